What follows belongs to an exercise in optimizing a design on an open flow for small area and a short achievable clock period; a production flow would make more cautious choices. At most, simulation tests tie the RTL to the original design; equivalence was not proved. The runs stand in the order in which they began. Some may have run side by side, so a run need not build on the results above it, and the first need not be the original design. The series may have gaps, and a smaller design here may also do less where the tests do not look. The RTL of runs 5 to 7, 9, 13, 14, 16 to 19, 26 and 49 was laid out without a check of its function. The flow treats the clock pin as an ideal source, which a real chip does not have.

==> flow/design.v <==
module Transmitter #(parameter BIT_RATE_VAL = 16'h01B0)(
	input wire clk,
	input wire rst,
	input wire res,
	input wire drl,
	output wire load,
	input wire [7:0] din,
	output wire tx
);
reg [3:0] FSM;
reg [3:0] bit_count;
reg [15:0] clk_count;
reg [9:0] transmit;
reg tx_reg;
assign tx = tx_reg;
assign load = (FSM == 4'h1)? 1'b1:1'b0;
always @(posedge clk) begin
	if (rst | res)
		FSM <= 4'h0;
	else begin
		case (FSM)
			4'h0: begin
				if (drl)
					FSM <= 4'h1;
			end
			4'h1:
				FSM <= 4'h2;
			4'h2:
				FSM <= 4'h3;
			4'h3:
				FSM <= 4'h4;
			4'h4: begin
				if (clk_count == 4'h0)
					FSM <= 4'h5;
			end
			4'h5: begin
				if (bit_count == 'h0)
					FSM <= 4'h0;
				else
					FSM <= 4'h3;
			end
			default: 
				FSM <= 4'h0;
		endcase
	end
end
always @ (posedge clk) begin
	if (rst | res) begin
		bit_count <= 4'h0;
	end
	else begin
		if (FSM == 4'h2)
			bit_count <= 4'ha;
		if (FSM == 4'h3)
			bit_count <= bit_count - 1;
	end
end
always @ (posedge clk) begin
	if (rst | res)
		clk_count <= 16'h0000;
	else begin
		if (FSM == 4'h3)
			clk_count <= BIT_RATE_VAL;
		if (FSM == 4'h4)
			clk_count <= clk_count - 1;
	end
end
always @ (posedge clk) begin
	if (rst | res)
		transmit <= {10{1'b0}};
	else begin
		if (FSM == 4'h2)
			transmit <= {1'b1,din,1'b0};
		if (FSM == 4'h3)
			transmit <= {1'b0,transmit[9:1]};
	end
end
always @ (posedge clk) begin
	if (rst | res)
		tx_reg <= 1'b1;
	else begin 
		if (FSM == 4'h3) 
			tx_reg <= transmit[0];
	end
end
endmodule
module Interface #(parameter NUM_OF_TAPS = 5, NUM_OF_MODULES = 20)(
	input clk,
	input rst,
	input [NUM_OF_MODULES*(NUM_OF_TAPS*8)-1:0] co_buf,	
	input [NUM_OF_MODULES-1:0] found,
	output reg [NUM_OF_MODULES-1:0] res,
	output TX
);
reg [7:0] 	byte_out;
reg 			transmit_byte;
reg [(NUM_OF_TAPS*8)-1:0] 	buff;
reg [5:0] state;
parameter	IDLE 		= 6'b000001,
				SELECT 	= 6'b000010,
				SENDING	= 6'b000100,
				RESET		= 6'b001000;
wire jeden; 
assign jeden = 1'b0;
wire tx_ready;
wire transmit;
reg [5:0] which;
reg [5:0] i;
integer k;
Transmitter transmitter (
	.clk		(clk),
	.rst		(rst),
	.res		(jeden),
	.drl		(transmit),
	.load		(tx_ready),
	.din		(byte_out),
	.tx		(TX)
);
always @ (posedge clk) begin
	if (rst) begin
		byte_out		<= 8'h11;
		buff			<= {NUM_OF_TAPS{8'h00}};
		which			<= 0;
		transmit_byte		<= 1'b0;
		i				<= 1;
		state 		<= IDLE;
		res 			<= {NUM_OF_MODULES{1'b0}};
	end else begin
	case (state)
		IDLE: begin
			if (found != {NUM_OF_MODULES{1'b0}}) begin
				state <= SELECT;
				for (k=0;k<NUM_OF_MODULES;k=k+1) begin
					if (found[k] == 1'b1) begin
						which <= k;
					end
				end
			end
		end
		SELECT: begin
			buff 		<= co_buf[(which+1)*(NUM_OF_TAPS*8)-1-:NUM_OF_TAPS*8];
			transmit_byte <= 1'b1;
			state 	<= SENDING;
			i <= 0;
		end
		SENDING: begin
			if (buff	== {NUM_OF_TAPS{8'h00}} || buff[7:0] == 8'h00) begin
				state <= RESET;
			end else begin
				if (tx_ready) begin
					if (i == 0) begin
						byte_out <= 8'hff;
					end
					if (i>0 && i<NUM_OF_TAPS+1) begin
						byte_out <= buff[i*8-1-:8];
					end
					if (i == NUM_OF_TAPS + 1) begin
						byte_out <= 8'hfe;
					end
					i 	<= i + 1;
				end
				if (i == NUM_OF_TAPS + 2) begin
					transmit_byte		<= 1'b0;
					res[which] 			<= 1'b1;
					i <= i + 1;
				end
				if (i == NUM_OF_TAPS + 3) begin
					state					<= RESET;
				end
			end
		end
		RESET: begin
			res 			<= {NUM_OF_MODULES{1'b0}};
			byte_out		<= 8'h11;
			buff			<= {NUM_OF_TAPS{8'h00}};
			which			<= 0;
			i				<= 1;
			state 		<= IDLE;
		end
	endcase
	end
end
assign transmit = (transmit_byte) ? 1'b1:1'b0;
endmodule
module PRNG #(parameter SEED = 3515) (
	input 				clk,
	input 				rst,
	input					res,
	output reg [7:0] 	dout,
	output reg 			done
);
reg [31:0] 	lfsr;
reg [7:0] 	waiter;
reg [3:0] 	i;
wire feedback;
assign feedback 	= (lfsr[31] ^ lfsr[21] ^ lfsr[1] ^ lfsr[0]);
always @ (posedge clk) begin
	if (rst) begin
		lfsr 			<= SEED;
		dout			<= 8'h00;
		waiter		<= 8'h00;
		i 				<= 4'b0000;
		done 			<= 1'b0;
	end else begin
	if (res) begin
		dout		<= 8'h00;
		done 		<= 1'b0;
		waiter	<= 8'h00;
	end 
	if (waiter < 33) begin
		waiter <= waiter + 1;  
	end 
	if (waiter >= 33) begin
		lfsr <= {feedback,lfsr[31:1]};
		if (i < 7) begin
			done <= 1'b0;
			dout[i] <= lfsr[31];
			i <= i + 1;
		end
		if (i == 7) begin
			dout[i] <= lfsr[31];
			done <= 1'b1;
			i <= 0;
		end
	end
	end
end
endmodule
module Selector #(parameter NUM_OF_TAPS = 15, SIZE = 32)(
	input 		rst,
	input 		res,
	input 		clk,
	input [7:0] din,
	input 		take,
	input			ena,
	output reg [NUM_OF_TAPS*8-1:0] taps,
	output reg done
);
reg 		occured;	 
reg 		finished;  
integer 	count;
always @ (posedge clk) begin
	if (rst) begin
		done 		<= 1'b0;
		count 	<= 1;
		taps		<= {NUM_OF_TAPS*8{1'b0}};
		occured	<= 1'b0;
		finished	<= 1'b0;
	end else begin
	if (res) begin
		done 		<= 1'b0;
		count 	<= 1;
		taps		<= {NUM_OF_TAPS*8{1'b0}};
		occured	<= 1'b0;
		finished	<= 1'b0;
	end
	if (ena) begin
		if (take && !finished) begin
			if (din[4:0] != 5'b00000 && din[4:0] < SIZE) begin
				case(count)
					1:	begin
						taps[count*8-1-:8] <= {3'b000,din[4:0]};
					end
					2: begin
						if ({3'b000,din[4:0]} != taps[(count-1)*8-1-:8]) begin
							taps[count*8-1-:8] <= {3'b000,din[4:0]};
						end
					end
					3: begin
							taps[count*8-1-:8] <= {3'b000,din[4:0]};
					end
					4: begin
							taps[count*8-1-:8] <= {3'b000,din[4:0]};
					end
					5:	begin
						taps[count*8-1-:8] <= {3'b000,din[4:0]};
					end
					6: begin
							taps[count*8-1-:8] <= {3'b000,din[4:0]};
					end
				endcase
				count <= count + 1;
				if (count == NUM_OF_TAPS + 1)
					finished <= 1'b1;
			end
		end
		if (finished && !done) begin
			done <= 1'b1;
		end
	end
	end
end
endmodule
module XORs #(parameter NUM_OF_TAPS = 16,SIZE = 32)(
	input clk,
	input res,
	input start,
	input [NUM_OF_TAPS*8-1:0] co_buf,	 
	input [SIZE-1:0] register,					 
	output result
);
reg [NUM_OF_TAPS:1] TAPS;
assign result = (TAPS[1] & TAPS[2]) ^ TAPS[3] ^ TAPS[4] ^ TAPS[5] ^ TAPS[6]; 
genvar i;
generate
for (i = 1; i <= NUM_OF_TAPS; i = i + 1) 
	begin: TAPSY
	always @ (*) begin
		TAPS[i] = 1'b0;
		begin
			case (co_buf[i*8-1-:8])
				8'h01 :	TAPS[i] = register[1];
				8'h02 :	TAPS[i] = register[2];
				8'h03 :	TAPS[i] = register[3];
				8'h04 :	TAPS[i] = register[4];
				8'h05 :	TAPS[i] = register[5];
				8'h06 :	TAPS[i] = register[6];
				8'h07 :	TAPS[i] = register[7];
				8'h08 :	TAPS[i] = register[8];
				8'h09 :	TAPS[i] = register[9];
				8'h0a :	TAPS[i] = register[10];
			endcase
		end
	end
end
endgenerate
endmodule
module NLFSR #(parameter SIZE = 32)(
	input 						clk,
	input 						rst,
	input 						res,
	input 						ena,
	input							selector_done,
	input 						feedback,
	output reg					failure,
	output reg					found,
	output reg [SIZE-1:0]	state
);
wire feedback1 = feedback ^ state[0];
parameter [35:0] period = (2**SIZE) - 1;
parameter per1 = (2**SIZE) / 4;
parameter per2 = (2**SIZE) / 2;
reg [35:0] i;
reg [SIZE-1:0] control1, control2;
parameter INIT_VAL = {1'b1,{SIZE-1{1'b0}}};
always @ (posedge clk) begin
	if (rst) begin
		i <= 0;
		state <= INIT_VAL;
		failure <= 1'b0;
		found 	<= 1'b0;
		control1 <= {SIZE{1'b0}};
		control2 <= {SIZE{1'b0}};
	end else begin
	if (res) begin
		state 	<= INIT_VAL;
		found 	<= 1'b0;
		failure 	<= 1'b0;
		i 			<= 0;
		control1 <= {SIZE{1'b0}};
		control2 <= {SIZE{1'b0}};
	end
	if (ena && selector_done) begin
		if (!found && !failure) begin
			state <= {feedback1,state[SIZE-1:1]};
			i <= i + 1;
		end
		if (state == INIT_VAL) begin
			if (i == period) begin
				found <= 1'b1;   
			end
			if (i > 5 && i < period) begin
				failure <= 1'b1;
			end
		end
		if (i > period + 3)
			failure <= 1'b1;
	end
	end
end
endmodule
module SearchModule #(parameter NUM_OF_TAPS = 16, SIZE = 32, SEED = 13413515)(
	input 			clk		,
	input 			rst		,
	input 			start		,
	input				ext_res	,
	output 	wire 	found		,
	output	reg	started	,
	output 	[NUM_OF_TAPS*8-1:0]		co_buf
);
reg 	ena;
reg   res;
wire [7:0] temp1; 
wire temp2, temp3;
wire failure;
wire feedback;
wire [SIZE-1:0]	nlfsr_reg;
wire [NUM_OF_TAPS*8-1:0] taps_from_selector; 
assign co_buf = taps_from_selector;
PRNG #(.SEED(SEED) ) generator (
	.clk 		(clk)			,
	.rst 		(rst)			,
	.res 		(res)			,
	.dout 	(temp1)		,
	.done 	(temp2)
);
Selector #(.NUM_OF_TAPS (NUM_OF_TAPS), .SIZE(SIZE)) selector (
	.rst 		(rst)						,
	.res 		(res)						,
	.clk 		(clk)						,
	.din 		(temp1)					,
	.ena		(ena)						,
	.take 	(temp2)					,
	.taps 	(taps_from_selector)	,
	.done 	(temp3)
);
XORs #(
	.NUM_OF_TAPS (NUM_OF_TAPS), .SIZE (SIZE) ) xory (
	.clk			(clk)						,
	.res			(res)						,
	.start		(temp3)					,
	.co_buf		(taps_from_selector)	,	
	.register	(nlfsr_reg)				,	
	.result		(feedback)
);
NLFSR #(.SIZE(SIZE) ) nlfsr (
	.clk				(clk)			,
	.rst				(rst)			,
	.res				(res)			,
	.ena				(ena)			,
	.feedback		(feedback)	,
	.selector_done	(temp3)		,
	.found			(found)		,
	.failure			(failure)	,
	.state			(nlfsr_reg)	
);
always @ (posedge clk) begin
	if (rst) begin
		ena <= 1'b0;
		started <= 1'b0;
		res <= 1'b0;
	end else begin
	if (start) begin
		ena <= 1'b1;
		started <= 1'b1;
	end
	if (started) begin
		if (failure) begin
			res <= 1'b1;
		end
		if (res) begin
			res <= 1'b0;
		end
		if (ext_res) begin
			res <= 1'b1;
		end
	end
	end
end
endmodule
module FPGA #(parameter NUM_OF_TAPS = 6, SIZE = 11, NUM_OF_MODULES = 30, SEED = 1351) (
	input clk,
	input rst,
	input start,
	output wire TX,
	output reg found_smth,
	output wire startedmod,
	output wire [NUM_OF_MODULES-1:0] found_mods
);
reg start_S;
wire [NUM_OF_MODULES*(NUM_OF_TAPS*8)-1:0] coefficient_buff;
wire [NUM_OF_MODULES-1:0] found;
wire [NUM_OF_MODULES-1:0] res;
wire [NUM_OF_MODULES-1:0] started;
assign startedmod = started[2];
assign found_mods = found;
Interface #(
			.NUM_OF_TAPS		(NUM_OF_TAPS)		, 
			.NUM_OF_MODULES	(NUM_OF_MODULES)	)
	interfejs (	
		.clk		(clk)					,
		.rst		(rst)					,
		.co_buf	(coefficient_buff),	
		.found	(found)				,
		.res		(res)					,
		.TX		(TX)
);
genvar i;
generate
for (i=0; i<NUM_OF_MODULES; i=i+1) begin: Trololo
	SearchModule #(
				.NUM_OF_TAPS 	(NUM_OF_TAPS), 
				.SIZE 			(SIZE), 
				.SEED 			(SEED + i) )
		szukacz (
			.clk		(clk)	,
			.rst		(rst)	,
			.start	(start_S)	,
			.ext_res (res[i]),
			.found	(found[i])	,
			.started	(started[i]),
			.co_buf	(coefficient_buff[(i+1)*(NUM_OF_TAPS*8)-1-:NUM_OF_TAPS*8])
	);
end
endgenerate
always @ (posedge clk) begin
	if (rst) begin
		found_smth <= 1'b0;
		start_S <= 1'b0;
	end else begin
	if (!start) begin
		start_S <= 1'b1;
	end
	if (found != {NUM_OF_MODULES{1'b0}}) begin
		found_smth <= 1'b1;
	end
	else found_smth <= 1'b0;
	end
end
endmodule
==> flow/run.sh <==
#!/bin/bash
# synth_recipe.tcl (not shown) runs the flow's synth.tcl, then flattens the netlist and writes it again
# the make line also repeats each setting of config.mk as NAME=value (left out here)
make -C /OpenROAD-flow-scripts/flow DESIGN_CONFIG=/design/flow/config.mk WORK_HOME=/design/flow/orfs CLKGATE_MAP_FILE= SYNTH_SCRIPT=/design/flow/synth_recipe.tcl finish
==> flow/config.mk <==
export PLATFORM = sky130hd
export DESIGN_NAME = FPGA
export DESIGN_NICKNAME = FPGA
export VERILOG_FILES = /design/flow/design.v
export SDC_FILE = /design/flow/constraint.sdc
export NUM_CORES = 8
export LEC_CHECK = 0
export CAP_MARGIN = 20
export CORE_MARGIN = 2
export CORE_UTILIZATION = 40
export SLEW_MARGIN = 20
==> flow/constraint.sdc <==
create_clock -name core_clock -period 8.0 [get_ports {clk}]
set_input_delay 1.6000 -clock core_clock [delete_from_list [all_inputs] [get_ports {clk}]]
set_output_delay 1.6000 -clock core_clock [all_outputs]
set_load 0.01 [all_outputs]
==> impl_metrics.py, run 1 <==
metrics = {
    "cts": {
        "clk_path_buf_depth": 5,
        "cts_tree": "built",
        "insertion_delay_ns": 1.16,
        "htree_levels": 6,
        "post_cts_buffers": 0,
        "clock-sinks": 5599,
        "holdBufCountCts": 0,
        "numCtsBuffers": 689,
        "cts_resized": 0,
        "path_clk_slew_ns": 0.06,
        "clockRootBuffer": "clkbuf_16",
    },
    "logic_synthesis": {
        "yosysMostFrequentCell": "nand2_1",
        "synth_edf_count": 0,
        "postSynthCellCount": 49500,
        "synthFlopType": "dfxtp_1",
        "ys_top_cells_by_count": "nand2_1, dfxtp_1, nor2_1",
        "synth.avg_cell_area_um2": 7.69,
        "ys_ff_latch": 5599,
        "ys_types": 121,
        "synth_top_area_frac": 0.294,
        "syn_nets": 50100,
        "syn-cell-area_um2": 381000,
        "synth_area_leaders": "dfxtp_1, mux4_2, nand2_1",
        "ys_seq_area_frac": 0.294,
        "yosys.area.top_type": "dfxtp_1",
        "ys_warn_count": 66,
        "async_flop_share": 0,
    },
    "timing": {
        "drv_slew": 0,
        "max_freq_mhz": 144,
        "layout_min_cycle_time_ns": 6.94,
        "finalSetupTns_ns": 0,
        "slew_headroom": 0.0625,
        "clock_skew_ns": 0.119,
        "post-route-period-util": 0.867,
        "finalHoldViolCount": 0,
        "setup_viol": 0,
        "rsz0062_at_grt": "no",
        "worst_pin_slew_ns": 1.39,
    },
    "routing": {
        "vias": 386000,
        "drc": 0,
        "antenna_left": 0,
        "vias_per_cell": 6.40,
        "drtIter0Drc": 41600,
        "postRouteWirelength_um": 1540000,
        "routedWlPerCell_um": 25.5,
        "dr.pass1.iters": 8,
    },
    "die": {
        "die_h_um": 980,
        "die_w_um": 980,
        "die-area_um2": 960000,
        "pin_count": 36,
        "initial_core_util": 0.401,
        "core_area_um2": 950000,
        "rows": 358,
    },
    "setup_path": {
        "worstSetupPathType": "reg2reg",
        "crit_path_top_delay_cell": "nor2b_1",
        "cp_data_arrival_time_ns": 7.90,
        "r2r_cells": 15,
        "path_cells": "buf_4 -> inv_1 -> ha_1 -> nor2b_1 -> nand4_1 -> xnor2_1 -> or3_1 -> or2_2 -> or4_1 -> xor2_1 -> or4b_1 -> a211oi_2 -> nand2_1 -> o31ai_1 -> o22ai_1",
        "cp_max_fo": 30,
        "reg2reg_to": "Trololo[25].szukacz.selector.taps[9]",
        "regToRegSetupSlack_ns": 1.06,
        "r2r_start": "Trololo[25].szukacz.selector.count[0]",
        "cpPeakStageDelay_ns": 0.79,
        "startpoint_type": "register",
        "worstPathRequired_ns": 8.97,
        "worstSetupStartpoint": "Trololo[25].szukacz.selector.count[0]",
        "cp-end-kind": "register",
    },
    "final_layout": {
        "largest-register": "Trololo.szukacz.selector.taps",
        "biggestRegsByFlops": "Trololo.szukacz.selector.taps (1440), Trololo.szukacz.nlfsr.i (1080)",
        "final_util": 0.435,
        "largest_reg_flops": 1440,
        "area_growth_pct": 8.58,
        "nNetsFinal": 47700,
        "drive_above_1_share": 0.0888,
    },
    "worst_hold_path": {
        "hold_end": "Trololo[25].szukacz.generator.lfsr[28]",
        "holdPathStages": 2,
        "hp-class": "reg2reg",
        "hp-start": "Trololo[25].szukacz.generator.lfsr[29]",
    },
    "place": {
        "place_congestion": 1.04,
        "io_buffers": 35,
        "hpwlAfterDp_um": 1130000,
    },
    "global_route": {
        "gr-usage-all-layers": 0.303,
        "gr-usage-met2": 0.477,
        "antenna_found_initial": 124,
        "top_usage_layer": "met2",
        "use_met3": 0.0625,
        "grt_start_max_net_pins": 169,
        "first_global_vias": 354000,
        "grt_pass1_wl_um": 2280000,
        "grt-ovfl-total": 0,
        "met1_usage": 0.384,
    },
    "outcome": {
        "status": "timing/DRC/antenna clean",
    },
    "run": {
        "maxCapViolCount": 0,
    },
}
metal layers:
| layer | share of wire | wire, µm |
|---|---|---|
| met5 | 0.00030 | 464 |
| met4 | 0.069 | 106000 |
| met1 | 0.41 | 623000 |
| met3 | 0.083 | 128000 |
| met2 | 0.44 | 680000 |
metrics by stage:
| stage | hold slack (ns) | setup WS, ns | cells | cell area, µm² |
|---|---|---|---|---|
| 3_5_place_dp | 0.443 | 1.31 | 59100 | 389000 |
| 2_1_floorplan | 0.420 | 0.0896 | 49500 | 381000 |
| 6_report | 0.420 | 1.06 | 60400 | 413000 |
| 4_1_cts | 0.404 | 1.26 | 60300 | 413000 |
| 3_3_place_gp | 0.437 | 1.41 | 59100 | 389000 |
| 5_1_grt | 0.443 | 0.712 | 60300 | 413000 |
kinds of logic after synthesis:
group	synth area share
and+or+nand+nor	0.294
AOI/OAI and AO/OA	0.200
DFF	0.294
buffers and inverters	0.0480
muxes	0.108
xor gates and xnor gates	0.0367
adders and majority gates	0.0184
final cells by class:
class / count / area, µm²
Clock inverter: 293 / 3980
Antenna cell: 76 / 190
Multi-Input combinational cell: 39100 / 251000
Clock buffer: 946 / 19600
Fill cell: 94200 / 536000
Inverter: 888 / 3350
Tap cell: 12600 / 15800
Sequential cell: 5599 / 112000
Timing Repair Buffer: 869 / 7130
worst max-delay path by stage:
stage                                             to  slack [ns]  depth (start not counted)
2_1_floorplan                     interfejs.buff[33]        0.09                         28
3_3_place_gp   Trololo[25].szukacz.selector.taps[18]        1.41                         15
3_5_place_dp   Trololo[25].szukacz.selector.taps[18]        1.31                         15
4_1_cts         Trololo[25].szukacz.selector.taps[9]        1.26                         15
5_1_grt        Trololo[25].szukacz.selector.taps[10]        0.71                         15
6_report        Trololo[25].szukacz.selector.taps[9]        1.06                         15
critical path: cells and delay by family (launching register included):
kind	cells	cell delay, ns
XOR/XNOR	2	0.40
adder cells (fa/ha/maj)	1	0.47
buffers and inverters	2	0.51
AO/OA/AOI/OAI	3	1.45
flip-flops	1	0.29
AND/OR/NAND/NOR	7	3.61
cell usage in the layout, fill, tap and decap left out, drive strengths merged, types with 557 or more instances in the layout:
cell type / instances
mux4: 1381
nor3: 1635
and2: 807
inv: 910
buf: 834
nand2: 6389
a31oi: 781
ha: 557
nor4: 1202
or3: 624
clkbuf: 949
mux2i: 833
nor2: 4979
xor2: 599
a21oi: 4062
xnor2: 899
o21ai: 2702
dfxtp: 5599
nand4: 740
and3: 1041
nand3: 2331
a211oi: 578
Power of run 1 is not shown: the default activity estimate is doubtful for this run.
==> run 2, diff against run 1 <==
==> flow/design.v (replaced) <==
module Interface (
	input clk,
	input rst,
	input [30*24-1:0] co_buf,
	input [29:0] found,
	output ext_on,           
	output reg [4:0] which,
	output reg TX
);
localparam [2:0] IDLE = 3'd0, IDLEC = 3'd1, SELECT = 3'd2, SEND = 3'd3, RESET = 3'd4;
reg [2:0] state;
reg [3:0] i;
reg [2:0] fsm;
reg [3:0] bit_count;
reg [8:0] clk_count;
reg [3:0] nib;
reg       upper;
assign ext_on = (state == RESET) | (state == IDLEC);
wire load = (fsm == 3'd1);
integer k;
reg [4:0] hi;
always @(*) begin
	hi = 5'd0;
	for (k = 0; k < 30; k = k + 1)
		if (found[k]) hi = k;
end
wire [23:0] sel = co_buf[which*24 +: 24];
reg [3:0] tap;
always @(*) begin
	case (i)
		4'd2: tap = sel[3:0];
		4'd3: tap = sel[7:4];
		4'd4: tap = sel[11:8];
		4'd5: tap = sel[15:12];
		4'd6: tap = sel[19:16];
		default: tap = sel[23:20];
	endcase
end
always @(posedge clk) begin
	if (rst) begin
		state <= IDLE;
	end else begin
		case (state)
			IDLE, IDLEC: begin
				if (found != 30'd0) begin
					state <= SELECT;
					which <= hi;
				end else
					state <= IDLE;
			end
			SELECT: begin
				state <= SEND;
				i <= 4'd0;
			end
			SEND: begin
				if (load) i <= i + 4'd1;
				if (i == 4'd8) i <= 4'd9;
				if (i == 4'd9) state <= RESET;
			end
			default: state <= IDLEC;
		endcase
	end
end
wire drl = (state == SEND) & (i != 4'd9);
always @(posedge clk) begin
	if (rst) begin
		fsm <= 3'd0;
		TX <= 1'b1;
	end else begin
		case (fsm)
			3'd0: if (drl) fsm <= 3'd1;
			3'd1: fsm <= 3'd2;
			3'd2: begin
				fsm <= 3'd3;
				bit_count <= 4'd10;
				if (i == 4'd1) begin
					nib <= 4'hf; upper <= 1'b1;
				end else if (i == 4'd8) begin
					nib <= 4'he; upper <= 1'b1;
				end else begin
					nib <= tap; upper <= 1'b0;
				end
			end
			3'd3: begin
				fsm <= 3'd4;
				bit_count <= bit_count - 4'd1;
				clk_count <= 9'd432;
				case (bit_count)
					4'd10: TX <= 1'b0;
					4'd9: TX <= nib[0];
					4'd8: TX <= nib[1];
					4'd7: TX <= nib[2];
					4'd6: TX <= nib[3];
					4'd1: TX <= 1'b1;
					default: TX <= upper;
				endcase
			end
			3'd4: begin
				clk_count <= clk_count - 9'd1;
				if (clk_count == 9'd0) fsm <= 3'd5;
			end
			3'd5: fsm <= (bit_count == 4'd0) ? 3'd0 : 3'd3;
			default: fsm <= 3'd0;
		endcase
	end
end
endmodule
module SearchModule #(parameter SEED = 1351) (
	input clk,
	input rst,
	input ena,             
	input ext,             
	output reg found,
	output [23:0] co_buf   
);
localparam [1:0] PW = 2'd0, PC = 2'd1, PR = 2'd2, PF = 2'd3;
localparam [10:0] S0 = 11'b10000000000;
localparam [10:0] INIT = 11'b10000000000;
reg [31:0] lfsr;
reg [2:0]  b;
reg [2:0]  m;
reg        take;
reg [1:0]  ph;
reg [10:0] cnt;
reg [10:0] st;
reg [3:0]  t1, t2, t3, t4, t5, t6;
assign co_buf = {t6, t5, t4, t3, t2, t1};
wire shifting = (ph != PW);
wire fail2    = (ph == PF) & cnt[9];
wire resp     = fail2 | ext;
wire w_end    = (ph == PW) & cnt[0] & cnt[5];
wire fin      = (ph == PC) & st[3];
wire [4:0] din = lfsr[27:23] & {(m <= 3'd4), (m <= 3'd3), (m <= 3'd2), (m <= 3'd1), (m == 3'd0)};
wire inrange  = ~din[4] & (din[3:0] != 4'd0) & (din[3:0] <= 4'd10);
wire valid    = take & ena & (ph == PC) & ~st[3] & inrange;
wire run      = (ph == PR) & ~found;
wire low0     = (cnt[9:0] == 10'd0);
wire stinit   = (st == INIT);
wire found_set = run & low0 & ~cnt[10];
wire fail_set  = run & stinit & ~low0;
function tapv(input [3:0] t, input [10:0] s);
	case (t)
		4'd1: tapv = s[1];
		4'd2: tapv = s[2];
		4'd3: tapv = s[3];
		4'd4: tapv = s[4];
		4'd5: tapv = s[5];
		4'd6: tapv = s[6];
		4'd7: tapv = s[7];
		4'd8: tapv = s[8];
		4'd9: tapv = s[9];
		4'd10: tapv = s[10];
		default: tapv = 1'b0;
	endcase
endfunction
wire fb = st[0] ^ (tapv(t1, st) & tapv(t2, st)) ^ tapv(t3, st) ^ tapv(t4, st) ^ tapv(t5, st) ^ tapv(t6, st);
wire cfb = cnt[0] ^ cnt[2] ^ (cnt[10:1] == 10'd0);
wire prfb = lfsr[31] ^ lfsr[21] ^ lfsr[1] ^ lfsr[0];
always @(posedge clk) begin
	if (rst) begin
		lfsr <= SEED;
		b <= 3'd0;
	end else if (shifting) begin
		lfsr <= {prfb, lfsr[31:1]};
		b <= b + 3'd1;
	end
	take <= shifting & (b == 3'd7) & ~resp;
	if (shifting & (b == 3'd0))
		m <= 3'd0;
	else if (resp)
		m <= b;
	if (rst | fail2 | (found & ext)) begin
		ph <= PW;
		cnt <= S0;
		found <= 1'b0;
	end else begin
		cnt <= {cfb, cnt[10:1]};
		if (w_end) ph <= PC;
		if (fin) begin
			ph <= PR;
			cnt <= S0;
		end
		if (fail_set) begin
			ph <= PF;
			cnt <= S0;
		end
		if (found_set) found <= 1'b1;
	end
	if ((ph == PW) | fin)
		st <= INIT;
	else if (valid)
		st <= {1'b0, st[10:1]};
	else if (run)
		st <= {fb, st[10:1]};
	if (valid) begin
		if (st[10]) begin
			t1 <= din[3:0];
			t2 <= 4'd0;
		end
		if (st[9] && din[3:0] != t1) t2 <= din[3:0];
		if (st[8]) t3 <= din[3:0];
		if (st[7]) t4 <= din[3:0];
		if (st[6]) t5 <= din[3:0];
		if (st[5]) t6 <= din[3:0];
	end
end
endmodule
module FPGA (
	input clk,
	input rst,
	input start,
	output wire TX,
	output reg found_smth,
	output wire startedmod,
	output wire [29:0] found_mods
);
reg start_S;
reg started;
wire [30*24-1:0] co_buf;
wire [29:0] found;
wire ext_on;
wire [4:0] which;
assign startedmod = started;
assign found_mods = found;
Interface interfejs (
	.clk    (clk),
	.rst    (rst),
	.co_buf (co_buf),
	.found  (found),
	.ext_on (ext_on),
	.which  (which),
	.TX     (TX)
);
genvar g;
generate
for (g = 0; g < 30; g = g + 1) begin: Trololo
	SearchModule #(.SEED(1351 + g)) szukacz (
		.clk    (clk),
		.rst    (rst),
		.ena    (started),
		.ext    (ext_on & (which == g)),
		.found  (found[g]),
		.co_buf (co_buf[g*24 +: 24])
	);
end
endgenerate
always @(posedge clk) begin
	if (rst) begin
		found_smth <= 1'b0;
		start_S <= 1'b0;
		started <= 1'b0;
	end else begin
		if (!start) start_S <= 1'b1;
		if (start_S) started <= 1'b1;
		found_smth <= (found != 30'd0);
	end
end
endmodule
==> impl_metrics.py, run 2 <==
metrics = {
    "routing": {
        "antenna_left": 0,
        "vias": 91800,
        "dr.pass1.iters": 6,
        "postRouteWirelength_um": 320000,
        "drtIter0Drc": 8279,
        "drc": 0,
        "routedWlPerCell_um": 19.0,
        "vias_per_cell": 5.46,
    },
    "final_layout": {
        "biggestRegsByFlops": "Trololo.szukacz.lfsr (960), Trololo.szukacz.cnt (330), Trololo.szukacz.st (330)",
        "nNetsFinal": 12600,
        "layout_commonest_cell": "nand2_1",
        "largest_reg_flops": 960,
        "final_cell_area_um2": 136000,
        "largest-register": "Trololo.szukacz.lfsr",
        "regArea_um2": 61100,
        "drive_above_1_share": 0.0844,
        "fillers": 29300,
        "area_growth_pct": 9.59,
        "final_util": 0.440,
        "mostFrequentLayoutCells": "nand2_1, dfxtp_1, a21oi_1",
        "multiInputGateArea_um2": 57500,
    },
    "global_route": {
        "grt-ovfl-total": 0,
        "met1_usage": 0.282,
        "use_met3": 0.0373,
        "top_usage_layer": "met2",
        "gr-usage-all-layers": 0.196,
        "grt_start_max_net_pins": 183,
        "antenna_found_initial": 12,
        "gr-usage-met2": 0.289,
        "first_global_vias": 84500,
        "grt_pass1_wl_um": 498000,
    },
    "logic_synthesis": {
        "yosysMostFrequentCell": "nand2_1",
        "ys_types": 84,
        "ys_top_cells_by_count": "nand2_1, dfxtp_1, a21oi_1",
        "yosys.area.top_type": "dfxtp_1",
        "synth.avg_cell_area_um2": 9.50,
        "ys_warn_count": 32,
        "synth_top_area_frac": 0.312,
        "synth_area_leaders": "dfxtp_1, edfxtp_1, nand2_1",
        "syn_nets": 13100,
        "synth_edf_count": 747,
        "ys_ff_latch": 2677,
        "async_flop_share": 0,
        "syn-cell-area_um2": 124000,
        "synthFlopType": "dfxtp_1",
        "postSynthCellCount": 13000,
        "ys_seq_area_frac": 0.493,
    },
    "timing": {
        "rsz0062_at_grt": "no",
        "finalSetupTns_ns": 0,
        "max_freq_mhz": 223,
        "post-route-period-util": 0.561,
        "finalHoldViolCount": 0,
        "setup_viol": 0,
        "slew_headroom": 0.203,
        "layout_min_cycle_time_ns": 4.49,
        "worst_pin_slew_ns": 1.18,
        "clock_skew_ns": 0.0573,
        "drv_slew": 0,
    },
    "die": {
        "die_h_um": 560,
        "die-area_um2": 314000,
        "core_area_um2": 309000,
        "initial_core_util": 0.401,
        "pin_count": 36,
        "die_w_um": 560,
        "rows": 204,
    },
    "setup_path": {
        "cp-end-kind": "primary output",
        "cp_data_arrival_time_ns": 2.89,
        "worstSetupPathType": "reg2out",
        "path_cells": "buf_4 -> clkdlybuf4s50_1",
        "cp_max_fo": 21,
        "r2r_cells": 7,
        "cpPeakStageDelay_ns": 0.74,
        "worstPathRequired_ns": 6.40,
        "crit_path_top_delay_cell": "buf_4",
        "startpoint_type": "register",
    },
    "place": {
        "hpwlAfterDp_um": 217000,
        "io_buffers": 35,
        "place_congestion": 0.928,
        "post_dp_cell_area_um2": 126000,
    },
    "cts": {
        "clock-sinks": 2677,
        "clockRootBuffer": "clkbuf_16",
        "numCtsBuffers": 296,
        "cts_tree": "built",
        "cts_resized": 0,
        "insertion_delay_ns": 0.88,
        "post_cts_buffers": 0,
        "clk_path_buf_depth": 4,
        "holdBufCountCts": 0,
        "htree_levels": 5,
        "path_clk_slew_ns": 0.06,
    },
    "run": {
        "maxCapViolCount": 0,
    },
    "worst_hold_path": {
        "hp-class": "reg2reg",
        "holdPathStages": 1,
    },
    "outcome": {
        "status": "timing/DRC/antenna clean",
    },
}
-- run 2: cell type report --
class / instances / share of cell area
antenna: 4 / 0.0000737
clock buffer: 419 / 0.0643
clock inverter: 112 / 0.00756
inverter: 340 / 0.00946
multi-input combinational: 9039 / 0.423
sequential: 2677 / 0.450
tap: 4120 / 0.0380
timing repair buffer: 113 / 0.00734
-- run 2: layer usage --
metal  vias up  share of wire
met5         -              0
met4         0          0.040
met3       544          0.078
met2      2860           0.43
met1     44000           0.46
li1      44400              -
-- run 2: final timing paths --
path                                  start                         to  slack (ns)
setup / recovery                    started                 startedmod        3.51
hold / removal    Trololo[3].szukacz.cnt[1]  Trololo[3].szukacz.cnt[0]        0.43
setup reg to reg         interfejs.which[1]  Trololo[1].szukacz.cnt[0]        4.06
hold reg to reg   Trololo[3].szukacz.cnt[1]  Trololo[3].szukacz.cnt[0]        0.43
-- run 2: cells by family after synthesis --
group | count (synthesis) | synth area share
AOI/OAI and AO/OA | 2311 | 0.113
adders and majority gates | 101 | 0.0102
buffers and inverters | 1327 | 0.0439
DFF | 2677 | 0.493
muxes | 1089 | 0.122
xor gates and xnor gates | 428 | 0.0303
and+or+nand+nor | 5110 | 0.187
-- run 2: worst max-delay path, delay by kind of cell, from the launching register on --
family   cells  cell delay [ns]
buf+inv      2             1.43
flops        1             0.59
-- run 2: metrics by stage --
| step | hold WS (ns) | instances | setup slack (ns) |
|---|---|---|---|
| floorplan | 0.425 | 13000 | 4.77 |
| global placement | 0.434 | 16300 | 3.80 |
| detailed placement | 0.438 | 16300 | 3.77 |
| CTS | 0.426 | 16800 | 3.40 |
| global route | 0.451 | 16800 | 3.45 |
| finish | 0.431 | 16800 | 3.51 |
Power of run 2 is not shown: the default activity estimate is doubtful for this run.
==> run 3, diff against run 2 <==
==> flow/design.v (replaced) <==
module Interface (
	input clk,
	input rst,
	input [30*4-1:0] taps,   
	input [29:0] found,
	output ext_on,           
	output rotp,             
	output reg [4:0] which,
	output reg TX
);
localparam [2:0] IDLE = 3'd0, IDLEC = 3'd1, SELECT = 3'd2, SEND = 3'd3, RESET = 3'd4;
reg [2:0] state;
reg [3:0] i;
reg [2:0] fsm;
reg [3:0] bit_count;
reg [8:0] clk_count;
reg       upper;         
reg       last;          
assign ext_on = (state == RESET) | (state == IDLEC);
wire load = (fsm == 3'd1);
assign rotp = load & (i >= 4'd2) & (i <= 4'd6);
integer k;
reg [4:0] hi;
always @(*) begin
	hi = 5'd0;
	for (k = 0; k < 30; k = k + 1)
		if (found[k]) hi = k;
end
wire [3:0] tap = taps[which*4 +: 4];
always @(posedge clk) begin
	if (rst) begin
		state <= IDLE;
	end else begin
		case (state)
			IDLE, IDLEC: begin
				if (found != 30'd0) begin
					state <= SELECT;
					which <= hi;
				end else
					state <= IDLE;
			end
			SELECT: begin
				state <= SEND;
				i <= 4'd0;
			end
			SEND: begin
				if (load) i <= i + 4'd1;
				if (i == 4'd8) i <= 4'd9;
				if (i == 4'd9) state <= RESET;
			end
			default: state <= IDLEC;
		endcase
	end
end
wire drl = (state == SEND) & (i != 4'd9);
always @(posedge clk) begin
	if (rst) begin
		fsm <= 3'd0;
		TX <= 1'b1;
	end else begin
		case (fsm)
			3'd0: if (drl) fsm <= 3'd1;
			3'd1: begin
				fsm <= 3'd2;
				upper <= (i == 4'd0) | (i == 4'd7);
				last <= (i == 4'd7);
			end
			3'd2: begin
				fsm <= 3'd3;
				bit_count <= 4'd10;
			end
			3'd3: begin
				fsm <= 3'd4;
				bit_count <= bit_count - 4'd1;
				clk_count <= 9'd432;
				case (bit_count)
					4'd10: TX <= 1'b0;
					4'd9: TX <= upper ? ~last : tap[0];
					4'd8: TX <= upper | tap[1];
					4'd7: TX <= upper | tap[2];
					4'd6: TX <= upper | tap[3];
					4'd1: TX <= 1'b1;
					default: TX <= upper;
				endcase
			end
			3'd4: begin
				clk_count <= clk_count - 9'd1;
				if (clk_count == 9'd0) fsm <= 3'd5;
			end
			3'd5: fsm <= (bit_count == 4'd0) ? 3'd0 : 3'd3;
			default: fsm <= 3'd0;
		endcase
	end
end
endmodule
module SearchModule #(parameter SEED = 1351) (
	input clk,
	input rst,
	input enan,            
	input ext,             
	input rot,             
	input boot,            
	input bootend,         
	input [10:0] sl,       
	output reg found,
	output [3:0] tap       
);
localparam [1:0] PW = 2'd0, PC = 2'd1, PR = 2'd2, PF = 2'd3;
localparam [10:0] S0 = 11'b10000000000;
localparam [10:0] INIT = 11'b10000000000;
reg [32:0] r;
reg [2:0]  b;       
reg [2:0]  m;       
reg [1:0]  ph;
reg [10:0] cnt;
reg [10:0] st;
reg [3:0]  c0, c1, c2, c3, c4, c5;
assign tap = c5;
wire shifting = (ph != PW);
wire fail2    = (ph == PF) & cnt[9];
wire resp     = fail2 | ext;
wire w_end    = (ph == PW) & (boot ? bootend : (cnt[0] & cnt[5]));
wire fin      = (ph == PC) & st[2];
wire [4:0] din = r[29:25] & {(m <= 3'd4), (m <= 3'd3), (m <= 3'd2), (m <= 3'd1), (m == 3'd0)};
wire inrange  = ~din[4] & (din[3:0] != 4'd0) & (din[3:0] <= 4'd10);
wire valid    = (b == 3'd7) & enan & (ph == PC) & ~st[3] & ~st[2] & inrange;
wire run      = (ph == PR) & ~found;
wire low0     = (cnt[9:0] == 10'd0);
wire stinit   = (st == INIT);
wire found_set = run & low0 & ~cnt[10];
wire fail_set  = run & stinit & ~low0;
function tapv(input [3:0] t, input [10:0] s);
	reg [15:0] v;
	begin
		v = {5'b0, s[10:1], 1'b0};
		tapv = v[t];
	end
endfunction
wire fb = st[0] ^ (tapv(c5, st) & tapv(c4, st)) ^ tapv(c3, st) ^ tapv(c2, st) ^ tapv(c1, st) ^ tapv(c0, st);
wire cfb = cnt[0] ^ cnt[2] ^ (cnt[10:1] == 10'd0);
wire prfb = r[32] ^ r[22] ^ r[2] ^ r[1];
wire seedbit = |(sl & SEED[10:0]);
always @(posedge clk) begin
	r <= {boot ? seedbit : shifting ? prfb : r[0], r[32:1]};
	if (rst)
		b <= 3'd0;
	else if (shifting)
		b <= b + 3'd1;
	if (shifting & (b == 3'd0))
		m <= 3'd0;
	else if (resp)
		m <= b;
	if (rst | fail2 | (found & ext)) begin
		ph <= PW;
		found <= 1'b0;
	end else begin
		if (w_end) ph <= PC;
		if (fin) ph <= PR;
		if (fail_set) ph <= PF;
		if (found_set) found <= 1'b1;
	end
	if (fail2 | (found & ext) | fin | fail_set)
		cnt <= S0;
	else
		cnt <= {cfb, cnt[10:1]};
	if ((ph == PW) | fin)
		st <= INIT;
	else if (valid | ((ph == PC) & st[3]))
		st <= {1'b0, st[10:1]};
	else if (run)
		st <= {fb, st[10:1]};
	if (valid & ~st[4]) begin
		c0 <= (st[9] && din[3:0] == c0) ? 4'd0 : din[3:0];
		{c5, c4, c3, c2, c1} <= {c4, c3, c2, c1, c0};
	end else if (rot) begin
		{c5, c4, c3, c2, c1, c0} <= {c4, c3, c2, c1, c0, c5};
	end
end
endmodule
module FPGA (
	input clk,
	input rst,
	input start,
	output wire TX,
	output reg found_smth,
	output wire startedmod,
	output wire [29:0] found_mods
);
reg start_S;
reg started;
reg started_o;     
reg [5:0] gcnt;      
wire boot = (gcnt != 6'd33);
wire bootend = (gcnt == 6'd32);
wire [10:0] sl;
genvar j;
generate
for (j = 0; j < 11; j = j + 1) begin: SL
	assign sl[j] = (gcnt == j + 1);
end
endgenerate
wire [30*4-1:0] taps;
wire [29:0] found;
wire ext_on, rotp;
wire [4:0] which;
wire enan = started | start_S;
assign startedmod = started_o;
assign found_mods = found;
Interface interfejs (
	.clk    (clk),
	.rst    (rst),
	.taps   (taps),
	.found  (found),
	.ext_on (ext_on),
	.rotp   (rotp),
	.which  (which),
	.TX     (TX)
);
genvar g;
generate
for (g = 0; g < 30; g = g + 1) begin: Trololo
	SearchModule #(.SEED(1351 + g)) szukacz (
		.clk     (clk),
		.rst     (rst),
		.enan    (enan),
		.ext     (ext_on & (which == g)),
		.rot     (rotp & (which == g)),
		.boot    (boot),
		.bootend (bootend),
		.sl      (sl),
		.found   (found[g]),
		.tap     (taps[g*4 +: 4])
	);
end
endgenerate
always @(posedge clk) begin
	if (rst) begin
		found_smth <= 1'b0;
		start_S <= 1'b0;
		started <= 1'b0;
		started_o <= 1'b0;
		gcnt <= 6'd0;
	end else begin
		if (boot) gcnt <= gcnt + 6'd1;
		if (!start) start_S <= 1'b1;
		if (start_S) started <= 1'b1;
		if (start_S) started_o <= 1'b1;
		found_smth <= (found != 30'd0);
	end
end
endmodule
--- a/flow/config.mk
+++ b/flow/config.mk
@@ -9,3 +9,4 @@
 export CORE_MARGIN = 2
 export CORE_UTILIZATION = 40
+export SETUP_SLACK_MARGIN = 5
 export SLEW_MARGIN = 20
==> impl_metrics.py, run 3 <==
metrics = {
    "outcome": {
        "status": "timing/DRC/antenna clean",
    },
    "logic_synthesis": {
        "ys_seq_area_frac": 0.574,
        "ys_types": 75,
        "ys_warn_count": 32,
        "yosys.area.top_type": "dfxtp_1",
        "postSynthCellCount": 9514,
        "async_flop_share": 0,
        "syn_nets": 9620,
        "synth_edf_count": 744,
        "ys_top_cells_by_count": "dfxtp_1, nor2_1, nand2_1",
        "ys_ff_latch": 2680,
        "synth_top_area_frac": 0.364,
        "synthFlopType": "dfxtp_1",
        "syn-cell-area_um2": 106000,
        "synth_area_leaders": "dfxtp_1, edfxtp_1, mux2i_1",
        "synth.avg_cell_area_um2": 11.2,
        "yosysMostFrequentCell": "dfxtp_1",
    },
    "routing": {
        "vias": 71600,
        "antenna_left": 0,
        "vias_per_cell": 5.42,
        "drtIter0Drc": 6316,
        "drc": 0,
        "postRouteWirelength_um": 262000,
        "dr.pass1.iters": 8,
        "routedWlPerCell_um": 19.8,
    },
    "timing": {
        "finalSetupTns_ns": 0,
        "drv_slew": 0,
        "rsz0062_at_grt": "yes",
        "setup_slack_ns": 4.97,
        "clock_skew_ns": 0.0660,
        "post-route-period-util": 0.379,
        "finalHoldViolCount": 0,
        "layout_min_cycle_time_ns": 3.03,
        "worst_pin_slew_ns": 1.09,
        "slew_headroom": 0.273,
        "max_freq_mhz": 330,
        "setup_viol": 0,
    },
    "die": {
        "die-area_um2": 270000,
        "die_h_um": 520,
        "pin_count": 36,
        "initial_core_util": 0.402,
        "die_w_um": 520,
        "rows": 189,
        "core_area_um2": 265000,
    },
    "setup_path": {
        "crit_path_top_delay_cell": "dfxtp_2",
        "worstPathRequired_ns": 6.40,
        "startpoint_type": "register",
        "cp_top_family": "flip-flops",
        "cp-end-kind": "primary output",
        "worstSetupPathType": "reg2out",
        "cp_data_arrival_time_ns": 1.43,
        "path_cells": "buf_6 -> buf_8",
        "cp_max_fo": 2,
        "cp_num_buf_inv": 2,
        "cpPeakStageDelay_ns": 0.31,
    },
    "global_route": {
        "use_met3": 0.0320,
        "grt_start_max_net_pins": 53,
        "grt_pass1_wl_um": 404000,
        "grt-ovfl-total": 0,
        "first_global_vias": 69100,
        "met1_usage": 0.260,
        "top_usage_layer": "met2",
        "antenna_found_initial": 9,
        "gr-usage-met2": 0.289,
        "gr-usage-all-layers": 0.186,
    },
    "cts": {
        "clock-sinks": 2680,
        "numCtsBuffers": 289,
        "cts_tree": "built",
        "htree_levels": 5,
        "clockRootBuffer": "clkbuf_16",
        "path_clk_slew_ns": 0.06,
        "clk_path_buf_depth": 4,
        "insertion_delay_ns": 0.86,
    },
    "worst_hold_path": {
        "hp-class": "reg2reg",
    },
    "place": {
        "place_ws_ns": 4.19,
        "place_congestion": 0.884,
        "io_buffers": 35,
        "hpwlAfterDp_um": 172000,
    },
    "run": {
        "maxCapViolCount": 0,
    },
    "final_layout": {
        "layout_commonest_cell": "dfxtp_1",
        "largest_reg_flops": 990,
        "mostFrequentLayoutCells": "dfxtp_1, nor2_1, nand2_1",
        "largest-register": "Trololo.szukacz.r",
        "biggestRegsByFlops": "Trololo.szukacz.r (990), Trololo.szukacz.cnt (330), Trololo.szukacz.st (330)",
        "drive_above_1_share": 0.113,
        "area_growth_pct": 13.4,
        "nNetsFinal": 9549,
        "final_util": 0.456,
    },
}
[run 3: changes by cell type in the layout (fill, tap and decap cells not counted), sizes merged, moves of 151 or more]
cell,delta
a21oi,-778
nand2,-1586
nor2,-191
o221ai,+189
nand3,-151
o21ai,+295
[run 3: per-stage QoR]
stage / hold WS (ns) / instance area, µm² / instances
after global placement: 0.310 / 110000 / 12600
after global routing: 0.304 / 121000 / 13200
after detailed placement: 0.312 / 110000 / 12600
after CTS: 0.287 / 120000 / 13200
after floorplan: 0.310 / 107000 / 9514
final: 0.283 / 121000 / 13200
[run 3: metal layers]
layer,vias to the layer above,share of wire
met4,4,0.036
met1,35000,0.45
met5,-,0.00010
li1,33800,-
met2,2216,0.45
met3,500,0.063
[run 3: final timing paths]
path                            slack, ns  cells after the start                        end                       from
worst min-delay path                 0.28                      0   Trololo[13].szukacz.r[5]   Trololo[13].szukacz.r[6]
worst min register to register       0.28                      0   Trololo[13].szukacz.r[5]   Trololo[13].szukacz.r[6]
worst max-delay path                 4.97                      2             found_mods[12]  Trololo[12].szukacz.found
worst max register to register       4.99                      4  Trololo[10].szukacz.c1[3]         interfejs.which[1]
[run 3: logic make-up (layout without fill, tap and decap cells)]
family	count (synthesis)	count (layout)	share of synthesized area
AO/OA/AOI/OAI	1603	1622	0.0946
XOR/XNOR	456	456	0.0384
adder cells (fa/ha/maj)	103	103	0.0121
buffers and inverters	745	885	0.0291
flip-flops	2680	2680	0.574
multiplexers	981	981	0.117
other	0	2	0
AND/OR/NAND/NOR	2946	2946	0.135
[run 3: cell type report]
cell class / count / area, µm²
Tap cell: 3533 / 4420
Fill cell: 23800 / 144000
Antenna cell: 2 / 5.00
Inverter: 226 / 848
Clock inverter: 117 / 1290
Sequential cell: 2680 / 61200
Clock buffer: 404 / 8620
Timing Repair Buffer: 138 / 1280
Multi-Input combinational cell: 6108 / 43100
[run 3: repair_timing]
item | in CTS | in global routing
hold buffers | 0 | 0
setup endpoints to repair | 1124 | 740
setup buffers | 27 | 16
gates cloned | 12 | 7
pin swaps | 13 | 17
gates resized for setup | 290 | 30
Power of run 3 is not shown: the default activity estimate is doubtful for this run.
==> run 4, diff against run 3 <==
--- a/flow/config.mk
+++ b/flow/config.mk
@@ -8,5 +8,8 @@
 export CAP_MARGIN = 20
 export CORE_MARGIN = 2
-export CORE_UTILIZATION = 40
+export CORE_UTILIZATION = 60
+export CTS_CLUSTER_DIAMETER = 110
+export CTS_CLUSTER_SIZE = 26
+export PLACE_DENSITY = 0.72
 export SETUP_SLACK_MARGIN = 5
 export SLEW_MARGIN = 20
==> impl_metrics.py, run 4 <==
metrics = {
    "logic_synthesis": {
        "yosysMostFrequentCell": "dfxtp_1",
        "ys_top_cells_by_count": "dfxtp_1, nor2_1, nand2_1",
        "synth-compound-area-share": 0.0946,
        "synthFlopType": "dfxtp_1",
        "async_flop_share": 0,
        "ys_warn_count": 32,
        "synth_mux_area_frac": 0.117,
        "ys_ff_latch": 2680,
        "synth_area_leaders": "dfxtp_1, edfxtp_1, mux2i_1",
        "ys_types": 75,
        "ys_seq_area_frac": 0.574,
        "synth_edf_count": 744,
        "synth.avg_cell_area_um2": 11.2,
        "postSynthCellCount": 9514,
        "synth-xor-area-share": 0.0384,
        "yosys.area.top_type": "dfxtp_1",
        "synth_top_family_by_area": "simple AND/OR/NAND/NOR gates",
        "yosys.area_share.simple": 0.135,
        "synth_top_area_frac": 0.364,
        "syn_nets": 9620,
        "synthAdderAreaFrac": 0.0121,
        "syn-cell-area_um2": 106000,
    },
    "setup_path": {
        "cp_max_fo": 2,
        "worstSetupPathType": "reg2out",
        "cp_data_arrival_time_ns": 1.42,
        "r2r_start": "interfejs.which[3]",
        "startpoint_type": "register",
        "regToRegSetupSlack_ns": 5.03,
        "r2r_cells": 6,
        "worstPathRequired_ns": 6.40,
        "cp-end-kind": "primary output",
        "reg2reg_to": "Trololo[19].szukacz.cnt[4]",
    },
    "cts": {
        "numCtsBuffers": 113,
        "htree_levels": 3,
        "insertion_delay_ns": 0.84,
        "clk_path_buf_depth": 3,
        "cts_tree": "built",
        "clockRootBuffer": "clkbuf_16",
        "clock-sinks": 2680,
        "path_clk_slew_ns": 0.10,
    },
    "worst_hold_path": {
        "hold_end": "Trololo[12].szukacz.r[15]",
        "hp-class": "reg2reg",
        "holdPathStages": 0,
        "hp-start": "Trololo[12].szukacz.r[16]",
    },
    "final_layout": {
        "mostFrequentLayoutCells": "dfxtp_1, nor2_1, nand2_1",
        "biggestRegsByFlops": "Trololo.szukacz.r (990), Trololo.szukacz.cnt (330), Trololo.szukacz.st (330)",
        "drive_above_1_share": 0.0810,
        "largest_reg_flops": 990,
        "largest-register": "Trololo.szukacz.r",
        "area_growth_pct": 6.04,
        "fin_cells": 11700,
        "nNetsFinal": 9387,
        "layout_commonest_cell": "dfxtp_1",
    },
    "routing": {
        "routedWlPerCell_um": 21.0,
        "vias": 70800,
        "drc": 0,
        "postRouteWirelength_um": 246000,
        "antenna_left": 0,
        "drtIter0Drc": 7118,
        "dr.pass1.iters": 6,
        "vias_per_cell": 6.05,
    },
    "die": {
        "initial_core_util": 0.604,
        "die-area_um2": 181000,
        "core_area_um2": 176000,
        "die_h_um": 425,
        "die_w_um": 425,
        "rows": 154,
        "pin_count": 36,
    },
    "timing": {
        "post-route-period-util": 0.377,
        "drv_slew": 0,
        "setup_slack_ns": 4.98,
        "clock_skew_ns": 0.0485,
        "max_freq_mhz": 331,
        "worst_pin_slew_ns": 1.14,
        "finalSetupTns_ns": 0,
        "rsz0062_at_grt": "yes",
        "finalHoldViolCount": 0,
        "setup_viol": 0,
        "slew_headroom": 0.236,
        "layout_min_cycle_time_ns": 3.02,
    },
    "place": {
        "place_congestion": 0.943,
        "io_buffers": 35,
        "place_ws_ns": 4.24,
        "dpl.cell_count": 11400,
        "hpwlAfterDp_um": 165000,
    },
    "run": {
        "maxCapViolCount": 0,
    },
    "global_route": {
        "grt_start_max_net_pins": 83,
        "gr-usage-all-layers": 0.265,
        "grt-ovfl-total": 0,
        "grt_pass1_wl_um": 382000,
        "antenna_found_initial": 8,
        "first_global_vias": 67100,
    },
    "outcome": {
        "status": "timing/DRC/antenna clean",
    },
}
-- run 4: cell counts after synthesis --
Identical to the previous run, type by type.
-- run 4: how the worst max path moves through the flow --
stage | start | endpoint | slack [ns] | depth (start not counted)
detailed placement | interfejs.which[1] | Trololo[18].szukacz.c2[1] | 4.24 | 4
finish | Trololo[28].szukacz.found | found_mods[28] | 4.98 | 2
global placement | interfejs.which[1] | Trololo[18].szukacz.c1[2] | 4.34 | 4
floorplan | interfejs.i[0] | Trololo[11].szukacz.c0[0] | 4.44 | 6
CTS | Trololo[25].szukacz.found | found_mods[25] | 4.69 | 1
global route | Trololo[28].szukacz.found | found_mods[28] | 4.92 | 2
-- run 4: timing repair --
action | in CTS | in global routing
setup endpoints to repair | 1034 | 629
setup buffers | 39 | 24
pin swaps | 25 | 19
gates cloned | 15 | 5
hold endpoints to repair | 0 | 0
hold buffers | 0 | 0
gates resized for setup | 276 | 29
-- run 4: through the flow --
stage	cell area, µm²	hold slack (ns)	utilization
2_1_floorplan	107000	0.310	-
3_3_place_gp	108000	0.309	0.613
3_5_place_dp	108000	0.312	0.613
4_1_cts	112000	0.312	0.637
5_1_grt	113000	0.306	0.640
6_report	113000	0.306	0.640
-- run 4: cell families after synthesis --
kind of cell	after synthesis
AND/OR/NAND/NOR	2946
flip-flops	2680
AO/OA/AOI/OAI	1603
multiplexers	981
buffers and inverters	745
XOR/XNOR	456
adder cells (fa/ha/maj)	103
-- run 4: critical path, cell delays in order, from the launching register on --
cell and delay, ns:
dfxtp_2 0.34, buf_12 0.13, buf_6 0.11
-- run 4: layout make-up --
cell class	count	area, µm²
Inverter	226	848
Fill cell	13500	63400
Clock buffer	194	3150
Tap cell	2340	2930
Multi-Input combinational cell	6109	43100
Clock inverter	9	103
Timing Repair Buffer	151	1540
Sequential cell	2680	61200
Antenna cell	1	2.50
-- run 4: layer usage --
layer  GRT usage  vias up  wire length [µm]
li1            -    33300                 -
met1       0.381    34600            108000
met2       0.410     2501            110000
met3      0.0369      371             17800
met4      0.0969        0              9170
met5           0        -                 0
Power of run 4 is not shown: the default activity estimate is doubtful for this run.
==> run 5, diff against run 4 <==
--- a/flow/design.v
+++ b/flow/design.v
@@ -122,5 +122,5 @@
 wire w_end    = (ph == PW) & (boot ? bootend : (cnt[0] & cnt[5]));
 wire fin      = (ph == PC) & st[2];
-wire [4:0] din = r[29:25] & {(m <= 3'd4), (m <= 3'd3), (m <= 3'd2), (m <= 3'd1), (m == 3'd0)};
+wire [4:0] din = r[29:25] & {~(m[2] & (m[1] | m[0])), ~m[2], ~(m[2] | (m[1] & m[0])), ~(m[2] | m[1]), ~(m[2] | m[1] | m[0])};
 wire inrange  = ~din[4] & (din[3:0] != 4'd0) & (din[3:0] <= 4'd10);
 wire valid    = (b == 3'd7) & enan & (ph == PC) & ~st[3] & ~st[2] & inrange;
==> flow/flow/run.sh (new file) <==
#!/bin/bash
set -e
bash standard.sh SETUP_SLACK_MARGIN=5.5 finish > standard.log 2>&1
==> flow/standard.sh (new file) <==
#!/bin/bash
# synth_recipe.tcl (not shown) runs the flow's synth.tcl, then flattens the netlist and writes it again
# the make line also repeats each setting of config.mk as NAME=value (left out here)
make -C /OpenROAD-flow-scripts/flow DESIGN_CONFIG=/design/flow/config.mk WORK_HOME=/design/flow/orfs CLKGATE_MAP_FILE= SYNTH_SCRIPT=/design/flow/synth_recipe.tcl "${@:-finish}"
--- a/flow/config.mk
+++ b/flow/config.mk
@@ -8,8 +8,7 @@
 export CAP_MARGIN = 20
 export CORE_MARGIN = 2
-export CORE_UTILIZATION = 60
-export CTS_CLUSTER_DIAMETER = 110
-export CTS_CLUSTER_SIZE = 26
-export PLACE_DENSITY = 0.72
+export CORE_UTILIZATION = 40
+export CTS_CLUSTER_DIAMETER = 100
+export CTS_CLUSTER_SIZE = 24
 export SETUP_SLACK_MARGIN = 5
 export SLEW_MARGIN = 20
removed: flow/run.sh
==> impl_metrics.py, run 5 <==
metrics = {
    "outcome": {
        "status": "timing/DRC/antenna clean",
    },
    "cts": {
        "clk_path_buf_depth": 3,
        "insertion_delay_ns": 0.83,
        "clock-sinks": 2680,
        "htree_levels": 4,
        "numCtsBuffers": 135,
        "path_clk_slew_ns": 0.10,
        "cts_tree": "built",
        "clockRootBuffer": "clkbuf_16",
        "holdBufCountCts": 0,
    },
    "place": {
        "place_ws_ns": 3.90,
        "place_congestion": 0.867,
        "dpl.cell_count": 12600,
        "hpwlAfterDp_um": 172000,
        "io_buffers": 35,
    },
    "timing": {
        "worst_pin_slew_ns": 0.997,
        "finalSetupTns_ns": 0,
        "max_freq_mhz": 336,
        "layout_min_cycle_time_ns": 2.98,
        "setup_slack_ns": 5.02,
        "slew_headroom": 0.336,
        "whs_ns": 0.305,
        "post-route-period-util": 0.372,
        "finalHoldViolCount": 0,
        "rsz0062_at_grt": "yes",
        "setup_viol": 0,
        "drv_slew": 0,
        "clock_skew_ns": 0.0603,
    },
    "run": {
        "maxCapViolCount": 0,
    },
    "setup_path": {
        "worstSetupPathType": "reg2out",
        "r2r_start": "started_o",
        "startpoint_type": "register",
        "cp-end-kind": "primary output",
        "crit_path_top_delay_cell": "dfxtp_4",
        "cp_max_fo": 2,
        "reg2reg_to": "Trololo[23].szukacz.st[0]",
        "regToRegSetupSlack_ns": 5.12,
        "cpPeakStageDelay_ns": 0.39,
        "cp_data_arrival_time_ns": 1.38,
        "cp_num_buf_inv": 1,
        "cp_top_family": "flip-flops",
        "path_cells": "buf_8",
        "worstPathRequired_ns": 6.40,
        "r2r_cells": 15,
    },
    "die": {
        "die_w_um": 520,
        "die_h_um": 520,
        "die-area_um2": 271000,
        "rows": 189,
        "pin_count": 36,
        "core_area_um2": 265000,
        "initial_core_util": 0.402,
    },
    "final_layout": {
        "biggestRegsByFlops": "Trololo.szukacz.r (990), Trololo.szukacz.cnt (330), Trololo.szukacz.st (330)",
        "fin_cells": 13100,
        "drive_above_1_share": 0.115,
        "layout_commonest_cell": "dfxtp_1",
        "largest-register": "Trololo.szukacz.r",
        "largest_reg_flops": 990,
        "area_growth_pct": 11.8,
        "mostFrequentLayoutCells": "dfxtp_1, nor2_1, nand2_1",
        "nNetsFinal": 9589,
    },
    "logic_synthesis": {
        "ys_warn_count": 32,
        "synthAdderAreaFrac": 0.0121,
        "yosysMostFrequentCell": "dfxtp_1",
        "async_flop_share": 0,
        "synth_edf_count": 744,
        "ys_ff_latch": 2680,
        "postSynthCellCount": 9545,
        "synth-xor-area-share": 0.0368,
        "synth_area_leaders": "dfxtp_1, edfxtp_1, mux2i_1",
        "syn-cell-area_um2": 107000,
        "synth_top_family_by_area": "simple AND/OR/NAND/NOR gates",
        "ys_types": 71,
        "synth-compound-area-share": 0.0908,
        "ys_seq_area_frac": 0.573,
        "synth.avg_cell_area_um2": 11.2,
        "ys_top_cells_by_count": "dfxtp_1, nor2_1, nand2_1",
        "synth_mux_area_frac": 0.125,
        "yosys.area_share.simple": 0.134,
        "synth_top_area_frac": 0.364,
        "yosys.area.top_type": "dfxtp_1",
        "synthFlopType": "dfxtp_1",
        "syn_nets": 9651,
    },
    "routing": {
        "drtIter0Drc": 6190,
        "drc": 0,
        "dr.pass1.iters": 7,
        "vias_per_cell": 5.48,
        "antenna_left": 0,
        "postRouteWirelength_um": 264000,
        "routedWlPerCell_um": 20.1,
        "vias": 71900,
    },
    "worst_hold_path": {
        "holdPathStages": 0,
        "hp-class": "reg2reg",
        "hp-start": "Trololo[7].szukacz.r[4]",
        "hold_end": "Trololo[7].szukacz.r[3]",
    },
    "global_route": {
        "grt_start_max_net_pins": 85,
        "gr-usage-all-layers": 0.186,
        "grt_pass1_wl_um": 402000,
        "grt-ovfl-total": 0,
        "first_global_vias": 68800,
        "antenna_found_initial": 11,
    },
}
run 5: cell types whose count changed after synthesis, sizes merged, moves of 25 or more:
cell | previous run | this run
mux2i | 703 | 777
buf | 148 | 75
a22o | 34 | 7
clkbuf | 371 | 464
nand3b | 158 | 183
or2 | 67 | 32
mux2 | 73 | 48
o21ai | 518 | 592
a21oi | 475 | 422
run 5: worst max-delay path by stage:
stage / slack (ns) / startpoint / cells after the start / to
floorplan: 4.98 / interfejs.i[0] / 8 / Trololo[16].szukacz.c0[0]
global placement: 4.00 / interfejs.which[0] / 4 / Trololo[29].szukacz.c5[3]
detailed placement: 3.90 / interfejs.which[0] / 4 / Trololo[13].szukacz.c2[1]
CTS: 4.96 / Trololo[17].szukacz.found / 1 / found_mods[17]
global route: 4.96 / Trololo[22].szukacz.found / 2 / found_mods[22]
finish: 5.02 / Trololo[18].szukacz.found / 1 / found_mods[18]
run 5: cell type report:
cell class	instances	area (µm²)
multi-input combinational	6153	45000
clock buffer	211	3790
sequential	2680	61200
inverter	218	818
timing repair buffer	295	3670
antenna	3	7.51
tap	3533	4420
clock inverter	25	293
fill	24000	146000
run 5: routing by layer:
metal / up-vias / wire length [µm] / GRT usage / part of all wire
met5: - / 13 / 0 / 0.000049
met4: 2 / 8110 / 0.0603 / 0.031
met3: 372 / 17200 / 0.0293 / 0.065
met2: 2227 / 119000 / 0.295 / 0.45
met1: 35500 / 119000 / 0.259 / 0.45
li1: 33900 / - / - / -
run 5: per-stage QoR:
stage               area, µm²  utilization
floorplan              107000            -
global placement       110000        0.414
detailed placement     110000        0.415
CTS                    117000        0.441
global route           119000        0.450
finish                 119000        0.450
run 5: what timing repair did:
action,in CTS,in global routing
gates cloned,31,33
setup buffers,112,87
gates resized for setup,462,227
endpoints found under the setup margin,1634,1019
pin swaps,53,62
run 5: cell families (layout without fill, tap and decap cells):
| logic type | Yosys count | count (layout) |
|---|---|---|
| simple gates | 2938 | 2948 |
| buf+inv | 757 | 749 |
| other cells | 0 | 3 |
| fa+ha+maj | 103 | 103 |
| xor+xnor | 448 | 448 |
| mux | 1046 | 1046 |
| compound gates | 1573 | 1608 |
| flops | 2680 | 2680 |
Power of run 5 is not shown: the default activity estimate is doubtful for this run.
==> run 6, diff against run 5 <==
==> flow/run.sh (new file) <==
#!/bin/bash
# synth_recipe.tcl (not shown) runs the flow's synth.tcl, then flattens the netlist and writes it again
# the make line also repeats each setting of config.mk as NAME=value (left out here)
make -C /OpenROAD-flow-scripts/flow DESIGN_CONFIG=/design/flow/config.mk WORK_HOME=/design/flow/orfs CLKGATE_MAP_FILE= SYNTH_SCRIPT=/design/flow/synth_recipe.tcl finish
--- a/flow/config.mk
+++ b/flow/config.mk
@@ -6,4 +6,5 @@
 export NUM_CORES = 8
 export LEC_CHECK = 0
+export ABC_AREA = 1
 export CAP_MARGIN = 20
 export CORE_MARGIN = 2
removed: flow/flow/run.sh
removed: flow/standard.sh
==> impl_metrics.py, run 6 <==
metrics = {
    "timing": {
        "rsz0062_at_grt": "yes",
        "setup_viol": 0,
        "worst_pin_slew_ns": 1.13,
        "layout_min_cycle_time_ns": 3.12,
        "post-route-period-util": 0.390,
        "slew_headroom": 0.242,
        "max_freq_mhz": 320,
        "clock_skew_ns": 0.0316,
        "setup_slack_ns": 4.88,
        "finalHoldViolCount": 0,
        "drv_slew": 0,
        "finalSetupTns_ns": 0,
    },
    "cts": {
        "cts_tree": "built",
        "numCtsBuffers": 133,
        "clockRootBuffer": "clkbuf_16",
        "clock-sinks": 2680,
        "holdBufCountCts": 0,
        "insertion_delay_ns": 0.85,
        "clk_path_buf_depth": 3,
        "htree_levels": 4,
        "path_clk_slew_ns": 0.10,
    },
    "setup_path": {
        "path_cells": "buf_6 -> buf_6 -> buf_6",
        "endpoint": "found_mods[2]",
        "crit_path_top_delay_cell": "dfxtp_4",
        "r2r_start": "Trololo[2].szukacz.found",
        "cp_max_fo": 2,
        "cp_num_buf_inv": 3,
        "worstSetupPathType": "reg2out",
        "reg2reg_to": "interfejs.which[0]",
        "r2r_cells": 29,
        "cp-end-kind": "primary output",
        "worstSetupStartpoint": "Trololo[2].szukacz.found",
        "regToRegSetupSlack_ns": 4.96,
        "startpoint_type": "register",
        "worst-path-stages": 3,
        "worstPathRequired_ns": 6.40,
        "cp_top_family": "flip-flops",
        "cpPeakStageDelay_ns": 0.36,
        "crit_top_cell": "buf_6",
        "cp_data_arrival_time_ns": 1.52,
    },
    "logic_synthesis": {
        "ys_ff_latch": 2680,
        "synth_top_area_frac": 0.370,
        "syn_nets": 11500,
        "synth.avg_cell_area_um2": 9.20,
        "syn-cell-area_um2": 105000,
        "async_flop_share": 0,
        "ys_types": 59,
        "ys_warn_count": 32,
        "synthFlopType": "dfxtp_1",
        "synth_edf_count": 744,
        "synth_area_leaders": "dfxtp_1, edfxtp_1, o21ai_0",
        "yosysMostFrequentCell": "dfxtp_1",
        "yosys.area.top_type": "dfxtp_1",
        "postSynthCellCount": 11400,
        "ys_top_cells_by_count": "dfxtp_1, o21ai_0, inv_1",
        "ys_seq_area_frac": 0.583,
    },
    "die": {
        "core_area_um2": 260000,
        "pin_count": 36,
        "die-area_um2": 266000,
        "die_h_um": 516,
        "initial_core_util": 0.403,
        "rows": 187,
        "die_w_um": 516,
    },
    "final_layout": {
        "largest-register": "Trololo.szukacz.r",
        "nNetsFinal": 11500,
        "biggestRegsByFlops": "Trololo.szukacz.r (990), Trololo.szukacz.cnt (330), Trololo.szukacz.st (330)",
        "largest_reg_flops": 990,
        "area_growth_pct": 8.27,
        "drive_above_1_share": 0.0430,
        "mostFrequentLayoutCells": "dfxtp_1, o21ai_0, inv_1",
        "fillers": 24700,
        "layout_commonest_cell": "dfxtp_1",
    },
    "routing": {
        "dr.pass1.iters": 7,
        "drc": 0,
        "vias": 81100,
        "antenna_left": 0,
        "routedWlPerCell_um": 18.1,
        "postRouteWirelength_um": 271000,
        "vias_per_cell": 5.42,
        "drtIter0Drc": 8790,
    },
    "global_route": {
        "gr-usage-all-layers": 0.197,
        "grt_start_max_net_pins": 50,
        "grt-ovfl-total": 0,
        "grt_pass1_wl_um": 420000,
        "antenna_found_initial": 14,
        "first_global_vias": 76400,
    },
    "worst_hold_path": {
        "hp-class": "reg2reg",
    },
    "run": {
        "maxCapViolCount": 0,
    },
    "outcome": {
        "status": "timing/DRC/antenna clean",
    },
    "place": {
        "hpwlAfterDp_um": 187000,
        "place_ws_ns": 4.01,
        "place_congestion": 0.901,
        "io_buffers": 35,
    },
}
## run 6: cell count changes in the layout (fill, tap and decap cells not counted), moves of 139 or more
| cell | delta |
|---|---|
| inv_1 | +1436 |
| o21ai_0 | +1148 |
| a21oi_1 | +867 |
| mux2i_1 | -773 |
| and2_1 | -303 |
| nand3_1 | +299 |
| a31oi_1 | +225 |
| mux4_2 | -215 |
| xnor2_1 | -177 |
| o221ai_1 | -149 |
| nor2_1 | -139 |
## run 6: timing repair
item / in CTS / in global routing
endpoints found under the setup margin: 1048 / 685
setup buffers: 33 / 9
gates cloned: 0 / 1
resized for setup: 319 / 34
pin swaps: 1 / 4
## run 6: cell families after synthesis
family,synth area share
buffers and inverters,0.0722
xor gates and xnor gates,0.0297
adders and majority gates,0.0123
and+or+nand+nor,0.108
DFF,0.583
AOI/OAI and AO/OA,0.194
## run 6: worst min path at each step
stage                         startpoint                         to  slack (ns)  cells after the start
6_report        Trololo[19].szukacz.r[4]   Trololo[19].szukacz.r[3]        0.31                      0
4_1_cts         Trololo[19].szukacz.r[4]   Trololo[19].szukacz.r[3]        0.31                      0
2_1_floorplan   Trololo[0].szukacz.r[11]   Trololo[0].szukacz.r[10]        0.31                      0
3_5_place_dp   Trololo[13].szukacz.r[14]  Trololo[13].szukacz.r[13]        0.31                      0
5_1_grt          Trololo[0].szukacz.r[9]    Trololo[0].szukacz.r[8]        0.32                      0
3_3_place_gp   Trololo[19].szukacz.r[17]  Trololo[19].szukacz.r[16]        0.31                      0
## run 6: through the flow
step	area, µm²	hold WS, ns	util	instances
global placement	109000	0.310	0.418	14700
floorplan	105000	0.310	-	11400
CTS	113000	0.306	0.435	15000
detailed placement	109000	0.312	0.418	14700
finish	113000	0.307	0.436	15000
global route	113000	0.320	0.436	15000
## run 6: cell type report
type	count	area (µm²)	area share
Sequential cell	2680	61200	0.540
Multi-Input combinational cell	6742	36500	0.322
Inverter	1725	6500	0.0573
Tap cell	3496	4370	0.0386
Clock buffer	213	3720	0.0328
Timing Repair Buffer	95	873	0.00770
Clock inverter	22	248	0.00218
Antenna cell	4	10.0	0.0000882
## run 6: routing by layer
layer	up-vias	part of all wire	GRT usage
met2	3005	0.45	0.317
met4	2	0.034	0.0728
met5	-	0.000048	0
li1	39200	-	-
met1	38300	0.45	0.268
met3	542	0.066	0.0273
Power of run 6 is not shown: the default activity estimate is doubtful for this run.
==> run 7, diff against run 6 <==
--- a/flow/config.mk
+++ b/flow/config.mk
@@ -9,7 +9,8 @@
 export CAP_MARGIN = 20
 export CORE_MARGIN = 2
-export CORE_UTILIZATION = 40
+export CORE_UTILIZATION = 50
 export CTS_CLUSTER_DIAMETER = 100
 export CTS_CLUSTER_SIZE = 24
+export PLACE_DENSITY = 0.65
 export SETUP_SLACK_MARGIN = 5
 export SLEW_MARGIN = 20
==> impl_metrics.py, run 7 <==
metrics = {
    "routing": {
        "vias": 81600,
        "drtIter0Drc": 8711,
        "routedWlPerCell_um": 18.6,
        "drc": 0,
        "antenna_left": 0,
        "postRouteWirelength_um": 266000,
        "dr.pass1.iters": 9,
        "vias_per_cell": 5.71,
    },
    "cts": {
        "insertion_delay_ns": 0.84,
        "htree_levels": 4,
        "cts_tree": "built",
        "path_clk_slew_ns": 0.10,
        "numCtsBuffers": 133,
        "clock-sinks": 2680,
        "clockRootBuffer": "clkbuf_16",
        "clk_path_buf_depth": 3,
    },
    "timing": {
        "whs_ns": 0.301,
        "setup_viol": 0,
        "max_freq_mhz": 328,
        "finalHoldViolCount": 0,
        "slew_headroom": 0.322,
        "layout_min_cycle_time_ns": 3.05,
        "post-route-period-util": 0.381,
        "drv_slew": 0,
        "finalSetupTns_ns": 0,
        "worst_pin_slew_ns": 1.01,
        "rsz0062_at_grt": "yes",
        "clock_skew_ns": 0.0445,
    },
    "final_layout": {
        "regArea_um2": 61200,
        "mostFrequentLayoutCells": "dfxtp_1, o21ai_0, inv_1",
        "drive_above_1_share": 0.0428,
        "nNetsFinal": 11500,
        "largest-register": "Trololo.szukacz.r",
        "final_cell_area_um2": 112000,
        "final_util": 0.538,
        "fillers": 18700,
        "largest_reg_flops": 990,
        "area_growth_pct": 7.38,
        "layout_commonest_cell": "dfxtp_1",
        "biggestRegsByFlops": "Trololo.szukacz.r (990), Trololo.szukacz.cnt (330), Trololo.szukacz.st (330)",
        "multiInputGateArea_um2": 36500,
    },
    "logic_synthesis": {
        "ys_warn_count": 32,
        "ys_seq_area_frac": 0.583,
        "synth_area_leaders": "dfxtp_1, edfxtp_1, o21ai_0",
        "yosysMostFrequentCell": "dfxtp_1",
        "syn_nets": 11500,
        "syn-cell-area_um2": 105000,
        "ys_types": 59,
        "synth.avg_cell_area_um2": 9.20,
        "synth_edf_count": 744,
        "ys_ff_latch": 2680,
        "yosys.area.top_type": "dfxtp_1",
        "ys_top_cells_by_count": "dfxtp_1, o21ai_0, inv_1",
        "postSynthCellCount": 11400,
        "async_flop_share": 0,
        "synthFlopType": "dfxtp_1",
        "synth_top_area_frac": 0.370,
    },
    "die": {
        "initial_core_util": 0.501,
        "core_area_um2": 209000,
        "rows": 168,
        "die_w_um": 462,
        "die-area_um2": 213000,
        "pin_count": 36,
        "die_h_um": 462,
    },
    "place": {
        "io_buffers": 35,
        "post_dp_cell_area_um2": 108000,
        "place_congestion": 0.919,
        "hpwlAfterDp_um": 182000,
    },
    "global_route": {
        "grt_start_max_net_pins": 50,
        "gr-usage-all-layers": 0.240,
        "antenna_found_initial": 9,
        "first_global_vias": 75900,
        "grt_pass1_wl_um": 411000,
        "grt-ovfl-total": 0,
    },
    "setup_path": {
        "r2r_cells": 11,
        "cp_data_arrival_time_ns": 3.75,
        "worstSetupStartpoint": "interfejs.which[3]",
        "cp_max_fo": 11,
        "endpoint": "interfejs.TX",
        "worstSetupPathType": "reg2reg",
        "startpoint_type": "register",
        "r2r_start": "interfejs.which[3]",
        "regToRegSetupSlack_ns": 4.95,
        "worstPathRequired_ns": 8.70,
        "cp-end-kind": "register",
        "reg2reg_to": "interfejs.TX",
    },
    "worst_hold_path": {
        "holdPathStages": 0,
        "hp-class": "reg2reg",
    },
    "outcome": {
        "status": "timing/DRC/antenna clean",
    },
    "run": {
        "maxCapViolCount": 0,
    },
}
run 7: logic make-up after synthesis:
logic type,count (synthesis),share of synthesized area
buf+inv,1962,0.0722
xor+xnor,355,0.0297
fa+ha+maj,103,0.0123
flops,2680,0.583
simple gates,2519,0.108
compound gates,3764,0.194
run 7: worst min-delay path by stage:
stage | startpoint | endpoint | slack (ns)
final | Trololo[1].szukacz.r[7] | Trololo[1].szukacz.r[6] | 0.30
after global routing | Trololo[11].szukacz.r[5] | Trololo[11].szukacz.r[4] | 0.31
after CTS | Trololo[8].szukacz.r[12] | Trololo[8].szukacz.r[11] | 0.30
after detailed placement | Trololo[10].szukacz.r[20] | Trololo[10].szukacz.r[19] | 0.31
after global placement | Trololo[17].szukacz.r[17] | Trololo[17].szukacz.r[16] | 0.31
after floorplan | Trololo[0].szukacz.r[11] | Trololo[0].szukacz.r[10] | 0.31
run 7: layout make-up:
cell class	instances	share of cell area
Antenna cell	3	0.0000667
Clock buffer	210	0.0334
Clock inverter	22	0.00208
Inverter	1725	0.0577
Multi-Input combinational cell	6746	0.324
Sequential cell	2680	0.544
Tap cell	2805	0.0312
Timing Repair Buffer	95	0.00706
run 7: worst max-delay path, stage by stage, from the launching register on:
cell	delay, ns
edfxtp_1	0.49
nand2_2	0.54
inv_1	0.43
o21ai_1	0.38
o211ai_1	0.22
a211oi_2	0.38
a211oi_1	0.07
nand3b_1	0.18
nand2_1	0.07
nand2_1	0.05
nand2_1	0.05
nand2_1	0.04
run 7: metrics by stage:
step | setup slack [ns] | cells
after floorplan | 5.13 | 11400
after global placement | 4.12 | 14000
after detailed placement | 3.98 | 14000
after CTS | 4.97 | 14300
after global routing | 4.92 | 14300
final | 4.95 | 14300
run 7: metal layers:
metal | up-vias | part of all wire | GRT usage
met1 | 38500 | 0.44 | 0.335
met3 | 544 | 0.076 | 0.0358
met5 | - | 0 | 0
met4 | 0 | 0.039 | 0.0993
li1 | 39200 | - | -
met2 | 3335 | 0.44 | 0.375
run 7: timing repair:
| action | in CTS | in global routing |
|---|---|---|
| pin swaps | 0 | 9 |
| setup endpoints to repair | 1019 | 471 |
| hold buffers | 0 | 0 |
| buffers inserted | 35 | 4 |
| resized for setup | 296 | 32 |
| cloned | 0 | 5 |
Power of run 7 is not shown: the default activity estimate is doubtful for this run.
==> run 8, diff against run 7 <==
--- a/flow/design.v
+++ b/flow/design.v
@@ -122,5 +122,5 @@
 wire w_end    = (ph == PW) & (boot ? bootend : (cnt[0] & cnt[5]));
 wire fin      = (ph == PC) & st[2];
-wire [4:0] din = r[29:25] & {~(m[2] & (m[1] | m[0])), ~m[2], ~(m[2] | (m[1] & m[0])), ~(m[2] | m[1]), ~(m[2] | m[1] | m[0])};
+wire [4:0] din = r[29:25] & {(m <= 3'd4), (m <= 3'd3), (m <= 3'd2), (m <= 3'd1), (m == 3'd0)};
 wire inrange  = ~din[4] & (din[3:0] != 4'd0) & (din[3:0] <= 4'd10);
 wire valid    = (b == 3'd7) & enan & (ph == PC) & ~st[3] & ~st[2] & inrange;
--- a/flow/config.mk
+++ b/flow/config.mk
@@ -6,11 +6,9 @@
 export NUM_CORES = 8
 export LEC_CHECK = 0
-export ABC_AREA = 1
 export CAP_MARGIN = 20
 export CORE_MARGIN = 2
-export CORE_UTILIZATION = 50
+export CORE_UTILIZATION = 40
 export CTS_CLUSTER_DIAMETER = 100
 export CTS_CLUSTER_SIZE = 24
-export PLACE_DENSITY = 0.65
 export SETUP_SLACK_MARGIN = 5
 export SLEW_MARGIN = 20
==> impl_metrics.py, run 8 <==
metrics = {
    "routing": {
        "dr.pass1.iters": 8,
        "antenna_left": 0,
        "vias": 70200,
        "drc": 0,
        "drtIter0Drc": 6433,
        "routedWlPerCell_um": 19.9,
        "postRouteWirelength_um": 257000,
        "vias_per_cell": 5.43,
    },
    "timing": {
        "slew_headroom": 0.267,
        "max_freq_mhz": 331,
        "layout_min_cycle_time_ns": 3.03,
        "finalSetupTns_ns": 0,
        "drv_slew": 0,
        "finalHoldViolCount": 0,
        "post-route-period-util": 0.378,
        "clock_skew_ns": 0.0489,
        "worst_pin_slew_ns": 1.10,
        "rsz0062_at_grt": "yes",
        "setup_viol": 0,
    },
    "cts": {
        "holdBufCountCts": 0,
        "insertion_delay_ns": 0.86,
        "clk_path_buf_depth": 3,
        "path_clk_slew_ns": 0.10,
        "clock-sinks": 2680,
        "cts_tree": "built",
        "htree_levels": 4,
        "numCtsBuffers": 133,
        "clockRootBuffer": "clkbuf_16",
    },
    "run": {
        "maxCapViolCount": 0,
    },
    "logic_synthesis": {
        "ys_top_cells_by_count": "dfxtp_1, nor2_1, nand2_1",
        "synth.avg_cell_area_um2": 11.2,
        "async_flop_share": 0,
        "yosys.area.top_type": "dfxtp_1",
        "synthFlopType": "dfxtp_1",
        "syn_nets": 9620,
        "syn-cell-area_um2": 106000,
        "yosysMostFrequentCell": "dfxtp_1",
        "synth_edf_count": 744,
        "ys_types": 75,
        "synth_area_leaders": "dfxtp_1, edfxtp_1, mux2i_1",
        "postSynthCellCount": 9514,
        "synth_top_area_frac": 0.364,
        "ys_warn_count": 32,
        "ys_seq_area_frac": 0.574,
        "ys_ff_latch": 2680,
    },
    "setup_path": {
        "cp_data_arrival_time_ns": 1.43,
        "worstSetupPathType": "reg2out",
        "cp_num_buf_inv": 2,
        "crit_top_cell": "buf_6",
        "crit_path_top_delay_cell": "dfxtp_1",
        "r2r_cells": 4,
        "startpoint_type": "register",
        "cp_max_fo": 2,
        "cp-end-kind": "primary output",
        "worst-path-stages": 2,
        "cpPeakStageDelay_ns": 0.32,
        "cp_top_family": "flip-flops",
        "worstPathRequired_ns": 6.40,
        "path_cells": "buf_6 -> buf_6",
    },
    "global_route": {
        "antenna_found_initial": 12,
        "first_global_vias": 67100,
        "grt_pass1_wl_um": 395000,
        "grt_start_max_net_pins": 53,
        "met1_usage": 0.260,
        "gr-usage-all-layers": 0.183,
        "gr-usage-met2": 0.285,
        "use_met3": 0.0248,
        "top_usage_layer": "met2",
        "grt-ovfl-total": 0,
    },
    "final_layout": {
        "layout_commonest_cell": "dfxtp_1",
        "fillers": 24300,
        "area_growth_pct": 8.02,
        "final_cell_area_um2": 115000,
        "nNetsFinal": 9400,
        "fin_cells": 12900,
        "largest-register": "Trololo.szukacz.r",
        "biggestRegsByFlops": "Trololo.szukacz.r (990), Trololo.szukacz.cnt (330), Trololo.szukacz.st (330)",
        "mostFrequentLayoutCells": "dfxtp_1, nor2_1, nand2_1",
        "drive_above_1_share": 0.0845,
        "largest_reg_flops": 990,
    },
    "place": {
        "io_buffers": 35,
        "post_dp_cell_area_um2": 110000,
        "dpl.cell_count": 12600,
        "hpwlAfterDp_um": 172000,
        "place_congestion": 0.884,
    },
    "die": {
        "die-area_um2": 270000,
        "pin_count": 36,
        "die_w_um": 520,
        "die_h_um": 520,
        "rows": 189,
        "initial_core_util": 0.402,
        "core_area_um2": 265000,
    },
    "worst_hold_path": {
        "hp-class": "reg2reg",
        "holdPathStages": 0,
    },
    "outcome": {
        "status": "timing/DRC/antenna clean",
    },
}
==> run 8: path summary, 6_finish.rpt <==
kind,slack (ns),to,start
max reg2reg,4.99,Trololo[26].szukacz.c4[3],interfejs.which[1]
min reg2reg,0.31,Trololo[3].szukacz.r[8],Trololo[3].szukacz.r[9]
min,0.31,Trololo[3].szukacz.r[8],Trololo[3].szukacz.r[9]
max,4.97,found_mods[29],Trololo[29].szukacz.found
==> run 8: layer usage <==
layer	part of all wire	wire length [µm]
met5	0.00018	46
met4	0.035	8970
met3	0.054	13900
met2	0.45	115000
met1	0.46	119000
==> run 8: cell families after synthesis <==
logic type,after synthesis,share of synthesized area
xor gates and xnor gates,456,0.0384
AOI/OAI and AO/OA,1603,0.0946
and+or+nand+nor,2946,0.135
adders and majority gates,103,0.0121
muxes,981,0.117
DFF,2680,0.574
buffers and inverters,745,0.0291
==> run 8: timing repair <==
action | CTS | global route
setup buffers | 33 | 14
pin swaps | 17 | 13
setup endpoints to repair | 1139 | 557
cloned | 15 | 7
resized for setup | 303 | 27
==> run 8: layout make-up <==
cell class                 instances  area, µm²  share of cell area
sequential                      2680      61200               0.532
multi-input combinational       6111      43100               0.375
tap                             3533       4420              0.0384
clock buffer                     215       3780              0.0329
timing repair buffer             142       1380              0.0120
inverter                         226        848             0.00738
clock inverter                    18        231             0.00201
antenna                            2       5.00           0.0000435
==> run 8: worst reg2reg max path: stages, from the launching register on <==
cell,delay (ns)
edfxtp_1,0.40
buf_6,0.46
nor2b_2,0.48
nand2_1,0.55
o21bai_2,0.74
==> run 8: through the flow <==
stage / hold WS [ns] / setup WS [ns] / util
finish: 0.310 / 4.97 / 0.434
global route: 0.309 / 4.92 / 0.434
CTS: 0.312 / 4.69 / 0.433
detailed placement: 0.312 / 4.19 / 0.414
global placement: 0.310 / 3.70 / 0.414
floorplan: 0.310 / 4.44 / -
Power of run 8 is not shown: the default activity estimate is doubtful for this run.
==> run 9, diff against run 8 <==
--- a/flow/design.v
+++ b/flow/design.v
@@ -27,5 +27,14 @@
 		if (found[k]) hi = k;
 end
-wire [3:0] tap = taps[which*4 +: 4];
+wire [3:0] tcode = taps[which*4 +: 4];
+reg [3:0] tap;           
+always @(*) begin
+	case (tcode[3:2])
+		2'b00: tap = (tcode[1:0] == 2'b00) ? 4'd8 : {2'b00, tcode[1:0]};
+		2'b01: tap = {2'b01, tcode[1:0]};
+		2'b10: tap = 4'd9;
+		default: tap = tcode[1] ? 4'd10 : 4'd0;
+	endcase
+end
 always @(posedge clk) begin
 	if (rst) begin
@@ -122,5 +131,5 @@
 wire w_end    = (ph == PW) & (boot ? bootend : (cnt[0] & cnt[5]));
 wire fin      = (ph == PC) & st[2];
-wire [4:0] din = r[29:25] & {(m <= 3'd4), (m <= 3'd3), (m <= 3'd2), (m <= 3'd1), (m == 3'd0)};
+wire [4:0] din = r[29:25] & {~(m[2] & (m[1] | m[0])), ~m[2], ~(m[2] | (m[1] & m[0])), ~(m[2] | m[1]), ~(m[2] | m[1] | m[0])};
 wire inrange  = ~din[4] & (din[3:0] != 4'd0) & (din[3:0] <= 4'd10);
 wire valid    = (b == 3'd7) & enan & (ph == PC) & ~st[3] & ~st[2] & inrange;
@@ -130,12 +139,17 @@
 wire found_set = run & low0 & ~cnt[10];
 wire fail_set  = run & stinit & ~low0;
+function [3:0] tcode(input [3:0] p);
+	tcode = {p[3] & (p[1] | p[0]), p[2] | (p[3] & p[1]), p[1:0]};
+endfunction
 function tapv(input [3:0] t, input [10:0] s);
-	reg [15:0] v;
+	reg a, b;
 	begin
-		v = {5'b0, s[10:1], 1'b0};
-		tapv = v[t];
+		case (t[1:0]) 2'd0: a = s[8]; 2'd1: a = s[1]; 2'd2: a = s[2]; default: a = s[3]; endcase
+		case (t[1:0]) 2'd0: b = s[4]; 2'd1: b = s[5]; 2'd2: b = s[6]; default: b = s[7]; endcase
+		case (t[3:2]) 2'd0: tapv = a; 2'd1: tapv = b; 2'd2: tapv = s[9]; default: tapv = s[10] & t[1]; endcase
 	end
 endfunction
 wire fb = st[0] ^ (tapv(c5, st) & tapv(c4, st)) ^ tapv(c3, st) ^ tapv(c2, st) ^ tapv(c1, st) ^ tapv(c0, st);
+wire [3:0] dcode = tcode(din[3:0]);
 wire cfb = cnt[0] ^ cnt[2] ^ (cnt[10:1] == 10'd0);
 wire prfb = r[32] ^ r[22] ^ r[2] ^ r[1];
@@ -171,5 +185,5 @@
 		st <= {fb, st[10:1]};
 	if (valid & ~st[4]) begin
-		c0 <= (st[9] && din[3:0] == c0) ? 4'd0 : din[3:0];
+		c0 <= (st[9] && dcode == c0) ? 4'b1100 : dcode;
 		{c5, c4, c3, c2, c1} <= {c4, c3, c2, c1, c0};
 	end else if (rot) begin
==> impl_metrics.py, run 9 <==
metrics = {
    "outcome": {
        "status": "timing/DRC/antenna clean",
    },
    "setup_path": {
        "cp_max_fo": 8,
        "crit_path_top_delay_cell": "a222oi_1",
        "cp_data_arrival_time_ns": 3.72,
        "path_cells": "clkbuf_16 -> mux2_2 -> a222oi_1 -> a2111oi_4 -> a31oi_1 -> nand3_2 -> mux2i_1 -> a41o_1 -> a211oi_1 -> a221o_1",
        "r2r_start": "interfejs.which[0]",
        "reg2reg_to": "interfejs.TX",
        "worstSetupPathType": "reg2reg",
        "regToRegSetupSlack_ns": 4.98,
        "cp-end-kind": "register",
        "r2r_cells": 10,
        "cpPeakStageDelay_ns": 0.53,
        "worstPathRequired_ns": 8.70,
        "startpoint_type": "register",
    },
    "timing": {
        "rsz0062_at_grt": "yes",
        "finalHoldViolCount": 0,
        "finalSetupTns_ns": 0,
        "layout_min_cycle_time_ns": 3.02,
        "setup_viol": 0,
        "drv_slew": 0,
        "clock_skew_ns": 0.0410,
        "worst_pin_slew_ns": 1.20,
        "setup_slack_ns": 4.98,
        "whs_ns": 0.298,
        "slew_headroom": 0.203,
        "post-route-period-util": 0.378,
        "max_freq_mhz": 331,
    },
    "place": {
        "hpwlAfterDp_um": 159000,
        "place_ws_ns": 3.82,
        "place_congestion": 0.850,
        "io_buffers": 35,
    },
    "logic_synthesis": {
        "yosys.area.top_type": "dfxtp_1",
        "ys_ff_latch": 2680,
        "ys_seq_area_frac": 0.591,
        "postSynthCellCount": 8194,
        "ys_top_cells_by_count": "dfxtp_1, nor2_1, edfxtp_1",
        "ys_types": 84,
        "synth.avg_cell_area_um2": 12.6,
        "synthFlopType": "dfxtp_1",
        "async_flop_share": 0,
        "ys_warn_count": 32,
        "syn-cell-area_um2": 103000,
        "yosysMostFrequentCell": "dfxtp_1",
        "synth_edf_count": 744,
        "synth_area_leaders": "dfxtp_1, edfxtp_1, mux4_2",
        "syn_nets": 8301,
        "synth_top_area_frac": 0.375,
    },
    "routing": {
        "vias": 63100,
        "postRouteWirelength_um": 238000,
        "wl_met1_um": 105000,
        "routed-wl-met3_um": 13400,
        "wl_met2_um": 112000,
        "routedWlPerCell_um": 20.5,
        "vias_per_cell": 5.43,
        "drtIter0Drc": 5132,
        "top_layer": "met5",
        "dr.pass1.iters": 5,
        "antenna_left": 0,
        "drc": 0,
    },
    "global_route": {
        "grt_pass1_wl_um": 369000,
        "grt-ovfl-total": 0,
        "grt_start_max_net_pins": 116,
        "first_global_vias": 62500,
        "gr-usage-all-layers": 0.177,
        "antenna_found_initial": 13,
    },
    "final_layout": {
        "drive_above_1_share": 0.127,
        "largest-register": "Trololo.szukacz.r",
        "biggestRegsByFlops": "Trololo.szukacz.r (990), Trololo.szukacz.cnt (330), Trololo.szukacz.st (330)",
        "fillers": 23300,
        "area_growth_pct": 8.75,
        "nNetsFinal": 8253,
        "largest_reg_flops": 990,
        "layout_commonest_cell": "dfxtp_1",
        "mostFrequentLayoutCells": "dfxtp_1, nor2_1, edfxtp_1",
        "final_util": 0.438,
    },
    "die": {
        "die_w_um": 512,
        "die-area_um2": 263000,
        "die_h_um": 512,
        "rows": 186,
        "pin_count": 36,
        "initial_core_util": 0.402,
        "core_area_um2": 257000,
    },
    "worst_hold_path": {
        "hp-class": "reg2reg",
        "hp-start": "Trololo[4].szukacz.r[5]",
        "holdPathStages": 0,
        "hold_end": "Trololo[4].szukacz.r[4]",
    },
    "cts": {
        "cts_tree": "built",
        "numCtsBuffers": 132,
        "holdBufCountCts": 0,
        "insertion_delay_ns": 0.82,
        "clockRootBuffer": "clkbuf_16",
        "clock-sinks": 2680,
        "path_clk_slew_ns": 0.10,
        "htree_levels": 4,
        "clk_path_buf_depth": 3,
    },
    "run": {
        "maxCapViolCount": 0,
    },
}
==> run 9: cells by family (layout without fill, tap and decap cells) <==
family / Yosys count / in the layout / share of synthesized area
multiplexers: 822 / 822 / 0.147
AO/OA/AOI/OAI: 1105 / 1133 / 0.0683
AND/OR/NAND/NOR: 2480 / 2481 / 0.121
other: 0 / 3 / 0
flip-flops: 2680 / 2680 / 0.591
XOR/XNOR: 464 / 464 / 0.0393
buffers and inverters: 539 / 558 / 0.0216
adder cells (fa/ha/maj): 104 / 104 / 0.0126
==> run 9: how the worst max path moves through the flow <==
stage	startpoint	to	slack (ns)	cells past startpoint
6_report	interfejs.which[0]	interfejs.TX	4.98	10
5_1_grt	interfejs.which[0]	interfejs.TX	4.78	10
4_1_cts	interfejs.which[0]	interfejs.TX	4.74	10
3_5_place_dp	interfejs.which[0]	interfejs.TX	3.82	10
3_3_place_gp	interfejs.which[0]	interfejs.TX	3.92	10
2_1_floorplan	interfejs.fsm[0]	Trololo[13].szukacz.c0[0]	4.86	6
==> run 9: per-stage QoR <==
step | instances | cell area [µm²]
6_report | 11600 | 112000
5_1_grt | 11600 | 112000
4_1_cts | 11600 | 112000
3_5_place_dp | 11300 | 107000
3_3_place_gp | 11300 | 107000
2_1_floorplan | 8194 | 104000
==> run 9: what timing repair did <==
item,CTS,global route
hold endpoints to repair,0,0
buffers inserted,41,10
endpoints found under the setup margin,1110,97
gates resized for setup,295,27
pin swaps,34,7
gates cloned,29,2
==> run 9: cell type report <==
cell class                 count  area, µm²  area share
clock inverter                19        213     0.00189
clock buffer                 211       3750      0.0334
sequential                  2680      61200       0.544
tap                         3384       4230      0.0377
timing repair buffer         139       1190      0.0106
multi-input combinational   5004      41100       0.366
antenna                        3       7.51   0.0000668
inverter                     189        709     0.00631
==> run 9: metal layers <==
layer  GRT usage  vias up
li1            -    29500
met1       0.242    31600
met2       0.290     1629
met3      0.0272      323
met4      0.0510        4
met5           0        -
==> run 9: critical path: cells and delay by family, from the launching register on <==
family	cells	cell delay, ns
flip-flops	1	0.46
buffers and inverters	1	0.20
AND/OR/NAND/NOR	1	0.14
multiplexers	2	0.53
AO/OA/AOI/OAI	6	1.60
Power of run 9 is not shown: the default activity estimate is doubtful for this run.
==> run 10, diff against run 9 <==
--- a/flow/design.v
+++ b/flow/design.v
@@ -27,5 +27,6 @@
 		if (found[k]) hi = k;
 end
-wire [3:0] tcode = taps[which*4 +: 4];
+reg [3:0] tcode;
+always @(posedge clk) tcode <= taps[which*4 +: 4];
 reg [3:0] tap;           
 always @(*) begin
==> impl_metrics.py, run 10 <==
metrics = {
    "routing": {
        "vias": 65100,
        "dr.pass1.iters": 7,
        "drtIter0Drc": 5671,
        "routedWlPerCell_um": 19.8,
        "drc": 0,
        "vias_per_cell": 5.37,
        "antenna_left": 0,
        "postRouteWirelength_um": 240000,
    },
    "logic_synthesis": {
        "ys_seq_area_frac": 0.583,
        "async_flop_share": 0,
        "postSynthCellCount": 8519,
        "synth.avg_cell_area_um2": 12.3,
        "synthFlopType": "dfxtp_1",
        "ys_top_cells_by_count": "dfxtp_1, nor2_1, edfxtp_1",
        "synth_edf_count": 744,
        "ys_types": 76,
        "yosysMostFrequentCell": "dfxtp_1",
        "syn_nets": 8626,
        "ys_warn_count": 32,
        "ys_ff_latch": 2684,
        "synth_area_leaders": "dfxtp_1, edfxtp_1, mux4_2",
        "synth_top_area_frac": 0.370,
        "syn-cell-area_um2": 105000,
        "yosys.area.top_type": "dfxtp_1",
    },
    "timing": {
        "rsz0062_at_grt": "yes",
        "clock_skew_ns": 0.0407,
        "layout_min_cycle_time_ns": 3.02,
        "setup_slack_ns": 4.98,
        "worst_pin_slew_ns": 1.08,
        "whs_ns": 0.303,
        "drv_slew": 0,
        "slew_headroom": 0.281,
        "max_freq_mhz": 331,
        "setup_viol": 0,
        "finalHoldViolCount": 0,
        "finalSetupTns_ns": 0,
        "post-route-period-util": 0.377,
    },
    "cts": {
        "numCtsBuffers": 134,
        "path_clk_slew_ns": 0.10,
        "holdBufCountCts": 0,
        "clock-sinks": 2684,
        "insertion_delay_ns": 0.85,
        "clockRootBuffer": "clkbuf_16",
        "htree_levels": 4,
        "cts_tree": "built",
        "clk_path_buf_depth": 3,
    },
    "die": {
        "die-area_um2": 266000,
        "core_area_um2": 262000,
        "rows": 188,
        "initial_core_util": 0.401,
        "die_h_um": 516,
        "die_w_um": 516,
        "pin_count": 36,
    },
    "setup_path": {
        "cp_data_arrival_time_ns": 1.42,
        "worstPathRequired_ns": 6.40,
        "cp-end-kind": "primary output",
        "regToRegSetupSlack_ns": 5.03,
        "cp_max_fo": 2,
        "startpoint_type": "register",
        "worstSetupPathType": "reg2out",
    },
    "final_layout": {
        "mostFrequentLayoutCells": "dfxtp_1, nor2_1, edfxtp_1",
        "largest_reg_flops": 990,
        "area_growth_pct": 9.00,
        "layout_commonest_cell": "dfxtp_1",
        "biggestRegsByFlops": "Trololo.szukacz.r (990), Trololo.szukacz.cnt (330), Trololo.szukacz.st (330)",
        "drive_above_1_share": 0.0994,
        "nNetsFinal": 8611,
        "final_util": 0.437,
        "largest-register": "Trololo.szukacz.r",
    },
    "global_route": {
        "grt-ovfl-total": 0,
        "antenna_found_initial": 9,
        "grt_start_max_net_pins": 60,
        "grt_pass1_wl_um": 375000,
        "first_global_vias": 63200,
        "gr-usage-all-layers": 0.177,
    },
    "place": {
        "hpwlAfterDp_um": 160000,
        "io_buffers": 35,
        "place_ws_ns": 3.79,
        "place_congestion": 0.842,
    },
    "run": {
        "maxCapViolCount": 0,
    },
    "outcome": {
        "status": "timing/DRC/antenna clean",
    },
    "worst_hold_path": {
        "hp-class": "reg2reg",
    },
}
[run 10: cell types whose count changed after synthesis, moves of 50 or more]
cell	change
nor2b_1	+66
mux4_1	+107
mux2i_1	+151
nor2_1	+50
mux4_2	-214
clkbuf_1	-58
a211oi_1	+51
xor2_1	+62
and2_1	-84
nand2_1	-128
o21ai_0	+71
xnor2_1	-80
nand3_1	+122
[run 10: final cells by class]
type / count / area, µm²
Inverter: 234 / 878
Clock inverter: 26 / 375
Tap cell: 3515 / 4400
Sequential cell: 2684 / 61300
Timing Repair Buffer: 165 / 1700
Antenna cell: 5 / 12.5
Multi-Input combinational cell: 5285 / 42000
Fill cell: 23900 / 147000
Clock buffer: 215 / 3770
[run 10: final timing paths]
check / from / cells past startpoint / to
setup / recovery: Trololo[27].szukacz.found / 2 / found_mods[27]
setup reg to reg: interfejs.fsm[0] / 6 / Trololo[8].szukacz.c4[0]
hold reg to reg: Trololo[6].szukacz.r[5] / 0 / Trololo[6].szukacz.r[4]
hold / removal: Trololo[6].szukacz.r[5] / 0 / Trololo[6].szukacz.r[4]
[run 10: per-layer routing]
| layer | global-route usage | part of all wire |
|---|---|---|
| met2 | 0.288 | 0.47 |
| met5 | 0 | 0.000092 |
| met4 | 0.0483 | 0.025 |
| met3 | 0.0223 | 0.043 |
| met1 | 0.248 | 0.46 |
[run 10: through the flow]
stage / cells / cell area, µm²
2_1_floorplan: 8519 / 105000
4_1_cts: 12100 / 114000
3_3_place_gp: 11800 / 108000
3_5_place_dp: 11800 / 108000
5_1_grt: 12100 / 114000
6_report: 12100 / 114000
[run 10: what timing repair did]
action,CTS,global route
setup endpoints to repair,1201,279
gates resized for setup,323,13
hold endpoints to repair,0,0
gates cloned,22,1
pin swaps,34,11
setup buffers,69,17
[run 10: cells by family after synthesis]
kind of cell               after synthesis  synth area share
AOI/OAI and AO/OA                     1304            0.0801
xor gates and xnor gates               461            0.0396
adders and majority gates              104            0.0124
buffers and inverters                  573            0.0251
DFF                                   2684             0.583
muxes                                  851             0.138
and+or+nand+nor                       2542             0.122
[run 10: worst max-delay path: stages (launching register included)]
cell	delay (ns)
dfxtp_2	0.33
buf_6	0.13
buf_6	0.12
Power of run 10 is not shown: the default activity estimate is doubtful for this run.
==> run 11, diff against run 10 <==
--- a/flow/config.mk
+++ b/flow/config.mk
@@ -9,6 +9,6 @@
 export CORE_MARGIN = 2
 export CORE_UTILIZATION = 40
-export CTS_CLUSTER_DIAMETER = 100
-export CTS_CLUSTER_SIZE = 24
+export CTS_CLUSTER_DIAMETER = 90
+export CTS_CLUSTER_SIZE = 30
 export SETUP_SLACK_MARGIN = 5
 export SLEW_MARGIN = 20
==> impl_metrics.py, run 11 <==
metrics = {
    "final_layout": {
        "mostFrequentLayoutCells": "dfxtp_1, nor2_1, edfxtp_1",
        "biggestRegsByFlops": "Trololo.szukacz.r (990), Trololo.szukacz.cnt (330), Trololo.szukacz.st (330)",
        "area_growth_pct": 8.87,
        "largest-register": "Trololo.szukacz.r",
        "fillers": 23900,
        "drive_above_1_share": 0.101,
        "nNetsFinal": 8590,
        "largest_reg_flops": 990,
        "layout_commonest_cell": "dfxtp_1",
    },
    "logic_synthesis": {
        "ys_types": 76,
        "ys_seq_area_frac": 0.583,
        "postSynthCellCount": 8519,
        "synth_edf_count": 744,
        "ys_warn_count": 32,
        "yosys.area.top_type": "dfxtp_1",
        "synth_top_area_frac": 0.370,
        "syn-cell-area_um2": 105000,
        "syn_nets": 8626,
        "ys_ff_latch": 2684,
        "synth.avg_cell_area_um2": 12.3,
        "synth_area_leaders": "dfxtp_1, edfxtp_1, mux4_2",
        "async_flop_share": 0,
        "synthFlopType": "dfxtp_1",
        "ys_top_cells_by_count": "dfxtp_1, nor2_1, edfxtp_1",
        "yosysMostFrequentCell": "dfxtp_1",
    },
    "setup_path": {
        "reg2reg_to": "Trololo[19].szukacz.c2[0]",
        "crit_top_cell": "buf_6",
        "path_cells": "buf_6 -> buf_6",
        "crit_path_top_delay_cell": "dfxtp_2",
        "r2r_start": "interfejs.fsm[0]",
        "regToRegSetupSlack_ns": 5.08,
        "r2r_cells": 7,
        "cp_data_arrival_time_ns": 1.44,
        "cp_num_buf_inv": 2,
        "cp-end-kind": "primary output",
        "worstSetupPathType": "reg2out",
        "cp_max_fo": 2,
        "startpoint_type": "register",
        "cp_top_family": "flip-flops",
        "cpPeakStageDelay_ns": 0.34,
        "worstPathRequired_ns": 6.40,
    },
    "routing": {
        "drtIter0Drc": 5521,
        "routedWlPerCell_um": 19.8,
        "drc": 0,
        "postRouteWirelength_um": 239000,
        "dr.pass1.iters": 6,
        "vias_per_cell": 5.37,
        "vias": 64900,
        "antenna_left": 0,
    },
    "timing": {
        "clock_skew_ns": 0.0750,
        "drv_slew": 0,
        "finalSetupTns_ns": 0,
        "worst_pin_slew_ns": 1.08,
        "setup_viol": 0,
        "post-route-period-util": 0.380,
        "max_freq_mhz": 329,
        "finalHoldViolCount": 0,
        "layout_min_cycle_time_ns": 3.04,
        "slew_headroom": 0.271,
        "rsz0062_at_grt": "yes",
    },
    "global_route": {
        "gr-usage-all-layers": 0.176,
        "met1_usage": 0.247,
        "grt_pass1_wl_um": 374000,
        "top_usage_layer": "met2",
        "use_met3": 0.0215,
        "grt_start_max_net_pins": 60,
        "grt-ovfl-total": 0,
        "first_global_vias": 63100,
        "antenna_found_initial": 9,
        "gr-usage-met2": 0.289,
    },
    "cts": {
        "clock-sinks": 2684,
        "clk_path_buf_depth": 3,
        "htree_levels": 3,
        "insertion_delay_ns": 0.85,
        "holdBufCountCts": 0,
        "numCtsBuffers": 115,
        "path_clk_slew_ns": 0.11,
        "clockRootBuffer": "clkbuf_16",
        "cts_tree": "built",
    },
    "outcome": {
        "status": "timing/DRC/antenna clean",
    },
    "die": {
        "die-area_um2": 266000,
        "die_w_um": 516,
        "core_area_um2": 262000,
        "rows": 188,
        "die_h_um": 516,
        "initial_core_util": 0.401,
        "pin_count": 36,
    },
    "worst_hold_path": {
        "hold_end": "Trololo[2].szukacz.r[19]",
        "hp-start": "Trololo[2].szukacz.r[20]",
        "hp-class": "reg2reg",
        "holdPathStages": 0,
    },
    "place": {
        "io_buffers": 35,
        "hpwlAfterDp_um": 160000,
        "place_congestion": 0.842,
    },
    "run": {
        "maxCapViolCount": 0,
    },
}
run 11: cell counts after synthesis:
No cell type changed its count.
run 11: cell families (layout without fill, tap and decap cells):
kind of cell,count (synthesis),in the layout,share of synthesized area
AO/OA/AOI/OAI,1304,1327,0.0801
XOR/XNOR,461,461,0.0396
adder cells (fa/ha/maj),104,104,0.0124
other,0,3,0
AND/OR/NAND/NOR,2542,2542,0.122
multiplexers,851,851,0.138
buffers and inverters,573,613,0.0251
flip-flops,2684,2684,0.583
run 11: worst max-delay path by stage:
stage / startpoint / endpoint / slack (ns) / cells past startpoint
after floorplan: interfejs.fsm[0] / Trololo[27].szukacz.c0[0] / 4.72 / 6
after global placement: interfejs.fsm[0] / Trololo[23].szukacz.c4[2] / 3.87 / 5
after detailed placement: interfejs.which[0] / Trololo[15].szukacz.c1[0] / 3.79 / 4
after CTS: Trololo[27].szukacz.found / found_mods[27] / 4.86 / 2
after global routing: Trololo[27].szukacz.found / found_mods[27] / 4.87 / 2
final: Trololo[27].szukacz.found / found_mods[27] / 4.96 / 2
run 11: timing repair:
action,4_1_cts,5_1_grt
gates resized for setup,329,10
endpoints found under the setup margin,1223,302
buffers inserted,73,11
pin swaps,38,5
gates cloned,23,0
run 11: per-stage QoR:
step | area, µm² | hold slack (ns) | worst slack, ns | util | instances
finish | 114000 | 0.300 | 4.96 | 0.437 | 12100
global route | 114000 | 0.308 | 4.87 | 0.437 | 12100
CTS | 114000 | 0.299 | 4.86 | 0.436 | 12100
detailed placement | 108000 | 0.312 | 3.79 | 0.415 | 11800
global placement | 108000 | 0.310 | 3.87 | 0.414 | 11800
floorplan | 105000 | 0.310 | 4.72 | - | 8519
run 11: final cells by class:
class / instances / area [µm²] / area share
antenna: 3 / 7.51 / 0.0000657
inverter: 234 / 878 / 0.00769
multi-input combinational: 5285 / 42000 / 0.367
timing repair buffer: 163 / 1750 / 0.0154
tap: 3515 / 4400 / 0.0385
sequential: 2684 / 61300 / 0.537
clock inverter: 57 / 781 / 0.00683
clock buffer: 159 / 3160 / 0.0277
run 11: per-layer routing:
| layer | share of wire | wire [µm] |
|---|---|---|
| met1 | 0.46 | 111000 |
| met2 | 0.47 | 112000 |
| met3 | 0.042 | 10100 |
| met4 | 0.025 | 5980 |
| met5 | 0.000092 | 22 |
Power of run 11 is not shown: the default activity estimate is doubtful for this run.
==> run 12, diff against run 11 <==
--- a/flow/config.mk
+++ b/flow/config.mk
@@ -9,6 +9,8 @@
 export CORE_MARGIN = 2
 export CORE_UTILIZATION = 40
-export CTS_CLUSTER_DIAMETER = 90
-export CTS_CLUSTER_SIZE = 30
+export CTS_BUF_LIST = sky130_fd_sc_hd__clkbuf_16
+export CTS_CLUSTER_DIAMETER = 120
+export CTS_CLUSTER_SIZE = 28
+export PLACE_DENSITY = 0.7
 export SETUP_SLACK_MARGIN = 5
 export SLEW_MARGIN = 20
==> impl_metrics.py, run 12 <==
metrics = {
    "cts": {
        "clockRootBuffer": "clkbuf_16",
        "path_clk_slew_ns": 0.11,
        "clk_path_buf_depth": 3,
        "numCtsBuffers": 107,
        "htree_levels": 3,
        "insertion_delay_ns": 0.84,
        "clock-sinks": 2684,
        "cts_tree": "built",
    },
    "final_layout": {
        "area_growth_pct": 7.82,
        "layout_commonest_cell": "dfxtp_1",
        "drive_above_1_share": 0.0907,
        "mostFrequentLayoutCells": "dfxtp_1, nor2_1, edfxtp_1",
        "biggestRegsByFlops": "Trololo.szukacz.r (990), Trololo.szukacz.cnt (330), Trololo.szukacz.st (330)",
        "largest_reg_flops": 990,
        "nNetsFinal": 8556,
        "largest-register": "Trololo.szukacz.r",
    },
    "timing": {
        "setup_slack_ns": 4.91,
        "drv_slew": 0,
        "post-route-period-util": 0.386,
        "finalSetupTns_ns": 0,
        "rsz0062_at_grt": "yes",
        "finalHoldViolCount": 0,
        "slew_headroom": 0.262,
        "max_freq_mhz": 324,
        "setup_viol": 0,
        "layout_min_cycle_time_ns": 3.09,
        "worst_pin_slew_ns": 1.11,
        "clock_skew_ns": 0.0676,
    },
    "logic_synthesis": {
        "ys_ff_latch": 2684,
        "syn-cell-area_um2": 105000,
        "async_flop_share": 0,
        "ys_seq_area_frac": 0.583,
        "syn_nets": 8626,
        "ys_top_cells_by_count": "dfxtp_1, nor2_1, edfxtp_1",
        "synth_top_area_frac": 0.370,
        "synth_area_leaders": "dfxtp_1, edfxtp_1, mux4_2",
        "yosys.area.top_type": "dfxtp_1",
        "ys_warn_count": 32,
        "postSynthCellCount": 8519,
        "synth_edf_count": 744,
        "synth.avg_cell_area_um2": 12.3,
        "synthFlopType": "dfxtp_1",
        "ys_types": 76,
        "yosysMostFrequentCell": "dfxtp_1",
    },
    "place": {
        "place_ws_ns": 3.97,
        "io_buffers": 35,
        "place_congestion": 0.849,
        "hpwlAfterDp_um": 155000,
    },
    "outcome": {
        "status": "timing/DRC/antenna clean",
    },
    "worst_hold_path": {
        "holdPathStages": 0,
        "hp-class": "reg2reg",
    },
    "setup_path": {
        "cp-end-kind": "register",
        "startpoint_type": "register",
        "r2r_cells": 4,
        "worstPathRequired_ns": 8.45,
        "cp_max_fo": 12,
        "worstSetupPathType": "reg2reg",
        "cp_data_arrival_time_ns": 3.54,
    },
    "routing": {
        "wl_met2_um": 109000,
        "vias_per_cell": 5.46,
        "drtIter0Drc": 5602,
        "routedWlPerCell_um": 19.3,
        "vias": 65800,
        "routed-wl-met3_um": 13800,
        "drc": 0,
        "dr.pass1.iters": 6,
        "antenna_left": 0,
        "postRouteWirelength_um": 232000,
        "wl_met1_um": 101000,
        "top_layer": "met5",
    },
    "die": {
        "pin_count": 36,
        "die-area_um2": 266000,
        "die_h_um": 516,
        "initial_core_util": 0.401,
        "die_w_um": 516,
        "rows": 188,
        "core_area_um2": 262000,
    },
    "global_route": {
        "grt_pass1_wl_um": 365000,
        "gr-usage-all-layers": 0.170,
        "grt_start_max_net_pins": 102,
        "grt-ovfl-total": 0,
        "first_global_vias": 63800,
        "antenna_found_initial": 11,
    },
    "run": {
        "maxCapViolCount": 0,
    },
}
==> run 12: final cells by class <==
cell class,count,area [µm²]
inverters,234,878
flip-flops and latches,2684,61300
diodes,1,2.50
fillers,23700,148000
repair buffers,132,1310
well taps,3515,4400
clock buffers,109,2730
clock inverters,88,478
multi-input cells,5290,42100
==> run 12: path summary, 6_finish.rpt <==
check | start | end | slack (ns)
max | interfejs.fsm[0] | Trololo[4].szukacz.c2[1] | 4.91
max reg2reg | interfejs.fsm[0] | Trololo[4].szukacz.c2[1] | 4.91
min | Trololo[18].szukacz.r[14] | Trololo[18].szukacz.r[13] | 0.29
min reg2reg | Trololo[18].szukacz.r[14] | Trololo[18].szukacz.r[13] | 0.29
==> run 12: timing repair <==
action,in CTS,in global routing
setup buffers,64,4
pin swaps,38,4
gates cloned,28,0
hold buffers,0,0
setup endpoints to repair,1205,673
gates resized for setup,329,9
==> run 12: per-layer routing <==
metal,up-vias,GRT usage
met5,-,0
met4,8,0.0612
met3,329,0.0213
met2,1997,0.279
met1,32700,0.231
li1,30700,-
==> run 12: cell families after synthesis <==
family,after synthesis,share of synthesized area
DFF,2684,0.583
and+or+nand+nor,2542,0.122
AOI/OAI and AO/OA,1304,0.0801
muxes,851,0.138
buffers and inverters,573,0.0251
xor gates and xnor gates,461,0.0396
adders and majority gates,104,0.0124
==> run 12: critical path, cell delays in order, from the launching register on <==
cell and delay [ns]:
dfxtp_1 0.48, or3b_2 0.54, a2111oi_4 0.49, nand2_2 0.56, o21ai_4 0.60
==> run 12: metrics by stage <==
stage               area [µm²]  hold slack, ns  utilization  std cells
global route            113000           0.300        0.433      12100
CTS                     113000           0.288        0.432      12000
global placement        108000           0.310        0.414      11800
floorplan               105000           0.310            -       8519
finish                  113000           0.288        0.433      12100
detailed placement      108000           0.312        0.414      11800
Power of run 12 is not shown: the default activity estimate is doubtful for this run.
==> run 13, diff against run 12 <==
--- a/flow/design.v
+++ b/flow/design.v
@@ -114,4 +114,5 @@
 	input [10:0] sl,       
 	output reg found,
+	output reg found_o,    
 	output [3:0] tap       
 );
@@ -175,4 +176,8 @@
 		if (found_set) found <= 1'b1;
 	end
+	if (rst | (found_o & ext))
+		found_o <= 1'b0;
+	else if (found_set)
+		found_o <= 1'b1;
 	if (fail2 | (found & ext) | fin | fail_set)
 		cnt <= S0;
@@ -217,9 +222,10 @@
 wire [30*4-1:0] taps;
 wire [29:0] found;
+wire [29:0] found_o;
 wire ext_on, rotp;
 wire [4:0] which;
 wire enan = started | start_S;
 assign startedmod = started_o;
-assign found_mods = found;
+assign found_mods = found_o;
 Interface interfejs (
 	.clk    (clk),
@@ -245,4 +251,5 @@
 		.sl      (sl),
 		.found   (found[g]),
+		.found_o (found_o[g]),
 		.tap     (taps[g*4 +: 4])
 	);
--- a/flow/config.mk
+++ b/flow/config.mk
@@ -12,5 +12,4 @@
 export CTS_CLUSTER_DIAMETER = 120
 export CTS_CLUSTER_SIZE = 28
-export PLACE_DENSITY = 0.7
 export SETUP_SLACK_MARGIN = 5
 export SLEW_MARGIN = 20
==> impl_metrics.py, run 13 <==
metrics = {
    "outcome": {
        "status": "timing/DRC/antenna clean",
    },
    "global_route": {
        "grt_pass1_wl_um": 377000,
        "antenna_found_initial": 10,
        "first_global_vias": 63900,
        "grt_start_max_net_pins": 68,
        "gr-usage-all-layers": 0.175,
        "grt-ovfl-total": 0,
    },
    "timing": {
        "max_freq_mhz": 325,
        "rsz0062_at_grt": "yes",
        "clock_skew_ns": 0.0519,
        "worst_pin_slew_ns": 1.08,
        "drv_slew": 0,
        "finalHoldViolCount": 0,
        "slew_headroom": 0.270,
        "finalSetupTns_ns": 0,
        "post-route-period-util": 0.384,
        "setup_slack_ns": 4.93,
        "setup_viol": 0,
        "layout_min_cycle_time_ns": 3.07,
    },
    "setup_path": {
        "r2r_start": "interfejs.which[3]",
        "crit_top_cell": "nor2_1",
        "cp_top_family": "simple AND/OR/NAND/NOR gates",
        "cp_data_arrival_time_ns": 3.79,
        "worstSetupPathType": "reg2reg",
        "worstPathRequired_ns": 8.72,
        "regToRegSetupSlack_ns": 4.93,
        "cpPeakStageDelay_ns": 0.65,
        "path_cells": "buf_4 -> nor2_1 -> nand3_1 -> or2_2 -> o21ai_1 -> nor2_1 -> and2_1",
        "cp_max_fo": 11,
        "crit_path_top_delay_cell": "nand3_1",
        "cp-end-kind": "register",
        "startpoint_type": "register",
        "reg2reg_to": "Trololo[18].szukacz.cnt[7]",
        "cp_num_buf_inv": 1,
        "r2r_cells": 7,
    },
    "logic_synthesis": {
        "async_flop_share": 0,
        "synth_edf_count": 744,
        "yosysMostFrequentCell": "dfxtp_1",
        "yosys.area.top_type": "dfxtp_1",
        "ys_top_cells_by_count": "dfxtp_1, nor2_1, edfxtp_1",
        "synth_top_area_frac": 0.374,
        "ys_warn_count": 32,
        "ys_types": 77,
        "syn-cell-area_um2": 106000,
        "ys_ff_latch": 2714,
        "ys_seq_area_frac": 0.585,
        "synth_area_leaders": "dfxtp_1, edfxtp_1, mux4_2",
        "postSynthCellCount": 8525,
        "syn_nets": 8632,
        "synth.avg_cell_area_um2": 12.4,
        "synthFlopType": "dfxtp_1",
    },
    "routing": {
        "postRouteWirelength_um": 242000,
        "antenna_left": 0,
        "dr.pass1.iters": 5,
        "vias_per_cell": 5.41,
        "drtIter0Drc": 5769,
        "drc": 0,
        "vias": 65100,
        "routedWlPerCell_um": 20.1,
    },
    "die": {
        "die_w_um": 518,
        "core_area_um2": 262000,
        "die-area_um2": 268000,
        "rows": 188,
        "initial_core_util": 0.402,
        "die_h_um": 518,
        "pin_count": 36,
    },
    "place": {
        "place_congestion": 0.848,
        "dpl.cell_count": 11700,
        "place_ws_ns": 4.21,
        "hpwlAfterDp_um": 163000,
        "io_buffers": 35,
    },
    "cts": {
        "numCtsBuffers": 106,
        "insertion_delay_ns": 0.83,
        "holdBufCountCts": 0,
        "clk_path_buf_depth": 3,
        "path_clk_slew_ns": 0.12,
        "cts_tree": "built",
        "clockRootBuffer": "clkbuf_16",
        "clock-sinks": 2714,
        "htree_levels": 3,
    },
    "worst_hold_path": {
        "holdPathStages": 0,
        "hp-start": "Trololo[9].szukacz.r[17]",
        "hp-class": "reg2reg",
        "hold_end": "Trololo[9].szukacz.r[16]",
    },
    "final_layout": {
        "biggestRegsByFlops": "Trololo.szukacz.r (990), Trololo.szukacz.cnt (330), Trololo.szukacz.st (330)",
        "mostFrequentLayoutCells": "dfxtp_1, nor2_1, edfxtp_1",
        "layout_commonest_cell": "dfxtp_1",
        "largest-register": "Trololo.szukacz.r",
        "drive_above_1_share": 0.111,
        "area_growth_pct": 7.96,
        "fin_cells": 12000,
        "fillers": 23800,
        "nNetsFinal": 8545,
        "largest_reg_flops": 990,
    },
    "run": {
        "maxCapViolCount": 0,
    },
}
## run 13: worst reg2reg max path: stages, from the launching register on
cell and delay (ns):
edfxtp_1 0.48, buf_4 0.18, nor2_1 0.47, nand3_1 0.66, or2_2 0.57, o21ai_1 0.23
nor2_1 0.18, and2_1 0.20
## run 13: metrics by stage
stage	cell area, µm²	hold slack [ns]	util
4_1_cts	113000	0.307	0.432
3_3_place_gp	109000	0.310	0.416
3_5_place_dp	109000	0.312	0.416
5_1_grt	114000	0.318	0.434
2_1_floorplan	106000	0.310	-
6_report	114000	0.312	0.434
## run 13: worst max path at each step
stage / start / to / cells past startpoint
floorplan: interfejs.fsm[0] / Trololo[27].szukacz.c0[0] / 6
global placement: interfejs.which[1] / Trololo[2].szukacz.c4[2] / 3
detailed placement: interfejs.which[1] / Trololo[2].szukacz.c4[3] / 3
finish: interfejs.which[3] / Trololo[18].szukacz.cnt[7] / 7
global route: Trololo[21].szukacz.found_o / found_mods[21] / 1
CTS: interfejs.fsm[0] / Trololo[9].szukacz.c0[3] / 5
## run 13: metal layers
metal / up-vias / wire length, µm / part of all wire / global-route usage
met3: 298 / 13400 / 0.055 / 0.0249
met1: 32700 / 110000 / 0.45 / 0.246
met5: - / 12 / 0.000050 / 0
li1: 30500 / - / - / -
met2: 1694 / 112000 / 0.46 / 0.280
met4: 2 / 7490 / 0.031 / 0.0524
## run 13: cells by family (layout without fill, tap and decap cells)
kind of cell | Yosys count | after routing | share of synthesized area
AOI/OAI and AO/OA | 1176 | 1202 | 0.0725
adders and majority gates | 104 | 104 | 0.0123
DFF | 2714 | 2714 | 0.585
other | 0 | 5 | 0
buffers and inverters | 638 | 599 | 0.0253
and+or+nand+nor | 2534 | 2535 | 0.120
muxes | 908 | 908 | 0.147
xor gates and xnor gates | 451 | 451 | 0.0381
## run 13: what timing repair did
item / in CTS / in global routing
endpoints found under the setup margin: 1330 / 632
buffers inserted: 54 / 22
resized for setup: 322 / 25
pin swaps: 29 / 23
gates cloned: 19 / 8
## run 13: cell type report
class	count	area [µm²]	share of cell area
sequential	2714	61900	0.543
multi-input combinational	5200	42100	0.369
tap	3515	4400	0.0386
clock buffer	106	2650	0.0233
timing repair buffer	136	1470	0.0129
inverter	280	1050	0.00922
clock inverter	77	380	0.00334
antenna	5	12.5	0.000110
Power of run 13 is not shown: the default activity estimate is doubtful for this run.
==> run 14, diff against run 13 <==
==> flow/flow/run.sh (new file) <==
#!/bin/bash
set -e
bash standard.sh SETUP_SLACK_MARGIN=5.25 finish > standard.log 2>&1
==> flow/standard.sh (new file) <==
#!/bin/bash
# synth_recipe.tcl (not shown) runs the flow's synth.tcl, then flattens the netlist and writes it again
# the make line also repeats each setting of config.mk as NAME=value (left out here)
make -C /OpenROAD-flow-scripts/flow DESIGN_CONFIG=/design/flow/config.mk WORK_HOME=/design/flow/orfs CLKGATE_MAP_FILE= SYNTH_SCRIPT=/design/flow/synth_recipe.tcl "${@:-finish}"
removed: flow/run.sh
==> impl_metrics.py, run 14 <==
metrics = {
    "setup_path": {
        "regToRegSetupSlack_ns": 5.24,
        "cp-end-kind": "primary output",
        "worstSetupPathType": "reg2out",
        "worstPathRequired_ns": 6.40,
        "cp_max_fo": 2,
        "startpoint_type": "register",
        "cpPeakStageDelay_ns": 0.43,
        "cp_num_buf_inv": 1,
        "cp_top_family": "flip-flops",
        "path_cells": "buf_6",
        "cp_data_arrival_time_ns": 1.38,
        "crit_path_top_delay_cell": "dfxtp_4",
    },
    "logic_synthesis": {
        "ys_types": 77,
        "ys_ff_latch": 2714,
        "ys_warn_count": 32,
        "syn_nets": 8632,
        "yosys.area.top_type": "dfxtp_1",
        "yosysMostFrequentCell": "dfxtp_1",
        "synth_area_leaders": "dfxtp_1, edfxtp_1, mux4_2",
        "synth_edf_count": 744,
        "async_flop_share": 0,
        "syn-cell-area_um2": 106000,
        "ys_seq_area_frac": 0.585,
        "synth_top_area_frac": 0.374,
        "synthFlopType": "dfxtp_1",
        "postSynthCellCount": 8525,
        "ys_top_cells_by_count": "dfxtp_1, nor2_1, edfxtp_1",
        "synth.avg_cell_area_um2": 12.4,
    },
    "global_route": {
        "first_global_vias": 64200,
        "grt-ovfl-total": 0,
        "antenna_found_initial": 11,
        "gr-usage-all-layers": 0.177,
        "grt_start_max_net_pins": 82,
        "grt_pass1_wl_um": 381000,
    },
    "final_layout": {
        "largest-register": "Trololo.szukacz.r",
        "layout_commonest_cell": "dfxtp_1",
        "mostFrequentLayoutCells": "dfxtp_1, nor2_1, edfxtp_1",
        "fillers": 23800,
        "final_util": 0.438,
        "area_growth_pct": 8.82,
        "largest_reg_flops": 990,
        "nNetsFinal": 8595,
        "drive_above_1_share": 0.123,
        "biggestRegsByFlops": "Trololo.szukacz.r (990), Trololo.szukacz.cnt (330), Trololo.szukacz.st (330)",
    },
    "cts": {
        "path_clk_slew_ns": 0.11,
        "holdBufCountCts": 0,
        "insertion_delay_ns": 0.85,
        "clk_path_buf_depth": 3,
        "clockRootBuffer": "clkbuf_16",
        "clock-sinks": 2714,
        "numCtsBuffers": 107,
        "cts_tree": "built",
        "htree_levels": 3,
    },
    "routing": {
        "vias": 65400,
        "antenna_left": 0,
        "dr.pass1.iters": 6,
        "drtIter0Drc": 6044,
        "vias_per_cell": 5.41,
        "drc": 0,
        "postRouteWirelength_um": 245000,
        "routedWlPerCell_um": 20.3,
    },
    "die": {
        "rows": 188,
        "initial_core_util": 0.402,
        "die-area_um2": 268000,
        "die_w_um": 518,
        "die_h_um": 518,
        "pin_count": 36,
        "core_area_um2": 262000,
    },
    "timing": {
        "whs_ns": 0.304,
        "drv_slew": 0,
        "slew_headroom": 0.332,
        "max_freq_mhz": 336,
        "worst_pin_slew_ns": 0.995,
        "layout_min_cycle_time_ns": 2.98,
        "finalSetupTns_ns": 0,
        "rsz0062_at_grt": "yes",
        "setup_viol": 0,
        "clock_skew_ns": 0.0513,
        "finalHoldViolCount": 0,
        "post-route-period-util": 0.372,
    },
    "place": {
        "io_buffers": 35,
        "hpwlAfterDp_um": 166000,
        "place_congestion": 0.857,
    },
    "worst_hold_path": {
        "hp-class": "reg2reg",
    },
    "outcome": {
        "status": "timing/DRC/antenna clean",
    },
    "run": {
        "maxCapViolCount": 0,
    },
}
-- run 14: cell counts after synthesis --
No cell type changed its count.
-- run 14: repair_timing --
action	4_1_cts	5_1_grt
setup endpoints to repair	1372	968
cloned	26	2
setup buffers	104	13
pin swaps	49	13
resized for setup	337	79
-- run 14: kinds of logic (layout without fill, tap and decap cells) --
| kind of cell | Yosys count | after routing | share of synthesized area |
|---|---|---|---|
| flip-flops | 2714 | 2714 | 0.585 |
| AND/OR/NAND/NOR | 2534 | 2535 | 0.120 |
| AO/OA/AOI/OAI | 1176 | 1203 | 0.0725 |
| multiplexers | 908 | 908 | 0.147 |
| buffers and inverters | 638 | 647 | 0.0253 |
| XOR/XNOR | 451 | 451 | 0.0381 |
| adder cells (fa/ha/maj) | 104 | 104 | 0.0123 |
| other | 0 | 8 | 0 |
-- run 14: cell type report --
class / count / area, µm² / area share
sequential: 2714 / 61900 / 0.539
multi-input combinational: 5201 / 42400 / 0.369
tap: 3515 / 4400 / 0.0383
clock buffer: 109 / 2730 / 0.0238
timing repair buffer: 184 / 1990 / 0.0173
inverter: 280 / 1050 / 0.00915
clock inverter: 74 / 350 / 0.00305
antenna: 8 / 20.0 / 0.000174
-- run 14: path summary, 6_finish.rpt --
check                                  start                          to  depth (start not counted)
setup / recovery  Trololo[9].szukacz.found_o               found_mods[9]                          1
setup reg to reg          interfejs.which[3]  Trololo[20].szukacz.cnt[3]                          6
hold reg to reg      Trololo[9].szukacz.r[8]     Trololo[9].szukacz.r[7]                          0
hold / removal       Trololo[9].szukacz.r[8]     Trololo[9].szukacz.r[7]                          0
-- run 14: layer usage --
metal,routed length [µm],global-route usage,up-vias
met5,0,0,-
met4,7050,0.0495,0
met3,13100,0.0266,292
met2,113000,0.285,1625
met1,112000,0.247,32800
li1,-,-,30600
-- run 14: stage by stage --
step,std cells,cell area (µm²),setup WS [ns]
final,12100,115000,5.02
after global routing,12100,115000,4.96
after CTS,12100,114000,4.90
after detailed placement,11700,109000,4.39
after floorplan,8525,106000,4.87
after global placement,11700,109000,4.41
Power of run 14 is not shown: the default activity estimate is doubtful for this run.
==> run 15, diff against run 14 <==
--- a/flow/design.v
+++ b/flow/design.v
@@ -114,5 +114,4 @@
 	input [10:0] sl,       
 	output reg found,
-	output reg found_o,    
 	output [3:0] tap       
 );
@@ -176,8 +175,4 @@
 		if (found_set) found <= 1'b1;
 	end
-	if (rst | (found_o & ext))
-		found_o <= 1'b0;
-	else if (found_set)
-		found_o <= 1'b1;
 	if (fail2 | (found & ext) | fin | fail_set)
 		cnt <= S0;
@@ -222,10 +217,9 @@
 wire [30*4-1:0] taps;
 wire [29:0] found;
-wire [29:0] found_o;
 wire ext_on, rotp;
 wire [4:0] which;
 wire enan = started | start_S;
 assign startedmod = started_o;
-assign found_mods = found_o;
+assign found_mods = found;
 Interface interfejs (
 	.clk    (clk),
@@ -251,5 +245,4 @@
 		.sl      (sl),
 		.found   (found[g]),
-		.found_o (found_o[g]),
 		.tap     (taps[g*4 +: 4])
 	);
==> flow/run.sh (new file) <==
#!/bin/bash
# synth_recipe.tcl (not shown) runs the flow's synth.tcl, then flattens the netlist and writes it again
# the make line also repeats each setting of config.mk as NAME=value (left out here)
make -C /OpenROAD-flow-scripts/flow DESIGN_CONFIG=/design/flow/config.mk WORK_HOME=/design/flow/orfs CLKGATE_MAP_FILE= SYNTH_SCRIPT=/design/flow/synth_recipe.tcl finish
removed: flow/flow/run.sh
removed: flow/standard.sh
==> impl_metrics.py, run 15 <==
metrics = {
    "die": {
        "die_h_um": 516,
        "rows": 188,
        "die_w_um": 516,
        "die-area_um2": 266000,
        "core_area_um2": 262000,
        "initial_core_util": 0.401,
        "pin_count": 36,
    },
    "logic_synthesis": {
        "yosys.area.top_type": "dfxtp_1",
        "synthFlopType": "dfxtp_1",
        "synth_top_family_by_area": "multiplexers",
        "async_flop_share": 0,
        "synth_top_area_frac": 0.370,
        "synth-compound-area-share": 0.0801,
        "syn-cell-area_um2": 105000,
        "synth_edf_count": 744,
        "synth-xor-area-share": 0.0396,
        "ys_warn_count": 32,
        "ys_types": 76,
        "postSynthCellCount": 8519,
        "synth_area_leaders": "dfxtp_1, edfxtp_1, mux4_2",
        "yosysMostFrequentCell": "dfxtp_1",
        "syn_nets": 8626,
        "synthAdderAreaFrac": 0.0124,
        "synth_mux_area_frac": 0.138,
        "yosys.area_share.simple": 0.122,
        "synth.avg_cell_area_um2": 12.3,
        "ys_seq_area_frac": 0.583,
        "ys_top_cells_by_count": "dfxtp_1, nor2_1, edfxtp_1",
        "ys_ff_latch": 2684,
    },
    "cts": {
        "clk_path_buf_depth": 3,
        "cts_tree": "built",
        "path_clk_slew_ns": 0.11,
        "htree_levels": 3,
        "clockRootBuffer": "clkbuf_16",
        "numCtsBuffers": 106,
        "insertion_delay_ns": 0.85,
        "clock-sinks": 2684,
    },
    "global_route": {
        "first_global_vias": 63000,
        "antenna_found_initial": 10,
        "grt-ovfl-total": 0,
        "grt_pass1_wl_um": 372000,
        "gr-usage-all-layers": 0.175,
        "grt_start_max_net_pins": 60,
    },
    "routing": {
        "postRouteWirelength_um": 238000,
        "vias": 64800,
        "dr.pass1.iters": 5,
        "vias_per_cell": 5.37,
        "antenna_left": 0,
        "routedWlPerCell_um": 19.7,
        "drtIter0Drc": 5314,
        "drc": 0,
    },
    "timing": {
        "worst_pin_slew_ns": 1.09,
        "post-route-period-util": 0.378,
        "finalSetupTns_ns": 0,
        "layout_min_cycle_time_ns": 3.03,
        "drv_slew": 0,
        "clock_skew_ns": 0.0915,
        "finalHoldViolCount": 0,
        "rsz0062_at_grt": "yes",
        "setup_viol": 0,
        "max_freq_mhz": 331,
        "slew_headroom": 0.265,
    },
    "final_layout": {
        "area_growth_pct": 7.97,
        "nNetsFinal": 8574,
        "drive_above_1_share": 0.0934,
        "largest-register": "Trololo.szukacz.r",
        "biggestRegsByFlops": "Trololo.szukacz.r (990), Trololo.szukacz.cnt (330), Trololo.szukacz.st (330)",
        "mostFrequentLayoutCells": "dfxtp_1, nor2_1, edfxtp_1",
        "layout_commonest_cell": "dfxtp_1",
        "largest_reg_flops": 990,
    },
    "setup_path": {
        "worstSetupPathType": "reg2out",
        "startpoint_type": "register",
        "cpPeakStageDelay_ns": 0.33,
        "cp-end-kind": "primary output",
        "cp_max_fo": 2,
        "cp_data_arrival_time_ns": 1.43,
        "crit_path_top_delay_cell": "dfxtp_2",
        "worstPathRequired_ns": 6.40,
        "path_cells": "buf_6 -> buf_6",
        "crit_top_cell": "buf_6",
    },
    "run": {
        "maxCapViolCount": 0,
    },
    "worst_hold_path": {
        "hp-class": "reg2reg",
    },
    "place": {
        "hpwlAfterDp_um": 160000,
        "place_congestion": 0.842,
        "io_buffers": 35,
    },
    "outcome": {
        "status": "timing/DRC/antenna clean",
    },
}
run 15: critical path: cells and delay by family, from the launching register on:
kind / cells / cell delay [ns]
buffers and inverters: 2 / 0.25
DFF: 1 / 0.33
run 15: final cells by class:
type                       instances  area [µm²]
fill                           24000      148000
sequential                      2684       61300
multi-input combinational       5285       42000
tap                             3515        4400
clock buffer                     106        2650
timing repair buffer             156        1620
inverter                         234         878
clock inverter                    89         484
antenna                            4        10.0
run 15: path summary, 6_finish.rpt:
check | slack [ns] | to | startpoint | depth (start not counted)
max | 4.97 | found_mods[27] | Trololo[27].szukacz.found | 2
min | 0.27 | Trololo[3].szukacz.r[16] | Trololo[3].szukacz.r[17] | 0
max reg2reg | 5.13 | Trololo[6].szukacz.ph[0] | gcnt[1] | 8
min reg2reg | 0.27 | Trololo[3].szukacz.r[16] | Trololo[3].szukacz.r[17] | 0
run 15: timing repair:
action,4_1_cts,5_1_grt
gates resized for setup,323,16
hold buffers,0,0
setup endpoints to repair,1225,300
pin swaps,33,5
cloned,21,2
setup buffers,69,8
hold endpoints to repair,0,0
run 15: per-layer routing:
metal  global-route usage  up-vias  routed length [µm]  part of all wire
met2                0.287     1358              112000              0.47
met5                    0        -                   0                 0
li1                     -    30700                   -                 -
met4               0.0446        0                6060             0.025
met1                0.247    32500              110000              0.46
met3               0.0206      232               10100             0.042
run 15: per-stage QoR:
stage               std cells   util  cell area (µm²)  setup slack (ns)  hold slack [ns]
global placement        11800  0.414           108000              3.87            0.310
CTS                     12100  0.432           113000              4.79            0.269
floorplan                8519      -           105000              4.72            0.310
global route            12100  0.433           113000              4.90            0.290
detailed placement      11800  0.415           108000              3.79            0.312
finish                  12100  0.433           113000              4.97            0.270
run 15: logic make-up after synthesis:
kind of cell / after synthesis
simple gates: 2542
mux: 851
buf+inv: 573
compound gates: 1304
xor+xnor: 461
fa+ha+maj: 104
flops: 2684
Power of run 15 is not shown: the default activity estimate is doubtful for this run.
==> run 16, diff against run 15 <==
--- a/flow/design.v
+++ b/flow/design.v
@@ -64,4 +64,6 @@
 end
 wire drl = (state == SEND) & (i != 4'd9);
+always @(posedge clk)
+	clk_count <= (fsm == 3'd3) ? 9'd432 : clk_count - 9'd1;
 always @(posedge clk) begin
 	if (rst) begin
@@ -83,5 +85,4 @@
 				fsm <= 3'd4;
 				bit_count <= bit_count - 4'd1;
-				clk_count <= 9'd432;
 				case (bit_count)
 					4'd10: TX <= 1'b0;
@@ -95,5 +96,4 @@
 			end
 			3'd4: begin
-				clk_count <= clk_count - 9'd1;
 				if (clk_count == 9'd0) fsm <= 3'd5;
 			end
==> flow/flow/run.sh (new file) <==
#!/bin/bash
set -e
bash standard.sh SETUP_SLACK_MARGIN=5.25 finish > standard.log 2>&1
==> flow/standard.sh (new file) <==
#!/bin/bash
# synth_recipe.tcl (not shown) runs the flow's synth.tcl, then flattens the netlist and writes it again
# the make line also repeats each setting of config.mk as NAME=value (left out here)
make -C /OpenROAD-flow-scripts/flow DESIGN_CONFIG=/design/flow/config.mk WORK_HOME=/design/flow/orfs CLKGATE_MAP_FILE= SYNTH_SCRIPT=/design/flow/synth_recipe.tcl "${@:-finish}"
--- a/flow/config.mk
+++ b/flow/config.mk
@@ -6,4 +6,5 @@
 export NUM_CORES = 8
 export LEC_CHECK = 0
+export ABC_AREA = 1
 export CAP_MARGIN = 20
 export CORE_MARGIN = 2
removed: flow/run.sh
==> impl_metrics.py, run 16 <==
metrics = {
    "logic_synthesis": {
        "ys_ff_latch": 2684,
        "synth_area_leaders": "dfxtp_1, edfxtp_1, a21oi_1",
        "yosys.area.top_type": "dfxtp_1",
        "ys_types": 63,
        "ys_warn_count": 32,
        "synth_edf_count": 735,
        "synthFlopType": "dfxtp_1",
        "ys_seq_area_frac": 0.579,
        "synth_top_area_frac": 0.370,
        "postSynthCellCount": 11600,
        "syn_nets": 11700,
        "yosysMostFrequentCell": "dfxtp_1",
        "ys_top_cells_by_count": "dfxtp_1, inv_1, a21oi_1",
        "synth.avg_cell_area_um2": 9.10,
        "async_flop_share": 0,
        "syn-cell-area_um2": 106000,
    },
    "routing": {
        "vias": 80600,
        "vias_per_cell": 5.31,
        "dr.pass1.iters": 8,
        "antenna_left": 0,
        "routedWlPerCell_um": 17.8,
        "drc": 0,
        "postRouteWirelength_um": 270000,
        "drtIter0Drc": 7846,
    },
    "setup_path": {
        "startpoint_type": "register",
        "worstSetupPathType": "reg2out",
        "cp-end-kind": "primary output",
        "cp_data_arrival_time_ns": 1.42,
        "worstPathRequired_ns": 6.40,
        "cp_max_fo": 2,
    },
    "timing": {
        "layout_min_cycle_time_ns": 3.02,
        "finalHoldViolCount": 0,
        "rsz0062_at_grt": "yes",
        "clock_skew_ns": 0.0388,
        "max_freq_mhz": 331,
        "setup_viol": 0,
        "drv_slew": 0,
        "finalSetupTns_ns": 0,
        "worst_pin_slew_ns": 1.14,
        "slew_headroom": 0.233,
        "post-route-period-util": 0.377,
    },
    "cts": {
        "insertion_delay_ns": 0.81,
        "numCtsBuffers": 106,
        "clk_path_buf_depth": 3,
        "path_clk_slew_ns": 0.11,
        "clockRootBuffer": "clkbuf_16",
        "clock-sinks": 2684,
        "htree_levels": 3,
        "cts_tree": "built",
    },
    "outcome": {
        "status": "timing/DRC/antenna clean",
    },
    "final_layout": {
        "largest-register": "Trololo.szukacz.r",
        "largest_reg_flops": 990,
        "layout_commonest_cell": "dfxtp_1",
        "nNetsFinal": 11700,
        "final_cell_area_um2": 114000,
        "drive_above_1_share": 0.0456,
        "fillers": 24900,
        "area_growth_pct": 8.10,
        "mostFrequentLayoutCells": "dfxtp_1, inv_1, a21oi_1",
        "biggestRegsByFlops": "Trololo.szukacz.r (990), Trololo.szukacz.cnt (330), Trololo.szukacz.st (330)",
    },
    "worst_hold_path": {
        "hp-class": "reg2reg",
    },
    "die": {
        "initial_core_util": 0.402,
        "die_h_um": 518,
        "pin_count": 36,
        "die_w_um": 518,
        "core_area_um2": 262000,
        "die-area_um2": 268000,
        "rows": 188,
    },
    "place": {
        "io_buffers": 35,
        "place_congestion": 0.917,
        "post_dp_cell_area_um2": 109000,
        "hpwlAfterDp_um": 191000,
    },
    "global_route": {
        "first_global_vias": 74700,
        "gr-usage-all-layers": 0.192,
        "grt_start_max_net_pins": 79,
        "antenna_found_initial": 10,
        "grt-ovfl-total": 0,
        "grt_pass1_wl_um": 419000,
    },
    "run": {
        "maxCapViolCount": 0,
    },
}
-- run 16: cells by family (layout without fill, tap and decap cells) --
logic type | Yosys count | count (layout) | share of synthesized area
XOR/XNOR | 335 | 335 | 0.0278
AO/OA/AOI/OAI | 3369 | 3375 | 0.181
other | 0 | 5 | 0
flip-flops | 2684 | 2684 | 0.579
adder cells (fa/ha/maj) | 104 | 104 | 0.0123
AND/OR/NAND/NOR | 3088 | 3088 | 0.126
buffers and inverters | 2020 | 2071 | 0.0739
-- run 16: final timing paths --
kind / slack (ns) / from / end / cells past startpoint
max: 4.98 / Trololo[3].szukacz.found / found_mods[3] / 2
min: 0.32 / Trololo[12].szukacz.r[7] / Trololo[12].szukacz.r[6] / 0
max reg2reg: 5.12 / Trololo[3].szukacz.found / interfejs.which[0] / 29
min reg2reg: 0.32 / Trololo[12].szukacz.r[7] / Trololo[12].szukacz.r[6] / 0
-- run 16: area by class of cell --
cell class / count / area [µm²] / area share
antenna: 5 / 12.5 / 0.000110
tap: 3515 / 4400 / 0.0386
timing repair inverter: 1 / 5.00 / 0.0000439
inverter: 1731 / 6540 / 0.0573
clock inverter: 82 / 360 / 0.00316
sequential: 2684 / 61200 / 0.537
timing repair buffer: 151 / 1470 / 0.0129
clock buffer: 106 / 2650 / 0.0233
multi-input combinational: 6902 / 37400 / 0.328
-- run 16: repair_timing --
item                                     CTS  global route
pin swaps                                 20             8
gates resized for setup                  386            74
endpoints found under the setup margin  1423           866
setup buffers                             50            22
gates cloned                               6             1
hold buffers                               0             0
-- run 16: stage by stage --
stage,cells,hold WS (ns),utilization,setup slack [ns]
2_1_floorplan,11600,0.310,-,5.26
3_3_place_gp,14900,0.310,0.417,4.09
3_5_place_dp,14900,0.312,0.417,4.03
4_1_cts,15100,0.315,0.433,4.95
5_1_grt,15200,0.323,0.435,4.93
6_report,15200,0.319,0.435,4.98
-- run 16: worst max-delay path, stage by stage (launching register included) --
cell and delay (ns):
dfxtp_4 0.36, buf_6 0.13, buf_6 0.12
-- run 16: layer usage --
metal | up-vias | global-route usage | share of wire | wire (µm)
met3 | 416 | 0.0230 | 0.059 | 15900
met4 | 4 | 0.0697 | 0.035 | 9490
met1 | 38300 | 0.276 | 0.47 | 126000
met2 | 2546 | 0.298 | 0.44 | 118000
met5 | - | 0 | 0.00010 | 27
li1 | 39400 | - | - | -
Power of run 16 is not shown: the default activity estimate is doubtful for this run.
==> run 17, diff against run 16 <==
==> flow/run.sh (new file) <==
#!/bin/bash
# synth_recipe.tcl (not shown) runs the flow's synth.tcl, then flattens the netlist and writes it again
# the make line also repeats each setting of config.mk as NAME=value (left out here)
make -C /OpenROAD-flow-scripts/flow DESIGN_CONFIG=/design/flow/config.mk WORK_HOME=/design/flow/orfs CLKGATE_MAP_FILE= SYNTH_SCRIPT=/design/flow/synth_recipe.tcl finish
removed: flow/flow/run.sh
removed: flow/standard.sh
==> impl_metrics.py, run 17 <==
metrics = {
    "setup_path": {
        "worstSetupStartpoint": "start_S",
        "reg2reg_to": "Trololo[26].szukacz.c1[3]",
        "startpoint_type": "register",
        "cp_data_arrival_time_ns": 3.45,
        "worstPathRequired_ns": 8.45,
        "path_cells": "nor2_4 -> buf_6 -> clkinvlp_4 -> buf_12 -> buf_4 -> nand4_1 -> a2111oi_0 -> o221ai_1 -> o21ai_2",
        "cp_max_fo": 20,
        "endpoint": "Trololo[26].szukacz.c1[3]",
        "worstSetupPathType": "reg2reg",
        "cp_top_family": "compound AO/OA/AOI/OAI gates",
        "r2r_start": "start_S",
        "cp_num_buf_inv": 4,
        "regToRegSetupSlack_ns": 5.00,
        "cpPeakStageDelay_ns": 0.64,
        "crit_path_top_delay_cell": "o21ai_2",
        "worst-path-stages": 9,
        "r2r_cells": 9,
        "cp-end-kind": "register",
    },
    "worst_hold_path": {
        "hp-class": "reg2reg",
    },
    "logic_synthesis": {
        "ys_top_cells_by_count": "dfxtp_1, inv_1, a21oi_1",
        "synth-xor-area-share": 0.0278,
        "synth_top_area_frac": 0.370,
        "ys_warn_count": 32,
        "yosys.area_share.simple": 0.126,
        "ys_types": 63,
        "synth_mux_area_frac": 0,
        "syn-cell-area_um2": 106000,
        "synth.avg_cell_area_um2": 9.10,
        "syn_nets": 11700,
        "synth_top_family_by_area": "compound AO/OA/AOI/OAI gates",
        "yosysMostFrequentCell": "dfxtp_1",
        "postSynthCellCount": 11600,
        "synth-compound-area-share": 0.181,
        "ys_ff_latch": 2684,
        "synthAdderAreaFrac": 0.0123,
        "yosys.area.top_type": "dfxtp_1",
        "async_flop_share": 0,
        "synth_edf_count": 735,
        "synth_area_leaders": "dfxtp_1, edfxtp_1, a21oi_1",
        "ys_seq_area_frac": 0.579,
        "synthFlopType": "dfxtp_1",
    },
    "cts": {
        "numCtsBuffers": 106,
        "cts_tree": "built",
        "htree_levels": 3,
        "holdBufCountCts": 0,
        "clk_path_buf_depth": 3,
        "clockRootBuffer": "clkbuf_16",
        "insertion_delay_ns": 0.81,
        "path_clk_slew_ns": 0.10,
        "clock-sinks": 2684,
    },
    "place": {
        "dpl.cell_count": 14900,
        "post_dp_cell_area_um2": 109000,
        "hpwlAfterDp_um": 191000,
        "io_buffers": 35,
        "place_congestion": 0.917,
    },
    "timing": {
        "layout_min_cycle_time_ns": 3.00,
        "slew_headroom": 0.229,
        "rsz0062_at_grt": "yes",
        "worst_pin_slew_ns": 1.14,
        "finalHoldViolCount": 0,
        "max_freq_mhz": 334,
        "finalSetupTns_ns": 0,
        "drv_slew": 0,
        "setup_viol": 0,
        "clock_skew_ns": 0.0360,
        "post-route-period-util": 0.375,
    },
    "final_layout": {
        "biggestRegsByFlops": "Trololo.szukacz.r (990), Trololo.szukacz.cnt (330), Trololo.szukacz.st (330)",
        "final_util": 0.432,
        "area_growth_pct": 7.45,
        "drive_above_1_share": 0.0392,
        "final_cell_area_um2": 113000,
        "largest_reg_flops": 990,
        "fin_cells": 15100,
        "nNetsFinal": 11600,
        "layout_commonest_cell": "dfxtp_1",
        "mostFrequentLayoutCells": "dfxtp_1, inv_1, a21oi_1",
        "largest-register": "Trololo.szukacz.r",
    },
    "routing": {
        "vias": 80400,
        "dr.pass1.iters": 6,
        "postRouteWirelength_um": 269000,
        "routedWlPerCell_um": 17.8,
        "antenna_left": 0,
        "drc": 0,
        "drtIter0Drc": 7793,
        "vias_per_cell": 5.31,
    },
    "outcome": {
        "status": "timing/DRC/antenna clean",
    },
    "global_route": {
        "grt_start_max_net_pins": 79,
        "grt-ovfl-total": 0,
        "gr-usage-all-layers": 0.192,
        "antenna_found_initial": 11,
        "grt_pass1_wl_um": 418000,
        "first_global_vias": 74500,
    },
    "die": {
        "die-area_um2": 268000,
        "core_area_um2": 262000,
        "pin_count": 36,
        "rows": 188,
        "initial_core_util": 0.402,
        "die_w_um": 518,
        "die_h_um": 518,
    },
    "run": {
        "maxCapViolCount": 0,
    },
}
-- run 17: logic make-up (layout without fill, tap and decap cells) --
group / count (synthesis) / in the layout
xor gates and xnor gates: 335 / 335
other: 0 / 4
buffers and inverters: 2020 / 2039
DFF: 2684 / 2684
and+or+nand+nor: 3088 / 3088
AOI/OAI and AO/OA: 3369 / 3371
adders and majority gates: 104 / 104
-- run 17: repair_timing --
action	CTS	global route
gates resized for setup	329	45
setup endpoints to repair	1154	645
buffers inserted	37	3
gates cloned	0	2
pin swaps	13	7
-- run 17: how the worst min path moves through the flow --
stage / startpoint / end / slack (ns) / depth (start not counted)
2_1_floorplan: Trololo[0].szukacz.r[11] / Trololo[0].szukacz.r[10] / 0.31 / 0
3_3_place_gp: Trololo[28].szukacz.r[10] / Trololo[28].szukacz.r[9] / 0.31 / 0
3_5_place_dp: Trololo[25].szukacz.r[30] / Trololo[25].szukacz.r[29] / 0.31 / 0
4_1_cts: Trololo[11].szukacz.r[31] / Trololo[11].szukacz.r[30] / 0.31 / 0
5_1_grt: Trololo[3].szukacz.r[21] / Trololo[3].szukacz.r[20] / 0.32 / 0
6_report: Trololo[11].szukacz.r[31] / Trololo[11].szukacz.r[30] / 0.32 / 0
-- run 17: area by class of cell --
type                            count  area [µm²]
Antenna cell                        4        10.0
Sequential cell                  2684       61200
Multi-Input combinational cell   6898       37100
Timing Repair Buffer              120        1120
Clock buffer                      106        2650
Fill cell                       24900      149000
Inverter                         1731        6520
Clock inverter                     82         360
Tap cell                         3515        4400
-- run 17: metrics by stage --
stage          hold slack [ns]  setup WS (ns)
2_1_floorplan            0.310           5.26
3_3_place_gp             0.310           4.09
3_5_place_dp             0.312           4.03
4_1_cts                  0.315           4.94
5_1_grt                  0.323           4.83
6_report                 0.318           5.00
-- run 17: worst reg2reg max path: stages (launching register included) --
cell and delay (ns):
dfxtp_1 0.39, nor2_4 0.05, buf_6 0.28, clkinvlp_4 0.20, buf_12 0.14, buf_4 0.16, nand4_1 0.08, a2111oi_0 0.30
o221ai_1 0.41, o21ai_2 0.64
-- run 17: metal layers --
layer | global-route usage | part of all wire | wire, µm
met4 | 0.0689 | 0.035 | 9320
met2 | 0.297 | 0.44 | 118000
met3 | 0.0245 | 0.063 | 17100
met1 | 0.274 | 0.46 | 125000
met5 | 0 | 0.00010 | 27
Power of run 17 is not shown: the default activity estimate is doubtful for this run.
==> run 18, diff against run 17 <==
--- a/flow/design.v
+++ b/flow/design.v
@@ -219,4 +219,8 @@
 wire ext_on, rotp;
 wire [4:0] which;
+wire [3:0] hi_dec = 4'b0001 << which[4:3];
+wire [7:0] lo_dec = 8'b00000001 << which[2:0];
+wire [3:0] xa = hi_dec & {4{ext_on}};
+wire [3:0] ra = hi_dec & {4{rotp}};
 wire enan = started | start_S;
 assign startedmod = started_o;
@@ -239,6 +243,6 @@
 		.rst     (rst),
 		.enan    (enan),
-		.ext     (ext_on & (which == g)),
-		.rot     (rotp & (which == g)),
+		.ext     (xa[g / 8] & lo_dec[g % 8]),
+		.rot     (ra[g / 8] & lo_dec[g % 8]),
 		.boot    (boot),
 		.bootend (bootend),
--- a/flow/config.mk
+++ b/flow/config.mk
@@ -6,5 +6,4 @@
 export NUM_CORES = 8
 export LEC_CHECK = 0
-export ABC_AREA = 1
 export CAP_MARGIN = 20
 export CORE_MARGIN = 2
==> impl_metrics.py, run 18 <==
metrics = {
    "setup_path": {
        "worstPathRequired_ns": 8.44,
        "cp_data_arrival_time_ns": 3.45,
        "startpoint_type": "register",
        "cp_max_fo": 24,
        "crit_path_top_delay_cell": "o21ai_4",
        "crit_top_cell": "nand3b_1",
        "worstSetupPathType": "reg2reg",
        "cpPeakStageDelay_ns": 0.69,
        "cp-end-kind": "register",
        "regToRegSetupSlack_ns": 4.99,
        "path_cells": "inv_1 -> ha_1 -> nand3b_1 -> o21ai_0 -> nor3_2 -> nand3b_1 -> buf_4 -> o21ai_4",
    },
    "final_layout": {
        "layout_commonest_cell": "dfxtp_1",
        "biggestRegsByFlops": "Trololo.szukacz.r (990), Trololo.szukacz.cnt (330), Trololo.szukacz.st (330)",
        "final_util": 0.432,
        "nNetsFinal": 8529,
        "drive_above_1_share": 0.0986,
        "fillers": 23400,
        "largest_reg_flops": 990,
        "mostFrequentLayoutCells": "dfxtp_1, nor2_1, edfxtp_1",
        "largest-register": "Trololo.szukacz.r",
        "area_growth_pct": 7.63,
    },
    "logic_synthesis": {
        "yosysMostFrequentCell": "dfxtp_1",
        "syn-cell-area_um2": 104000,
        "postSynthCellCount": 8485,
        "synth_edf_count": 735,
        "ys_ff_latch": 2684,
        "ys_top_cells_by_count": "dfxtp_1, nor2_1, edfxtp_1",
        "synth_top_area_frac": 0.375,
        "synth.avg_cell_area_um2": 12.3,
        "yosys.area.top_type": "dfxtp_1",
        "synthFlopType": "dfxtp_1",
        "ys_seq_area_frac": 0.588,
        "async_flop_share": 0,
        "syn_nets": 8592,
        "synth_area_leaders": "dfxtp_1, edfxtp_1, mux4_2",
        "ys_warn_count": 32,
        "ys_types": 69,
    },
    "global_route": {
        "gr-usage-all-layers": 0.174,
        "grt-ovfl-total": 0,
        "antenna_found_initial": 7,
        "grt_start_max_net_pins": 76,
        "grt_pass1_wl_um": 367000,
        "first_global_vias": 62400,
    },
    "timing": {
        "post-route-period-util": 0.377,
        "whs_ns": 0.309,
        "finalHoldViolCount": 0,
        "finalSetupTns_ns": 0,
        "slew_headroom": 0.309,
        "rsz0062_at_grt": "yes",
        "worst_pin_slew_ns": 1.04,
        "clock_skew_ns": 0.0536,
        "setup_viol": 0,
        "drv_slew": 0,
        "max_freq_mhz": 332,
        "layout_min_cycle_time_ns": 3.01,
    },
    "die": {
        "core_area_um2": 259000,
        "initial_core_util": 0.401,
        "die-area_um2": 264000,
        "rows": 187,
        "die_h_um": 514,
        "die_w_um": 514,
        "pin_count": 36,
    },
    "cts": {
        "clock-sinks": 2684,
        "htree_levels": 3,
        "cts_tree": "built",
        "insertion_delay_ns": 0.83,
        "numCtsBuffers": 107,
        "path_clk_slew_ns": 0.12,
        "clockRootBuffer": "clkbuf_16",
        "holdBufCountCts": 0,
        "clk_path_buf_depth": 3,
    },
    "place": {
        "io_buffers": 35,
        "place_congestion": 0.844,
        "hpwlAfterDp_um": 159000,
    },
    "routing": {
        "postRouteWirelength_um": 237000,
        "antenna_left": 0,
        "dr.pass1.iters": 5,
        "vias_per_cell": 5.43,
        "drc": 0,
        "drtIter0Drc": 5216,
        "routedWlPerCell_um": 19.9,
        "vias": 64700,
    },
    "run": {
        "maxCapViolCount": 0,
    },
    "worst_hold_path": {
        "hp-class": "reg2reg",
    },
    "outcome": {
        "status": "timing/DRC/antenna clean",
    },
}
==> run 18: kinds of logic (layout without fill, tap and decap cells) <==
logic type / Yosys count / in the layout / synth area share
adders and majority gates: 104 / 104 / 0.0125
muxes: 849 / 849 / 0.136
xor gates and xnor gates: 465 / 465 / 0.0398
other: 0 / 7 / 0
AOI/OAI and AO/OA: 1326 / 1346 / 0.0799
and+or+nand+nor: 2486 / 2486 / 0.121
buffers and inverters: 571 / 567 / 0.0234
DFF: 2684 / 2684 / 0.588
==> run 18: critical path: cells and delay by family (launching register included) <==
family | cells | cell delay [ns]
DFF | 1 | 0.48
adders and majority gates | 1 | 0.16
AOI/OAI and AO/OA | 2 | 0.83
and+or+nand+nor | 3 | 0.66
buffers and inverters | 2 | 0.45
==> run 18: final cells by class <==
type / count / area, µm² / share of cell area
clock inverter: 80 / 448 / 0.00400
timing repair buffer: 136 / 1210 / 0.0108
inverter: 243 / 912 / 0.00815
tap: 3402 / 4260 / 0.0380
multi-input combinational: 5250 / 41100 / 0.368
sequential: 2684 / 61200 / 0.547
antenna: 7 / 17.5 / 0.000157
clock buffer: 108 / 2700 / 0.0242
==> run 18: per-stage QoR <==
step / instance area [µm²] / instances / setup WS (ns)
floorplan: 104000 / 8485 / 4.37
global placement: 108000 / 11700 / 4.18
detailed placement: 108000 / 11700 / 4.22
CTS: 112000 / 11900 / 4.78
global route: 112000 / 11900 / 4.85
finish: 112000 / 11900 / 4.99
==> run 18: worst paths after layout <==
path,start,endpoint,cells after the start
setup / recovery,interfejs.i[0],Trololo[9].szukacz.c2[1],8
hold / removal,Trololo[4].szukacz.r[4],Trololo[4].szukacz.r[3],0
setup reg to reg,interfejs.i[0],Trololo[9].szukacz.c2[1],8
hold reg to reg,Trololo[4].szukacz.r[4],Trololo[4].szukacz.r[3],0
==> run 18: repair_timing <==
item,in CTS,in global routing
pin swaps,13,11
buffers inserted,31,5
setup endpoints to repair,1058,524
resized for setup,289,13
gates cloned,11,9
==> run 18: layer usage <==
layer / vias to the layer above / global-route usage / wire length, µm
met3: 269 / 0.0203 / 11500
met2: 1544 / 0.278 / 109000
met5: - / 0 / 0
met4: 0 / 0.0518 / 6290
li1: 30600 / - / -
met1: 32300 / 0.248 / 109000
Power of run 18 is not shown: the default activity estimate is doubtful for this run.
==> run 19, diff against run 18 <==
--- a/flow/design.v
+++ b/flow/design.v
@@ -4,6 +4,6 @@
 	input [30*4-1:0] taps,   
 	input [29:0] found,
-	output ext_on,           
-	output rotp,             
+	output reg ext_on,       
+	output reg rotp,         
 	output reg [4:0] which,
 	output reg TX
@@ -17,7 +17,5 @@
 reg       upper;         
 reg       last;          
-assign ext_on = (state == RESET) | (state == IDLEC);
 wire load = (fsm == 3'd1);
-assign rotp = load & (i >= 4'd2) & (i <= 4'd6);
 integer k;
 reg [4:0] hi;
@@ -37,4 +35,13 @@
 		default: tap = tcode[1] ? 4'd10 : 4'd0;
 	endcase
+end
+always @(posedge clk) begin
+	if (rst) begin
+		ext_on <= 1'b0;
+		rotp <= 1'b0;
+	end else begin
+		ext_on <= ((state == SEND) & (i == 4'd9)) | (state == RESET);
+		rotp <= load & (i >= 4'd2) & (i <= 4'd6);
+	end
 end
 always @(posedge clk) begin
==> impl_metrics.py, run 19 <==
metrics = {
    "outcome": {
        "status": "timing/DRC/antenna clean",
    },
    "global_route": {
        "grt_pass1_wl_um": 361000,
        "grt_start_max_net_pins": 70,
        "antenna_found_initial": 9,
        "gr-usage-all-layers": 0.169,
        "first_global_vias": 62000,
        "grt-ovfl-total": 0,
    },
    "place": {
        "hpwlAfterDp_um": 155000,
        "io_buffers": 35,
        "post_dp_cell_area_um2": 108000,
        "place_congestion": 0.829,
    },
    "die": {
        "initial_core_util": 0.401,
        "die_w_um": 516,
        "core_area_um2": 262000,
        "rows": 188,
        "pin_count": 36,
        "die-area_um2": 267000,
        "die_h_um": 516,
    },
    "routing": {
        "drc": 0,
        "vias": 63200,
        "routedWlPerCell_um": 19.4,
        "antenna_left": 0,
        "dr.pass1.iters": 6,
        "vias_per_cell": 5.34,
        "drtIter0Drc": 5005,
        "postRouteWirelength_um": 230000,
    },
    "logic_synthesis": {
        "ys_warn_count": 32,
        "async_flop_share": 0,
        "ys_types": 69,
        "synth_area_leaders": "dfxtp_1, edfxtp_1, mux4_2",
        "synth_edf_count": 735,
        "ys_top_cells_by_count": "dfxtp_1, nor2_1, edfxtp_1",
        "yosysMostFrequentCell": "dfxtp_1",
        "syn-cell-area_um2": 105000,
        "ys_ff_latch": 2686,
        "syn_nets": 8471,
        "synthFlopType": "dfxtp_1",
        "postSynthCellCount": 8364,
        "ys_seq_area_frac": 0.582,
        "yosys.area.top_type": "dfxtp_1",
        "synth_top_area_frac": 0.372,
        "synth.avg_cell_area_um2": 12.5,
    },
    "timing": {
        "max_freq_mhz": 324,
        "slew_headroom": 0.245,
        "rsz0062_at_grt": "yes",
        "layout_min_cycle_time_ns": 3.09,
        "clock_skew_ns": 0.0468,
        "whs_ns": 0.317,
        "drv_slew": 0,
        "finalHoldViolCount": 0,
        "finalSetupTns_ns": 0,
        "worst_pin_slew_ns": 1.13,
        "setup_viol": 0,
        "post-route-period-util": 0.386,
    },
    "setup_path": {
        "cp_num_buf_inv": 1,
        "cp_data_arrival_time_ns": 1.49,
        "worstPathRequired_ns": 6.40,
        "path_cells": "clkbuf_4",
        "cpPeakStageDelay_ns": 0.47,
        "cp_max_fo": 8,
        "cp_top_family": "flip-flops",
        "cp-end-kind": "primary output",
        "startpoint_type": "register",
        "worstSetupPathType": "reg2out",
        "crit_path_top_delay_cell": "dfxtp_4",
    },
    "final_layout": {
        "largest_reg_flops": 990,
        "largest-register": "Trololo.szukacz.r",
        "mostFrequentLayoutCells": "dfxtp_1, nor2_1, edfxtp_1",
        "drive_above_1_share": 0.0974,
        "nNetsFinal": 8348,
        "biggestRegsByFlops": "Trololo.szukacz.r (990), Trololo.szukacz.cnt (330), Trololo.szukacz.st (330)",
        "final_cell_area_um2": 112000,
        "layout_commonest_cell": "dfxtp_1",
        "fillers": 24000,
        "final_util": 0.428,
        "area_growth_pct": 6.65,
    },
    "run": {
        "maxCapViolCount": 0,
    },
    "cts": {
        "clk_path_buf_depth": 3,
        "cts_tree": "built",
        "insertion_delay_ns": 0.82,
        "clockRootBuffer": "clkbuf_16",
        "numCtsBuffers": 106,
        "path_clk_slew_ns": 0.10,
        "clock-sinks": 2686,
        "htree_levels": 3,
        "holdBufCountCts": 0,
    },
    "worst_hold_path": {
        "hp-class": "reg2reg",
    },
}
run 19: repair_timing:
| item | 4_1_cts | 5_1_grt |
|---|---|---|
| buffers inserted | 39 | 0 |
| pin swaps | 4 | 0 |
| resized for setup | 266 | 6 |
| gates cloned | 4 | 0 |
| setup endpoints to repair | 1129 | 188 |
run 19: path summary, 6_finish.rpt:
| check | end | slack (ns) | cells past startpoint | startpoint |
|---|---|---|---|---|
| min | Trololo[10].szukacz.r[6] | 0.32 | 0 | Trololo[10].szukacz.r[7] |
| min reg2reg | Trololo[10].szukacz.r[6] | 0.32 | 0 | Trololo[10].szukacz.r[7] |
| max reg2reg | Trololo[21].szukacz.cnt[6] | 5.11 | 5 | interfejs.which[3] |
| max | found_mods[21] | 4.91 | 1 | Trololo[21].szukacz.found |
run 19: area by class of cell:
type                       count  area, µm²  area share
multi-input combinational   5106      41400       0.370
sequential                  2686      61200       0.547
inverter                     227        852     0.00761
timing repair buffer         114        976     0.00872
clock inverter                78        378     0.00338
clock buffer                 107       2680      0.0239
tap                         3515       4400      0.0393
antenna                        5       12.5    0.000112
run 19: metal layers:
metal  global-route usage  vias up  part of all wire
li1                     -    30000                 -
met1                0.238    31700              0.46
met2                0.278     1303              0.47
met3               0.0184      214             0.043
met4               0.0453        2             0.022
met5                    0        -          0.000057
run 19: cell families (layout without fill, tap and decap cells):
group                      Yosys count  in the layout  synth area share
xor gates and xnor gates           463            463            0.0394
other                                0              5                 0
adders and majority gates          104            104            0.0124
DFF                               2686           2686             0.582
buffers and inverters              576            526            0.0269
muxes                              901            901             0.147
AOI/OAI and AO/OA                 1125           1129            0.0711
and+or+nand+nor                   2509           2509             0.121
run 19: metrics by stage:
| stage | instances | setup WS (ns) |
|---|---|---|
| after global routing | 11800 | 4.80 |
| after detailed placement | 11600 | 4.17 |
| final | 11800 | 4.91 |
| after global placement | 11600 | 4.05 |
| after floorplan | 8364 | 4.57 |
| after CTS | 11800 | 4.80 |
Power of run 19 is not shown: the default activity estimate is doubtful for this run.
==> run 20, diff against run 19 <==
--- a/flow/design.v
+++ b/flow/design.v
@@ -121,4 +121,5 @@
 	input [10:0] sl,       
 	output reg found,
+	output reg found_o,    
 	output [3:0] tap       
 );
@@ -182,4 +183,8 @@
 		if (found_set) found <= 1'b1;
 	end
+	if (rst | (found_o & ext))
+		found_o <= 1'b0;
+	else if (found_set)
+		found_o <= 1'b1;
 	if (fail2 | (found & ext) | fin | fail_set)
 		cnt <= S0;
@@ -224,4 +229,5 @@
 wire [30*4-1:0] taps;
 wire [29:0] found;
+wire [29:0] found_o;
 wire ext_on, rotp;
 wire [4:0] which;
@@ -232,5 +238,5 @@
 wire enan = started | start_S;
 assign startedmod = started_o;
-assign found_mods = found;
+assign found_mods = found_o;
 Interface interfejs (
 	.clk    (clk),
@@ -256,4 +262,5 @@
 		.sl      (sl),
 		.found   (found[g]),
+		.found_o (found_o[g]),
 		.tap     (taps[g*4 +: 4])
 	);
==> flow/flow/run.sh (new file) <==
#!/bin/bash
set -e
bash standard.sh SETUP_SLACK_MARGIN=5.25 finish > standard.log 2>&1
==> flow/standard.sh (new file) <==
#!/bin/bash
# synth_recipe.tcl (not shown) runs the flow's synth.tcl, then flattens the netlist and writes it again
# the make line also repeats each setting of config.mk as NAME=value (left out here)
make -C /OpenROAD-flow-scripts/flow DESIGN_CONFIG=/design/flow/config.mk WORK_HOME=/design/flow/orfs CLKGATE_MAP_FILE= SYNTH_SCRIPT=/design/flow/synth_recipe.tcl "${@:-finish}"
removed: flow/run.sh
==> impl_metrics.py, run 20 <==
metrics = {
    "setup_path": {
        "cp_top_family": "flip-flops",
        "startpoint_type": "register",
        "path_cells": "buf_6",
        "cpPeakStageDelay_ns": 0.43,
        "cp_max_fo": 2,
        "crit_path_top_delay_cell": "dfxtp_4",
        "cp-end-kind": "primary output",
        "worstSetupPathType": "reg2out",
        "cp_num_buf_inv": 1,
        "worstPathRequired_ns": 6.40,
        "cp_data_arrival_time_ns": 1.38,
    },
    "timing": {
        "layout_min_cycle_time_ns": 2.98,
        "drv_slew": 0,
        "whs_ns": 0.305,
        "clock_skew_ns": 0.0485,
        "worst_pin_slew_ns": 1.19,
        "rsz0062_at_grt": "yes",
        "max_freq_mhz": 336,
        "post-route-period-util": 0.373,
        "finalSetupTns_ns": 0,
        "slew_headroom": 0.198,
        "setup_viol": 0,
        "finalHoldViolCount": 0,
        "setup_slack_ns": 5.02,
    },
    "final_layout": {
        "mostFrequentLayoutCells": "dfxtp_1, nor2_1, edfxtp_1",
        "biggestRegsByFlops": "Trololo.szukacz.r (990), Trololo.szukacz.cnt (330), Trololo.szukacz.st (330)",
        "layout_commonest_cell": "dfxtp_1",
        "largest_reg_flops": 990,
        "area_growth_pct": 7.32,
        "fillers": 24000,
        "drive_above_1_share": 0.105,
        "fin_cells": 12000,
        "nNetsFinal": 8494,
        "largest-register": "Trololo.szukacz.r",
    },
    "routing": {
        "drtIter0Drc": 5214,
        "postRouteWirelength_um": 239000,
        "drc": 0,
        "vias": 64400,
        "vias_per_cell": 5.37,
        "routedWlPerCell_um": 20.0,
        "dr.pass1.iters": 5,
        "antenna_left": 0,
    },
    "cts": {
        "path_clk_slew_ns": 0.11,
        "insertion_delay_ns": 0.82,
        "clk_path_buf_depth": 3,
        "htree_levels": 3,
        "clockRootBuffer": "clkbuf_16",
        "holdBufCountCts": 0,
        "cts_tree": "built",
        "numCtsBuffers": 107,
        "clock-sinks": 2716,
    },
    "global_route": {
        "grt_start_max_net_pins": 74,
        "met1_usage": 0.243,
        "grt-ovfl-total": 0,
        "antenna_found_initial": 11,
        "top_usage_layer": "met2",
        "gr-usage-met2": 0.281,
        "first_global_vias": 62700,
        "grt_pass1_wl_um": 372000,
        "use_met3": 0.0205,
        "gr-usage-all-layers": 0.173,
    },
    "die": {
        "die_h_um": 518,
        "rows": 188,
        "initial_core_util": 0.403,
        "pin_count": 36,
        "die_w_um": 518,
        "core_area_um2": 263000,
        "die-area_um2": 268000,
    },
    "logic_synthesis": {
        "syn_nets": 8627,
        "ys_ff_latch": 2716,
        "synth.avg_cell_area_um2": 12.4,
        "ys_types": 71,
        "synth_area_leaders": "dfxtp_1, edfxtp_1, mux4_2",
        "ys_warn_count": 32,
        "yosys.area.top_type": "dfxtp_1",
        "syn-cell-area_um2": 106000,
        "async_flop_share": 0,
        "ys_seq_area_frac": 0.584,
        "ys_top_cells_by_count": "dfxtp_1, nor2_1, edfxtp_1",
        "synthFlopType": "dfxtp_1",
        "postSynthCellCount": 8520,
        "synth_top_area_frac": 0.375,
        "yosysMostFrequentCell": "dfxtp_1",
        "synth_edf_count": 735,
    },
    "run": {
        "maxCapViolCount": 0,
    },
    "outcome": {
        "status": "timing/DRC/antenna clean",
    },
    "place": {
        "io_buffers": 35,
        "hpwlAfterDp_um": 162000,
        "place_ws_ns": 4.52,
        "place_congestion": 0.844,
        "dpl.cell_count": 11700,
    },
    "worst_hold_path": {
        "hp-class": "reg2reg",
    },
}
## run 20: changes by cell type in the layout (fill, tap and decap cells not counted), sizes merged, moves of 26 or more
cell   change
nor2      -59
inv       +46
and3      +45
mux2i     +36
dfxtp     +30
nand2     +26
## run 20: worst register-to-register path, stage by stage, from the launching register on
cell,delay (ns)
edfxtp_1,0.39
buf_4,0.41
nand3_2,0.74
o21ai_2,0.86
## run 20: final timing paths
check	from	end	slack, ns	cells after the start
setup reg to reg	interfejs.which[1]	Trololo[7].szukacz.c5[0]	5.25	3
hold reg to reg	Trololo[10].szukacz.r[5]	Trololo[10].szukacz.r[4]	0.31	0
setup / recovery	Trololo[12].szukacz.found_o	found_mods[12]	5.02	1
hold / removal	Trololo[10].szukacz.r[5]	Trololo[10].szukacz.r[4]	0.31	0
## run 20: cells by family (layout without fill, tap and decap cells)
family          count (synthesis)  in the layout  synth area share
simple gates                 2535           2535             0.122
other cells                     0              2                 0
xor+xnor                      456            456            0.0384
flops                        2716           2716             0.584
buf+inv                       631            566            0.0252
fa+ha+maj                     104            104            0.0123
mux                           932            932             0.145
compound gates               1146           1161            0.0722
## run 20: layout make-up
class | instances | area [µm²] | area share
flip-flops and latches | 2716 | 61800 | 0.545
multi-input cells | 5188 | 42000 | 0.371
well taps | 3515 | 4400 | 0.0388
clock buffers | 112 | 2800 | 0.0247
inverters | 271 | 1020 | 0.00897
repair buffers | 103 | 992 | 0.00875
clock inverters | 80 | 324 | 0.00286
diodes | 2 | 5.00 | 0.0000441
## run 20: timing repair
| action | in CTS | in global routing |
|---|---|---|
| setup endpoints to repair | 1179 | 451 |
| pin swaps | 17 | 2 |
| gates resized for setup | 286 | 42 |
| gates cloned | 11 | 4 |
| buffers inserted | 21 | 14 |
## run 20: through the flow
| step | util | area, µm² |
|---|---|---|
| finish | 0.432 | 113000 |
| detailed placement | 0.416 | 109000 |
| global route | 0.432 | 113000 |
| floorplan | - | 106000 |
| CTS | 0.431 | 113000 |
| global placement | 0.416 | 109000 |
## run 20: metal layers
layer  vias to the layer above  share of wire
met1                     32300           0.46
met3                       256          0.046
met2                      1470           0.47
met5                         -        0.00011
met4                         4          0.024
li1                      30400              -
Power of run 20 is not shown: the default activity estimate is doubtful for this run.
==> run 21, diff against run 20 <==
==> flow/run.sh (new file) <==
#!/bin/bash
# synth_recipe.tcl (not shown) runs the flow's synth.tcl, then flattens the netlist and writes it again
# the make line also repeats each setting of config.mk as NAME=value (left out here)
make -C /OpenROAD-flow-scripts/flow DESIGN_CONFIG=/design/flow/config.mk WORK_HOME=/design/flow/orfs CLKGATE_MAP_FILE= SYNTH_SCRIPT=/design/flow/synth_recipe.tcl finish
removed: flow/flow/run.sh
removed: flow/standard.sh
==> impl_metrics.py, run 21 <==
metrics = {
    "outcome": {
        "status": "timing/DRC/antenna clean",
    },
    "die": {
        "die_h_um": 518,
        "die-area_um2": 268000,
        "core_area_um2": 263000,
        "die_w_um": 518,
        "rows": 188,
        "pin_count": 36,
        "initial_core_util": 0.403,
    },
    "final_layout": {
        "fillers": 24200,
        "regArea_um2": 61800,
        "multiInputGateArea_um2": 41700,
        "nNetsFinal": 8472,
        "largest_reg_flops": 990,
        "biggestRegsByFlops": "Trololo.szukacz.r (990), Trololo.szukacz.cnt (330), Trololo.szukacz.st (330)",
        "largest-register": "Trololo.szukacz.r",
        "drive_above_1_share": 0.0991,
        "mostFrequentLayoutCells": "dfxtp_1, nor2_1, edfxtp_1",
        "layout_commonest_cell": "dfxtp_1",
        "area_growth_pct": 6.91,
    },
    "routing": {
        "vias_per_cell": 5.36,
        "dr.pass1.iters": 5,
        "antenna_left": 0,
        "vias": 64200,
        "drtIter0Drc": 5002,
        "postRouteWirelength_um": 235000,
        "drc": 0,
        "routedWlPerCell_um": 19.6,
    },
    "place": {
        "place_congestion": 0.828,
        "io_buffers": 35,
        "place_ws_ns": 3.77,
        "hpwlAfterDp_um": 159000,
    },
    "cts": {
        "clockRootBuffer": "clkbuf_16",
        "clock-sinks": 2716,
        "htree_levels": 3,
        "holdBufCountCts": 0,
        "clk_path_buf_depth": 3,
        "path_clk_slew_ns": 0.11,
        "insertion_delay_ns": 0.80,
        "cts_tree": "built",
        "numCtsBuffers": 108,
    },
    "timing": {
        "drv_slew": 0,
        "worst_pin_slew_ns": 1.13,
        "finalSetupTns_ns": 0,
        "setup_slack_ns": 5.01,
        "rsz0062_at_grt": "yes",
        "post-route-period-util": 0.373,
        "finalHoldViolCount": 0,
        "layout_min_cycle_time_ns": 2.99,
        "clock_skew_ns": 0.0291,
        "slew_headroom": 0.243,
        "max_freq_mhz": 335,
        "setup_viol": 0,
    },
    "logic_synthesis": {
        "ys_seq_area_frac": 0.584,
        "ys_ff_latch": 2716,
        "async_flop_share": 0,
        "synth_area_leaders": "dfxtp_1, edfxtp_1, mux4_2",
        "ys_warn_count": 32,
        "syn_nets": 8627,
        "synth_edf_count": 735,
        "synth.avg_cell_area_um2": 12.4,
        "ys_types": 71,
        "syn-cell-area_um2": 106000,
        "yosysMostFrequentCell": "dfxtp_1",
        "synth_top_area_frac": 0.375,
        "postSynthCellCount": 8520,
        "synthFlopType": "dfxtp_1",
        "yosys.area.top_type": "dfxtp_1",
        "ys_top_cells_by_count": "dfxtp_1, nor2_1, edfxtp_1",
    },
    "setup_path": {
        "cp_data_arrival_time_ns": 1.39,
        "cp_max_fo": 2,
        "crit_path_top_delay_cell": "dfxtp_4",
        "cp_num_buf_inv": 1,
        "cpPeakStageDelay_ns": 0.44,
        "path_cells": "buf_6",
        "startpoint_type": "register",
        "cp-end-kind": "primary output",
        "worstPathRequired_ns": 6.40,
        "regToRegSetupSlack_ns": 5.16,
        "cp_top_family": "flip-flops",
        "worstSetupPathType": "reg2out",
    },
    "worst_hold_path": {
        "hp-class": "reg2reg",
    },
    "global_route": {
        "first_global_vias": 63100,
        "gr-usage-all-layers": 0.170,
        "grt_start_max_net_pins": 92,
        "grt_pass1_wl_um": 368000,
        "grt-ovfl-total": 0,
        "antenna_found_initial": 16,
    },
    "run": {
        "maxCapViolCount": 0,
    },
}
[run 21: cell families (layout without fill, tap and decap cells)]
group                    Yosys count  in the layout  synth area share
adder cells (fa/ha/maj)          104            104            0.0123
buffers and inverters            631            564            0.0252
flip-flops                      2716           2716             0.584
AND/OR/NAND/NOR                 2535           2535             0.122
multiplexers                     932            932             0.145
AO/OA/AOI/OAI                   1146           1146            0.0722
other                              0              5                 0
XOR/XNOR                         456            456            0.0384
[run 21: layout make-up]
class | instances | area share
Clock buffer | 114 | 0.0253
Timing Repair Buffer | 95 | 0.00748
Inverter | 271 | 0.00900
Multi-Input combinational cell | 5173 | 0.369
Clock inverter | 84 | 0.00316
Tap cell | 3515 | 0.0389
Sequential cell | 2716 | 0.547
Antenna cell | 5 | 0.000111
[run 21: worst paths after layout]
path                                                  start                   endpoint  depth (start not counted)
worst min-delay path              Trololo[15].szukacz.r[23]  Trololo[15].szukacz.r[22]                          0
worst min register to register    Trololo[15].szukacz.r[23]  Trololo[15].szukacz.r[22]                          0
worst max-delay path            Trololo[16].szukacz.found_o             found_mods[16]                          1
worst max register to register                      gcnt[1]  Trololo[21].szukacz.r[32]                          6
[run 21: routing by layer]
metal | wire length (µm) | share of wire | vias up | GRT usage
met2 | 109000 | 0.46 | 1513 | 0.275
met4 | 5860 | 0.025 | 2 | 0.0437
met3 | 10800 | 0.046 | 260 | 0.0207
met1 | 109000 | 0.46 | 32100 | 0.242
met5 | 17 | 0.000072 | - | 0
li1 | - | - | 30400 | -
[run 21: what timing repair did]
item / in CTS / in global routing
resized for setup: 249 / 7
pin swaps: 4 / 1
cloned: 0 / 0
setup endpoints to repair: 1317 / 134
buffers inserted: 24 / 3
[run 21: stage by stage]
| step | utilization | hold WS, ns | cells | instance area [µm²] |
|---|---|---|---|---|
| final | 0.430 | 0.319 | 12000 | 113000 |
| after global routing | 0.430 | 0.326 | 12000 | 113000 |
| after CTS | 0.430 | 0.321 | 12000 | 113000 |
| after detailed placement | 0.416 | 0.312 | 11700 | 109000 |
| after global placement | 0.416 | 0.310 | 11700 | 109000 |
| after floorplan | - | 0.310 | 8520 | 106000 |
Power of run 21 is not shown: the default activity estimate is doubtful for this run.
==> run 22, diff against run 21 <==
--- a/flow/config.mk
+++ b/flow/config.mk
@@ -6,4 +6,5 @@
 export NUM_CORES = 8
 export LEC_CHECK = 0
+export ABC_CLOCK_PERIOD_IN_PS = 3000
 export CAP_MARGIN = 20
 export CORE_MARGIN = 2
==> impl_metrics.py, run 22 <==
metrics = {
    "setup_path": {
        "startpoint_type": "register",
        "cp_max_fo": 2,
        "endpoint": "found_mods[16]",
        "r2r_start": "gcnt[1]",
        "worstSetupPathType": "reg2out",
        "cp_top_family": "flip-flops",
        "regToRegSetupSlack_ns": 5.16,
        "worst-path-stages": 1,
        "r2r_cells": 6,
        "cp-end-kind": "primary output",
        "crit_path_top_delay_cell": "dfxtp_4",
        "reg2reg_to": "Trololo[21].szukacz.r[32]",
        "cpPeakStageDelay_ns": 0.44,
        "worstPathRequired_ns": 6.40,
        "path_cells": "buf_6",
        "cp_num_buf_inv": 1,
        "cp_data_arrival_time_ns": 1.39,
        "worstSetupStartpoint": "Trololo[16].szukacz.found_o",
    },
    "routing": {
        "drtIter0Drc": 5002,
        "dr.pass1.iters": 5,
        "vias": 64200,
        "postRouteWirelength_um": 235000,
        "routedWlPerCell_um": 19.6,
        "vias_per_cell": 5.36,
        "antenna_left": 0,
        "drc": 0,
    },
    "place": {
        "place_congestion": 0.828,
        "io_buffers": 35,
        "place_ws_ns": 3.77,
        "hpwlAfterDp_um": 159000,
    },
    "logic_synthesis": {
        "synth_mux_area_frac": 0.145,
        "yosys.area.top_type": "dfxtp_1",
        "ys_warn_count": 32,
        "synth-xor-area-share": 0.0384,
        "synth_top_area_frac": 0.375,
        "synth_edf_count": 735,
        "synthAdderAreaFrac": 0.0123,
        "syn-cell-area_um2": 106000,
        "ys_ff_latch": 2716,
        "synthFlopType": "dfxtp_1",
        "postSynthCellCount": 8520,
        "yosys.area_share.simple": 0.122,
        "syn_nets": 8627,
        "ys_top_cells_by_count": "dfxtp_1, nor2_1, edfxtp_1",
        "synth-compound-area-share": 0.0722,
        "synth_area_leaders": "dfxtp_1, edfxtp_1, mux4_2",
        "async_flop_share": 0,
        "ys_types": 71,
        "synth.avg_cell_area_um2": 12.4,
        "ys_seq_area_frac": 0.584,
        "synth_top_family_by_area": "multiplexers",
        "yosysMostFrequentCell": "dfxtp_1",
    },
    "die": {
        "die-area_um2": 268000,
        "core_area_um2": 263000,
        "rows": 188,
        "pin_count": 36,
        "die_w_um": 518,
        "die_h_um": 518,
        "initial_core_util": 0.403,
    },
    "final_layout": {
        "biggestRegsByFlops": "Trololo.szukacz.r (990), Trololo.szukacz.cnt (330), Trololo.szukacz.st (330)",
        "area_growth_pct": 6.91,
        "largest-register": "Trololo.szukacz.r",
        "fillers": 24200,
        "layout_commonest_cell": "dfxtp_1",
        "drive_above_1_share": 0.0991,
        "mostFrequentLayoutCells": "dfxtp_1, nor2_1, edfxtp_1",
        "largest_reg_flops": 990,
        "nNetsFinal": 8472,
    },
    "global_route": {
        "grt-ovfl-total": 0,
        "gr-usage-all-layers": 0.170,
        "first_global_vias": 63100,
        "grt_pass1_wl_um": 368000,
        "grt_start_max_net_pins": 92,
        "antenna_found_initial": 16,
    },
    "timing": {
        "setup_viol": 0,
        "slew_headroom": 0.243,
        "clock_skew_ns": 0.0291,
        "worst_pin_slew_ns": 1.13,
        "rsz0062_at_grt": "yes",
        "layout_min_cycle_time_ns": 2.99,
        "max_freq_mhz": 335,
        "post-route-period-util": 0.373,
        "drv_slew": 0,
        "setup_slack_ns": 5.01,
        "finalHoldViolCount": 0,
        "finalSetupTns_ns": 0,
    },
    "worst_hold_path": {
        "hp-class": "reg2reg",
    },
    "outcome": {
        "status": "timing/DRC/antenna clean",
    },
    "cts": {
        "clockRootBuffer": "clkbuf_16",
        "numCtsBuffers": 108,
        "insertion_delay_ns": 0.80,
        "clk_path_buf_depth": 3,
        "htree_levels": 3,
        "holdBufCountCts": 0,
        "path_clk_slew_ns": 0.11,
        "clock-sinks": 2716,
        "cts_tree": "built",
    },
    "run": {
        "maxCapViolCount": 0,
    },
}
-- run 22: layer usage --
metal  routed length [µm]  vias to the layer above  share of wire  track usage
met1               109000                    32100           0.46        0.242
li1                     -                    30400              -            -
met5                   17                        -       0.000072            0
met4                 5860                        2          0.025       0.0437
met2               109000                     1513           0.46        0.275
met3                10800                      260          0.046       0.0207
-- run 22: final cells by class --
cell class	count	area, µm²	area share
antenna	5	12.5	0.000111
tap	3515	4400	0.0389
timing repair buffer	95	845	0.00748
clock buffer	114	2850	0.0253
inverter	271	1020	0.00900
clock inverter	84	357	0.00316
sequential	2716	61800	0.547
multi-input combinational	5173	41700	0.369
-- run 22: how the worst min path moves through the flow --
stage                                         start                        end  slack [ns]  cells after the start
after floorplan            Trololo[0].szukacz.r[11]   Trololo[0].szukacz.r[10]        0.31                      0
after global placement    Trololo[21].szukacz.r[31]  Trololo[21].szukacz.r[30]        0.31                      0
after detailed placement  Trololo[23].szukacz.r[23]  Trololo[23].szukacz.r[22]        0.31                      0
after CTS                 Trololo[15].szukacz.r[23]  Trololo[15].szukacz.r[22]        0.32                      0
after global routing      Trololo[26].szukacz.r[31]  Trololo[26].szukacz.r[30]        0.33                      0
final                     Trololo[15].szukacz.r[23]  Trololo[15].szukacz.r[22]        0.32                      0
-- run 22: logic make-up (layout without fill, tap and decap cells) --
| logic type | count (synthesis) | count (layout) |
|---|---|---|
| simple gates | 2535 | 2535 |
| compound gates | 1146 | 1146 |
| other cells | 0 | 5 |
| flops | 2716 | 2716 |
| xor+xnor | 456 | 456 |
| mux | 932 | 932 |
| fa+ha+maj | 104 | 104 |
| buf+inv | 631 | 564 |
-- run 22: repair_timing --
action                                   CTS  global route
gates resized for setup                  249             7
setup buffers                             24             3
cloned                                     0             0
endpoints found under the setup margin  1317           134
pin swaps                                  4             1
-- run 22: through the flow --
step	hold WS, ns	cell area [µm²]	cells	utilization
global route	0.326	113000	12000	0.430
global placement	0.310	109000	11700	0.416
CTS	0.321	113000	12000	0.430
floorplan	0.310	106000	8520	-
finish	0.319	113000	12000	0.430
detailed placement	0.312	109000	11700	0.416
Power of run 22 is not shown: the default activity estimate is doubtful for this run.
==> run 23, diff against run 22 <==
--- a/flow/config.mk
+++ b/flow/config.mk
@@ -6,11 +6,11 @@
 export NUM_CORES = 8
 export LEC_CHECK = 0
-export ABC_CLOCK_PERIOD_IN_PS = 3000
 export CAP_MARGIN = 20
 export CORE_MARGIN = 2
-export CORE_UTILIZATION = 40
+export CORE_UTILIZATION = 65
 export CTS_BUF_LIST = sky130_fd_sc_hd__clkbuf_16
 export CTS_CLUSTER_DIAMETER = 120
 export CTS_CLUSTER_SIZE = 28
+export PLACE_DENSITY = 0.74
 export SETUP_SLACK_MARGIN = 5
 export SLEW_MARGIN = 20
==> impl_metrics.py, run 23 <==
metrics = {
    "worst_hold_path": {
        "hp-class": "reg2reg",
        "holdPathStages": 0,
        "hp-start": "Trololo[12].szukacz.r[16]",
        "hold_end": "Trololo[12].szukacz.r[15]",
    },
    "cts": {
        "insertion_delay_ns": 0.78,
        "htree_levels": 3,
        "clk_path_buf_depth": 3,
        "path_clk_slew_ns": 0.12,
        "numCtsBuffers": 106,
        "cts_tree": "built",
        "clock-sinks": 2716,
        "clockRootBuffer": "clkbuf_16",
    },
    "setup_path": {
        "r2r_cells": 7,
        "cpPeakStageDelay_ns": 0.38,
        "cp_top_family": "flip-flops",
        "cp_num_buf_inv": 1,
        "r2r_start": "start_S",
        "reg2reg_to": "Trololo[0].szukacz.c2[2]",
        "worstPathRequired_ns": 6.40,
        "worstSetupPathType": "reg2out",
        "crit_path_top_delay_cell": "dfxtp_2",
        "cp_data_arrival_time_ns": 1.36,
        "path_cells": "clkdlybuf4s15_2",
        "cp_max_fo": 3,
        "cp-end-kind": "primary output",
        "startpoint_type": "register",
        "regToRegSetupSlack_ns": 5.08,
    },
    "logic_synthesis": {
        "yosys.area.top_type": "dfxtp_1",
        "syn-cell-area_um2": 106000,
        "syn_nets": 8627,
        "synth_area_leaders": "dfxtp_1, edfxtp_1, mux4_2",
        "synthFlopType": "dfxtp_1",
        "synth_edf_count": 735,
        "synth.avg_cell_area_um2": 12.4,
        "synth_top_area_frac": 0.375,
        "ys_seq_area_frac": 0.584,
        "ys_warn_count": 32,
        "ys_ff_latch": 2716,
        "async_flop_share": 0,
        "ys_types": 71,
        "ys_top_cells_by_count": "dfxtp_1, nor2_1, edfxtp_1",
        "postSynthCellCount": 8520,
        "yosysMostFrequentCell": "dfxtp_1",
    },
    "routing": {
        "vias": 64800,
        "dr.pass1.iters": 6,
        "drtIter0Drc": 5965,
        "postRouteWirelength_um": 224000,
        "antenna_left": 0,
        "vias_per_cell": 6.11,
        "drc": 0,
        "routedWlPerCell_um": 21.1,
    },
    "timing": {
        "slew_headroom": 0.247,
        "rsz0062_at_grt": "yes",
        "drv_slew": 0,
        "finalSetupTns_ns": 0,
        "layout_min_cycle_time_ns": 2.96,
        "post-route-period-util": 0.370,
        "finalHoldViolCount": 0,
        "max_freq_mhz": 338,
        "worst_pin_slew_ns": 1.12,
        "setup_viol": 0,
        "clock_skew_ns": 0.0317,
    },
    "final_layout": {
        "area_growth_pct": 5.01,
        "layout_commonest_cell": "dfxtp_1",
        "mostFrequentLayoutCells": "dfxtp_1, nor2_1, edfxtp_1",
        "fillers": 11500,
        "nNetsFinal": 8469,
        "drive_above_1_share": 0.0978,
        "biggestRegsByFlops": "Trololo.szukacz.r (990), Trololo.szukacz.cnt (330), Trololo.szukacz.st (330)",
        "largest-register": "Trololo.szukacz.r",
        "largest_reg_flops": 990,
    },
    "global_route": {
        "grt_start_max_net_pins": 83,
        "grt-ovfl-total": 0,
        "grt_pass1_wl_um": 354000,
        "first_global_vias": 63200,
        "gr-usage-all-layers": 0.265,
        "antenna_found_initial": 8,
    },
    "outcome": {
        "status": "timing/DRC/antenna clean",
    },
    "die": {
        "pin_count": 36,
        "initial_core_util": 0.657,
        "rows": 147,
        "core_area_um2": 161000,
        "die-area_um2": 166000,
        "die_h_um": 407,
        "die_w_um": 407,
    },
    "place": {
        "io_buffers": 35,
        "hpwlAfterDp_um": 151000,
        "place_congestion": 0.873,
    },
    "run": {
        "maxCapViolCount": 0,
    },
}
[run 23: stage by stage]
step	cells	instance area (µm²)	hold WS (ns)	setup slack [ns]	utilization
2_1_floorplan	8520	106000	0.310	4.40	-
3_3_place_gp	10400	107000	0.310	3.94	0.667
3_5_place_dp	10400	107000	0.312	3.78	0.668
4_1_cts	10600	111000	0.316	4.76	0.688
5_1_grt	10600	111000	0.324	5.00	0.689
6_report	10600	111000	0.320	5.04	0.689
[run 23: cell type report]
class / count / area [µm²] / share of cell area
Antenna cell: 2 / 5.00 / 0.0000451
Clock inverter: 82 / 352 / 0.00317
Timing Repair Buffer: 93 / 699 / 0.00630
Tap cell: 2160 / 2700 / 0.0244
Clock buffer: 108 / 2700 / 0.0244
Multi-Input combinational cell: 5174 / 41700 / 0.376
Sequential cell: 2716 / 61800 / 0.557
Inverter: 271 / 1020 / 0.00917
[run 23: repair_timing]
action | in CTS | in global routing
gates cloned | 1 | 0
gates resized for setup | 197 | 10
pin swaps | 5 | 1
hold buffers | 0 | 0
buffers inserted | 24 | 5
setup endpoints to repair | 1421 | 95
[run 23: worst max-delay path by stage]
stage / slack (ns) / cells past startpoint / endpoint / start
2_1_floorplan: 4.40 / 5 / Trololo[16].szukacz.c0[0] / interfejs.which[4]
3_3_place_gp: 3.94 / 3 / Trololo[19].szukacz.c2[1] / interfejs.which[1]
3_5_place_dp: 3.78 / 3 / Trololo[27].szukacz.c5[3] / interfejs.which[1]
4_1_cts: 4.76 / 2 / Trololo[26].szukacz.c4[1] / interfejs.which[3]
5_1_grt: 5.00 / 1 / found_mods[27] / Trololo[27].szukacz.found_o
6_report: 5.04 / 1 / found_mods[27] / Trololo[27].szukacz.found_o
[run 23: cell families (layout without fill, tap and decap cells)]
family,count (synthesis),after routing,share of synthesized area
AND/OR/NAND/NOR,2535,2535,0.122
XOR/XNOR,456,456,0.0384
multiplexers,932,932,0.145
buffers and inverters,631,554,0.0252
flip-flops,2716,2716,0.584
other,0,2,0
adder cells (fa/ha/maj),104,104,0.0123
AO/OA/AOI/OAI,1146,1147,0.0722
[run 23: routing by layer]
layer	routed length (µm)	track usage	part of all wire
met1	98900	0.382	0.44
met2	104000	0.421	0.47
met3	14400	0.0369	0.064
met4	5940	0.0767	0.027
met5	76	0	0.00034
Power of run 23 is not shown: the default activity estimate is doubtful for this run.
==> run 24, diff against run 23 <==
--- a/flow/config.mk
+++ b/flow/config.mk
@@ -8,9 +8,9 @@
 export CAP_MARGIN = 20
 export CORE_MARGIN = 2
-export CORE_UTILIZATION = 65
+export CORE_UTILIZATION = 75
 export CTS_BUF_LIST = sky130_fd_sc_hd__clkbuf_16
 export CTS_CLUSTER_DIAMETER = 120
 export CTS_CLUSTER_SIZE = 28
-export PLACE_DENSITY = 0.74
+export PLACE_DENSITY = 0.82
 export SETUP_SLACK_MARGIN = 5
 export SLEW_MARGIN = 20
==> impl_metrics.py, run 24 <==
metrics = {
    "die": {
        "die-area_um2": 144000,
        "die_h_um": 379,
        "initial_core_util": 0.756,
        "pin_count": 36,
        "rows": 137,
        "core_area_um2": 140000,
        "die_w_um": 379,
    },
    "final_layout": {
        "drive_above_1_share": 0.0982,
        "fillers": 8313,
        "area_growth_pct": 4.78,
        "mostFrequentLayoutCells": "dfxtp_1, nor2_1, edfxtp_1",
        "largest_reg_flops": 990,
        "biggestRegsByFlops": "Trololo.szukacz.r (990), Trololo.szukacz.cnt (330), Trololo.szukacz.st (330)",
        "nNetsFinal": 8468,
        "multiInputGateArea_um2": 41800,
        "layout_commonest_cell": "dfxtp_1",
        "largest-register": "Trololo.szukacz.r",
        "regArea_um2": 61800,
    },
    "setup_path": {
        "crit_path_top_delay_cell": "dfxtp_2",
        "worstPathRequired_ns": 6.40,
        "startpoint_type": "register",
        "r2r_start": "gcnt[0]",
        "cp_num_buf_inv": 1,
        "cp_data_arrival_time_ns": 1.44,
        "cp-end-kind": "primary output",
        "cp_max_fo": 3,
        "cp_top_family": "flip-flops",
        "worstSetupPathType": "reg2out",
        "path_cells": "clkdlybuf4s15_2",
        "cpPeakStageDelay_ns": 0.42,
        "worstSetupStartpoint": "started_o",
    },
    "logic_synthesis": {
        "yosysMostFrequentCell": "dfxtp_1",
        "async_flop_share": 0,
        "ys_warn_count": 32,
        "synth_area_leaders": "dfxtp_1, edfxtp_1, mux4_2",
        "ys_seq_area_frac": 0.584,
        "postSynthCellCount": 8520,
        "synth_edf_count": 735,
        "synth.avg_cell_area_um2": 12.4,
        "ys_types": 71,
        "ys_ff_latch": 2716,
        "synthFlopType": "dfxtp_1",
        "yosys.area.top_type": "dfxtp_1",
        "syn-cell-area_um2": 106000,
        "syn_nets": 8627,
        "ys_top_cells_by_count": "dfxtp_1, nor2_1, edfxtp_1",
        "synth_top_area_frac": 0.375,
    },
    "timing": {
        "finalSetupTns_ns": 0,
        "setup_viol": 0,
        "worst_pin_slew_ns": 1.03,
        "rsz0062_at_grt": "yes",
        "drv_slew": 0,
        "slew_headroom": 0.308,
        "finalHoldViolCount": 0,
        "layout_min_cycle_time_ns": 3.04,
        "post-route-period-util": 0.381,
        "clock_skew_ns": 0.0221,
        "max_freq_mhz": 328,
    },
    "place": {
        "hpwlAfterDp_um": 153000,
        "io_buffers": 35,
        "place_congestion": 0.873,
    },
    "global_route": {
        "grt-ovfl-total": 0,
        "grt_start_max_net_pins": 119,
        "gr-usage-all-layers": 0.316,
        "antenna_found_initial": 10,
        "grt_pass1_wl_um": 358000,
        "first_global_vias": 64100,
    },
    "run": {
        "maxCapViolCount": 0,
    },
    "worst_hold_path": {
        "hp-start": "Trololo[11].szukacz.r[21]",
        "hp-class": "reg2reg",
    },
    "routing": {
        "drtIter0Drc": 7009,
        "routedWlPerCell_um": 22.2,
        "vias_per_cell": 6.44,
        "vias": 66500,
        "drc": 0,
        "postRouteWirelength_um": 229000,
        "dr.pass1.iters": 6,
        "antenna_left": 0,
    },
    "cts": {
        "path_clk_slew_ns": 0.11,
        "cts_tree": "built",
        "numCtsBuffers": 106,
        "insertion_delay_ns": 0.77,
        "clock-sinks": 2716,
        "htree_levels": 3,
        "holdBufCountCts": 0,
        "clk_path_buf_depth": 3,
        "clockRootBuffer": "clkbuf_16",
    },
    "outcome": {
        "status": "timing/DRC/antenna clean",
    },
}
-- run 24: cell counts after synthesis --
Identical to the previous run, type by type.
-- run 24: logic make-up after synthesis --
kind of cell             Yosys count  synth area share
flip-flops                      2716             0.584
adder cells (fa/ha/maj)          104            0.0123
multiplexers                     932             0.145
AND/OR/NAND/NOR                 2535             0.122
XOR/XNOR                         456            0.0384
buffers and inverters            631            0.0252
AO/OA/AOI/OAI                   1146            0.0722
-- run 24: metal layers --
| metal | global-route usage | share of wire | vias up | routed length [µm] |
|---|---|---|---|---|
| li1 | - | - | 30400 | - |
| met1 | 0.439 | 0.41 | 32900 | 94000 |
| met2 | 0.509 | 0.47 | 2706 | 109000 |
| met3 | 0.0463 | 0.076 | 469 | 17400 |
| met4 | 0.122 | 0.041 | 6 | 9490 |
| met5 | 0 | 0.00018 | - | 42 |
-- run 24: layout make-up --
cell class / count / area share
Timing Repair Buffer: 90 / 0.00676
Inverter: 271 / 0.00919
Sequential cell: 2716 / 0.558
Clock buffer: 109 / 0.0246
Multi-Input combinational cell: 5176 / 0.377
Antenna cell: 1 / 0.0000226
Tap cell: 1876 / 0.0212
Clock inverter: 83 / 0.00290
-- run 24: final timing paths --
kind                                                   to  slack [ns]  cells after the start
worst max-delay path                           startedmod        4.96                      1
worst min-delay path            Trololo[11].szukacz.r[20]        0.32                      0
worst min register to register  Trololo[11].szukacz.r[20]        0.32                      0
worst max register to register  Trololo[21].szukacz.r[32]        4.99                      5
-- run 24: repair_timing --
item | 4_1_cts | 5_1_grt
gates resized for setup | 208 | 14
pin swaps | 4 | 2
gates cloned | 3 | 0
setup endpoints to repair | 1386 | 305
setup buffers | 27 | 7
-- run 24: metrics by stage --
stage	cells	util	instance area, µm²	worst slack, ns	hold WS [ns]
floorplan	8520	-	106000	4.40	0.310
global placement	10100	0.766	107000	4.04	0.310
detailed placement	10100	0.766	107000	3.88	0.312
CTS	10300	0.792	111000	4.79	0.325
global route	10300	0.793	111000	4.91	0.328
finish	10300	0.793	111000	4.96	0.319
Power of run 24 is not shown: the default activity estimate is doubtful for this run.
==> run 25, diff against run 24 <==
--- a/flow/config.mk
+++ b/flow/config.mk
@@ -8,9 +8,9 @@
 export CAP_MARGIN = 20
 export CORE_MARGIN = 2
-export CORE_UTILIZATION = 75
+export CORE_UTILIZATION = 55
 export CTS_BUF_LIST = sky130_fd_sc_hd__clkbuf_16
 export CTS_CLUSTER_DIAMETER = 120
 export CTS_CLUSTER_SIZE = 28
-export PLACE_DENSITY = 0.82
+export PLACE_DENSITY = 0.66
 export SETUP_SLACK_MARGIN = 5
 export SLEW_MARGIN = 20
==> impl_metrics.py, run 25 <==
metrics = {
    "final_layout": {
        "layout_commonest_cell": "dfxtp_1",
        "largest-register": "Trololo.szukacz.r",
        "largest_reg_flops": 990,
        "drive_above_1_share": 0.0977,
        "nNetsFinal": 8470,
        "mostFrequentLayoutCells": "dfxtp_1, nor2_1, edfxtp_1",
        "area_growth_pct": 5.43,
        "fillers": 15400,
        "biggestRegsByFlops": "Trololo.szukacz.r (990), Trololo.szukacz.cnt (330), Trololo.szukacz.st (330)",
    },
    "logic_synthesis": {
        "ys_top_cells_by_count": "dfxtp_1, nor2_1, edfxtp_1",
        "ys_ff_latch": 2716,
        "yosys.area.top_type": "dfxtp_1",
        "ys_types": 71,
        "syn_nets": 8627,
        "synthFlopType": "dfxtp_1",
        "synth_top_area_frac": 0.375,
        "ys_warn_count": 32,
        "synth.avg_cell_area_um2": 12.4,
        "yosysMostFrequentCell": "dfxtp_1",
        "postSynthCellCount": 8520,
        "synth_area_leaders": "dfxtp_1, edfxtp_1, mux4_2",
        "synth_edf_count": 735,
        "syn-cell-area_um2": 106000,
        "async_flop_share": 0,
        "ys_seq_area_frac": 0.584,
    },
    "cts": {
        "htree_levels": 3,
        "clockRootBuffer": "clkbuf_16",
        "cts_tree": "built",
        "insertion_delay_ns": 0.80,
        "clk_path_buf_depth": 3,
        "numCtsBuffers": 106,
        "path_clk_slew_ns": 0.11,
        "clock-sinks": 2716,
        "holdBufCountCts": 0,
    },
    "die": {
        "die_h_um": 442,
        "rows": 160,
        "core_area_um2": 191000,
        "die_w_um": 442,
        "die-area_um2": 196000,
        "initial_core_util": 0.554,
        "pin_count": 36,
    },
    "setup_path": {
        "cp-end-kind": "primary output",
        "r2r_cells": 3,
        "startpoint_type": "register",
        "worstPathRequired_ns": 6.40,
        "cp_num_buf_inv": 1,
        "cp_max_fo": 1,
        "cp_data_arrival_time_ns": 1.36,
        "crit_path_top_delay_cell": "dfxtp_4",
        "worstSetupPathType": "reg2out",
        "path_cells": "buf_6",
        "cp_top_family": "flip-flops",
        "worst-path-stages": 1,
        "cpPeakStageDelay_ns": 0.44,
    },
    "timing": {
        "worst_pin_slew_ns": 1.15,
        "post-route-period-util": 0.370,
        "finalHoldViolCount": 0,
        "setup_viol": 0,
        "rsz0062_at_grt": "yes",
        "max_freq_mhz": 338,
        "layout_min_cycle_time_ns": 2.96,
        "slew_headroom": 0.226,
        "finalSetupTns_ns": 0,
        "drv_slew": 0,
        "clock_skew_ns": 0.0400,
    },
    "place": {
        "hpwlAfterDp_um": 153000,
        "place_congestion": 0.835,
        "io_buffers": 35,
    },
    "global_route": {
        "gr-usage-all-layers": 0.226,
        "antenna_found_initial": 3,
        "grt-ovfl-total": 0,
        "first_global_vias": 62200,
        "grt_start_max_net_pins": 91,
        "grt_pass1_wl_um": 356000,
    },
    "worst_hold_path": {
        "hp-class": "reg2reg",
        "holdPathStages": 0,
    },
    "routing": {
        "vias_per_cell": 5.85,
        "drc": 0,
        "dr.pass1.iters": 8,
        "routedWlPerCell_um": 20.6,
        "postRouteWirelength_um": 226000,
        "vias": 64100,
        "drtIter0Drc": 4921,
        "antenna_left": 0,
    },
    "outcome": {
        "status": "timing/DRC/antenna clean",
    },
    "run": {
        "maxCapViolCount": 0,
    },
}
[run 25: cell counts after synthesis]
Identical to the previous run, type by type.
[run 25: layout make-up]
cell class	instances	area, µm²	share of cell area
clock buffers	108	2700	0.0243
repair buffers	94	751	0.00674
clock inverters	81	322	0.00289
multi-input cells	5174	41700	0.374
inverters	271	1020	0.00913
diodes	2	5.00	0.0000449
well taps	2511	3140	0.0282
flip-flops and latches	2716	61800	0.555
[run 25: worst paths after layout]
path | startpoint | to | slack (ns)
worst min register to register | Trololo[14].szukacz.r[30] | Trololo[14].szukacz.r[29] | 0.32
worst max register to register | interfejs.which[3] | Trololo[7].szukacz.c1[1] | 5.15
worst max-delay path | found_smth | found_smth | 5.04
worst min-delay path | Trololo[14].szukacz.r[30] | Trololo[14].szukacz.r[29] | 0.32
[run 25: layer usage]
layer / up-vias / GRT usage / routed length, µm
li1: 30300 / - / -
met3: 270 / 0.0236 / 9790
met1: 32100 / 0.324 / 104000
met5: - / 0 / 13
met4: 2 / 0.0586 / 5790
met2: 1427 / 0.369 / 107000
[run 25: timing repair]
| action | in CTS | in global routing |
|---|---|---|
| pin swaps | 2 | 0 |
| buffers inserted | 24 | 0 |
| endpoints found under the setup margin | 1472 | 182 |
| gates resized for setup | 225 | 8 |
| gates cloned | 1 | 0 |
[run 25: cell families after synthesis]
family / after synthesis / synth area share
and+or+nand+nor: 2535 / 0.122
DFF: 2716 / 0.584
xor gates and xnor gates: 456 / 0.0384
buffers and inverters: 631 / 0.0252
adders and majority gates: 104 / 0.0123
muxes: 932 / 0.145
AOI/OAI and AO/OA: 1146 / 0.0722
[run 25: metrics by stage]
step,cells,utilization,worst slack [ns],hold WS [ns],area [µm²]
after floorplan,8520,-,4.40,0.310,106000
after global placement,10700,0.566,4.04,0.310,108000
after detailed placement,10700,0.566,3.93,0.312,108000
after CTS,11000,0.584,4.97,0.319,111000
after global routing,11000,0.585,5.00,0.327,111000
final,11000,0.585,5.04,0.316,111000
Power of run 25 is not shown: the default activity estimate is doubtful for this run.
==> run 26, diff against run 25 <==
--- a/flow/design.v
+++ b/flow/design.v
@@ -166,8 +166,5 @@
 always @(posedge clk) begin
 	r <= {boot ? seedbit : shifting ? prfb : r[0], r[32:1]};
-	if (rst)
-		b <= 3'd0;
-	else if (shifting)
-		b <= b + 3'd1;
+	b <= {3{~rst}} & (b ^ {shifting & b[1] & b[0], shifting & b[0], shifting});
 	if (shifting & (b == 3'd0))
 		m <= 3'd0;
@@ -220,11 +217,5 @@
 wire boot = (gcnt != 6'd33);
 wire bootend = (gcnt == 6'd32);
-wire [10:0] sl;
-genvar j;
-generate
-for (j = 0; j < 11; j = j + 1) begin: SL
-	assign sl[j] = (gcnt == j + 1);
-end
-endgenerate
+reg [10:0] sl;       
 wire [30*4-1:0] taps;
 wire [29:0] found;
@@ -274,6 +265,8 @@
 		started_o <= 1'b0;
 		gcnt <= 6'd0;
+		sl <= 11'd0;
 	end else begin
 		if (boot) gcnt <= gcnt + 6'd1;
+		sl <= {sl[9:0], gcnt == 6'd0};
 		if (!start) start_S <= 1'b1;
 		if (start_S) started <= 1'b1;
==> impl_metrics.py, run 26 <==
metrics = {
    "setup_path": {
        "r2r_cells": 6,
        "cp_num_buf_inv": 1,
        "cp-end-kind": "primary output",
        "regToRegSetupSlack_ns": 5.07,
        "cp_max_fo": 3,
        "worstSetupPathType": "reg2out",
        "cp_top_family": "flip-flops",
        "startpoint_type": "register",
        "crit_path_top_delay_cell": "dfxtp_4",
        "path_cells": "buf_6",
        "cp_data_arrival_time_ns": 1.35,
        "worstPathRequired_ns": 6.40,
        "worst-path-stages": 1,
        "cpPeakStageDelay_ns": 0.43,
    },
    "routing": {
        "dr.pass1.iters": 6,
        "drc": 0,
        "antenna_left": 0,
        "routedWlPerCell_um": 20.6,
        "drtIter0Drc": 5555,
        "vias_per_cell": 5.92,
        "postRouteWirelength_um": 227000,
        "vias": 65200,
    },
    "timing": {
        "setup_slack_ns": 5.05,
        "rsz0062_at_grt": "yes",
        "setup_viol": 0,
        "drv_slew": 0,
        "layout_min_cycle_time_ns": 2.95,
        "max_freq_mhz": 338,
        "slew_headroom": 0.257,
        "clock_skew_ns": 0.0416,
        "finalHoldViolCount": 0,
        "post-route-period-util": 0.369,
        "worst_pin_slew_ns": 1.11,
        "finalSetupTns_ns": 0,
    },
    "logic_synthesis": {
        "ys_seq_area_frac": 0.592,
        "ys_ff_latch": 2727,
        "synth_area_leaders": "dfxtp_1, edfxtp_1, mux4_2",
        "async_flop_share": 0,
        "ys_types": 77,
        "synth_top_area_frac": 0.381,
        "yosysMostFrequentCell": "dfxtp_1",
        "syn-cell-area_um2": 105000,
        "synth_edf_count": 735,
        "synthFlopType": "dfxtp_1",
        "ys_top_cells_by_count": "dfxtp_1, nor2_1, edfxtp_1",
        "syn_nets": 8592,
        "yosys.area.top_type": "dfxtp_1",
        "ys_warn_count": 32,
        "synth.avg_cell_area_um2": 12.2,
        "postSynthCellCount": 8547,
    },
    "final_layout": {
        "biggestRegsByFlops": "Trololo.szukacz.r (990), Trololo.szukacz.cnt (330), Trololo.szukacz.st (330)",
        "mostFrequentLayoutCells": "dfxtp_1, nor2_1, edfxtp_1",
        "area_growth_pct": 5.93,
        "nNetsFinal": 8461,
        "largest-register": "Trololo.szukacz.r",
        "fillers": 15300,
        "drive_above_1_share": 0.0998,
        "largest_reg_flops": 990,
        "layout_commonest_cell": "dfxtp_1",
    },
    "global_route": {
        "gr-usage-all-layers": 0.231,
        "grt_pass1_wl_um": 357000,
        "first_global_vias": 62500,
        "antenna_found_initial": 4,
        "grt_start_max_net_pins": 98,
        "grt-ovfl-total": 0,
    },
    "cts": {
        "clk_path_buf_depth": 3,
        "clock-sinks": 2727,
        "htree_levels": 3,
        "insertion_delay_ns": 0.80,
        "path_clk_slew_ns": 0.11,
        "clockRootBuffer": "clkbuf_16",
        "cts_tree": "built",
        "numCtsBuffers": 107,
    },
    "place": {
        "hpwlAfterDp_um": 153000,
        "place_ws_ns": 4.22,
        "io_buffers": 35,
        "place_congestion": 0.851,
    },
    "die": {
        "die_h_um": 440,
        "rows": 160,
        "core_area_um2": 190000,
        "die-area_um2": 194000,
        "initial_core_util": 0.552,
        "die_w_um": 440,
        "pin_count": 36,
    },
    "outcome": {
        "status": "timing/DRC/antenna clean",
    },
    "worst_hold_path": {
        "holdPathStages": 0,
        "hp-class": "reg2reg",
    },
    "run": {
        "maxCapViolCount": 0,
    },
}
-- run 26: cell types whose count changed after synthesis, moves of 43 or more --
cell,delta
a21oi_1,+117
and2_1,-72
ha_1,-62
inv_1,-113
mux2i_1,-97
nand2_1,+61
nand2b_1,-43
nor2_1,+61
nor3_1,+85
o21ai_0,+135
o22a_1,+72
-- run 26: worst paths after layout --
check,start,end
max,Trololo[19].szukacz.found_o,found_mods[19]
min,Trololo[18].szukacz.r[6],Trololo[18].szukacz.r[5]
max reg2reg,start_S,Trololo[8].szukacz.c5[1]
min reg2reg,Trololo[18].szukacz.r[6],Trololo[18].szukacz.r[5]
-- run 26: final cells by class --
cell class | instances | area, µm² | area share
Clock inverter | 82 | 360 | 0.00325
Timing Repair Buffer | 89 | 737 | 0.00665
Tap cell | 2511 | 3140 | 0.0284
Antenna cell | 1 | 2.50 | 0.0000226
Multi-Input combinational cell | 5333 | 41200 | 0.372
Inverter | 158 | 593 | 0.00535
Clock buffer | 109 | 2730 | 0.0246
Sequential cell | 2727 | 62000 | 0.560
-- run 26: cell families after synthesis --
family                     Yosys count  synth area share
DFF                               2727             0.592
and+or+nand+nor                   2577             0.122
AOI/OAI and AO/OA                 1410            0.0855
muxes                              831             0.136
buffers and inverters              488            0.0192
xor gates and xnor gates           472            0.0396
adders and majority gates           42           0.00502
-- run 26: routing by layer --
layer	wire length, µm	track usage	up-vias
met5	0	0	-
met4	5320	0.0571	0
met3	11300	0.0258	251
met2	107000	0.373	1659
met1	104000	0.334	32500
li1	-	-	30800
-- run 26: timing repair --
| action | CTS | global route |
|---|---|---|
| endpoints found under the setup margin | 996 | 391 |
| hold buffers | 0 | 0 |
| gates resized for setup | 252 | 21 |
| pin swaps | 1 | 0 |
| gates cloned | 0 | 1 |
| endpoints found under the hold margin | 0 | 0 |
| buffers inserted | 8 | 2 |
-- run 26: metrics by stage --
step | cell area, µm² | utilization | instances | hold slack, ns
6_report | 111000 | 0.584 | 11000 | 0.310
5_1_grt | 111000 | 0.584 | 11000 | 0.327
4_1_cts | 111000 | 0.583 | 11000 | 0.318
3_5_place_dp | 107000 | 0.565 | 10800 | 0.312
3_3_place_gp | 107000 | 0.565 | 10800 | 0.310
2_1_floorplan | 105000 | - | 8547 | 0.310
Power of run 26 is not shown: the default activity estimate is doubtful for this run.
==> run 27, diff against run 26 <==
--- a/flow/design.v
+++ b/flow/design.v
@@ -194,9 +194,7 @@
 	else if (run)
 		st <= {fb, st[10:1]};
-	if (valid & ~st[4]) begin
+	if ((valid & ~st[4]) | rot) begin
 		c0 <= (st[9] && dcode == c0) ? 4'b1100 : dcode;
 		{c5, c4, c3, c2, c1} <= {c4, c3, c2, c1, c0};
-	end else if (rot) begin
-		{c5, c4, c3, c2, c1, c0} <= {c4, c3, c2, c1, c0, c5};
 	end
 end
--- a/flow/config.mk
+++ b/flow/config.mk
@@ -10,6 +10,6 @@
 export CORE_UTILIZATION = 55
 export CTS_BUF_LIST = sky130_fd_sc_hd__clkbuf_16
-export CTS_CLUSTER_DIAMETER = 120
-export CTS_CLUSTER_SIZE = 28
+export CTS_CLUSTER_DIAMETER = 100
+export CTS_CLUSTER_SIZE = 24
 export PLACE_DENSITY = 0.66
 export SETUP_SLACK_MARGIN = 5
==> impl_metrics.py, run 27 <==
metrics = {
    "timing": {
        "clock_skew_ns": 0.0332,
        "rsz0062_at_grt": "yes",
        "layout_min_cycle_time_ns": 2.97,
        "worst_pin_slew_ns": 1.09,
        "slew_headroom": 0.272,
        "setup_slack_ns": 5.03,
        "finalSetupTns_ns": 0,
        "setup_viol": 0,
        "max_freq_mhz": 337,
        "drv_slew": 0,
        "post-route-period-util": 0.371,
        "finalHoldViolCount": 0,
    },
    "final_layout": {
        "largest-register": "Trololo.szukacz.r",
        "nNetsFinal": 8152,
        "final_util": 0.591,
        "biggestRegsByFlops": "Trololo.szukacz.r (990), Trololo.szukacz.cnt (330), Trololo.szukacz.st (330)",
        "fillers": 15100,
        "largest_reg_flops": 990,
        "area_growth_pct": 6.81,
        "regArea_um2": 62000,
        "drive_above_1_share": 0.117,
        "layout_commonest_cell": "dfxtp_1",
        "multiInputGateArea_um2": 40200,
        "mostFrequentLayoutCells": "dfxtp_1, nor2_1, edfxtp_1",
    },
    "outcome": {
        "status": "timing/DRC/antenna clean",
    },
    "setup_path": {
        "worstSetupPathType": "reg2out",
        "worstSetupStartpoint": "Trololo[13].szukacz.found_o",
        "startpoint_type": "register",
        "regToRegSetupSlack_ns": 5.15,
        "cp_top_family": "flip-flops",
        "cpPeakStageDelay_ns": 0.42,
        "reg2reg_to": "Trololo[4].szukacz.c2[0]",
        "cp_max_fo": 2,
        "cp_num_buf_inv": 1,
        "r2r_start": "Trololo[4].szukacz.st[2]",
        "r2r_cells": 5,
        "worstPathRequired_ns": 6.40,
        "cp-end-kind": "primary output",
        "crit_path_top_delay_cell": "dfxtp_4",
        "path_cells": "buf_6",
        "cp_data_arrival_time_ns": 1.37,
        "worst-path-stages": 1,
    },
    "logic_synthesis": {
        "postSynthCellCount": 8183,
        "synth_edf_count": 735,
        "synth.avg_cell_area_um2": 12.7,
        "yosys.area.top_type": "dfxtp_1",
        "async_flop_share": 0,
        "ys_ff_latch": 2727,
        "ys_types": 67,
        "syn_nets": 8228,
        "ys_seq_area_frac": 0.596,
        "synth_top_area_frac": 0.384,
        "ys_warn_count": 32,
        "synthFlopType": "dfxtp_1",
        "syn-cell-area_um2": 104000,
        "synth_area_leaders": "dfxtp_1, edfxtp_1, mux4_2",
        "ys_top_cells_by_count": "dfxtp_1, nor2_1, edfxtp_1",
        "yosysMostFrequentCell": "dfxtp_1",
    },
    "cts": {
        "holdBufCountCts": 0,
        "clk_path_buf_depth": 3,
        "insertion_delay_ns": 0.83,
        "clock-sinks": 2727,
        "path_clk_slew_ns": 0.10,
        "clockRootBuffer": "clkbuf_16",
        "cts_tree": "built",
        "htree_levels": 4,
        "numCtsBuffers": 132,
    },
    "global_route": {
        "gr-usage-met2": 0.365,
        "met1_usage": 0.330,
        "top_usage_layer": "met2",
        "first_global_vias": 61400,
        "grt-ovfl-total": 0,
        "grt_start_max_net_pins": 71,
        "antenna_found_initial": 7,
        "grt_pass1_wl_um": 350000,
        "gr-usage-all-layers": 0.229,
        "use_met3": 0.0283,
    },
    "die": {
        "pin_count": 36,
        "die_h_um": 439,
        "core_area_um2": 188000,
        "die_w_um": 439,
        "initial_core_util": 0.553,
        "rows": 159,
        "die-area_um2": 192000,
    },
    "routing": {
        "postRouteWirelength_um": 222000,
        "antenna_left": 0,
        "drtIter0Drc": 5141,
        "drc": 0,
        "vias_per_cell": 5.89,
        "dr.pass1.iters": 16,
        "vias": 63100,
        "routedWlPerCell_um": 20.7,
    },
    "worst_hold_path": {
        "hold_end": "Trololo[7].szukacz.r[29]",
        "hp-class": "reg2reg",
        "hp-start": "Trololo[7].szukacz.r[30]",
        "holdPathStages": 0,
    },
    "place": {
        "place_congestion": 0.826,
        "place_ws_ns": 4.03,
        "io_buffers": 35,
        "hpwlAfterDp_um": 148000,
    },
    "run": {
        "maxCapViolCount": 0,
    },
}
run 27: cell count changes after synthesis, sizes merged, moves of 32 or more:
cell	previous run	this run
o21ai	331	135
clkbuf	250	207
nor2b	177	133
inv	158	239
nand4	28	99
and3	28	90
nor2	874	805
a21oi	491	282
o22ai	33	65
and2	400	459
a22oi	8	60
nand3	182	144
mux4	471	537
run 27: layout make-up:
| cell class | instances | area share |
|---|---|---|
| clock buffer | 135 | 0.0304 |
| clock inverter | 101 | 0.00430 |
| inverter | 239 | 0.00808 |
| antenna | 3 | 0.0000676 |
| tap | 2495 | 0.0281 |
| sequential | 2727 | 0.559 |
| timing repair buffer | 101 | 0.00800 |
| multi-input combinational | 4906 | 0.362 |
run 27: timing repair:
| item | 4_1_cts | 5_1_grt |
|---|---|---|
| pin swaps | 3 | 4 |
| endpoints found under the setup margin | 1211 | 309 |
| buffers inserted | 16 | 4 |
| gates resized for setup | 269 | 7 |
| cloned | 1 | 3 |
run 27: logic make-up (layout without fill, tap and decap cells):
kind of cell	after synthesis	count (layout)	synth area share
flip-flops	2727	2727	0.596
AND/OR/NAND/NOR	2539	2539	0.124
AO/OA/AOI/OAI	981	985	0.0640
multiplexers	872	872	0.149
buffers and inverters	554	576	0.0223
XOR/XNOR	468	468	0.0396
adder cells (fa/ha/maj)	42	42	0.00506
other	0	3	0
run 27: metrics by stage:
| stage | area [µm²] | hold WS (ns) | cells |
|---|---|---|---|
| 3_3_place_gp | 107000 | 0.310 | 10400 |
| 3_5_place_dp | 107000 | 0.312 | 10400 |
| 5_1_grt | 111000 | 0.322 | 10700 |
| 2_1_floorplan | 104000 | 0.310 | 8183 |
| 4_1_cts | 111000 | 0.311 | 10700 |
| 6_report | 111000 | 0.314 | 10700 |
run 27: how the worst max path moves through the flow:
| stage | end | slack [ns] |
|---|---|---|
| floorplan | Trololo[20].szukacz.c0[0] | 5.01 |
| global placement | interfejs.which[0] | 4.08 |
| detailed placement | Trololo[26].szukacz.cnt[2] | 4.03 |
| CTS | found_mods[13] | 4.94 |
| global route | found_mods[13] | 4.97 |
| finish | found_mods[13] | 5.03 |
run 27: routing by layer:
layer / part of all wire / wire length (µm) / vias up
met1: 0.46 / 101000 / 31600
met5: 0.00012 / 27 / -
met2: 0.47 / 104000 / 1542
met3: 0.050 / 11000 / 274
li1: - / - / 29700
met4: 0.024 / 5340 / 4
Power of run 27 is not shown: the default activity estimate is doubtful for this run.
==> run 28, diff against run 27 <==
==> flow/flow/run.sh (new file) <==
#!/bin/bash
set -e
bash standard.sh SETUP_SLACK_MARGIN=5.25 finish > standard.log 2>&1
==> flow/standard.sh (new file) <==
#!/bin/bash
# synth_recipe.tcl (not shown) runs the flow's synth.tcl, then flattens the netlist and writes it again
# the make line also repeats each setting of config.mk as NAME=value (left out here)
make -C /OpenROAD-flow-scripts/flow DESIGN_CONFIG=/design/flow/config.mk WORK_HOME=/design/flow/orfs CLKGATE_MAP_FILE= SYNTH_SCRIPT=/design/flow/synth_recipe.tcl "${@:-finish}"
removed: flow/run.sh
==> impl_metrics.py, run 28 <==
metrics = {
    "final_layout": {
        "largest-register": "Trololo.szukacz.r",
        "largest_reg_flops": 990,
        "fillers": 15000,
        "area_growth_pct": 7.38,
        "drive_above_1_share": 0.123,
        "biggestRegsByFlops": "Trololo.szukacz.r (990), Trololo.szukacz.cnt (330), Trololo.szukacz.st (330)",
        "mostFrequentLayoutCells": "dfxtp_1, nor2_1, edfxtp_1",
        "layout_commonest_cell": "dfxtp_1",
        "nNetsFinal": 8181,
    },
    "die": {
        "die-area_um2": 192000,
        "die_w_um": 439,
        "die_h_um": 439,
        "initial_core_util": 0.553,
        "pin_count": 36,
        "rows": 159,
        "core_area_um2": 188000,
    },
    "routing": {
        "vias_per_cell": 5.89,
        "antenna_left": 0,
        "dr.pass1.iters": 8,
        "drc": 0,
        "drtIter0Drc": 5395,
        "postRouteWirelength_um": 224000,
        "vias": 63200,
        "routedWlPerCell_um": 20.9,
    },
    "global_route": {
        "met1_usage": 0.327,
        "use_met3": 0.0281,
        "antenna_found_initial": 9,
        "first_global_vias": 61500,
        "top_usage_layer": "met2",
        "gr-usage-met2": 0.370,
        "grt_pass1_wl_um": 352000,
        "grt-ovfl-total": 0,
        "grt_start_max_net_pins": 91,
        "gr-usage-all-layers": 0.229,
    },
    "cts": {
        "clk_path_buf_depth": 3,
        "numCtsBuffers": 132,
        "clock-sinks": 2727,
        "clockRootBuffer": "clkbuf_16",
        "holdBufCountCts": 0,
        "cts_tree": "built",
        "path_clk_slew_ns": 0.10,
        "insertion_delay_ns": 0.83,
        "htree_levels": 4,
    },
    "setup_path": {
        "r2r_start": "Trololo[7].szukacz.found",
        "path_cells": "buf_6",
        "worstSetupPathType": "reg2out",
        "worstPathRequired_ns": 6.40,
        "cp_num_buf_inv": 1,
        "cp_max_fo": 2,
        "startpoint_type": "register",
        "crit_path_top_delay_cell": "dfxtp_4",
        "worstSetupStartpoint": "Trololo[15].szukacz.found_o",
        "cp_top_family": "flip-flops",
        "cpPeakStageDelay_ns": 0.42,
        "cp-end-kind": "primary output",
        "cp_data_arrival_time_ns": 1.36,
    },
    "logic_synthesis": {
        "ys_top_cells_by_count": "dfxtp_1, nor2_1, edfxtp_1",
        "synth_area_leaders": "dfxtp_1, edfxtp_1, mux4_2",
        "ys_warn_count": 32,
        "ys_types": 67,
        "ys_ff_latch": 2727,
        "synth_edf_count": 735,
        "yosys.area.top_type": "dfxtp_1",
        "syn-cell-area_um2": 104000,
        "syn_nets": 8228,
        "ys_seq_area_frac": 0.596,
        "async_flop_share": 0,
        "synthFlopType": "dfxtp_1",
        "yosysMostFrequentCell": "dfxtp_1",
        "postSynthCellCount": 8183,
        "synth.avg_cell_area_um2": 12.7,
        "synth_top_area_frac": 0.384,
    },
    "run": {
        "maxCapViolCount": 0,
    },
    "worst_hold_path": {
        "hp-start": "Trololo[16].szukacz.r[11]",
        "hp-class": "reg2reg",
    },
    "timing": {
        "max_freq_mhz": 338,
        "finalSetupTns_ns": 0,
        "slew_headroom": 0.224,
        "setup_viol": 0,
        "finalHoldViolCount": 0,
        "layout_min_cycle_time_ns": 2.96,
        "clock_skew_ns": 0.0446,
        "post-route-period-util": 0.370,
        "setup_slack_ns": 5.04,
        "worst_pin_slew_ns": 1.15,
        "rsz0062_at_grt": "yes",
        "drv_slew": 0,
    },
    "place": {
        "io_buffers": 35,
        "place_ws_ns": 4.38,
        "hpwlAfterDp_um": 147000,
        "place_congestion": 0.854,
    },
    "outcome": {
        "status": "timing/DRC/antenna clean",
    },
}
-- run 28: final timing paths --
| check | endpoint | slack, ns | cells after the start |
|---|---|---|---|
| max reg2reg | interfejs.which[0] | 5.30 | 6 |
| max | found_mods[15] | 5.04 | 1 |
| min reg2reg | Trololo[16].szukacz.r[10] | 0.31 | 0 |
| min | Trololo[16].szukacz.r[10] | 0.31 | 0 |
-- run 28: layout make-up --
class                      count  area [µm²]  share of cell area
clock inverter                97         473             0.00424
tap                         2495        3120              0.0280
timing repair buffer         124        1180              0.0106
inverter                     239         897             0.00804
sequential                  2727       62100               0.556
clock buffer                 136        3400              0.0305
antenna                        3        7.51           0.0000673
multi-input combinational   4912       40400               0.362
-- run 28: kinds of logic after synthesis --
family          synth area share
compound gates            0.0640
xor+xnor                  0.0396
fa+ha+maj                0.00506
buf+inv                   0.0223
flops                      0.596
mux                        0.149
simple gates               0.124
-- run 28: routing by layer --
layer,up-vias,routed length (µm)
met1,31600,101000
met4,2,5990
met3,297,11300
met2,1592,106000
met5,-,16
li1,29700,-
-- run 28: stage by stage --
| stage | hold slack, ns | util | cell area [µm²] | instances |
|---|---|---|---|---|
| after floorplan | 0.310 | - | 104000 | 8183 |
| after global placement | 0.311 | 0.567 | 107000 | 10400 |
| after detailed placement | 0.312 | 0.568 | 107000 | 10400 |
| after CTS | 0.314 | 0.592 | 111000 | 10700 |
| after global routing | 0.315 | 0.594 | 112000 | 10700 |
| final | 0.312 | 0.594 | 112000 | 10700 |
-- run 28: repair_timing --
| item | 4_1_cts | 5_1_grt |
|---|---|---|
| buffers inserted | 34 | 8 |
| setup endpoints to repair | 1367 | 614 |
| gates resized for setup | 280 | 40 |
| gates cloned | 5 | 5 |
| pin swaps | 7 | 8 |
Power of run 28 is not shown: the default activity estimate is doubtful for this run.
==> run 29, diff against run 28 <==
--- a/flow/config.mk
+++ b/flow/config.mk
@@ -10,6 +10,6 @@
 export CORE_UTILIZATION = 55
 export CTS_BUF_LIST = sky130_fd_sc_hd__clkbuf_16
-export CTS_CLUSTER_DIAMETER = 100
-export CTS_CLUSTER_SIZE = 24
+export CTS_CLUSTER_DIAMETER = 120
+export CTS_CLUSTER_SIZE = 28
 export PLACE_DENSITY = 0.66
 export SETUP_SLACK_MARGIN = 5
==> impl_metrics.py, run 29 <==
metrics = {
    "routing": {
        "postRouteWirelength_um": 223000,
        "drc": 0,
        "vias_per_cell": 5.90,
        "drtIter0Drc": 5321,
        "antenna_left": 0,
        "routedWlPerCell_um": 20.8,
        "vias": 63000,
        "dr.pass1.iters": 6,
    },
    "die": {
        "core_area_um2": 188000,
        "die_w_um": 439,
        "die_h_um": 439,
        "rows": 159,
        "initial_core_util": 0.553,
        "die-area_um2": 192000,
        "pin_count": 36,
    },
    "run": {
        "maxCapViolCount": 0,
    },
    "setup_path": {
        "cp_top_family": "flip-flops",
        "worstSetupPathType": "reg2out",
        "path_cells": "buf_6",
        "worstPathRequired_ns": 6.40,
        "cp_data_arrival_time_ns": 1.34,
        "r2r_cells": 7,
        "reg2reg_to": "Trololo[0].szukacz.cnt[7]",
        "r2r_start": "interfejs.which[1]",
        "cpPeakStageDelay_ns": 0.43,
        "cp_num_buf_inv": 1,
        "regToRegSetupSlack_ns": 5.32,
        "cp-end-kind": "primary output",
        "crit_path_top_delay_cell": "dfxtp_4",
        "cp_max_fo": 2,
        "startpoint_type": "register",
    },
    "global_route": {
        "grt_start_max_net_pins": 91,
        "grt_pass1_wl_um": 350000,
        "antenna_found_initial": 8,
        "first_global_vias": 61100,
        "gr-usage-all-layers": 0.228,
        "grt-ovfl-total": 0,
    },
    "worst_hold_path": {
        "hp-start": "Trololo[26].szukacz.r[16]",
        "holdPathStages": 0,
        "hold_end": "Trololo[26].szukacz.r[15]",
        "hp-class": "reg2reg",
    },
    "logic_synthesis": {
        "ys_ff_latch": 2727,
        "synthFlopType": "dfxtp_1",
        "synth_area_leaders": "dfxtp_1, edfxtp_1, mux4_2",
        "yosysMostFrequentCell": "dfxtp_1",
        "yosys.area.top_type": "dfxtp_1",
        "ys_seq_area_frac": 0.596,
        "syn_nets": 8228,
        "synth_edf_count": 735,
        "ys_types": 67,
        "postSynthCellCount": 8183,
        "async_flop_share": 0,
        "synth_top_area_frac": 0.384,
        "ys_top_cells_by_count": "dfxtp_1, nor2_1, edfxtp_1",
        "synth.avg_cell_area_um2": 12.7,
        "syn-cell-area_um2": 104000,
        "ys_warn_count": 32,
    },
    "timing": {
        "whs_ns": 0.317,
        "worst_pin_slew_ns": 1.09,
        "rsz0062_at_grt": "yes",
        "drv_slew": 0,
        "max_freq_mhz": 340,
        "post-route-period-util": 0.367,
        "setup_viol": 0,
        "slew_headroom": 0.265,
        "finalHoldViolCount": 0,
        "finalSetupTns_ns": 0,
        "layout_min_cycle_time_ns": 2.94,
        "clock_skew_ns": 0.0303,
    },
    "cts": {
        "htree_levels": 3,
        "path_clk_slew_ns": 0.11,
        "cts_tree": "built",
        "holdBufCountCts": 0,
        "clockRootBuffer": "clkbuf_16",
        "clock-sinks": 2727,
        "clk_path_buf_depth": 3,
        "insertion_delay_ns": 0.81,
        "numCtsBuffers": 107,
    },
    "final_layout": {
        "biggestRegsByFlops": "Trololo.szukacz.r (990), Trololo.szukacz.cnt (330), Trololo.szukacz.st (330)",
        "area_growth_pct": 6.61,
        "nNetsFinal": 8156,
        "layout_commonest_cell": "dfxtp_1",
        "mostFrequentLayoutCells": "dfxtp_1, nor2_1, edfxtp_1",
        "largest_reg_flops": 990,
        "drive_above_1_share": 0.119,
        "largest-register": "Trololo.szukacz.r",
    },
    "place": {
        "io_buffers": 35,
        "hpwlAfterDp_um": 147000,
        "place_congestion": 0.854,
    },
    "outcome": {
        "status": "timing/DRC/antenna clean",
    },
}
-- run 29: changes by cell type in the layout (fill, tap and decap cells not counted), moves of 2 or more --
cell,delta
buf_6,-2
inv_1,-8
o22ai_4,-3
buf_8,+2
inv_6,-5
clkinv_8,-3
inv_16,-2
clkbuf_16,-25
diode_2,+2
o22ai_2,+3
nand3_2,-2
-- run 29: worst max-delay path by stage --
stage                                           start                   endpoint  slack, ns  cells after the start
after global routing      Trololo[11].szukacz.found_o             found_mods[11]       5.01                      1
after detailed placement                          rst             interfejs.rotp       4.38                      4
final                     Trololo[15].szukacz.found_o             found_mods[15]       5.06                      1
after global placement                            rst         interfejs.state[1]       4.39                      5
after CTS                 Trololo[15].szukacz.found_o             found_mods[15]       4.97                      1
after floorplan                             started_o  Trololo[23].szukacz.c0[0]       5.01                      7
-- run 29: kinds of logic after synthesis --
family | count (synthesis) | synth area share
buffers and inverters | 554 | 0.0223
XOR/XNOR | 468 | 0.0396
multiplexers | 872 | 0.149
AO/OA/AOI/OAI | 981 | 0.0640
AND/OR/NAND/NOR | 2539 | 0.124
flip-flops | 2727 | 0.596
adder cells (fa/ha/maj) | 42 | 0.00506
-- run 29: final cells by class --
class | count | area, µm²
timing repair buffer | 124 | 1190
inverter | 239 | 897
clock inverter | 78 | 310
antenna | 5 | 12.5
fill | 15000 | 77000
tap | 2495 | 3120
multi-input combinational | 4912 | 40400
sequential | 2727 | 62100
clock buffer | 111 | 2780
-- run 29: what timing repair did --
action,in CTS,in global routing
setup endpoints to repair,1360,685
resized for setup,282,38
pin swaps,7,8
cloned,5,5
setup buffers,33,9
-- run 29: layer usage --
| metal | global-route usage | vias to the layer above | wire length [µm] |
|---|---|---|---|
| met4 | 0.0617 | 2 | 6460 |
| li1 | - | 29600 | - |
| met5 | 0 | - | 20 |
| met2 | 0.371 | 1525 | 105000 |
| met1 | 0.328 | 31600 | 100000 |
| met3 | 0.0231 | 274 | 10400 |
-- run 29: metrics by stage --
stage	setup slack (ns)	util	instance area (µm²)	std cells
floorplan	5.01	-	104000	8183
global placement	4.39	0.567	107000	10400
detailed placement	4.38	0.568	107000	10400
CTS	4.97	0.588	110000	10700
global route	5.01	0.590	111000	10700
finish	5.06	0.590	111000	10700
-- run 29: worst register-to-register path, cell delays in order, from the launching register on --
cell and delay (ns):
edfxtp_1 0.38, buf_6 0.45, or3_4 0.44, buf_4 0.29
nor2_1 0.11, a32o_1 0.29, a211oi_2 0.45, and2_1 0.21
Power of run 29 is not shown: the default activity estimate is doubtful for this run.
==> run 30, diff against run 29 <==
==> flow/flow/run.sh (replaced) <==
#!/bin/bash
set -e
bash standard.sh SETUP_SLACK_MARGIN=5.4 finish > standard.log 2>&1
==> impl_metrics.py, run 30 <==
metrics = {
    "setup_path": {
        "r2r_start": "start_S",
        "worstSetupPathType": "reg2out",
        "cp_num_buf_inv": 1,
        "cp_top_family": "flip-flops",
        "startpoint_type": "register",
        "worstPathRequired_ns": 6.40,
        "cp-end-kind": "primary output",
        "regToRegSetupSlack_ns": 5.42,
        "cpPeakStageDelay_ns": 0.44,
        "path_cells": "buf_6",
        "cp_max_fo": 1,
        "cp_data_arrival_time_ns": 1.36,
        "crit_path_top_delay_cell": "dfxtp_4",
        "reg2reg_to": "Trololo[29].szukacz.c4[1]",
        "r2r_cells": 6,
    },
    "timing": {
        "drv_slew": 0,
        "layout_min_cycle_time_ns": 2.96,
        "finalSetupTns_ns": 0,
        "post-route-period-util": 0.370,
        "worst_pin_slew_ns": 1.10,
        "max_freq_mhz": 338,
        "rsz0062_at_grt": "yes",
        "slew_headroom": 0.265,
        "clock_skew_ns": 0.0349,
        "finalHoldViolCount": 0,
        "setup_viol": 0,
    },
    "die": {
        "die_h_um": 439,
        "rows": 159,
        "die-area_um2": 192000,
        "core_area_um2": 188000,
        "die_w_um": 439,
        "initial_core_util": 0.553,
        "pin_count": 36,
    },
    "final_layout": {
        "layout_commonest_cell": "dfxtp_1",
        "fillers": 14800,
        "multiInputGateArea_um2": 41100,
        "mostFrequentLayoutCells": "dfxtp_1, nor2_1, edfxtp_1",
        "drive_above_1_share": 0.133,
        "largest-register": "Trololo.szukacz.r",
        "area_growth_pct": 8.22,
        "largest_reg_flops": 990,
        "biggestRegsByFlops": "Trololo.szukacz.r (990), Trololo.szukacz.cnt (330), Trololo.szukacz.st (330)",
        "nNetsFinal": 8243,
        "regArea_um2": 62100,
        "fin_cells": 10800,
        "final_cell_area_um2": 112000,
    },
    "logic_synthesis": {
        "synthAdderAreaFrac": 0.00506,
        "syn_nets": 8228,
        "ys_top_cells_by_count": "dfxtp_1, nor2_1, edfxtp_1",
        "syn-cell-area_um2": 104000,
        "synth_edf_count": 735,
        "ys_warn_count": 32,
        "ys_ff_latch": 2727,
        "synth-xor-area-share": 0.0396,
        "postSynthCellCount": 8183,
        "ys_seq_area_frac": 0.596,
        "ys_types": 67,
        "yosysMostFrequentCell": "dfxtp_1",
        "synth_area_leaders": "dfxtp_1, edfxtp_1, mux4_2",
        "synth-compound-area-share": 0.0640,
        "synth_top_area_frac": 0.384,
        "yosys.area_share.simple": 0.124,
        "synth.avg_cell_area_um2": 12.7,
        "async_flop_share": 0,
        "synth_mux_area_frac": 0.149,
        "yosys.area.top_type": "dfxtp_1",
        "synthFlopType": "dfxtp_1",
        "synth_top_family_by_area": "multiplexers",
    },
    "routing": {
        "antenna_left": 0,
        "drtIter0Drc": 5382,
        "vias": 63800,
        "drc": 0,
        "routedWlPerCell_um": 21.0,
        "dr.pass1.iters": 17,
        "vias_per_cell": 5.92,
        "postRouteWirelength_um": 226000,
    },
    "cts": {
        "clk_path_buf_depth": 3,
        "clockRootBuffer": "clkbuf_16",
        "insertion_delay_ns": 0.81,
        "path_clk_slew_ns": 0.11,
        "htree_levels": 3,
        "numCtsBuffers": 107,
        "holdBufCountCts": 0,
        "clock-sinks": 2727,
        "cts_tree": "built",
    },
    "place": {
        "dpl.cell_count": 10400,
        "io_buffers": 35,
        "hpwlAfterDp_um": 147000,
        "place_congestion": 0.848,
        "post_dp_cell_area_um2": 107000,
    },
    "global_route": {
        "grt_pass1_wl_um": 355000,
        "grt_start_max_net_pins": 120,
        "grt-ovfl-total": 0,
        "antenna_found_initial": 11,
        "first_global_vias": 61600,
        "gr-usage-all-layers": 0.232,
    },
    "outcome": {
        "status": "timing/DRC/antenna clean",
    },
    "worst_hold_path": {
        "hp-class": "reg2reg",
        "holdPathStages": 0,
        "hold_end": "Trololo[19].szukacz.r[3]",
        "hp-start": "Trololo[19].szukacz.r[4]",
    },
    "run": {
        "maxCapViolCount": 0,
    },
}
==> run 30: changes by cell type in the layout (fill, tap and decap cells not counted), moves of 7 or more <==
| cell | delta |
|---|---|
| dfxtp_2 | +7 |
| nand3_1 | -12 |
| o22ai_4 | +26 |
| dfxtp_1 | -7 |
| o22ai_2 | -15 |
| buf_4 | +41 |
| nand3_4 | +18 |
| buf_12 | +26 |
==> run 30: metrics by stage <==
| step | hold slack, ns | util | worst slack [ns] |
|---|---|---|---|
| floorplan | 0.310 | - | 5.01 |
| global placement | 0.310 | 0.567 | 4.38 |
| detailed placement | 0.312 | 0.568 | 4.36 |
| CTS | 0.321 | 0.594 | 4.96 |
| global route | 0.330 | 0.599 | 5.00 |
| finish | 0.321 | 0.599 | 5.04 |
==> run 30: how the worst max path moves through the flow <==
stage                                start                         to  slack (ns)  cells past startpoint
6_report                        found_smth                 found_smth        5.04                      1
5_1_grt        Trololo[17].szukacz.found_o             found_mods[17]        5.00                      1
4_1_cts                         found_smth                 found_smth        4.96                      1
3_5_place_dp                           rst  Trololo[15].szukacz.ph[0]        4.36                      4
3_3_place_gp                           rst  Trololo[15].szukacz.found        4.38                      4
2_1_floorplan                    started_o  Trololo[23].szukacz.c0[0]        5.01                      7
==> run 30: per-layer routing <==
layer	track usage	wire [µm]	share of wire
met3	0.0308	13300	0.059
met5	0	14	0.000062
met4	0.0686	6690	0.030
met1	0.333	101000	0.45
met2	0.369	105000	0.46
==> run 30: logic make-up after synthesis <==
| group | count (synthesis) |
|---|---|
| muxes | 872 |
| AOI/OAI and AO/OA | 981 |
| and+or+nand+nor | 2539 |
| DFF | 2727 |
| buffers and inverters | 554 |
| adders and majority gates | 42 |
| xor gates and xnor gates | 468 |
==> run 30: worst register-to-register path, stage by stage, from the launching register on <==
cell	delay [ns]
dfxtp_2	0.51
nor2_2	0.13
buf_4	0.21
or4_1	0.52
or4b_4	0.61
o22ai_4	0.19
buf_4	0.17
==> run 30: what timing repair did <==
item                        CTS  global route
buffers inserted             82            44
gates resized for setup     343            68
pin swaps                    37            36
hold endpoints to repair      0             0
gates cloned                 21             2
setup endpoints to repair  1461          1110
==> run 30: final cells by class <==
type,instances,share of cell area
sequential,2727,0.552
multi-input combinational,4925,0.366
tap,2495,0.0278
clock buffer,111,0.0247
timing repair buffer,198,0.0187
inverter,239,0.00798
clock inverter,84,0.00329
antenna,4,0.0000890
Power of run 30 is not shown: the default activity estimate is doubtful for this run.
==> run 31, diff against run 30 <==
==> flow/flow/run.sh (replaced) <==
#!/bin/bash
set -e
bash standard.sh SETUP_SLACK_MARGIN=5.25 finish > standard.log 2>&1
--- a/flow/config.mk
+++ b/flow/config.mk
@@ -10,6 +10,6 @@
 export CORE_UTILIZATION = 55
 export CTS_BUF_LIST = sky130_fd_sc_hd__clkbuf_16
-export CTS_CLUSTER_DIAMETER = 120
-export CTS_CLUSTER_SIZE = 28
+export CTS_CLUSTER_DIAMETER = 110
+export CTS_CLUSTER_SIZE = 26
 export PLACE_DENSITY = 0.66
 export SETUP_SLACK_MARGIN = 5
==> impl_metrics.py, run 31 <==
metrics = {
    "die": {
        "initial_core_util": 0.553,
        "die_w_um": 439,
        "pin_count": 36,
        "core_area_um2": 188000,
        "die_h_um": 439,
        "rows": 159,
        "die-area_um2": 192000,
    },
    "logic_synthesis": {
        "ys_seq_area_frac": 0.596,
        "synth_area_leaders": "dfxtp_1, edfxtp_1, mux4_2",
        "syn_nets": 8228,
        "ys_top_cells_by_count": "dfxtp_1, nor2_1, edfxtp_1",
        "synth-xor-area-share": 0.0396,
        "syn-cell-area_um2": 104000,
        "synth_top_family_by_area": "multiplexers",
        "ys_warn_count": 32,
        "synth-compound-area-share": 0.0640,
        "ys_ff_latch": 2727,
        "synth_top_area_frac": 0.384,
        "synth_edf_count": 735,
        "synth.avg_cell_area_um2": 12.7,
        "synthFlopType": "dfxtp_1",
        "yosys.area_share.simple": 0.124,
        "postSynthCellCount": 8183,
        "async_flop_share": 0,
        "ys_types": 67,
        "synthAdderAreaFrac": 0.00506,
        "synth_mux_area_frac": 0.149,
        "yosys.area.top_type": "dfxtp_1",
        "yosysMostFrequentCell": "dfxtp_1",
    },
    "cts": {
        "htree_levels": 3,
        "holdBufCountCts": 0,
        "cts_tree": "built",
        "clk_path_buf_depth": 3,
        "numCtsBuffers": 114,
        "clock-sinks": 2727,
        "clockRootBuffer": "clkbuf_16",
        "path_clk_slew_ns": 0.11,
        "insertion_delay_ns": 0.82,
    },
    "place": {
        "place_congestion": 0.854,
        "place_ws_ns": 4.38,
        "hpwlAfterDp_um": 147000,
        "io_buffers": 35,
    },
    "final_layout": {
        "regArea_um2": 62100,
        "layout_commonest_cell": "dfxtp_1",
        "largest-register": "Trololo.szukacz.r",
        "area_growth_pct": 6.80,
        "largest_reg_flops": 990,
        "nNetsFinal": 8162,
        "fillers": 15000,
        "mostFrequentLayoutCells": "dfxtp_1, nor2_1, edfxtp_1",
        "drive_above_1_share": 0.119,
        "biggestRegsByFlops": "Trololo.szukacz.r (990), Trololo.szukacz.cnt (330), Trololo.szukacz.st (330)",
        "multiInputGateArea_um2": 40400,
    },
    "setup_path": {
        "r2r_cells": 5,
        "cp_data_arrival_time_ns": 1.36,
        "cpPeakStageDelay_ns": 0.43,
        "path_cells": "buf_6",
        "r2r_start": "sl[0]",
        "cp-end-kind": "primary output",
        "worstSetupPathType": "reg2out",
        "reg2reg_to": "Trololo[0].szukacz.r[32]",
        "worst-path-stages": 1,
        "regToRegSetupSlack_ns": 5.32,
        "cp_top_family": "flip-flops",
        "startpoint_type": "register",
        "cp_num_buf_inv": 1,
        "worstPathRequired_ns": 6.40,
        "worstSetupStartpoint": "Trololo[15].szukacz.found_o",
        "cp_max_fo": 2,
        "endpoint": "found_mods[15]",
        "crit_path_top_delay_cell": "dfxtp_4",
    },
    "run": {
        "maxCapViolCount": 0,
    },
    "timing": {
        "layout_min_cycle_time_ns": 2.96,
        "clock_skew_ns": 0.0485,
        "finalHoldViolCount": 0,
        "setup_viol": 0,
        "slew_headroom": 0.183,
        "worst_pin_slew_ns": 1.22,
        "finalSetupTns_ns": 0,
        "setup_slack_ns": 5.04,
        "rsz0062_at_grt": "yes",
        "post-route-period-util": 0.370,
        "drv_slew": 0,
        "max_freq_mhz": 338,
    },
    "worst_hold_path": {
        "hp-class": "reg2reg",
        "hp-start": "Trololo[26].szukacz.r[16]",
    },
    "routing": {
        "vias_per_cell": 5.90,
        "drtIter0Drc": 5524,
        "vias": 63200,
        "antenna_left": 0,
        "dr.pass1.iters": 5,
        "drc": 0,
        "routedWlPerCell_um": 20.8,
        "postRouteWirelength_um": 223000,
    },
    "global_route": {
        "first_global_vias": 61100,
        "grt_pass1_wl_um": 351000,
        "antenna_found_initial": 9,
        "grt_start_max_net_pins": 91,
        "gr-usage-all-layers": 0.228,
        "grt-ovfl-total": 0,
    },
    "outcome": {
        "status": "timing/DRC/antenna clean",
    },
}
==> run 31: cell types whose count changed in the layout (fill, tap and decap cells not counted), sizes merged <==
cell	change
buf	-74
o22ai	-12
clkbuf	+6
and3	-2
clkinv	-2
diode	+1
inv	+1
==> run 31: kinds of logic (layout without fill, tap and decap cells) <==
logic type,after synthesis,after routing
XOR/XNOR,468,468
adder cells (fa/ha/maj),42,42
AO/OA/AOI/OAI,981,989
buffers and inverters,554,563
AND/OR/NAND/NOR,2539,2540
other,0,5
flip-flops,2727,2727
multiplexers,872,872
==> run 31: how the worst min path moves through the flow <==
stage	to	slack, ns	depth (start not counted)
after global placement	Trololo[19].szukacz.r[29]	0.31	0
after detailed placement	Trololo[9].szukacz.r[23]	0.31	0
after floorplan	Trololo[0].szukacz.r[10]	0.31	0
final	Trololo[26].szukacz.r[15]	0.32	0
after global routing	Trololo[16].szukacz.r[12]	0.32	0
after CTS	Trololo[16].szukacz.r[12]	0.31	0
==> run 31: metal layers <==
metal / part of all wire / wire [µm] / global-route usage / vias to the layer above
met3: 0.046 / 10400 / 0.0238 / 269
met1: 0.45 / 100000 / 0.328 / 31700
li1: - / - / - / 29700
met5: 0 / 0 / 0 / -
met2: 0.47 / 106000 / 0.370 / 1574
met4: 0.028 / 6330 / 0.0640 / 0
==> run 31: final cells by class <==
type	instances	area share
clock inverters	83	0.00291
inverters	239	0.00808
multi-input cells	4911	0.364
diodes	5	0.000113
well taps	2495	0.0281
repair buffers	124	0.0109
clock buffers	117	0.0264
flip-flops and latches	2727	0.559
==> run 31: timing repair <==
item / 4_1_cts / 5_1_grt
pin swaps: 7 / 8
endpoints found under the setup margin: 1366 / 594
setup buffers: 32 / 10
hold endpoints to repair: 0 / 0
cloned: 5 / 4
resized for setup: 281 / 39
==> run 31: per-stage QoR <==
| step | utilization | hold slack (ns) | instances | instance area (µm²) |
|---|---|---|---|---|
| floorplan | - | 0.310 | 8183 | 104000 |
| global placement | 0.567 | 0.311 | 10400 | 107000 |
| detailed placement | 0.568 | 0.312 | 10400 | 107000 |
| CTS | 0.589 | 0.310 | 10700 | 111000 |
| global route | 0.591 | 0.325 | 10700 | 111000 |
| finish | 0.591 | 0.315 | 10700 | 111000 |
Power of run 31 is not shown: the default activity estimate is doubtful for this run.
==> run 32, diff against run 31 <==
--- a/flow/config.mk
+++ b/flow/config.mk
@@ -10,6 +10,7 @@
 export CORE_UTILIZATION = 55
 export CTS_BUF_LIST = sky130_fd_sc_hd__clkbuf_16
-export CTS_CLUSTER_DIAMETER = 110
-export CTS_CLUSTER_SIZE = 26
+export CTS_CLUSTER_DIAMETER = 120
+export CTS_CLUSTER_SIZE = 28
+export GPL_TIMING_DRIVEN = 0
 export PLACE_DENSITY = 0.66
 export SETUP_SLACK_MARGIN = 5
==> impl_metrics.py, run 32 <==
metrics = {
    "outcome": {
        "status": "timing/DRC/antenna clean",
    },
    "cts": {
        "clock-sinks": 2727,
        "insertion_delay_ns": 0.81,
        "numCtsBuffers": 107,
        "clockRootBuffer": "clkbuf_16",
        "path_clk_slew_ns": 0.12,
        "htree_levels": 3,
        "cts_tree": "built",
        "holdBufCountCts": 0,
        "clk_path_buf_depth": 3,
    },
    "routing": {
        "postRouteWirelength_um": 243000,
        "routedWlPerCell_um": 21.9,
        "antenna_left": 0,
        "drc": 0,
        "dr.pass1.iters": 6,
        "vias_per_cell": 5.92,
        "vias": 65500,
        "drtIter0Drc": 5756,
    },
    "logic_synthesis": {
        "yosysMostFrequentCell": "dfxtp_1",
        "syn-cell-area_um2": 104000,
        "syn_nets": 8228,
        "ys_top_cells_by_count": "dfxtp_1, nor2_1, edfxtp_1",
        "async_flop_share": 0,
        "yosys.area.top_type": "dfxtp_1",
        "ys_seq_area_frac": 0.596,
        "synth_edf_count": 735,
        "synthFlopType": "dfxtp_1",
        "ys_types": 67,
        "synth_area_leaders": "dfxtp_1, edfxtp_1, mux4_2",
        "synth_top_area_frac": 0.384,
        "ys_ff_latch": 2727,
        "ys_warn_count": 32,
        "synth.avg_cell_area_um2": 12.7,
        "postSynthCellCount": 8183,
    },
    "final_layout": {
        "largest-register": "Trololo.szukacz.r",
        "largest_reg_flops": 990,
        "area_growth_pct": 9.55,
        "mostFrequentLayoutCells": "dfxtp_1, nor2_1, edfxtp_1",
        "fillers": 14800,
        "drive_above_1_share": 0.136,
        "final_util": 0.606,
        "layout_commonest_cell": "dfxtp_1",
        "nNetsFinal": 8534,
        "biggestRegsByFlops": "Trololo.szukacz.r (990), Trololo.szukacz.cnt (330), Trololo.szukacz.st (330)",
    },
    "timing": {
        "max_freq_mhz": 328,
        "rsz0062_at_grt": "yes",
        "slew_headroom": 0.298,
        "worst_pin_slew_ns": 1.04,
        "post-route-period-util": 0.381,
        "finalSetupTns_ns": 0,
        "finalHoldViolCount": 0,
        "clock_skew_ns": 0.0512,
        "drv_slew": 0,
        "layout_min_cycle_time_ns": 3.05,
        "setup_viol": 0,
    },
    "die": {
        "initial_core_util": 0.553,
        "die_h_um": 439,
        "rows": 159,
        "pin_count": 36,
        "core_area_um2": 188000,
        "die_w_um": 439,
        "die-area_um2": 192000,
    },
    "worst_hold_path": {
        "hp-start": "Trololo[19].szukacz.r[21]",
        "hp-class": "reg2reg",
    },
    "global_route": {
        "grt-ovfl-total": 0,
        "first_global_vias": 63100,
        "grt_pass1_wl_um": 373000,
        "antenna_found_initial": 11,
        "gr-usage-all-layers": 0.249,
        "grt_start_max_net_pins": 30,
    },
    "setup_path": {
        "cp-end-kind": "primary output",
        "cp_max_fo": 2,
        "r2r_start": "start_S",
        "worstPathRequired_ns": 6.40,
        "cp_data_arrival_time_ns": 1.45,
        "worstSetupPathType": "reg2out",
        "worstSetupStartpoint": "Trololo[15].szukacz.found_o",
        "startpoint_type": "register",
    },
    "run": {
        "maxCapViolCount": 0,
    },
    "place": {
        "io_buffers": 34,
        "hpwlAfterDp_um": 166000,
        "place_congestion": 0.870,
    },
}
==> run 32: critical path: stages (launching register included) <==
cell and delay, ns:
dfxtp_4 0.41, buf_6 0.13, buf_6 0.11
==> run 32: worst paths after layout <==
path | end | slack, ns | depth (start not counted)
setup / recovery | found_mods[15] | 4.95 | 2
hold / removal | Trololo[19].szukacz.r[20] | 0.31 | 0
setup reg to reg | Trololo[16].szukacz.c1[3] | 5.29 | 9
hold reg to reg | Trololo[19].szukacz.r[20] | 0.31 | 0
==> run 32: per-stage QoR <==
| stage | cells | area [µm²] | hold WS, ns | setup slack [ns] |
|---|---|---|---|---|
| detailed placement | 10700 | 109000 | 0.312 | 4.01 |
| floorplan | 8183 | 104000 | 0.310 | 5.01 |
| finish | 11100 | 114000 | 0.310 | 4.95 |
| CTS | 11100 | 113000 | 0.312 | 4.86 |
| global route | 11100 | 114000 | 0.322 | 4.89 |
| global placement | 10700 | 108000 | 0.310 | 3.07 |
==> run 32: logic make-up after synthesis <==
| group | after synthesis | synth area share |
|---|---|---|
| flip-flops | 2727 | 0.596 |
| AND/OR/NAND/NOR | 2539 | 0.124 |
| AO/OA/AOI/OAI | 981 | 0.0640 |
| multiplexers | 872 | 0.149 |
| buffers and inverters | 554 | 0.0223 |
| XOR/XNOR | 468 | 0.0396 |
| adder cells (fa/ha/maj) | 42 | 0.00506 |
==> run 32: layout make-up <==
cell class	count	area [µm²]	share of cell area
buffer	315	1730	0.0152
clock inverter	83	368	0.00323
clock buffer	108	2700	0.0237
antenna	4	10.0	0.0000879
sequential	2727	62000	0.545
timing repair buffer	172	2160	0.0190
multi-input combinational	4927	40800	0.359
inverter	239	897	0.00788
tap	2495	3120	0.0274
==> run 32: layer usage <==
metal  wire (µm)  vias up  share of wire  GRT usage
met3       14000      380          0.058     0.0320
met4        9130        6          0.038     0.0816
met5          34        -        0.00014          0
li1            -    30500              -          -
met2      113000     1927           0.46      0.395
met1      107000    32800           0.44      0.356
==> run 32: repair_timing <==
action / 4_1_cts / 5_1_grt
gates resized for setup: 326 / 49
cloned: 23 / 2
pin swaps: 55 / 17
setup buffers: 89 / 14
endpoints found under the hold margin: 0 / 0
endpoints found under the setup margin: 1301 / 751
Power of run 32 is not shown: the default activity estimate is doubtful for this run.
==> run 33, diff against run 32 <==
--- a/flow/config.mk
+++ b/flow/config.mk
@@ -12,5 +12,5 @@
 export CTS_CLUSTER_DIAMETER = 120
 export CTS_CLUSTER_SIZE = 28
-export GPL_TIMING_DRIVEN = 0
+export GPL_ROUTABILITY_DRIVEN = 0
 export PLACE_DENSITY = 0.66
 export SETUP_SLACK_MARGIN = 5
==> impl_metrics.py, run 33 <==
metrics = {
    "outcome": {
        "status": "timing/DRC/antenna clean",
    },
    "logic_synthesis": {
        "synth.avg_cell_area_um2": 12.7,
        "postSynthCellCount": 8183,
        "ys_warn_count": 32,
        "synth_top_area_frac": 0.384,
        "async_flop_share": 0,
        "yosysMostFrequentCell": "dfxtp_1",
        "ys_top_cells_by_count": "dfxtp_1, nor2_1, edfxtp_1",
        "syn_nets": 8228,
        "ys_seq_area_frac": 0.596,
        "synth_edf_count": 735,
        "syn-cell-area_um2": 104000,
        "ys_types": 67,
        "yosys.area.top_type": "dfxtp_1",
        "synthFlopType": "dfxtp_1",
        "ys_ff_latch": 2727,
        "synth_area_leaders": "dfxtp_1, edfxtp_1, mux4_2",
    },
    "final_layout": {
        "drive_above_1_share": 0.119,
        "largest_reg_flops": 990,
        "largest-register": "Trololo.szukacz.r",
        "layout_commonest_cell": "dfxtp_1",
        "mostFrequentLayoutCells": "dfxtp_1, nor2_1, edfxtp_1",
        "fillers": 15000,
        "area_growth_pct": 6.61,
        "nNetsFinal": 8156,
        "biggestRegsByFlops": "Trololo.szukacz.r (990), Trololo.szukacz.cnt (330), Trololo.szukacz.st (330)",
        "final_util": 0.590,
    },
    "cts": {
        "cts_tree": "built",
        "numCtsBuffers": 107,
        "path_clk_slew_ns": 0.11,
        "clockRootBuffer": "clkbuf_16",
        "insertion_delay_ns": 0.81,
        "htree_levels": 3,
        "clock-sinks": 2727,
        "clk_path_buf_depth": 3,
    },
    "global_route": {
        "gr-usage-all-layers": 0.228,
        "grt-ovfl-total": 0,
        "first_global_vias": 61100,
        "grt_pass1_wl_um": 350000,
        "antenna_found_initial": 8,
        "grt_start_max_net_pins": 91,
    },
    "routing": {
        "drc": 0,
        "antenna_left": 0,
        "postRouteWirelength_um": 223000,
        "vias_per_cell": 5.90,
        "dr.pass1.iters": 6,
        "routedWlPerCell_um": 20.8,
        "vias": 63000,
        "drtIter0Drc": 5321,
    },
    "setup_path": {
        "cp_max_fo": 2,
        "cpPeakStageDelay_ns": 0.43,
        "regToRegSetupSlack_ns": 5.32,
        "startpoint_type": "register",
        "worst-path-stages": 1,
        "cp_num_buf_inv": 1,
        "cp-end-kind": "primary output",
        "cp_top_family": "flip-flops",
        "reg2reg_to": "Trololo[0].szukacz.cnt[7]",
        "crit_path_top_delay_cell": "dfxtp_4",
        "cp_data_arrival_time_ns": 1.34,
        "r2r_cells": 7,
        "worstSetupPathType": "reg2out",
        "worstPathRequired_ns": 6.40,
        "r2r_start": "interfejs.which[1]",
        "path_cells": "buf_6",
    },
    "timing": {
        "max_freq_mhz": 340,
        "rsz0062_at_grt": "yes",
        "drv_slew": 0,
        "finalSetupTns_ns": 0,
        "layout_min_cycle_time_ns": 2.94,
        "finalHoldViolCount": 0,
        "clock_skew_ns": 0.0303,
        "post-route-period-util": 0.367,
        "slew_headroom": 0.265,
        "worst_pin_slew_ns": 1.09,
        "setup_viol": 0,
    },
    "worst_hold_path": {
        "hold_end": "Trololo[26].szukacz.r[15]",
        "holdPathStages": 0,
        "hp-start": "Trololo[26].szukacz.r[16]",
        "hp-class": "reg2reg",
    },
    "die": {
        "pin_count": 36,
        "die_w_um": 439,
        "rows": 159,
        "die_h_um": 439,
        "initial_core_util": 0.553,
        "die-area_um2": 192000,
        "core_area_um2": 188000,
    },
    "place": {
        "io_buffers": 35,
        "hpwlAfterDp_um": 147000,
    },
    "run": {
        "maxCapViolCount": 0,
    },
}
==> run 33: kinds of logic after synthesis <==
| family | synth area share |
|---|---|
| fa+ha+maj | 0.00506 |
| xor+xnor | 0.0396 |
| simple gates | 0.124 |
| compound gates | 0.0640 |
| flops | 0.596 |
| mux | 0.149 |
| buf+inv | 0.0223 |
==> run 33: worst max path at each step <==
stage | to | from | slack [ns]
detailed placement | interfejs.rotp | rst | 4.38
CTS | found_mods[15] | Trololo[15].szukacz.found_o | 4.97
floorplan | Trololo[23].szukacz.c0[0] | started_o | 5.01
global placement | interfejs.state[1] | rst | 4.39
finish | found_mods[15] | Trololo[15].szukacz.found_o | 5.06
global route | found_mods[11] | Trololo[11].szukacz.found_o | 5.01
==> run 33: timing repair <==
item,in CTS,in global routing
resized for setup,282,38
buffers inserted,33,9
cloned,5,5
hold buffers,0,0
pin swaps,7,8
setup endpoints to repair,1360,685
==> run 33: worst register-to-register path, cell delays in order, from the launching register on <==
cell	delay [ns]
edfxtp_1	0.38
buf_6	0.45
or3_4	0.44
buf_4	0.29
nor2_1	0.11
a32o_1	0.29
a211oi_2	0.45
and2_1	0.21
==> run 33: through the flow <==
step | cells | hold slack, ns | setup slack [ns] | cell area, µm²
2_1_floorplan | 8183 | 0.310 | 5.01 | 104000
3_3_place_gp | 10400 | 0.311 | 4.39 | 107000
3_5_place_dp | 10400 | 0.312 | 4.38 | 107000
4_1_cts | 10700 | 0.316 | 4.97 | 110000
5_1_grt | 10700 | 0.315 | 5.01 | 111000
6_report | 10700 | 0.317 | 5.06 | 111000
==> run 33: layer usage <==
layer  routed length [µm]  GRT usage  vias up  part of all wire
li1                     -          -    29600                 -
met1               100000      0.328    31600              0.45
met2               105000      0.371     1525              0.47
met3                10400     0.0231      274             0.047
met4                 6460     0.0617        2             0.029
met5                   20          0        -          0.000090
==> run 33: layout make-up <==
type	count	area, µm²	share of cell area
inverters	239	897	0.00810
flip-flops and latches	2727	62100	0.560
repair buffers	124	1190	0.0107
well taps	2495	3120	0.0282
clock inverters	78	310	0.00280
clock buffers	111	2780	0.0251
diodes	5	12.5	0.000113
multi-input cells	4912	40400	0.365
Power of run 33 is not shown: the default activity estimate is doubtful for this run.
==> run 34, diff against run 33 <==
==> flow/flow/run.sh (replaced) <==
#!/bin/bash
set -e
bash standard.sh SETUP_SLACK_MARGIN=5.1 finish > standard.log 2>&1
--- a/flow/config.mk
+++ b/flow/config.mk
@@ -12,5 +12,4 @@
 export CTS_CLUSTER_DIAMETER = 120
 export CTS_CLUSTER_SIZE = 28
-export GPL_ROUTABILITY_DRIVEN = 0
 export PLACE_DENSITY = 0.66
 export SETUP_SLACK_MARGIN = 5
==> impl_metrics.py, run 34 <==
metrics = {
    "place": {
        "hpwlAfterDp_um": 148000,
        "dpl.cell_count": 10400,
        "io_buffers": 35,
        "place_ws_ns": 4.31,
        "place_congestion": 0.836,
        "post_dp_cell_area_um2": 107000,
    },
    "final_layout": {
        "layout_commonest_cell": "dfxtp_1",
        "mostFrequentLayoutCells": "dfxtp_1, nor2_1, edfxtp_1",
        "drive_above_1_share": 0.116,
        "nNetsFinal": 8136,
        "area_growth_pct": 6.34,
        "regArea_um2": 62100,
        "fillers": 15100,
        "multiInputGateArea_um2": 40400,
        "fin_cells": 10700,
        "final_cell_area_um2": 110000,
        "largest-register": "Trololo.szukacz.r",
        "largest_reg_flops": 990,
        "biggestRegsByFlops": "Trololo.szukacz.r (990), Trololo.szukacz.cnt (330), Trololo.szukacz.st (330)",
    },
    "setup_path": {
        "regToRegSetupSlack_ns": 5.17,
        "worstPathRequired_ns": 6.40,
        "worstSetupPathType": "reg2out",
        "worstSetupStartpoint": "Trololo[19].szukacz.found_o",
        "startpoint_type": "register",
        "cpPeakStageDelay_ns": 0.42,
        "r2r_cells": 7,
        "r2r_start": "Trololo[1].szukacz.found",
        "cp_max_fo": 3,
        "cp_num_buf_inv": 1,
        "reg2reg_to": "interfejs.which[0]",
        "cp_top_family": "flip-flops",
        "cp_data_arrival_time_ns": 1.34,
        "worst-path-stages": 1,
        "endpoint": "found_mods[19]",
        "path_cells": "buf_6",
        "cp-end-kind": "primary output",
        "crit_path_top_delay_cell": "dfxtp_4",
    },
    "logic_synthesis": {
        "async_flop_share": 0,
        "yosysMostFrequentCell": "dfxtp_1",
        "synthFlopType": "dfxtp_1",
        "ys_warn_count": 32,
        "ys_ff_latch": 2727,
        "synth_edf_count": 735,
        "syn_nets": 8228,
        "postSynthCellCount": 8183,
        "yosys.area.top_type": "dfxtp_1",
        "synth_top_area_frac": 0.384,
        "syn-cell-area_um2": 104000,
        "ys_top_cells_by_count": "dfxtp_1, nor2_1, edfxtp_1",
        "ys_seq_area_frac": 0.596,
        "synth_area_leaders": "dfxtp_1, edfxtp_1, mux4_2",
        "ys_types": 67,
        "synth.avg_cell_area_um2": 12.7,
    },
    "die": {
        "pin_count": 36,
        "initial_core_util": 0.553,
        "die-area_um2": 192000,
        "die_w_um": 439,
        "core_area_um2": 188000,
        "die_h_um": 439,
        "rows": 159,
    },
    "cts": {
        "insertion_delay_ns": 0.80,
        "clockRootBuffer": "clkbuf_16",
        "holdBufCountCts": 0,
        "htree_levels": 3,
        "clk_path_buf_depth": 3,
        "cts_tree": "built",
        "numCtsBuffers": 107,
        "path_clk_slew_ns": 0.12,
        "clock-sinks": 2727,
    },
    "timing": {
        "layout_min_cycle_time_ns": 2.94,
        "post-route-period-util": 0.367,
        "rsz0062_at_grt": "yes",
        "clock_skew_ns": 0.0345,
        "finalHoldViolCount": 0,
        "finalSetupTns_ns": 0,
        "worst_pin_slew_ns": 1.10,
        "setup_slack_ns": 5.06,
        "max_freq_mhz": 340,
        "drv_slew": 0,
        "slew_headroom": 0.262,
        "setup_viol": 0,
    },
    "run": {
        "maxCapViolCount": 0,
    },
    "outcome": {
        "status": "timing/DRC/antenna clean",
    },
    "routing": {
        "vias_per_cell": 5.92,
        "postRouteWirelength_um": 223000,
        "drtIter0Drc": 5775,
        "dr.pass1.iters": 19,
        "vias": 63200,
        "routedWlPerCell_um": 20.9,
        "drc": 0,
        "antenna_left": 0,
    },
    "global_route": {
        "grt_start_max_net_pins": 148,
        "antenna_found_initial": 7,
        "first_global_vias": 60900,
        "grt_pass1_wl_um": 350000,
        "grt-ovfl-total": 0,
        "gr-usage-all-layers": 0.228,
    },
    "worst_hold_path": {
        "hp-class": "reg2reg",
    },
}
-- run 34: cell counts after synthesis --
No cell type changed its count.
-- run 34: logic make-up (layout without fill, tap and decap cells) --
family,after synthesis,after routing,share of synthesized area
XOR/XNOR,468,468,0.0396
flip-flops,2727,2727,0.596
multiplexers,872,872,0.149
AND/OR/NAND/NOR,2539,2540,0.124
adder cells (fa/ha/maj),42,42,0.00506
buffers and inverters,554,528,0.0223
other,0,4,0
AO/OA/AOI/OAI,981,991,0.0640
-- run 34: through the flow --
step	util	hold slack, ns
floorplan	-	0.310
global placement	0.567	0.310
detailed placement	0.567	0.312
CTS	0.587	0.321
global route	0.588	0.328
finish	0.588	0.316
-- run 34: worst reg2reg max path, cell delays in order, from the launching register on --
cell and delay (ns):
dfxtp_1 0.43, inv_1 0.09, o21ai_0 0.73, a221oi_2 0.23, o221ai_1 0.36, a221o_1 0.19, a21oi_1 0.06, o21ai_0 0.48
-- run 34: worst min path at each step --
| stage | start | endpoint | slack, ns | cells after the start |
|---|---|---|---|---|
| 4_1_cts | Trololo[24].szukacz.r[11] | Trololo[24].szukacz.r[10] | 0.32 | 0 |
| 2_1_floorplan | Trololo[0].szukacz.r[11] | Trololo[0].szukacz.r[10] | 0.31 | 0 |
| 5_1_grt | Trololo[26].szukacz.r[4] | Trololo[26].szukacz.r[3] | 0.33 | 0 |
| 3_5_place_dp | Trololo[22].szukacz.r[16] | Trololo[22].szukacz.r[15] | 0.31 | 0 |
| 3_3_place_gp | Trololo[10].szukacz.r[24] | Trololo[10].szukacz.r[23] | 0.31 | 0 |
| 6_report | Trololo[21].szukacz.r[4] | Trololo[21].szukacz.r[3] | 0.32 | 0 |
-- run 34: repair_timing --
item / 4_1_cts / 5_1_grt
resized for setup: 266 / 30
setup buffers: 26 / 4
gates cloned: 6 / 5
pin swaps: 7 / 8
setup endpoints to repair: 1105 / 496
-- run 34: final cells by class --
class	instances	area share
well taps	2495	0.0283
diodes	4	0.0000906
repair buffers	103	0.00881
flip-flops and latches	2727	0.562
clock inverters	77	0.00282
clock buffers	109	0.0247
inverters	239	0.00812
multi-input cells	4913	0.366
-- run 34: per-layer routing --
layer | GRT usage | part of all wire
met4 | 0.0642 | 0.029
met2 | 0.366 | 0.47
met3 | 0.0287 | 0.054
met1 | 0.326 | 0.45
met5 | 0 | 0.000054
Power of run 34 is not shown: the default activity estimate is doubtful for this run.
==> run 35, diff against run 34 <==
==> flow/flow/run.sh (replaced) <==
#!/bin/bash
set -e
bash standard.sh SETUP_SLACK_MARGIN=5.18 finish > standard.log 2>&1
==> impl_metrics.py, run 35 <==
metrics = {
    "outcome": {
        "status": "timing/DRC/antenna clean",
    },
    "setup_path": {
        "cp_data_arrival_time_ns": 1.36,
        "cpPeakStageDelay_ns": 0.43,
        "startpoint_type": "register",
        "cp_top_family": "flip-flops",
        "worstSetupPathType": "reg2out",
        "cp_num_buf_inv": 1,
        "worstPathRequired_ns": 6.40,
        "path_cells": "buf_6",
        "crit_path_top_delay_cell": "dfxtp_4",
        "cp_max_fo": 2,
        "cp-end-kind": "primary output",
    },
    "global_route": {
        "grt-ovfl-total": 0,
        "grt_start_max_net_pins": 111,
        "grt_pass1_wl_um": 347000,
        "gr-usage-all-layers": 0.226,
        "first_global_vias": 60600,
        "antenna_found_initial": 4,
    },
    "die": {
        "rows": 159,
        "pin_count": 36,
        "die-area_um2": 192000,
        "core_area_um2": 188000,
        "die_w_um": 439,
        "initial_core_util": 0.553,
        "die_h_um": 439,
    },
    "logic_synthesis": {
        "ys_ff_latch": 2727,
        "syn-cell-area_um2": 104000,
        "ys_seq_area_frac": 0.596,
        "yosys.area.top_type": "dfxtp_1",
        "ys_warn_count": 32,
        "synth_edf_count": 735,
        "ys_types": 67,
        "ys_top_cells_by_count": "dfxtp_1, nor2_1, edfxtp_1",
        "synthFlopType": "dfxtp_1",
        "syn_nets": 8228,
        "async_flop_share": 0,
        "synth_top_area_frac": 0.384,
        "synth.avg_cell_area_um2": 12.7,
        "yosysMostFrequentCell": "dfxtp_1",
        "postSynthCellCount": 8183,
        "synth_area_leaders": "dfxtp_1, edfxtp_1, mux4_2",
    },
    "final_layout": {
        "drive_above_1_share": 0.120,
        "fin_cells": 10700,
        "final_util": 0.590,
        "biggestRegsByFlops": "Trololo.szukacz.r (990), Trololo.szukacz.cnt (330), Trololo.szukacz.st (330)",
        "nNetsFinal": 8156,
        "area_growth_pct": 6.59,
        "mostFrequentLayoutCells": "dfxtp_1, nor2_1, edfxtp_1",
        "fillers": 15000,
        "largest-register": "Trololo.szukacz.r",
        "layout_commonest_cell": "dfxtp_1",
        "largest_reg_flops": 990,
    },
    "cts": {
        "insertion_delay_ns": 0.81,
        "clock-sinks": 2727,
        "path_clk_slew_ns": 0.11,
        "htree_levels": 3,
        "clk_path_buf_depth": 3,
        "numCtsBuffers": 107,
        "holdBufCountCts": 0,
        "clockRootBuffer": "clkbuf_16",
        "cts_tree": "built",
    },
    "routing": {
        "drtIter0Drc": 5405,
        "postRouteWirelength_um": 221000,
        "dr.pass1.iters": 17,
        "routedWlPerCell_um": 20.7,
        "drc": 0,
        "vias": 63100,
        "vias_per_cell": 5.90,
        "antenna_left": 0,
    },
    "timing": {
        "clock_skew_ns": 0.0371,
        "rsz0062_at_grt": "yes",
        "finalHoldViolCount": 0,
        "setup_viol": 0,
        "worst_pin_slew_ns": 1.16,
        "post-route-period-util": 0.370,
        "drv_slew": 0,
        "slew_headroom": 0.229,
        "finalSetupTns_ns": 0,
        "layout_min_cycle_time_ns": 2.96,
        "max_freq_mhz": 337,
    },
    "place": {
        "place_congestion": 0.836,
        "hpwlAfterDp_um": 147000,
        "dpl.cell_count": 10400,
        "io_buffers": 35,
    },
    "run": {
        "maxCapViolCount": 0,
    },
    "worst_hold_path": {
        "hp-class": "reg2reg",
    },
}
run 35: cell counts after synthesis:
No cell type changed its count.
run 35: through the flow:
step / worst slack (ns) / area (µm²) / hold WS, ns
2_1_floorplan: 5.01 / 104000 / 0.310
3_3_place_gp: 4.17 / 106000 / 0.310
3_5_place_dp: 3.99 / 107000 / 0.312
4_1_cts: 4.96 / 110000 / 0.315
5_1_grt: 4.99 / 111000 / 0.326
6_report: 5.04 / 111000 / 0.314
run 35: per-layer routing:
metal / GRT usage / share of wire / wire length, µm / vias to the layer above
li1: - / - / - / 29700
met1: 0.326 / 0.45 / 99600 / 31500
met2: 0.361 / 0.47 / 104000 / 1650
met3: 0.0252 / 0.052 / 11400 / 257
met4: 0.0661 / 0.027 / 5950 / 2
met5: 0 / 0.000041 / 9 / -
run 35: layout make-up:
cell class,count,area [µm²],area share
inverter,239,897,0.00810
clock inverter,85,372,0.00336
tap,2495,3120,0.0282
timing repair buffer,124,1150,0.0103
multi-input combinational,4912,40500,0.365
sequential,2727,62000,0.560
antenna,4,10.0,0.0000904
clock buffer,108,2700,0.0244
run 35: repair_timing:
action / 4_1_cts / 5_1_grt
gates resized for setup: 285 / 42
gates cloned: 5 / 5
endpoints found under the setup margin: 1306 / 625
pin swaps: 8 / 12
buffers inserted: 34 / 12
run 35: final timing paths:
path	slack (ns)	start	cells past startpoint	end
worst max-delay path	5.04	Trololo[15].szukacz.found_o	1	found_mods[15]
worst max register to register	5.22	started_o	8	Trololo[23].szukacz.c0[1]
worst min register to register	0.31	Trololo[12].szukacz.r[7]	0	Trololo[12].szukacz.r[6]
worst min-delay path	0.31	Trololo[12].szukacz.r[7]	0	Trololo[12].szukacz.r[6]
run 35: cell families (layout without fill, tap and decap cells):
family | Yosys count | in the layout | share of synthesized area
adder cells (fa/ha/maj) | 42 | 42 | 0.00506
AND/OR/NAND/NOR | 2539 | 2541 | 0.124
other | 0 | 4 | 0
XOR/XNOR | 468 | 468 | 0.0396
AO/OA/AOI/OAI | 981 | 989 | 0.0640
multiplexers | 872 | 872 | 0.149
flip-flops | 2727 | 2727 | 0.596
buffers and inverters | 554 | 556 | 0.0223
Power of run 35 is not shown: the default activity estimate is doubtful for this run.
==> run 36, diff against run 35 <==
--- a/flow/design.v
+++ b/flow/design.v
@@ -129,5 +129,4 @@
 reg [32:0] r;
 reg [2:0]  b;       
-reg [2:0]  m;       
 reg [1:0]  ph;
 reg [10:0] cnt;
@@ -140,5 +139,11 @@
 wire w_end    = (ph == PW) & (boot ? bootend : (cnt[0] & cnt[5]));
 wire fin      = (ph == PC) & st[2];
-wire [4:0] din = r[29:25] & {~(m[2] & (m[1] | m[0])), ~m[2], ~(m[2] | (m[1] & m[0])), ~(m[2] | m[1]), ~(m[2] | m[1] | m[0])};
+wire [4:0] ob;      
+assign ob[4] = cnt[10] | cnt[9] | cnt[8];
+assign ob[3] = ob[4] | cnt[7];
+assign ob[2] = ob[3] | cnt[6];
+assign ob[1] = ob[2] | cnt[5];
+assign ob[0] = ob[1] | cnt[4];
+wire [4:0] din = r[29:25] & ~ob;
 wire inrange  = ~din[4] & (din[3:0] != 4'd0) & (din[3:0] <= 4'd10);
 wire valid    = (b == 3'd7) & enan & (ph == PC) & ~st[3] & ~st[2] & inrange;
@@ -167,8 +172,4 @@
 	r <= {boot ? seedbit : shifting ? prfb : r[0], r[32:1]};
 	b <= {3{~rst}} & (b ^ {shifting & b[1] & b[0], shifting & b[0], shifting});
-	if (shifting & (b == 3'd0))
-		m <= 3'd0;
-	else if (resp)
-		m <= b;
 	if (rst | fail2 | (found & ext)) begin
 		ph <= PW;
@@ -184,9 +185,11 @@
 	else if (found_set)
 		found_o <= 1'b1;
-	if (fail2 | (found & ext) | fin | fail_set)
+	if (fail2 | (found & ext) | fin | fail_set | (w_end & ~st[0]))
 		cnt <= S0;
+	else if (w_end)
+		cnt <= S0 >> 1;
 	else
-		cnt <= {cfb, cnt[10:1]};
-	if ((ph == PW) | fin)
+		cnt <= {cfb & (ph != PC), cnt[10:1]};
+	if (w_end | fin)
 		st <= INIT;
 	else if (valid | ((ph == PC) & st[3]))
@@ -194,4 +197,6 @@
 	else if (run)
 		st <= {fb, st[10:1]};
+	else if (resp)
+		st[0] <= fail2;      
 	if ((valid & ~st[4]) | rot) begin
 		c0 <= (st[9] && dcode == c0) ? 4'b1100 : dcode;
==> flow/flow/run.sh (replaced) <==
#!/bin/bash
set -e
bash standard.sh SETUP_SLACK_MARGIN=5.25 finish > standard.log 2>&1
==> impl_metrics.py, run 36 <==
metrics = {
    "setup_path": {
        "cpPeakStageDelay_ns": 0.42,
        "cp_data_arrival_time_ns": 1.33,
        "r2r_cells": 4,
        "cp_top_family": "flip-flops",
        "path_cells": "buf_6",
        "cp-end-kind": "primary output",
        "worstSetupPathType": "reg2out",
        "cp_num_buf_inv": 1,
        "cp_max_fo": 2,
        "startpoint_type": "register",
        "crit_path_top_delay_cell": "dfxtp_4",
        "worstPathRequired_ns": 6.40,
        "worst-path-stages": 1,
    },
    "logic_synthesis": {
        "ys_seq_area_frac": 0.595,
        "ys_top_cells_by_count": "dfxtp_1, edfxtp_1, nor2_1",
        "yosysMostFrequentCell": "dfxtp_1",
        "syn-cell-area_um2": 101000,
        "synthFlopType": "dfxtp_1",
        "postSynthCellCount": 8059,
        "synth_top_area_frac": 0.377,
        "ys_ff_latch": 2637,
        "synth.avg_cell_area_um2": 12.5,
        "ys_warn_count": 32,
        "synth_edf_count": 735,
        "yosys.area.top_type": "dfxtp_1",
        "synth_area_leaders": "dfxtp_1, edfxtp_1, mux4_2",
        "ys_types": 71,
        "async_flop_share": 0,
        "syn_nets": 8105,
    },
    "place": {
        "place_congestion": 0.848,
        "io_buffers": 35,
        "hpwlAfterDp_um": 145000,
    },
    "global_route": {
        "gr-usage-all-layers": 0.231,
        "first_global_vias": 60000,
        "grt-ovfl-total": 0,
        "grt_pass1_wl_um": 344000,
        "grt_start_max_net_pins": 89,
        "antenna_found_initial": 7,
    },
    "routing": {
        "postRouteWirelength_um": 219000,
        "drtIter0Drc": 5431,
        "drc": 0,
        "dr.pass1.iters": 5,
        "routedWlPerCell_um": 20.9,
        "vias_per_cell": 5.89,
        "antenna_left": 0,
        "vias": 61500,
    },
    "cts": {
        "insertion_delay_ns": 0.80,
        "cts_tree": "built",
        "path_clk_slew_ns": 0.11,
        "clockRootBuffer": "clkbuf_16",
        "clk_path_buf_depth": 3,
        "numCtsBuffers": 104,
        "clock-sinks": 2637,
        "htree_levels": 3,
    },
    "outcome": {
        "status": "timing/DRC/antenna clean",
    },
    "die": {
        "core_area_um2": 183000,
        "rows": 157,
        "initial_core_util": 0.553,
        "die_h_um": 433,
        "die_w_um": 433,
        "pin_count": 36,
        "die-area_um2": 187000,
    },
    "worst_hold_path": {
        "hp-class": "reg2reg",
        "holdPathStages": 0,
    },
    "final_layout": {
        "mostFrequentLayoutCells": "dfxtp_1, edfxtp_1, nor2_1",
        "largest_reg_flops": 990,
        "biggestRegsByFlops": "Trololo.szukacz.r (990), Trololo.szukacz.cnt (330), Trololo.szukacz.st (330)",
        "layout_commonest_cell": "dfxtp_1",
        "area_growth_pct": 6.59,
        "fillers": 14700,
        "final_util": 0.589,
        "drive_above_1_share": 0.115,
        "nNetsFinal": 8022,
        "largest-register": "Trololo.szukacz.r",
    },
    "timing": {
        "finalHoldViolCount": 0,
        "worst_pin_slew_ns": 1.16,
        "post-route-period-util": 0.367,
        "slew_headroom": 0.218,
        "setup_viol": 0,
        "finalSetupTns_ns": 0,
        "layout_min_cycle_time_ns": 2.93,
        "drv_slew": 0,
        "rsz0062_at_grt": "yes",
        "clock_skew_ns": 0.0483,
        "max_freq_mhz": 341,
    },
    "run": {
        "maxCapViolCount": 0,
    },
}
run 36: cell types whose count changed after synthesis, moves of 57 or more:
| cell | delta |
|---|---|
| a31oi_1 | +69 |
| dfxtp_1 | -90 |
| inv_1 | -95 |
| nand2_1 | +182 |
| nor2_1 | -92 |
| nor3_1 | -61 |
| o21ai_0 | +96 |
| o22a_1 | -115 |
| xnor2_1 | -93 |
| xor2_1 | +57 |
run 36: area by class of cell:
class / instances / area, µm² / share of cell area
Clock inverter: 75 / 318 / 0.00295
Inverter: 144 / 541 / 0.00502
Tap cell: 2385 / 2980 / 0.0277
Multi-Input combinational cell: 4976 / 39700 / 0.369
Antenna cell: 5 / 12.5 / 0.000116
Sequential cell: 2637 / 60200 / 0.560
Timing Repair Buffer: 113 / 1120 / 0.0104
Clock buffer: 109 / 2730 / 0.0253
run 36: path summary, 6_finish.rpt:
check / slack, ns / start / end
worst max register to register: 5.18 / interfejs.which[1] / Trololo[9].szukacz.c5[2]
worst min register to register: 0.32 / Trololo[6].szukacz.r[24] / Trololo[6].szukacz.r[23]
worst min-delay path: 0.32 / Trololo[6].szukacz.r[24] / Trololo[6].szukacz.r[23]
worst max-delay path: 5.07 / Trololo[6].szukacz.found_o / found_mods[6]
run 36: logic make-up (layout without fill, tap and decap cells):
logic type | Yosys count | count (layout) | share of synthesized area
other | 0 | 5 | 0
AO/OA/AOI/OAI | 978 | 982 | 0.0593
buffers and inverters | 453 | 441 | 0.0188
AND/OR/NAND/NOR | 2646 | 2649 | 0.134
multiplexers | 870 | 870 | 0.150
adder cells (fa/ha/maj) | 43 | 43 | 0.00533
flip-flops | 2637 | 2637 | 0.595
XOR/XNOR | 432 | 432 | 0.0375
run 36: metrics by stage:
step           instances  setup WS, ns  hold slack, ns  instance area, µm²
2_1_floorplan       8059          5.02           0.310              101000
3_3_place_gp       10200          4.01           0.309              104000
3_5_place_dp       10200          3.89           0.312              104000
4_1_cts            10400          4.99           0.319              107000
5_1_grt            10400          5.01           0.325              108000
6_report           10400          5.07           0.318              108000
run 36: per-layer routing:
metal | track usage | wire [µm] | up-vias
met3 | 0.0261 | 11200 | 257
met1 | 0.331 | 98100 | 30700
met4 | 0.0728 | 6350 | 0
met5 | 0 | 0 | -
li1 | - | - | 29100
met2 | 0.371 | 103000 | 1504
run 36: what timing repair did:
action	4_1_cts	5_1_grt
hold buffers	0	0
gates resized for setup	294	50
pin swaps	8	12
cloned	2	5
setup endpoints to repair	1499	595
buffers inserted	25	8
Power of run 36 is not shown: the default activity estimate is doubtful for this run.
==> run 37, diff against run 36 <==
--- a/flow/config.mk
+++ b/flow/config.mk
@@ -8,9 +8,9 @@
 export CAP_MARGIN = 20
 export CORE_MARGIN = 2
-export CORE_UTILIZATION = 55
+export CORE_UTILIZATION = 60
 export CTS_BUF_LIST = sky130_fd_sc_hd__clkbuf_16
 export CTS_CLUSTER_DIAMETER = 120
 export CTS_CLUSTER_SIZE = 28
-export PLACE_DENSITY = 0.66
+export PLACE_DENSITY = 0.7
 export SETUP_SLACK_MARGIN = 5
 export SLEW_MARGIN = 20
==> impl_metrics.py, run 37 <==
metrics = {
    "final_layout": {
        "biggestRegsByFlops": "Trololo.szukacz.r (990), Trololo.szukacz.cnt (330), Trololo.szukacz.st (330)",
        "final_cell_area_um2": 108000,
        "mostFrequentLayoutCells": "dfxtp_1, edfxtp_1, nor2_1",
        "layout_commonest_cell": "dfxtp_1",
        "nNetsFinal": 8038,
        "largest_reg_flops": 990,
        "area_growth_pct": 6.58,
        "largest-register": "Trololo.szukacz.r",
        "drive_above_1_share": 0.117,
    },
    "routing": {
        "postRouteWirelength_um": 215000,
        "drc": 0,
        "vias_per_cell": 6.05,
        "vias": 62200,
        "antenna_left": 0,
        "drtIter0Drc": 5502,
        "dr.pass1.iters": 6,
        "routedWlPerCell_um": 20.9,
    },
    "logic_synthesis": {
        "synth.avg_cell_area_um2": 12.5,
        "synth_edf_count": 735,
        "ys_ff_latch": 2637,
        "async_flop_share": 0,
        "synthFlopType": "dfxtp_1",
        "syn_nets": 8105,
        "yosysMostFrequentCell": "dfxtp_1",
        "ys_seq_area_frac": 0.595,
        "syn-cell-area_um2": 101000,
        "yosys.area.top_type": "dfxtp_1",
        "ys_types": 71,
        "postSynthCellCount": 8059,
        "synth_area_leaders": "dfxtp_1, edfxtp_1, mux4_2",
        "ys_top_cells_by_count": "dfxtp_1, edfxtp_1, nor2_1",
        "ys_warn_count": 32,
        "synth_top_area_frac": 0.377,
    },
    "timing": {
        "setup_slack_ns": 5.07,
        "drv_slew": 0,
        "finalSetupTns_ns": 0,
        "finalHoldViolCount": 0,
        "clock_skew_ns": 0.0339,
        "rsz0062_at_grt": "yes",
        "post-route-period-util": 0.366,
        "layout_min_cycle_time_ns": 2.93,
        "slew_headroom": 0.255,
        "max_freq_mhz": 342,
        "worst_pin_slew_ns": 1.12,
        "setup_viol": 0,
    },
    "die": {
        "core_area_um2": 167000,
        "initial_core_util": 0.604,
        "rows": 150,
        "die-area_um2": 172000,
        "die_h_um": 414,
        "die_w_um": 414,
        "pin_count": 36,
    },
    "place": {
        "place_congestion": 0.854,
        "io_buffers": 35,
        "hpwlAfterDp_um": 142000,
        "place_ws_ns": 4.36,
        "post_dp_cell_area_um2": 103000,
    },
    "setup_path": {
        "path_cells": "clkbuf_2",
        "startpoint_type": "register",
        "cp_max_fo": 2,
        "worstPathRequired_ns": 6.40,
        "worstSetupPathType": "reg2out",
        "cpPeakStageDelay_ns": 0.41,
        "cp_data_arrival_time_ns": 1.33,
        "cp_num_buf_inv": 1,
        "crit_path_top_delay_cell": "dfxtp_4",
        "cp-end-kind": "primary output",
        "cp_top_family": "flip-flops",
    },
    "cts": {
        "cts_tree": "built",
        "numCtsBuffers": 104,
        "clk_path_buf_depth": 3,
        "insertion_delay_ns": 0.76,
        "clockRootBuffer": "clkbuf_16",
        "path_clk_slew_ns": 0.11,
        "clock-sinks": 2637,
        "htree_levels": 3,
    },
    "global_route": {
        "grt_pass1_wl_um": 340000,
        "first_global_vias": 60100,
        "grt_start_max_net_pins": 91,
        "gr-usage-all-layers": 0.245,
        "grt-ovfl-total": 0,
        "antenna_found_initial": 7,
    },
    "run": {
        "maxCapViolCount": 0,
    },
    "outcome": {
        "status": "timing/DRC/antenna clean",
    },
    "worst_hold_path": {
        "hp-class": "reg2reg",
    },
}
-- run 37: metrics by stage --
stage / cells / utilization / hold slack (ns)
2_1_floorplan: 8059 / - / 0.310
3_3_place_gp: 10000 / 0.618 / 0.310
3_5_place_dp: 10000 / 0.618 / 0.312
4_1_cts: 10200 / 0.640 / 0.322
5_1_grt: 10300 / 0.644 / 0.326
6_report: 10300 / 0.644 / 0.306
-- run 37: worst reg2reg max path: stages, from the launching register on --
cell and delay [ns]:
dfxtp_1 0.36, nor2_4 0.25, buf_6 0.41, nor3b_1 0.13, nand4_1 0.12, nor4_1 0.05
o21ai_0 0.36, and3_1 0.71, mux2i_1 0.25, a21oi_1 0.08
-- run 37: logic make-up after synthesis --
group	share of synthesized area
multiplexers	0.150
flip-flops	0.595
buffers and inverters	0.0188
AND/OR/NAND/NOR	0.134
AO/OA/AOI/OAI	0.0593
XOR/XNOR	0.0375
adder cells (fa/ha/maj)	0.00533
-- run 37: what timing repair did --
| item | CTS | global route |
|---|---|---|
| setup buffers | 31 | 12 |
| pin swaps | 9 | 19 |
| gates resized for setup | 274 | 62 |
| endpoints found under the setup margin | 1200 | 679 |
| gates cloned | 5 | 14 |
| hold buffers | 0 | 0 |
| hold endpoints to repair | 0 | 0 |
-- run 37: cell type report --
class | instances | area [µm²]
timing repair buffer | 117 | 1140
sequential | 2637 | 60200
fill | 12400 | 59600
multi-input combinational | 4988 | 40000
inverter | 144 | 541
tap | 2204 | 2760
clock inverter | 80 | 340
clock buffer | 106 | 2650
antenna | 1 | 2.50
-- run 37: per-layer routing --
layer / track usage / vias up / wire length, µm
li1: - / 29100 / -
met1: 0.354 / 31000 / 95700
met2: 0.393 / 1797 / 101000
met3: 0.0301 / 280 / 12100
met4: 0.0690 / 2 / 6020
met5: 0 / - / 13
-- run 37: path summary, 6_finish.rpt --
check	startpoint	end	slack, ns	cells past startpoint
hold / removal	Trololo[29].szukacz.r[4]	Trololo[29].szukacz.r[3]	0.31	0
setup reg to reg	start_S	Trololo[4].szukacz.st[0]	5.17	9
hold reg to reg	Trololo[29].szukacz.r[4]	Trololo[29].szukacz.r[3]	0.31	0
setup / recovery	Trololo[22].szukacz.found_o	found_mods[22]	5.07	1
Power of run 37 is not shown: the default activity estimate is doubtful for this run.
==> run 38, diff against run 37 <==
--- a/flow/config.mk
+++ b/flow/config.mk
@@ -8,9 +8,9 @@
 export CAP_MARGIN = 20
 export CORE_MARGIN = 2
-export CORE_UTILIZATION = 60
+export CORE_UTILIZATION = 50
 export CTS_BUF_LIST = sky130_fd_sc_hd__clkbuf_16
 export CTS_CLUSTER_DIAMETER = 120
 export CTS_CLUSTER_SIZE = 28
-export PLACE_DENSITY = 0.7
+export PLACE_DENSITY = 0.62
 export SETUP_SLACK_MARGIN = 5
 export SLEW_MARGIN = 20
==> impl_metrics.py, run 38 <==
metrics = {
    "setup_path": {
        "cp_data_arrival_time_ns": 1.36,
        "reg2reg_to": "Trololo[6].szukacz.st[8]",
        "worstSetupPathType": "reg2out",
        "crit_path_top_delay_cell": "dfxtp_4",
        "r2r_start": "started_o",
        "cp_top_family": "flip-flops",
        "cpPeakStageDelay_ns": 0.43,
        "cp_max_fo": 2,
        "cp-end-kind": "primary output",
        "r2r_cells": 10,
        "startpoint_type": "register",
        "path_cells": "buf_6",
        "worstPathRequired_ns": 6.40,
        "regToRegSetupSlack_ns": 5.24,
        "cp_num_buf_inv": 1,
    },
    "cts": {
        "path_clk_slew_ns": 0.11,
        "htree_levels": 3,
        "clk_path_buf_depth": 3,
        "numCtsBuffers": 104,
        "holdBufCountCts": 0,
        "cts_tree": "built",
        "insertion_delay_ns": 0.81,
        "clockRootBuffer": "clkbuf_16",
        "clock-sinks": 2637,
    },
    "final_layout": {
        "largest-register": "Trololo.szukacz.r",
        "area_growth_pct": 7.06,
        "mostFrequentLayoutCells": "dfxtp_1, edfxtp_1, nor2_1",
        "layout_commonest_cell": "dfxtp_1",
        "nNetsFinal": 8039,
        "biggestRegsByFlops": "Trololo.szukacz.r (990), Trololo.szukacz.cnt (330), Trololo.szukacz.st (330)",
        "final_util": 0.540,
        "drive_above_1_share": 0.118,
        "largest_reg_flops": 990,
    },
    "logic_synthesis": {
        "ys_ff_latch": 2637,
        "synth_edf_count": 735,
        "yosys.area.top_type": "dfxtp_1",
        "ys_types": 71,
        "synth.avg_cell_area_um2": 12.5,
        "ys_seq_area_frac": 0.595,
        "syn-cell-area_um2": 101000,
        "async_flop_share": 0,
        "synth_area_leaders": "dfxtp_1, edfxtp_1, mux4_2",
        "syn_nets": 8105,
        "synth_top_area_frac": 0.377,
        "ys_warn_count": 32,
        "synthFlopType": "dfxtp_1",
        "yosysMostFrequentCell": "dfxtp_1",
        "postSynthCellCount": 8059,
        "ys_top_cells_by_count": "dfxtp_1, edfxtp_1, nor2_1",
    },
    "global_route": {
        "grt_start_max_net_pins": 116,
        "antenna_found_initial": 5,
        "grt_pass1_wl_um": 347000,
        "first_global_vias": 60100,
        "grt-ovfl-total": 0,
        "gr-usage-all-layers": 0.212,
    },
    "worst_hold_path": {
        "hp-class": "reg2reg",
        "hold_end": "Trololo[7].szukacz.r[3]",
        "holdPathStages": 0,
        "hp-start": "Trololo[7].szukacz.r[4]",
    },
    "timing": {
        "drv_slew": 0,
        "clock_skew_ns": 0.0394,
        "finalHoldViolCount": 0,
        "rsz0062_at_grt": "yes",
        "max_freq_mhz": 338,
        "slew_headroom": 0.258,
        "finalSetupTns_ns": 0,
        "worst_pin_slew_ns": 1.10,
        "layout_min_cycle_time_ns": 2.96,
        "post-route-period-util": 0.369,
        "setup_viol": 0,
    },
    "routing": {
        "vias_per_cell": 5.75,
        "drc": 0,
        "drtIter0Drc": 5283,
        "antenna_left": 0,
        "vias": 61600,
        "routedWlPerCell_um": 20.9,
        "postRouteWirelength_um": 224000,
        "dr.pass1.iters": 6,
    },
    "die": {
        "initial_core_util": 0.504,
        "rows": 164,
        "die_w_um": 453,
        "die-area_um2": 206000,
        "die_h_um": 453,
        "pin_count": 36,
        "core_area_um2": 200000,
    },
    "run": {
        "maxCapViolCount": 0,
    },
    "place": {
        "hpwlAfterDp_um": 147000,
        "place_congestion": 0.842,
        "io_buffers": 35,
    },
    "outcome": {
        "status": "timing/DRC/antenna clean",
    },
}
[run 38: cell counts after synthesis]
Identical to the previous run, type by type.
[run 38: cells by family (layout without fill, tap and decap cells)]
group | after synthesis | after routing | share of synthesized area
simple gates | 2646 | 2649 | 0.134
flops | 2637 | 2637 | 0.595
compound gates | 978 | 985 | 0.0593
mux | 870 | 870 | 0.150
buf+inv | 453 | 453 | 0.0188
xor+xnor | 432 | 432 | 0.0375
fa+ha+maj | 43 | 43 | 0.00533
other cells | 0 | 4 | 0
[run 38: worst max-delay path by stage]
stage                     cells after the start                   endpoint          startpoint  slack, ns
after floorplan                               4  Trololo[20].szukacz.c0[0]  interfejs.which[2]       5.02
after detailed placement                      4  Trololo[18].szukacz.c5[3]  interfejs.which[1]       4.16
final                                         1                         TX        interfejs.TX       5.04
after global placement                        4  Trololo[18].szukacz.c5[3]  interfejs.which[1]       4.31
after CTS                                     1                         TX        interfejs.TX       4.96
after global routing                          1                         TX        interfejs.TX       4.97
[run 38: area by class of cell]
cell class / count / area [µm²]
diodes: 4 / 10.0
clock buffers: 104 / 2600
clock inverters: 78 / 383
fillers: 16900 / 92100
inverters: 144 / 541
multi-input cells: 4979 / 39800
flip-flops and latches: 2637 / 60200
well taps: 2656 / 3320
repair buffers: 127 / 1260
[run 38: routing by layer]
layer / up-vias / track usage / wire, µm
met5: - / 0 / 0
met4: 0 / 0.0635 / 6640
met3: 301 / 0.0258 / 10400
met2: 1431 / 0.342 / 106000
met1: 30800 / 0.300 / 101000
li1: 29100 / - / -
[run 38: per-stage QoR]
step	instances	worst slack, ns	area, µm²	hold slack [ns]
CTS	10700	4.96	108000	0.316
floorplan	8059	5.02	101000	0.310
global placement	10500	4.31	104000	0.310
detailed placement	10500	4.16	104000	0.312
global route	10700	4.97	108000	0.323
finish	10700	5.04	108000	0.314
[run 38: what timing repair did]
action | 4_1_cts | 5_1_grt
buffers inserted | 32 | 12
endpoints found under the setup margin | 1324 | 504
gates resized for setup | 285 | 50
cloned | 4 | 9
pin swaps | 12 | 14
Power of run 38 is not shown: the default activity estimate is doubtful for this run.
==> run 39, diff against run 38 <==
--- a/flow/config.mk
+++ b/flow/config.mk
@@ -6,11 +6,12 @@
 export NUM_CORES = 8
 export LEC_CHECK = 0
+export ABC_AREA = 1
 export CAP_MARGIN = 20
 export CORE_MARGIN = 2
-export CORE_UTILIZATION = 50
+export CORE_UTILIZATION = 55
 export CTS_BUF_LIST = sky130_fd_sc_hd__clkbuf_16
 export CTS_CLUSTER_DIAMETER = 120
 export CTS_CLUSTER_SIZE = 28
-export PLACE_DENSITY = 0.62
+export PLACE_DENSITY = 0.66
 export SETUP_SLACK_MARGIN = 5
 export SLEW_MARGIN = 20
==> impl_metrics.py, run 39 <==
metrics = {
    "outcome": {
        "status": "timing/DRC/antenna clean",
    },
    "global_route": {
        "grt-ovfl-total": 0,
        "grt_pass1_wl_um": 399000,
        "grt_start_max_net_pins": 49,
        "first_global_vias": 72500,
        "gr-usage-all-layers": 0.259,
        "antenna_found_initial": 1,
    },
    "timing": {
        "layout_min_cycle_time_ns": 2.99,
        "setup_viol": 0,
        "finalSetupTns_ns": 0,
        "rsz0062_at_grt": "yes",
        "slew_headroom": 0.265,
        "finalHoldViolCount": 0,
        "clock_skew_ns": 0.0332,
        "worst_pin_slew_ns": 1.10,
        "post-route-period-util": 0.374,
        "max_freq_mhz": 335,
        "drv_slew": 0,
    },
    "setup_path": {
        "startpoint_type": "register",
        "cp_num_buf_inv": 1,
        "cpPeakStageDelay_ns": 0.45,
        "cp_data_arrival_time_ns": 1.39,
        "cp_top_family": "flip-flops",
        "worstPathRequired_ns": 6.40,
        "path_cells": "buf_6",
        "crit_path_top_delay_cell": "dfxtp_4",
        "cp-end-kind": "primary output",
        "cp_max_fo": 2,
        "worstSetupPathType": "reg2out",
    },
    "cts": {
        "clk_path_buf_depth": 3,
        "holdBufCountCts": 0,
        "path_clk_slew_ns": 0.11,
        "clockRootBuffer": "clkbuf_16",
        "clock-sinks": 2637,
        "numCtsBuffers": 104,
        "cts_tree": "built",
        "htree_levels": 3,
        "insertion_delay_ns": 0.82,
    },
    "logic_synthesis": {
        "synthFlopType": "dfxtp_1",
        "yosysMostFrequentCell": "dfxtp_1",
        "synth.avg_cell_area_um2": 9.19,
        "async_flop_share": 0,
        "ys_ff_latch": 2637,
        "synth_area_leaders": "dfxtp_1, edfxtp_1, a21oi_1",
        "ys_top_cells_by_count": "dfxtp_1, inv_1, a21oi_1",
        "synth_edf_count": 735,
        "syn_nets": 11200,
        "ys_types": 83,
        "ys_warn_count": 32,
        "yosys.area.top_type": "dfxtp_1",
        "syn-cell-area_um2": 103000,
        "synth_top_area_frac": 0.371,
        "postSynthCellCount": 11200,
        "ys_seq_area_frac": 0.586,
    },
    "place": {
        "place_congestion": 0.915,
        "io_buffers": 35,
        "hpwlAfterDp_um": 177000,
    },
    "final_layout": {
        "nNetsFinal": 11300,
        "largest-register": "Trololo.szukacz.r",
        "biggestRegsByFlops": "Trololo.szukacz.r (990), Trololo.szukacz.cnt (330), Trololo.szukacz.st (330)",
        "layout_commonest_cell": "dfxtp_1",
        "drive_above_1_share": 0.0591,
        "area_growth_pct": 7.46,
        "largest_reg_flops": 990,
        "mostFrequentLayoutCells": "dfxtp_1, inv_1, a21oi_1",
    },
    "routing": {
        "drc": 0,
        "vias": 78400,
        "drtIter0Drc": 8144,
        "antenna_left": 0,
        "postRouteWirelength_um": 256000,
        "vias_per_cell": 5.69,
        "routedWlPerCell_um": 18.6,
        "dr.pass1.iters": 6,
    },
    "die": {
        "pin_count": 36,
        "core_area_um2": 185000,
        "die-area_um2": 190000,
        "die_h_um": 436,
        "initial_core_util": 0.554,
        "die_w_um": 436,
        "rows": 158,
    },
    "run": {
        "maxCapViolCount": 0,
    },
    "worst_hold_path": {
        "hp-class": "reg2reg",
    },
}
[run 39: cell types whose count changed in the layout (fill, tap and decap cells not counted), sizes merged, moves of 277 or more]
cell,before,now
a21oi,284,1269
and2,420,2
mux2i,353,2
mux4,512,0
nand2,496,942
o21ai,244,1136
nand3,163,440
nor2,713,1249
inv,215,1696
[run 39: final timing paths]
kind                               start                   endpoint  slack, ns  cells after the start
max          Trololo[16].szukacz.found_o             found_mods[16]       5.01                      1
min            Trololo[25].szukacz.r[12]  Trololo[25].szukacz.r[11]       0.30                      0
max reg2reg           interfejs.which[4]   Trololo[2].szukacz.c0[0]       5.33                      7
min reg2reg    Trololo[25].szukacz.r[12]  Trololo[25].szukacz.r[11]       0.30                      0
[run 39: kinds of logic after synthesis]
group / synth area share
AOI/OAI and AO/OA: 0.178
DFF: 0.586
muxes: 0.000195
and+or+nand+nor: 0.135
adders and majority gates: 0.00524
buffers and inverters: 0.0707
xor gates and xnor gates: 0.0257
[run 39: cell type report]
type	instances	area, µm²
Clock buffer	106	2650
Timing Repair inverter	1	11.3
Antenna cell	3	7.51
Clock inverter	84	364
Fill cell	15900	75100
Sequential cell	2637	60300
Inverter	1643	6240
Timing Repair Buffer	142	1400
Multi-Input combinational cell	6683	36300
Tap cell	2480	3100
[run 39: what timing repair did]
item | in CTS | in global routing
endpoints found under the hold margin | 0 | 0
pin swaps | 27 | 22
buffers inserted | 48 | 17
resized for setup | 330 | 88
endpoints found under the setup margin | 1320 | 601
gates cloned | 11 | 4
[run 39: metal layers]
metal	vias up	track usage	wire (µm)
met3	418	0.0319	17100
met2	2723	0.403	113000
met1	37100	0.373	117000
met4	2	0.0891	9270
li1	38200	-	-
met5	-	0	11
[run 39: per-stage QoR]
| stage | cell area [µm²] | worst slack, ns | util | instances | hold WS, ns |
|---|---|---|---|---|---|
| 6_report | 110000 | 5.01 | 0.595 | 13800 | 0.300 |
| 3_3_place_gp | 106000 | 4.30 | 0.569 | 13500 | 0.310 |
| 4_1_cts | 110000 | 4.96 | 0.591 | 13800 | 0.305 |
| 2_1_floorplan | 103000 | 5.26 | - | 11200 | 0.310 |
| 5_1_grt | 110000 | 4.97 | 0.595 | 13800 | 0.309 |
| 3_5_place_dp | 106000 | 4.32 | 0.569 | 13500 | 0.312 |
[run 39: worst register-to-register path, cell delays in order (launching register included)]
cell and delay, ns:
edfxtp_1 0.46, nor2_2 0.29, inv_1 0.16, nor2_1 0.12, inv_1 0.25, buf_4 0.35
o22ai_4 0.40, buf_4 0.33
Power of run 39 is not shown: the default activity estimate is doubtful for this run.
==> run 40, diff against run 39 <==
==> flow/config.mk (replaced) <==
export PLATFORM = sky130hd
export DESIGN_NAME = FPGA
export DESIGN_NICKNAME = FPGA
export VERILOG_FILES = /design/flow/design.v
export SDC_FILE = /design/flow/constraint.sdc
export NUM_CORES = 8
export LEC_CHECK = 0
export CAP_MARGIN = 20
export CORE_MARGIN = 2
export CORE_UTILIZATION = 55
export CTS_BUF_LIST = sky130_fd_sc_hd__clkbuf_8 sky130_fd_sc_hd__clkbuf_16
export CTS_CLUSTER_DIAMETER = 100
export CTS_CLUSTER_SIZE = 22
export PLACE_DENSITY = 0.66
export SETUP_SLACK_MARGIN = 5
export SLEW_MARGIN = 20
==> impl_metrics.py, run 40 <==
metrics = {
    "routing": {
        "routedWlPerCell_um": 20.9,
        "wl_met1_um": 98600,
        "antenna_left": 0,
        "vias": 61900,
        "drtIter0Drc": 5195,
        "vias_per_cell": 5.90,
        "dr.pass1.iters": 6,
        "routed-wl-met3_um": 11000,
        "drc": 0,
        "wl_met2_um": 103000,
        "postRouteWirelength_um": 219000,
        "top_layer": "met4",
    },
    "die": {
        "pin_count": 36,
        "rows": 157,
        "initial_core_util": 0.553,
        "die_h_um": 433,
        "die_w_um": 433,
        "die-area_um2": 187000,
        "core_area_um2": 183000,
    },
    "final_layout": {
        "regArea_um2": 60200,
        "fin_cells": 10500,
        "largest_reg_flops": 990,
        "biggestRegsByFlops": "Trololo.szukacz.r (990), Trololo.szukacz.cnt (330), Trololo.szukacz.st (330)",
        "multiInputGateArea_um2": 39700,
        "final_cell_area_um2": 109000,
        "mostFrequentLayoutCells": "dfxtp_1, edfxtp_1, nor2_1",
        "nNetsFinal": 8059,
        "largest-register": "Trololo.szukacz.r",
        "drive_above_1_share": 0.121,
        "layout_commonest_cell": "dfxtp_1",
        "fillers": 14600,
        "area_growth_pct": 7.55,
    },
    "timing": {
        "setup_viol": 0,
        "setup_slack_ns": 5.05,
        "max_freq_mhz": 338,
        "finalHoldViolCount": 0,
        "rsz0062_at_grt": "yes",
        "clock_skew_ns": 0.0434,
        "drv_slew": 0,
        "finalSetupTns_ns": 0,
        "post-route-period-util": 0.369,
        "slew_headroom": 0.293,
        "worst_pin_slew_ns": 1.06,
        "layout_min_cycle_time_ns": 2.95,
    },
    "cts": {
        "clk_path_buf_depth": 3,
        "clock-sinks": 2637,
        "cts_tree": "built",
        "htree_levels": 4,
        "numCtsBuffers": 137,
        "clockRootBuffer": "clkbuf_16",
        "holdBufCountCts": 0,
        "path_clk_slew_ns": 0.10,
        "insertion_delay_ns": 0.84,
    },
    "setup_path": {
        "cp_max_fo": 2,
        "cp_top_family": "flip-flops",
        "cp-end-kind": "primary output",
        "cp_data_arrival_time_ns": 1.35,
        "path_cells": "buf_6",
        "cp_num_buf_inv": 1,
        "worstPathRequired_ns": 6.40,
        "cpPeakStageDelay_ns": 0.40,
        "crit_path_top_delay_cell": "dfxtp_4",
        "worstSetupPathType": "reg2out",
        "startpoint_type": "register",
    },
    "place": {
        "place_ws_ns": 3.89,
        "post_dp_cell_area_um2": 104000,
        "io_buffers": 35,
        "place_congestion": 0.848,
        "dpl.cell_count": 10200,
        "hpwlAfterDp_um": 145000,
    },
    "logic_synthesis": {
        "syn_nets": 8105,
        "synth_area_leaders": "dfxtp_1, edfxtp_1, mux4_2",
        "ys_ff_latch": 2637,
        "ys_warn_count": 32,
        "synthFlopType": "dfxtp_1",
        "ys_top_cells_by_count": "dfxtp_1, edfxtp_1, nor2_1",
        "synth_mux_area_frac": 0.150,
        "postSynthCellCount": 8059,
        "synth-xor-area-share": 0.0375,
        "ys_types": 71,
        "synth-compound-area-share": 0.0593,
        "synth_edf_count": 735,
        "syn-cell-area_um2": 101000,
        "synth_top_family_by_area": "multiplexers",
        "yosys.area.top_type": "dfxtp_1",
        "yosysMostFrequentCell": "dfxtp_1",
        "ys_seq_area_frac": 0.595,
        "synthAdderAreaFrac": 0.00533,
        "synth.avg_cell_area_um2": 12.5,
        "async_flop_share": 0,
        "synth_top_area_frac": 0.377,
        "yosys.area_share.simple": 0.134,
    },
    "global_route": {
        "first_global_vias": 60500,
        "gr-usage-all-layers": 0.233,
        "antenna_found_initial": 7,
        "grt_start_max_net_pins": 89,
        "grt-ovfl-total": 0,
        "grt_pass1_wl_um": 345000,
    },
    "worst_hold_path": {
        "hp-class": "reg2reg",
    },
    "run": {
        "maxCapViolCount": 0,
    },
    "outcome": {
        "status": "timing/DRC/antenna clean",
    },
}
==> run 40: changes by cell type after synthesis, moves of 436 or more <==
| cell | previous run | this run |
|---|---|---|
| a21oi_1 | 1268 | 284 |
| nor2_1 | 1209 | 713 |
| o21ai_0 | 1003 | 226 |
| nand2_1 | 932 | 496 |
| inv_1 | 1531 | 144 |
| mux4_2 | 0 | 506 |
==> run 40: through the flow <==
stage | utilization | hold slack [ns]
floorplan | - | 0.310
global placement | 0.567 | 0.309
detailed placement | 0.567 | 0.312
CTS | 0.593 | 0.304
global route | 0.595 | 0.312
finish | 0.595 | 0.301
==> run 40: worst paths after layout <==
| kind | startpoint | to | depth (start not counted) | slack (ns) |
|---|---|---|---|---|
| setup / recovery | Trololo[6].szukacz.found_o | found_mods[6] | 1 | 5.05 |
| hold / removal | Trololo[24].szukacz.r[18] | Trololo[24].szukacz.r[17] | 0 | 0.30 |
| setup reg to reg | Trololo[16].szukacz.st[2] | Trololo[16].szukacz.c2[2] | 4 | 5.26 |
| hold reg to reg | Trololo[24].szukacz.r[18] | Trololo[24].szukacz.r[17] | 0 | 0.30 |
==> run 40: layout make-up <==
class                           count  share of cell area
Sequential cell                  2637               0.555
Multi-Input combinational cell   4976               0.366
Clock buffer                      143              0.0328
Tap cell                         2385              0.0275
Timing Repair Buffer              117              0.0106
Inverter                          144             0.00498
Clock inverter                     90             0.00369
Antenna cell                        1           0.0000230
==> run 40: what timing repair did <==
item | in CTS | in global routing
setup buffers | 32 | 5
endpoints found under the setup margin | 1486 | 527
pin swaps | 8 | 9
gates resized for setup | 295 | 52
gates cloned | 3 | 4
==> run 40: per-layer routing <==
| layer | vias up | GRT usage |
|---|---|---|
| met5 | - | 0 |
| li1 | 29200 | - |
| met4 | 0 | 0.0738 |
| met1 | 30900 | 0.331 |
| met2 | 1529 | 0.374 |
| met3 | 296 | 0.0294 |
==> run 40: logic make-up (layout without fill, tap and decap cells) <==
family / after synthesis / after routing
flops: 2637 / 2637
fa+ha+maj: 43 / 43
compound gates: 978 / 981
xor+xnor: 432 / 432
buf+inv: 453 / 494
simple gates: 2646 / 2650
other cells: 0 / 1
mux: 870 / 870
Power of run 40 is not shown: the default activity estimate is doubtful for this run.
==> run 41, diff against run 40 <==
==> flow/flow/run.sh (replaced) <==
#!/bin/bash
set -e
R=orfs/results/sky130hd/FPGA/base
bash standard.sh SETUP_SLACK_MARGIN=5.25 place > standard_place.log 2>&1
IN_ODB=$R/3_place.odb OUT_ODB=$R/3_place_moved.odb openroad -no_init -exit flow/move_out.tcl > move_out.log 2>&1
cp $R/3_place_moved.odb $R/3_place.odb
bash standard.sh SETUP_SLACK_MARGIN=5.25 finish > standard.log 2>&1
==> flow/flow/move_out.tcl (new file) <==
# Move each output port's driving flip-flop next to the port's output buffer,
# then legalize. Inputs: IN_ODB, OUT_ODB env vars.
read_db $::env(IN_ODB)
set block [ord::get_db_block]
set moved 0
foreach bt [$block getBTerms] {
  if {[$bt getIoType] ne "OUTPUT"} continue
  set net [$bt getNet]
  set buf ""
  foreach it [$net getITerms] { if {[$it isOutputSignal]} { set buf [$it getInst] } }
  if {$buf eq ""} continue
  set ff ""
  foreach it [$buf getITerms] {
    if {[$it isInputSignal]} {
      set n2 [$it getNet]
      if {$n2 eq "NULL"} continue
      foreach it2 [$n2 getITerms] {
        if {[$it2 isOutputSignal] && [string match "*df*" [[[$it2 getInst] getMaster] getName]]} { set ff [$it2 getInst] }
      }
    }
  }
  if {$ff eq ""} { puts "no flop for [$bt getName]"; continue }
  set bb [$buf getBBox]
  set fb [$ff getBBox]
  set d [expr {abs([$bb xMin]-[$fb xMin]) + abs([$bb yMin]-[$fb yMin])}]
  puts "MOVE [$bt getName] [$ff getName] dist_um [expr {$d/1000.0}]"
  $ff setLocation [$bb xMin] [$bb yMin]
  incr moved
}
puts "moved $moved"
detailed_placement
check_placement -verbose
write_db $::env(OUT_ODB)
--- a/flow/config.mk
+++ b/flow/config.mk
@@ -9,7 +9,7 @@
 export CORE_MARGIN = 2
 export CORE_UTILIZATION = 55
-export CTS_BUF_LIST = sky130_fd_sc_hd__clkbuf_8 sky130_fd_sc_hd__clkbuf_16
-export CTS_CLUSTER_DIAMETER = 100
-export CTS_CLUSTER_SIZE = 22
+export CTS_BUF_LIST = sky130_fd_sc_hd__clkbuf_16
+export CTS_CLUSTER_DIAMETER = 120
+export CTS_CLUSTER_SIZE = 28
 export PLACE_DENSITY = 0.66
 export SETUP_SLACK_MARGIN = 5
==> impl_metrics.py, run 41 <==
metrics = {
    "logic_synthesis": {
        "async_flop_share": 0,
        "ys_top_cells_by_count": "dfxtp_1, edfxtp_1, nor2_1",
        "postSynthCellCount": 8059,
        "ys_types": 71,
        "synth.avg_cell_area_um2": 12.5,
        "synth_area_leaders": "dfxtp_1, edfxtp_1, mux4_2",
        "yosysMostFrequentCell": "dfxtp_1",
        "synth_top_area_frac": 0.377,
        "syn-cell-area_um2": 101000,
        "synth_edf_count": 735,
        "ys_ff_latch": 2637,
        "ys_seq_area_frac": 0.595,
        "synthFlopType": "dfxtp_1",
        "ys_warn_count": 32,
        "yosys.area.top_type": "dfxtp_1",
        "syn_nets": 8105,
    },
    "timing": {
        "clock_skew_ns": 0.0402,
        "layout_min_cycle_time_ns": 2.91,
        "rsz0062_at_grt": "yes",
        "max_freq_mhz": 344,
        "drv_slew": 0,
        "setup_viol": 0,
        "worst_pin_slew_ns": 1.03,
        "finalHoldViolCount": 0,
        "finalSetupTns_ns": 0,
        "post-route-period-util": 0.364,
        "slew_headroom": 0.307,
    },
    "routing": {
        "routedWlPerCell_um": 21.1,
        "drtIter0Drc": 5244,
        "dr.pass1.iters": 6,
        "antenna_left": 0,
        "vias": 61700,
        "drc": 0,
        "vias_per_cell": 5.90,
        "postRouteWirelength_um": 221000,
    },
    "final_layout": {
        "drive_above_1_share": 0.118,
        "layout_commonest_cell": "dfxtp_1",
        "fin_cells": 10500,
        "biggestRegsByFlops": "Trololo.szukacz.r (990), Trololo.szukacz.cnt (330), Trololo.szukacz.st (330)",
        "mostFrequentLayoutCells": "dfxtp_1, edfxtp_1, nor2_1",
        "largest-register": "Trololo.szukacz.r",
        "area_growth_pct": 6.72,
        "largest_reg_flops": 990,
        "nNetsFinal": 8042,
        "final_util": 0.590,
    },
    "cts": {
        "path_clk_slew_ns": 0.11,
        "insertion_delay_ns": 0.80,
        "clockRootBuffer": "clkbuf_16",
        "cts_tree": "built",
        "clock-sinks": 2637,
        "htree_levels": 3,
        "holdBufCountCts": 0,
        "clk_path_buf_depth": 3,
        "numCtsBuffers": 104,
    },
    "setup_path": {
        "cp_data_arrival_time_ns": 1.31,
        "cp_top_family": "flip-flops",
        "regToRegSetupSlack_ns": 5.29,
        "r2r_cells": 4,
        "path_cells": "buf_6",
        "cp_num_buf_inv": 1,
        "startpoint_type": "register",
        "worstPathRequired_ns": 6.40,
        "cp_max_fo": 3,
        "r2r_start": "Trololo[16].szukacz.st[2]",
        "worstSetupPathType": "reg2out",
        "crit_path_top_delay_cell": "dfxtp_2",
        "cpPeakStageDelay_ns": 0.36,
        "reg2reg_to": "Trololo[16].szukacz.c1[0]",
        "cp-end-kind": "primary output",
    },
    "global_route": {
        "gr-usage-all-layers": 0.233,
        "grt_pass1_wl_um": 346000,
        "grt_start_max_net_pins": 89,
        "grt-ovfl-total": 0,
        "first_global_vias": 60000,
        "antenna_found_initial": 10,
    },
    "worst_hold_path": {
        "hold_end": "Trololo[10].szukacz.r[29]",
        "hp-class": "reg2reg",
        "holdPathStages": 0,
        "hp-start": "Trololo[10].szukacz.r[30]",
    },
    "place": {
        "dpl.cell_count": 10200,
        "place_congestion": 0.848,
        "hpwlAfterDp_um": 145000,
        "io_buffers": 35,
    },
    "die": {
        "pin_count": 36,
        "die-area_um2": 187000,
        "die_w_um": 433,
        "initial_core_util": 0.553,
        "core_area_um2": 183000,
        "die_h_um": 433,
        "rows": 157,
    },
    "run": {
        "maxCapViolCount": 0,
    },
    "outcome": {
        "status": "timing/DRC/antenna clean",
    },
}
run 41: logic make-up after synthesis:
logic type	after synthesis	share of synthesized area
flops	2637	0.595
mux	870	0.150
fa+ha+maj	43	0.00533
xor+xnor	432	0.0375
buf+inv	453	0.0188
simple gates	2646	0.134
compound gates	978	0.0593
run 41: worst max path at each step:
stage	start	to	slack (ns)	cells after the start
after global placement	interfejs.which[0]	Trololo[2].szukacz.cnt[4]	4.01	9
after detailed placement	interfejs.which[0]	Trololo[8].szukacz.cnt[0]	3.89	7
final	Trololo[5].szukacz.found_o	found_mods[5]	5.09	1
after floorplan	interfejs.which[2]	Trololo[20].szukacz.c0[0]	5.02	4
after CTS	Trololo[5].szukacz.found_o	found_mods[5]	5.02	1
after global routing	Trololo[5].szukacz.found_o	found_mods[5]	5.03	1
run 41: metrics by stage:
step	instance area, µm²	hold WS [ns]	setup slack [ns]
6_report	108000	0.318	5.09
5_1_grt	108000	0.323	5.03
4_1_cts	107000	0.319	5.02
2_1_floorplan	101000	0.310	5.02
3_5_place_dp	104000	0.312	3.89
3_3_place_gp	104000	0.309	4.01
run 41: per-layer routing:
metal | up-vias | GRT usage | routed length (µm)
met2 | 1475 | 0.375 | 104000
li1 | 29100 | - | -
met5 | - | 0 | 19
met1 | 30900 | 0.330 | 98800
met3 | 289 | 0.0293 | 10500
met4 | 2 | 0.0765 | 7720
run 41: area by class of cell:
type	count	area [µm²]
flip-flops and latches	2637	60200
well taps	2385	2980
diodes	4	10.0
repair buffers	131	1240
multi-input cells	4978	39800
inverters	144	541
clock inverters	72	318
clock buffers	107	2680
fillers	14700	74900
run 41: worst register-to-register path, stage by stage, from the launching register on:
cell     delay (ns)
dfxtp_1        0.45
or4b_2         0.71
nor3_1         0.20
o21ai_0        0.29
o22ai_4        0.68
run 41: repair_timing:
item	in CTS	in global routing
gates resized for setup	300	51
pin swaps	9	12
gates cloned	3	6
buffers inserted	40	11
endpoints found under the setup margin	1507	594
Power of run 41 is not shown: the default activity estimate is doubtful for this run.
==> run 42, diff against run 41 <==
--- a/flow/flow/move_out.tcl
+++ b/flow/flow/move_out.tcl
@@ -21,9 +21,24 @@
   }
   if {$ff eq ""} { puts "no flop for [$bt getName]"; continue }
+  # the port's pin position, pulled inside the core area
+  set pb [$bt getBBox]
+  set px [expr {([$pb xMin] + [$pb xMax]) / 2}]
+  set py [expr {([$pb yMin] + [$pb yMax]) / 2}]
+  set core [$block getCoreArea]
+  set m 3000
+  set px [expr {max([$core xMin] + $m, min([$core xMax] - 3*$m, $px))}]
+  set py [expr {max([$core yMin] + $m, min([$core yMax] - 3*$m, $py))}]
   set bb [$buf getBBox]
   set fb [$ff getBBox]
-  set d [expr {abs([$bb xMin]-[$fb xMin]) + abs([$bb yMin]-[$fb yMin])}]
+  set d [expr {abs($px-[$fb xMin]) + abs($py-[$fb yMin])}]
   puts "MOVE [$bt getName] [$ff getName] dist_um [expr {$d/1000.0}]"
-  $ff setLocation [$bb xMin] [$bb yMin]
+  $buf setLocation $px $py
+  # flop just inside of the buffer, towards the core centre
+  set cx [expr {([$core xMin] + [$core xMax]) / 2}]
+  set cy [expr {([$core yMin] + [$core yMax]) / 2}]
+  set dx [expr {$cx > $px ? 6000 : -6000}]
+  set dy [expr {$cy > $py ? 3000 : -3000}]
+  if {abs($cx - $px) > abs($cy - $py)} { set dy 0 } else { set dx 0 }
+  $ff setLocation [expr {$px + $dx}] [expr {$py + $dy}]
   incr moved
 }
==> impl_metrics.py, run 42 <==
metrics = {
    "logic_synthesis": {
        "ys_warn_count": 32,
        "synthFlopType": "dfxtp_1",
        "synth_area_leaders": "dfxtp_1, edfxtp_1, mux4_2",
        "ys_top_cells_by_count": "dfxtp_1, edfxtp_1, nor2_1",
        "ys_types": 71,
        "synth_top_area_frac": 0.377,
        "postSynthCellCount": 8059,
        "ys_ff_latch": 2637,
        "ys_seq_area_frac": 0.595,
        "syn-cell-area_um2": 101000,
        "syn_nets": 8105,
        "yosysMostFrequentCell": "dfxtp_1",
        "async_flop_share": 0,
        "synth_edf_count": 735,
        "synth.avg_cell_area_um2": 12.5,
        "yosys.area.top_type": "dfxtp_1",
    },
    "global_route": {
        "antenna_found_initial": 7,
        "grt-ovfl-total": 0,
        "gr-usage-met2": 0.380,
        "gr-usage-all-layers": 0.235,
        "top_usage_layer": "met2",
        "first_global_vias": 60200,
        "met1_usage": 0.333,
        "grt_pass1_wl_um": 348000,
        "grt_start_max_net_pins": 89,
        "use_met3": 0.0274,
    },
    "die": {
        "die_w_um": 433,
        "pin_count": 36,
        "rows": 157,
        "die-area_um2": 187000,
        "initial_core_util": 0.553,
        "die_h_um": 433,
        "core_area_um2": 183000,
    },
    "cts": {
        "holdBufCountCts": 0,
        "numCtsBuffers": 104,
        "clockRootBuffer": "clkbuf_16",
        "path_clk_slew_ns": 0.11,
        "insertion_delay_ns": 0.78,
        "cts_tree": "built",
        "htree_levels": 3,
        "clock-sinks": 2637,
        "clk_path_buf_depth": 3,
    },
    "timing": {
        "layout_min_cycle_time_ns": 2.88,
        "finalSetupTns_ns": 0,
        "post-route-period-util": 0.360,
        "setup_viol": 0,
        "rsz0062_at_grt": "yes",
        "clock_skew_ns": 0.0443,
        "slew_headroom": 0.295,
        "setup_slack_ns": 5.12,
        "drv_slew": 0,
        "max_freq_mhz": 347,
        "finalHoldViolCount": 0,
        "worst_pin_slew_ns": 1.05,
    },
    "setup_path": {
        "reg2reg_to": "Trololo[16].szukacz.c0[0]",
        "cp_max_fo": 3,
        "worstSetupPathType": "reg2out",
        "regToRegSetupSlack_ns": 5.28,
        "startpoint_type": "register",
        "cpPeakStageDelay_ns": 0.39,
        "cp_top_family": "flip-flops",
        "worstPathRequired_ns": 6.40,
        "r2r_start": "Trololo[16].szukacz.st[2]",
        "cp-end-kind": "primary output",
        "worst-path-stages": 1,
        "crit_path_top_delay_cell": "dfxtp_4",
        "cp_num_buf_inv": 1,
        "r2r_cells": 4,
        "endpoint": "startedmod",
        "path_cells": "buf_6",
        "worstSetupStartpoint": "started_o",
        "cp_data_arrival_time_ns": 1.28,
    },
    "routing": {
        "postRouteWirelength_um": 222000,
        "drtIter0Drc": 5622,
        "dr.pass1.iters": 6,
        "drc": 0,
        "routedWlPerCell_um": 21.2,
        "antenna_left": 0,
        "vias": 61800,
        "vias_per_cell": 5.91,
    },
    "place": {
        "hpwlAfterDp_um": 145000,
        "place_congestion": 0.848,
        "place_ws_ns": 3.89,
        "io_buffers": 35,
    },
    "final_layout": {
        "mostFrequentLayoutCells": "dfxtp_1, edfxtp_1, nor2_1",
        "largest-register": "Trololo.szukacz.r",
        "largest_reg_flops": 990,
        "biggestRegsByFlops": "Trololo.szukacz.r (990), Trololo.szukacz.cnt (330), Trololo.szukacz.st (330)",
        "nNetsFinal": 8046,
        "layout_commonest_cell": "dfxtp_1",
        "area_growth_pct": 6.78,
        "drive_above_1_share": 0.119,
    },
    "outcome": {
        "status": "timing/DRC/antenna clean",
    },
    "worst_hold_path": {
        "hp-class": "reg2reg",
    },
    "run": {
        "maxCapViolCount": 0,
    },
}
==> run 42: metal layers <==
layer,part of all wire,vias up
met3,0.046,301
met1,0.45,30900
met2,0.47,1487
met4,0.033,0
met5,0,-
li1,-,29100
==> run 42: logic make-up after synthesis <==
| family | count (synthesis) | synth area share |
|---|---|---|
| buffers and inverters | 453 | 0.0188 |
| XOR/XNOR | 432 | 0.0375 |
| flip-flops | 2637 | 0.595 |
| adder cells (fa/ha/maj) | 43 | 0.00533 |
| AND/OR/NAND/NOR | 2646 | 0.134 |
| AO/OA/AOI/OAI | 978 | 0.0593 |
| multiplexers | 870 | 0.150 |
==> run 42: cell type report <==
cell class,instances,area [µm²]
tap,2385,2980
clock buffer,108,2700
multi-input combinational,4978,39800
antenna,2,5.00
inverter,144,541
clock inverter,72,314
fill,14600,74800
timing repair buffer,135,1260
sequential,2637,60300
==> run 42: through the flow <==
step	instances	hold WS, ns	util	area [µm²]
after CTS	10400	0.325	0.589	108000
after global placement	10200	0.309	0.567	104000
final	10500	0.322	0.590	108000
after global routing	10500	0.332	0.590	108000
after detailed placement	10200	0.312	0.567	104000
after floorplan	8059	0.310	-	101000
==> run 42: how the worst min path moves through the flow <==
stage                                          from                        end  slack, ns  depth (start not counted)
final                     Trololo[15].szukacz.r[31]  Trololo[15].szukacz.r[30]       0.32                          0
after global routing      Trololo[10].szukacz.r[20]  Trololo[10].szukacz.r[19]       0.33                          0
after CTS                  Trololo[26].szukacz.r[4]   Trololo[26].szukacz.r[3]       0.33                          0
after detailed placement  Trololo[17].szukacz.r[23]  Trololo[17].szukacz.r[22]       0.31                          0
after global placement     Trololo[28].szukacz.r[7]   Trololo[28].szukacz.r[6]       0.31                          0
after floorplan            Trololo[0].szukacz.r[11]   Trololo[0].szukacz.r[10]       0.31                          0
==> run 42: what timing repair did <==
| action | CTS | global route |
|---|---|---|
| resized for setup | 282 | 52 |
| setup endpoints to repair | 1512 | 569 |
| pin swaps | 9 | 10 |
| setup buffers | 50 | 5 |
| cloned | 3 | 6 |
Power of run 42 is not shown: the default activity estimate is doubtful for this run.
==> run 43, diff against run 42 <==
==> flow/flow/run.sh (replaced) <==
#!/bin/bash
set -e
R=orfs/results/sky130hd/FPGA/base
bash standard.sh SETUP_SLACK_MARGIN=5.2 place > standard_place.log 2>&1
IN_ODB=$R/3_place.odb OUT_ODB=$R/3_place_moved.odb openroad -no_init -exit flow/move_out.tcl > move_out.log 2>&1
cp $R/3_place_moved.odb $R/3_place.odb
bash standard.sh SETUP_SLACK_MARGIN=5.2 finish > standard.log 2>&1
==> impl_metrics.py, run 43 <==
metrics = {
    "worst_hold_path": {
        "hp-start": "Trololo[24].szukacz.r[23]",
        "hp-class": "reg2reg",
        "hold_end": "Trololo[24].szukacz.r[22]",
        "holdPathStages": 0,
    },
    "cts": {
        "htree_levels": 3,
        "path_clk_slew_ns": 0.11,
        "clk_path_buf_depth": 3,
        "clock-sinks": 2637,
        "holdBufCountCts": 0,
        "numCtsBuffers": 104,
        "cts_tree": "built",
        "clockRootBuffer": "clkbuf_16",
        "insertion_delay_ns": 0.79,
    },
    "setup_path": {
        "worstPathRequired_ns": 6.40,
        "path_cells": "buf_6",
        "cp_max_fo": 3,
        "startpoint_type": "register",
        "r2r_start": "start_S",
        "reg2reg_to": "Trololo[25].szukacz.c2[1]",
        "cpPeakStageDelay_ns": 0.39,
        "cp_data_arrival_time_ns": 1.28,
        "regToRegSetupSlack_ns": 5.27,
        "cp_top_family": "flip-flops",
        "cp_num_buf_inv": 1,
        "cp-end-kind": "primary output",
        "r2r_cells": 5,
        "crit_path_top_delay_cell": "dfxtp_4",
        "worstSetupPathType": "reg2out",
    },
    "routing": {
        "drc": 0,
        "postRouteWirelength_um": 221000,
        "drtIter0Drc": 5421,
        "dr.pass1.iters": 6,
        "routedWlPerCell_um": 21.2,
        "antenna_left": 0,
        "vias": 61700,
        "vias_per_cell": 5.90,
    },
    "die": {
        "die_h_um": 433,
        "pin_count": 36,
        "die_w_um": 433,
        "initial_core_util": 0.553,
        "rows": 157,
        "die-area_um2": 187000,
        "core_area_um2": 183000,
    },
    "global_route": {
        "gr-usage-all-layers": 0.234,
        "grt_start_max_net_pins": 89,
        "first_global_vias": 60200,
        "grt-ovfl-total": 0,
        "grt_pass1_wl_um": 347000,
        "antenna_found_initial": 7,
    },
    "timing": {
        "finalSetupTns_ns": 0,
        "layout_min_cycle_time_ns": 2.88,
        "clock_skew_ns": 0.0467,
        "whs_ns": 0.315,
        "setup_viol": 0,
        "drv_slew": 0,
        "post-route-period-util": 0.360,
        "worst_pin_slew_ns": 1.09,
        "rsz0062_at_grt": "yes",
        "slew_headroom": 0.265,
        "finalHoldViolCount": 0,
        "max_freq_mhz": 347,
    },
    "logic_synthesis": {
        "synth_edf_count": 735,
        "synth_top_area_frac": 0.377,
        "ys_types": 71,
        "ys_seq_area_frac": 0.595,
        "syn_nets": 8105,
        "postSynthCellCount": 8059,
        "synth.avg_cell_area_um2": 12.5,
        "ys_warn_count": 32,
        "syn-cell-area_um2": 101000,
        "ys_top_cells_by_count": "dfxtp_1, edfxtp_1, nor2_1",
        "yosys.area.top_type": "dfxtp_1",
        "synth_area_leaders": "dfxtp_1, edfxtp_1, mux4_2",
        "ys_ff_latch": 2637,
        "async_flop_share": 0,
        "yosysMostFrequentCell": "dfxtp_1",
        "synthFlopType": "dfxtp_1",
    },
    "place": {
        "place_congestion": 0.848,
        "dpl.cell_count": 10200,
        "io_buffers": 35,
        "hpwlAfterDp_um": 145000,
    },
    "final_layout": {
        "regArea_um2": 60300,
        "drive_above_1_share": 0.117,
        "mostFrequentLayoutCells": "dfxtp_1, edfxtp_1, nor2_1",
        "layout_commonest_cell": "dfxtp_1",
        "multiInputGateArea_um2": 39700,
        "largest-register": "Trololo.szukacz.r",
        "largest_reg_flops": 990,
        "fin_cells": 10500,
        "nNetsFinal": 8039,
        "fillers": 14600,
        "biggestRegsByFlops": "Trololo.szukacz.r (990), Trololo.szukacz.cnt (330), Trololo.szukacz.st (330)",
        "final_util": 0.590,
        "area_growth_pct": 6.64,
    },
    "run": {
        "maxCapViolCount": 0,
    },
    "outcome": {
        "status": "timing/DRC/antenna clean",
    },
}
-- run 43: routing by layer --
| metal | wire [µm] | GRT usage | vias to the layer above | part of all wire |
|---|---|---|---|---|
| met2 | 104000 | 0.379 | 1469 | 0.47 |
| met3 | 10400 | 0.0275 | 285 | 0.047 |
| met4 | 7130 | 0.0715 | 0 | 0.032 |
| met1 | 99100 | 0.332 | 30900 | 0.45 |
| met5 | 0 | 0 | - | 0 |
| li1 | - | - | 29100 | - |
-- run 43: metrics by stage --
| step | cell area [µm²] | setup slack, ns |
|---|---|---|
| floorplan | 101000 | 5.02 |
| global placement | 104000 | 4.01 |
| CTS | 107000 | 5.05 |
| finish | 108000 | 5.12 |
| global route | 108000 | 5.05 |
| detailed placement | 104000 | 3.89 |
-- run 43: worst max-delay path by stage --
stage,from,end,slack (ns),cells past startpoint
CTS,started_o,startedmod,5.05,1
detailed placement,interfejs.which[0],Trololo[8].szukacz.cnt[0],3.89,7
global route,started_o,startedmod,5.05,1
global placement,interfejs.which[0],Trololo[2].szukacz.cnt[4],4.01,9
finish,started_o,startedmod,5.12,1
floorplan,interfejs.which[2],Trololo[20].szukacz.c0[0],5.02,4
-- run 43: timing repair --
| action | CTS | global route |
|---|---|---|
| pin swaps | 6 | 7 |
| resized for setup | 270 | 45 |
| buffers inserted | 47 | 5 |
| cloned | 2 | 3 |
| endpoints found under the setup margin | 1498 | 529 |
-- run 43: kinds of logic after synthesis --
kind of cell,count (synthesis),synth area share
compound gates,978,0.0593
xor+xnor,432,0.0375
fa+ha+maj,43,0.00533
buf+inv,453,0.0188
flops,2637,0.595
mux,870,0.150
simple gates,2646,0.134
-- run 43: cell type report --
| cell class | instances | share of cell area |
|---|---|---|
| multi-input cells | 4974 | 0.368 |
| clock inverters | 72 | 0.00292 |
| diodes | 1 | 0.0000232 |
| repair buffers | 132 | 0.0114 |
| well taps | 2385 | 0.0277 |
| clock buffers | 108 | 0.0251 |
| inverters | 144 | 0.00502 |
| flip-flops and latches | 2637 | 0.559 |
Power of run 43 is not shown: the default activity estimate is doubtful for this run.
==> run 44, diff against run 43 <==
==> flow/flow/run.sh (replaced) <==
#!/bin/bash
set -e
R=orfs/results/sky130hd/FPGA/base
bash standard.sh SETUP_SLACK_MARGIN=5.05 place > standard_place.log 2>&1
IN_ODB=$R/3_place.odb OUT_ODB=$R/3_place_moved.odb openroad -no_init -exit flow/move_out.tcl > move_out.log 2>&1
cp $R/3_place_moved.odb $R/3_place.odb
bash standard.sh SETUP_SLACK_MARGIN=5.05 finish > standard.log 2>&1
==> impl_metrics.py, run 44 <==
metrics = {
    "final_layout": {
        "drive_above_1_share": 0.115,
        "mostFrequentLayoutCells": "dfxtp_1, edfxtp_1, nor2_1",
        "fillers": 14600,
        "nNetsFinal": 8041,
        "layout_commonest_cell": "dfxtp_1",
        "largest_reg_flops": 990,
        "area_growth_pct": 6.38,
        "final_util": 0.588,
        "largest-register": "Trololo.szukacz.r",
        "regArea_um2": 60300,
        "biggestRegsByFlops": "Trololo.szukacz.r (990), Trololo.szukacz.cnt (330), Trololo.szukacz.st (330)",
        "antenna_cells": 0,
        "multiInputGateArea_um2": 39600,
    },
    "routing": {
        "vias": 62100,
        "drc": 0,
        "dr.pass1.iters": 7,
        "antenna_left": 0,
        "routedWlPerCell_um": 21.2,
        "vias_per_cell": 5.94,
        "drtIter0Drc": 5406,
        "postRouteWirelength_um": 221000,
    },
    "die": {
        "die_h_um": 433,
        "core_area_um2": 183000,
        "pin_count": 36,
        "die_w_um": 433,
        "initial_core_util": 0.553,
        "die-area_um2": 187000,
        "rows": 157,
    },
    "logic_synthesis": {
        "ys_top_cells_by_count": "dfxtp_1, edfxtp_1, nor2_1",
        "ys_seq_area_frac": 0.595,
        "synth_edf_count": 735,
        "ys_types": 71,
        "yosysMostFrequentCell": "dfxtp_1",
        "syn-cell-area_um2": 101000,
        "async_flop_share": 0,
        "yosys.area.top_type": "dfxtp_1",
        "synth_top_area_frac": 0.377,
        "postSynthCellCount": 8059,
        "synthFlopType": "dfxtp_1",
        "ys_warn_count": 32,
        "synth.avg_cell_area_um2": 12.5,
        "synth_area_leaders": "dfxtp_1, edfxtp_1, mux4_2",
        "syn_nets": 8105,
        "ys_ff_latch": 2637,
    },
    "cts": {
        "cts_tree": "built",
        "insertion_delay_ns": 0.80,
        "clk_path_buf_depth": 3,
        "clockRootBuffer": "clkbuf_16",
        "htree_levels": 3,
        "numCtsBuffers": 104,
        "holdBufCountCts": 0,
        "path_clk_slew_ns": 0.11,
        "clock-sinks": 2637,
    },
    "timing": {
        "drv_slew": 0,
        "worst_pin_slew_ns": 1.06,
        "finalSetupTns_ns": 0,
        "finalHoldViolCount": 0,
        "layout_min_cycle_time_ns": 2.90,
        "rsz0062_at_grt": "yes",
        "max_freq_mhz": 345,
        "clock_skew_ns": 0.0417,
        "setup_viol": 0,
        "post-route-period-util": 0.363,
        "slew_headroom": 0.289,
    },
    "place": {
        "hpwlAfterDp_um": 145000,
        "io_buffers": 35,
        "place_congestion": 0.852,
    },
    "global_route": {
        "first_global_vias": 60100,
        "grt_pass1_wl_um": 345000,
        "antenna_found_initial": 4,
        "gr-usage-all-layers": 0.234,
        "grt-ovfl-total": 0,
        "grt_start_max_net_pins": 115,
    },
    "setup_path": {
        "r2r_cells": 4,
        "worst-path-stages": 4,
        "worstPathRequired_ns": 8.40,
        "worstSetupPathType": "reg2reg",
        "cp_data_arrival_time_ns": 3.30,
        "path_cells": "or4b_2 -> a2111oi_0 -> o21ai_0 -> o22ai_4",
        "cp_max_fo": 24,
        "cp-end-kind": "register",
        "cp_num_buf_inv": 0,
        "cpPeakStageDelay_ns": 0.71,
        "startpoint_type": "register",
        "crit_path_top_delay_cell": "or4b_2",
        "cp_top_family": "compound AO/OA/AOI/OAI gates",
    },
    "outcome": {
        "status": "timing/DRC/antenna clean",
    },
    "worst_hold_path": {
        "holdPathStages": 0,
        "hp-class": "reg2reg",
    },
    "run": {
        "maxCapViolCount": 0,
    },
}
run 44: final cells by class:
| type | count | share of cell area |
|---|---|---|
| multi-input combinational | 4975 | 0.368 |
| timing repair buffer | 133 | 0.00989 |
| sequential | 2637 | 0.561 |
| tap | 2385 | 0.0278 |
| inverter | 144 | 0.00503 |
| clock buffer | 109 | 0.0254 |
| clock inverter | 76 | 0.00292 |
run 44: per-stage QoR:
step                      setup slack [ns]  area [µm²]  hold WS, ns  std cells
after CTS                             5.05      107000        0.320      10500
after global routing                  4.96      107000        0.325      10500
after global placement                4.40      104000        0.310      10200
final                                 5.10      107000        0.322      10500
after floorplan                       5.02      101000        0.310       8059
after detailed placement              4.26      104000        0.312      10200
run 44: per-layer routing:
layer | track usage | routed length [µm] | up-vias
met3 | 0.0268 | 11700 | 272
met1 | 0.333 | 99500 | 31100
met2 | 0.378 | 104000 | 1652
met5 | 0 | 0 | -
li1 | - | - | 29100
met4 | 0.0680 | 6070 | 0
run 44: timing repair:
action | CTS | global route
gates cloned | 6 | 0
buffers inserted | 48 | 8
hold endpoints to repair | 0 | 0
pin swaps | 12 | 5
resized for setup | 237 | 19
setup endpoints to repair | 1172 | 273
run 44: cells by family (layout without fill, tap and decap cells):
| group | after synthesis | in the layout | synth area share |
|---|---|---|---|
| AOI/OAI and AO/OA | 978 | 983 | 0.0593 |
| muxes | 870 | 870 | 0.150 |
| buffers and inverters | 453 | 462 | 0.0188 |
| adders and majority gates | 43 | 43 | 0.00533 |
| xor gates and xnor gates | 432 | 432 | 0.0375 |
| and+or+nand+nor | 2646 | 2647 | 0.134 |
| DFF | 2637 | 2637 | 0.595 |
run 44: worst paths after layout:
check	startpoint	endpoint	slack [ns]
worst max register to register	Trololo[2].szukacz.st[2]	Trololo[2].szukacz.c1[3]	5.10
worst min-delay path	Trololo[8].szukacz.r[24]	Trololo[8].szukacz.r[23]	0.32
worst min register to register	Trololo[8].szukacz.r[24]	Trololo[8].szukacz.r[23]	0.32
worst max-delay path	Trololo[2].szukacz.st[2]	Trololo[2].szukacz.c1[3]	5.10
run 44: worst register-to-register path, cell delays in order (launching register included):
cell,delay [ns]
dfxtp_1,0.45
or4b_2,0.71
a2111oi_0,0.38
o21ai_0,0.31
o22ai_4,0.67
Power of run 44 is not shown: the default activity estimate is doubtful for this run.
==> run 45, diff against run 44 <==
==> flow/flow/run.sh (replaced) <==
#!/bin/bash
set -e
R=orfs/results/sky130hd/FPGA/base
bash standard.sh SETUP_SLACK_MARGIN=5.15 place > standard_place.log 2>&1
IN_ODB=$R/3_place.odb OUT_ODB=$R/3_place_moved.odb openroad -no_init -exit flow/move_out.tcl > move_out.log 2>&1
cp $R/3_place_moved.odb $R/3_place.odb
bash standard.sh SETUP_SLACK_MARGIN=5.15 finish > standard.log 2>&1
==> impl_metrics.py, run 45 <==
metrics = {
    "logic_synthesis": {
        "ys_warn_count": 32,
        "ys_top_cells_by_count": "dfxtp_1, edfxtp_1, nor2_1",
        "yosysMostFrequentCell": "dfxtp_1",
        "ys_seq_area_frac": 0.595,
        "synthFlopType": "dfxtp_1",
        "postSynthCellCount": 8059,
        "synth_edf_count": 735,
        "syn-cell-area_um2": 101000,
        "ys_types": 71,
        "yosys.area.top_type": "dfxtp_1",
        "async_flop_share": 0,
        "ys_ff_latch": 2637,
        "synth_area_leaders": "dfxtp_1, edfxtp_1, mux4_2",
        "syn_nets": 8105,
        "synth_top_area_frac": 0.377,
        "synth.avg_cell_area_um2": 12.5,
    },
    "worst_hold_path": {
        "holdPathStages": 0,
        "hp-start": "Trololo[16].szukacz.r[5]",
        "hold_end": "Trololo[16].szukacz.r[4]",
        "hp-class": "reg2reg",
    },
    "global_route": {
        "met1_usage": 0.331,
        "antenna_found_initial": 9,
        "gr-usage-met2": 0.380,
        "use_met3": 0.0289,
        "grt_start_max_net_pins": 72,
        "gr-usage-all-layers": 0.235,
        "first_global_vias": 60400,
        "grt_pass1_wl_um": 349000,
        "top_usage_layer": "met2",
        "grt-ovfl-total": 0,
    },
    "routing": {
        "antenna_left": 0,
        "drc": 0,
        "vias": 61800,
        "dr.pass1.iters": 5,
        "postRouteWirelength_um": 223000,
        "vias_per_cell": 5.90,
        "routedWlPerCell_um": 21.3,
        "drtIter0Drc": 4972,
    },
    "timing": {
        "rsz0062_at_grt": "yes",
        "whs_ns": 0.307,
        "finalHoldViolCount": 0,
        "max_freq_mhz": 349,
        "slew_headroom": 0.242,
        "drv_slew": 0,
        "worst_pin_slew_ns": 1.14,
        "setup_viol": 0,
        "layout_min_cycle_time_ns": 2.87,
        "finalSetupTns_ns": 0,
        "clock_skew_ns": 0.0502,
        "setup_slack_ns": 5.13,
        "post-route-period-util": 0.358,
    },
    "run": {
        "maxCapViolCount": 0,
    },
    "place": {
        "io_buffers": 35,
        "place_ws_ns": 4.14,
        "hpwlAfterDp_um": 145000,
        "place_congestion": 0.833,
    },
    "final_layout": {
        "largest-register": "Trololo.szukacz.r",
        "biggestRegsByFlops": "Trololo.szukacz.r (990), Trololo.szukacz.cnt (330), Trololo.szukacz.st (330)",
        "mostFrequentLayoutCells": "dfxtp_1, edfxtp_1, nor2_1",
        "largest_reg_flops": 990,
        "nNetsFinal": 8047,
        "layout_commonest_cell": "dfxtp_1",
        "fillers": 14600,
        "drive_above_1_share": 0.116,
        "area_growth_pct": 6.64,
    },
    "setup_path": {
        "cp_data_arrival_time_ns": 1.27,
        "cpPeakStageDelay_ns": 0.37,
        "startpoint_type": "register",
        "cp-end-kind": "primary output",
        "worstPathRequired_ns": 6.40,
        "crit_path_top_delay_cell": "dfxtp_4",
        "path_cells": "buf_6",
        "r2r_cells": 2,
        "cp_max_fo": 2,
        "cp_num_buf_inv": 1,
        "worstSetupPathType": "reg2out",
        "cp_top_family": "flip-flops",
        "reg2reg_to": "Trololo[0].szukacz.c0[3]",
        "regToRegSetupSlack_ns": 5.25,
        "r2r_start": "interfejs.which[3]",
    },
    "die": {
        "pin_count": 36,
        "die_w_um": 433,
        "initial_core_util": 0.553,
        "core_area_um2": 183000,
        "die_h_um": 433,
        "die-area_um2": 187000,
        "rows": 157,
    },
    "cts": {
        "insertion_delay_ns": 0.80,
        "clockRootBuffer": "clkbuf_16",
        "clk_path_buf_depth": 3,
        "htree_levels": 3,
        "cts_tree": "built",
        "clock-sinks": 2637,
        "path_clk_slew_ns": 0.11,
        "numCtsBuffers": 104,
    },
    "outcome": {
        "status": "timing/DRC/antenna clean",
    },
}
[run 45: cell counts after synthesis]
Identical to the previous run, type by type.
[run 45: area by class of cell]
| type | count | area, µm² | area share |
|---|---|---|---|
| clock inverters | 71 | 303 | 0.00281 |
| inverters | 144 | 541 | 0.00502 |
| diodes | 6 | 15.0 | 0.000139 |
| well taps | 2385 | 2980 | 0.0277 |
| flip-flops and latches | 2637 | 60300 | 0.559 |
| repair buffers | 134 | 1220 | 0.0114 |
| multi-input cells | 4980 | 39700 | 0.369 |
| clock buffers | 107 | 2680 | 0.0249 |
[run 45: per-stage QoR]
step	utilization	instance area, µm²	instances
3_3_place_gp	0.567	104000	10200
3_5_place_dp	0.567	104000	10200
6_report	0.590	108000	10500
2_1_floorplan	-	101000	8059
5_1_grt	0.590	108000	10500
4_1_cts	0.588	107000	10400
[run 45: kinds of logic (layout without fill, tap and decap cells)]
logic type,count (synthesis),count (layout),share of synthesized area
flops,2637,2637,0.595
fa+ha+maj,43,43,0.00533
mux,870,870,0.150
buf+inv,453,456,0.0188
xor+xnor,432,432,0.0375
compound gates,978,985,0.0593
simple gates,2646,2650,0.134
other cells,0,6,0
[run 45: layer usage]
metal,wire length (µm),part of all wire
met1,99400,0.45
met2,105000,0.47
met3,11700,0.052
met4,6870,0.031
met5,27,0.00012
[run 45: worst max-delay path by stage]
| stage | start | to | cells past startpoint | slack (ns) |
|---|---|---|---|---|
| floorplan | interfejs.which[2] | Trololo[20].szukacz.c0[0] | 4 | 5.02 |
| global placement | interfejs.which[1] | Trololo[3].szukacz.c5[2] | 3 | 4.23 |
| detailed placement | interfejs.which[1] | Trololo[3].szukacz.c5[2] | 3 | 4.14 |
| CTS | started_o | Trololo[14].szukacz.st[0] | 9 | 5.00 |
| global route | Trololo[13].szukacz.r[25] | Trololo[13].szukacz.st[0] | 7 | 5.07 |
| finish | Trololo[28].szukacz.found_o | found_mods[28] | 1 | 5.13 |
[run 45: what timing repair did]
item,CTS,global route
setup endpoints to repair,1108,526
cloned,7,5
endpoints found under the hold margin,0,0
pin swaps,10,7
setup buffers,46,5
hold buffers,0,0
gates resized for setup,265,35
Power of run 45 is not shown: the default activity estimate is doubtful for this run.
==> run 46, diff against run 45 <==
--- a/flow/config.mk
+++ b/flow/config.mk
@@ -8,9 +8,9 @@
 export CAP_MARGIN = 20
 export CORE_MARGIN = 2
-export CORE_UTILIZATION = 55
+export CORE_UTILIZATION = 65
 export CTS_BUF_LIST = sky130_fd_sc_hd__clkbuf_16
 export CTS_CLUSTER_DIAMETER = 120
 export CTS_CLUSTER_SIZE = 28
-export PLACE_DENSITY = 0.66
+export PLACE_DENSITY = 0.74
 export SETUP_SLACK_MARGIN = 5
 export SLEW_MARGIN = 20
==> impl_metrics.py, run 46 <==
metrics = {
    "final_layout": {
        "layout_commonest_cell": "dfxtp_1",
        "fillers": 10800,
        "largest_reg_flops": 990,
        "largest-register": "Trololo.szukacz.r",
        "area_growth_pct": 6.00,
        "drive_above_1_share": 0.114,
        "mostFrequentLayoutCells": "dfxtp_1, edfxtp_1, nor2_1",
        "biggestRegsByFlops": "Trololo.szukacz.r (990), Trololo.szukacz.cnt (330), Trololo.szukacz.st (330)",
        "multiInputGateArea_um2": 39600,
        "nNetsFinal": 8027,
        "regArea_um2": 60300,
    },
    "run": {
        "maxCapViolCount": 0,
    },
    "cts": {
        "holdBufCountCts": 0,
        "clock-sinks": 2637,
        "path_clk_slew_ns": 0.11,
        "clockRootBuffer": "clkbuf_16",
        "htree_levels": 3,
        "insertion_delay_ns": 0.78,
        "numCtsBuffers": 104,
        "clk_path_buf_depth": 3,
        "cts_tree": "built",
    },
    "routing": {
        "drc": 0,
        "vias_per_cell": 6.16,
        "postRouteWirelength_um": 216000,
        "vias": 62200,
        "dr.pass1.iters": 5,
        "antenna_left": 0,
        "drtIter0Drc": 5510,
        "routedWlPerCell_um": 21.4,
    },
    "logic_synthesis": {
        "synth.avg_cell_area_um2": 12.5,
        "syn_nets": 8105,
        "synth_top_area_frac": 0.377,
        "ys_top_cells_by_count": "dfxtp_1, edfxtp_1, nor2_1",
        "synthFlopType": "dfxtp_1",
        "async_flop_share": 0,
        "ys_warn_count": 32,
        "synth_edf_count": 735,
        "yosys.area.top_type": "dfxtp_1",
        "ys_seq_area_frac": 0.595,
        "yosysMostFrequentCell": "dfxtp_1",
        "postSynthCellCount": 8059,
        "ys_ff_latch": 2637,
        "ys_types": 71,
        "syn-cell-area_um2": 101000,
        "synth_area_leaders": "dfxtp_1, edfxtp_1, mux4_2",
    },
    "place": {
        "place_congestion": 0.875,
        "io_buffers": 35,
        "hpwlAfterDp_um": 143000,
    },
    "setup_path": {
        "startpoint_type": "register",
        "path_cells": "buf_6",
        "cp_top_family": "flip-flops",
        "worstPathRequired_ns": 6.40,
        "cp_num_buf_inv": 1,
        "cp_max_fo": 3,
        "cp-end-kind": "primary output",
        "worstSetupPathType": "reg2out",
        "regToRegSetupSlack_ns": 5.17,
        "crit_path_top_delay_cell": "dfxtp_4",
        "cpPeakStageDelay_ns": 0.40,
        "cp_data_arrival_time_ns": 1.26,
    },
    "timing": {
        "finalSetupTns_ns": 0,
        "clock_skew_ns": 0.0320,
        "max_freq_mhz": 349,
        "drv_slew": 0,
        "setup_viol": 0,
        "finalHoldViolCount": 0,
        "rsz0062_at_grt": "yes",
        "post-route-period-util": 0.358,
        "slew_headroom": 0.219,
        "worst_pin_slew_ns": 1.17,
        "layout_min_cycle_time_ns": 2.86,
    },
    "global_route": {
        "grt_pass1_wl_um": 340000,
        "grt-ovfl-total": 0,
        "gr-usage-all-layers": 0.270,
        "first_global_vias": 60300,
        "grt_start_max_net_pins": 78,
        "antenna_found_initial": 8,
    },
    "die": {
        "pin_count": 36,
        "die_h_um": 398,
        "initial_core_util": 0.655,
        "die_w_um": 398,
        "rows": 144,
        "die-area_um2": 159000,
        "core_area_um2": 154000,
    },
    "worst_hold_path": {
        "hp-class": "reg2reg",
    },
    "outcome": {
        "status": "timing/DRC/antenna clean",
    },
}
run 46: cell families (layout without fill, tap and decap cells):
logic type,Yosys count,count (layout),share of synthesized area
flops,2637,2637,0.595
simple gates,2646,2647,0.134
buf+inv,453,453,0.0188
fa+ha+maj,43,43,0.00533
other cells,0,5,0
compound gates,978,981,0.0593
xor+xnor,432,432,0.0375
mux,870,870,0.150
run 46: area by class of cell:
| type | instances | share of cell area |
|---|---|---|
| antenna | 5 | 0.000117 |
| clock buffer | 106 | 0.0248 |
| clock inverter | 82 | 0.00333 |
| inverter | 144 | 0.00505 |
| multi-input combinational | 4973 | 0.369 |
| sequential | 2637 | 0.563 |
| tap | 2044 | 0.0239 |
| timing repair buffer | 121 | 0.0106 |
run 46: per-stage QoR:
| step | hold slack [ns] | util | std cells | worst slack (ns) | area [µm²] |
|---|---|---|---|---|---|
| floorplan | 0.310 | - | 8059 | 5.02 | 101000 |
| global placement | 0.310 | 0.668 | 9868 | 4.58 | 103000 |
| detailed placement | 0.312 | 0.669 | 9871 | 4.44 | 103000 |
| CTS | 0.321 | 0.693 | 10100 | 4.87 | 107000 |
| global route | 0.326 | 0.694 | 10100 | 4.96 | 107000 |
| finish | 0.321 | 0.694 | 10100 | 5.14 | 107000 |
run 46: metal layers:
layer	up-vias	wire length (µm)	global-route usage
met5	-	0	0
met4	0	6440	0.0850
met3	307	13300	0.0336
met2	1884	102000	0.435
met1	31000	94300	0.386
li1	29100	-	-
run 46: path summary, 6_finish.rpt:
check / start / endpoint / cells past startpoint
max: started_o / startedmod / 1
min: Trololo[14].szukacz.r[19] / Trololo[14].szukacz.r[18] / 0
min reg2reg: Trololo[14].szukacz.r[19] / Trololo[14].szukacz.r[18] / 0
max reg2reg: Trololo[2].szukacz.st[2] / Trololo[2].szukacz.c0[2] / 4
run 46: what timing repair did:
item                                   in CTS  in global routing
cloned                                      1                  3
setup buffers                              37                  7
gates resized for setup                   268                 25
endpoints found under the hold margin       0                  0
pin swaps                                   6                  6
setup endpoints to repair                1014                478
Power of run 46 is not shown: the default activity estimate is doubtful for this run.
==> run 47, diff against run 46 <==
==> flow/flow/run.sh (replaced) <==
#!/bin/bash
set -e
R=orfs/results/sky130hd/FPGA/base
bash standard.sh SETUP_SLACK_MARGIN=5.15 place > standard_place.log 2>&1
IN_ODB=$R/3_place.odb OUT_ODB=$R/3_place_moved.odb openroad -no_init -exit flow/move_out.tcl > move_out.log 2>&1
cp $R/3_place_moved.odb $R/3_place.odb
bash standard.sh SETUP_SLACK_MARGIN=5.15 "CTS_ARGS=-sink_clustering_enable -repair_clock_nets -sink_clustering_size 28 -sink_clustering_max_diameter 120 -buf_list sky130_fd_sc_hd__clkbuf_16 -dont_use_dummy_load" finish > standard.log 2>&1
--- a/flow/config.mk
+++ b/flow/config.mk
@@ -8,9 +8,9 @@
 export CAP_MARGIN = 20
 export CORE_MARGIN = 2
-export CORE_UTILIZATION = 65
+export CORE_UTILIZATION = 55
 export CTS_BUF_LIST = sky130_fd_sc_hd__clkbuf_16
 export CTS_CLUSTER_DIAMETER = 120
 export CTS_CLUSTER_SIZE = 28
-export PLACE_DENSITY = 0.74
+export PLACE_DENSITY = 0.66
 export SETUP_SLACK_MARGIN = 5
 export SLEW_MARGIN = 20
==> impl_metrics.py, run 47 <==
metrics = {
    "logic_synthesis": {
        "syn-cell-area_um2": 101000,
        "ys_seq_area_frac": 0.595,
        "synth_top_family_by_area": "multiplexers",
        "postSynthCellCount": 8059,
        "syn_nets": 8105,
        "async_flop_share": 0,
        "yosysMostFrequentCell": "dfxtp_1",
        "synthFlopType": "dfxtp_1",
        "synth_area_leaders": "dfxtp_1, edfxtp_1, mux4_2",
        "yosys.area_share.simple": 0.134,
        "synth-xor-area-share": 0.0375,
        "synth_edf_count": 735,
        "synth-compound-area-share": 0.0593,
        "yosys.area.top_type": "dfxtp_1",
        "synth_mux_area_frac": 0.150,
        "ys_types": 71,
        "synth.avg_cell_area_um2": 12.5,
        "synth_top_area_frac": 0.377,
        "ys_ff_latch": 2637,
        "ys_top_cells_by_count": "dfxtp_1, edfxtp_1, nor2_1",
        "synthAdderAreaFrac": 0.00533,
        "ys_warn_count": 32,
    },
    "routing": {
        "wl_met2_um": 105000,
        "antenna_left": 0,
        "dr.pass1.iters": 8,
        "routedWlPerCell_um": 21.5,
        "top_layer": "met4",
        "vias_per_cell": 5.95,
        "drtIter0Drc": 4912,
        "routed-wl-met3_um": 11000,
        "postRouteWirelength_um": 223000,
        "wl_met1_um": 100000,
        "vias": 61800,
        "drc": 0,
    },
    "die": {
        "die-area_um2": 187000,
        "pin_count": 36,
        "initial_core_util": 0.553,
        "rows": 157,
        "core_area_um2": 183000,
        "die_w_um": 433,
        "die_h_um": 433,
    },
    "global_route": {
        "grt_start_max_net_pins": 72,
        "gr-usage-all-layers": 0.235,
        "antenna_found_initial": 7,
        "grt-ovfl-total": 0,
        "first_global_vias": 60200,
        "grt_pass1_wl_um": 348000,
    },
    "cts": {
        "cts_tree": "built",
        "numCtsBuffers": 104,
        "path_clk_slew_ns": 0.11,
        "clk_path_buf_depth": 3,
        "clockRootBuffer": "clkbuf_16",
        "htree_levels": 3,
        "clock-sinks": 2637,
        "holdBufCountCts": 0,
        "insertion_delay_ns": 0.80,
    },
    "place": {
        "hpwlAfterDp_um": 145000,
        "dpl.cell_count": 10200,
        "io_buffers": 35,
        "place_congestion": 0.833,
    },
    "final_layout": {
        "mostFrequentLayoutCells": "dfxtp_1, edfxtp_1, nor2_1",
        "fillers": 14600,
        "drive_above_1_share": 0.116,
        "final_util": 0.587,
        "biggestRegsByFlops": "Trololo.szukacz.r (990), Trololo.szukacz.cnt (330), Trololo.szukacz.st (330)",
        "nNetsFinal": 8045,
        "largest-register": "Trololo.szukacz.r",
        "fin_cells": 10400,
        "largest_reg_flops": 990,
        "area_growth_pct": 6.23,
        "layout_commonest_cell": "dfxtp_1",
    },
    "setup_path": {
        "path_cells": "buf_6",
        "cp_data_arrival_time_ns": 1.26,
        "cpPeakStageDelay_ns": 0.37,
        "cp_max_fo": 2,
        "cp_num_buf_inv": 1,
        "worstPathRequired_ns": 6.40,
        "worstSetupPathType": "reg2out",
        "crit_path_top_delay_cell": "dfxtp_4",
        "startpoint_type": "register",
        "cp_top_family": "flip-flops",
        "cp-end-kind": "primary output",
    },
    "run": {
        "maxCapViolCount": 0,
    },
    "worst_hold_path": {
        "hp-class": "reg2reg",
    },
    "timing": {
        "finalHoldViolCount": 0,
        "worst_pin_slew_ns": 1.11,
        "setup_viol": 0,
        "layout_min_cycle_time_ns": 2.86,
        "post-route-period-util": 0.358,
        "rsz0062_at_grt": "yes",
        "drv_slew": 0,
        "slew_headroom": 0.255,
        "finalSetupTns_ns": 0,
        "clock_skew_ns": 0.0545,
        "max_freq_mhz": 349,
    },
    "outcome": {
        "status": "timing/DRC/antenna clean",
    },
}
run 47: cell counts after synthesis:
Identical to the previous run, type by type.
run 47: final cells by class:
class	count	area (µm²)	area share
inverter	144	541	0.00504
sequential	2637	60300	0.562
timing repair buffer	132	1200	0.0111
antenna	5	12.5	0.000117
clock buffer	104	2600	0.0243
multi-input combinational	4980	39700	0.370
tap	2385	2980	0.0278
run 47: routing by layer:
layer  vias to the layer above  track usage
li1                      29000            -
met1                     30900        0.331
met2                      1589        0.381
met3                       270       0.0279
met4                         0       0.0772
met5                         -            0
run 47: final timing paths:
path	start	to	slack, ns	depth (start not counted)
setup / recovery	Trololo[28].szukacz.found_o	found_mods[28]	5.14	1
hold / removal	Trololo[11].szukacz.r[5]	Trololo[11].szukacz.r[4]	0.28	0
setup reg to reg	Trololo[25].szukacz.cnt[9]	Trololo[25].szukacz.c5[2]	5.22	5
hold reg to reg	Trololo[11].szukacz.r[5]	Trololo[11].szukacz.r[4]	0.28	0
run 47: cells by family (layout without fill, tap and decap cells):
logic type	after synthesis	after routing
multiplexers	870	870
XOR/XNOR	432	432
AO/OA/AOI/OAI	978	985
AND/OR/NAND/NOR	2646	2650
adder cells (fa/ha/maj)	43	43
flip-flops	2637	2637
buffers and inverters	453	380
other	0	5
run 47: metrics by stage:
stage | area, µm² | setup slack [ns] | hold slack (ns)
floorplan | 101000 | 5.02 | 0.310
CTS | 107000 | 5.06 | 0.288
finish | 107000 | 5.14 | 0.285
global route | 107000 | 5.07 | 0.295
global placement | 104000 | 4.23 | 0.309
detailed placement | 104000 | 4.14 | 0.312
run 47: timing repair:
action / CTS / global route
gates resized for setup: 264 / 34
buffers inserted: 43 / 6
pin swaps: 9 / 8
endpoints found under the setup margin: 1102 / 489
gates cloned: 5 / 7
Power of run 47 is not shown: the default activity estimate is doubtful for this run.
==> run 48, diff against run 47 <==
==> flow/flow/run.sh (replaced) <==
#!/bin/bash
set -e
R=orfs/results/sky130hd/FPGA/base
bash standard.sh SETUP_SLACK_MARGIN=5.15 place > standard_place.log 2>&1
IN_ODB=$R/3_place.odb OUT_ODB=$R/3_place_moved.odb openroad -no_init -exit flow/move_out.tcl > move_out.log 2>&1
cp $R/3_place_moved.odb $R/3_place.odb
bash standard.sh SETUP_SLACK_MARGIN=5.15 "CTS_ARGS=-sink_clustering_enable -repair_clock_nets -sink_clustering_size 28 -sink_clustering_max_diameter 120 -buf_list sky130_fd_sc_hd__clkbuf_16 -dont_use_dummy_load -no_insertion_delay" finish > standard.log 2>&1
==> impl_metrics.py, run 48 <==
metrics = {
    "outcome": {
        "status": "timing/DRC/antenna clean",
    },
    "logic_synthesis": {
        "synth.avg_cell_area_um2": 12.5,
        "async_flop_share": 0,
        "yosysMostFrequentCell": "dfxtp_1",
        "ys_seq_area_frac": 0.595,
        "syn-cell-area_um2": 101000,
        "synth_edf_count": 735,
        "yosys.area.top_type": "dfxtp_1",
        "synth_area_leaders": "dfxtp_1, edfxtp_1, mux4_2",
        "ys_types": 71,
        "ys_ff_latch": 2637,
        "synthFlopType": "dfxtp_1",
        "syn_nets": 8105,
        "ys_warn_count": 32,
        "postSynthCellCount": 8059,
        "ys_top_cells_by_count": "dfxtp_1, edfxtp_1, nor2_1",
        "synth_top_area_frac": 0.377,
    },
    "die": {
        "core_area_um2": 183000,
        "die-area_um2": 187000,
        "pin_count": 36,
        "rows": 157,
        "die_h_um": 433,
        "die_w_um": 433,
        "initial_core_util": 0.553,
    },
    "timing": {
        "max_freq_mhz": 349,
        "slew_headroom": 0.255,
        "setup_viol": 0,
        "whs_ns": 0.285,
        "clock_skew_ns": 0.0545,
        "worst_pin_slew_ns": 1.11,
        "finalSetupTns_ns": 0,
        "drv_slew": 0,
        "layout_min_cycle_time_ns": 2.86,
        "rsz0062_at_grt": "yes",
        "finalHoldViolCount": 0,
        "post-route-period-util": 0.358,
    },
    "final_layout": {
        "biggestRegsByFlops": "Trololo.szukacz.r (990), Trololo.szukacz.cnt (330), Trololo.szukacz.st (330)",
        "layout_commonest_cell": "dfxtp_1",
        "multiInputGateArea_um2": 39700,
        "mostFrequentLayoutCells": "dfxtp_1, edfxtp_1, nor2_1",
        "largest_reg_flops": 990,
        "fillers": 14600,
        "drive_above_1_share": 0.116,
        "nNetsFinal": 8045,
        "area_growth_pct": 6.23,
        "largest-register": "Trololo.szukacz.r",
        "regArea_um2": 60300,
    },
    "routing": {
        "routedWlPerCell_um": 21.5,
        "postRouteWirelength_um": 223000,
        "vias": 61800,
        "drtIter0Drc": 4912,
        "drc": 0,
        "dr.pass1.iters": 8,
        "antenna_left": 0,
        "vias_per_cell": 5.95,
    },
    "cts": {
        "clock-sinks": 2637,
        "numCtsBuffers": 104,
        "insertion_delay_ns": 0.80,
        "clockRootBuffer": "clkbuf_16",
        "clk_path_buf_depth": 3,
        "path_clk_slew_ns": 0.11,
        "htree_levels": 3,
        "cts_tree": "built",
    },
    "setup_path": {
        "cp_top_family": "flip-flops",
        "path_cells": "buf_6",
        "worstSetupPathType": "reg2out",
        "r2r_start": "Trololo[25].szukacz.cnt[9]",
        "worst-path-stages": 1,
        "cp_max_fo": 2,
        "reg2reg_to": "Trololo[25].szukacz.c5[2]",
        "cp_data_arrival_time_ns": 1.26,
        "cpPeakStageDelay_ns": 0.37,
        "r2r_cells": 5,
        "cp-end-kind": "primary output",
        "worstPathRequired_ns": 6.40,
        "crit_path_top_delay_cell": "dfxtp_4",
        "regToRegSetupSlack_ns": 5.22,
        "cp_num_buf_inv": 1,
        "startpoint_type": "register",
        "worstSetupStartpoint": "Trololo[28].szukacz.found_o",
        "endpoint": "found_mods[28]",
    },
    "run": {
        "maxCapViolCount": 0,
    },
    "global_route": {
        "grt_pass1_wl_um": 348000,
        "antenna_found_initial": 7,
        "grt-ovfl-total": 0,
        "grt_start_max_net_pins": 72,
        "first_global_vias": 60200,
        "gr-usage-all-layers": 0.235,
    },
    "place": {
        "place_congestion": 0.833,
        "io_buffers": 35,
        "hpwlAfterDp_um": 145000,
    },
    "worst_hold_path": {
        "hp-class": "reg2reg",
    },
}
-- run 48: cell counts in the layout (fill, tap and decap cells not counted) --
Identical to the previous run, type by type.
-- run 48: cell type report --
class,instances,area share
tap,2385,0.0278
inverter,144,0.00504
clock buffer,104,0.0243
multi-input combinational,4980,0.370
timing repair buffer,132,0.0111
antenna,5,0.000117
sequential,2637,0.562
-- run 48: per-stage QoR --
| stage | utilization | area (µm²) | setup slack [ns] | cells |
|---|---|---|---|---|
| 2_1_floorplan | - | 101000 | 5.02 | 8059 |
| 5_1_grt | 0.587 | 107000 | 5.07 | 10400 |
| 6_report | 0.587 | 107000 | 5.14 | 10400 |
| 4_1_cts | 0.586 | 107000 | 5.06 | 10400 |
| 3_5_place_dp | 0.567 | 104000 | 4.14 | 10200 |
| 3_3_place_gp | 0.567 | 104000 | 4.23 | 10200 |
-- run 48: worst min-delay path by stage --
stage	from	end	slack, ns	depth (start not counted)
after floorplan	Trololo[0].szukacz.r[11]	Trololo[0].szukacz.r[10]	0.31	0
after global placement	Trololo[9].szukacz.r[12]	Trololo[9].szukacz.r[11]	0.31	0
after detailed placement	Trololo[26].szukacz.r[14]	Trololo[26].szukacz.r[13]	0.31	0
after CTS	Trololo[11].szukacz.r[5]	Trololo[11].szukacz.r[4]	0.29	0
after global routing	Trololo[11].szukacz.r[5]	Trololo[11].szukacz.r[4]	0.30	0
final	Trololo[11].szukacz.r[5]	Trololo[11].szukacz.r[4]	0.28	0
-- run 48: repair_timing --
action                                  4_1_cts  5_1_grt
resized for setup                           264       34
endpoints found under the hold margin         0        0
pin swaps                                     9        8
buffers inserted                             43        6
hold buffers                                  0        0
endpoints found under the setup margin     1102      489
gates cloned                                  5        7
-- run 48: cell families (layout without fill, tap and decap cells) --
| family | count (synthesis) | count (layout) | synth area share |
|---|---|---|---|
| xor gates and xnor gates | 432 | 432 | 0.0375 |
| adders and majority gates | 43 | 43 | 0.00533 |
| DFF | 2637 | 2637 | 0.595 |
| and+or+nand+nor | 2646 | 2650 | 0.134 |
| muxes | 870 | 870 | 0.150 |
| buffers and inverters | 453 | 380 | 0.0188 |
| AOI/OAI and AO/OA | 978 | 985 | 0.0593 |
| other | 0 | 5 | 0 |
-- run 48: routing by layer --
layer / global-route usage / wire, µm / up-vias
met5: 0 / 0 / -
li1: - / - / 29000
met3: 0.0279 / 11000 / 270
met4: 0.0772 / 6850 / 0
met1: 0.331 / 100000 / 30900
met2: 0.381 / 105000 / 1589
Power of run 48 is not shown: the default activity estimate is doubtful for this run.
==> run 49, diff against run 48 <==
--- a/flow/design.v
+++ b/flow/design.v
@@ -181,8 +181,8 @@
 		if (found_set) found <= 1'b1;
 	end
-	if (rst | (found_o & ext))
+	if (rst | (found & ext))
 		found_o <= 1'b0;
-	else if (found_set)
-		found_o <= 1'b1;
+	else
+		found_o <= found | found_set;
 	if (fail2 | (found & ext) | fin | fail_set | (w_end & ~st[0]))
 		cnt <= S0;
==> flow/flow/run.sh (replaced) <==
#!/bin/bash
set -e
R=orfs/results/sky130hd/FPGA/base
bash standard.sh SETUP_SLACK_MARGIN=5.15 place > standard_place.log 2>&1
IN_ODB=$R/3_place.odb OUT_ODB=$R/3_place_moved.odb openroad -no_init -exit flow/move_out.tcl > move_out.log 2>&1
cp $R/3_place_moved.odb $R/3_place.odb
bash standard.sh SETUP_SLACK_MARGIN=5.15 finish > standard.log 2>&1
==> impl_metrics.py, run 49 <==
metrics = {
    "outcome": {
        "status": "timing/DRC/antenna clean",
    },
    "logic_synthesis": {
        "async_flop_share": 0,
        "ys_warn_count": 32,
        "synth.avg_cell_area_um2": 12.1,
        "ys_types": 80,
        "syn_nets": 8406,
        "yosys.area.top_type": "dfxtp_1",
        "postSynthCellCount": 8360,
        "synthFlopType": "dfxtp_1",
        "ys_ff_latch": 2637,
        "synth_area_leaders": "dfxtp_1, edfxtp_1, mux4_2",
        "ys_seq_area_frac": 0.597,
        "yosysMostFrequentCell": "dfxtp_1",
        "synth_top_area_frac": 0.378,
        "syn-cell-area_um2": 101000,
        "ys_top_cells_by_count": "dfxtp_1, nor2_1, edfxtp_1",
        "synth_edf_count": 735,
    },
    "global_route": {
        "gr-usage-all-layers": 0.231,
        "first_global_vias": 60800,
        "antenna_found_initial": 8,
        "grt-ovfl-total": 0,
        "grt_pass1_wl_um": 345000,
        "grt_start_max_net_pins": 84,
    },
    "cts": {
        "cts_tree": "built",
        "holdBufCountCts": 0,
        "htree_levels": 3,
        "clk_path_buf_depth": 3,
        "numCtsBuffers": 104,
        "insertion_delay_ns": 0.79,
        "clock-sinks": 2637,
        "clockRootBuffer": "clkbuf_16",
        "path_clk_slew_ns": 0.11,
    },
    "timing": {
        "finalHoldViolCount": 0,
        "layout_min_cycle_time_ns": 2.93,
        "drv_slew": 0,
        "rsz0062_at_grt": "yes",
        "setup_viol": 0,
        "max_freq_mhz": 342,
        "finalSetupTns_ns": 0,
        "clock_skew_ns": 0.0389,
        "slew_headroom": 0.283,
        "worst_pin_slew_ns": 1.07,
        "post-route-period-util": 0.366,
    },
    "setup_path": {
        "path_cells": "clkbuf_2",
        "r2r_start": "started_o",
        "worstSetupStartpoint": "interfejs.TX",
        "reg2reg_to": "Trololo[9].szukacz.st[0]",
        "worstPathRequired_ns": 6.40,
        "cp_max_fo": 2,
        "endpoint": "TX",
        "cp_top_family": "flip-flops",
        "cp_num_buf_inv": 1,
        "worstSetupPathType": "reg2out",
        "cp_data_arrival_time_ns": 1.33,
        "cpPeakStageDelay_ns": 0.40,
        "crit_path_top_delay_cell": "dfxtp_4",
        "regToRegSetupSlack_ns": 5.08,
        "cp-end-kind": "primary output",
        "startpoint_type": "register",
        "r2r_cells": 11,
        "worst-path-stages": 1,
    },
    "final_layout": {
        "final_util": 0.588,
        "mostFrequentLayoutCells": "dfxtp_1, nor2_1, edfxtp_1",
        "fin_cells": 10800,
        "largest-register": "Trololo.szukacz.r",
        "area_growth_pct": 6.64,
        "drive_above_1_share": 0.0983,
        "largest_reg_flops": 990,
        "layout_commonest_cell": "dfxtp_1",
        "biggestRegsByFlops": "Trololo.szukacz.r (990), Trololo.szukacz.cnt (330), Trololo.szukacz.st (330)",
        "nNetsFinal": 8335,
    },
    "routing": {
        "drtIter0Drc": 5668,
        "vias_per_cell": 5.92,
        "drc": 0,
        "vias": 63700,
        "postRouteWirelength_um": 221000,
        "antenna_left": 0,
        "routedWlPerCell_um": 20.6,
        "dr.pass1.iters": 6,
    },
    "die": {
        "rows": 157,
        "die_h_um": 432,
        "die_w_um": 432,
        "die-area_um2": 187000,
        "initial_core_util": 0.552,
        "core_area_um2": 183000,
        "pin_count": 36,
    },
    "worst_hold_path": {
        "hp-class": "reg2reg",
    },
    "run": {
        "maxCapViolCount": 0,
    },
    "place": {
        "place_congestion": 0.869,
        "io_buffers": 35,
        "dpl.cell_count": 10500,
        "hpwlAfterDp_um": 150000,
    },
}
## run 49: final cells by class
type / instances / area (µm²)
clock buffers: 108 / 2700
repair buffers: 118 / 1150
diodes: 3 / 7.51
flip-flops and latches: 2637 / 60200
clock inverters: 78 / 337
inverters: 155 / 582
well taps: 2385 / 2980
multi-input cells: 5273 / 39500
fillers: 14700 / 75200
## run 49: worst min-delay path by stage
| stage | from | endpoint | cells after the start |
|---|---|---|---|
| finish | Trololo[21].szukacz.r[6] | Trololo[21].szukacz.r[5] | 0 |
| detailed placement | Trololo[16].szukacz.r[15] | Trololo[16].szukacz.r[14] | 0 |
| CTS | Trololo[21].szukacz.r[6] | Trololo[21].szukacz.r[5] | 0 |
| floorplan | Trololo[0].szukacz.r[11] | Trololo[0].szukacz.r[10] | 0 |
| global route | Trololo[21].szukacz.r[6] | Trololo[21].szukacz.r[5] | 0 |
| global placement | Trololo[23].szukacz.r[31] | Trololo[23].szukacz.r[30] | 0 |
## run 49: logic make-up after synthesis
group | share of synthesized area
xor+xnor | 0.0378
buf+inv | 0.0190
flops | 0.597
mux | 0.135
fa+ha+maj | 0.00534
simple gates | 0.139
compound gates | 0.0673
## run 49: per-layer routing
metal  track usage  vias up  share of wire
met5             0        -        0.00013
met4        0.0754        4          0.032
met3        0.0281      314          0.057
met2         0.363     1772           0.45
met1         0.336    31400           0.46
li1              -    30200              -
## run 49: timing repair
item,CTS,global route
setup buffers,15,16
gates cloned,3,10
pin swaps,11,16
setup endpoints to repair,868,621
resized for setup,197,59
## run 49: stage by stage
step	hold WS (ns)	worst slack [ns]	instance area (µm²)
after floorplan	0.310	4.96	101000
after global placement	0.310	4.34	103000
after detailed placement	0.312	4.48	104000
after CTS	0.308	4.87	107000
after global routing	0.301	4.96	107000
final	0.306	5.07	107000
Power of run 49 is not shown: the default activity estimate is doubtful for this run.

==> separate check: timing with driven ports <==
The flow's constraints put no driver on any port. The routed layouts listed below were extracted and timed again, unchanged, in two steps. Step 1 sets driving cells, clkbuf_16 on the clock port and buf_2 on the other inputs (assumed; they add their load-dependent delay and slew). Step 2, shift: input delay + t, output delay - t, t = (earliest + latest rising clock arrival at the registers) / 2. This alone moves slack from input paths to output paths. Slacks: no drivers / after step 1 / after step 2; pairs: no drivers / after step 1.
run	t, ns	setup slack, ns	worst setup path after step 2	cell pins on the clock port's net
run 1	1.252	1.064 / 1.064 / 1.064	register to register	1
run 2	0.944	3.513 / 3.419 / 3.828	input to register	1
run 3	0.921	4.965 / 4.870 / 4.581	input to register	1
run 4	0.895	4.980 / 4.900 / 4.286	input to register	1
run 5	0.896	5.024 / 4.935 / 4.800	input to register	1
run 6	0.935	4.879 / 4.776 / 4.212	input to register	1
run 7	0.902	4.952 / 4.927 / 4.338	input to register	1
run 8	0.929	4.975 / 4.878 / 4.577	input to register	1
run 9	0.888	4.976 / 4.914 / 4.679	input to register	1
run 10	0.911	4.982 / 4.894 / 4.315	input to register	1
run 11	0.906	4.958 / 4.871 / 4.261	input to register	1
run 12	0.895	4.915 / 4.915 / 4.478	input to register	1
run 13	0.896	4.925 / 4.913 / 4.571	input to register	1
run 14	0.905	5.021 / 4.931 / 4.458	input to register	1
run 15	0.885	4.974 / 4.886 / 4.307	input to register	1
run 16	0.887	4.982 / 4.883 / 4.562	input to register	1
run 17	0.887	5.002 / 4.948 / 4.274	input to register	1
run 18	0.893	4.986 / 4.897 / 4.571	input to register	1
run 19	0.871	4.910 / 4.835 / 4.482	input to register	1
run 20	0.879	5.020 / 4.941 / 4.648	input to register	1
run 21	0.883	5.013 / 4.922 / 4.323	input to register	1
run 22	0.883	5.013 / 4.922 / 4.323	input to register	1
run 23	0.847	5.041 / 4.955 / 4.460	input to register	1
run 24	0.836	4.956 / 4.876 / 4.549	input to register	1
run 25	0.870	5.040 / 4.952 / 4.415	input to register	1
run 26	0.877	5.046 / 4.956 / 4.435	input to register	1
run 27	0.896	5.030 / 4.945 / 4.252	input to register	1
run 28	0.897	5.042 / 4.950 / 4.550	input to register	1
run 29	0.867	5.063 / 4.980 / 4.547	input to register	1
run 30	0.881	5.040 / 4.951 / 4.654	input to register	1
run 31	0.885	5.042 / 4.956 / 4.534	input to register	1
run 32	0.877	4.949 / 4.854 / 4.431	input to register	1
run 33	0.867	5.063 / 4.980 / 4.547	input to register	1
run 34	0.873	5.062 / 4.970 / 4.417	input to register	1
run 35	0.881	5.037 / 4.951 / 4.472	input to register	1
run 36	0.859	5.066 / 4.983 / 4.611	input to register	1
run 37	0.836	5.072 / 4.983 / 4.535	input to register	1
run 38	0.879	5.045 / 4.959 / 4.454	input to register	1
run 39	0.889	5.011 / 4.921 / 4.421	input to register	1
run 40	0.903	5.046 / 4.961 / 4.449	input to register	1
run 41	0.865	5.091 / 5.008 / 4.454	input to register	1
run 42	0.846	5.119 / 5.036 / 4.592	input to register	1
run 43	0.844	5.120 / 5.038 / 4.458	input to register	1
run 44	0.871	5.099 / 5.036 / 4.484	input to register	1
run 45	0.860	5.134 / 5.050 / 4.515	input to register	1
run 46	0.845	5.137 / 5.052 / 4.526	input to register	1
run 47	0.850	5.136 / 5.054 / 4.496	input to register	1
run 48	0.850	5.136 / 5.054 / 4.496	input to register	1
run 49	0.862	5.072 / 4.986 / 4.483	input to register	1
After both steps every run listed still meets setup and hold. The setup slack of run 27, which loses most, moves by -0.085 ns with the drivers and by -0.778 ns with both steps.
